What follows belongs to an exercise in optimizing a design on an open flow for small area, a short achievable clock period and few clock cycles; a production flow would make more cautious choices. RTL that was checked went through simulation tests only; none was proved equivalent to the original. Runs are listed by start time; runs that overlapped did not see each other's results, and the first one shown may already differ from the original design. The series may have gaps, and a smaller design here may also do less where the tests do not look. For runs 2 to 7, 13 and 14, only the layout was checked, not whether the RTL still works.

==> design.v <==
module mux #(
    DATA_WIDTH = 32
) (
    input   logic [DATA_WIDTH-1:0]  in0,
    input   logic [DATA_WIDTH-1:0]  in1,
    input   logic                   sel,
    output  logic [DATA_WIDTH-1:0]  out
);
    assign out = sel ? in1 : in0;
endmodule
module  mux4 #(
    parameter   DATA_WIDTH = 32
) (
    input logic [DATA_WIDTH - 1: 0]     in0,
    input logic [DATA_WIDTH - 1: 0]     in1,
    input logic [DATA_WIDTH - 1: 0]     in2,
    input logic [DATA_WIDTH - 1: 0]     in3,
    input logic [1:0]                   sel,
    output logic [DATA_WIDTH - 1: 0]    out 
);
logic [DATA_WIDTH - 1: 0] mux0_out;
logic [DATA_WIDTH - 1: 0] mux1_out;
mux mux0(
    .in0    (in0),
    .in1    (in1),
    .sel    (sel[0]),
    .out    (mux0_out)
);
mux mux1(
    .in0    (in2),
    .in1    (in3),
    .sel    (sel[0]),
    .out    (mux1_out)
);
mux muxMSB(
    .in0    (mux0_out),
    .in1    (mux1_out),
    .sel    (sel[1]),
    .out    (out)
);
endmodule
module Adder(
    input logic [31:0]                in0,
    input logic [31:0]                in1,
    output logic[31:0]                out 
);
always_comb begin
    out = in0 + in1;
end
endmodule
module PCreg (
    input logic [31:0]          next_PC,         
    input logic                 rst,             
    input logic                 clk,             
    input logic                 stall_in,
    output logic [31:0]         PC               
);
logic [31:0] sreg;                               
logic hold;                                      
always_ff @(posedge clk or posedge rst)
    if (rst) begin
        sreg <= 32'b0;                         
        hold <= 1'b1;                          
    end
    else if (hold) begin
        sreg <= 32'b0;                           
        hold <= 1'b0;                      
    end
    else if (!stall_in)
        sreg <= next_PC;                       
assign PC = sreg;                                
endmodule
module ff1 (
    input logic             clk,
    input logic [31:0]      InstrF,
    input logic [31:0]      PCF,
    input logic [31:0]      inc_PCF,
    input logic             stall_in,
    output logic [31:0]     InstrD,
    output logic [31:0]     PCD,
    output logic [31:0]     inc_PCD
);
always_ff @ (posedge clk)
    begin
        if (!stall_in) begin
            InstrD <= InstrF; 
            PCD <= PCF;
            inc_PCD <= inc_PCF;
        end
    end
endmodule
module fetch (
    input logic             clk,
    input logic             rst,
    input logic             PCSrc,
    input logic [31:0]      PCTarget,
    input logic             stall_in,
    input logic             Flush,
    output logic [31:0]     imem_addr,
    input logic [31:0]      imem_rdata,
    output logic [31:0]     InstrD,
    output logic [31:0]     PCD,
    output logic [31:0]     inc_PCD
);
wire [31:0]         PCNext;
wire [31:0]         PC;
wire [31:0]         inc_PC;
wire [31:0]         InstrF;
wire [31:0]         Instr;
mux PC_mux(
    .in0        (inc_PC),
    .in1        (PCTarget),
    .sel        (PCSrc),
    .out        (PCNext)
);
PCreg PCreg(
    .next_PC    (PCNext),
    .rst        (rst),
    .clk        (clk),
    .stall_in   (stall_in),
    .PC         (PC)
);
Adder PC_inc_adder(
    .in0        (PC),
    .in1        (32'h0004),
    .out        (inc_PC)
);
assign imem_addr = PC;
assign InstrF = imem_rdata;
mux FLush_mux(
    .in0        (InstrF),
    .in1        (32'h0013),    
    .sel        (Flush),
    .out        (Instr)
);
ff1 FD_FF(
    .clk        (clk),
    .InstrF     (Instr),
    .PCF        (PC),
    .inc_PCF    (inc_PC),
    .stall_in   (stall_in),
    .InstrD     (InstrD),
    .PCD        (PCD),
    .inc_PCD    (inc_PCD)
);
endmodule
module CU (
    input logic [2:0]       funct3,
    input logic [6:0]       op,
    input logic             funct7_5,
    input logic             Flush,
    input logic             stall_in,
    output logic [2:0]      ImmSrc,
    output logic            MemWrite,
    output logic            RegWrite,
    output logic [3:0]      ALUctrl,
    output logic            ALUSrcA,
    output logic            ALUSrcB,
    output logic [1:0]      ResultSrc,
    output logic            Branch,
    output logic            Jump
);
always_comb begin
    ImmSrc = 3'b000;
    ResultSrc = 2'b00;
    ALUSrcA = 1'b0;
    ALUSrcB = 1'b0;
    ALUctrl = 4'b0000;
    RegWrite = 1'b0;
    MemWrite = 1'b0;
    Branch = 1'b0;
    Jump = 1'b0;
    if (!Flush) begin
        case(op)
            7'b0110011: begin
                if (!stall_in)
                    RegWrite = 1'b1;
                case(funct3)
                    3'b000: begin
                        ALUctrl = funct7_5 ? 4'b0001 : 4'b0000;
                    end
                    3'b100: begin
                        ALUctrl = 4'b0100;
                    end
                    3'b110: begin
                        ALUctrl = 4'b0011;
                    end
                    3'b111: begin
                        ALUctrl = 4'b0010;
                    end
                    3'b001: begin
                        ALUctrl = 4'b0101;
                    end
                    3'b101: begin
                        ALUctrl = funct7_5 ? 4'b0111 : 4'b0110;  
                    end
                    3'b010: begin
                        ALUctrl = 4'b1001;
                    end
                    3'b011: begin
                        ALUctrl = 4'b1010;
                        ImmSrc = 3'b001;
                    end
                endcase
            end
            7'b0010011: begin
                if (!stall_in)
                    RegWrite = 1'b1;
                ALUSrcB = 1'b1;
                case(funct3)
                    3'b000: begin
                        ALUctrl = 4'b0000;
                    end
                    3'b100: begin
                        ALUctrl = 4'b0100;
                    end
                    3'b110: begin
                        ALUctrl = 4'b0011;
                    end
                    3'b111: begin
                        ALUctrl = 4'b0010;
                    end
                    3'b001: begin
                        if (~funct7_5) begin
                            ALUctrl = 4'b0101;
                            ImmSrc = 3'b001;
                        end
                    end
                    3'b101: begin
                        ALUctrl = funct7_5 ? 4'b1000 : 4'b0110;
                        ImmSrc = 3'b001;
                    end
                    3'b010: begin
                        ALUctrl = 4'b1001;
                    end
                    3'b011: begin
                        ALUctrl = 4'b1010;
                    end
                endcase
            end
            7'b0000011: begin
                if (!stall_in)
                    RegWrite = 1'b1;
                ALUctrl = 4'b0000;
                ALUSrcB = 1'b1;
                if (!stall_in)
                    ResultSrc = 2'b01;   
            end
            7'b0100011: begin
                if (!stall_in)
                    MemWrite = 1'b1;
                ALUctrl = 4'b0000;
                ALUSrcB = 1'b1;
                ImmSrc = 3'b010;
            end
            7'b0110111: begin
                if (!stall_in)
                    RegWrite = 1'b1;
                ALUctrl = 4'b1011;
                ALUSrcB = 1'b1;
                ImmSrc = 3'b100;
            end
            7'b0010111: begin
                if (!stall_in)
                    RegWrite = 1'b1;
                ALUSrcA = 1'b1;
                ALUSrcB = 1'b1;
                ImmSrc = 3'b100;
                ALUctrl = 4'b0000;       
            end
            7'b1101111: begin
                if (!stall_in)
                    RegWrite = 1'b1;
                ALUSrcA = 1'b1;
                ALUSrcB = 1'b1;
                ImmSrc = 3'b101;
                ResultSrc = 2'b10;
                if (!stall_in)
                    Jump = 1'b1;
            end
            7'b1100111: begin
                if (!stall_in) begin
                    RegWrite = 1'b1;
                    Jump = 1'b1;
                end
                ALUSrcA = 1'b0;
                ALUSrcB = 1'b1;
                ResultSrc = 2'b10;
            end
            7'b1100011: begin
                if (!stall_in)
                    Branch = 1'b1;
                ALUSrcA = 1'b1;
                ALUSrcB = 1'b1;
                ImmSrc = 3'b011;
            end
        endcase
    end
end
endmodule
module regfile #(
    parameter ADDR_WIDTH = 5,           
    DATA_WIDTH = 32
)(
    input logic                     clk,
    input logic [ADDR_WIDTH-1:0]    A1,
    input logic [ADDR_WIDTH-1:0]    A2,
    input logic [ADDR_WIDTH-1:0]    A3,
    input logic                     WE3,  
    input logic [DATA_WIDTH-1:0]    WD3,
    output logic [DATA_WIDTH-1:0]   RD1,
    output logic [DATA_WIDTH-1:0]   RD2,
    output logic [DATA_WIDTH-1:0]   a0
);
logic [DATA_WIDTH-1:0] regfile_array [2**ADDR_WIDTH-1:1];
always_comb begin
        if (A1 == 5'b00000)
            RD1 = '0;
        else if (WE3 && A3 == A1)
            RD1 = WD3;
        else
            RD1 = regfile_array[A1];
        if (A2 == 5'b00000)
            RD2 = '0;
        else if (WE3 && A3 == A2)
            RD2 = WD3;
        else
            RD2 = regfile_array[A2];
        a0 = regfile_array[5'b01010];
    end
always_ff @(posedge clk)
    begin
        if(WE3 == 1'b1 && A3 != 5'b00000)
            regfile_array[A3] <= WD3;
    end
endmodule
module sign_ext (
    input   logic [31:7]      Instr,
    input   logic [2:0]       ImmSrc,
    output  logic [31:0]      ImmExt
);
always_comb begin
    case (ImmSrc)
        3'b000: ImmExt = {{20{Instr[31]}}, Instr[31:20]};
        3'b001: ImmExt = {{20{1'b0}}, Instr[31:20]};
        3'b010: ImmExt = {{20{Instr[31]}}, Instr[31:25], Instr[11:7]};
        3'b011: ImmExt = {{20{Instr[31]}}, Instr[7], Instr[30:25], Instr[11:8], 1'b0};
        3'b100: ImmExt = {Instr[31:12], {12{1'b0}}};
        3'b101: ImmExt = {{11{Instr[31]}}, Instr[31], Instr[19:12], Instr[20], Instr[30:21], 1'b0};
        default: begin
            ImmExt = 32'b0;
        end
    endcase
end
endmodule
module ff2 (
    input logic             clk,
    input logic             rst,
    input logic             JumpD,
    input logic             BranchD,
    input logic             RegWriteD,
    input logic [1:0]       ResultSrcD,
    input logic             MemWriteD,
    input logic [3:0]       ALUCtrlD,
    input logic             ALUSrcAD,
    input logic             ALUSrcBD,
    input logic [31:0]      RD1D,
    input logic [31:0]      RD2D,
    input logic [31:0]      ImmExtD,
    input logic [31:0]      PCD,
    input logic [2:0]       funct3D,
    input logic [4:0]       RdD,
    input logic [4:0]       Rs1D,
    input logic [4:0]       Rs2D,
    input logic [31:0]      inc_PCD,
    input logic             stall_cache,
    output logic             JumpE,
    output logic             BranchE,
    output logic             RegWriteE,
    output logic [1:0]       ResultSrcE,
    output logic             MemWriteE,
    output logic [3:0]       ALUCtrlE,
    output logic             ALUSrcAE,
    output logic             ALUSrcBE,
    output logic [31:0]      RD1E,
    output logic [31:0]      RD2E,
    output logic [31:0]      ImmExtE,
    output logic [31:0]      PCE,
    output logic [2:0]       funct3E,
    output logic [4:0]       RdE,
    output logic [4:0]       Rs1E,
    output logic [4:0]       Rs2E,
    output logic [31:0]      inc_PCE
);
always_ff @(posedge clk or posedge rst) begin
    if (rst) begin
        JumpE <= 1'b0;
        BranchE <= 1'b0;
        RegWriteE <= 1'b0;
        ResultSrcE <= 2'b00;
        MemWriteE <= 1'b0;
    end
    else if (!stall_cache) begin
        JumpE <= JumpD;
        BranchE <= BranchD;
        RegWriteE <= RegWriteD; 
        ResultSrcE <= ResultSrcD;
        MemWriteE <= MemWriteD;
    end
end
always_ff @(posedge clk) begin
    if (!stall_cache) begin
        ALUCtrlE <= ALUCtrlD;
        ALUSrcAE <= ALUSrcAD;
        ALUSrcBE <= ALUSrcBD;
        RD1E <= RD1D;
        RD2E <= RD2D;
        ImmExtE <= ImmExtD;
        PCE <= PCD;
        funct3E <= funct3D;
        RdE <= RdD;
        Rs1E <= Rs1D;
        Rs2E <= Rs2D;
        inc_PCE <= inc_PCD;
    end
end
endmodule
module decode (
    input logic                 clk,
    input logic                 rst,
    input logic [31:0]          InstrD,
    input logic [31:0]          PCD,
    input logic [31:0]          inc_PCD,
    input logic                 RegWriteW,
    input logic [4:0]           RdW,
    input logic [31:0]          ResultW,
    input logic                 Flush,
    input logic                 stall_in,
    input logic                 stall_cache,
    output logic                JumpE,
    output logic                BranchE,
    output logic                RegWriteE,
    output logic [1:0]          ResultSrcE,
    output logic                MemWriteE,
    output logic [3:0]          ALUCtrlE,
    output logic                ALUSrcAE,
    output logic                ALUSrcBE,
    output logic [31:0]         RD1E,
    output logic [31:0]         RD2E,
    output logic [31:0]         ImmExtE,
    output logic [31:0]         PCE,
    output logic [2:0]          funct3E,
    output logic [4:0]          RdE,
    output logic [4:0]          Rs1D,
    output logic [4:0]          Rs2D,
    output logic [4:0]          Rs1E,
    output logic [4:0]          Rs2E,
    output logic [31:0]         inc_PCE,
    output logic [31:0]         a0
);
wire                JumpD;
wire                BranchD;
wire                RegWriteD;
wire [1:0]          ResultSrcD;
wire                MemWriteD;
wire [3:0]          ALUCtrlD;
wire                ALUSrcAD;
wire                ALUSrcBD;
wire [31:0]         RD1D;
wire [31:0]         RD2D;
wire [31:0]         ImmExtD;
wire [2:0]          ImmSrc;
assign Rs1D = InstrD[19:15];
assign Rs2D = InstrD[24:20];
CU control_unit(
    .funct3         (InstrD[14:12]),
    .op             (InstrD[6:0]),
    .funct7_5       (InstrD[30]),
    .Flush          (Flush),
    .stall_in       (stall_in),
    .ImmSrc         (ImmSrc),
    .MemWrite       (MemWriteD),
    .RegWrite       (RegWriteD),
    .ALUctrl        (ALUCtrlD),
    .ALUSrcA        (ALUSrcAD),
    .ALUSrcB        (ALUSrcBD),
    .ResultSrc      (ResultSrcD),
    .Branch         (BranchD),
    .Jump           (JumpD)
);
regfile RegFile(
    .clk            (clk),
    .A1             (InstrD[19:15]),
    .A2             (InstrD[24:20]),
    .A3             (RdW),
    .WE3            (RegWriteW),
    .WD3            (ResultW),
    .RD1            (RD1D),
    .RD2            (RD2D),
    .a0             (a0)
);
sign_ext signext(
    .Instr          (InstrD[31:7]),
    .ImmSrc         (ImmSrc),
    .ImmExt         (ImmExtD)
);
ff2 DE_FF(
    .clk            (clk),
    .rst            (rst),
    .JumpD          (JumpD),
    .BranchD        (BranchD),
    .RegWriteD      (RegWriteD),
    .ResultSrcD     (ResultSrcD),
    .MemWriteD      (MemWriteD),
    .ALUCtrlD       (ALUCtrlD),
    .ALUSrcAD       (ALUSrcAD),
    .ALUSrcBD       (ALUSrcBD),
    .RD1D           (RD1D),
    .RD2D           (RD2D),
    .ImmExtD        (ImmExtD),
    .PCD            (PCD),
    .funct3D        (InstrD[14:12]),
    .RdD            (InstrD[11:7]),
    .Rs1D           (InstrD[19:15]),
    .Rs2D           (InstrD[24:20]),
    .inc_PCD        (inc_PCD),
    .stall_cache    (stall_cache),
    .JumpE          (JumpE),
    .BranchE        (BranchE),
    .RegWriteE      (RegWriteE),
    .ResultSrcE     (ResultSrcE),
    .MemWriteE      (MemWriteE),
    .ALUCtrlE       (ALUCtrlE),
    .ALUSrcAE       (ALUSrcAE),
    .ALUSrcBE       (ALUSrcBE),
    .RD1E           (RD1E),
    .RD2E           (RD2E),
    .ImmExtE        (ImmExtE),
    .PCE            (PCE),
    .funct3E        (funct3E),
    .RdE            (RdE),
    .Rs1E           (Rs1E),
    .Rs2E           (Rs2E),
    .inc_PCE        (inc_PCE)
);
endmodule
module ALU #(
    DATA_WIDTH = 32
) (
    input logic     [DATA_WIDTH-1:0]    ALUop1,
    input logic     [DATA_WIDTH-1:0]    ALUop2,
    input logic     [3:0]               ALUctrl,
    output logic    [DATA_WIDTH-1:0]    ALUout   
);
always_comb begin
    case(ALUctrl)
        4'b0000: ALUout = ALUop1 + ALUop2;           
        4'b0001: ALUout = ALUop1 - ALUop2;           
        4'b0010: ALUout = ALUop1 & ALUop2;           
        4'b0011: ALUout = ALUop1 | ALUop2;           
        4'b0100: ALUout = ALUop1 ^ ALUop2;           
        4'b0101: ALUout = ALUop1 << ALUop2[4:0];        
        4'b0110: ALUout = ALUop1 >> ALUop2[4:0];        
        4'b0111: ALUout = $signed(ALUop1) >>> ALUop2[4:0];       
        4'b1000: ALUout = $signed(ALUop1) >>> ALUop2[4:0];     
        4'b1001: ALUout = ($signed(ALUop1) < $signed(ALUop2)) ? 32'd1 : 32'd0;  
        4'b1010: ALUout = (ALUop1 < ALUop2) ? 32'd1 : 32'd0;  
        4'b1011: ALUout = ALUop2;
        default: begin
            ALUout = 32'b0;
        end
    endcase
end
endmodule
module Comparator(
    input logic [31:0]      rs1,
    input logic [31:0]      rs2,
    input logic [2:0]       funct3,
    output logic            Relation     
);
always_comb begin
    case (funct3)
        3'b000: Relation = (rs1 == rs2);
        3'b001: Relation = ~(rs1 == rs2);
        3'b100: Relation = ($signed(rs1) < $signed(rs2));
        3'b101: Relation = ~($signed(rs1) < $signed(rs2));
        3'b110: Relation = (rs1 < rs2);
        3'b111: Relation = ~(rs1 < rs2);
        default: Relation = 0;
    endcase
end
endmodule
module ff3 (
    input logic             clk,
    input logic             rst,
    input logic             RegWriteE,
    input logic [1:0]       ResultSrcE,
    input logic             MemWriteE,
    input logic [31:0]      ALUoutE,
    input logic [2:0]       funct3E,
    input logic [4:0]       RdE,
    input logic [31:0]      Rd2E,
    input logic [31:0]      inc_PCE,
    input logic             stall_cache,
    output logic            RegWriteM,
    output logic [1:0]      ResultSrcM,
    output logic            MemWriteM,
    output logic [31:0]     ALUoutM,
    output logic [2:0]      funct3M,
    output logic [31:0]     Rd2M,
    output logic [4:0]      RdM,
    output logic [31:0]     inc_PCM
);
always_ff @ (posedge clk or posedge rst) begin
    if (rst) begin
        RegWriteM <= 1'b0;
        ResultSrcM <= 2'b00;
        MemWriteM <= 1'b0;
    end
    else if (!stall_cache) begin
        RegWriteM <= RegWriteE;
        ResultSrcM <= ResultSrcE;
        MemWriteM <= MemWriteE;
    end
end
always_ff @ (posedge clk) begin
    if (!stall_cache) begin
        ALUoutM <= ALUoutE;
        funct3M <= funct3E;
        RdM <= RdE;
        Rd2M <= Rd2E;
        inc_PCM <= inc_PCE;
    end
end
endmodule
module execute (
    input logic             clk,
    input logic             rst,
    input logic             JumpE,
    input logic             BranchE,
    input logic             RegWriteE,
    input logic [1:0]       ResultSrcE,
    input logic             MemWriteE,
    input logic [3:0]       ALUCtrlE,
    input logic             ALUSrcAE,
    input logic             ALUSrcBE,
    input logic [31:0]      RD1E,
    input logic [31:0]      RD2E,
    input logic [31:0]      ImmExtE,
    input logic [31:0]      PCE,
    input logic [2:0]       funct3E,
    input logic [4:0]       RdE,
    input logic [31:0]      inc_PCE,
    input logic [1:0]       ForwardA,
    input logic [1:0]       ForwardB,
    input logic [31:0]      ResultW,
    input logic [31:0]      ALUoutM_i,
    input logic             stall_cache,
    output logic [31:0]     PCTarget,
    output logic            PCSrc,
    output logic            RegWriteM,
    output logic [1:0]      ResultSrcM,
    output logic            MemWriteM,
    output logic [31:0]     ALUoutM_o,
    output logic [2:0]      funct3M,
    output logic [4:0]      RdM,
    output logic [31:0]     Rd2M,
    output logic [31:0]     inc_PCM
);
logic                       Relation;
wire [31:0]                 SrcA;
wire [31:0]                 SrcB;
wire [31:0]                 ALUoutE;
logic [31:0]                Rd1;
logic [31:0]                Rd2;
mux4 ForwardA_mux(
    .in0                    (RD1E),
    .in1                    (ResultW),
    .in2                    (ALUoutM_i),
    .in3                    (32'd0000),
    .sel                    (ForwardA),
    .out                    (Rd1)
);
mux4 ForwardB_mux(
    .in0                    (RD2E),
    .in1                    (ResultW),
    .in2                    (ALUoutM_i),
    .in3                    (32'd0000),
    .sel                    (ForwardB),
    .out                    (Rd2)
);
mux SrcA_mux(
    .in0                    (Rd1),
    .in1                    (PCE),
    .sel                    (ALUSrcAE),
    .out                    (SrcA)
);
mux SrcB_mux(
    .in0                    (Rd2),
    .in1                    (ImmExtE),
    .sel                    (ALUSrcBE),
    .out                    (SrcB)
);
Comparator comparator_unit(
    .rs1                    (Rd1),
    .rs2                    (Rd2),
    .funct3                 (funct3E),
    .Relation               (Relation)
);
ALU ALU_unit(
    .ALUop1                 (SrcA),
    .ALUop2                 (SrcB),
    .ALUctrl                (ALUCtrlE),
    .ALUout                 (ALUoutE)
);
ff3 EM_FF(
    .clk                    (clk),
    .rst                    (rst),
    .RegWriteE              (RegWriteE),
    .ResultSrcE             (ResultSrcE),
    .MemWriteE              (MemWriteE),
    .ALUoutE                (ALUoutE),
    .funct3E                (funct3E),
    .RdE                    (RdE),
    .Rd2E                   (Rd2),
    .inc_PCE                (inc_PCE),
    .stall_cache            (stall_cache),
    .RegWriteM              (RegWriteM),
    .ResultSrcM             (ResultSrcM),
    .MemWriteM              (MemWriteM),
    .ALUoutM                (ALUoutM_o),
    .funct3M                (funct3M),
    .RdM                    (RdM),
    .Rd2M                   (Rd2M),
    .inc_PCM                (inc_PCM)
);
assign PCSrc = (BranchE & Relation) | JumpE;
assign PCTarget = ALUoutE;
endmodule
module setascache #(
    parameter DATA_WIDTH = 32
) (
    input logic clk,
    input logic rst,
    input logic WE,                   
    input logic [DATA_WIDTH-1:0] RD,   
    input logic ready,                
    input logic [DATA_WIDTH-1:0] WD,  
    input logic [DATA_WIDTH-1:0] A,   
    input logic Read,
    input logic [2:0] funct3,         
    output logic stall_cache,               
    output logic hit,                 
    output logic fetch,               
    output logic writeback,           
    output logic [DATA_WIDTH-1:0] WB_DATA,   
    output logic [DATA_WIDTH-1:0] WB_addr,
    output logic [DATA_WIDTH-1:0] DATA_OUT   
);
    logic [3:0] U;
    logic [3:0] ValidityBit0, ValidityBit1;
    logic [3:0] DB0, DB1;     
    logic [27:0] tag0 [4];
    logic [27:0] tag1 [4];
    logic [DATA_WIDTH-1:0] data0 [4];
    logic [DATA_WIDTH-1:0] data1 [4];
    logic [27:0] tag;
    logic [1:0] set;
    logic [DATA_WIDTH-1:0] Data;
    logic way_hit;
    logic fill;
    always_comb begin
        tag = A[31:4];   
        set = A[3:2];    
    end
    assign fetch = !hit && (Read || WE);
    assign fill = fetch && ready;
    always_comb begin
        hit = 0;
        way_hit = 0;
        stall_cache = 0;
        writeback = 0;
        WB_DATA = '0;
        WB_addr = '0;
        DATA_OUT = '0;
        Data = '0;
        if (ValidityBit0[set] && (tag0[set] == tag)) begin
            hit = 1;
            Data = data0[set];
            way_hit = 0;  
        end 
        else if (ValidityBit1[set] && (tag1[set] == tag)) begin
            hit = 1;
            Data = data1[set];
            way_hit = 1;  
        end 
        else if (Read || WE) begin
            hit = 0;
            stall_cache = 1;   
            if (U[set] == 0) begin
                if (DB0[set]) begin
                    writeback = 1;
                    WB_addr = {tag0[set], set, 2'b00};
                    WB_DATA = data0[set];
                end
            end else begin
                if (DB1[set]) begin
                    writeback = 1;
                    WB_addr = {tag1[set], set, 2'b00};
                    WB_DATA = data1[set];
                end
            end
        end
        if (Read && hit) begin
                case (funct3)
                    3'b000: begin                                            
                        case (A[1:0])
                            2'b00: DATA_OUT = {{24{Data[7]}}, Data[7:0]};
                            2'b01: DATA_OUT = {{24{Data[15]}}, Data[15:8]};
                            2'b10: DATA_OUT = {{24{Data[23]}}, Data[23:16]};
                            2'b11: DATA_OUT = {{24{Data[31]}}, Data[31:24]};      
                        endcase
                    end 
                    3'b001: begin                                            
                        if (A[1]) begin
                            DATA_OUT = {{16{Data[31]}}, Data[31:16]};
                        end 
                        else begin
                            DATA_OUT = {{16{Data[15]}}, Data[15:0]};
                        end
                    end          
                    3'b010: DATA_OUT = Data;                                 
                    3'b100: begin                                            
                        case (A[1:0])
                            2'b00: DATA_OUT = {{24{1'b0}}, Data[7:0]};
                            2'b01: DATA_OUT = {{24{1'b0}}, Data[15:8]};
                            2'b10: DATA_OUT = {{24{1'b0}}, Data[23:16]};
                            2'b11: DATA_OUT = {{24{1'b0}}, Data[31:24]};      
                        endcase
                    end
                    3'b101: begin                                            
                        if (A[1]) begin
                            DATA_OUT = {{16{1'b0}}, Data[31:16]};
                        end 
                        else begin
                            DATA_OUT = {{16{1'b0}}, Data[15:0]};
                        end
                    end           
                    default: DATA_OUT = 32'b0;                         
                endcase
            end
    end
    always_ff @(posedge clk or posedge rst) begin
        if (rst) begin
            U <= '0;
            ValidityBit0 <= '0;
            ValidityBit1 <= '0;
            DB0 <= '0;
            DB1 <= '0;
            for (int i = 0; i < 4; i++) begin
                tag0[i] <= '0;
                tag1[i] <= '0;
            end
        end 
        else begin
            if (hit) begin
                U[set] <= !(way_hit);
            end 
            if (hit && WE) begin
                if (way_hit == 0) begin 
                    DB0[set] <= 1;  
                    U[set] <= 1;
                end else begin
                    DB1[set] <= 1;  
                    U[set] <= 0;
                end
            end
            if (fill) begin  
                if (U[set] == 0) begin
                    DB0[set] <= 0;           
                    ValidityBit0[set] <= 1;
                    tag0[set] <= tag;
                    U[set] <= 1;             
                end 
                else begin
                    DB1[set] <= 0;           
                    ValidityBit1[set] <= 1;
                    tag1[set] <= tag;
                    U[set] <= 0;             
                end
            end
        end
    end
    always_ff @(posedge clk) begin
        if (hit && WE) begin  
            if (way_hit == 0) begin 
                case (funct3)
                    3'b000: begin  
                        case (A[1:0])
                            2'b00: data0[set][7:0] <= WD[7:0];
                            2'b01: data0[set][15:8] <= WD[7:0];
                            2'b10: data0[set][23:16] <= WD[7:0];
                            2'b11: data0[set][31:24] <= WD[7:0];       
                        endcase
                    end
                    3'b001: begin
                        if (A[1]) begin
                            data0[set][31:16] <= WD[15:0];     
                        end
                        else begin
                            data0[set][15:0] <= WD[15:0];
                        end
                    end
                    3'b010: data0[set] <= WD;                 
                    default: ;
                endcase
            end else begin
                case (funct3)
                    3'b000: begin  
                        case (A[1:0])
                            2'b00: data1[set][7:0] <= WD[7:0];
                            2'b01: data1[set][15:8] <= WD[7:0];
                            2'b10: data1[set][23:16] <= WD[7:0];
                            2'b11: data1[set][31:24] <= WD[7:0];       
                        endcase
                    end
                    3'b001: begin
                        if (A[1]) begin
                            data1[set][31:16] <= WD[15:0];     
                        end
                        else begin
                            data1[set][15:0] <= WD[15:0];
                        end
                    end
                    3'b010: data1[set] <= WD;                 
                    default: ;
                endcase
            end
        end
        if (fill) begin
            if (U[set] == 0)
                data0[set] <= RD;  
            else
                data1[set] <= RD;
        end
    end
endmodule
module ff4 (
    input logic                     clk,
    input logic                     rst,
    input logic                     RegWriteM,
    input logic [1:0]               ResultSrcM,
    input logic [31:0]              ALUoutM,
    input logic [31:0]              ReadDataM,  
    input logic [4:0]               RdM,
    input logic [31:0]              inc_PCM,
    input logic                     stall_cache,
    output logic                    RegWriteW,
    output logic [1:0]              ResultSrcW,
    output logic [31:0]             ALUoutW,
    output logic [31:0]             ReadDataW,
    output logic [4:0]              RdW,
    output logic [31:0]             inc_PCW
);
always_ff @ (posedge clk or posedge rst)
    begin
        if (rst) begin
            RegWriteW <= 1'b0;
        end
        else if (!stall_cache) begin
            RegWriteW <= RegWriteM;
        end
    end
always_ff @ (posedge clk)
    begin
        if (!stall_cache) begin
            ResultSrcW <= ResultSrcM;
            ALUoutW <= ALUoutM;
            ReadDataW <= ReadDataM;
            RdW <= RdM;
            inc_PCW <= inc_PCM;
        end
    end
endmodule
module memory(
    input logic                 clk, 
    input logic                 rst,
    input logic                 RegWriteM, 
    input logic [1:0]           ResultSrcM, 
    input logic                 MemWriteM, 
    input logic [31:0]          ALUoutM_i, 
    input logic [31:0]          Rd2M, 
    input logic [2:0]           funct3M, 
    input logic [4:0]           RdM, 
    input logic [31:0]          inc_PCM,  
    output logic                dmem_req,
    output logic [31:0]         dmem_addr,
    input logic [31:0]          dmem_rdata,
    input logic                 dmem_ready,
    output logic                dmem_we,
    output logic [31:0]         dmem_waddr,
    output logic [31:0]         dmem_wdata,
    output logic                RegWriteW, 
    output logic [1:0]          ResultSrcW, 
    output logic [31:0]         ALUoutW, 
    output logic [31:0]         ReadDataW,  
    output logic [4:0]          RdW, 
    output logic [31:0]         inc_PCW, 
    output logic                stall_cache
);
logic [31:0]            ReadDataM;
wire                    fetch;
wire                    writeback;
wire  [31:0]            WB_addr;
wire  [31:0]            WB_DATA;
assign dmem_req   = fetch;
assign dmem_addr  = {ALUoutM_i[31:2], 2'b00};
assign dmem_we    = writeback;
assign dmem_waddr = WB_addr;
assign dmem_wdata = WB_DATA;
ff4 MW_FF(
    .clk                        (clk),
    .rst                        (rst),
    .RegWriteM                  (RegWriteM),
    .ResultSrcM                 (ResultSrcM),
    .ALUoutM                    (ALUoutM_i),
    .ReadDataM                  (ReadDataM),
    .RdM                        (RdM),
    .inc_PCM                    (inc_PCM),
    .stall_cache                (stall_cache),
    .RegWriteW                  (RegWriteW),
    .ResultSrcW                 (ResultSrcW),
    .ALUoutW                    (ALUoutW),
    .ReadDataW                  (ReadDataW),
    .RdW                        (RdW),
    .inc_PCW                    (inc_PCW)
);
setascache two_way_cache (
    .clk                        (clk),
    .WE                         (MemWriteM),
    .RD                         (dmem_rdata),
    .ready                      (dmem_ready),
    .fetch                      (fetch),        
    .A                          (ALUoutM_i),
    .WD                         (Rd2M),
    .rst                        (rst),
    .funct3                     (funct3M),
    .Read                       (ResultSrcM[0]),
    .stall_cache                (stall_cache),
    .hit                        (),    
    .DATA_OUT                   (ReadDataM),
    .WB_DATA                    (WB_DATA),
    .WB_addr                    (WB_addr),
    .writeback                  (writeback)                    
);
endmodule
module writeback(
    input logic [1:0]               ResultSrcW,
    input logic [31:0]              ALUoutW,
    input logic [31:0]              ReadDataW,
    input logic [31:0]              inc_PCW,
    output logic [31:0]             ResultW
);
mux4 Result_mux(
    .in0                            (ALUoutW),
    .in1                            (ReadDataW),
    .in2                            (inc_PCW),
    .in3                            (32'h0000),
    .sel                            (ResultSrcW),
    .out                            (ResultW)
);
endmodule
module hazard_unit( 
    input logic             rst,
    input logic [4:0]       Rs1D,            
    input logic [4:0]       Rs2D,            
    input logic [4:0]       Rs1E,            
    input logic [4:0]       Rs2E,            
    input logic [4:0]       RdE,             
    input logic [4:0]       RdM,             
    input logic [4:0]       RdW,             
    input logic             RegWriteM,       
    input logic             RegWriteW,
    input logic             LoadE,           
    input logic             PCSrc,           
    output logic [1:0]      ForwardA,       
    output logic [1:0]      ForwardB,        
    output logic            Stall,           
    output logic            Flush            
);
always_comb begin
    Stall = 1'b0;
    Flush = (PCSrc || rst) ? 1'b1: 1'b0;  
    ForwardA = 2'b00;
    ForwardB = 2'b00;
    if (RegWriteM && (RdM == Rs1E) && (Rs1E != 5'b00000)) begin
        ForwardA = 2'b10;  
    end
    else if (RegWriteW && (RdW == Rs1E) && (Rs1E != 5'b00000)) begin
        ForwardA = 2'b01;  
    end
    if(RegWriteM && (RdM == Rs2E) && (Rs2E != 5'b00000)) begin
        ForwardB = 2'b10;  
    end
    else if (RegWriteW && (RdW == Rs2E) && (Rs2E != 5'b00000)) begin
        ForwardB = 2'b01;  
    end
    if(LoadE && ((RdE == Rs1D) || (RdE == Rs2D)))
        Stall = 1'b1;
end
endmodule
module top(
    input   logic           clk,
    input   logic           rst,
    output  logic [31:0]    imem_addr,
    input   logic [31:0]    imem_rdata,
    output  logic           dmem_req,
    output  logic [31:0]    dmem_addr,
    input   logic [31:0]    dmem_rdata,
    input   logic           dmem_ready,
    output  logic           dmem_we,
    output  logic [31:0]    dmem_waddr,
    output  logic [31:0]    dmem_wdata,
    output  logic [31:0]    a0
);
wire                        PCSrc;
wire [4:0]                  RdW;
wire                        RegWriteW;
wire [31:0]                 ResultW;
wire [31:0]                 PCTarget;
wire                        Stall;
wire                        Flush;
wire [1:0]                  ForwardA;
wire [1:0]                  ForwardB;
wire [4:0]                  Rs1D;
wire [4:0]                  Rs2D;
wire [4:0]                  Rs1E;
wire [4:0]                  Rs2E;
wire [31:0]                 InstrD;
wire [31:0]                 PCD;
wire [31:0]                 inc_PCD;
wire                        JumpE;
wire                        BranchE;
wire                        RegWriteE;
wire [1:0]                  ResultSrcE;
wire                        MemWriteE;
wire [3:0]                  ALUCtrlE;
wire                        ALUSrcAE;
wire                        ALUSrcBE;
wire [31:0]                 RD1E;
wire [31:0]                 RD2E;
wire [31:0]                 ImmExtE;
wire [31:0]                 PCE;
wire [2:0]                  funct3E;
wire [4:0]                  RdE;
wire [31:0]                 inc_PCE;
wire                        RegWriteM;
wire [1:0]                  ResultSrcM;
wire                        MemWriteM;
wire [31:0]                 ALUoutM;
wire [31:0]                 Rd2M;
wire [2:0]                  funct3M;
wire [4:0]                  RdM;
wire [31:0]                 inc_PCM;
wire [1:0]                  ResultSrcW;
wire [31:0]                 ALUoutW;
wire [31:0]                 ReadDataW;
wire [31:0]                 inc_PCW;
wire                        stall_in;
wire                        stall_cache;
assign stall_in = (stall_cache || Stall);
fetch fetch(
    .clk                    (clk),
    .rst                    (rst),
    .PCSrc                  (PCSrc),
    .PCTarget               (PCTarget),
    .stall_in               (stall_in),
    .Flush                  (Flush),
    .imem_addr              (imem_addr),
    .imem_rdata             (imem_rdata),
    .InstrD                 (InstrD),
    .PCD                    (PCD),
    .inc_PCD                (inc_PCD)
);
decode decode(
    .clk                    (clk),
    .rst                    (rst),
    .InstrD                 (InstrD),
    .PCD                    (PCD),
    .inc_PCD                (inc_PCD),
    .RegWriteW              (RegWriteW),
    .RdW                    (RdW),
    .ResultW                (ResultW),
    .stall_in               (stall_in),
    .stall_cache            (stall_cache),
    .Flush                  (Flush),
    .JumpE                  (JumpE),
    .BranchE                (BranchE),
    .RegWriteE              (RegWriteE),
    .ResultSrcE             (ResultSrcE),
    .MemWriteE              (MemWriteE),
    .ALUCtrlE               (ALUCtrlE),
    .ALUSrcAE               (ALUSrcAE),
    .ALUSrcBE               (ALUSrcBE),
    .RD1E                   (RD1E),
    .RD2E                   (RD2E),
    .ImmExtE                (ImmExtE),
    .PCE                    (PCE),
    .funct3E                (funct3E),
    .Rs1D                   (Rs1D),
    .Rs2D                   (Rs2D),
    .Rs1E                   (Rs1E),
    .Rs2E                   (Rs2E),
    .RdE                    (RdE),
    .inc_PCE                (inc_PCE),
    .a0                     (a0)
);
execute exectue(
    .clk                    (clk),
    .rst                    (rst),
    .JumpE                  (JumpE),
    .BranchE                (BranchE),
    .RegWriteE              (RegWriteE),
    .ResultSrcE             (ResultSrcE),
    .MemWriteE              (MemWriteE),
    .ALUCtrlE               (ALUCtrlE),
    .ALUSrcAE               (ALUSrcAE),
    .ALUSrcBE               (ALUSrcBE),
    .RD1E                   (RD1E),
    .RD2E                   (RD2E),
    .ImmExtE                (ImmExtE),
    .PCE                    (PCE),
    .funct3E                (funct3E),
    .RdE                    (RdE),
    .inc_PCE                (inc_PCE),
    .ForwardA               (ForwardA),
    .ForwardB               (ForwardB),
    .ResultW                (ResultW),
    .ALUoutM_i              (ALUoutM),
    .stall_cache            (stall_cache),
    .PCTarget               (PCTarget),
    .PCSrc                  (PCSrc),
    .RegWriteM              (RegWriteM),
    .ResultSrcM             (ResultSrcM),
    .MemWriteM              (MemWriteM),
    .ALUoutM_o              (ALUoutM),
    .funct3M                (funct3M),
    .Rd2M                   (Rd2M),
    .RdM                    (RdM),
    .inc_PCM                (inc_PCM)
);
memory memory(
    .clk                    (clk),
    .RegWriteM              (RegWriteM),
    .ResultSrcM             (ResultSrcM),
    .MemWriteM              (MemWriteM),
    .ALUoutM_i              (ALUoutM),
    .Rd2M                   (Rd2M),
    .funct3M                (funct3M),
    .RdM                    (RdM),
    .inc_PCM                (inc_PCM),
    .dmem_req               (dmem_req),
    .dmem_addr              (dmem_addr),
    .dmem_rdata             (dmem_rdata),
    .dmem_ready             (dmem_ready),
    .dmem_we                (dmem_we),
    .dmem_waddr             (dmem_waddr),
    .dmem_wdata             (dmem_wdata),
    .RegWriteW              (RegWriteW),
    .ResultSrcW             (ResultSrcW),
    .ALUoutW                (ALUoutW),
    .ReadDataW              (ReadDataW),
    .RdW                    (RdW),
    .inc_PCW                (inc_PCW),
    .stall_cache            (stall_cache),
    .rst                    (rst)
);
writeback writeback(
    .ResultSrcW             (ResultSrcW),
    .ALUoutW                (ALUoutW),
    .ReadDataW              (ReadDataW),
    .inc_PCW                (inc_PCW),
    .ResultW                (ResultW)
);
hazard_unit hazard_unit(
    .rst                    (rst),
    .Rs1D                   (Rs1D),
    .Rs2D                   (Rs2D),
    .Rs1E                   (Rs1E),
    .Rs2E                   (Rs2E),
    .RdE                    (RdE),
    .RdM                    (RdM),
    .RdW                    (RdW),
    .RegWriteM              (RegWriteM),
    .RegWriteW              (RegWriteW),
    .LoadE                  (ResultSrcE[0]),
    .PCSrc                  (PCSrc),
    .ForwardA               (ForwardA),
    .ForwardB               (ForwardB),
    .Stall                  (Stall),
    .Flush                  (Flush)
);
endmodule
==> run.sh <==
#!/bin/bash
# synth_recipe.tcl (not shown) runs the flow's synth.tcl, then flattens the netlist and writes it again
# the make line also repeats each setting of config.mk as NAME=value (left out here)
make -C /OpenROAD-flow-scripts/flow DESIGN_CONFIG=/design/flow/config.mk WORK_HOME=/design/flow/orfs CLKGATE_MAP_FILE= SYNTH_SCRIPT=/design/flow/synth_recipe.tcl finish
==> config.mk <==
export PLATFORM = sky130hd
export DESIGN_NAME = top
export DESIGN_NICKNAME = top
export VERILOG_FILES = /design/flow/design.v
export SDC_FILE = /design/flow/constraint.sdc
export NUM_CORES = 4
export LEC_CHECK = 0
export CAP_MARGIN = 20
export CORE_MARGIN = 2
export CORE_UTILIZATION = 40
export PLACE_DENSITY = 0.6
export SLEW_MARGIN = 20
==> constraint.sdc <==
create_clock -name core_clock -period 10.0 [get_ports {clk}]
set_input_delay 2.0000 -clock core_clock [delete_from_list [all_inputs] [get_ports {clk}]]
set_output_delay 2.0000 -clock core_clock [all_outputs]
set_load 0.01 [all_outputs]
==> out/qor.json, run 1 <==
{
  "clock_network": {
    "clockRootBuffer": "sky130_fd_sc_hd__clkbuf_16",
    "clk_path_buf_depth": 3,
    "tritoncts": "done",
    "ctsHtreeMaxLevel": 4,
    "worst_skew_late_latency_ps": 900,
    "cts.clk_slew.worst_paths_ps": 60,
    "postCtsResizedCells": 0,
    "numCtsBuffers": 214,
    "cts_hold_buffers": 0,
    "cts_setup_buffers": 0,
    "clock-sinks": 2021
  },
  "timing": {
    "worst_skew_ps": 61.3,
    "slew_headroom": 0.196,
    "report.final.hold_viol_count": 0,
    "final_period_minus_worst_setup_slack_ps": 8170,
    "totalNegativeSetupSlack_ps": 0,
    "timing.final.max_slew_violations": 0,
    "setup_viol": 0,
    "grt_setup_unrepaired": "no",
    "minimum_hold_slack_ps": 382,
    "worst_pin_slew_ps": 1170,
    "achievable-frequency_mhz": 122,
    "worst_slack_ps": 1830,
    "fin_crit_sh": 0.817
  },
  "worst_setup_path": {
    "worst_ep_arrival_time_ps": 6170,
    "critical_path.slowest_cell": "sky130_fd_sc_hd__ha_4",
    "crit_path_start_kind": "register",
    "critical_path_class": "reg2out",
    "crit_top_cell": "sky130_fd_sc_hd__buf_4",
    "cp.required_ps": 8000,
    "crit_chain": "inv_1, ha_4, buf_4, buf_4, mux2i_1, xnor2_1, nand4_1, nor4_1, nand2_1, nor3b_4, o21ai_4, o21bai_4, buf_12, nor2_1, clkdlybuf4s50_1",
    "worstSetupEndpointType": "primary output",
    "worst_path_largest_cell_delay_ps": 750,
    "worstPathMaxFanout": 51
  },
  "place": {
    "dp_hpwl_um": 256000,
    "post-place-ws_ps": 2640,
    "io_buffers": 224,
    "placer_congestion": 0.985
  },
  "routing": {
    "first_iter_violations": 10000,
    "detail_route.drc_violations": 0,
    "ant_nets": 0,
    "route.vias.total": 71700,
    "routed_wl_um": 385000,
    "drt_pass1_iterations": 7,
    "avgViaCountPerCell": 6.43,
    "routed_wire_length_per_instance_um": 34.5
  },
  "synth": {
    "synth_top_family_by_area": "multiplexers",
    "synth.area.top_cells": "sky130_fd_sc_hd__edfxtp_1, sky130_fd_sc_hd__mux4_2, sky130_fd_sc_hd__dfrtp_1, sky130_fd_sc_hd__mux2i_1, sky130_fd_sc_hd__nand2_1",
    "yosys_warnings": 15,
    "sequential_fraction_of_the_synthesis_area": 0.579,
    "postSynth.topFlopCell": "sky130_fd_sc_hd__edfxtp_1",
    "post_synth_mux_area_share": 0.188,
    "count_of_different_cell_masters_after_synthesis": 101,
    "synth_area_um2": 102000,
    "edff_count_synth": 1731,
    "yosys.area_share.simple": 0.0746,
    "yosys.area.top_type": "sky130_fd_sc_hd__edfxtp_1",
    "synth_compound_area_frac": 0.0974,
    "post_synth_xor_area_fraction": 0.0109,
    "avgSynthCellArea_um2": 13.6,
    "synth_async_sr_flop_share": 0.143,
    "yosys.area_share.adder": 0.0168,
    "yosys_register_bits": 2021,
    "syn_inst": 7523,
    "synth_largest_type_area_fraction": 0.509
  },
  "grt": {
    "grt_antenna_before_repair": 21,
    "overall_global_routing_resource_usage": 0.292,
    "grt_first_pass_wirelength_um": 539000,
    "grt_start_max_net_pins": 146,
    "global_route.overflow_total": 0,
    "grt_pass1_vias": 69100
  },
  "die": {
    "floorplan.initialDensity": 0.402,
    "die_width_um": 509,
    "row_count": 185,
    "floorplan.die.height_um": 509,
    "floorplan.io_pins": 229,
    "die_area_um2": 260000,
    "core_footprint_um2": 254000
  },
  "cells_and_area": {
    "ff_latch_area_um2": 59200,
    "syn_to_final_growth_pct": 13.7,
    "n_fill_cell": 22400,
    "nets": 7802,
    "final_layout_size_suffix_gt1_frac": 0.194,
    "postLayoutCoreUtil": 0.457,
    "multi_input_area_um2": 40300
  },
  "run": {
    "drv_cap": 0
  },
  "worst_hold_path": {
    "hold_class": "reg2reg"
  },
  "outcome": {
    "run_status": "complete, no violations"
  }
}
[final timing paths]
path,from,endpoint,slack [ps],cells past startpoint
max reg2reg,memory.MW_FF.ResultSrcW[1],fetch.PCreg.sreg[0],2480,21
min reg2reg,exectue.EM_FF.inc_PCM[20],memory.MW_FF.inc_PCW[20],380,0
max,exectue.EM_FF.ALUoutM[3],dmem_waddr[3],1830,15
min in group asynchronous,rst,decode.DE_FF.JumpE,2050,2
min,exectue.EM_FF.inc_PCM[20],memory.MW_FF.inc_PCW[20],380,0
max in group asynchronous,rst,memory.two_way_cache.tag1[1][9],5780,4
[layout make-up]
type / count / area share
diodes: 14 / 0.000301
clock buffers: 245 / 0.0472
clock inverters: 154 / 0.0169
inverters: 216 / 0.00711
multi-input cells: 4685 / 0.346
flip-flops and latches: 2021 / 0.510
well taps: 3366 / 0.0362
repair buffers: 461 / 0.0361
[flip-flops by register name (all words and copies together) (netlist names), 112 cells and up, named ones only]
| signal | count |
|---|---|
| memory.two_way_cache.tag1 | 112 |
| memory.two_way_cache.data0 | 128 |
| memory.two_way_cache.tag0 | 112 |
| decode.RegFile.regfile_array | 992 |
| memory.two_way_cache.data1 | 128 |
[cell usage after synthesis (18+ instances only)]
library cell	n
sky130_fd_sc_hd__nor3b_1	34
sky130_fd_sc_hd__o22ai_1	56
sky130_fd_sc_hd__and3_1	58
sky130_fd_sc_hd__and2_1	44
sky130_fd_sc_hd__a221oi_1	65
sky130_fd_sc_hd__ha_1	134
sky130_fd_sc_hd__o31ai_1	21
sky130_fd_sc_hd__mux2_2	227
sky130_fd_sc_hd__a222oi_1	65
sky130_fd_sc_hd__a22o_1	42
sky130_fd_sc_hd__a22oi_1	69
sky130_fd_sc_hd__mux2i_1	477
sky130_fd_sc_hd__nor2_1	440
sky130_fd_sc_hd__o221ai_1	68
sky130_fd_sc_hd__o21bai_1	18
sky130_fd_sc_hd__buf_4	41
sky130_fd_sc_hd__clkbuf_1	384
sky130_fd_sc_hd__a221o_1	23
sky130_fd_sc_hd__xor2_1	25
sky130_fd_sc_hd__a211oi_1	56
sky130_fd_sc_hd__o211ai_1	29
sky130_fd_sc_hd__nand2b_1	21
sky130_fd_sc_hd__nor3_1	106
sky130_fd_sc_hd__dfrtp_1	287
sky130_fd_sc_hd__a31oi_1	32
sky130_fd_sc_hd__nand3_1	78
sky130_fd_sc_hd__nor4_1	25
sky130_fd_sc_hd__buf_1	102
sky130_fd_sc_hd__or2_2	20
sky130_fd_sc_hd__a221oi_2	18
sky130_fd_sc_hd__a21oi_1	391
sky130_fd_sc_hd__mux4_2	520
sky130_fd_sc_hd__nand4_1	31
sky130_fd_sc_hd__edfxtp_1	1731
sky130_fd_sc_hd__o21ai_0	308
sky130_fd_sc_hd__a311oi_1	28
sky130_fd_sc_hd__nand2_1	756
sky130_fd_sc_hd__a21o_1	43
sky130_fd_sc_hd__xnor2_1	102
sky130_fd_sc_hd__nor2b_1	39
sky130_fd_sc_hd__buf_2	74
sky130_fd_sc_hd__inv_1	212
[cell families (layout without fill, tap and decap cells)]
| group | after synthesis | in the layout |
|---|---|---|
| AND/OR/NAND/NOR | 1711 | 1711 |
| buffers and inverters | 821 | 1076 |
| XOR/XNOR | 127 | 127 |
| flip-flops | 2021 | 2021 |
| other | 1 | 19 |
| multiplexers | 1236 | 1236 |
| AO/OA/AOI/OAI | 1470 | 1470 |
| adder cells (fa/ha/maj) | 136 | 136 |
[critical path, delay by kind of cell, from the launching register on]
family                   cells  cell delay, ps
adder cells (fa/ha/maj)      1             750
multiplexers                 1             290
AO/OA/AOI/OAI                2             380
buffers and inverters        5            1890
AND/OR/NAND/NOR              5            1070
XOR/XNOR                     1             130
flip-flops                   1             690
[metrics by stage]
step | area (µm²) | instances
finish | 116000 | 11200
floorplan | 102000 | 7527
CTS | 116000 | 11100
detailed placement | 109000 | 10700
global route | 116000 | 11200
global placement | 109000 | 10700
[layer usage]
metal	global-route usage	vias up	wire length (µm)
li1	-	29400	-
met1	0.394	37200	151000
met2	0.453	4356	177000
met3	0.0598	792	37600
met4	0.134	8	19900
met5	0	-	55
[cell usage in the layout, fill, tap and decap left out, types with 50 or more instances in the layout]
master / instances
sky130_fd_sc_hd__a211oi_1: 56
sky130_fd_sc_hd__a21oi_1: 391
sky130_fd_sc_hd__a221oi_1: 64
sky130_fd_sc_hd__a222oi_1: 65
sky130_fd_sc_hd__a22oi_1: 69
sky130_fd_sc_hd__and3_1: 50
sky130_fd_sc_hd__buf_4: 221
sky130_fd_sc_hd__clkbuf_16: 214
sky130_fd_sc_hd__clkdlybuf4s50_1: 224
sky130_fd_sc_hd__dfrtp_1: 287
sky130_fd_sc_hd__edfxtp_1: 1731
sky130_fd_sc_hd__ha_1: 130
sky130_fd_sc_hd__inv_1: 207
sky130_fd_sc_hd__mux2_2: 227
sky130_fd_sc_hd__mux2i_1: 477
sky130_fd_sc_hd__mux4_2: 520
sky130_fd_sc_hd__nand2_1: 756
sky130_fd_sc_hd__nand3_1: 76
sky130_fd_sc_hd__nor2_1: 400
sky130_fd_sc_hd__nor3_1: 98
sky130_fd_sc_hd__o21ai_0: 276
sky130_fd_sc_hd__o221ai_1: 68
sky130_fd_sc_hd__o22ai_1: 56
sky130_fd_sc_hd__xnor2_1: 102
Testbench counts, summed over its fixed seeds: cycles 94,057.
Power of run 1 is not shown: the default activity estimate is doubtful for this run.
==> run 2: changes to the inputs <==
==> design.v (replaced) <==
module regfile (
    input  logic        clk,
    input  logic [4:0]  ra1,
    input  logic [4:0]  ra2,
    input  logic        we,      
    input  logic [4:0]  wa,
    input  logic [31:0] wd,
    output logic [31:0] rd1,
    output logic [31:0] rd2,
    output logic [31:0] a0
);
logic [31:0] rf [1:31];
always_ff @(posedge clk)
    if (we) rf[wa] <= wd;
always_comb begin
    if (ra1 == 5'd0)           rd1 = '0;
    else if (we && wa == ra1)  rd1 = wd;
    else                       rd1 = rf[ra1];
    if (ra2 == 5'd0)           rd2 = '0;
    else if (we && wa == ra2)  rd2 = wd;
    else                       rd2 = rf[ra2];
end
assign a0 = rf[10];
endmodule
module top(
    input   logic           clk,
    input   logic           rst,
    output  logic [31:0]    imem_addr,
    input   logic [31:0]    imem_rdata,
    output  logic           dmem_req,
    output  logic [31:0]    dmem_addr,
    input   logic [31:0]    dmem_rdata,
    input   logic           dmem_ready,
    output  logic           dmem_we,
    output  logic [31:0]    dmem_waddr,
    output  logic [31:0]    dmem_wdata,
    output  logic [31:0]    a0
);
localparam logic [23:0] DREGION = 24'h000100;
logic        stallM;             
logic        stallD;             
logic        redirE;             
logic [31:0] tgtE;
logic        redirD;             
logic [31:0] tgtD;
logic [31:0] pcF;
always_ff @(posedge clk or posedge rst)
    if (rst)
        pcF <= '0;
    else if (!stallM) begin
        if (redirE)       pcF <= tgtE;
        else if (!stallD) pcF <= redirD ? tgtD : pcF + 32'd4;
    end
assign imem_addr = pcF;
logic        vD;
logic [31:0] instrD, pcD;
always_ff @(posedge clk or posedge rst)
    if (rst)
        vD <= 1'b0;
    else if (!stallM) begin
        if (redirE || redirD) vD <= 1'b0;
        else if (!stallD)     vD <= 1'b1;
    end
always_ff @(posedge clk)
    if (!stallM && !stallD) begin
        instrD <= imem_rdata;
        pcD    <= pcF;
    end
wire [4:0] opc = instrD[6:2];
wire [2:0] f3D = instrD[14:12];
wire [4:0] rs1 = instrD[19:15];
wire [4:0] rs2 = instrD[24:20];
wire [4:0] rdD = instrD[11:7];
wire isLoad   = opc == 5'b00000;
wire isStore  = opc == 5'b01000;
wire isOpImm  = opc == 5'b00100;
wire isOp     = opc == 5'b01100;
wire isLui    = opc == 5'b01101;
wire isAuipc  = opc == 5'b00101;
wire isJal    = opc == 5'b11011;
wire isJalr   = opc == 5'b11001;
wire isBranch = opc == 5'b11000;
wire usesRs1 = isLoad | isStore | isOpImm | isOp | isJalr | isBranch;
wire usesRs2 = isOp | isStore | isBranch;
wire wrD     = vD & (isLoad | isOpImm | isOp | isLui | isAuipc | isJal | isJalr) & (rdD != 5'd0);
wire [31:0] immI = {{20{instrD[31]}}, instrD[31:20]};
wire [31:0] immS = {{20{instrD[31]}}, instrD[31:25], instrD[11:7]};
wire [31:0] immB = {{20{instrD[31]}}, instrD[7], instrD[30:25], instrD[11:8], 1'b0};
wire [31:0] immU = {instrD[31:12], 12'b0};
wire [31:0] immJ = {{12{instrD[31]}}, instrD[19:12], instrD[20], instrD[30:21], 1'b0};
wire [31:0] tgtImm = isBranch ? immB : isJal ? immJ : immU;
assign tgtD = pcD + tgtImm;
wire [31:0] pcD4 = pcD + 32'd4;
wire predD = isJal | (isBranch & instrD[31]);
logic        wrE, ldE, stE, brE, jrE, predE;
logic [4:0]  rdE;
logic        wrM, ldM, stM;
logic [4:0]  rdM;
logic        wrW;
logic [4:0]  rdW;
logic [31:0] resM, resW;
assign stallD = vD & ldE & (((rdE == rs1) & usesRs1) | ((rdE == rs2) & usesRs2));
assign redirD = vD & predD & !stallD;
logic [31:0] rf1, rf2;
regfile rf (
    .clk (clk),
    .ra1 (rs1),
    .ra2 (rs2),
    .we  (wrW),
    .wa  (rdW),
    .wd  (resW),
    .rd1 (rf1),
    .rd2 (rf2),
    .a0  (a0)
);
wire [31:0] opBD  = usesRs2 ? rf2 : immI;
wire [31:0] auxD  = isStore ? immS :
                    isLui   ? immU :
                    (isJal | isJalr | (isBranch & predD)) ? pcD4 :
                    tgtD;                
wire aluOp  = isOp | isOpImm;
wire selAdd = (aluOp & f3D == 3'b000) | isLoad | isStore;
wire selSlt = aluOp & f3D == 3'b010;
wire selSltu= aluOp & f3D == 3'b011;
wire selXor = aluOp & f3D == 3'b100;
wire selOr  = aluOp & f3D == 3'b110;
wire selAnd = aluOp & f3D == 3'b111;
wire selSll = aluOp & f3D == 3'b001;
wire selSr  = aluOp & f3D == 3'b101;
wire selAux = isLui | isAuipc | isJal | isJalr;
wire subD   = (isOp & f3D == 3'b000 & instrD[30]) | selSlt | selSltu | isBranch;
wire sraD   = instrD[30];
wire fAM = wrE & (rdE == rs1);
wire fAW = !fAM & wrM & (rdM == rs1);
wire fBM = usesRs2 & wrE & (rdE == rs2);
wire fBW = usesRs2 & !fBM & wrM & (rdM == rs2);
logic [31:0] opA, opB, aux;
logic [2:0]  f3E;
logic        sAdd, sSlt, sSltu, sXor, sOr, sAnd, sSll, sSr, sAux, subE, sraE;
logic        eAM, eAW, eBM, eBW;
wire killE = !vD | stallD | redirE;
always_ff @(posedge clk or posedge rst)
    if (rst) begin
        wrE <= 1'b0; ldE <= 1'b0; stE <= 1'b0; brE <= 1'b0; jrE <= 1'b0;
    end else if (!stallM) begin
        wrE <= wrD & !killE;
        ldE <= isLoad & !killE;
        stE <= isStore & !killE;
        brE <= isBranch & !killE;
        jrE <= isJalr & !killE;
    end
always_ff @(posedge clk)
    if (!stallM) begin
        predE <= predD;
        rdE   <= rdD;
        f3E   <= f3D;
        opA   <= rf1;
        opB   <= opBD;
        aux   <= auxD;
        sAdd <= selAdd; sSlt <= selSlt; sSltu <= selSltu; sXor <= selXor;
        sOr  <= selOr;  sAnd <= selAnd; sSll  <= selSll;  sSr  <= selSr;
        sAux <= selAux; subE <= subD;   sraE  <= sraD;
        eAM <= fAM; eAW <= fAW; eBM <= fBM; eBW <= fBW;
    end
wire [31:0] A  = eAM ? resM : eAW ? resW : opA;
wire [31:0] Bf = eBM ? resM : eBW ? resW : opB;
wire [31:0] B  = stE ? aux : Bf;
wire [31:0] Bx = subE ? ~B : B;
wire [32:0] sum = {1'b0, A} + {1'b0, Bx} + {32'd0, subE};
wire ltu = !sum[32];
wire lt  = (A[31] ^ B[31]) ? A[31] : sum[31];
wire eq  = (A == B);
logic taken;
always_comb
    case (f3E)
        3'b000:  taken = eq;
        3'b001:  taken = !eq;
        3'b100:  taken = lt;
        3'b101:  taken = !lt;
        3'b110:  taken = ltu;
        3'b111:  taken = !ltu;
        default: taken = 1'b0;
    endcase
assign redirE = (brE & (taken ^ predE)) | jrE;
assign tgtE   = jrE ? {sum[31:1], 1'b0} : aux;
logic [31:0] shIn, shRev, shOut;
always_comb
    for (int i = 0; i < 32; i++) shRev[i] = A[31 - i];
assign shIn = sSll ? shRev : A;
wire         shFill = sraE & A[31] & !sSll;
wire [63:0]  shWide = {{32{shFill}}, shIn} >> B[4:0];
logic [31:0] shL;
always_comb
    for (int i = 0; i < 32; i++) shL[i] = shWide[31 - i];
assign shOut = sSll ? shL : shWide[31:0];
wire [31:0] resE = ({32{sAdd}}  & sum[31:0])
                 | ({32{sSlt}}  & {31'd0, lt})
                 | ({32{sSltu}} & {31'd0, ltu})
                 | ({32{sXor}}  & (A ^ B))
                 | ({32{sOr}}   & (A | B))
                 | ({32{sAnd}}  & (A & B))
                 | ({32{sSll | sSr}} & shOut)
                 | ({32{sAux}}  & aux);
logic [31:0] stdM;
logic [2:0]  f3M;
always_ff @(posedge clk or posedge rst)
    if (rst) begin
        wrM <= 1'b0; ldM <= 1'b0; stM <= 1'b0;
    end else if (!stallM) begin
        wrM <= wrE; ldM <= ldE; stM <= stE;
    end
always_ff @(posedge clk)
    if (!stallM) begin
        resM <= resE;
        stdM <= Bf;
        rdM  <= rdE;
        f3M  <= f3E;
    end
logic [31:0] cdata [8];
logic [2:0]  ctag  [8];
logic [7:0]  cvalid, cdirty;
wire [2:0] idx   = resM[4:2];
wire [2:0] tagA  = resM[7:5];
wire       inReg = resM[31:8] == DREGION;
wire [31:0] lineData = cdata[idx];
wire       hit   = inReg & cvalid[idx] & (ctag[idx] == tagA);
wire       memop = ldM | stM;
wire       vdirty = cvalid[idx] & cdirty[idx];
wire       isSW  = stM & (f3M[1:0] == 2'b10);
wire       noFetch = isSW & inReg & !vdirty;      
wire       needMem = memop & !hit & !noFetch;
assign stallM     = needMem & !dmem_ready;
assign dmem_req   = needMem;
assign dmem_addr  = {resM[31:2], 2'b00};
assign dmem_we    = needMem & inReg & vdirty;
assign dmem_waddr = {DREGION, ctag[idx], idx, 2'b00};
assign dmem_wdata = lineData;
wire [31:0] word = hit ? lineData : dmem_rdata;
wire [1:0] bo = resM[1:0];
logic [31:0] merged;
always_comb begin
    merged = word;
    if (stM) case (f3M[1:0])
        2'b00: merged[8*bo +: 8] = stdM[7:0];
        2'b01: merged[16*bo[1] +: 16] = stdM[15:0];
        default: merged = stdM;
    endcase
end
wire cwrite = memop & inReg & !stallM & (stM | !hit);
always_ff @(posedge clk or posedge rst)
    if (rst) begin
        cvalid <= '0;
        cdirty <= '0;
    end else if (cwrite) begin
        cvalid[idx] <= 1'b1;
        cdirty[idx] <= stM | (hit & cdirty[idx]);
    end
always_ff @(posedge clk)
    if (cwrite) begin
        cdata[idx] <= merged;
        ctag[idx]  <= tagA;
    end
logic [31:0] ldv;
always_comb begin
    logic [15:0] h;
    logic [7:0]  b;
    h = bo[1] ? word[31:16] : word[15:0];
    b = bo[0] ? h[15:8] : h[7:0];
    case (f3M)
        3'b000:  ldv = {{24{b[7]}}, b};
        3'b001:  ldv = {{16{h[15]}}, h};
        3'b100:  ldv = {24'd0, b};
        3'b101:  ldv = {16'd0, h};
        default: ldv = word;
    endcase
end
always_ff @(posedge clk or posedge rst)
    if (rst)
        wrW <= 1'b0;
    else if (!stallM)
        wrW <= wrM;
always_ff @(posedge clk)
    if (!stallM) begin
        resW <= ldM ? ldv : resM;
        rdW  <= rdM;
    end
endmodule
==> run 2 against run 1 <==
Final cell count fell by 20%. Global-route usage fell by 3.2 points. First-iteration DRC count fell by 25%. Clock skew fell by 6.4 ps. Register-to-register slack improved by 440 ps. Worst setup slack improved by 1100 ps. Synthesized cell count fell by 22%. Flip-flop and latch count fell by 392. Via count fell by 22%. Critical path type is now reg2reg.
==> out/qor.json, run 2 <==
{
  "place": {
    "io_buffers": {"value": 198, "change": "was 224"},
    "dp_hpwl": {"value": 184000, "unit": "µm", "change": "was 256000 µm"},
    "post-place-ws": {"value": 3150, "unit": "ps", "change": "was 2640 ps"},
    "placer_congestion": {"value": 0.946, "change": "was 0.985"}
  },
  "clock_network": {
    "numCtsBuffers": {"value": 175, "change": "was 214"},
    "ctsHtreeMaxLevel": {"value": 4, "change": "unchanged"},
    "worst_skew_late_latency": {"value": 860, "unit": "ps", "change": "was 900 ps"},
    "clock-sinks": {"value": 1629, "change": "was 2021"},
    "cts.clk_slew.worst_paths": {"value": 60, "unit": "ps", "change": "about the same"},
    "cts_setup_buffers": {"value": 0, "change": "unchanged"},
    "tritoncts": {"value": "done", "change": "unchanged"},
    "clockRootBuffer": {"value": "sky130_fd_sc_hd__clkbuf_16", "change": "unchanged"},
    "cts_hold_buffers": {"value": 0, "change": "unchanged"},
    "clk_path_buf_depth": {"value": 3, "change": "unchanged"},
    "postCtsResizedCells": {"value": 0, "change": "unchanged"}
  },
  "routing": {
    "detail_route.drc_violations": {"value": 0, "change": "unchanged"},
    "first_iter_violations": {"value": 7572, "change": "was 10000"},
    "routed_wl": {"value": 284000, "unit": "µm", "change": "was 385000 µm"},
    "avgViaCountPerCell": {"value": 6.25, "change": "was 6.43"},
    "routed_wire_length_per_instance": {"value": 31.7, "unit": "µm", "change": "was 34.5 µm"},
    "drt_pass1_iterations": {"value": 5, "change": "was 7"},
    "route.vias.total": {"value": 56100, "change": "was 71700"},
    "ant_nets": {"value": 0, "change": "unchanged"}
  },
  "timing": {
    "worst_skew": {"value": 54.9, "unit": "ps", "change": "was 61.3 ps"},
    "achievable-frequency": {"value": 141, "unit": "MHz", "change": "was 122 MHz"},
    "timing.final.max_slew_violations": {"value": 0, "change": "unchanged"},
    "totalNegativeSetupSlack": {"value": 0, "unit": "ps", "change": "unchanged"},
    "report.final.hold_viol_count": {"value": 0, "change": "unchanged"},
    "final_period_minus_worst_setup_slack": {"value": 7080, "unit": "ps", "change": "was 8170 ps"},
    "grt_setup_unrepaired": {"value": "no", "change": "unchanged"},
    "minimum_hold_slack": {"value": 464, "unit": "ps", "change": "was 382 ps"},
    "worst_pin_slew": {"value": 1270, "unit": "ps", "change": "was 1170 ps"},
    "slew_headroom": {"value": 0.131, "change": "was 0.196"},
    "fin_crit_sh": {"value": 0.708, "change": "was 0.817"},
    "setup_viol": {"value": 0, "change": "unchanged"},
    "worst_slack": {"value": 2920, "unit": "ps", "change": "was 1830 ps"}
  },
  "synth": {
    "synth_compound_area_frac": {"value": 0.0853, "change": "was 0.0974"},
    "syn_inst": {"value": 5868, "change": "was 7523"},
    "synth_async_sr_flop_share": {"value": 0.0356, "change": "was 0.143"},
    "yosys_register_bits": {"value": 1629, "change": "was 2021"},
    "synth_top_family_by_area": {"value": "multiplexers", "change": "unchanged"},
    "yosys.area.top_type": {"value": "sky130_fd_sc_hd__edfxtp_1", "change": "unchanged"},
    "most_numerous_cell_types_in_the_synthesized_netlist": {"value": "sky130_fd_sc_hd__edfxtp_1, sky130_fd_sc_hd__mux4_2, sky130_fd_sc_hd__a21oi_1", "change": "was sky130_fd_sc_hd__edfxtp_1, sky130_fd_sc_hd__nand2_1, sky130_fd_sc_hd__mux4_2"},
    "edff_count_synth": {"value": 1563, "change": "was 1731"},
    "yosys.area_share.adder": {"value": 0.0203, "change": "was 0.0168"},
    "yosys.area_share.simple": {"value": 0.0581, "change": "was 0.0746"},
    "post_synth_xor_area_fraction": {"value": 0.0182, "change": "was 0.0109"},
    "count_of_different_cell_masters_after_synthesis": {"value": 80, "change": "was 101"},
    "post_synth_mux_area_share": {"value": 0.215, "change": "was 0.188"},
    "synth.most_common_cell": {"value": "sky130_fd_sc_hd__edfxtp_1", "change": "unchanged"},
    "postSynth.topFlopCell": {"value": "sky130_fd_sc_hd__edfxtp_1", "change": "unchanged"},
    "sequential_fraction_of_the_synthesis_area": {"value": 0.574, "change": "was 0.579"},
    "synth_area": {"value": 84600, "unit": "µm²", "change": "was 102000 µm²"},
    "synth_largest_type_area_fraction": {"value": 0.555, "change": "was 0.509"},
    "synth.area.top_cells": {"value": "sky130_fd_sc_hd__edfxtp_1, sky130_fd_sc_hd__mux4_2, sky130_fd_sc_hd__mux2i_1, sky130_fd_sc_hd__a21oi_1, sky130_fd_sc_hd__ha_1", "change": "was sky130_fd_sc_hd__edfxtp_1, sky130_fd_sc_hd__mux4_2, sky130_fd_sc_hd__dfrtp_1, sky130_fd_sc_hd__mux2i_1, sky130_fd_sc_hd__nand2_1"},
    "avgSynthCellArea": {"value": 14.4, "unit": "µm²", "change": "was 13.6 µm²"},
    "yosys_warnings": {"value": 2, "change": "was 15"}
  },
  "worst_setup_path": {
    "critical_path.slowest_cell": {"value": "sky130_fd_sc_hd__edfxtp_1", "change": "was sky130_fd_sc_hd__ha_4"},
    "worstSetupEndpointType": {"value": "register", "change": "was primary output"},
    "setup.reg_to_reg.worst_slack": {"value": 2920, "unit": "ps", "change": "was 2480 ps"},
    "worstReg2RegStart": {"value": "eBW", "change": "was memory.MW_FF.ResultSrcW[1]"},
    "timing.critical_path.buf_inv": {"value": 6, "change": "was 5"},
    "worstPathMaxFanout": {"value": 32, "change": "was 51"},
    "crit_path_start_kind": {"value": "register", "change": "unchanged"},
    "critical_path_class": {"value": "reg2reg", "change": "was reg2out"},
    "worstSetupStartpoint": {"value": "eBW", "change": "was exectue.EM_FF.ALUoutM[3]"},
    "worst_ep_arrival_time": {"value": 7750, "unit": "ps", "change": "was 6170 ps"},
    "path_depth": {"value": 22, "change": "was 15"},
    "cp_top_family": {"value": "buffers and inverters", "change": "unchanged"},
    "ff2ff_path_depth": {"value": 22, "change": "was 21"},
    "cp.required": {"value": 10670, "unit": "ps", "change": "was 8000 ps"},
    "worstReg2RegEnd": {"value": "pcF[31]", "change": "was fetch.PCreg.sreg[0]"},
    "worst_path_largest_cell_delay": {"value": 720, "unit": "ps", "change": "was 750 ps"},
    "crit_chain": {"value": "buf_4, mux2_2, mux2i_1, o21a_1, buf_4, xnor2_1, inv_1, fa_1, nand2b_1, a21oi_1, o41ai_1, buf_4, o21ai_0, nand4b_1, a21oi_1, mux2i_1, a311oi_4, nor4_4, buf_4, or3_1, buf_4, o211ai_1", "change": "was inv_1, ha_4, buf_4, buf_4, mux2i_1, xnor2_1, nand4_1, nor4_1, nand2_1, nor3b_4, o21ai_4, o21bai_4, buf_12, nor2_1, clkdlybuf4s50_1"},
    "crit_top_cell": {"value": "sky130_fd_sc_hd__buf_4", "change": "unchanged"},
    "worstSetupEndpoint": {"value": "pcF[31]", "change": "was dmem_waddr[3]"}
  },
  "grt": {
    "overall_global_routing_resource_usage": {"value": 0.260, "change": "was 0.292"},
    "global_route.overflow_total": {"value": 0, "change": "unchanged"},
    "grt_first_pass_wirelength": {"value": 404000, "unit": "µm", "change": "was 539000 µm"},
    "grt_start_max_net_pins": {"value": 137, "change": "was 146"},
    "grt_pass1_vias": {"value": 55300, "change": "was 69100"},
    "grt_antenna_before_repair": {"value": 17, "change": "was 21"}
  },
  "cells_and_area": {
    "highest_count_cells_in_the_layout_ignoring_fill_and_taps": {"value": "sky130_fd_sc_hd__edfxtp_1, sky130_fd_sc_hd__mux4_2, sky130_fd_sc_hd__a21oi_1", "change": "was sky130_fd_sc_hd__edfxtp_1, sky130_fd_sc_hd__nand2_1, sky130_fd_sc_hd__mux4_2"},
    "final_layout_size_suffix_gt1_frac": {"value": 0.207, "change": "was 0.194"},
    "final_common_cell": {"value": "sky130_fd_sc_hd__edfxtp_1", "change": "unchanged"},
    "largest_register": {"value": "rf.rf", "change": "was decode.RegFile.regfile_array"},
    "n_fill_cell": {"value": 18200, "change": "was 22400"},
    "syn_to_final_growth": {"value": 13.7, "unit": "%", "change": "about the same"},
    "nets": {"value": 6223, "change": "was 7802"},
    "largest_reg_flops": {"value": 992, "change": "unchanged"},
    "postLayoutCoreUtil": {"value": 0.458, "change": "was 0.457"},
    "biggestRegsByFlops": {"value": "rf.rf: 992 flops, cdata: 256 flops", "change": "was decode.RegFile.regfile_array: 992 flops, memory.two_way_cache.data0: 128 flops, memory.two_way_cache.data1: 128 flops"}
  },
  "die": {
    "floorplan.io_pins": {"value": 229, "change": "unchanged"},
    "die_area": {"value": 215000, "unit": "µm²", "change": "was 260000 µm²"},
    "floorplan.initialDensity": {"value": 0.403, "change": "was 0.402"},
    "core_footprint": {"value": 210000, "unit": "µm²", "change": "was 254000 µm²"},
    "row_count": {"value": 168, "change": "was 185"},
    "floorplan.die.height": {"value": 464, "unit": "µm", "change": "was 509 µm"},
    "die_width": {"value": 464, "unit": "µm", "change": "was 509 µm"}
  },
  "worst_hold_path": {
    "hold_class": {"value": "reg2reg", "change": "unchanged"}
  },
  "run": {
    "drv_cap": {"value": 0, "change": "unchanged"}
  },
  "outcome": {
    "run_status": {"value": "complete, no violations", "change": "unchanged"}
  }
}
==> run 2: worst min-delay path by stage <==
stage,from,endpoint,slack [ps],cells past startpoint
floorplan,cvalid[4],cvalid[4],430,1
finish,cvalid[3],cvalid[3],460,1
global placement,cvalid[5],cvalid[5],450,1
detailed placement,cvalid[6],cvalid[6],450,1
CTS,cvalid[6],cvalid[6],470,1
global route,cvalid[4],cvalid[4],470,1
==> run 2: kinds of logic after synthesis <==
logic type | Yosys count
flops | 1629
compound gates | 1156
simple gates | 1099
mux | 1058
buf+inv | 612
xor+xnor | 176
fa+ha+maj | 136
other cells | 2
==> run 2: layout make-up <==
| class | count | area (µm²) | area share |
|---|---|---|---|
| tap | 2805 | 3510 | 0.0365 |
| timing repair buffer | 395 | 3660 | 0.0380 |
| sequential | 1629 | 48600 | 0.505 |
| antenna | 1 | 2.50 | 0.0000260 |
| clock inverter | 112 | 1280 | 0.0133 |
| multi-input combinational | 3653 | 34100 | 0.354 |
| clock buffer | 212 | 4530 | 0.0471 |
| inverter | 166 | 631 | 0.00655 |
==> run 2: stage by stage <==
stage / cell area, µm² / instances
after detailed placement: 90300 / 8637
final: 96200 / 8973
after global routing: 96200 / 8973
after global placement: 90300 / 8636
after CTS: 96100 / 8961
after floorplan: 84700 / 5894
==> run 2: metal layers <==
metal  routed length, µm  part of all wire  vias to the layer above  track usage
met2              128000              0.45                     3015        0.396
met5                 135           0.00048                        -      0.00111
met1              116000              0.41                    29000        0.366
met4               12900             0.045                       24        0.107
li1                    -                 -                    23500            -
met3               26400             0.093                      540       0.0492
Power of run 2 is not shown: the default activity estimate is doubtful for this run.
==> run 3: changes to the inputs <==
--- a/config.mk
+++ b/config.mk
@@ -6,7 +6,9 @@
 export NUM_CORES = 4
 export LEC_CHECK = 0
+export ABC_CLOCK_PERIOD_IN_PS = 3000
 export CAP_MARGIN = 20
 export CORE_MARGIN = 2
 export CORE_UTILIZATION = 40
 export PLACE_DENSITY = 0.6
+export SETUP_SLACK_MARGIN = 5
 export SLEW_MARGIN = 20
==> run 3 against run 2 <==
Largest cell class unchanged. Critical path depth is 14 lower. Worst setup slack better by 1900 ps. Flip-flop and latch count unchanged. First-iteration DRC count increased by 0.88%. Sequential share of layout area decreased by 1.5 points. Routed wire length increased by 3.3%. Still clean. Global-route usage rose by 0.76 points. Die area is the same. Final cell count grew 1.7%. Clock skew increased by 20 ps. Design area increased by 3.1%. Utilization grew 1.4 points.
==> out/qor.json, run 3 <==
{
  "routing": {
    "met3_wirelength": {"value": 28000, "unit": "µm", "change": "was 26400 µm"},
    "routed_wire_length_per_instance": {"value": 32.1, "unit": "µm", "change": "was 31.7 µm"},
    "dr_wl_met2": {"value": 135000, "unit": "µm", "change": "was 128000 µm"},
    "route.vias.total": {"value": 57200, "change": "was 56100"},
    "routed_wl": {"value": 293000, "unit": "µm", "change": "was 284000 µm"},
    "ant_nets": {"value": 0, "change": "unchanged"},
    "detail_route.drc_violations": {"value": 0, "change": "unchanged"},
    "drt_pass1_iterations": {"value": 9, "change": "was 5"},
    "first_iter_violations": {"value": 7639, "change": "was 7572"},
    "highest_signal_layer_in_the_routed_design": {"value": "met5", "change": "unchanged"},
    "avgViaCountPerCell": {"value": 6.26, "change": "was 6.25"},
    "wl_met1": {"value": 117000, "unit": "µm", "change": "was 116000 µm"}
  },
  "synth": {
    "avgSynthCellArea": {"value": 14.4, "unit": "µm²", "change": "unchanged"},
    "most_numerous_cell_types_in_the_synthesized_netlist": {"value": "sky130_fd_sc_hd__edfxtp_1, sky130_fd_sc_hd__mux4_2, sky130_fd_sc_hd__a21oi_1", "change": "unchanged"},
    "count_of_different_cell_masters_after_synthesis": {"value": 80, "change": "unchanged"},
    "post_synth_mux_area_share": {"value": 0.215, "change": "unchanged"},
    "synth.area.top_cells": {"value": "sky130_fd_sc_hd__edfxtp_1, sky130_fd_sc_hd__mux4_2, sky130_fd_sc_hd__mux2i_1, sky130_fd_sc_hd__a21oi_1, sky130_fd_sc_hd__ha_1", "change": "unchanged"},
    "yosys.area_share.simple": {"value": 0.0581, "change": "unchanged"},
    "synth_largest_type_area_fraction": {"value": 0.555, "change": "unchanged"},
    "yosys.area.top_type": {"value": "sky130_fd_sc_hd__edfxtp_1", "change": "unchanged"},
    "postSynth.topFlopCell": {"value": "sky130_fd_sc_hd__edfxtp_1", "change": "unchanged"},
    "syn_inst": {"value": 5868, "change": "unchanged"},
    "edff_count_synth": {"value": 1563, "change": "unchanged"},
    "post_synth_xor_area_fraction": {"value": 0.0182, "change": "unchanged"},
    "synth_async_sr_flop_share": {"value": 0.0356, "change": "unchanged"},
    "synth_top_family_by_area": {"value": "multiplexers", "change": "unchanged"},
    "synth_area": {"value": 84600, "unit": "µm²", "change": "unchanged"},
    "yosys_register_bits": {"value": 1629, "change": "unchanged"},
    "yosys_warnings": {"value": 2, "change": "unchanged"},
    "synth.most_common_cell": {"value": "sky130_fd_sc_hd__edfxtp_1", "change": "unchanged"},
    "synth_compound_area_frac": {"value": 0.0853, "change": "unchanged"},
    "yosys.area_share.adder": {"value": 0.0203, "change": "unchanged"},
    "sequential_fraction_of_the_synthesis_area": {"value": 0.574, "change": "unchanged"}
  },
  "timing": {
    "final_period_minus_worst_setup_slack": {"value": 5170, "unit": "ps", "change": "was 7080 ps"},
    "achievable-frequency": {"value": 194, "unit": "MHz", "change": "was 141 MHz"},
    "setup_viol": {"value": 0, "change": "unchanged"},
    "minimum_hold_slack": {"value": 465, "unit": "ps", "change": "was 464 ps"},
    "worst_pin_slew": {"value": 1120, "unit": "ps", "change": "was 1270 ps"},
    "timing.final.max_slew_violations": {"value": 0, "change": "unchanged"},
    "totalNegativeSetupSlack": {"value": 0, "unit": "ps", "change": "unchanged"},
    "report.final.hold_viol_count": {"value": 0, "change": "unchanged"},
    "fin_crit_sh": {"value": 0.517, "change": "was 0.708"},
    "slew_headroom": {"value": 0.252, "change": "was 0.131"},
    "worst_skew": {"value": 75.0, "unit": "ps", "change": "was 54.9 ps"},
    "grt_setup_unrepaired": {"value": "yes", "change": "was no"},
    "worst_slack": {"value": 4830, "unit": "ps", "change": "was 2920 ps"}
  },
  "grt": {
    "grt_pass1_vias": {"value": 56200, "change": "was 55300"},
    "global_route.overflow_total": {"value": 0, "change": "unchanged"},
    "grt_start_max_net_pins": {"value": 147, "change": "was 137"},
    "grt_antenna_before_repair": {"value": 18, "change": "was 17"},
    "grt_first_pass_wirelength": {"value": 415000, "unit": "µm", "change": "was 404000 µm"},
    "overall_global_routing_resource_usage": {"value": 0.267, "change": "was 0.260"}
  },
  "place": {
    "placer_congestion": {"value": 0.965, "change": "was 0.946"},
    "post-place-ws": {"value": 2730, "unit": "ps", "change": "was 3150 ps"},
    "dp_hpwl": {"value": 185000, "unit": "µm", "change": "was 184000 µm"},
    "numPlacedInstances": {"value": 8634, "change": "was 8637"},
    "io_buffers": {"value": 198, "change": "unchanged"}
  },
  "die": {
    "die_width": {"value": 464, "unit": "µm", "change": "unchanged"},
    "floorplan.initialDensity": {"value": 0.403, "change": "unchanged"},
    "row_count": {"value": 168, "change": "unchanged"},
    "floorplan.die.height": {"value": 464, "unit": "µm", "change": "unchanged"},
    "core_footprint": {"value": 210000, "unit": "µm²", "change": "unchanged"},
    "die_area": {"value": 215000, "unit": "µm²", "change": "unchanged"},
    "floorplan.io_pins": {"value": 229, "change": "unchanged"}
  },
  "outcome": {
    "run_status": {"value": "complete, no violations", "change": "unchanged"}
  },
  "cells_and_area": {
    "largest_register": {"value": "rf.rf", "change": "unchanged"},
    "nets": {"value": 6384, "change": "was 6223"},
    "syn_to_final_growth": {"value": 17.2, "unit": "%", "change": "was 13.7%"},
    "final_layout_size_suffix_gt1_frac": {"value": 0.253, "change": "was 0.207"},
    "n_fill_cell": {"value": 18000, "change": "was 18200"},
    "highest_count_cells_in_the_layout_ignoring_fill_and_taps": {"value": "sky130_fd_sc_hd__edfxtp_1, sky130_fd_sc_hd__mux4_2, sky130_fd_sc_hd__a21oi_1", "change": "unchanged"},
    "largest_reg_flops": {"value": 992, "change": "unchanged"},
    "final_common_cell": {"value": "sky130_fd_sc_hd__edfxtp_1", "change": "unchanged"},
    "ff_latch_area": {"value": 48600, "unit": "µm²", "change": "about the same"},
    "final_cell_count_no_fill": {"value": 9130, "change": "was 8973"},
    "biggestRegsByFlops": {"value": "rf.rf: 992 flops, cdata: 256 flops", "change": "unchanged"},
    "multi_input_area": {"value": 35000, "unit": "µm²", "change": "was 34100 µm²"}
  },
  "clock_network": {
    "clock-sinks": {"value": 1629, "change": "unchanged"},
    "clockRootBuffer": {"value": "sky130_fd_sc_hd__clkbuf_16", "change": "unchanged"},
    "cts.clk_slew.worst_paths": {"value": 60, "unit": "ps", "change": "about the same"},
    "worst_skew_late_latency": {"value": 850, "unit": "ps", "change": "was 860 ps"},
    "clk_path_buf_depth": {"value": 3, "change": "unchanged"},
    "cts_hold_buffers": {"value": 0, "change": "unchanged"},
    "tritoncts": {"value": "done", "change": "unchanged"},
    "ctsHtreeMaxLevel": {"value": 4, "change": "unchanged"},
    "numCtsBuffers": {"value": 172, "change": "was 175"}
  },
  "worst_setup_path": {
    "worstSetupEndpointType": {"value": "primary output", "change": "was register"},
    "cp.required": {"value": 8000, "unit": "ps", "change": "was 10670 ps"},
    "critical_path_class": {"value": "reg2out", "change": "was reg2reg"},
    "worstPathMaxFanout": {"value": 5, "change": "was 32"},
    "crit_path_start_kind": {"value": "register", "change": "unchanged"},
    "worst_ep_arrival_time": {"value": 3170, "unit": "ps", "change": "was 7750 ps"}
  },
  "worst_hold_path": {
    "hold_class": {"value": "reg2reg", "change": "unchanged"}
  },
  "run": {
    "drv_cap": {"value": 0, "change": "unchanged"}
  }
}
==> run 3: final timing paths <==
check / to / startpoint / slack (ps) / cells past startpoint
min in group asynchronous: cdirty[2] / rst / 1740 / 3
min: cvalid[2] / cvalid[2] / 460 / 1
max reg2reg: pcF[27] / eBW / 4840 / 23
max: dmem_we / register / 4830 / 8
max in group asynchronous: stE / rst / 7530 / 3
min reg2reg: cvalid[2] / cvalid[2] / 460 / 1
==> run 3: cell families after synthesis <==
family          count (synthesis)
compound gates               1156
simple gates                 1099
flops                        1629
buf+inv                       612
other cells                     2
xor+xnor                      176
fa+ha+maj                     136
mux                          1058
==> run 3: repair_timing <==
action,4_1_cts,5_1_grt
pin swaps,65,40
cloned,19,0
setup endpoints to repair,225,147
gates resized for setup,295,72
setup buffers,127,32
==> run 3: per-layer routing <==
layer  track usage  vias up
met2         0.415     3100
li1              -    23800
met5             0        -
met4         0.113       24
met1         0.360    29600
met3        0.0630      582
==> run 3: critical path, stage by stage, from the launching register on <==
cell,delay [ps]
sky130_fd_sc_hd__dfxtp_4,370
sky130_fd_sc_hd__buf_12,120
sky130_fd_sc_hd__mux4_2,490
sky130_fd_sc_hd__mux2_4,330
sky130_fd_sc_hd__xnor2_4,210
sky130_fd_sc_hd__nor4_4,80
sky130_fd_sc_hd__clkbuf_16,160
sky130_fd_sc_hd__nor4b_4,360
sky130_fd_sc_hd__buf_2,200
==> run 3: through the flow <==
step | area, µm² | util
2_1_floorplan | 84800 | -
3_3_place_gp | 90200 | 0.430
3_5_place_dp | 90200 | 0.430
4_1_cts | 98700 | 0.470
5_1_grt | 99200 | 0.472
6_report | 99200 | 0.473
==> run 3: layout make-up <==
type                    instances  share of cell area
well taps                    2805              0.0354
repair buffers                558              0.0565
clock buffers                 210              0.0455
inverters                     166             0.00660
diodes                          5            0.000126
flip-flops and latches       1629               0.490
clock inverters               103              0.0134
multi-input cells            3654               0.353
Power of run 3 is not shown: the default activity estimate is doubtful for this run.
==> run 4: changes to the inputs <==
--- a/design.v
+++ b/design.v
@@ -45,11 +45,10 @@
 logic [31:0] tgtD;
 logic [31:0] pcF;
+wire  [31:0] pcSeq = stallD ? pcF : redirD ? tgtD : pcF + 32'd4;
 always_ff @(posedge clk or posedge rst)
     if (rst)
         pcF <= '0;
-    else if (!stallM) begin
-        if (redirE)       pcF <= tgtE;
-        else if (!stallD) pcF <= redirD ? tgtD : pcF + 32'd4;
-    end
+    else if (!stallM)
+        pcF <= redirE ? tgtE : pcSeq;
 assign imem_addr = pcF;
 logic        vD;
@@ -129,5 +128,5 @@
 wire selSr  = aluOp & f3D == 3'b101;
 wire selAux = isLui | isAuipc | isJal | isJalr;
-wire subD   = (isOp & f3D == 3'b000 & instrD[30]) | selSlt | selSltu | isBranch;
+wire subD   = isOp & f3D == 3'b000 & instrD[30];
 wire sraD   = instrD[30];
 wire fAM = wrE & (rdE == rs1);
@@ -166,9 +165,8 @@
 wire [31:0] Bf = eBM ? resM : eBW ? resW : opB;
 wire [31:0] B  = stE ? aux : Bf;
-wire [31:0] Bx = subE ? ~B : B;
-wire [32:0] sum = {1'b0, A} + {1'b0, Bx} + {32'd0, subE};
-wire ltu = !sum[32];
-wire lt  = (A[31] ^ B[31]) ? A[31] : sum[31];
-wire eq  = (A == B);
+wire [31:0] sum = A + (subE ? ~B : B) + {31'd0, subE};
+wire eq  = (A == Bf);
+wire ltu = A < Bf;
+wire lt  = (A[31] ^ Bf[31]) ? A[31] : ltu;
 logic taken;
 always_comb
@@ -194,5 +192,5 @@
     for (int i = 0; i < 32; i++) shL[i] = shWide[31 - i];
 assign shOut = sSll ? shL : shWide[31:0];
-wire [31:0] resE = ({32{sAdd}}  & sum[31:0])
+wire [31:0] resE = ({32{sAdd}}  & sum)
                  | ({32{sSlt}}  & {31'd0, lt})
                  | ({32{sSltu}} & {31'd0, ltu})
@@ -202,6 +200,24 @@
                  | ({32{sSll | sSr}} & shOut)
                  | ({32{sAux}}  & aux);
+logic [31:0] cdata [8];
+logic [2:0]  ctag  [8];
+logic [7:0]  cvalid, cdirty;
+logic        cwrite;
+logic [31:0] merged;
+logic        wdirty;
+wire  [2:0]  idxM = resM[4:2];
+wire [2:0] idxE = sum[4:2];
+wire       byp  = cwrite & (idxM == idxE);
+wire [31:0] lnDataE  = byp ? merged    : cdata[idxE];
+wire [2:0]  lnTagE   = byp ? resM[7:5] : ctag[idxE];
+wire        lnValidE = byp | cvalid[idxE];
+wire        lnDirtyE = byp ? wdirty    : cdirty[idxE];
+wire        hitTagE  = lnValidE & (lnTagE == sum[7:5]);
+wire        inRegE   = sum[31:8] == DREGION;
 logic [31:0] stdM;
 logic [2:0]  f3M;
+logic [31:0] lnData;
+logic [2:0]  lnTag;
+logic        lnVD, hitTagM, inRegM;
 always_ff @(posedge clk or posedge rst)
     if (rst) begin
@@ -212,31 +228,35 @@
 always_ff @(posedge clk)
     if (!stallM) begin
-        resM <= resE;
-        stdM <= Bf;
-        rdM  <= rdE;
-        f3M  <= f3E;
+        resM    <= resE;
+        stdM    <= Bf;
+        rdM     <= rdE;
+        f3M     <= f3E;
+        lnData  <= lnDataE;
+        lnTag   <= lnTagE;
+        lnVD    <= lnValidE & lnDirtyE;
+        hitTagM <= hitTagE;
+        inRegM  <= inRegE;
     end
-logic [31:0] cdata [8];
-logic [2:0]  ctag  [8];
-logic [7:0]  cvalid, cdirty;
-wire [2:0] idx   = resM[4:2];
-wire [2:0] tagA  = resM[7:5];
-wire       inReg = resM[31:8] == DREGION;
-wire [31:0] lineData = cdata[idx];
-wire       hit   = inReg & cvalid[idx] & (ctag[idx] == tagA);
-wire       memop = ldM | stM;
-wire       vdirty = cvalid[idx] & cdirty[idx];
-wire       isSW  = stM & (f3M[1:0] == 2'b10);
-wire       noFetch = isSW & inReg & !vdirty;      
-wire       needMem = memop & !hit & !noFetch;
-assign stallM     = needMem & !dmem_ready;
-assign dmem_req   = needMem;
-assign dmem_addr  = {resM[31:2], 2'b00};
-assign dmem_we    = needMem & inReg & vdirty;
-assign dmem_waddr = {DREGION, ctag[idx], idx, 2'b00};
-assign dmem_wdata = lineData;
-wire [31:0] word = hit ? lineData : dmem_rdata;
+logic        pbValid, pfPend, pfBusy;
+logic [5:0]  pbAddr, pfAddr;
+logic [31:0] pbData;
+wire memop    = ldM | stM;
+wire cacheHit = hitTagM & inRegM;
+wire pbHit    = ldM & inRegM & pbValid & (pbAddr == resM[7:2]);
+wire isSW     = stM & (f3M[1:0] == 2'b10);
+wire noFetch  = isSW & inRegM & !cacheHit & !lnVD;    
+wire needMem  = memop & !cacheHit & !pbHit & !noFetch;
+wire pfOwn    = pfBusy | (pfPend & !memop);           
+wire pfJoin     = ldM & inRegM & pfBusy & (pfAddr == resM[7:2]);
+wire demGo    = needMem & !pfOwn;
+wire done     = !needMem | (demGo & dmem_ready) | (pfJoin & dmem_ready);
+assign stallM     = memop & !done;
+assign dmem_req   = pfOwn | needMem;
+assign dmem_addr  = pfOwn ? {DREGION, pfAddr, 2'b00} : {resM[31:2], 2'b00};
+assign dmem_we    = demGo & inRegM & lnVD;
+assign dmem_waddr = {DREGION, lnTag, idxM, 2'b00};
+assign dmem_wdata = lnData;
+wire [31:0] word = cacheHit ? lnData : pbHit ? pbData : dmem_rdata;
 wire [1:0] bo = resM[1:0];
-logic [31:0] merged;
 always_comb begin
     merged = word;
@@ -247,5 +267,6 @@
     endcase
 end
-wire cwrite = memop & inReg & !stallM & (stM | !hit);
+assign cwrite = memop & inRegM & !stallM & (stM | (!cacheHit & !pbHit & !pfJoin));
+assign wdirty = stM | (cacheHit & lnVD);
 always_ff @(posedge clk or posedge rst)
     if (rst) begin
@@ -253,12 +274,34 @@
         cdirty <= '0;
     end else if (cwrite) begin
-        cvalid[idx] <= 1'b1;
-        cdirty[idx] <= stM | (hit & cdirty[idx]);
+        cvalid[idxM] <= 1'b1;
+        cdirty[idxM] <= wdirty;
     end
 always_ff @(posedge clk)
     if (cwrite) begin
-        cdata[idx] <= merged;
-        ctag[idx]  <= tagA;
+        cdata[idxM] <= merged;
+        ctag[idxM]  <= resM[7:5];
     end
+wire pfDone  = pfOwn & dmem_ready;
+wire trigger = ldM & inRegM & !stallM & !cacheHit & !(pfOwn & !dmem_ready);
+wire wbPb    = demGo & dmem_ready & dmem_we & ({lnTag, idxM} == pbAddr);
+always_ff @(posedge clk or posedge rst)
+    if (rst) begin
+        pbValid <= 1'b0;
+        pfPend  <= 1'b0;
+        pfBusy  <= 1'b0;
+    end else begin
+        pfBusy <= pfOwn & !dmem_ready;
+        if (trigger)    pfPend <= 1'b1;
+        else if (pfOwn) pfPend <= 1'b0;
+        if (pfDone)     pbValid <= 1'b1;
+        else if (wbPb)  pbValid <= 1'b0;
+    end
+always_ff @(posedge clk) begin
+    if (trigger) pfAddr <= resM[7:2] + 6'd1;
+    if (pfDone) begin
+        pbData <= dmem_rdata;
+        pbAddr <= pfAddr;
+    end
+end
 logic [31:0] ldv;
 always_comb begin
==> run 4 against run 3 <==
Routed wire length up 2.3%. Worst setup slack better by 160 ps. Hold slack worse by 2.5 ps. Final cell count up 3.4%. Non-clock buffer count up 3. Clock skew down 21 ps. Critical path depth up 11. Register-to-register slack better by 150 ps. First-iteration DRC count down 6.6%.
==> out/qor.json, run 4 <==
{
  "cells_and_area": {
    "nets": {"value": 6556, "change": "was 6384"},
    "multi_input_area": {"value": 36600, "unit": "µm²", "change": "was 35000 µm²"},
    "syn_to_final_growth": {"value": 16.6, "unit": "%", "change": "was 17.2%"},
    "ff_latch_area": {"value": 51000, "unit": "µm²", "change": "was 48600 µm²"},
    "largest_reg_flops": {"value": 992, "change": "unchanged"},
    "final_layout_size_suffix_gt1_frac": {"value": 0.245, "change": "was 0.253"},
    "final_common_cell": {"value": "sky130_fd_sc_hd__edfxtp_1", "change": "unchanged"},
    "n_fill_cell": {"value": 18900, "change": "was 18000"},
    "biggestRegsByFlops": {"value": "rf.rf: 992 flops, cdata: 256 flops", "change": "unchanged"},
    "highest_count_cells_in_the_layout_ignoring_fill_and_taps": {"value": "sky130_fd_sc_hd__edfxtp_1, sky130_fd_sc_hd__mux4_2, sky130_fd_sc_hd__nand2_1", "change": "was sky130_fd_sc_hd__edfxtp_1, sky130_fd_sc_hd__mux4_2, sky130_fd_sc_hd__a21oi_1"},
    "largest_register": {"value": "rf.rf", "change": "unchanged"}
  },
  "clock_network": {
    "numCtsBuffers": {"value": 184, "change": "was 172"},
    "clockRootBuffer": {"value": "sky130_fd_sc_hd__clkbuf_16", "change": "unchanged"},
    "worst_skew_late_latency": {"value": 870, "unit": "ps", "change": "was 850 ps"},
    "cts.clk_slew.worst_paths": {"value": 60, "unit": "ps", "change": "about the same"},
    "tritoncts": {"value": "done", "change": "unchanged"},
    "clk_path_buf_depth": {"value": 3, "change": "unchanged"},
    "ctsHtreeMaxLevel": {"value": 4, "change": "unchanged"},
    "clock-sinks": {"value": 1711, "change": "was 1629"}
  },
  "worst_setup_path": {
    "worstPathMaxFanout": {"value": 20, "change": "was 5"},
    "critical_path.slowest_cell": {"value": "sky130_fd_sc_hd__a311oi_4", "change": "was sky130_fd_sc_hd__mux4_2"},
    "worstSetupEndpointType": {"value": "register", "change": "was primary output"},
    "cp.required": {"value": 10640, "unit": "ps", "change": "was 8000 ps"},
    "critical_path_class": {"value": "reg2reg", "change": "was reg2out"},
    "worst_path_largest_cell_delay": {"value": 480, "unit": "ps", "change": "was 490 ps"},
    "crit_path_start_kind": {"value": "register", "change": "unchanged"},
    "crit_chain": {"value": "buf_6, bufbuf_16, mux2i_1, o21a_1, o21a_2, buf_12, xnor2_1, ha_4, a21o_1, and4_4, o2111ai_4, a311oi_4, buf_4, nor3_4, o31ai_2, a21oi_2, xnor2_2, or4_4, nor4_4", "change": "was buf_12, mux4_2, mux2_4, xnor2_4, nor4_4, clkbuf_16, nor4b_4, buf_2"},
    "worst_ep_arrival_time": {"value": 5660, "unit": "ps", "change": "was 3170 ps"}
  },
  "timing": {
    "achievable-frequency": {"value": 200, "unit": "MHz", "change": "was 194 MHz"},
    "grt_setup_unrepaired": {"value": "yes", "change": "unchanged"},
    "slew_headroom": {"value": 0.227, "change": "was 0.252"},
    "final_period_minus_worst_setup_slack": {"value": 5010, "unit": "ps", "change": "was 5170 ps"},
    "worst_skew": {"value": 54.0, "unit": "ps", "change": "was 75.0 ps"},
    "fin_crit_sh": {"value": 0.501, "change": "was 0.517"},
    "totalNegativeSetupSlack": {"value": 0, "unit": "ps", "change": "unchanged"},
    "timing.final.max_slew_violations": {"value": 0, "change": "unchanged"},
    "report.final.hold_viol_count": {"value": 0, "change": "unchanged"},
    "setup_viol": {"value": 0, "change": "unchanged"},
    "worst_pin_slew": {"value": 1160, "unit": "ps", "change": "was 1120 ps"}
  },
  "place": {
    "io_buffers": {"value": 198, "change": "unchanged"},
    "placer_congestion": {"value": 0.988, "change": "was 0.965"},
    "dp_hpwl": {"value": 188000, "unit": "µm", "change": "was 185000 µm"}
  },
  "synth": {
    "avgSynthCellArea": {"value": 14.8, "unit": "µm²", "change": "was 14.4 µm²"},
    "edff_count_synth": {"value": 1645, "change": "was 1563"},
    "synth_area": {"value": 88700, "unit": "µm²", "change": "was 84600 µm²"},
    "synth_largest_type_area_fraction": {"value": 0.557, "change": "was 0.555"},
    "syn_inst": {"value": 5995, "change": "was 5868"},
    "synth_async_sr_flop_share": {"value": 0.0357, "change": "was 0.0356"},
    "postSynth.topFlopCell": {"value": "sky130_fd_sc_hd__edfxtp_1", "change": "unchanged"},
    "sequential_fraction_of_the_synthesis_area": {"value": 0.576, "change": "was 0.574"},
    "count_of_different_cell_masters_after_synthesis": {"value": 94, "change": "was 80"},
    "most_numerous_cell_types_in_the_synthesized_netlist": {"value": "sky130_fd_sc_hd__edfxtp_1, sky130_fd_sc_hd__mux4_2, sky130_fd_sc_hd__nor2_1", "change": "was sky130_fd_sc_hd__edfxtp_1, sky130_fd_sc_hd__mux4_2, sky130_fd_sc_hd__a21oi_1"},
    "yosys_warnings": {"value": 2, "change": "unchanged"},
    "synth.area.top_cells": {"value": "sky130_fd_sc_hd__edfxtp_1, sky130_fd_sc_hd__mux4_2, sky130_fd_sc_hd__mux2i_1, sky130_fd_sc_hd__ha_1, sky130_fd_sc_hd__a21oi_1", "change": "was sky130_fd_sc_hd__edfxtp_1, sky130_fd_sc_hd__mux4_2, sky130_fd_sc_hd__mux2i_1, sky130_fd_sc_hd__a21oi_1, sky130_fd_sc_hd__ha_1"},
    "yosys_register_bits": {"value": 1711, "change": "was 1629"},
    "yosys.area.top_type": {"value": "sky130_fd_sc_hd__edfxtp_1", "change": "unchanged"},
    "synth.most_common_cell": {"value": "sky130_fd_sc_hd__edfxtp_1", "change": "unchanged"}
  },
  "routing": {
    "ant_nets": {"value": 0, "change": "unchanged"},
    "detail_route.drc_violations": {"value": 0, "change": "unchanged"},
    "first_iter_violations": {"value": 7137, "change": "was 7639"},
    "avgViaCountPerCell": {"value": 6.15, "change": "was 6.26"},
    "routed_wire_length_per_instance": {"value": 31.8, "unit": "µm", "change": "was 32.1 µm"},
    "routed_wl": {"value": 300000, "unit": "µm", "change": "was 293000 µm"},
    "drt_pass1_iterations": {"value": 8, "change": "was 9"},
    "route.vias.total": {"value": 58100, "change": "was 57200"}
  },
  "grt": {
    "grt_first_pass_wirelength": {"value": 421000, "unit": "µm", "change": "was 415000 µm"},
    "overall_global_routing_resource_usage": {"value": 0.262, "change": "was 0.267"},
    "global_route.overflow_total": {"value": 0, "change": "unchanged"},
    "grt_antenna_before_repair": {"value": 17, "change": "was 18"},
    "grt_start_max_net_pins": {"value": 152, "change": "was 147"},
    "grt_pass1_vias": {"value": 56400, "change": "was 56200"}
  },
  "worst_hold_path": {
    "hold_class": {"value": "reg2reg", "change": "unchanged"}
  },
  "die": {
    "floorplan.io_pins": {"value": 229, "change": "unchanged"},
    "core_footprint": {"value": 220000, "unit": "µm²", "change": "was 210000 µm²"},
    "floorplan.die.height": {"value": 475, "unit": "µm", "change": "was 464 µm"},
    "die_area": {"value": 225000, "unit": "µm²", "change": "was 215000 µm²"},
    "floorplan.initialDensity": {"value": 0.403, "change": "about the same"},
    "die_width": {"value": 475, "unit": "µm", "change": "was 464 µm"},
    "row_count": {"value": 172, "change": "was 168"}
  },
  "outcome": {
    "run_status": {"value": "complete, no violations", "change": "unchanged"}
  },
  "run": {
    "drv_cap": {"value": 0, "change": "unchanged"}
  }
}
-- run 4: cell type report --
class | count | share of cell area
Tap cell | 2958 | 0.0358
Clock buffer | 230 | 0.0471
Clock inverter | 111 | 0.0109
Timing Repair Buffer | 561 | 0.0519
Inverter | 155 | 0.00591
Multi-Input combinational cell | 3707 | 0.354
Sequential cell | 1711 | 0.494
Antenna cell | 4 | 0.0000969
-- run 4: critical path, delay by kind of cell (launching register included) --
kind / cells / cell delay, ps
AOI/OAI and AO/OA: 7 / 1670
and+or+nand+nor: 4 / 1080
buffers and inverters: 4 / 820
DFF: 1 / 370
xor gates and xnor gates: 2 / 360
adders and majority gates: 1 / 340
muxes: 1 / 140
-- run 4: path summary, 6_finish.rpt --
kind | startpoint | end | slack, ps | cells past startpoint
worst max register to register | eBW | inRegM | 4990 | 19
worst min-delay path | cvalid[2] | cvalid[2] | 460 | 1
min in group asynchronous | rst | pcF[6] | 1800 | 3
worst max-delay path | eBW | inRegM | 4990 | 19
worst min register to register | cvalid[2] | cvalid[2] | 460 | 1
max in group asynchronous | rst | ldM | 7480 | 3
-- run 4: repair_timing --
item                       in CTS  in global routing
cloned                          7                  2
gates resized for setup       179                 75
pin swaps                      27                 47
hold buffers                    0                  0
setup endpoints to repair     144                 62
buffers inserted              104                 57
-- run 4: cell families after synthesis --
group,after synthesis,synth area share
fa+ha+maj,169,0.0240
flops,1711,0.576
compound gates,1154,0.0840
simple gates,1128,0.0567
mux,1026,0.212
other cells,2,0.0000847
buf+inv,604,0.0276
xor+xnor,201,0.0201
-- run 4: layer usage --
| layer | share of wire | up-vias | GRT usage |
|---|---|---|---|
| li1 | - | 24500 | - |
| met1 | 0.40 | 30000 | 0.363 |
| met2 | 0.46 | 3016 | 0.405 |
| met3 | 0.095 | 522 | 0.0515 |
| met4 | 0.045 | 6 | 0.104 |
| met5 | 0.00014 | - | 0 |
-- run 4: metrics by stage --
stage | worst slack, ps | instances | utilization | hold slack (ps) | area [µm²]
5_1_grt | 4860 | 9434 | 0.470 | 486 | 103000
6_report | 4990 | 9437 | 0.470 | 462 | 103000
4_1_cts | 5000 | 9374 | 0.466 | 465 | 102000
3_3_place_gp | 3460 | 8919 | 0.430 | 447 | 94500
2_1_floorplan | 4500 | 6021 | - | 429 | 88800
3_5_place_dp | 3390 | 8922 | 0.430 | 449 | 94500
Power of run 4 is not shown: the default activity estimate is doubtful for this run.
==> run 5: changes to the inputs <==
--- a/design.v
+++ b/design.v
@@ -38,4 +38,18 @@
 );
 localparam logic [23:0] DREGION = 24'h000100;
+function automatic logic [32:0] add32(input logic [31:0] a, input logic [31:0] b, input logic ci);
+    logic [31:0] g, p, gg, pp;
+    g = a & b;
+    p = a ^ b;
+    gg = g;
+    pp = p;
+    gg[0] = g[0] | (p[0] & ci);
+    for (int d = 1; d < 32; d = d * 2)
+        for (int i = 31; i >= d; i--) begin
+            gg[i] = gg[i] | (pp[i] & gg[i - d]);
+            pp[i] = pp[i] & pp[i - d];
+        end
+    add32 = {gg[31], p ^ {gg[30:0], ci}};
+endfunction
 logic        stallM;             
 logic        stallD;             
@@ -89,5 +103,6 @@
 wire [31:0] immJ = {{12{instrD[31]}}, instrD[19:12], instrD[20], instrD[30:21], 1'b0};
 wire [31:0] tgtImm = isBranch ? immB : isJal ? immJ : immU;
-assign tgtD = pcD + tgtImm;
+wire [32:0] tgtSum = add32(pcD, tgtImm, 1'b0);
+assign tgtD = tgtSum[31:0];
 wire [31:0] pcD4 = pcD + 32'd4;
 wire predD = isJal | (isBranch & instrD[31]);
@@ -113,6 +128,6 @@
     .a0  (a0)
 );
-wire [31:0] opBD  = usesRs2 ? rf2 : immI;
-wire [31:0] auxD  = isStore ? immS :
+wire [31:0] opBD  = (isOp | isBranch) ? rf2 : isStore ? immS : immI;
+wire [31:0] auxD  = isStore ? rf2 :
                     isLui   ? immU :
                     (isJal | isJalr | (isBranch & predD)) ? pcD4 :
@@ -128,14 +143,17 @@
 wire selSr  = aluOp & f3D == 3'b101;
 wire selAux = isLui | isAuipc | isJal | isJalr;
-wire subD   = isOp & f3D == 3'b000 & instrD[30];
+wire subD   = (isOp & f3D == 3'b000 & instrD[30]) | selSlt | selSltu | isBranch;
 wire sraD   = instrD[30];
 wire fAM = wrE & (rdE == rs1);
 wire fAW = !fAM & wrM & (rdM == rs1);
-wire fBM = usesRs2 & wrE & (rdE == rs2);
-wire fBW = usesRs2 & !fBM & wrM & (rdM == rs2);
+wire useB = isOp | isBranch;
+wire fBM = useB & wrE & (rdE == rs2);
+wire fBW = useB & !fBM & wrM & (rdM == rs2);
+wire fSM = isStore & wrE & (rdE == rs2);
+wire fSW = isStore & !fSM & wrM & (rdM == rs2);
 logic [31:0] opA, opB, aux;
 logic [2:0]  f3E;
 logic        sAdd, sSlt, sSltu, sXor, sOr, sAnd, sSll, sSr, sAux, subE, sraE;
-logic        eAM, eAW, eBM, eBW;
+logic        eAM, eAW, eBM, eBW, eSM, eSW;
 wire killE = !vD | stallD | redirE;
 always_ff @(posedge clk or posedge rst)
@@ -160,13 +178,15 @@
         sOr  <= selOr;  sAnd <= selAnd; sSll  <= selSll;  sSr  <= selSr;
         sAux <= selAux; subE <= subD;   sraE  <= sraD;
-        eAM <= fAM; eAW <= fAW; eBM <= fBM; eBW <= fBW;
+        eAM <= fAM; eAW <= fAW; eBM <= fBM; eBW <= fBW; eSM <= fSM; eSW <= fSW;
     end
 wire [31:0] A  = eAM ? resM : eAW ? resW : opA;
 wire [31:0] Bf = eBM ? resM : eBW ? resW : opB;
-wire [31:0] B  = stE ? aux : Bf;
-wire [31:0] sum = A + (subE ? ~B : B) + {31'd0, subE};
-wire eq  = (A == Bf);
-wire ltu = A < Bf;
-wire lt  = (A[31] ^ Bf[31]) ? A[31] : ltu;
+wire [31:0] B  = Bf;
+wire [31:0] stdE = eSM ? resM : eSW ? resW : aux;    
+wire [32:0] sumc = add32(A, subE ? ~B : B, subE);
+wire [31:0] sum  = sumc[31:0];
+wire eq  = (A == B);
+wire ltu = !sumc[32];
+wire lt  = (A[31] ^ B[31]) ? A[31] : sum[31];
 logic taken;
 always_comb
@@ -213,11 +233,11 @@
 wire        lnValidE = byp | cvalid[idxE];
 wire        lnDirtyE = byp ? wdirty    : cdirty[idxE];
-wire        hitTagE  = lnValidE & (lnTagE == sum[7:5]);
-wire        inRegE   = sum[31:8] == DREGION;
+wire        lnVDE    = lnValidE & lnDirtyE;
+wire        hitE     = lnValidE & (lnTagE == sum[7:5]);
 logic [31:0] stdM;
 logic [2:0]  f3M;
 logic [31:0] lnData;
 logic [2:0]  lnTag;
-logic        lnVD, hitTagM, inRegM;
+logic        lnVD, cacheHit;
 always_ff @(posedge clk or posedge rst)
     if (rst) begin
@@ -228,31 +248,30 @@
 always_ff @(posedge clk)
     if (!stallM) begin
-        resM    <= resE;
-        stdM    <= Bf;
-        rdM     <= rdE;
-        f3M     <= f3E;
-        lnData  <= lnDataE;
-        lnTag   <= lnTagE;
-        lnVD    <= lnValidE & lnDirtyE;
-        hitTagM <= hitTagE;
-        inRegM  <= inRegE;
+        resM     <= resE;
+        stdM     <= stdE;
+        rdM      <= rdE;
+        f3M      <= f3E;
+        lnData   <= lnDataE;
+        lnTag    <= lnTagE;
+        lnVD     <= lnVDE;
+        cacheHit <= hitE;
     end
-logic        pbValid, pfPend, pfBusy;
+logic        reqR, weR, ownPF;
+logic [29:0] addrR;
+logic        pbValid, pfPend;
 logic [5:0]  pbAddr, pfAddr;
 logic [31:0] pbData;
-wire memop    = ldM | stM;
-wire cacheHit = hitTagM & inRegM;
-wire pbHit    = ldM & inRegM & pbValid & (pbAddr == resM[7:2]);
-wire isSW     = stM & (f3M[1:0] == 2'b10);
-wire noFetch  = isSW & inRegM & !cacheHit & !lnVD;    
-wire needMem  = memop & !cacheHit & !pbHit & !noFetch;
-wire pfOwn    = pfBusy | (pfPend & !memop);           
-wire pfJoin     = ldM & inRegM & pfBusy & (pfAddr == resM[7:2]);
-wire demGo    = needMem & !pfOwn;
-wire done     = !needMem | (demGo & dmem_ready) | (pfJoin & dmem_ready);
+wire memop   = ldM | stM;
+wire inRegM  = resM[31:8] == DREGION;
+wire pbHit   = ldM & pbValid & (pbAddr == resM[7:2]);
+wire noFetch = stM & (f3M[1:0] == 2'b10) & !cacheHit & !lnVD;
+wire needMem = memop & !cacheHit & !pbHit & !noFetch;
+wire demGo   = reqR & !ownPF;                           
+wire pfJoin  = ldM & reqR & ownPF & (addrR[5:0] == resM[7:2]);
+wire done    = !needMem | ((demGo | pfJoin) & dmem_ready);
 assign stallM     = memop & !done;
-assign dmem_req   = pfOwn | needMem;
-assign dmem_addr  = pfOwn ? {DREGION, pfAddr, 2'b00} : {resM[31:2], 2'b00};
-assign dmem_we    = demGo & inRegM & lnVD;
+assign dmem_req   = reqR;
+assign dmem_addr  = {addrR, 2'b00};
+assign dmem_we    = weR;
 assign dmem_waddr = {DREGION, lnTag, idxM, 2'b00};
 assign dmem_wdata = lnData;
@@ -282,24 +301,42 @@
         ctag[idxM]  <= resM[7:5];
     end
-wire pfDone  = pfOwn & dmem_ready;
-wire trigger = ldM & inRegM & !stallM & !cacheHit & !(pfOwn & !dmem_ready);
-wire wbPb    = demGo & dmem_ready & dmem_we & ({lnTag, idxM} == pbAddr);
+wire       cont    = reqR & !dmem_ready;                
+wire       pfDone  = reqR & ownPF & dmem_ready;
+wire       wbPb    = demGo & dmem_ready & weR & ({lnTag, idxM} == pbAddr);
+wire       pbValidN = pfDone | (pbValid & !wbPb);
+wire [5:0] pbAddrN  = pfDone ? addrR[5:0] : pbAddr;
+wire       trigger = ldM & !stallM & !cacheHit;
+wire       pfPendN = trigger | pfPend;
+wire [5:0] pfAddrN = trigger ? resM[7:2] + 6'd1 : pfAddr;
+wire pbHitE   = ldE & pbValidN & (pbAddrN == sum[7:2]);
+wire noFetchE = stE & (f3E[1:0] == 2'b10) & !hitE & !lnVDE;
+wire needE    = (ldE | stE) & !hitE & !pbHitE & !noFetchE;
+wire nNeed    = stallM ? needMem : needE;
+wire [29:0] nAddr = stallM ? resM[31:2] : sum[31:2];
+wire nWe      = stallM ? lnVD : lnVDE;
+wire issuePF  = !cont & !nNeed & pfPendN;
 always_ff @(posedge clk or posedge rst)
     if (rst) begin
+        reqR    <= 1'b0;
+        weR     <= 1'b0;
+        ownPF   <= 1'b0;
         pbValid <= 1'b0;
         pfPend  <= 1'b0;
-        pfBusy  <= 1'b0;
     end else begin
-        pfBusy <= pfOwn & !dmem_ready;
-        if (trigger)    pfPend <= 1'b1;
-        else if (pfOwn) pfPend <= 1'b0;
-        if (pfDone)     pbValid <= 1'b1;
-        else if (wbPb)  pbValid <= 1'b0;
+        if (!cont) begin
+            reqR  <= nNeed | pfPendN;
+            weR   <= nNeed & nWe;
+            ownPF <= !nNeed;
+        end
+        pfPend  <= pfPendN & !issuePF;
+        pbValid <= pbValidN;
     end
 always_ff @(posedge clk) begin
-    if (trigger) pfAddr <= resM[7:2] + 6'd1;
+    if (!cont)
+        addrR <= nNeed ? nAddr : {DREGION, pfAddrN};
+    pfAddr <= pfAddrN;
     if (pfDone) begin
         pbData <= dmem_rdata;
-        pbAddr <= pfAddr;
+        pbAddr <= addrR[5:0];
     end
 end
--- a/config.mk
+++ b/config.mk
@@ -6,5 +6,4 @@
 export NUM_CORES = 4
 export LEC_CHECK = 0
-export ABC_CLOCK_PERIOD_IN_PS = 3000
 export CAP_MARGIN = 20
 export CORE_MARGIN = 2
==> run 5 against run 4 <==
Global-route usage increased by 0.88 points. Design area increased by 1.6%. Synthesized area increased by 1.6%. Non-clock buffer count decreased by 19. Final cell count increased by 2.7%. Flip-flop and latch count increased by 33.
==> out/qor.json, run 5 <==
{
  "die": {
    "floorplan.initialDensity": {"value": 0.401, "change": "was 0.403"},
    "row_count": {"value": 174, "change": "was 172"},
    "core_footprint": {"value": 224000, "unit": "µm²", "change": "was 220000 µm²"},
    "floorplan.io_pins": {"value": 229, "change": "unchanged"},
    "floorplan.die.height": {"value": 479, "unit": "µm", "change": "was 475 µm"},
    "die_width": {"value": 479, "unit": "µm", "change": "was 475 µm"},
    "die_area": {"value": 229000, "unit": "µm²", "change": "was 225000 µm²"}
  },
  "synth": {
    "synth_area": {"value": 90100, "unit": "µm²", "change": "was 88700 µm²"},
    "avgSynthCellArea": {"value": 14.4, "unit": "µm²", "change": "was 14.8 µm²"},
    "yosys_register_bits": {"value": 1744, "change": "was 1711"},
    "edff_count_synth": {"value": 1663, "change": "was 1645"},
    "yosys.area.top_type": {"value": "sky130_fd_sc_hd__edfxtp_1", "change": "unchanged"},
    "synth.most_common_cell": {"value": "sky130_fd_sc_hd__edfxtp_1", "change": "unchanged"},
    "count_of_different_cell_masters_after_synthesis": {"value": 92, "change": "was 94"},
    "synth_async_sr_flop_share": {"value": 0.0361, "change": "was 0.0357"},
    "syn_inst": {"value": 6261, "change": "was 5995"},
    "synth.area.top_cells": {"value": "sky130_fd_sc_hd__edfxtp_1, sky130_fd_sc_hd__mux4_2, sky130_fd_sc_hd__mux2i_1, sky130_fd_sc_hd__nand2_1, sky130_fd_sc_hd__ha_1", "change": "was sky130_fd_sc_hd__edfxtp_1, sky130_fd_sc_hd__mux4_2, sky130_fd_sc_hd__mux2i_1, sky130_fd_sc_hd__ha_1, sky130_fd_sc_hd__a21oi_1"},
    "sequential_fraction_of_the_synthesis_area": {"value": 0.576, "change": "about the same"},
    "most_numerous_cell_types_in_the_synthesized_netlist": {"value": "sky130_fd_sc_hd__edfxtp_1, sky130_fd_sc_hd__mux4_2, sky130_fd_sc_hd__nand2_1", "change": "was sky130_fd_sc_hd__edfxtp_1, sky130_fd_sc_hd__mux4_2, sky130_fd_sc_hd__nor2_1"},
    "yosys_warnings": {"value": 2, "change": "unchanged"},
    "postSynth.topFlopCell": {"value": "sky130_fd_sc_hd__edfxtp_1", "change": "unchanged"},
    "synth_largest_type_area_fraction": {"value": 0.554, "change": "was 0.557"}
  },
  "worst_setup_path": {
    "crit_path_start_kind": {"value": "register", "change": "unchanged"},
    "worstPathMaxFanout": {"value": 6, "change": "was 20"},
    "worstSetupEndpointType": {"value": "register", "change": "unchanged"},
    "worst_ep_arrival_time": {"value": 5930, "unit": "ps", "change": "was 5660 ps"},
    "cp.required": {"value": 10710, "unit": "ps", "change": "was 10640 ps"},
    "critical_path_class": {"value": "reg2reg", "change": "unchanged"}
  },
  "timing": {
    "fin_crit_sh": {"value": 0.522, "change": "was 0.501"},
    "totalNegativeSetupSlack": {"value": 0, "unit": "ps", "change": "unchanged"},
    "minimum_hold_slack": {"value": 469, "unit": "ps", "change": "was 462 ps"},
    "slew_headroom": {"value": 0.136, "change": "was 0.227"},
    "worst_pin_slew": {"value": 1290, "unit": "ps", "change": "was 1160 ps"},
    "grt_setup_unrepaired": {"value": "yes", "change": "unchanged"},
    "report.final.hold_viol_count": {"value": 0, "change": "unchanged"},
    "achievable-frequency": {"value": 192, "unit": "MHz", "change": "was 200 MHz"},
    "worst_skew": {"value": 80.3, "unit": "ps", "change": "was 54.0 ps"},
    "setup_viol": {"value": 0, "change": "unchanged"},
    "timing.final.max_slew_violations": {"value": 0, "change": "unchanged"},
    "final_period_minus_worst_setup_slack": {"value": 5220, "unit": "ps", "change": "was 5010 ps"}
  },
  "grt": {
    "grt_pass1_vias": {"value": 58900, "change": "was 56400"},
    "global_route.overflow_total": {"value": 0, "change": "unchanged"},
    "grt_first_pass_wirelength": {"value": 445000, "unit": "µm", "change": "was 421000 µm"},
    "overall_global_routing_resource_usage": {"value": 0.271, "change": "was 0.262"},
    "grt_antenna_before_repair": {"value": 6, "change": "was 17"},
    "grt_start_max_net_pins": {"value": 120, "change": "was 152"}
  },
  "cells_and_area": {
    "syn_to_final_growth": {"value": 16.5, "unit": "%", "change": "was 16.6%"},
    "final_common_cell": {"value": "sky130_fd_sc_hd__edfxtp_1", "change": "unchanged"},
    "nets": {"value": 6741, "change": "was 6556"},
    "largest_reg_flops": {"value": 992, "change": "unchanged"},
    "highest_count_cells_in_the_layout_ignoring_fill_and_taps": {"value": "sky130_fd_sc_hd__edfxtp_1, sky130_fd_sc_hd__mux4_2, sky130_fd_sc_hd__nand2_1", "change": "unchanged"},
    "largest_register": {"value": "rf.rf", "change": "unchanged"},
    "final_layout_size_suffix_gt1_frac": {"value": 0.228, "change": "was 0.245"},
    "biggestRegsByFlops": {"value": "rf.rf: 992 flops, cdata: 256 flops", "change": "unchanged"}
  },
  "routing": {
    "route.vias.total": {"value": 60600, "change": "was 58100"},
    "routed_wire_length_per_instance": {"value": 32.7, "unit": "µm", "change": "was 31.8 µm"},
    "ant_nets": {"value": 0, "change": "unchanged"},
    "detail_route.drc_violations": {"value": 0, "change": "unchanged"},
    "first_iter_violations": {"value": 7490, "change": "was 7137"},
    "avgViaCountPerCell": {"value": 6.26, "change": "was 6.15"},
    "drt_pass1_iterations": {"value": 6, "change": "was 8"},
    "routed_wl": {"value": 317000, "unit": "µm", "change": "was 300000 µm"}
  },
  "clock_network": {
    "clockRootBuffer": {"value": "sky130_fd_sc_hd__clkbuf_16", "change": "unchanged"},
    "cts.clk_slew.worst_paths": {"value": 70, "unit": "ps", "change": "was 60 ps"},
    "numCtsBuffers": {"value": 186, "change": "was 184"},
    "tritoncts": {"value": "done", "change": "unchanged"},
    "clock-sinks": {"value": 1744, "change": "was 1711"},
    "ctsHtreeMaxLevel": {"value": 4, "change": "unchanged"},
    "worst_skew_late_latency": {"value": 860, "unit": "ps", "change": "was 870 ps"},
    "clk_path_buf_depth": {"value": 3, "change": "unchanged"},
    "cts_hold_buffers": {"value": 0, "change": "unchanged"}
  },
  "run": {
    "drv_cap": {"value": 0, "change": "unchanged"}
  },
  "place": {
    "dp_hpwl": {"value": 209000, "unit": "µm", "change": "was 188000 µm"},
    "io_buffers": {"value": 198, "change": "unchanged"},
    "placer_congestion": {"value": 0.974, "change": "was 0.988"}
  },
  "worst_hold_path": {
    "hold_class": {"value": "reg2reg", "change": "unchanged"}
  },
  "outcome": {
    "run_status": {"value": "complete, no violations", "change": "unchanged"}
  }
}
run 5: cell types whose count changed after synthesis, sizes merged, moves of 22 or more:
| cell | before | now |
|---|---|---|
| a21o | 88 | 66 |
| a22oi | 31 | 53 |
| clkbuf | 293 | 333 |
| o211ai | 39 | 66 |
| mux4 | 673 | 631 |
| a21oi | 356 | 302 |
| o21ai | 255 | 293 |
| o21a | 32 | 54 |
| mux2i | 303 | 355 |
| ha | 167 | 136 |
| nand2 | 380 | 530 |
| a211oi | 107 | 207 |
| nor2 | 413 | 361 |
run 5: final timing paths:
check	startpoint	end	slack [ps]	cells past startpoint
min in group asynchronous	rst	pcF[20]	1820	3
max in group asynchronous	rst	cdirty[6]	7490	3
max	eBM	pcF[25]	4780	21
max reg2reg	eBM	pcF[25]	4780	21
min	pfPend	reqR	470	1
min reg2reg	pfPend	reqR	470	1
run 5: final cells by class:
cell class	instances	area, µm²
Timing Repair inverter	2	17.5
Sequential cell	1744	51900
Multi-Input combinational cell	3912	37200
Tap cell	2992	3740
Inverter	148	572
Clock buffer	230	4980
Clock inverter	118	1270
Antenna cell	4	10.0
Timing Repair Buffer	542	5290
Fill cell	19400	120000
run 5: timing repair:
action                     in CTS  in global routing
pin swaps                      34                 30
gates resized for setup       202                 52
hold endpoints to repair        0                  0
gates cloned                   14                  2
setup buffers                  95                 44
setup endpoints to repair     182                 84
run 5: per-layer routing:
metal  vias to the layer above  wire, µm  global-route usage  share of wire
met5                         -        34                   0        0.00011
met4                         6     14600               0.106          0.046
met3                       568     28200              0.0494          0.089
met2                      3212    146000               0.424           0.46
met1                     31500    128000               0.375           0.40
li1                      25400         -                   -              -
run 5: cells by family after synthesis:
group / synth area share
AO/OA/AOI/OAI: 0.0951
XOR/XNOR: 0.0199
adder cells (fa/ha/maj): 0.0193
buffers and inverters: 0.0282
flip-flops: 0.576
multiplexers: 0.203
other: 0.0000834
AND/OR/NAND/NOR: 0.0588
run 5: critical path, cell delays in order, from the launching register on:
cell and delay, ps:
sky130_fd_sc_hd__edfxtp_1 540, sky130_fd_sc_hd__buf_12 210, sky130_fd_sc_hd__nor2b_4 130, sky130_fd_sc_hd__a21o_4 220
sky130_fd_sc_hd__buf_12 120, sky130_fd_sc_hd__buf_4 120, sky130_fd_sc_hd__a21oi_2 160, sky130_fd_sc_hd__fa_2 250
sky130_fd_sc_hd__nor2b_2 50, sky130_fd_sc_hd__o31a_1 370, sky130_fd_sc_hd__o2111ai_4 360, sky130_fd_sc_hd__a2111oi_4 130
sky130_fd_sc_hd__o211ai_1 500, sky130_fd_sc_hd__and3_1 250, sky130_fd_sc_hd__a311o_1 230, sky130_fd_sc_hd__buf_4 160
sky130_fd_sc_hd__nor3_4 40, sky130_fd_sc_hd__buf_12 140, sky130_fd_sc_hd__buf_4 140, sky130_fd_sc_hd__nor2_4 260
sky130_fd_sc_hd__mux2_2 380, sky130_fd_sc_hd__a221o_1 300
run 5: stage by stage:
stage,area (µm²),setup slack [ps],utilization,instances
2_1_floorplan,90400,4220,-,6287
3_3_place_gp,95900,2740,0.427,9181
3_5_place_dp,95900,2690,0.427,9184
4_1_cts,104000,4950,0.465,9641
5_1_grt,105000,4700,0.468,9688
6_report,105000,4780,0.468,9692
Power of run 5 is not shown: default switching activity piles up to over one toggle a cycle in this logic, so the estimate is an artifact.
==> run 6: changes to the inputs <==
--- a/design.v
+++ b/design.v
@@ -4,4 +4,5 @@
     input  logic [4:0]  ra2,
     input  logic        we,      
+    input  logic        byp,     
     input  logic [4:0]  wa,
     input  logic [31:0] wd,
@@ -15,8 +16,8 @@
 always_comb begin
     if (ra1 == 5'd0)           rd1 = '0;
-    else if (we && wa == ra1)  rd1 = wd;
+    else if (byp && wa == ra1) rd1 = wd;
     else                       rd1 = rf[ra1];
     if (ra2 == 5'd0)           rd2 = '0;
-    else if (we && wa == ra2)  rd2 = wd;
+    else if (byp && wa == ra2) rd2 = wd;
     else                       rd2 = rf[ra2];
 end
@@ -67,5 +68,5 @@
 assign imem_addr = pcF;
 logic        vD;
-logic [31:0] instrD, pcD;
+logic [31:0] instrD;
 always_ff @(posedge clk or posedge rst)
     if (rst)
@@ -78,5 +79,4 @@
     if (!stallM && !stallD) begin
         instrD <= imem_rdata;
-        pcD    <= pcF;
     end
 wire [4:0] opc = instrD[6:2];
@@ -103,7 +103,9 @@
 wire [31:0] immJ = {{12{instrD[31]}}, instrD[19:12], instrD[20], instrD[30:21], 1'b0};
 wire [31:0] tgtImm = isBranch ? immB : isJal ? immJ : immU;
-wire [32:0] tgtSum = add32(pcD, tgtImm, 1'b0);
+wire [31:0] csaS = ~(pcF ^ tgtImm ^ 32'h3);
+wire [31:0] csaC = (pcF & tgtImm) | ((pcF | tgtImm) & 32'hFFFF_FFFC);
+wire [32:0] tgtSum = add32(csaS, {csaC[30:0], 1'b0}, 1'b0);
 assign tgtD = tgtSum[31:0];
-wire [31:0] pcD4 = pcD + 32'd4;
+wire [31:0] pcD4 = pcF;
 wire predD = isJal | (isBranch & instrD[31]);
 logic        wrE, ldE, stE, brE, jrE, predE;
@@ -111,7 +113,5 @@
 logic        wrM, ldM, stM;
 logic [4:0]  rdM;
-logic        wrW;
-logic [4:0]  rdW;
-logic [31:0] resM, resW;
+logic [31:0] resM, resultM;
 assign stallD = vD & ldE & (((rdE == rs1) & usesRs1) | ((rdE == rs2) & usesRs2));
 assign redirD = vD & predD & !stallD;
@@ -121,7 +121,8 @@
     .ra1 (rs1),
     .ra2 (rs2),
-    .we  (wrW),
-    .wa  (rdW),
-    .wd  (resW),
+    .we  (wrM & !stallM),
+    .byp (wrM),
+    .wa  (rdM),
+    .wd  (resultM),
     .rd1 (rf1),
     .rd2 (rf2),
@@ -146,14 +147,10 @@
 wire sraD   = instrD[30];
 wire fAM = wrE & (rdE == rs1);
-wire fAW = !fAM & wrM & (rdM == rs1);
-wire useB = isOp | isBranch;
-wire fBM = useB & wrE & (rdE == rs2);
-wire fBW = useB & !fBM & wrM & (rdM == rs2);
+wire fBM = (isOp | isBranch) & wrE & (rdE == rs2);
 wire fSM = isStore & wrE & (rdE == rs2);
-wire fSW = isStore & !fSM & wrM & (rdM == rs2);
 logic [31:0] opA, opB, aux;
 logic [2:0]  f3E;
 logic        sAdd, sSlt, sSltu, sXor, sOr, sAnd, sSll, sSr, sAux, subE, sraE;
-logic        eAM, eAW, eBM, eBW, eSM, eSW;
+logic        eAM, eBM, eSM;
 wire killE = !vD | stallD | redirE;
 always_ff @(posedge clk or posedge rst)
@@ -178,10 +175,10 @@
         sOr  <= selOr;  sAnd <= selAnd; sSll  <= selSll;  sSr  <= selSr;
         sAux <= selAux; subE <= subD;   sraE  <= sraD;
-        eAM <= fAM; eAW <= fAW; eBM <= fBM; eBW <= fBW; eSM <= fSM; eSW <= fSW;
+        eAM <= fAM; eBM <= fBM; eSM <= fSM;
     end
-wire [31:0] A  = eAM ? resM : eAW ? resW : opA;
-wire [31:0] Bf = eBM ? resM : eBW ? resW : opB;
+wire [31:0] A  = eAM ? resM : opA;
+wire [31:0] Bf = eBM ? resM : opB;
 wire [31:0] B  = Bf;
-wire [31:0] stdE = eSM ? resM : eSW ? resW : aux;    
+wire [31:0] stdE = eSM ? resM : aux;    
 wire [32:0] sumc = add32(A, subE ? ~B : B, subE);
 wire [31:0] sum  = sumc[31:0];
@@ -355,13 +352,4 @@
     endcase
 end
-always_ff @(posedge clk or posedge rst)
-    if (rst)
-        wrW <= 1'b0;
-    else if (!stallM)
-        wrW <= wrM;
-always_ff @(posedge clk)
-    if (!stallM) begin
-        resW <= ldM ? ldv : resM;
-        rdW  <= rdM;
-    end
+assign resultM = ldM ? ldv : resM;
 endmodule
==> run 6 against run 5 <==
Still clean on timing, DRC and antenna. Die area shrank 2.8%. Highest routed layer unchanged. Flip-flop and latch count is 73 lower. Non-clock buffer count is 76 lower. Largest cell class unchanged. Synthesized area shrank 2.8%. Clock skew rose by 11 ps. Final cell count fell by 5.0%.
==> out/qor.json, run 6 <==
{
  "outcome": {
    "run_status": {"value": "complete, no violations", "change": "unchanged"}
  },
  "timing": {
    "fin_crit_sh": {"value": 0.513, "change": "was 0.522"},
    "worst_slack": {"value": 4870, "unit": "ps", "change": "was 4780 ps"},
    "totalNegativeSetupSlack": {"value": 0, "unit": "ps", "change": "unchanged"},
    "worst_pin_slew": {"value": 1260, "unit": "ps", "change": "was 1290 ps"},
    "final_period_minus_worst_setup_slack": {"value": 5130, "unit": "ps", "change": "was 5220 ps"},
    "setup_viol": {"value": 0, "change": "unchanged"},
    "timing.final.max_slew_violations": {"value": 0, "change": "unchanged"},
    "report.final.hold_viol_count": {"value": 0, "change": "unchanged"},
    "grt_setup_unrepaired": {"value": "yes", "change": "unchanged"},
    "worst_skew": {"value": 91.1, "unit": "ps", "change": "was 80.3 ps"},
    "achievable-frequency": {"value": 195, "unit": "MHz", "change": "was 192 MHz"},
    "slew_headroom": {"value": 0.157, "change": "was 0.136"}
  },
  "cells_and_area": {
    "final_layout_size_suffix_gt1_frac": {"value": 0.233, "change": "was 0.228"},
    "highest_count_cells_in_the_layout_ignoring_fill_and_taps": {"value": "sky130_fd_sc_hd__edfxtp_1, sky130_fd_sc_hd__mux4_2, sky130_fd_sc_hd__nand2_1", "change": "unchanged"},
    "final_common_cell": {"value": "sky130_fd_sc_hd__edfxtp_1", "change": "unchanged"},
    "biggestRegsByFlops": {"value": "rf.rf: 992 flops, cdata: 256 flops", "change": "unchanged"},
    "largest_reg_flops": {"value": 992, "change": "unchanged"},
    "nets": {"value": 6428, "change": "was 6741"},
    "syn_to_final_growth": {"value": 15.2, "unit": "%", "change": "was 16.5%"},
    "largest_register": {"value": "rf.rf", "change": "unchanged"}
  },
  "worst_setup_path": {
    "critical_path_class": {"value": "reg2reg", "change": "unchanged"},
    "worst_ep_arrival_time": {"value": 5870, "unit": "ps", "change": "was 5930 ps"},
    "crit_top_cell": "sky130_fd_sc_hd__nor2_1",
    "crit_chain": {"value": "mux2i_1, ha_1, nor4_1, nand4_1, nor3_1, nor2_1, o31a_1, nor2_1, and3_4, nor3_2, buf_6, a211oi_2, o31ai_1", "change": "was buf_12, nor2b_4, a21o_4, buf_12, buf_4, a21oi_2, fa_2, nor2b_2, o31a_1, o2111ai_4, a2111oi_4, o211ai_1, and3_1, a311o_1, buf_4, nor3_4, buf_12, buf_4, nor2_4, mux2_2, a221o_1"},
    "crit_path_start_kind": {"value": "register", "change": "unchanged"},
    "critical_path.slowest_cell": {"value": "sky130_fd_sc_hd__edfxtp_1", "change": "unchanged"},
    "worstPathMaxFanout": {"value": 26, "change": "was 6"},
    "timing.critical_path.buf_inv": {"value": 1, "change": "was 6"},
    "worstSetupEndpointType": {"value": "register", "change": "unchanged"},
    "worst_path_largest_cell_delay": {"value": 790, "unit": "ps", "change": "was 540 ps"},
    "cp_top_family": {"value": "simple AND/OR/NAND/NOR gates", "change": "was compound AO/OA/AOI/OAI gates"},
    "cp.required": {"value": 10740, "unit": "ps", "change": "was 10710 ps"}
  },
  "routing": {
    "first_iter_violations": {"value": 8585, "change": "was 7490"},
    "routed_wire_length_per_instance": {"value": 34.0, "unit": "µm", "change": "was 32.7 µm"},
    "avgViaCountPerCell": {"value": 6.42, "change": "was 6.26"},
    "detail_route.drc_violations": {"value": 0, "change": "unchanged"},
    "ant_nets": {"value": 0, "change": "unchanged"},
    "routed_wl": {"value": 313000, "unit": "µm", "change": "was 317000 µm"},
    "route.vias.total": {"value": 59100, "change": "was 60600"},
    "drt_pass1_iterations": {"value": 7, "change": "was 6"}
  },
  "place": {
    "placer_congestion": {"value": 0.991, "change": "was 0.974"},
    "post-place-ws": {"value": 2770, "unit": "ps", "change": "was 2690 ps"},
    "dp_hpwl": {"value": 205000, "unit": "µm", "change": "was 209000 µm"},
    "io_buffers": {"value": 198, "change": "unchanged"}
  },
  "synth": {
    "sequential_fraction_of_the_synthesis_area": {"value": 0.567, "change": "was 0.576"},
    "most_numerous_cell_types_in_the_synthesized_netlist": {"value": "sky130_fd_sc_hd__edfxtp_1, sky130_fd_sc_hd__mux4_2, sky130_fd_sc_hd__nand2_1", "change": "unchanged"},
    "yosys_register_bits": {"value": 1671, "change": "was 1744"},
    "count_of_different_cell_masters_after_synthesis": {"value": 98, "change": "was 92"},
    "postSynth.topFlopCell": {"value": "sky130_fd_sc_hd__edfxtp_1", "change": "unchanged"},
    "syn_inst": {"value": 5965, "change": "was 6261"},
    "synth.most_common_cell": {"value": "sky130_fd_sc_hd__edfxtp_1", "change": "unchanged"},
    "yosys.area.top_type": {"value": "sky130_fd_sc_hd__edfxtp_1", "change": "unchanged"},
    "synth_async_sr_flop_share": {"value": 0.0371, "change": "was 0.0361"},
    "synth.area.top_cells": {"value": "sky130_fd_sc_hd__edfxtp_1, sky130_fd_sc_hd__mux4_2, sky130_fd_sc_hd__mux2i_1, sky130_fd_sc_hd__ha_1, sky130_fd_sc_hd__nand2_1", "change": "was sky130_fd_sc_hd__edfxtp_1, sky130_fd_sc_hd__mux4_2, sky130_fd_sc_hd__mux2i_1, sky130_fd_sc_hd__nand2_1, sky130_fd_sc_hd__ha_1"},
    "yosys_warnings": {"value": 2, "change": "unchanged"},
    "avgSynthCellArea": {"value": 14.7, "unit": "µm²", "change": "was 14.4 µm²"},
    "synth_area": {"value": 87600, "unit": "µm²", "change": "was 90100 µm²"},
    "synth_largest_type_area_fraction": {"value": 0.545, "change": "was 0.554"},
    "edff_count_synth": {"value": 1591, "change": "was 1663"}
  },
  "run": {
    "drv_cap": {"value": 0, "change": "unchanged"}
  },
  "die": {
    "floorplan.initialDensity": {"value": 0.403, "change": "was 0.401"},
    "core_footprint": {"value": 217000, "unit": "µm²", "change": "was 224000 µm²"},
    "die_area": {"value": 223000, "unit": "µm²", "change": "was 229000 µm²"},
    "die_width": {"value": 472, "unit": "µm", "change": "was 479 µm"},
    "floorplan.io_pins": {"value": 229, "change": "unchanged"},
    "floorplan.die.height": {"value": 472, "unit": "µm", "change": "was 479 µm"},
    "row_count": {"value": 171, "change": "was 174"}
  },
  "clock_network": {
    "worst_skew_late_latency": {"value": 870, "unit": "ps", "change": "was 860 ps"},
    "tritoncts": {"value": "done", "change": "unchanged"},
    "ctsHtreeMaxLevel": {"value": 4, "change": "unchanged"},
    "numCtsBuffers": {"value": 180, "change": "was 186"},
    "clk_path_buf_depth": {"value": 3, "change": "unchanged"},
    "cts_hold_buffers": {"value": 0, "change": "unchanged"},
    "clockRootBuffer": {"value": "sky130_fd_sc_hd__clkbuf_16", "change": "unchanged"},
    "cts.clk_slew.worst_paths": {"value": 60, "unit": "ps", "change": "was 70 ps"},
    "clock-sinks": {"value": 1671, "change": "was 1744"}
  },
  "grt": {
    "grt_first_pass_wirelength": {"value": 434000, "unit": "µm", "change": "was 445000 µm"},
    "grt_start_max_net_pins": {"value": 108, "change": "was 120"},
    "grt_pass1_vias": {"value": 56300, "change": "was 58900"},
    "grt_antenna_before_repair": {"value": 17, "change": "was 6"},
    "global_route.overflow_total": {"value": 0, "change": "unchanged"},
    "overall_global_routing_resource_usage": {"value": 0.274, "change": "was 0.271"}
  },
  "worst_hold_path": {
    "hold_class": {"value": "reg2reg", "change": "unchanged"}
  }
}
run 6: cell count changes after synthesis, moves of 35 or more:
| cell | change |
|---|---|
| sky130_fd_sc_hd__nand2_1 | -115 |
| sky130_fd_sc_hd__a211oi_1 | -111 |
| sky130_fd_sc_hd__edfxtp_1 | -72 |
| sky130_fd_sc_hd__o21ai_0 | -67 |
| sky130_fd_sc_hd__inv_1 | +61 |
| sky130_fd_sc_hd__a21oi_1 | -48 |
| sky130_fd_sc_hd__mux4_2 | +36 |
| sky130_fd_sc_hd__mux2i_1 | -35 |
run 6: cells by family after synthesis:
group,count (synthesis),synth area share
and+or+nand+nor,1078,0.0546
buffers and inverters,662,0.0301
xor gates and xnor gates,162,0.0164
AOI/OAI and AO/OA,1173,0.0910
other,2,0.0000857
adders and majority gates,166,0.0239
muxes,1051,0.216
DFF,1671,0.567
run 6: final cells by class:
| cell class | instances | area [µm²] |
|---|---|---|
| timing repair buffer | 466 | 4330 |
| antenna | 5 | 12.5 |
| tap | 2854 | 3570 |
| multi-input combinational | 3662 | 36500 |
| sequential | 1671 | 49700 |
| clock inverter | 107 | 1240 |
| inverter | 213 | 818 |
| clock buffer | 224 | 4740 |
| timing repair inverter | 1 | 7.51 |
| fill | 18800 | 117000 |
run 6: metrics by stage:
step | instances | area [µm²] | util | hold slack (ps)
finish | 9203 | 101000 | 0.464 | 476
global route | 9200 | 101000 | 0.464 | 486
CTS | 9168 | 100000 | 0.462 | 477
detailed placement | 8784 | 93400 | 0.430 | 462
global placement | 8784 | 93400 | 0.430 | 457
floorplan | 5991 | 87700 | - | 443
run 6: timing repair:
action                                  4_1_cts  5_1_grt
endpoints found under the setup margin     1035      369
pin swaps                                    28       16
gates resized for setup                     117       62
endpoints found under the hold margin         0        0
setup buffers                                49       25
gates cloned                                  4        5
run 6: worst register-to-register path, delay by kind of cell, from the launching register on:
kind / cells / cell delay (ps)
fa+ha+maj: 1 / 380
buf+inv: 1 / 200
simple gates: 7 / 1950
flops: 1 / 790
mux: 1 / 790
compound gates: 3 / 910
run 6: worst paths after layout:
kind / cells past startpoint / end / start / slack [ps]
worst max-delay path: 13 / pcF[28] / resM[9] / 4870
worst min-delay path: 1 / pfAddr[0] / pfAddr[0] / 480
worst max register to register: 13 / pcF[28] / resM[9] / 4870
worst min register to register: 1 / pfAddr[0] / pfAddr[0] / 480
max in group asynchronous: 3 / cdirty[6] / rst / 7590
min in group asynchronous: 3 / pcF[23] / rst / 1730
run 6: metal layers:
layer  wire length (µm)  GRT usage
met5                 65          0
met4              16500      0.126
met3              28900     0.0466
met2             144000      0.426
met1             123000      0.377
Power of run 6 is not shown: the default activity estimate is doubtful for this run.
==> run 7: changes to the inputs <==
==> flow/run.sh (new file) <==
#!/bin/bash
set -euo pipefail
bash standard.sh SETUP_SLACK_MARGIN=6 finish > standard.log 2>&1
==> standard.sh (new file) <==
#!/bin/bash
# synth_recipe.tcl (not shown) runs the flow's synth.tcl, then flattens the netlist and writes it again
# the make line also repeats each setting of config.mk as NAME=value (left out here)
make -C /OpenROAD-flow-scripts/flow DESIGN_CONFIG=/design/flow/config.mk WORK_HOME=/design/flow/orfs CLKGATE_MAP_FILE= SYNTH_SCRIPT=/design/flow/synth_recipe.tcl "${@:-finish}"
--- a/config.mk
+++ b/config.mk
@@ -10,4 +10,3 @@
 export CORE_UTILIZATION = 40
 export PLACE_DENSITY = 0.6
-export SETUP_SLACK_MARGIN = 5
 export SLEW_MARGIN = 20
removed: run.sh
==> run 7 against run 6 <==
Critical path depth grew 6. Still clean on timing, DRC and antenna. Hold slack lost 3.6 ps. Sequential share of layout area shrank 4.3 points. Global-route usage grew 1.9 points. Routed wire length grew 7.6%. Design area grew 9.6%. Largest cell class unchanged. Flip-flop and latch count is the same. Highest routed layer unchanged.
==> out/qor.json, run 7 <==
{
  "worst_setup_path": {
    "cp.required": {"value": 10740, "unit": "ps", "change": "about the same"},
    "ff2ff_path_depth": {"value": 19, "change": "was 13"},
    "crit_chain": {"value": "mux2i_4, buf_4, ha_1, nor4_2, nand4_1, buf_4, nor2_2, buf_4, o211a_1, o31a_1, nand3_2, nor3_4, buf_6, nor3_4, buf_6, buf_6, buf_16, a211oi_4, o31ai_4", "change": "was mux2i_1, ha_1, nor4_1, nand4_1, nor3_1, nor2_1, o31a_1, nor2_1, and3_4, nor3_2, buf_6, a211oi_2, o31ai_1"},
    "worstSetupEndpointType": {"value": "register", "change": "unchanged"},
    "timing.critical_path.buf_inv": {"value": 7, "change": "was 1"},
    "worstReg2RegStart": {"value": "resM[22]", "change": "was resM[9]"},
    "critical_path_class": {"value": "reg2reg", "change": "unchanged"},
    "worstPathMaxFanout": {"value": 8, "change": "was 26"},
    "crit_path_start_kind": {"value": "register", "change": "unchanged"},
    "setup.reg_to_reg.worst_slack": {"value": 5380, "unit": "ps", "change": "was 4870 ps"},
    "critical_path.slowest_cell": {"value": "sky130_fd_sc_hd__edfxtp_1", "change": "unchanged"},
    "worst_path_largest_cell_delay": {"value": 990, "unit": "ps", "change": "was 790 ps"},
    "cp_top_family": {"value": "buffers and inverters", "change": "was simple AND/OR/NAND/NOR gates"},
    "worstReg2RegEnd": {"value": "pcF[10]", "change": "was pcF[28]"},
    "worst_ep_arrival_time": {"value": 5360, "unit": "ps", "change": "was 5870 ps"}
  },
  "grt": {
    "global_route.overflow_total": {"value": 0, "change": "unchanged"},
    "grt_start_max_net_pins": {"value": 124, "change": "was 108"},
    "grt_first_pass_wirelength": {"value": 464000, "unit": "µm", "change": "was 434000 µm"},
    "grt_pass1_vias": {"value": 60100, "change": "was 56300"},
    "grt_antenna_before_repair": {"value": 19, "change": "was 17"},
    "overall_global_routing_resource_usage": {"value": 0.293, "change": "was 0.274"}
  },
  "timing": {
    "fin_crit_sh": {"value": 0.462, "change": "was 0.513"},
    "report.final.hold_viol_count": {"value": 0, "change": "unchanged"},
    "achievable-frequency": {"value": 217, "unit": "MHz", "change": "was 195 MHz"},
    "setup_viol": {"value": 0, "change": "unchanged"},
    "worst_pin_slew": {"value": 1090, "unit": "ps", "change": "was 1260 ps"},
    "totalNegativeSetupSlack": {"value": 0, "unit": "ps", "change": "unchanged"},
    "final_period_minus_worst_setup_slack": {"value": 4620, "unit": "ps", "change": "was 5130 ps"},
    "worst_skew": {"value": 81.2, "unit": "ps", "change": "was 91.1 ps"},
    "timing.final.max_slew_violations": {"value": 0, "change": "unchanged"},
    "grt_setup_unrepaired": {"value": "yes", "change": "unchanged"},
    "slew_headroom": {"value": 0.271, "change": "was 0.157"}
  },
  "routing": {
    "first_iter_violations": {"value": 8449, "change": "was 8585"},
    "routed_wire_length_per_instance": {"value": 34.7, "unit": "µm", "change": "was 34.0 µm"},
    "ant_nets": {"value": 0, "change": "unchanged"},
    "avgViaCountPerCell": {"value": 6.48, "change": "was 6.42"},
    "drt_pass1_iterations": {"value": 6, "change": "was 7"},
    "route.vias.total": {"value": 62900, "change": "was 59100"},
    "routed_wl": {"value": 336000, "unit": "µm", "change": "was 313000 µm"},
    "detail_route.drc_violations": {"value": 0, "change": "unchanged"}
  },
  "worst_hold_path": {
    "timing.hold.worst_path_depth": {"value": 1, "change": "unchanged"},
    "holdCritStartpoint": {"value": "pfAddr[1]", "change": "was pfAddr[0]"},
    "hold_class": {"value": "reg2reg", "change": "unchanged"},
    "hold_path_end": {"value": "pfAddr[1]", "change": "was pfAddr[0]"}
  },
  "die": {
    "floorplan.io_pins": {"value": 229, "change": "unchanged"},
    "row_count": {"value": 171, "change": "unchanged"},
    "die_area": {"value": 223000, "unit": "µm²", "change": "unchanged"},
    "floorplan.die.height": {"value": 472, "unit": "µm", "change": "unchanged"},
    "die_width": {"value": 472, "unit": "µm", "change": "unchanged"},
    "floorplan.initialDensity": {"value": 0.403, "change": "unchanged"},
    "core_footprint": {"value": 217000, "unit": "µm²", "change": "unchanged"}
  },
  "cells_and_area": {
    "largest_reg_flops": {"value": 992, "change": "unchanged"},
    "final_common_cell": {"value": "sky130_fd_sc_hd__edfxtp_1", "change": "unchanged"},
    "ff_latch_area": {"value": 49700, "unit": "µm²", "change": "about the same"},
    "multi_input_area": {"value": 40600, "unit": "µm²", "change": "was 36500 µm²"},
    "n_fill_cell": {"value": 17700, "change": "was 18800"},
    "syn_to_final_growth": {"value": 26.3, "unit": "%", "change": "was 15.2%"},
    "nets": {"value": 6927, "change": "was 6428"},
    "final_layout_size_suffix_gt1_frac": {"value": 0.355, "change": "was 0.233"},
    "highest_count_cells_in_the_layout_ignoring_fill_and_taps": {"value": "sky130_fd_sc_hd__edfxtp_1, sky130_fd_sc_hd__mux4_2, sky130_fd_sc_hd__buf_4", "change": "was sky130_fd_sc_hd__edfxtp_1, sky130_fd_sc_hd__mux4_2, sky130_fd_sc_hd__nand2_1"},
    "largest_register": {"value": "rf.rf", "change": "unchanged"},
    "biggestRegsByFlops": {"value": "rf.rf: 992 flops, cdata: 256 flops", "change": "unchanged"}
  },
  "clock_network": {
    "clockRootBuffer": {"value": "sky130_fd_sc_hd__clkbuf_16", "change": "unchanged"},
    "ctsHtreeMaxLevel": {"value": 4, "change": "unchanged"},
    "cts.clk_slew.worst_paths": {"value": 60, "unit": "ps", "change": "about the same"},
    "clock-sinks": {"value": 1671, "change": "unchanged"},
    "numCtsBuffers": {"value": 178, "change": "was 180"},
    "clk_path_buf_depth": {"value": 3, "change": "unchanged"},
    "worst_skew_late_latency": {"value": 870, "unit": "ps", "change": "about the same"},
    "tritoncts": {"value": "done", "change": "unchanged"},
    "cts_hold_buffers": {"value": 0, "change": "unchanged"}
  },
  "place": {
    "placer_congestion": {"value": 1.01, "change": "was 0.991"},
    "dp_hpwl": {"value": 202000, "unit": "µm", "change": "was 205000 µm"},
    "io_buffers": {"value": 198, "change": "unchanged"}
  },
  "synth": {
    "yosys.area.top_type": {"value": "sky130_fd_sc_hd__edfxtp_1", "change": "unchanged"},
    "synth.most_common_cell": {"value": "sky130_fd_sc_hd__edfxtp_1", "change": "unchanged"},
    "syn_inst": {"value": 5965, "change": "unchanged"},
    "postSynth.topFlopCell": {"value": "sky130_fd_sc_hd__edfxtp_1", "change": "unchanged"},
    "yosys_register_bits": {"value": 1671, "change": "unchanged"},
    "most_numerous_cell_types_in_the_synthesized_netlist": {"value": "sky130_fd_sc_hd__edfxtp_1, sky130_fd_sc_hd__mux4_2, sky130_fd_sc_hd__nand2_1", "change": "unchanged"},
    "synth_largest_type_area_fraction": {"value": 0.545, "change": "unchanged"},
    "yosys_warnings": {"value": 2, "change": "unchanged"},
    "synth_area": {"value": 87600, "unit": "µm²", "change": "unchanged"},
    "count_of_different_cell_masters_after_synthesis": {"value": 98, "change": "unchanged"},
    "synth_async_sr_flop_share": {"value": 0.0371, "change": "unchanged"},
    "avgSynthCellArea": {"value": 14.7, "unit": "µm²", "change": "unchanged"},
    "edff_count_synth": {"value": 1591, "change": "unchanged"},
    "synth.area.top_cells": {"value": "sky130_fd_sc_hd__edfxtp_1, sky130_fd_sc_hd__mux4_2, sky130_fd_sc_hd__mux2i_1, sky130_fd_sc_hd__ha_1, sky130_fd_sc_hd__nand2_1", "change": "unchanged"},
    "sequential_fraction_of_the_synthesis_area": {"value": 0.567, "change": "unchanged"}
  },
  "run": {
    "drv_cap": {"value": 0, "change": "unchanged"}
  },
  "outcome": {
    "run_status": {"value": "complete, no violations", "change": "unchanged"}
  }
}
run 7: cell counts after synthesis:
Identical to the previous run, type by type.
run 7: worst reg2reg max path: cells and delay by family, from the launching register on:
family          cells  cell delay [ps]
buf+inv             7             1090
flops               1              990
simple gates        6              950
compound gates      4              870
fa+ha+maj           1              320
mux                 1              280
run 7: worst max-delay path by stage:
stage / startpoint / endpoint / slack, ps / cells past startpoint
2_1_floorplan: dmem_ready / rf.rf[13][0] / 5470 / 8
5_1_grt: resM[22] / pcF[10] / 5470 / 19
4_1_cts: instrD[4] / aux[31] / 5730 / 18
3_3_place_gp: dmem_ready / rf.rf[1][26] / 3360 / 8
3_5_place_dp: dmem_ready / addrR[0] / 3350 / 11
6_report: resM[22] / pcF[10] / 5380 / 19
run 7: layout make-up:
class                           instances  share of cell area
Clock buffer                          224              0.0424
Antenna cell                           10            0.000226
Sequential cell                      1671               0.450
Inverter                              213             0.00760
Multi-Input combinational cell       3689               0.367
Tap cell                             2854              0.0323
Clock inverter                         98             0.00918
Timing Repair inverter                  6            0.000385
Timing Repair Buffer                  935              0.0911
run 7: metrics by stage:
| stage | area [µm²] | hold WS, ps | setup slack, ps | std cells | utilization |
|---|---|---|---|---|---|
| finish | 111000 | 472 | 5380 | 9700 | 0.509 |
| global route | 111000 | 508 | 5470 | 9693 | 0.509 |
| CTS | 108000 | 476 | 5730 | 9563 | 0.495 |
| detailed placement | 93800 | 458 | 3350 | 8803 | 0.431 |
| global placement | 93600 | 455 | 3360 | 8798 | 0.431 |
| floorplan | 88200 | 443 | 5470 | 5991 | - |
run 7: logic make-up (layout without fill, tap and decap cells):
| kind of cell | count (synthesis) | after routing | share of synthesized area |
|---|---|---|---|
| AOI/OAI and AO/OA | 1173 | 1192 | 0.0910 |
| buffers and inverters | 662 | 1476 | 0.0301 |
| other | 2 | 38 | 0.0000857 |
| DFF | 1671 | 1671 | 0.567 |
| muxes | 1051 | 1052 | 0.216 |
| adders and majority gates | 166 | 166 | 0.0239 |
| xor gates and xnor gates | 162 | 162 | 0.0164 |
| and+or+nand+nor | 1078 | 1089 | 0.0546 |
run 7: routing by layer:
metal  wire length [µm]  up-vias  global-route usage
met5                 99        -                   0
met4              20700       16               0.142
met3              37000      953              0.0763
met2             152000     3990               0.454
met1             126000    32500               0.384
li1                   -    25400                   -
run 7: what timing repair did:
| item | 4_1_cts | 5_1_grt |
|---|---|---|
| setup buffers | 374 | 116 |
| hold endpoints to repair | 0 | 0 |
| pin swaps | 234 | 201 |
| resized for setup | 829 | 369 |
| endpoints found under the setup margin | 2905 | 750 |
| cloned | 64 | 11 |
Power of run 7 is not shown: the default activity estimate is doubtful for this run.
==> run 8: changes to the inputs <==
--- a/design.v
+++ b/design.v
@@ -114,4 +114,5 @@
 logic [4:0]  rdM;
 logic [31:0] resM, resultM;
+logic [31:0] fwdM;           
 assign stallD = vD & ldE & (((rdE == rs1) & usesRs1) | ((rdE == rs2) & usesRs2));
 assign redirD = vD & predD & !stallD;
@@ -177,8 +178,8 @@
         eAM <= fAM; eBM <= fBM; eSM <= fSM;
     end
-wire [31:0] A  = eAM ? resM : opA;
-wire [31:0] Bf = eBM ? resM : opB;
+wire [31:0] A  = eAM ? fwdM : opA;
+wire [31:0] Bf = eBM ? fwdM : opB;
 wire [31:0] B  = Bf;
-wire [31:0] stdE = eSM ? resM : aux;    
+wire [31:0] stdE = eSM ? fwdM : aux;    
 wire [32:0] sumc = add32(A, subE ? ~B : B, subE);
 wire [31:0] sum  = sumc[31:0];
@@ -246,4 +247,5 @@
     if (!stallM) begin
         resM     <= resE;
+        if (wrE) fwdM <= resE;
         stdM     <= stdE;
         rdM      <= rdE;
@@ -309,8 +311,9 @@
 wire noFetchE = stE & (f3E[1:0] == 2'b10) & !hitE & !lnVDE;
 wire needE    = (ldE | stE) & !hitE & !pbHitE & !noFetchE;
+wire nMemop   = stallM | ldE | stE;
 wire nNeed    = stallM ? needMem : needE;
 wire [29:0] nAddr = stallM ? resM[31:2] : sum[31:2];
 wire nWe      = stallM ? lnVD : lnVDE;
-wire issuePF  = !cont & !nNeed & pfPendN;
+wire issuePF  = !cont & !nMemop & pfPendN;
 always_ff @(posedge clk or posedge rst)
     if (rst) begin
@@ -322,7 +325,7 @@
     end else begin
         if (!cont) begin
-            reqR  <= nNeed | pfPendN;
+            reqR  <= nNeed | issuePF;
             weR   <= nNeed & nWe;
-            ownPF <= !nNeed;
+            ownPF <= !nMemop;
         end
         pfPend  <= pfPendN & !issuePF;
@@ -331,5 +334,5 @@
 always_ff @(posedge clk) begin
     if (!cont)
-        addrR <= nNeed ? nAddr : {DREGION, pfAddrN};
+        addrR <= nMemop ? nAddr : {DREGION, pfAddrN};
     pfAddr <= pfAddrN;
     if (pfDone) begin
==> run 8 against run 7 <==
First-iteration DRC count rose by 0.80%. Register-to-register slack better by 70 ps. Critical path type unchanged. Final cell count is 0.62% lower. Synthesized area grew 0.88%. Clock skew shrank 19 ps. Highest routed layer unchanged. Die area increased by 0.87%. Non-clock buffer count down 209.
==> out/qor.json, run 8 <==
{
  "outcome": {
    "run_status": {"value": "complete, no violations", "change": "unchanged"}
  },
  "synth": {
    "avgSynthCellArea": {"value": 14.7, "unit": "µm²", "change": "about the same"},
    "yosys_warnings": {"value": 2, "change": "unchanged"},
    "sequential_fraction_of_the_synthesis_area": {"value": 0.573, "change": "was 0.567"},
    "edff_count_synth": {"value": 1623, "change": "was 1591"},
    "synth_area": {"value": 88400, "unit": "µm²", "change": "was 87600 µm²"},
    "syn_inst": {"value": 6026, "change": "was 5965"},
    "synth.most_common_cell": {"value": "sky130_fd_sc_hd__edfxtp_1", "change": "unchanged"},
    "yosys_register_bits": {"value": 1703, "change": "was 1671"},
    "synth.area.top_cells": {"value": "sky130_fd_sc_hd__edfxtp_1, sky130_fd_sc_hd__mux4_2, sky130_fd_sc_hd__mux2i_1, sky130_fd_sc_hd__ha_1, sky130_fd_sc_hd__dfrtp_1", "change": "was sky130_fd_sc_hd__edfxtp_1, sky130_fd_sc_hd__mux4_2, sky130_fd_sc_hd__mux2i_1, sky130_fd_sc_hd__ha_1, sky130_fd_sc_hd__nand2_1"},
    "yosys.area.top_type": {"value": "sky130_fd_sc_hd__edfxtp_1", "change": "unchanged"},
    "most_numerous_cell_types_in_the_synthesized_netlist": {"value": "sky130_fd_sc_hd__edfxtp_1, sky130_fd_sc_hd__mux4_2, sky130_fd_sc_hd__nand2_1", "change": "unchanged"},
    "postSynth.topFlopCell": {"value": "sky130_fd_sc_hd__edfxtp_1", "change": "unchanged"},
    "synth_largest_type_area_fraction": {"value": 0.552, "change": "was 0.545"},
    "count_of_different_cell_masters_after_synthesis": {"value": 92, "change": "was 98"},
    "synth_async_sr_flop_share": {"value": 0.0364, "change": "was 0.0371"}
  },
  "clock_network": {
    "cts_hold_buffers": {"value": 0, "change": "unchanged"},
    "ctsHtreeMaxLevel": {"value": 4, "change": "unchanged"},
    "clockRootBuffer": {"value": "sky130_fd_sc_hd__clkbuf_16", "change": "unchanged"},
    "cts.clk_slew.worst_paths": {"value": 60, "unit": "ps", "change": "about the same"},
    "worst_skew_late_latency": {"value": 860, "unit": "ps", "change": "was 870 ps"},
    "tritoncts": {"value": "done", "change": "unchanged"},
    "clock-sinks": {"value": 1703, "change": "was 1671"},
    "clk_path_buf_depth": {"value": 3, "change": "unchanged"},
    "numCtsBuffers": {"value": 185, "change": "was 178"}
  },
  "routing": {
    "route.vias.total": {"value": 61400, "change": "was 62900"},
    "avgViaCountPerCell": {"value": 6.37, "change": "was 6.48"},
    "ant_nets": {"value": 0, "change": "unchanged"},
    "detail_route.drc_violations": {"value": 0, "change": "unchanged"},
    "routed_wl": {"value": 332000, "unit": "µm", "change": "was 336000 µm"},
    "first_iter_violations": {"value": 8517, "change": "was 8449"},
    "routed_wire_length_per_instance": {"value": 34.4, "unit": "µm", "change": "was 34.7 µm"},
    "drt_pass1_iterations": {"value": 8, "change": "was 6"}
  },
  "timing": {
    "worst_skew": {"value": 62.2, "unit": "ps", "change": "was 81.2 ps"},
    "slew_headroom": {"value": 0.237, "change": "was 0.271"},
    "final_period_minus_worst_setup_slack": {"value": 4540, "unit": "ps", "change": "was 4620 ps"},
    "totalNegativeSetupSlack": {"value": 0, "unit": "ps", "change": "unchanged"},
    "worst_pin_slew": {"value": 1140, "unit": "ps", "change": "was 1090 ps"},
    "timing.final.max_slew_violations": {"value": 0, "change": "unchanged"},
    "achievable-frequency": {"value": 220, "unit": "MHz", "change": "was 217 MHz"},
    "report.final.hold_viol_count": {"value": 0, "change": "unchanged"},
    "setup_viol": {"value": 0, "change": "unchanged"},
    "fin_crit_sh": {"value": 0.454, "change": "was 0.462"},
    "grt_setup_unrepaired": {"value": "yes", "change": "unchanged"}
  },
  "worst_hold_path": {
    "hold_class": {"value": "reg2reg", "change": "unchanged"},
    "holdCritStartpoint": {"value": "cvalid[5]", "change": "was pfAddr[1]"}
  },
  "die": {
    "floorplan.io_pins": {"value": 229, "change": "unchanged"},
    "floorplan.initialDensity": {"value": 0.402, "change": "was 0.403"},
    "die_width": {"value": 474, "unit": "µm", "change": "was 472 µm"},
    "row_count": {"value": 172, "change": "was 171"},
    "core_footprint": {"value": 220000, "unit": "µm²", "change": "was 217000 µm²"},
    "die_area": {"value": 225000, "unit": "µm²", "change": "was 223000 µm²"},
    "floorplan.die.height": {"value": 474, "unit": "µm", "change": "was 472 µm"}
  },
  "cells_and_area": {
    "nets": {"value": 6750, "change": "was 6927"},
    "n_fill_cell": {"value": 18400, "change": "was 17700"},
    "biggestRegsByFlops": {"value": "rf.rf: 992 flops, cdata: 256 flops", "change": "unchanged"},
    "largest_reg_flops": {"value": 992, "change": "unchanged"},
    "largest_register": {"value": "rf.rf", "change": "unchanged"},
    "highest_count_cells_in_the_layout_ignoring_fill_and_taps": {"value": "sky130_fd_sc_hd__edfxtp_1, sky130_fd_sc_hd__mux4_2, sky130_fd_sc_hd__nand2_1", "change": "was sky130_fd_sc_hd__edfxtp_1, sky130_fd_sc_hd__mux4_2, sky130_fd_sc_hd__buf_4"},
    "final_common_cell": {"value": "sky130_fd_sc_hd__edfxtp_1", "change": "unchanged"},
    "syn_to_final_growth": {"value": 23.3, "unit": "%", "change": "was 26.3%"},
    "final_layout_size_suffix_gt1_frac": {"value": 0.322, "change": "was 0.355"}
  },
  "worst_setup_path": {
    "worstSetupStartpoint": {"value": "eBM", "change": "was resM[22]"},
    "worst_ep_arrival_time": {"value": 5280, "unit": "ps", "change": "was 5360 ps"},
    "worstReg2RegStart": {"value": "eBM", "change": "was resM[22]"},
    "worstSetupEndpointType": {"value": "register", "change": "unchanged"},
    "cp.required": {"value": 10730, "unit": "ps", "change": "was 10740 ps"},
    "crit_path_start_kind": {"value": "register", "change": "unchanged"},
    "critical_path_class": {"value": "reg2reg", "change": "unchanged"},
    "worstPathMaxFanout": {"value": 8, "change": "unchanged"}
  },
  "place": {
    "io_buffers": {"value": 198, "change": "unchanged"},
    "dp_hpwl": {"value": 203000, "unit": "µm", "change": "was 202000 µm"},
    "placer_congestion": {"value": 0.992, "change": "was 1.01"}
  },
  "grt": {
    "grt_start_max_net_pins": {"value": 127, "change": "was 124"},
    "global_route.overflow_total": {"value": 0, "change": "unchanged"},
    "grt_pass1_vias": {"value": 59300, "change": "was 60100"},
    "grt_antenna_before_repair": {"value": 19, "change": "unchanged"},
    "grt_first_pass_wirelength": {"value": 459000, "unit": "µm", "change": "was 464000 µm"},
    "overall_global_routing_resource_usage": {"value": 0.289, "change": "was 0.293"}
  },
  "run": {
    "drv_cap": {"value": 0, "change": "unchanged"}
  }
}
==> run 8: cell count changes in the layout (fill, tap and decap cells not counted), moves of 32 or more <==
cell	previous run	this run
sky130_fd_sc_hd__a211oi_1	57	124
sky130_fd_sc_hd__a21oi_1	190	229
sky130_fd_sc_hd__buf_4	472	324
sky130_fd_sc_hd__buf_6	115	74
sky130_fd_sc_hd__edfxtp_1	1591	1623
sky130_fd_sc_hd__o21a_1	64	26
==> run 8: repair_timing <==
| action | CTS | global route |
|---|---|---|
| resized for setup | 777 | 253 |
| gates cloned | 46 | 7 |
| pin swaps | 224 | 113 |
| buffers inserted | 224 | 67 |
| setup endpoints to repair | 2769 | 1348 |
==> run 8: path summary, 6_finish.rpt <==
kind / to / slack (ps) / cells after the start
hold / removal: cvalid[5] / 470 / 1
min in group asynchronous: pcF[1] / 1750 / 3
setup reg to reg: pcF[13] / 5460 / 20
hold reg to reg: cvalid[5] / 470 / 1
max in group asynchronous: ldM / 7400 / 3
setup / recovery: pcF[13] / 5460 / 20
==> run 8: layout make-up <==
cell class,instances,area [µm²],area share
multi-input cells,3684,39400,0.362
clock buffers,225,4880,0.0448
flip-flops and latches,1703,50700,0.466
diodes,9,22.5,0.000207
well taps,2958,3700,0.0340
repair buffers,726,8090,0.0742
inverters,212,850,0.00780
clock inverters,118,1210,0.0111
repair inverters,5,41.3,0.000379
==> run 8: through the flow <==
step / utilization / std cells / area, µm² / hold WS (ps) / setup slack (ps)
2_1_floorplan: - / 6052 / 88900 / 429 / 5560
3_3_place_gp: 0.430 / 8944 / 94500 / 447 / 3100
3_5_place_dp: 0.430 / 8944 / 94500 / 451 / 2940
4_1_cts: 0.487 / 9557 / 107000 / 469 / 5610
5_1_grt: 0.496 / 9633 / 109000 / 478 / 5320
6_report: 0.496 / 9640 / 109000 / 467 / 5460
==> run 8: cells by family after synthesis <==
family / synth area share
xor+xnor: 0.0172
fa+ha+maj: 0.0237
other cells: 0.0000850
flops: 0.573
mux: 0.211
buf+inv: 0.0309
compound gates: 0.0884
simple gates: 0.0551
==> run 8: worst max-delay path, stage by stage, from the launching register on <==
cell and delay [ps]:
sky130_fd_sc_hd__edfxtp_1 340, sky130_fd_sc_hd__buf_6 170, sky130_fd_sc_hd__buf_8 160, sky130_fd_sc_hd__buf_16 210, sky130_fd_sc_hd__buf_12 140, sky130_fd_sc_hd__mux2i_4 280
sky130_fd_sc_hd__xnor2_1 110, sky130_fd_sc_hd__ha_2 430, sky130_fd_sc_hd__nand2_1 70, sky130_fd_sc_hd__o21ai_1 230, sky130_fd_sc_hd__nand4_1 140, sky130_fd_sc_hd__nand4_1 110
sky130_fd_sc_hd__buf_6 180, sky130_fd_sc_hd__o2111ai_4 170, sky130_fd_sc_hd__mux2_4 330, sky130_fd_sc_hd__o2111a_2 300, sky130_fd_sc_hd__o41ai_4 310, sky130_fd_sc_hd__buf_4 180
sky130_fd_sc_hd__buf_12 120, sky130_fd_sc_hd__nand2b_4 270, sky130_fd_sc_hd__o221ai_2 140
==> run 8: layer usage <==
metal  global-route usage  vias up  part of all wire
met1                0.387    32000              0.38
met3               0.0662      733              0.10
met5                    0        -           0.00027
met2                0.442     3606              0.45
met4                0.150       14             0.061
li1                     -    25100                 -
Testbench counts for the RTL of run 8, summed over its fixed seeds: cycles 73,124.
Power of run 8 is not shown: the default activity estimate is doubtful for this run.
==> run 9: changes to the inputs <==
==> flow/run.sh (replaced) <==
#!/bin/bash
set -euo pipefail
bash standard.sh SETUP_SLACK_MARGIN=5.5 finish > standard.log 2>&1
==> run 9 against run 8 <==
Still clean. Design area fell by 4.2%. Die area did not move. Non-clock buffer count fell by 180. Via count fell by 1.9%. Utilization fell by 2.1 points. Synthesized area did not move. Hold slack got worse by 1.1 ps. Sequential share of layout area rose by 2.0 points. Clock skew fell by 22 ps. Largest cell class unchanged. Highest routed layer unchanged.
==> out/qor.json, run 9 <==
{
  "cells_and_area": {
    "largest_reg_flops": {"value": 992, "change": "unchanged"},
    "syn_to_final_growth": {"value": 18.1, "unit": "%", "change": "was 23.3%"},
    "highest_count_cells_in_the_layout_ignoring_fill_and_taps": {"value": "sky130_fd_sc_hd__edfxtp_1, sky130_fd_sc_hd__mux4_2, sky130_fd_sc_hd__nand2_1", "change": "unchanged"},
    "biggestRegsByFlops": {"value": "rf.rf: 992 flops, cdata: 256 flops", "change": "unchanged"},
    "nets": {"value": 6568, "change": "was 6750"},
    "final_common_cell": {"value": "sky130_fd_sc_hd__edfxtp_1", "change": "unchanged"},
    "final_layout_size_suffix_gt1_frac": {"value": 0.263, "change": "was 0.322"},
    "largest_register": {"value": "rf.rf", "change": "unchanged"}
  },
  "synth": {
    "post_synth_xor_area_fraction": {"value": 0.0172, "change": "unchanged"},
    "count_of_different_cell_masters_after_synthesis": {"value": 92, "change": "unchanged"},
    "synth.area.top_cells": {"value": "sky130_fd_sc_hd__edfxtp_1, sky130_fd_sc_hd__mux4_2, sky130_fd_sc_hd__mux2i_1, sky130_fd_sc_hd__ha_1, sky130_fd_sc_hd__dfrtp_1", "change": "unchanged"},
    "synth.most_common_cell": {"value": "sky130_fd_sc_hd__edfxtp_1", "change": "unchanged"},
    "post_synth_mux_area_share": {"value": 0.211, "change": "unchanged"},
    "yosys_warnings": {"value": 2, "change": "unchanged"},
    "synth_compound_area_frac": {"value": 0.0884, "change": "unchanged"},
    "syn_inst": {"value": 6026, "change": "unchanged"},
    "yosys.area_share.simple": {"value": 0.0551, "change": "unchanged"},
    "edff_count_synth": {"value": 1623, "change": "unchanged"},
    "synth_area": {"value": 88400, "unit": "µm²", "change": "unchanged"},
    "sequential_fraction_of_the_synthesis_area": {"value": 0.573, "change": "unchanged"},
    "synth_top_family_by_area": {"value": "multiplexers", "change": "unchanged"},
    "most_numerous_cell_types_in_the_synthesized_netlist": {"value": "sky130_fd_sc_hd__edfxtp_1, sky130_fd_sc_hd__mux4_2, sky130_fd_sc_hd__nand2_1", "change": "unchanged"},
    "yosys_register_bits": {"value": 1703, "change": "unchanged"},
    "yosys.area_share.adder": {"value": 0.0237, "change": "unchanged"},
    "avgSynthCellArea": {"value": 14.7, "unit": "µm²", "change": "unchanged"},
    "postSynth.topFlopCell": {"value": "sky130_fd_sc_hd__edfxtp_1", "change": "unchanged"},
    "yosys.area.top_type": {"value": "sky130_fd_sc_hd__edfxtp_1", "change": "unchanged"},
    "synth_async_sr_flop_share": {"value": 0.0364, "change": "unchanged"},
    "synth_largest_type_area_fraction": {"value": 0.552, "change": "unchanged"}
  },
  "routing": {
    "routed_wire_length_per_instance": {"value": 32.7, "unit": "µm", "change": "was 34.4 µm"},
    "drt_pass1_iterations": {"value": 8, "change": "unchanged"},
    "route.vias.total": {"value": 60200, "change": "was 61400"},
    "detail_route.drc_violations": {"value": 0, "change": "unchanged"},
    "ant_nets": {"value": 0, "change": "unchanged"},
    "avgViaCountPerCell": {"value": 6.37, "change": "about the same"},
    "first_iter_violations": {"value": 8616, "change": "was 8517"},
    "routed_wl": {"value": 309000, "unit": "µm", "change": "was 332000 µm"}
  },
  "worst_setup_path": {
    "worstSetupEndpointType": {"value": "register", "change": "unchanged"},
    "worst_ep_arrival_time": {"value": 5260, "unit": "ps", "change": "was 5280 ps"},
    "worst_path_largest_cell_delay": {"value": 810, "unit": "ps", "change": "was 430 ps"},
    "worstPathMaxFanout": {"value": 4, "change": "was 8"},
    "worstReg2RegStart": {"value": "eBM", "change": "unchanged"},
    "cp.required": {"value": 10690, "unit": "ps", "change": "was 10730 ps"},
    "critical_path.slowest_cell": {"value": "sky130_fd_sc_hd__xnor2_1", "change": "was sky130_fd_sc_hd__ha_2"},
    "crit_chain": {"value": "buf_6, mux2i_4, buf_12, inv_16, a2bb2oi_4, nand2_2, fa_2, nor2b_2, o31a_1, buf_12, o2111ai_4, a41oi_4, buf_4, a21oi_1, o21bai_1, a21oi_1, xnor2_1, a221o_1", "change": "was buf_6, buf_8, buf_16, buf_12, mux2i_4, xnor2_1, ha_2, nand2_1, o21ai_1, nand4_1, nand4_1, buf_6, o2111ai_4, mux2_4, o2111a_2, o41ai_4, buf_4, buf_12, nand2b_4, o221ai_2"},
    "crit_path_start_kind": {"value": "register", "change": "unchanged"},
    "setup.reg_to_reg.worst_slack": {"value": 5430, "unit": "ps", "change": "was 5460 ps"},
    "worstReg2RegEnd": {"value": "resM[30]", "change": "was pcF[13]"},
    "ff2ff_path_depth": {"value": 18, "change": "was 20"},
    "cp_top_family": {"value": "compound AO/OA/AOI/OAI gates", "change": "was buffers and inverters"},
    "timing.critical_path.buf_inv": {"value": 5, "change": "was 7"},
    "critical_path_class": {"value": "reg2reg", "change": "unchanged"}
  },
  "timing": {
    "final_period_minus_worst_setup_slack": {"value": 4570, "unit": "ps", "change": "was 4540 ps"},
    "worst_pin_slew": {"value": 1220, "unit": "ps", "change": "was 1140 ps"},
    "worst_slack": {"value": 5430, "unit": "ps", "change": "was 5460 ps"},
    "report.final.hold_viol_count": {"value": 0, "change": "unchanged"},
    "totalNegativeSetupSlack": {"value": 0, "unit": "ps", "change": "unchanged"},
    "worst_skew": {"value": 40.0, "unit": "ps", "change": "was 62.2 ps"},
    "minimum_hold_slack": {"value": 466, "unit": "ps", "change": "was 467 ps"},
    "slew_headroom": {"value": 0.190, "change": "was 0.237"},
    "setup_viol": {"value": 0, "change": "unchanged"},
    "timing.final.max_slew_violations": {"value": 0, "change": "unchanged"},
    "grt_setup_unrepaired": {"value": "yes", "change": "unchanged"},
    "fin_crit_sh": {"value": 0.457, "change": "was 0.454"},
    "achievable-frequency": {"value": 219, "unit": "MHz", "change": "was 220 MHz"}
  },
  "clock_network": {
    "tritoncts": {"value": "done", "change": "unchanged"},
    "clockRootBuffer": {"value": "sky130_fd_sc_hd__clkbuf_16", "change": "unchanged"},
    "clock-sinks": {"value": 1703, "change": "unchanged"},
    "worst_skew_late_latency": {"value": 850, "unit": "ps", "change": "was 860 ps"},
    "ctsHtreeMaxLevel": {"value": 4, "change": "unchanged"},
    "clk_path_buf_depth": {"value": 3, "change": "unchanged"},
    "cts.clk_slew.worst_paths": {"value": 70, "unit": "ps", "change": "was 60 ps"},
    "numCtsBuffers": {"value": 184, "change": "was 185"}
  },
  "grt": {
    "global_route.overflow_total": {"value": 0, "change": "unchanged"},
    "grt_start_max_net_pins": {"value": 115, "change": "was 127"},
    "grt_antenna_before_repair": {"value": 16, "change": "was 19"},
    "grt_pass1_vias": {"value": 57700, "change": "was 59300"},
    "grt_first_pass_wirelength": {"value": 429000, "unit": "µm", "change": "was 459000 µm"},
    "overall_global_routing_resource_usage": {"value": 0.266, "change": "was 0.289"}
  },
  "die": {
    "core_footprint": {"value": 220000, "unit": "µm²", "change": "unchanged"},
    "floorplan.die.height": {"value": 474, "unit": "µm", "change": "unchanged"},
    "floorplan.initialDensity": {"value": 0.402, "change": "unchanged"},
    "die_area": {"value": 225000, "unit": "µm²", "change": "unchanged"},
    "row_count": {"value": 172, "change": "unchanged"},
    "floorplan.io_pins": {"value": 229, "change": "unchanged"},
    "die_width": {"value": 474, "unit": "µm", "change": "unchanged"}
  },
  "place": {
    "io_buffers": {"value": 198, "change": "unchanged"},
    "dp_hpwl": {"value": 195000, "unit": "µm", "change": "was 203000 µm"},
    "placer_congestion": {"value": 1.05, "change": "was 0.992"},
    "post-place-ws": {"value": 3270, "unit": "ps", "change": "was 2940 ps"}
  },
  "worst_hold_path": {
    "hold_class": {"value": "reg2reg", "change": "unchanged"},
    "timing.hold.worst_path_depth": {"value": 1, "change": "unchanged"},
    "holdCritStartpoint": {"value": "cvalid[1]", "change": "was cvalid[5]"},
    "hold_path_end": {"value": "cvalid[1]", "change": "was cvalid[5]"}
  },
  "outcome": {
    "run_status": {"value": "complete, no violations", "change": "unchanged"}
  },
  "run": {
    "drv_cap": {"value": 0, "change": "unchanged"}
  }
}
-- run 9: cell counts after synthesis --
No cell type changed its count.
-- run 9: layout make-up --
| class | instances | area (µm²) |
|---|---|---|
| Fill cell | 18800 | 115000 |
| Sequential cell | 1703 | 50700 |
| Multi-Input combinational cell | 3686 | 37500 |
| Timing Repair Buffer | 546 | 5350 |
| Clock buffer | 218 | 4890 |
| Tap cell | 2958 | 3700 |
| Clock inverter | 118 | 1360 |
| Inverter | 212 | 827 |
| Antenna cell | 7 | 17.5 |
| Timing Repair inverter | 2 | 16.3 |
-- run 9: per-stage QoR --
step,instances,util,instance area [µm²]
3_3_place_gp,8934,0.429,94400
6_report,9450,0.475,104000
2_1_floorplan,6052,-,88600
4_1_cts,9358,0.467,103000
5_1_grt,9446,0.475,104000
3_5_place_dp,8935,0.430,94400
-- run 9: worst max path at each step --
stage	startpoint	end	slack, ps	cells after the start
finish	eBM	resM[30]	5430	18
global route	instrD[4]	aux[28]	5320	21
CTS	dmem_ready	lnData[14]	5450	9
detailed placement	eBM	pcF[15]	3270	17
global placement	eBM	pcF[19]	3370	17
floorplan	dmem_rdata[23]	rf.rf[10][13]	5320	5
-- run 9: repair_timing --
action	CTS	global route
gates resized for setup	218	206
buffers inserted	69	75
setup endpoints to repair	1928	1263
hold buffers	0	0
cloned	18	10
pin swaps	39	81
-- run 9: cells by family (layout without fill, tap and decap cells) --
family | after synthesis | count (layout)
AND/OR/NAND/NOR | 1082 | 1087
AO/OA/AOI/OAI | 1184 | 1191
buffers and inverters | 675 | 1096
XOR/XNOR | 171 | 171
other | 2 | 35
multiplexers | 1043 | 1043
adder cells (fa/ha/maj) | 166 | 166
flip-flops | 1703 | 1703
-- run 9: per-layer routing --
layer	wire length, µm	track usage
met4	18100	0.138
met3	33100	0.0658
met5	51	0
met1	118000	0.354
met2	140000	0.405
Power of run 9 is not shown: the default activity estimate is doubtful for this run.
==> run 10: changes to the inputs <==
==> flow/run.sh (replaced) <==
#!/bin/bash
set -euo pipefail
bash standard.sh SETUP_SLACK_MARGIN=6.2 TNS_END_PERCENT=5 finish > standard.log 2>&1
==> run 10 against run 9 <==
Still clean. Flip-flop and latch count is the same. Clock skew is 59 ps higher. Hold slack worse by 1.8 ps. Count of clock-buffer cells in the layout grew 4. Critical endpoint is now pcF[21].
==> out/qor.json, run 10 <==
{
  "grt": {
    "grt_antenna_before_repair": {"value": 17, "change": "was 16"},
    "grt_first_pass_wirelength": {"value": 445000, "unit": "µm", "change": "was 429000 µm"},
    "grt_pass1_vias": {"value": 58700, "change": "was 57700"},
    "global_route.overflow_total": {"value": 0, "change": "unchanged"},
    "grt_start_max_net_pins": {"value": 132, "change": "was 115"},
    "overall_global_routing_resource_usage": {"value": 0.279, "change": "was 0.266"}
  },
  "synth": {
    "postSynth.topFlopCell": {"value": "sky130_fd_sc_hd__edfxtp_1", "change": "unchanged"},
    "syn_inst": {"value": 6026, "change": "unchanged"},
    "most_numerous_cell_types_in_the_synthesized_netlist": {"value": "sky130_fd_sc_hd__edfxtp_1, sky130_fd_sc_hd__mux4_2, sky130_fd_sc_hd__nand2_1", "change": "unchanged"},
    "avgSynthCellArea": {"value": 14.7, "unit": "µm²", "change": "unchanged"},
    "yosys.area.top_type": {"value": "sky130_fd_sc_hd__edfxtp_1", "change": "unchanged"},
    "synth_async_sr_flop_share": {"value": 0.0364, "change": "unchanged"},
    "yosys_warnings": {"value": 2, "change": "unchanged"},
    "count_of_different_cell_masters_after_synthesis": {"value": 92, "change": "unchanged"},
    "sequential_fraction_of_the_synthesis_area": {"value": 0.573, "change": "unchanged"},
    "synth_area": {"value": 88400, "unit": "µm²", "change": "unchanged"},
    "synth.area.top_cells": {"value": "sky130_fd_sc_hd__edfxtp_1, sky130_fd_sc_hd__mux4_2, sky130_fd_sc_hd__mux2i_1, sky130_fd_sc_hd__ha_1, sky130_fd_sc_hd__dfrtp_1", "change": "unchanged"},
    "yosys_register_bits": {"value": 1703, "change": "unchanged"},
    "synth.most_common_cell": {"value": "sky130_fd_sc_hd__edfxtp_1", "change": "unchanged"},
    "synth_largest_type_area_fraction": {"value": 0.552, "change": "unchanged"},
    "edff_count_synth": {"value": 1623, "change": "unchanged"}
  },
  "routing": {
    "routed_wire_length_per_instance": {"value": 34.2, "unit": "µm", "change": "was 32.7 µm"},
    "detail_route.drc_violations": {"value": 0, "change": "unchanged"},
    "first_iter_violations": {"value": 8921, "change": "was 8616"},
    "avgViaCountPerCell": {"value": 6.42, "change": "was 6.37"},
    "drt_pass1_iterations": {"value": 7, "change": "was 8"},
    "route.vias.total": {"value": 62500, "change": "was 60200"},
    "ant_nets": {"value": 0, "change": "unchanged"},
    "routed_wl": {"value": 333000, "unit": "µm", "change": "was 309000 µm"}
  },
  "timing": {
    "achievable-frequency": {"value": 222, "unit": "MHz", "change": "was 219 MHz"},
    "grt_setup_unrepaired": {"value": "yes", "change": "unchanged"},
    "report.final.hold_viol_count": {"value": 0, "change": "unchanged"},
    "minimum_hold_slack": {"value": 464, "unit": "ps", "change": "was 466 ps"},
    "worst_pin_slew": {"value": 1320, "unit": "ps", "change": "was 1220 ps"},
    "timing.final.max_slew_violations": {"value": 0, "change": "unchanged"},
    "setup_viol": {"value": 0, "change": "unchanged"},
    "slew_headroom": {"value": 0.117, "change": "was 0.190"},
    "fin_crit_sh": {"value": 0.451, "change": "was 0.457"},
    "worst_skew": {"value": 99.1, "unit": "ps", "change": "was 40.0 ps"},
    "totalNegativeSetupSlack": {"value": 0, "unit": "ps", "change": "unchanged"},
    "final_period_minus_worst_setup_slack": {"value": 4510, "unit": "ps", "change": "was 4570 ps"}
  },
  "cells_and_area": {
    "nets": {"value": 6849, "change": "was 6568"},
    "largest_register": {"value": "rf.rf", "change": "unchanged"},
    "biggestRegsByFlops": {"value": "rf.rf: 992 flops, cdata: 256 flops", "change": "unchanged"},
    "multi_input_area": {"value": 39400, "unit": "µm²", "change": "was 37500 µm²"},
    "final_layout_size_suffix_gt1_frac": {"value": 0.326, "change": "was 0.263"},
    "largest_reg_flops": {"value": 992, "change": "unchanged"},
    "syn_to_final_growth": {"value": 24.9, "unit": "%", "change": "was 18.1%"},
    "ff_latch_area": {"value": 50700, "unit": "µm²", "change": "about the same"},
    "final_common_cell": {"value": "sky130_fd_sc_hd__edfxtp_1", "change": "unchanged"},
    "n_fill_cell": {"value": 18100, "change": "was 18800"},
    "highest_count_cells_in_the_layout_ignoring_fill_and_taps": {"value": "sky130_fd_sc_hd__edfxtp_1, sky130_fd_sc_hd__mux4_2, sky130_fd_sc_hd__nand2_1", "change": "unchanged"}
  },
  "worst_setup_path": {
    "critical_path_class": {"value": "reg2reg", "change": "unchanged"},
    "timing.critical_path.buf_inv": {"value": 9, "change": "was 5"},
    "crit_top_cell": "sky130_fd_sc_hd__buf_4",
    "critical_path.slowest_cell": {"value": "sky130_fd_sc_hd__edfxtp_1", "change": "was sky130_fd_sc_hd__xnor2_1"},
    "worstSetupEndpointType": {"value": "register", "change": "unchanged"},
    "cp_top_family": {"value": "buffers and inverters", "change": "was compound AO/OA/AOI/OAI gates"},
    "worstSetupEndpoint": {"value": "pcF[21]", "change": "was resM[30]"},
    "worst_path_largest_cell_delay": {"value": 480, "unit": "ps", "change": "was 810 ps"},
    "worst_ep_arrival_time": {"value": 5270, "unit": "ps", "change": "was 5260 ps"},
    "worstReg2RegStart": {"value": "eBM", "change": "unchanged"},
    "ff2ff_path_depth": {"value": 21, "change": "was 18"},
    "cp.required": {"value": 10760, "unit": "ps", "change": "was 10690 ps"},
    "setup.reg_to_reg.worst_slack": {"value": 5490, "unit": "ps", "change": "was 5430 ps"},
    "path_depth": {"value": 21, "change": "was 18"},
    "worstSetupStartpoint": {"value": "eBM", "change": "unchanged"},
    "crit_path_start_kind": {"value": "register", "change": "unchanged"},
    "crit_chain": {"value": "buf_6, buf_16, mux2i_4, buf_12, buf_4, buf_6, ha_1, nor4_2, nand4_1, buf_4, or3_4, a21oi_2, a41oi_2, o211a_1, a41oi_4, o41ai_4, buf_4, buf_12, buf_16, o21bai_4, o31ai_2", "change": "was buf_6, mux2i_4, buf_12, inv_16, a2bb2oi_4, nand2_2, fa_2, nor2b_2, o31a_1, buf_12, o2111ai_4, a41oi_4, buf_4, a21oi_1, o21bai_1, a21oi_1, xnor2_1, a221o_1"},
    "worstReg2RegEnd": {"value": "pcF[21]", "change": "was resM[30]"},
    "worstPathMaxFanout": {"value": 12, "change": "was 4"}
  },
  "place": {
    "dp_hpwl": {"value": 201000, "unit": "µm", "change": "was 195000 µm"},
    "io_buffers": {"value": 198, "change": "unchanged"},
    "placer_congestion": {"value": 1.01, "change": "was 1.05"}
  },
  "worst_hold_path": {
    "holdCritStartpoint": {"value": "cvalid[4]", "change": "was cvalid[1]"},
    "hold_class": {"value": "reg2reg", "change": "unchanged"}
  },
  "die": {
    "die_area": {"value": 225000, "unit": "µm²", "change": "unchanged"},
    "floorplan.die.height": {"value": 474, "unit": "µm", "change": "unchanged"},
    "floorplan.io_pins": {"value": 229, "change": "unchanged"},
    "floorplan.initialDensity": {"value": 0.402, "change": "unchanged"},
    "die_width": {"value": 474, "unit": "µm", "change": "unchanged"},
    "row_count": {"value": 172, "change": "unchanged"},
    "core_footprint": {"value": 220000, "unit": "µm²", "change": "unchanged"}
  },
  "clock_network": {
    "cts_hold_buffers": {"value": 0, "change": "unchanged"},
    "ctsHtreeMaxLevel": {"value": 4, "change": "unchanged"},
    "clockRootBuffer": {"value": "sky130_fd_sc_hd__clkbuf_16", "change": "unchanged"},
    "cts.clk_slew.worst_paths": {"value": 60, "unit": "ps", "change": "was 70 ps"},
    "clock-sinks": {"value": 1703, "change": "unchanged"},
    "numCtsBuffers": {"value": 183, "change": "was 184"},
    "tritoncts": {"value": "done", "change": "unchanged"},
    "worst_skew_late_latency": {"value": 900, "unit": "ps", "change": "was 850 ps"},
    "clk_path_buf_depth": {"value": 3, "change": "unchanged"}
  },
  "outcome": {
    "run_status": {"value": "complete, no violations", "change": "unchanged"}
  },
  "run": {
    "drv_cap": {"value": 0, "change": "unchanged"}
  }
}
==> run 10: cell count changes in the layout (fill, tap and decap cells not counted), moves of 22 or more <==
cell | previous run | this run
sky130_fd_sc_hd__buf_4 | 267 | 358
sky130_fd_sc_hd__o21ai_0 | 214 | 143
sky130_fd_sc_hd__buf_12 | 24 | 87
sky130_fd_sc_hd__a21oi_1 | 265 | 212
sky130_fd_sc_hd__buf_6 | 35 | 86
sky130_fd_sc_hd__o21ai_2 | 5 | 48
sky130_fd_sc_hd__buf_16 | 7 | 36
sky130_fd_sc_hd__a21oi_2 | 32 | 59
sky130_fd_sc_hd__a21oi_4 | 13 | 39
sky130_fd_sc_hd__o21ai_1 | 24 | 49
sky130_fd_sc_hd__ha_4 | 18 | 42
sky130_fd_sc_hd__ha_1 | 133 | 111
==> run 10: metal layers <==
| layer | GRT usage | wire length [µm] | vias to the layer above |
|---|---|---|---|
| met1 | 0.367 | 123000 | 32300 |
| met3 | 0.0581 | 37200 | 855 |
| met4 | 0.149 | 21600 | 12 |
| li1 | - | - | 25300 |
| met2 | 0.434 | 152000 | 4048 |
| met5 | 0 | 85 | - |
==> run 10: how the worst min path moves through the flow <==
stage	end	cells past startpoint	slack [ps]
floorplan	cvalid[6]	1	430
global placement	cvalid[1]	1	450
detailed placement	cvalid[4]	1	450
CTS	cvalid[4]	1	470
global route	cvalid[7]	1	480
finish	cvalid[4]	1	460
==> run 10: metrics by stage <==
step / instance area [µm²] / setup WS, ps / utilization / cells
floorplan: 88800 / 5560 / - / 6052
global placement: 94400 / 3090 / 0.429 / 8938
detailed placement: 94400 / 3060 / 0.430 / 8939
CTS: 106000 / 5640 / 0.481 / 9511
global route: 110000 / 5400 / 0.502 / 9732
finish: 110000 / 5490 / 0.502 / 9735
==> run 10: logic make-up after synthesis <==
logic type | synth area share
and+or+nand+nor | 0.0551
adders and majority gates | 0.0237
AOI/OAI and AO/OA | 0.0884
muxes | 0.211
xor gates and xnor gates | 0.0172
buffers and inverters | 0.0309
DFF | 0.573
other | 0.0000850
==> run 10: cell type report <==
type	instances	share of cell area
antenna	4	0.0000907
clock buffer	222	0.0438
clock inverter	120	0.0105
inverter	212	0.00769
multi-input combinational	3689	0.357
sequential	1703	0.459
tap	2958	0.0336
timing repair buffer	823	0.0876
timing repair inverter	4	0.000272
==> run 10: what timing repair did <==
item	CTS	global route
cloned	43	38
pin swaps	154	181
hold endpoints to repair	0	0
setup buffers	187	182
endpoints found under the setup margin	3113	2795
gates resized for setup	595	495
Power of run 10 is not shown: the default activity estimate is doubtful for this run.
==> run 11: changes to the inputs <==
==> flow/run.sh (replaced) <==
#!/bin/bash
set -euo pipefail
bash standard.sh SETUP_SLACK_MARGIN=5.5 "BUFFER_PORTS_ARGS=-buffer_cell sky130_fd_sc_hd__buf_4" finish > standard.log 2>&1
==> run 11 against run 10 <==
Count of clock-buffer cells in the layout shrank 9. Routed wire length fell by 7.0%. Non-clock buffer count is 252 lower. Clock skew shrank 36 ps. First-iteration DRC count up 1.4%. Critical path type unchanged. Highest routed layer unchanged.
==> out/qor.json, run 11 <==
{
  "outcome": {
    "run_status": {"value": "complete, no violations", "change": "unchanged"}
  },
  "die": {
    "row_count": {"value": 172, "change": "unchanged"},
    "die_area": {"value": 225000, "unit": "µm²", "change": "unchanged"},
    "floorplan.initialDensity": {"value": 0.402, "change": "unchanged"},
    "core_footprint": {"value": 220000, "unit": "µm²", "change": "unchanged"},
    "floorplan.io_pins": {"value": 229, "change": "unchanged"},
    "floorplan.die.height": {"value": 474, "unit": "µm", "change": "unchanged"},
    "die_width": {"value": 474, "unit": "µm", "change": "unchanged"}
  },
  "worst_setup_path": {
    "crit_path_start_kind": {"value": "register", "change": "unchanged"},
    "timing.critical_path.buf_inv": {"value": 8, "change": "was 9"},
    "cp_top_family": {"value": "compound AO/OA/AOI/OAI gates", "change": "was buffers and inverters"},
    "critical_path.slowest_cell": {"value": "sky130_fd_sc_hd__edfxtp_1", "change": "unchanged"},
    "critical_path_class": {"value": "reg2reg", "change": "unchanged"},
    "worst_path_largest_cell_delay": {"value": 440, "unit": "ps", "change": "was 480 ps"},
    "worst_ep_arrival_time": {"value": 5340, "unit": "ps", "change": "was 5270 ps"},
    "cp.required": {"value": 10730, "unit": "ps", "change": "was 10760 ps"},
    "crit_chain": {"value": "buf_12, buf_12, clkbuf_16, buf_6, mux2i_4, xnor2_1, ha_2, a21o_1, a2111oi_4, o31a_1, a41oi_2, buf_6, nand3_4, mux2i_4, buf_6, o2111a_2, o41ai_4, buf_4, buf_12, nand2b_4, o211ai_1", "change": "was buf_6, buf_16, mux2i_4, buf_12, buf_4, buf_6, ha_1, nor4_2, nand4_1, buf_4, or3_4, a21oi_2, a41oi_2, o211a_1, a41oi_4, o41ai_4, buf_4, buf_12, buf_16, o21bai_4, o31ai_2"},
    "worstReg2RegStart": {"value": "eBM", "change": "unchanged"},
    "worstPathMaxFanout": {"value": 7, "change": "was 12"},
    "worstSetupEndpointType": {"value": "register", "change": "unchanged"},
    "worstSetupStartpoint": {"value": "eBM", "change": "unchanged"}
  },
  "synth": {
    "yosys_register_bits": {"value": 1703, "change": "unchanged"},
    "synth_area": {"value": 88400, "unit": "µm²", "change": "unchanged"},
    "synth_async_sr_flop_share": {"value": 0.0364, "change": "unchanged"},
    "yosys.area.top_type": {"value": "sky130_fd_sc_hd__edfxtp_1", "change": "unchanged"},
    "count_of_different_cell_masters_after_synthesis": {"value": 92, "change": "unchanged"},
    "synth.area.top_cells": {"value": "sky130_fd_sc_hd__edfxtp_1, sky130_fd_sc_hd__mux4_2, sky130_fd_sc_hd__mux2i_1, sky130_fd_sc_hd__ha_1, sky130_fd_sc_hd__dfrtp_1", "change": "unchanged"},
    "most_numerous_cell_types_in_the_synthesized_netlist": {"value": "sky130_fd_sc_hd__edfxtp_1, sky130_fd_sc_hd__mux4_2, sky130_fd_sc_hd__nand2_1", "change": "unchanged"},
    "syn_inst": {"value": 6026, "change": "unchanged"},
    "synth.most_common_cell": {"value": "sky130_fd_sc_hd__edfxtp_1", "change": "unchanged"},
    "avgSynthCellArea": {"value": 14.7, "unit": "µm²", "change": "unchanged"},
    "synth_largest_type_area_fraction": {"value": 0.552, "change": "unchanged"},
    "edff_count_synth": {"value": 1623, "change": "unchanged"},
    "yosys_warnings": {"value": 2, "change": "unchanged"},
    "postSynth.topFlopCell": {"value": "sky130_fd_sc_hd__edfxtp_1", "change": "unchanged"},
    "sequential_fraction_of_the_synthesis_area": {"value": 0.573, "change": "unchanged"}
  },
  "cells_and_area": {
    "ff_latch_area": {"value": 50700, "unit": "µm²", "change": "about the same"},
    "largest_register": {"value": "rf.rf", "change": "unchanged"},
    "syn_to_final_growth": {"value": 17.9, "unit": "%", "change": "was 24.9%"},
    "final_layout_size_suffix_gt1_frac": {"value": 0.301, "change": "was 0.326"},
    "largest_reg_flops": {"value": 992, "change": "unchanged"},
    "final_cell_count_no_fill": {"value": 9466, "change": "was 9735"},
    "multi_input_area": {"value": 37800, "unit": "µm²", "change": "was 39400 µm²"},
    "biggestRegsByFlops": {"value": "rf.rf: 992 flops, cdata: 256 flops", "change": "unchanged"},
    "final_common_cell": {"value": "sky130_fd_sc_hd__edfxtp_1", "change": "unchanged"},
    "n_fill_cell": {"value": 18800, "change": "was 18100"},
    "highest_count_cells_in_the_layout_ignoring_fill_and_taps": {"value": "sky130_fd_sc_hd__edfxtp_1, sky130_fd_sc_hd__mux4_2, sky130_fd_sc_hd__buf_4", "change": "was sky130_fd_sc_hd__edfxtp_1, sky130_fd_sc_hd__mux4_2, sky130_fd_sc_hd__nand2_1"},
    "nets": {"value": 6587, "change": "was 6849"}
  },
  "routing": {
    "detail_route.drc_violations": {"value": 0, "change": "unchanged"},
    "routed_wl": {"value": 310000, "unit": "µm", "change": "was 333000 µm"},
    "dr_wl_met2": {"value": 139000, "unit": "µm", "change": "was 152000 µm"},
    "met3_wirelength": {"value": 34500, "unit": "µm", "change": "was 37200 µm"},
    "wl_met1": {"value": 118000, "unit": "µm", "change": "was 123000 µm"},
    "drt_pass1_iterations": {"value": 9, "change": "was 7"},
    "route.vias.total": {"value": 60300, "change": "was 62500"},
    "highest_signal_layer_in_the_routed_design": {"value": "met5", "change": "unchanged"},
    "avgViaCountPerCell": {"value": 6.37, "change": "was 6.42"},
    "ant_nets": {"value": 0, "change": "unchanged"},
    "routed_wire_length_per_instance": {"value": 32.7, "unit": "µm", "change": "was 34.2 µm"},
    "first_iter_violations": {"value": 9044, "change": "was 8921"}
  },
  "clock_network": {
    "clockRootBuffer": {"value": "sky130_fd_sc_hd__clkbuf_16", "change": "unchanged"},
    "numCtsBuffers": {"value": 182, "change": "was 183"},
    "ctsHtreeMaxLevel": {"value": 4, "change": "unchanged"},
    "worst_skew_late_latency": {"value": 860, "unit": "ps", "change": "was 900 ps"},
    "clock-sinks": {"value": 1703, "change": "unchanged"},
    "cts.clk_slew.worst_paths": {"value": 60, "unit": "ps", "change": "about the same"},
    "clk_path_buf_depth": {"value": 3, "change": "unchanged"},
    "tritoncts": {"value": "done", "change": "unchanged"},
    "cts_hold_buffers": {"value": 0, "change": "unchanged"}
  },
  "place": {
    "numPlacedInstances": {"value": 8938, "change": "was 8939"},
    "io_buffers": {"value": 198, "change": "unchanged"},
    "dp_hpwl": {"value": 195000, "unit": "µm", "change": "was 201000 µm"},
    "placer_congestion": {"value": 1.04, "change": "was 1.01"}
  },
  "grt": {
    "global_route.overflow_total": {"value": 0, "change": "unchanged"},
    "grt_first_pass_wirelength": {"value": 429000, "unit": "µm", "change": "was 445000 µm"},
    "grt_pass1_vias": {"value": 57800, "change": "was 58700"},
    "overall_global_routing_resource_usage": {"value": 0.266, "change": "was 0.279"},
    "grt_antenna_before_repair": {"value": 25, "change": "was 17"},
    "grt_start_max_net_pins": {"value": 107, "change": "was 132"}
  },
  "timing": {
    "timing.final.max_slew_violations": {"value": 0, "change": "unchanged"},
    "final_period_minus_worst_setup_slack": {"value": 4610, "unit": "ps", "change": "was 4510 ps"},
    "grt_setup_unrepaired": {"value": "yes", "change": "unchanged"},
    "worst_skew": {"value": 63.5, "unit": "ps", "change": "was 99.1 ps"},
    "totalNegativeSetupSlack": {"value": 0, "unit": "ps", "change": "unchanged"},
    "report.final.hold_viol_count": {"value": 0, "change": "unchanged"},
    "worst_pin_slew": {"value": 1390, "unit": "ps", "change": "was 1320 ps"},
    "achievable-frequency": {"value": 217, "unit": "MHz", "change": "was 222 MHz"},
    "fin_crit_sh": {"value": 0.461, "change": "was 0.451"},
    "setup_viol": {"value": 0, "change": "unchanged"},
    "slew_headroom": {"value": 0.0736, "change": "was 0.117"}
  },
  "worst_hold_path": {
    "hold_class": {"value": "reg2reg", "change": "unchanged"},
    "holdCritStartpoint": {"value": "cvalid[3]", "change": "was cvalid[4]"}
  },
  "run": {
    "drv_cap": {"value": 0, "change": "unchanged"}
  }
}
## run 11: final timing paths
| path | endpoint | slack (ps) | cells after the start |
|---|---|---|---|
| max reg2reg | pcF[14] | 5390 | 21 |
| min reg2reg | cvalid[3] | 460 | 1 |
| max | pcF[14] | 5390 | 21 |
| max in group asynchronous | ldM | 7800 | 3 |
| min in group asynchronous | jrE | 1480 | 3 |
| min | cvalid[3] | 460 | 1 |
## run 11: metal layers
metal / GRT usage / up-vias
met5: 0 / -
met4: 0.138 / 6
met3: 0.0587 / 808
met2: 0.403 / 3751
met1: 0.361 / 31100
li1: - / 24700
## run 11: kinds of logic after synthesis
group,Yosys count,share of synthesized area
adder cells (fa/ha/maj),166,0.0237
multiplexers,1043,0.211
flip-flops,1703,0.573
buffers and inverters,675,0.0309
other,2,0.0000850
AO/OA/AOI/OAI,1184,0.0884
AND/OR/NAND/NOR,1082,0.0551
XOR/XNOR,171,0.0172
## run 11: final cells by class
cell class,instances,area share
Antenna cell,6,0.000144
Clock buffer,213,0.0451
Clock inverter,119,0.0132
Inverter,212,0.00791
Multi-Input combinational cell,3683,0.363
Sequential cell,1703,0.487
Tap cell,2958,0.0355
Timing Repair Buffer,571,0.0490
Timing Repair inverter,1,0.0000841
## run 11: repair_timing
| action | CTS | global route |
|---|---|---|
| gates cloned | 11 | 15 |
| endpoints found under the setup margin | 2089 | 796 |
| pin swaps | 30 | 103 |
| gates resized for setup | 218 | 242 |
| buffers inserted | 59 | 105 |
## run 11: through the flow
step	setup WS [ps]	hold WS, ps	cell area [µm²]	utilization
global route	5350	486	104000	0.474
CTS	5500	463	102000	0.463
global placement	3090	448	93900	0.427
floorplan	5320	429	88600	-
finish	5390	463	104000	0.474
detailed placement	3020	450	93900	0.427
Power of run 11 is not shown: the default activity estimate is doubtful for this run.
==> run 12: changes to the inputs <==
==> flow/run.sh (replaced) <==
#!/bin/bash
set -euo pipefail
bash standard.sh SETUP_SLACK_MARGIN=6 "BUFFER_PORTS_ARGS=-buffer_cell sky130_fd_sc_hd__buf_4" finish > standard.log 2>&1
==> run 12 against run 11 <==
Routed wire length is 3.7% higher. Flip-flop and latch count stayed put. Non-clock buffer count is 138 higher. Highest routed layer unchanged.
==> out/qor.json, run 12 <==
{
  "cells_and_area": {
    "nets": {"value": 6734, "change": "was 6587"},
    "largest_reg_flops": {"value": 992, "change": "unchanged"},
    "ff_latch_area": {"value": 50700, "unit": "µm²", "change": "about the same"},
    "largest_register": {"value": "rf.rf", "change": "unchanged"},
    "syn_to_final_growth": {"value": 21.4, "unit": "%", "change": "was 17.9%"},
    "multi_input_area": {"value": 38800, "unit": "µm²", "change": "was 37800 µm²"},
    "biggestRegsByFlops": {"value": "rf.rf: 992 flops, cdata: 256 flops", "change": "unchanged"},
    "highest_count_cells_in_the_layout_ignoring_fill_and_taps": {"value": "sky130_fd_sc_hd__edfxtp_1, sky130_fd_sc_hd__mux4_2, sky130_fd_sc_hd__buf_4", "change": "unchanged"},
    "n_fill_cell": {"value": 18500, "change": "was 18800"},
    "final_cell_count_no_fill": {"value": 9623, "change": "was 9466"},
    "final_layout_size_suffix_gt1_frac": {"value": 0.337, "change": "was 0.301"},
    "final_common_cell": {"value": "sky130_fd_sc_hd__edfxtp_1", "change": "unchanged"}
  },
  "synth": {
    "synth.most_common_cell": {"value": "sky130_fd_sc_hd__edfxtp_1", "change": "unchanged"},
    "count_of_different_cell_masters_after_synthesis": {"value": 92, "change": "unchanged"},
    "most_numerous_cell_types_in_the_synthesized_netlist": {"value": "sky130_fd_sc_hd__edfxtp_1, sky130_fd_sc_hd__mux4_2, sky130_fd_sc_hd__nand2_1", "change": "unchanged"},
    "synth_compound_area_frac": {"value": 0.0884, "change": "unchanged"},
    "yosys.area.top_type": {"value": "sky130_fd_sc_hd__edfxtp_1", "change": "unchanged"},
    "yosys.area_share.simple": {"value": 0.0551, "change": "unchanged"},
    "yosys_warnings": {"value": 2, "change": "unchanged"},
    "avgSynthCellArea": {"value": 14.7, "unit": "µm²", "change": "unchanged"},
    "yosys.area_share.adder": {"value": 0.0237, "change": "unchanged"},
    "postSynth.topFlopCell": {"value": "sky130_fd_sc_hd__edfxtp_1", "change": "unchanged"},
    "synth.area.top_cells": {"value": "sky130_fd_sc_hd__edfxtp_1, sky130_fd_sc_hd__mux4_2, sky130_fd_sc_hd__mux2i_1, sky130_fd_sc_hd__ha_1, sky130_fd_sc_hd__dfrtp_1", "change": "unchanged"},
    "sequential_fraction_of_the_synthesis_area": {"value": 0.573, "change": "unchanged"},
    "synth_async_sr_flop_share": {"value": 0.0364, "change": "unchanged"},
    "yosys_register_bits": {"value": 1703, "change": "unchanged"},
    "syn_inst": {"value": 6026, "change": "unchanged"},
    "post_synth_mux_area_share": {"value": 0.211, "change": "unchanged"},
    "synth_largest_type_area_fraction": {"value": 0.552, "change": "unchanged"},
    "synth_top_family_by_area": {"value": "multiplexers", "change": "unchanged"},
    "synth_area": {"value": 88400, "unit": "µm²", "change": "unchanged"},
    "edff_count_synth": {"value": 1623, "change": "unchanged"},
    "post_synth_xor_area_fraction": {"value": 0.0172, "change": "unchanged"}
  },
  "worst_setup_path": {
    "cp.required": {"value": 10740, "unit": "ps", "change": "was 10730 ps"},
    "worst_ep_arrival_time": {"value": 5210, "unit": "ps", "change": "was 5340 ps"},
    "worstPathMaxFanout": {"value": 8, "change": "was 7"},
    "critical_path_class": {"value": "reg2reg", "change": "unchanged"},
    "crit_path_start_kind": {"value": "register", "change": "unchanged"},
    "worstSetupEndpointType": {"value": "register", "change": "unchanged"}
  },
  "die": {
    "floorplan.initialDensity": {"value": 0.402, "change": "unchanged"},
    "row_count": {"value": 172, "change": "unchanged"},
    "die_width": {"value": 474, "unit": "µm", "change": "unchanged"},
    "floorplan.io_pins": {"value": 229, "change": "unchanged"},
    "floorplan.die.height": {"value": 474, "unit": "µm", "change": "unchanged"},
    "die_area": {"value": 225000, "unit": "µm²", "change": "unchanged"},
    "core_footprint": {"value": 220000, "unit": "µm²", "change": "unchanged"}
  },
  "timing": {
    "final_period_minus_worst_setup_slack": {"value": 4460, "unit": "ps", "change": "was 4610 ps"},
    "worst_slack": {"value": 5540, "unit": "ps", "change": "was 5390 ps"},
    "timing.final.max_slew_violations": {"value": 0, "change": "unchanged"},
    "minimum_hold_slack": {"value": 470, "unit": "ps", "change": "was 463 ps"},
    "report.final.hold_viol_count": {"value": 0, "change": "unchanged"},
    "slew_headroom": {"value": 0.161, "change": "was 0.0736"},
    "worst_pin_slew": {"value": 1260, "unit": "ps", "change": "was 1390 ps"},
    "fin_crit_sh": {"value": 0.446, "change": "was 0.461"},
    "setup_viol": {"value": 0, "change": "unchanged"},
    "grt_setup_unrepaired": {"value": "yes", "change": "unchanged"},
    "totalNegativeSetupSlack": {"value": 0, "unit": "ps", "change": "unchanged"},
    "worst_skew": {"value": 72.7, "unit": "ps", "change": "was 63.5 ps"},
    "achievable-frequency": {"value": 224, "unit": "MHz", "change": "was 217 MHz"}
  },
  "run": {
    "drv_cap": {"value": 0, "change": "unchanged"}
  },
  "routing": {
    "first_iter_violations": {"value": 9039, "change": "was 9044"},
    "route.vias.total": {"value": 61700, "change": "was 60300"},
    "routed_wl": {"value": 321000, "unit": "µm", "change": "was 310000 µm"},
    "ant_nets": {"value": 0, "change": "unchanged"},
    "drt_pass1_iterations": {"value": 8, "change": "was 9"},
    "avgViaCountPerCell": {"value": 6.41, "change": "was 6.37"},
    "routed_wire_length_per_instance": {"value": 33.4, "unit": "µm", "change": "was 32.7 µm"},
    "detail_route.drc_violations": {"value": 0, "change": "unchanged"}
  },
  "clock_network": {
    "numCtsBuffers": {"value": 186, "change": "was 182"},
    "worst_skew_late_latency": {"value": 870, "unit": "ps", "change": "was 860 ps"},
    "clock-sinks": {"value": 1703, "change": "unchanged"},
    "ctsHtreeMaxLevel": {"value": 4, "change": "unchanged"},
    "tritoncts": {"value": "done", "change": "unchanged"},
    "cts_hold_buffers": {"value": 0, "change": "unchanged"},
    "clk_path_buf_depth": {"value": 3, "change": "unchanged"},
    "cts.clk_slew.worst_paths": {"value": 60, "unit": "ps", "change": "about the same"},
    "clockRootBuffer": {"value": "sky130_fd_sc_hd__clkbuf_16", "change": "unchanged"}
  },
  "grt": {
    "grt_antenna_before_repair": {"value": 13, "change": "was 25"},
    "global_route.overflow_total": {"value": 0, "change": "unchanged"},
    "grt_start_max_net_pins": {"value": 121, "change": "was 107"},
    "grt_pass1_vias": {"value": 58600, "change": "was 57800"},
    "overall_global_routing_resource_usage": {"value": 0.278, "change": "was 0.266"},
    "grt_first_pass_wirelength": {"value": 445000, "unit": "µm", "change": "was 429000 µm"}
  },
  "place": {
    "post-place-ws": {"value": 3400, "unit": "ps", "change": "was 3020 ps"},
    "dp_hpwl": {"value": 197000, "unit": "µm", "change": "was 195000 µm"},
    "io_buffers": {"value": 198, "change": "unchanged"},
    "placer_congestion": {"value": 1.03, "change": "was 1.04"},
    "numPlacedInstances": {"value": 8934, "change": "was 8938"}
  },
  "worst_hold_path": {
    "hold_class": {"value": "reg2reg", "change": "unchanged"}
  },
  "outcome": {
    "run_status": {"value": "complete, no violations", "change": "unchanged"}
  }
}
-- run 12: final timing paths --
| check | startpoint | to | slack, ps | cells after the start |
|---|---|---|---|---|
| max in group asynchronous | rst | stM | 7780 | 3 |
| hold / removal | cvalid[1] | cvalid[1] | 470 | 1 |
| setup reg to reg | eBM | pcF[3] | 5540 | 18 |
| hold reg to reg | cvalid[1] | cvalid[1] | 470 | 1 |
| setup / recovery | eBM | pcF[3] | 5540 | 18 |
| min in group asynchronous | rst | jrE | 1450 | 3 |
-- run 12: cell families after synthesis --
logic type,count (synthesis)
AOI/OAI and AO/OA,1184
DFF,1703
adders and majority gates,166
buffers and inverters,675
muxes,1043
other,2
xor gates and xnor gates,171
and+or+nand+nor,1082
-- run 12: area by class of cell --
class / count / share of cell area
Antenna cell: 13 / 0.000303
Multi-Input combinational cell: 3684 / 0.362
Inverter: 212 / 0.00796
Clock buffer: 237 / 0.0462
Sequential cell: 1703 / 0.473
Timing Repair inverter: 5 / 0.000315
Timing Repair Buffer: 709 / 0.0667
Tap cell: 2958 / 0.0345
Clock inverter: 102 / 0.00973
-- run 12: per-stage QoR --
step / cell area (µm²) / utilization
detailed placement: 93900 / 0.428
CTS: 105000 / 0.479
global route: 107000 / 0.488
floorplan: 88900 / -
global placement: 93900 / 0.427
finish: 107000 / 0.488
-- run 12: critical path, cell delays in order (launching register included) --
cell and delay, ps:
sky130_fd_sc_hd__edfxtp_1 430, sky130_fd_sc_hd__buf_12 200, sky130_fd_sc_hd__buf_16 160, sky130_fd_sc_hd__buf_12 150, sky130_fd_sc_hd__mux2i_4 300, sky130_fd_sc_hd__ha_4 250
sky130_fd_sc_hd__nor4_4 510, sky130_fd_sc_hd__nand4_1 230, sky130_fd_sc_hd__or3_1 350, sky130_fd_sc_hd__a21oi_1 140, sky130_fd_sc_hd__a41oi_1 70, sky130_fd_sc_hd__o211a_1 320
sky130_fd_sc_hd__o2111a_2 190, sky130_fd_sc_hd__buf_4 150, sky130_fd_sc_hd__nor2_4 290, sky130_fd_sc_hd__buf_12 200, sky130_fd_sc_hd__buf_4 140, sky130_fd_sc_hd__mux2i_1 180
sky130_fd_sc_hd__o21ai_1 80
-- run 12: repair_timing --
item,CTS,global route
resized for setup,574,252
setup buffers,204,85
endpoints found under the hold margin,0,0
cloned,38,8
endpoints found under the setup margin,2585,931
pin swaps,166,127
-- run 12: routing by layer --
metal	up-vias	wire (µm)	share of wire	global-route usage
met5	-	43	0.00013	0
met4	8	20100	0.062	0.144
met3	819	33400	0.10	0.0593
met2	3704	146000	0.46	0.428
met1	32100	122000	0.38	0.372
li1	25000	-	-	-
Power of run 12 is not shown: the default activity estimate is doubtful for this run.
==> run 13: changes to the inputs <==
--- a/design.v
+++ b/design.v
@@ -4,5 +4,4 @@
     input  logic [4:0]  ra2,
     input  logic        we,      
-    input  logic        byp,     
     input  logic [4:0]  wa,
     input  logic [31:0] wd,
@@ -11,14 +10,15 @@
     output logic [31:0] a0
 );
-logic [31:0] rf [1:31];
+logic [31:1][31:0] rf;
 always_ff @(posedge clk)
-    if (we) rf[wa] <= wd;
+    for (int i = 1; i < 32; i++)
+        if (we && wa == i) rf[i] <= wd;
 always_comb begin
-    if (ra1 == 5'd0)           rd1 = '0;
-    else if (byp && wa == ra1) rd1 = wd;
-    else                       rd1 = rf[ra1];
-    if (ra2 == 5'd0)           rd2 = '0;
-    else if (byp && wa == ra2) rd2 = wd;
-    else                       rd2 = rf[ra2];
+    rd1 = '0;
+    rd2 = '0;
+    for (int i = 1; i < 32; i++) begin
+        rd1 = rd1 | ({32{ra1 == i}} & rf[i]);
+        rd2 = rd2 | ({32{ra2 == i}} & rf[i]);
+    end
 end
 assign a0 = rf[10];
@@ -109,10 +109,10 @@
 wire [31:0] pcD4 = pcF;
 wire predD = isJal | (isBranch & instrD[31]);
-logic        wrE, ldE, stE, brE, jrE, predE;
+logic        wrE, ldE, stE, brE, jrE;
+logic        bEq, bLt, bLtu, bInv;    
 logic [4:0]  rdE;
 logic        wrM, ldM, stM;
 logic [4:0]  rdM;
-logic [31:0] resM, resultM;
-logic [31:0] fwdM;           
+logic [31:0] resE, resM, resultM;
 assign stallD = vD & ldE & (((rdE == rs1) & usesRs1) | ((rdE == rs2) & usesRs2));
 assign redirD = vD & predD & !stallD;
@@ -123,5 +123,4 @@
     .ra2 (rs2),
     .we  (wrM & !stallM),
-    .byp (wrM),
     .wa  (rdM),
     .wd  (resultM),
@@ -130,6 +129,20 @@
     .a0  (a0)
 );
-wire [31:0] opBD  = (isOp | isBranch) ? rf2 : isStore ? immS : immI;
-wire [31:0] auxD  = isStore ? rf2 :
+wire fA   = wrE & (rdE == rs1);
+wire fB   = wrE & (rdE == rs2);
+wire bypA = wrM & (rdM == rs1);
+wire bypB = wrM & (rdM == rs2);
+wire takeB = isOp | isBranch;               
+wire [31:0] opAD = ({32{fA}}               & resE)
+                 | ({32{!fA & bypA}}       & resultM)
+                 | ({32{!fA & !bypA}}      & rf1);
+wire [31:0] opBD = ({32{takeB & fB}}       & resE)
+                 | ({32{takeB & !fB & bypB}}  & resultM)
+                 | ({32{takeB & !fB & !bypB}} & rf2)
+                 | ({32{!takeB}}           & (isStore ? immS : immI));
+wire [31:0] valB = ({32{fB}}               & resE)
+                 | ({32{!fB & bypB}}       & resultM)
+                 | ({32{!fB & !bypB}}      & rf2);
+wire [31:0] auxD  = isStore ? valB :
                     isLui   ? immU :
                     (isJal | isJalr | (isBranch & predD)) ? pcD4 :
@@ -147,11 +160,7 @@
 wire subD   = (isOp & f3D == 3'b000 & instrD[30]) | selSlt | selSltu | isBranch;
 wire sraD   = instrD[30];
-wire fAM = wrE & (rdE == rs1);
-wire fBM = (isOp | isBranch) & wrE & (rdE == rs2);
-wire fSM = isStore & wrE & (rdE == rs2);
 logic [31:0] opA, opB, aux;
 logic [2:0]  f3E;
 logic        sAdd, sSlt, sSltu, sXor, sOr, sAnd, sSll, sSr, sAux, subE, sraE;
-logic        eAM, eBM, eSM;
 wire killE = !vD | stallD | redirE;
 always_ff @(posedge clk or posedge rst)
@@ -167,8 +176,11 @@
 always_ff @(posedge clk)
     if (!stallM) begin
-        predE <= predD;
+        bEq  <= f3D[2:1] == 2'b00;
+        bLt  <= f3D[2:1] == 2'b10;
+        bLtu <= f3D[2:1] == 2'b11;
+        bInv <= f3D[0] ^ predD;
         rdE   <= rdD;
         f3E   <= f3D;
-        opA   <= rf1;
+        opA   <= opAD;
         opB   <= opBD;
         aux   <= auxD;
@@ -176,10 +188,8 @@
         sOr  <= selOr;  sAnd <= selAnd; sSll  <= selSll;  sSr  <= selSr;
         sAux <= selAux; subE <= subD;   sraE  <= sraD;
-        eAM <= fAM; eBM <= fBM; eSM <= fSM;
     end
-wire [31:0] A  = eAM ? fwdM : opA;
-wire [31:0] Bf = eBM ? fwdM : opB;
-wire [31:0] B  = Bf;
-wire [31:0] stdE = eSM ? fwdM : aux;    
+wire [31:0] A  = opA;
+wire [31:0] B  = opB;
+wire [31:0] stdE = aux;                 
 wire [32:0] sumc = add32(A, subE ? ~B : B, subE);
 wire [31:0] sum  = sumc[31:0];
@@ -187,16 +197,6 @@
 wire ltu = !sumc[32];
 wire lt  = (A[31] ^ B[31]) ? A[31] : sum[31];
-logic taken;
-always_comb
-    case (f3E)
-        3'b000:  taken = eq;
-        3'b001:  taken = !eq;
-        3'b100:  taken = lt;
-        3'b101:  taken = !lt;
-        3'b110:  taken = ltu;
-        3'b111:  taken = !ltu;
-        default: taken = 1'b0;
-    endcase
-assign redirE = (brE & (taken ^ predE)) | jrE;
+wire cond = (bEq & eq) | (bLt & lt) | (bLtu & ltu);
+assign redirE = (brE & (cond ^ bInv)) | jrE;
 assign tgtE   = jrE ? {sum[31:1], 1'b0} : aux;
 logic [31:0] shIn, shRev, shOut;
@@ -210,5 +210,5 @@
     for (int i = 0; i < 32; i++) shL[i] = shWide[31 - i];
 assign shOut = sSll ? shL : shWide[31:0];
-wire [31:0] resE = ({32{sAdd}}  & sum)
+assign resE = ({32{sAdd}}  & sum)
                  | ({32{sSlt}}  & {31'd0, lt})
                  | ({32{sSltu}} & {31'd0, ltu})
@@ -237,5 +237,5 @@
 logic [31:0] lnData;
 logic [2:0]  lnTag;
-logic        lnVD, cacheHit;
+logic        lnVD, cacheHit, pbHit;
 always_ff @(posedge clk or posedge rst)
     if (rst) begin
@@ -247,5 +247,4 @@
     if (!stallM) begin
         resM     <= resE;
-        if (wrE) fwdM <= resE;
         stdM     <= stdE;
         rdM      <= rdE;
@@ -263,5 +262,4 @@
 wire memop   = ldM | stM;
 wire inRegM  = resM[31:8] == DREGION;
-wire pbHit   = ldM & pbValid & (pbAddr == resM[7:2]);
 wire noFetch = stM & (f3M[1:0] == 2'b10) & !cacheHit & !lnVD;
 wire needMem = memop & !cacheHit & !pbHit & !noFetch;
@@ -311,4 +309,6 @@
 wire noFetchE = stE & (f3E[1:0] == 2'b10) & !hitE & !lnVDE;
 wire needE    = (ldE | stE) & !hitE & !pbHitE & !noFetchE;
+always_ff @(posedge clk)
+    if (!stallM) pbHit <= pbHitE;
 wire nMemop   = stallM | ldE | stE;
 wire nNeed    = stallM ? needMem : needE;
==> flow/run.sh (replaced) <==
#!/bin/bash
set -euo pipefail
bash standard.sh SETUP_SLACK_MARGIN=5.5 "BUFFER_PORTS_ARGS=-buffer_cell sky130_fd_sc_hd__buf_4" finish > standard.log 2>&1
==> run 13 against run 12 <==
Still clean on timing, DRC and antenna. Final cell count shrank 2.0%. Non-clock buffer count shrank 146. Utilization shrank 1.8 points. Design area shrank 12%. Synthesized area shrank 8.3%. Via count grew 8.2%. Hold slack lost 39 ps. Register-to-register slack lost 220 ps. Flip-flop and latch count shrank 36. Routed wire length grew 16%. Global-route usage grew 6.9 points. Critical endpoint is now opA[7].
==> out/qor.json, run 13 <==
{
  "worst_setup_path": {
    "worst_ep_arrival_time": {"value": 5230, "unit": "ps", "change": "was 5210 ps"},
    "setup.reg_to_reg.worst_slack": {"value": 5320, "unit": "ps", "change": "was 5540 ps"},
    "worstReg2RegEnd": {"value": "opA[7]", "change": "was pcF[3]"},
    "worstSetupEndpointType": {"value": "register", "change": "unchanged"},
    "cp.required": {"value": 10540, "unit": "ps", "change": "was 10740 ps"},
    "worstPathMaxFanout": {"value": 24, "change": "was 8"},
    "crit_path_start_kind": {"value": "register", "change": "unchanged"},
    "worstSetupStartpoint": {"value": "instrD[17]", "change": "was eBM"},
    "ff2ff_path_depth": {"value": 10, "change": "was 18"},
    "worstReg2RegStart": {"value": "instrD[17]", "change": "was eBM"},
    "worstSetupEndpoint": {"value": "opA[7]", "change": "was pcF[3]"},
    "critical_path_class": {"value": "reg2reg", "change": "unchanged"}
  },
  "synth": {
    "yosys.area.top_type": {"value": "sky130_fd_sc_hd__edfxtp_1", "change": "unchanged"},
    "edff_count_synth": {"value": 1592, "change": "was 1623"},
    "post_synth_mux_area_share": {"value": 0.0580, "change": "was 0.211"},
    "synth_area": {"value": 81000, "unit": "µm²", "change": "was 88400 µm²"},
    "postSynth.topFlopCell": {"value": "sky130_fd_sc_hd__edfxtp_1", "change": "unchanged"},
    "synth.area.top_cells": {"value": "sky130_fd_sc_hd__edfxtp_1, sky130_fd_sc_hd__a22oi_1, sky130_fd_sc_hd__mux4_2, sky130_fd_sc_hd__ha_1, sky130_fd_sc_hd__nand2_1", "change": "was sky130_fd_sc_hd__edfxtp_1, sky130_fd_sc_hd__mux4_2, sky130_fd_sc_hd__mux2i_1, sky130_fd_sc_hd__ha_1, sky130_fd_sc_hd__dfrtp_1"},
    "synth_largest_type_area_fraction": {"value": 0.590, "change": "was 0.552"},
    "synth_top_family_by_area": {"value": "compound AO/OA/AOI/OAI gates", "change": "was multiplexers"},
    "yosys.area_share.simple": {"value": 0.0788, "change": "was 0.0551"},
    "count_of_different_cell_masters_after_synthesis": {"value": 87, "change": "was 92"},
    "post_synth_xor_area_fraction": {"value": 0.0176, "change": "was 0.0172"},
    "syn_inst": {"value": 6312, "change": "was 6026"},
    "yosys_warnings": {"value": 2, "change": "unchanged"},
    "synth_async_sr_flop_share": {"value": 0.0372, "change": "was 0.0364"},
    "yosys_register_bits": {"value": 1667, "change": "was 1703"},
    "synth_compound_area_frac": {"value": 0.171, "change": "was 0.0884"},
    "yosys.area_share.adder": {"value": 0.0258, "change": "was 0.0237"},
    "avgSynthCellArea": {"value": 12.8, "unit": "µm²", "change": "was 14.7 µm²"},
    "most_numerous_cell_types_in_the_synthesized_netlist": {"value": "sky130_fd_sc_hd__edfxtp_1, sky130_fd_sc_hd__a22oi_1, sky130_fd_sc_hd__nand2_1", "change": "was sky130_fd_sc_hd__edfxtp_1, sky130_fd_sc_hd__mux4_2, sky130_fd_sc_hd__nand2_1"},
    "sequential_fraction_of_the_synthesis_area": {"value": 0.613, "change": "was 0.573"},
    "synth.most_common_cell": {"value": "sky130_fd_sc_hd__edfxtp_1", "change": "unchanged"}
  },
  "grt": {
    "grt_first_pass_wirelength": {"value": 497000, "unit": "µm", "change": "was 445000 µm"},
    "global_route.overflow_total": {"value": 0, "change": "unchanged"},
    "overall_global_routing_resource_usage": {"value": 0.347, "change": "was 0.278"},
    "grt_antenna_before_repair": {"value": 24, "change": "was 13"},
    "grt_pass1_vias": {"value": 61200, "change": "was 58600"},
    "grt_start_max_net_pins": {"value": 163, "change": "was 121"}
  },
  "die": {
    "row_count": {"value": 165, "change": "was 172"},
    "floorplan.initialDensity": {"value": 0.402, "change": "about the same"},
    "floorplan.io_pins": {"value": 229, "change": "unchanged"},
    "die_width": {"value": 454, "unit": "µm", "change": "was 474 µm"},
    "die_area": {"value": 206000, "unit": "µm²", "change": "was 225000 µm²"},
    "core_footprint": {"value": 202000, "unit": "µm²", "change": "was 220000 µm²"},
    "floorplan.die.height": {"value": 454, "unit": "µm", "change": "was 474 µm"}
  },
  "timing": {
    "final_period_minus_worst_setup_slack": {"value": 4680, "unit": "ps", "change": "was 4460 ps"},
    "grt_setup_unrepaired": {"value": "yes", "change": "unchanged"},
    "totalNegativeSetupSlack": {"value": 0, "unit": "ps", "change": "unchanged"},
    "report.final.hold_viol_count": {"value": 0, "change": "unchanged"},
    "worst_skew": {"value": 61.6, "unit": "ps", "change": "was 72.7 ps"},
    "timing.final.max_slew_violations": {"value": 0, "change": "unchanged"},
    "achievable-frequency": {"value": 213, "unit": "MHz", "change": "was 224 MHz"},
    "fin_crit_sh": {"value": 0.468, "change": "was 0.446"},
    "minimum_hold_slack": {"value": 430, "unit": "ps", "change": "was 470 ps"},
    "slew_headroom": {"value": 0.0365, "change": "was 0.161"},
    "worst_pin_slew": {"value": 1430, "unit": "ps", "change": "was 1260 ps"},
    "setup_viol": {"value": 0, "change": "unchanged"}
  },
  "cells_and_area": {
    "biggestRegsByFlops": {"value": "rf.rf: 992 flops, cdata: 256 flops", "change": "unchanged"},
    "n_fill_cell": {"value": 17800, "change": "was 18500"},
    "final_layout_size_suffix_gt1_frac": {"value": 0.198, "change": "was 0.337"},
    "nets": {"value": 6835, "change": "was 6734"},
    "postLayoutCoreUtil": {"value": 0.470, "change": "was 0.488"},
    "final_common_cell": {"value": "sky130_fd_sc_hd__edfxtp_1", "change": "unchanged"},
    "largest_reg_flops": {"value": 992, "change": "unchanged"},
    "syn_to_final_growth": {"value": 17.1, "unit": "%", "change": "was 21.4%"},
    "largest_register": {"value": "rf.rf", "change": "unchanged"},
    "highest_count_cells_in_the_layout_ignoring_fill_and_taps": {"value": "sky130_fd_sc_hd__edfxtp_1, sky130_fd_sc_hd__a22oi_1, sky130_fd_sc_hd__buf_4", "change": "was sky130_fd_sc_hd__edfxtp_1, sky130_fd_sc_hd__mux4_2, sky130_fd_sc_hd__buf_4"},
    "final_cell_count_no_fill": {"value": 9430, "change": "was 9623"}
  },
  "clock_network": {
    "worst_skew_late_latency": {"value": 870, "unit": "ps", "change": "about the same"},
    "tritoncts": {"value": "done", "change": "unchanged"},
    "clockRootBuffer": {"value": "sky130_fd_sc_hd__clkbuf_16", "change": "unchanged"},
    "numCtsBuffers": {"value": 173, "change": "was 186"},
    "ctsHtreeMaxLevel": {"value": 4, "change": "unchanged"},
    "clock-sinks": {"value": 1667, "change": "was 1703"},
    "clk_path_buf_depth": {"value": 3, "change": "unchanged"},
    "cts.clk_slew.worst_paths": {"value": 70, "unit": "ps", "change": "was 60 ps"}
  },
  "outcome": {
    "run_status": {"value": "complete, no violations", "change": "unchanged"}
  },
  "routing": {
    "routed_wl": {"value": 373000, "unit": "µm", "change": "was 321000 µm"},
    "routed_wire_length_per_instance": {"value": 39.6, "unit": "µm", "change": "was 33.4 µm"},
    "avgViaCountPerCell": {"value": 7.07, "change": "was 6.41"},
    "ant_nets": {"value": 0, "change": "unchanged"},
    "detail_route.drc_violations": {"value": 0, "change": "unchanged"},
    "drt_pass1_iterations": {"value": 13, "change": "was 8"},
    "first_iter_violations": {"value": 13900, "change": "was 9039"},
    "route.vias.total": {"value": 66700, "change": "was 61700"}
  },
  "place": {
    "dp_hpwl": {"value": 224000, "unit": "µm", "change": "was 197000 µm"},
    "io_buffers": {"value": 198, "change": "unchanged"},
    "placer_congestion": {"value": 1.00, "change": "was 1.03"},
    "numPlacedInstances": {"value": 8973, "change": "was 8934"}
  },
  "worst_hold_path": {
    "hold_class": {"value": "reg2reg", "change": "unchanged"}
  },
  "run": {
    "drv_cap": {"value": 0, "change": "unchanged"}
  }
}
## run 13: metal layers
layer  track usage  vias to the layer above  part of all wire  routed length, µm
met1         0.436                    32700              0.35             130000
met5       0.00140                        -            0.0011                398
met2         0.500                     6500              0.41             154000
met3         0.139                     1825              0.16              58900
met4         0.215                       30             0.081              30300
li1              -                    25700                 -                  -
## run 13: logic make-up (layout without fill, tap and decap cells)
family,Yosys count,in the layout
flip-flops,1667,1667
XOR/XNOR,163,163
multiplexers,323,323
AND/OR/NAND/NOR,1371,1371
adder cells (fa/ha/maj),166,166
buffers and inverters,710,1119
other,2,38
AO/OA/AOI/OAI,1910,1911
## run 13: stage by stage
step | cell area (µm²) | setup WS, ps
final | 94900 | 5320
after global routing | 94800 | 5320
after CTS | 93600 | 5450
after detailed placement | 86700 | 3950
after global placement | 86700 | 4110
after floorplan | 81300 | 5070
## run 13: worst min-delay path by stage
stage / from / end / slack (ps) / cells past startpoint
6_report: f3E[2] / f3M[2] / 430 / 0
5_1_grt: f3E[2] / f3M[2] / 430 / 0
4_1_cts: f3E[2] / f3M[2] / 430 / 0
3_5_place_dp: f3E[2] / f3M[2] / 410 / 0
3_3_place_gp: f3E[2] / f3M[2] / 410 / 0
2_1_floorplan: f3E[2] / f3M[2] / 400 / 0
## run 13: timing repair
| action | in CTS | in global routing |
|---|---|---|
| resized for setup | 128 | 133 |
| setup buffers | 43 | 65 |
| hold endpoints to repair | 0 | 0 |
| pin swaps | 41 | 69 |
| setup endpoints to repair | 244 | 143 |
| cloned | 10 | 8 |
| hold buffers | 0 | 0 |
## run 13: cell type report
cell class,instances,area [µm²],area share
Sequential cell,1667,49600,0.523
Clock buffer,212,4540,0.0478
Antenna cell,10,25.0,0.000264
Inverter,228,903,0.00952
Multi-Input combinational cell,3962,30400,0.320
Tap cell,2672,3340,0.0352
Timing Repair inverter,7,35.0,0.000369
Clock inverter,109,1320,0.0139
Timing Repair Buffer,563,4690,0.0494
## run 13: worst max-delay path, cell delays in order (launching register included)
cell and delay [ps]:
sky130_fd_sc_hd__edfxtp_1 830, sky130_fd_sc_hd__nand3b_1 470, sky130_fd_sc_hd__nor2_4 230, sky130_fd_sc_hd__buf_4 430
sky130_fd_sc_hd__a22o_1 340, sky130_fd_sc_hd__a221oi_1 290, sky130_fd_sc_hd__nand4_1 150, sky130_fd_sc_hd__nor3_1 820
sky130_fd_sc_hd__nand2_1 120, sky130_fd_sc_hd__o211ai_1 380, sky130_fd_sc_hd__o21ai_0 260
Power of run 13 is not shown: the default activity estimate is doubtful for this run.
==> run 14: changes to the inputs <==
--- a/design.v
+++ b/design.v
@@ -10,17 +10,10 @@
     output logic [31:0] a0
 );
-logic [31:1][31:0] rf;
+logic [31:0] rf [1:31];
 always_ff @(posedge clk)
-    for (int i = 1; i < 32; i++)
-        if (we && wa == i) rf[i] <= wd;
-always_comb begin
-    rd1 = '0;
-    rd2 = '0;
-    for (int i = 1; i < 32; i++) begin
-        rd1 = rd1 | ({32{ra1 == i}} & rf[i]);
-        rd2 = rd2 | ({32{ra2 == i}} & rf[i]);
-    end
-end
-assign a0 = rf[10];
+    if (we) rf[wa] <= wd;
+assign rd1 = (ra1 == 5'd0) ? '0 : rf[ra1];
+assign rd2 = (ra2 == 5'd0) ? '0 : rf[ra2];
+assign a0  = rf[10];
 endmodule
 module top(
==> run 14 against run 13 <==
Critical path depth is 3 higher. Clock skew down 4.5 ps. Maximum frequency increased by 1.9%. Critical endpoint is now aux[29].
==> out/qor.json, run 14 <==
{
  "outcome": {
    "run_status": {"value": "complete, no violations", "change": "unchanged"}
  },
  "synth": {
    "postSynth.topFlopCell": {"value": "sky130_fd_sc_hd__edfxtp_1", "change": "unchanged"},
    "synth_largest_type_area_fraction": {"value": 0.556, "change": "was 0.590"},
    "yosys.area.top_type": {"value": "sky130_fd_sc_hd__edfxtp_1", "change": "unchanged"},
    "synth.area.top_cells": {"value": "sky130_fd_sc_hd__edfxtp_1, sky130_fd_sc_hd__mux4_2, sky130_fd_sc_hd__mux2i_1, sky130_fd_sc_hd__ha_1, sky130_fd_sc_hd__a21oi_1", "change": "was sky130_fd_sc_hd__edfxtp_1, sky130_fd_sc_hd__a22oi_1, sky130_fd_sc_hd__mux4_2, sky130_fd_sc_hd__ha_1, sky130_fd_sc_hd__nand2_1"},
    "synth_area": {"value": 86000, "unit": "µm²", "change": "was 81000 µm²"},
    "yosys_warnings": {"value": 2, "change": "unchanged"},
    "edff_count_synth": {"value": 1592, "change": "unchanged"},
    "synth_async_sr_flop_share": {"value": 0.0370, "change": "was 0.0372"},
    "syn_inst": {"value": 5753, "change": "was 6312"},
    "count_of_different_cell_masters_after_synthesis": {"value": 91, "change": "was 87"},
    "sequential_fraction_of_the_synthesis_area": {"value": 0.579, "change": "was 0.613"},
    "synth.most_common_cell": {"value": "sky130_fd_sc_hd__edfxtp_1", "change": "unchanged"},
    "yosys_register_bits": {"value": 1677, "change": "was 1667"},
    "avgSynthCellArea": {"value": 15.0, "unit": "µm²", "change": "was 12.8 µm²"},
    "most_numerous_cell_types_in_the_synthesized_netlist": {"value": "sky130_fd_sc_hd__edfxtp_1, sky130_fd_sc_hd__mux4_2, sky130_fd_sc_hd__nor2_1", "change": "was sky130_fd_sc_hd__edfxtp_1, sky130_fd_sc_hd__a22oi_1, sky130_fd_sc_hd__nand2_1"}
  },
  "grt": {
    "grt_start_max_net_pins": {"value": 143, "change": "was 163"},
    "global_route.overflow_total": {"value": 0, "change": "unchanged"},
    "grt_antenna_before_repair": {"value": 16, "change": "was 24"},
    "grt_first_pass_wirelength": {"value": 418000, "unit": "µm", "change": "was 497000 µm"},
    "overall_global_routing_resource_usage": {"value": 0.268, "change": "was 0.347"},
    "grt_pass1_vias": {"value": 55600, "change": "was 61200"}
  },
  "routing": {
    "detail_route.drc_violations": {"value": 0, "change": "unchanged"},
    "routed_wire_length_per_instance": {"value": 33.1, "unit": "µm", "change": "was 39.6 µm"},
    "drt_pass1_iterations": {"value": 6, "change": "was 13"},
    "routed_wl": {"value": 298000, "unit": "µm", "change": "was 373000 µm"},
    "route.vias.total": {"value": 57000, "change": "was 66700"},
    "avgViaCountPerCell": {"value": 6.33, "change": "was 7.07"},
    "ant_nets": {"value": 0, "change": "unchanged"},
    "first_iter_violations": {"value": 7967, "change": "was 13900"}
  },
  "worst_setup_path": {
    "worstPathMaxFanout": {"value": 32, "change": "was 24"},
    "crit_top_cell": "sky130_fd_sc_hd__o21ai_0",
    "timing.critical_path.buf_inv": {"value": 4, "change": "was 1"},
    "critical_path.slowest_cell": {"value": "sky130_fd_sc_hd__a221oi_1", "change": "was sky130_fd_sc_hd__edfxtp_1"},
    "worst_path_largest_cell_delay": {"value": 410, "unit": "ps", "change": "was 830 ps"},
    "cp_top_family": {"value": "compound AO/OA/AOI/OAI gates", "change": "was simple AND/OR/NAND/NOR gates"},
    "crit_path_start_kind": {"value": "primary input", "change": "was register"},
    "worstSetupEndpointType": {"value": "register", "change": "unchanged"},
    "critical_path_class": {"value": "in2reg", "change": "was reg2reg"},
    "cp.required": {"value": 10560, "unit": "ps", "change": "was 10540 ps"},
    "crit_chain": {"value": "buf_4, mux2_2, mux2i_2, mux4_2, o21ai_0, a21oi_1, buf_4, o21ai_0, o21ai_0, inv_4, a221oi_1, buf_4, o21ai_0", "change": "was nand3b_1, nor2_4, buf_4, a22o_1, a221oi_1, nand4_1, nor3_1, nand2_1, o211ai_1, o21ai_0"},
    "worst_ep_arrival_time": {"value": 5160, "unit": "ps", "change": "was 5230 ps"}
  },
  "timing": {
    "report.final.hold_viol_count": {"value": 0, "change": "unchanged"},
    "slew_headroom": {"value": 0.231, "change": "was 0.0365"},
    "achievable-frequency": {"value": 218, "unit": "MHz", "change": "was 213 MHz"},
    "worst_pin_slew": {"value": 1140, "unit": "ps", "change": "was 1430 ps"},
    "worst_skew": {"value": 57.1, "unit": "ps", "change": "was 61.6 ps"},
    "setup_viol": {"value": 0, "change": "unchanged"},
    "fin_crit_sh": {"value": 0.460, "change": "was 0.468"},
    "timing.final.max_slew_violations": {"value": 0, "change": "unchanged"},
    "final_period_minus_worst_setup_slack": {"value": 4600, "unit": "ps", "change": "was 4680 ps"},
    "grt_setup_unrepaired": {"value": "yes", "change": "unchanged"},
    "totalNegativeSetupSlack": {"value": 0, "unit": "ps", "change": "unchanged"}
  },
  "cells_and_area": {
    "final_common_cell": {"value": "sky130_fd_sc_hd__edfxtp_1", "change": "unchanged"},
    "syn_to_final_growth": {"value": 15.5, "unit": "%", "change": "was 17.1%"},
    "largest_reg_flops": {"value": 992, "change": "unchanged"},
    "nets": {"value": 6245, "change": "was 6835"},
    "largest_register": {"value": "rf.rf", "change": "unchanged"},
    "highest_count_cells_in_the_layout_ignoring_fill_and_taps": {"value": "sky130_fd_sc_hd__edfxtp_1, sky130_fd_sc_hd__mux4_2, sky130_fd_sc_hd__buf_4", "change": "was sky130_fd_sc_hd__edfxtp_1, sky130_fd_sc_hd__a22oi_1, sky130_fd_sc_hd__buf_4"},
    "final_layout_size_suffix_gt1_frac": {"value": 0.279, "change": "was 0.198"},
    "biggestRegsByFlops": {"value": "rf.rf: 992 flops, cdata: 256 flops", "change": "unchanged"}
  },
  "clock_network": {
    "clock-sinks": {"value": 1677, "change": "was 1667"},
    "ctsHtreeMaxLevel": {"value": 4, "change": "unchanged"},
    "tritoncts": {"value": "done", "change": "unchanged"},
    "clk_path_buf_depth": {"value": 3, "change": "unchanged"},
    "numCtsBuffers": {"value": 179, "change": "was 173"},
    "worst_skew_late_latency": {"value": 860, "unit": "ps", "change": "was 870 ps"},
    "cts.clk_slew.worst_paths": {"value": 70, "unit": "ps", "change": "about the same"},
    "clockRootBuffer": {"value": "sky130_fd_sc_hd__clkbuf_16", "change": "unchanged"}
  },
  "worst_hold_path": {
    "hold_class": {"value": "reg2reg", "change": "unchanged"}
  },
  "die": {
    "floorplan.die.height": {"value": 468, "unit": "µm", "change": "was 454 µm"},
    "die_width": {"value": 468, "unit": "µm", "change": "was 454 µm"},
    "floorplan.io_pins": {"value": 229, "change": "unchanged"},
    "die_area": {"value": 219000, "unit": "µm²", "change": "was 206000 µm²"},
    "row_count": {"value": 170, "change": "was 165"},
    "core_footprint": {"value": 214000, "unit": "µm²", "change": "was 202000 µm²"},
    "floorplan.initialDensity": {"value": 0.402, "change": "about the same"}
  },
  "place": {
    "placer_congestion": {"value": 0.991, "change": "was 1.00"},
    "dp_hpwl": {"value": 197000, "unit": "µm", "change": "was 224000 µm"},
    "io_buffers": {"value": 198, "change": "unchanged"}
  },
  "run": {
    "drv_cap": {"value": 0, "change": "unchanged"}
  }
}
-- run 14: worst paths after layout --
| path | start | endpoint | slack, ps | cells past startpoint |
|---|---|---|---|---|
| setup / recovery | dmem_rdata[7] | aux[29] | 5400 | 13 |
| hold reg to reg | f3E[2] | f3M[2] | 420 | 0 |
| hold / removal | f3E[2] | f3M[2] | 420 | 0 |
| setup reg to reg | instrD[5] | aux[30] | 5430 | 21 |
| min in group asynchronous | rst | pbValid | 1470 | 3 |
| max in group asynchronous | rst | ldM | 7850 | 3 |
-- run 14: area by class of cell --
cell class / instances / area (µm²)
fillers: 18600 / 115000
flip-flops and latches: 1677 / 49900
multi-input cells: 3445 / 34900
clock buffers: 212 / 4670
repair buffers: 479 / 3980
well taps: 2838 / 3550
clock inverters: 123 / 1510
inverters: 226 / 890
repair inverters: 3 / 22.5
diodes: 2 / 5.00
-- run 14: worst reg2reg max path, delay by kind of cell (launching register included) --
| kind | cells | cell delay (ps) |
|---|---|---|
| buf+inv | 4 | 390 |
| flops | 1 | 450 |
| mux | 1 | 240 |
| compound gates | 8 | 1780 |
| fa+ha+maj | 3 | 830 |
| simple gates | 5 | 610 |
-- run 14: kinds of logic after synthesis --
group / count (synthesis) / synth area share
flip-flops: 1677 / 0.579
AO/OA/AOI/OAI: 1070 / 0.0817
AND/OR/NAND/NOR: 1035 / 0.0534
multiplexers: 985 / 0.213
buffers and inverters: 657 / 0.0313
adder cells (fa/ha/maj): 167 / 0.0245
XOR/XNOR: 160 / 0.0166
other: 2 / 0.0000873
-- run 14: through the flow --
stage	cell area, µm²	hold WS [ps]	worst slack, ps	utilization	cells
after floorplan	86400	400	4560	-	5779
after global placement	91400	402	4060	0.427	8573
after detailed placement	91400	406	4090	0.427	8576
after CTS	98600	420	5200	0.460	8962
after global routing	99400	429	5300	0.464	9004
final	99400	419	5400	0.464	9005
-- run 14: metal layers --
layer | up-vias | part of all wire | GRT usage
met5 | - | 0.00012 | 0
met4 | 6 | 0.042 | 0.0991
met3 | 612 | 0.093 | 0.0508
met2 | 3160 | 0.47 | 0.421
met1 | 29700 | 0.40 | 0.370
li1 | 23500 | - | -
-- run 14: what timing repair did --
item,in CTS,in global routing
endpoints found under the hold margin,0,0
buffers inserted,47,36
resized for setup,144,94
pin swaps,39,45
cloned,4,1
setup endpoints to repair,1213,395
hold buffers,0,0
Power of run 14 is not shown: the default activity estimate is doubtful for this run.
==> run 15: changes to the inputs <==
--- a/design.v
+++ b/design.v
@@ -10,10 +10,17 @@
     output logic [31:0] a0
 );
-logic [31:0] rf [1:31];
+logic [31:1][31:0] rf;
 always_ff @(posedge clk)
-    if (we) rf[wa] <= wd;
-assign rd1 = (ra1 == 5'd0) ? '0 : rf[ra1];
-assign rd2 = (ra2 == 5'd0) ? '0 : rf[ra2];
-assign a0  = rf[10];
+    for (int i = 1; i < 32; i++)
+        if (we && wa == i) rf[i] <= wd;
+always_comb begin
+    rd1 = '0;
+    rd2 = '0;
+    for (int i = 1; i < 32; i++) begin
+        rd1 = rd1 | ({32{ra1 == i}} & rf[i]);
+        rd2 = rd2 | ({32{ra2 == i}} & rf[i]);
+    end
+end
+assign a0 = rf[10];
 endmodule
 module top(
@@ -126,15 +133,7 @@
 wire bypA = wrM & (rdM == rs1);
 wire bypB = wrM & (rdM == rs2);
-wire takeB = isOp | isBranch;               
-wire [31:0] opAD = ({32{fA}}               & resE)
-                 | ({32{!fA & bypA}}       & resultM)
-                 | ({32{!fA & !bypA}}      & rf1);
-wire [31:0] opBD = ({32{takeB & fB}}       & resE)
-                 | ({32{takeB & !fB & bypB}}  & resultM)
-                 | ({32{takeB & !fB & !bypB}} & rf2)
-                 | ({32{!takeB}}           & (isStore ? immS : immI));
-wire [31:0] valB = ({32{fB}}               & resE)
-                 | ({32{!fB & bypB}}       & resultM)
-                 | ({32{!fB & !bypB}}      & rf2);
+wire [31:0] valA = fA ? resE : bypA ? resultM : rf1;
+wire [31:0] valB = fB ? resE : bypB ? resultM : rf2;
+wire [31:0] opBD  = (isOp | isBranch) ? valB : isStore ? immS : immI;
 wire [31:0] auxD  = isStore ? valB :
                     isLui   ? immU :
@@ -175,5 +174,5 @@
         rdE   <= rdD;
         f3E   <= f3D;
-        opA   <= opAD;
+        opA   <= valA;
         opB   <= opBD;
         aux   <= auxD;
==> run 15 against run 14 <==
Count of clock-buffer cells in the layout up 12. Register-to-register slack worse by 80 ps. Flip-flop and latch count down 10. Maximum frequency down 1.1%. Non-clock buffer count up 68. Final cell count up 5.6%. Worst setup slack worse by 51 ps. Routed wire length up 28%. Synthesized cell count up 12%. Critical endpoint is now opB[9]. Design area down 4.0%. Via count up 18%. Still clean.
==> out/qor.json, run 15 <==
{
  "synth": {
    "synth_top_family_by_area": {"value": "compound AO/OA/AOI/OAI gates", "change": "was multiplexers"},
    "sequential_fraction_of_the_synthesis_area": {"value": 0.607, "change": "was 0.579"},
    "syn_inst": {"value": 6420, "change": "was 5753"},
    "yosys_register_bits": {"value": 1667, "change": "was 1677"},
    "synth.area.top_cells": {"value": "sky130_fd_sc_hd__edfxtp_1, sky130_fd_sc_hd__a22oi_1, sky130_fd_sc_hd__mux4_2, sky130_fd_sc_hd__ha_1, sky130_fd_sc_hd__nand2_1", "change": "was sky130_fd_sc_hd__edfxtp_1, sky130_fd_sc_hd__mux4_2, sky130_fd_sc_hd__mux2i_1, sky130_fd_sc_hd__ha_1, sky130_fd_sc_hd__a21oi_1"},
    "avgSynthCellArea": {"value": 12.7, "unit": "µm²", "change": "was 15.0 µm²"},
    "count_of_different_cell_masters_after_synthesis": {"value": 99, "change": "was 91"},
    "synth_compound_area_frac": {"value": 0.173, "change": "was 0.0817"},
    "most_numerous_cell_types_in_the_synthesized_netlist": {"value": "sky130_fd_sc_hd__edfxtp_1, sky130_fd_sc_hd__a22oi_1, sky130_fd_sc_hd__nand2_1", "change": "was sky130_fd_sc_hd__edfxtp_1, sky130_fd_sc_hd__mux4_2, sky130_fd_sc_hd__nor2_1"},
    "post_synth_mux_area_share": {"value": 0.0583, "change": "was 0.213"},
    "synth_largest_type_area_fraction": {"value": 0.585, "change": "was 0.556"},
    "post_synth_xor_area_fraction": {"value": 0.0172, "change": "was 0.0166"},
    "synth_area": {"value": 81800, "unit": "µm²", "change": "was 86000 µm²"},
    "yosys.area_share.simple": {"value": 0.0817, "change": "was 0.0534"},
    "postSynth.topFlopCell": {"value": "sky130_fd_sc_hd__edfxtp_1", "change": "unchanged"},
    "yosys.area.top_type": {"value": "sky130_fd_sc_hd__edfxtp_1", "change": "unchanged"},
    "edff_count_synth": {"value": 1592, "change": "unchanged"},
    "yosys.area_share.adder": {"value": 0.0256, "change": "was 0.0245"},
    "synth_async_sr_flop_share": {"value": 0.0372, "change": "was 0.0370"},
    "yosys_warnings": {"value": 2, "change": "unchanged"},
    "synth.most_common_cell": {"value": "sky130_fd_sc_hd__edfxtp_1", "change": "unchanged"}
  },
  "routing": {
    "routed_wire_length_per_instance": {"value": 40.2, "unit": "µm", "change": "was 33.1 µm"},
    "avgViaCountPerCell": {"value": 7.10, "change": "was 6.33"},
    "ant_nets": {"value": 0, "change": "unchanged"},
    "route.vias.total": {"value": 67500, "change": "was 57000"},
    "drt_pass1_iterations": {"value": 10, "change": "was 6"},
    "routed_wl": {"value": 382000, "unit": "µm", "change": "was 298000 µm"},
    "detail_route.drc_violations": {"value": 0, "change": "unchanged"},
    "first_iter_violations": {"value": 14700, "change": "was 7967"}
  },
  "timing": {
    "timing.final.max_slew_violations": {"value": 0, "change": "unchanged"},
    "report.final.hold_viol_count": {"value": 0, "change": "unchanged"},
    "totalNegativeSetupSlack": {"value": 0, "unit": "ps", "change": "unchanged"},
    "achievable-frequency": {"value": 215, "unit": "MHz", "change": "was 218 MHz"},
    "worst_skew": {"value": 71.8, "unit": "ps", "change": "was 57.1 ps"},
    "grt_setup_unrepaired": {"value": "yes", "change": "unchanged"},
    "setup_viol": {"value": 0, "change": "unchanged"},
    "fin_crit_sh": {"value": 0.465, "change": "was 0.460"},
    "final_period_minus_worst_setup_slack": {"value": 4650, "unit": "ps", "change": "was 4600 ps"},
    "slew_headroom": {"value": 0.201, "change": "was 0.231"},
    "worst_pin_slew": {"value": 1190, "unit": "ps", "change": "was 1140 ps"}
  },
  "clock_network": {
    "clockRootBuffer": {"value": "sky130_fd_sc_hd__clkbuf_16", "change": "unchanged"},
    "ctsHtreeMaxLevel": {"value": 4, "change": "unchanged"},
    "cts_hold_buffers": {"value": 0, "change": "unchanged"},
    "worst_skew_late_latency": {"value": 890, "unit": "ps", "change": "was 860 ps"},
    "clk_path_buf_depth": {"value": 3, "change": "unchanged"},
    "cts.clk_slew.worst_paths": {"value": 60, "unit": "ps", "change": "was 70 ps"},
    "numCtsBuffers": {"value": 178, "change": "was 179"},
    "tritoncts": {"value": "done", "change": "unchanged"},
    "clock-sinks": {"value": 1667, "change": "was 1677"}
  },
  "grt": {
    "grt_start_max_net_pins": {"value": 71, "change": "was 143"},
    "grt_first_pass_wirelength": {"value": 513000, "unit": "µm", "change": "was 418000 µm"},
    "global_route.overflow_total": {"value": 0, "change": "unchanged"},
    "grt_antenna_before_repair": {"value": 17, "change": "was 16"},
    "overall_global_routing_resource_usage": {"value": 0.353, "change": "was 0.268"},
    "grt_pass1_vias": {"value": 62300, "change": "was 55600"}
  },
  "worst_hold_path": {
    "hold_class": {"value": "reg2reg", "change": "unchanged"}
  },
  "cells_and_area": {
    "highest_count_cells_in_the_layout_ignoring_fill_and_taps": {"value": "sky130_fd_sc_hd__edfxtp_1, sky130_fd_sc_hd__a22oi_1, sky130_fd_sc_hd__buf_4", "change": "was sky130_fd_sc_hd__edfxtp_1, sky130_fd_sc_hd__mux4_2, sky130_fd_sc_hd__buf_4"},
    "final_common_cell": {"value": "sky130_fd_sc_hd__edfxtp_1", "change": "unchanged"},
    "biggestRegsByFlops": {"value": "rf.rf: 992 flops, cdata: 256 flops", "change": "unchanged"},
    "syn_to_final_growth": {"value": 16.6, "unit": "%", "change": "was 15.5%"},
    "final_layout_size_suffix_gt1_frac": {"value": 0.197, "change": "was 0.279"},
    "largest_reg_flops": {"value": 992, "change": "unchanged"},
    "n_fill_cell": {"value": 17900, "change": "was 18600"},
    "nets": {"value": 6909, "change": "was 6245"},
    "largest_register": {"value": "rf.rf", "change": "unchanged"}
  },
  "die": {
    "floorplan.die.height": {"value": 456, "unit": "µm", "change": "was 468 µm"},
    "core_footprint": {"value": 203000, "unit": "µm²", "change": "was 214000 µm²"},
    "floorplan.initialDensity": {"value": 0.403, "change": "was 0.402"},
    "floorplan.io_pins": {"value": 229, "change": "unchanged"},
    "die_width": {"value": 456, "unit": "µm", "change": "was 468 µm"},
    "die_area": {"value": 208000, "unit": "µm²", "change": "was 219000 µm²"},
    "row_count": {"value": 165, "change": "was 170"}
  },
  "worst_setup_path": {
    "critical_path.slowest_cell": {"value": "sky130_fd_sc_hd__edfxtp_1", "change": "was sky130_fd_sc_hd__a221oi_1"},
    "worst_path_largest_cell_delay": {"value": 670, "unit": "ps", "change": "was 410 ps"},
    "critical_path_class": {"value": "reg2reg", "change": "was in2reg"},
    "crit_chain": {"value": "nand3b_1, nor2_4, buf_4, buf_4, a222oi_1, nand3_1, nor2_1, nand3_1, o211ai_1, o21ai_0, mux2_2", "change": "was buf_4, mux2_2, mux2i_2, mux4_2, o21ai_0, a21oi_1, buf_4, o21ai_0, o21ai_0, inv_4, a221oi_1, buf_4, o21ai_0"},
    "worstPathMaxFanout": {"value": 21, "change": "was 32"},
    "worstSetupEndpointType": {"value": "register", "change": "unchanged"},
    "crit_path_start_kind": {"value": "register", "change": "was primary input"},
    "cp.required": {"value": 10580, "unit": "ps", "change": "was 10560 ps"},
    "setup.reg_to_reg.worst_slack": {"value": 5350, "unit": "ps", "change": "was 5430 ps"},
    "worst_ep_arrival_time": {"value": 5230, "unit": "ps", "change": "was 5160 ps"}
  },
  "place": {
    "placer_congestion": {"value": 1.03, "change": "was 0.991"},
    "dp_hpwl": {"value": 231000, "unit": "µm", "change": "was 197000 µm"},
    "io_buffers": {"value": 198, "change": "unchanged"}
  },
  "run": {
    "drv_cap": {"value": 0, "change": "unchanged"}
  },
  "outcome": {
    "run_status": {"value": "complete, no violations", "change": "unchanged"}
  }
}
## run 15: logic make-up after synthesis
kind of cell | Yosys count
simple gates | 1438
xor+xnor | 158
flops | 1667
fa+ha+maj | 166
mux | 309
buf+inv | 730
compound gates | 1950
other cells | 2
## run 15: stage by stage
| step | instance area, µm² | cells | util | setup WS [ps] | hold WS, ps |
|---|---|---|---|---|---|
| finish | 95400 | 9511 | 0.470 | 5350 | 447 |
| global route | 95300 | 9497 | 0.470 | 5320 | 468 |
| CTS | 94200 | 9439 | 0.465 | 5410 | 443 |
| detailed placement | 87400 | 9066 | 0.431 | 3570 | 413 |
| global placement | 87400 | 9064 | 0.431 | 3580 | 406 |
| floorplan | 82100 | 6446 | - | 5150 | 400 |
## run 15: final timing paths
path,startpoint,to,cells after the start
max in group asynchronous,rst,ldM,3
setup reg to reg,instrD[23],opB[9],11
min in group asynchronous,rst,pcF[6],3
setup / recovery,instrD[23],opB[9],11
hold reg to reg,f3E[2],f3M[2],0
hold / removal,f3E[2],f3M[2],0
## run 15: per-layer routing
layer  part of all wire  GRT usage  vias up  wire length (µm)
li1                   -          -    26000                 -
met1               0.35      0.442    33200            134000
met2               0.41      0.505     6513            157000
met3               0.15      0.143     1833             59100
met4              0.083      0.223       19             31700
met5            0.00063    0.00321        -               241
## run 15: cell type report
class | instances | area (µm²) | share of cell area
sequential | 1667 | 49600 | 0.520
multi-input combinational | 4050 | 31200 | 0.327
clock buffer | 224 | 4690 | 0.0491
timing repair buffer | 547 | 4400 | 0.0461
tap | 2672 | 3340 | 0.0351
clock inverter | 103 | 1190 | 0.0125
inverter | 230 | 900 | 0.00943
antenna | 16 | 40.0 | 0.000420
timing repair inverter | 2 | 13.8 | 0.000144
## run 15: repair_timing
action                                  CTS  global route
pin swaps                                27            44
buffers inserted                         42            53
gates resized for setup                 117           143
cloned                                    4             2
hold endpoints to repair                  0             0
endpoints found under the setup margin  226           169
## run 15: critical path: cells and delay by family (launching register included)
kind,cells,cell delay [ps]
AO/OA/AOI/OAI,3,1400
AND/OR/NAND/NOR,5,1120
buffers and inverters,2,700
flip-flops,1,670
multiplexers,1,420
Testbench counts for the RTL of run 15, summed over its fixed seeds: cycles 73,124.
Power of run 15 is not shown: the default activity estimate is doubtful for this run.
==> run 16: changes to the inputs <==
==> flow/run.sh (replaced) <==
#!/bin/bash
set -euo pipefail
bash standard.sh SETUP_SLACK_MARGIN=6 "BUFFER_PORTS_ARGS=-buffer_cell sky130_fd_sc_hd__buf_4" finish > standard.log 2>&1
--- a/config.mk
+++ b/config.mk
@@ -9,4 +9,5 @@
 export CORE_MARGIN = 2
 export CORE_UTILIZATION = 40
+export CTS_BUF_LIST = sky130_fd_sc_hd__clkbuf_8
 export PLACE_DENSITY = 0.6
 export SLEW_MARGIN = 20
==> run 16 against run 15 <==
Utilization is 1.8 points higher. Synthesized area stayed put. Clock skew is 31 ps higher. Routed wire length is 4.9% higher. Critical endpoint is now aux[30]. Flip-flop and latch count stayed put. Critical path type unchanged. Register-to-register slack better by 80 ps. Worst setup slack better by 83 ps.
==> out/qor.json, run 16 <==
{
  "outcome": {
    "run_status": {"value": "complete, no violations", "change": "unchanged"}
  },
  "die": {
    "floorplan.io_pins": {"value": 229, "change": "unchanged"},
    "die_width": {"value": 456, "unit": "µm", "change": "unchanged"},
    "floorplan.die.height": {"value": 456, "unit": "µm", "change": "unchanged"},
    "die_area": {"value": 208000, "unit": "µm²", "change": "unchanged"},
    "core_footprint": {"value": 203000, "unit": "µm²", "change": "unchanged"},
    "row_count": {"value": 165, "change": "unchanged"},
    "floorplan.initialDensity": {"value": 0.403, "change": "unchanged"}
  },
  "routing": {
    "route.vias.total": {"value": 70600, "change": "was 67500"},
    "drt_pass1_iterations": {"value": 17, "change": "was 10"},
    "ant_nets": {"value": 0, "change": "unchanged"},
    "first_iter_violations": {"value": 14900, "change": "was 14700"},
    "routed_wire_length_per_instance": {"value": 40.5, "unit": "µm", "change": "was 40.2 µm"},
    "detail_route.drc_violations": {"value": 0, "change": "unchanged"},
    "avgViaCountPerCell": {"value": 7.14, "change": "was 7.10"},
    "routed_wl": {"value": 401000, "unit": "µm", "change": "was 382000 µm"}
  },
  "synth": {
    "most_numerous_cell_types_in_the_synthesized_netlist": {"value": "sky130_fd_sc_hd__edfxtp_1, sky130_fd_sc_hd__a22oi_1, sky130_fd_sc_hd__nand2_1", "change": "unchanged"},
    "synth_area": {"value": 81800, "unit": "µm²", "change": "unchanged"},
    "synth_largest_type_area_fraction": {"value": 0.585, "change": "unchanged"},
    "sequential_fraction_of_the_synthesis_area": {"value": 0.607, "change": "unchanged"},
    "synth_async_sr_flop_share": {"value": 0.0372, "change": "unchanged"},
    "yosys.area.top_type": {"value": "sky130_fd_sc_hd__edfxtp_1", "change": "unchanged"},
    "yosys_register_bits": {"value": 1667, "change": "unchanged"},
    "syn_inst": {"value": 6420, "change": "unchanged"},
    "avgSynthCellArea": {"value": 12.7, "unit": "µm²", "change": "unchanged"},
    "synth.area.top_cells": {"value": "sky130_fd_sc_hd__edfxtp_1, sky130_fd_sc_hd__a22oi_1, sky130_fd_sc_hd__mux4_2, sky130_fd_sc_hd__ha_1, sky130_fd_sc_hd__nand2_1", "change": "unchanged"},
    "count_of_different_cell_masters_after_synthesis": {"value": 99, "change": "unchanged"},
    "synth.most_common_cell": {"value": "sky130_fd_sc_hd__edfxtp_1", "change": "unchanged"},
    "yosys_warnings": {"value": 2, "change": "unchanged"},
    "edff_count_synth": {"value": 1592, "change": "unchanged"},
    "postSynth.topFlopCell": {"value": "sky130_fd_sc_hd__edfxtp_1", "change": "unchanged"}
  },
  "worst_hold_path": {
    "holdCritStartpoint": {"value": "f3E[2]", "change": "unchanged"},
    "hold_path_end": {"value": "f3M[2]", "change": "unchanged"},
    "timing.hold.worst_path_depth": {"value": 0, "change": "unchanged"},
    "hold_class": {"value": "reg2reg", "change": "unchanged"}
  },
  "clock_network": {
    "clk_path_buf_depth": {"value": 4, "change": "was 3"},
    "worst_skew_late_latency": {"value": 1110, "unit": "ps", "change": "was 890 ps"},
    "cts.clk_slew.worst_paths": {"value": 60, "unit": "ps", "change": "about the same"},
    "tritoncts": {"value": "done", "change": "unchanged"},
    "clock-sinks": {"value": 1667, "change": "unchanged"},
    "clockRootBuffer": {"value": "sky130_fd_sc_hd__clkbuf_8", "change": "was sky130_fd_sc_hd__clkbuf_16"},
    "ctsHtreeMaxLevel": {"value": 5, "change": "was 4"},
    "numCtsBuffers": {"value": 302, "change": "was 178"}
  },
  "timing": {
    "slew_headroom": {"value": 0.132, "change": "was 0.201"},
    "setup_viol": {"value": 0, "change": "unchanged"},
    "fin_crit_sh": {"value": 0.456, "change": "was 0.465"},
    "worst_pin_slew": {"value": 1300, "unit": "ps", "change": "was 1190 ps"},
    "totalNegativeSetupSlack": {"value": 0, "unit": "ps", "change": "unchanged"},
    "worst_skew": {"value": 103, "unit": "ps", "change": "was 71.8 ps"},
    "achievable-frequency": {"value": 219, "unit": "MHz", "change": "was 215 MHz"},
    "grt_setup_unrepaired": {"value": "yes", "change": "unchanged"},
    "final_period_minus_worst_setup_slack": {"value": 4560, "unit": "ps", "change": "was 4650 ps"},
    "timing.final.max_slew_violations": {"value": 0, "change": "unchanged"},
    "report.final.hold_viol_count": {"value": 0, "change": "unchanged"}
  },
  "worst_setup_path": {
    "worstReg2RegStart": {"value": "instrD[5]", "change": "was instrD[23]"},
    "worst_ep_arrival_time": {"value": 5340, "unit": "ps", "change": "was 5230 ps"},
    "crit_path_start_kind": {"value": "register", "change": "unchanged"},
    "worstPathMaxFanout": {"value": 4, "change": "was 21"},
    "setup.reg_to_reg.worst_slack": {"value": 5440, "unit": "ps", "change": "was 5350 ps"},
    "worstReg2RegEnd": {"value": "aux[30]", "change": "was opB[9]"},
    "critical_path_class": {"value": "reg2reg", "change": "unchanged"},
    "timing.critical_path.buf_inv": {"value": 5, "change": "was 2"},
    "ff2ff_path_depth": {"value": 20, "change": "was 11"},
    "crit_chain": {"value": "buf_4, nand2b_4, nor4b_4, buf_4, buf_4, a22oi_2, ha_1, inv_2, ha_4, nor2b_4, o31a_1, o211a_1, a31o_4, a2111oi_4, o31ai_2, xnor2_2, buf_4, nand2_2, a21oi_2, mux2_4", "change": "was nand3b_1, nor2_4, buf_4, buf_4, a222oi_1, nand3_1, nor2_1, nand3_1, o211ai_1, o21ai_0, mux2_2"},
    "critical_path.slowest_cell": {"value": "sky130_fd_sc_hd__a2111oi_4", "change": "was sky130_fd_sc_hd__edfxtp_1"},
    "cp.required": {"value": 10770, "unit": "ps", "change": "was 10580 ps"},
    "worst_path_largest_cell_delay": {"value": 450, "unit": "ps", "change": "was 670 ps"},
    "cp_top_family": {"value": "compound AO/OA/AOI/OAI gates", "change": "unchanged"},
    "crit_top_cell": "sky130_fd_sc_hd__buf_4",
    "worstSetupEndpointType": {"value": "register", "change": "unchanged"}
  },
  "cells_and_area": {
    "largest_reg_flops": {"value": 992, "change": "unchanged"},
    "highest_count_cells_in_the_layout_ignoring_fill_and_taps": {"value": "sky130_fd_sc_hd__edfxtp_1, sky130_fd_sc_hd__a22oi_1, sky130_fd_sc_hd__buf_4", "change": "unchanged"},
    "syn_to_final_growth": {"value": 21.2, "unit": "%", "change": "was 16.6%"},
    "final_layout_size_suffix_gt1_frac": {"value": 0.261, "change": "was 0.197"},
    "nets": {"value": 7217, "change": "was 6909"},
    "biggestRegsByFlops": {"value": "rf.rf: 992 flops, cdata: 256 flops", "change": "unchanged"},
    "n_fill_cell": {"value": 17700, "change": "was 17900"},
    "final_common_cell": {"value": "sky130_fd_sc_hd__edfxtp_1", "change": "unchanged"},
    "largest_register": {"value": "rf.rf", "change": "unchanged"}
  },
  "place": {
    "io_buffers": {"value": 198, "change": "unchanged"},
    "placer_congestion": {"value": 1.02, "change": "was 1.03"},
    "dp_hpwl": {"value": 232000, "unit": "µm", "change": "was 231000 µm"}
  },
  "grt": {
    "overall_global_routing_resource_usage": {"value": 0.365, "change": "was 0.353"},
    "grt_antenna_before_repair": {"value": 16, "change": "was 17"},
    "grt_pass1_vias": {"value": 64800, "change": "was 62300"},
    "global_route.overflow_total": {"value": 0, "change": "unchanged"},
    "grt_start_max_net_pins": {"value": 66, "change": "was 71"},
    "grt_first_pass_wirelength": {"value": 532000, "unit": "µm", "change": "was 513000 µm"}
  },
  "run": {
    "drv_cap": {"value": 0, "change": "unchanged"}
  }
}
-- run 16: cell count changes in the layout (fill, tap and decap cells not counted), sizes merged --
cell | before | now
and2 | 11 | 10
bufbuf | 1 | 6
buf | 543 | 708
nand3 | 163 | 164
clkinv | 71 | 97
clkbuf | 227 | 316
a21oi | 246 | 259
bufinv | 18 | 13
inv | 235 | 310
clkinvlp | 11 | 15
diode | 16 | 19
-- run 16: how the worst max path moves through the flow --
| stage | from | to | slack [ps] | cells past startpoint |
|---|---|---|---|---|
| 2_1_floorplan | dmem_ready | cdirty[0] | 5590 | 9 |
| 3_3_place_gp | dmem_rdata[13] | opB[5] | 3640 | 11 |
| 3_5_place_dp | dmem_rdata[13] | opB[5] | 3630 | 11 |
| 4_1_cts | instrD[4] | pcF[30] | 5600 | 17 |
| 5_1_grt | instrD[4] | pcF[30] | 5340 | 20 |
| 6_report | instrD[5] | aux[30] | 5440 | 20 |
-- run 16: cells by family after synthesis --
group	count (synthesis)	synth area share
AOI/OAI and AO/OA	1950	0.173
DFF	1667	0.607
and+or+nand+nor	1438	0.0817
other	2	0.0000919
muxes	309	0.0583
adders and majority gates	166	0.0256
buffers and inverters	730	0.0373
xor gates and xnor gates	158	0.0172
-- run 16: final cells by class --
type | count | area, µm² | area share
Antenna cell | 19 | 47.5 | 0.000480
Clock buffer | 314 | 4320 | 0.0436
Clock inverter | 201 | 1190 | 0.0120
Inverter | 230 | 892 | 0.00900
Multi-Input combinational cell | 4063 | 33300 | 0.337
Sequential cell | 1667 | 49600 | 0.501
Tap cell | 2672 | 3340 | 0.0337
Timing Repair Buffer | 716 | 6290 | 0.0635
Timing Repair inverter | 4 | 25.0 | 0.000253
-- run 16: metal layers --
metal	GRT usage	part of all wire	vias up
met2	0.521	0.41	7291
met3	0.146	0.16	2097
met4	0.239	0.087	16
met5	0.00367	0.00050	-
li1	-	-	26700
met1	0.458	0.34	34500
-- run 16: stage by stage --
stage	setup slack (ps)	utilization	instance area (µm²)	cells	hold slack, ps
after detailed placement	3630	0.433	87800	9051	405
after global placement	3640	0.433	87800	9049	409
after global routing	5340	0.489	99000	9870	433
after floorplan	5590	-	82900	6446	400
final	5440	0.489	99100	9886	417
after CTS	5600	0.477	96800	9749	417
-- run 16: timing repair --
item	4_1_cts	5_1_grt
setup endpoints to repair	516	193
resized for setup	362	233
hold buffers	0	0
pin swaps	129	165
cloned	21	10
buffers inserted	162	105
Power of run 16 is not shown: the default activity estimate is doubtful for this run.
==> run 17: changes to the inputs <==
--- a/config.mk
+++ b/config.mk
@@ -8,6 +8,5 @@
 export CAP_MARGIN = 20
 export CORE_MARGIN = 2
-export CORE_UTILIZATION = 40
-export CTS_BUF_LIST = sky130_fd_sc_hd__clkbuf_8
-export PLACE_DENSITY = 0.6
+export CORE_UTILIZATION = 50
+export PLACE_DENSITY = 0.7
 export SLEW_MARGIN = 20
==> run 17 against run 16 <==
Flip-flop and latch count unchanged. Routed wire length decreased by 2.1%. Design area increased by 0.76%. Count of clock-buffer cells in the layout decreased by 113. Final cell count decreased by 6.3%. Critical endpoint is now pcF[30]. Global-route usage increased by 8.0 points. First-iteration DRC count increased by 7.5%. Highest routed layer unchanged. Critical path depth decreased by 2. Hold slack improved by 7.8 ps. Die area decreased by 20%. Utilization increased by 13 points. Synthesized area unchanged.
==> out/qor.json, run 17 <==
{
  "synth": {
    "syn_inst": {"value": 6420, "change": "unchanged"},
    "synth.most_common_cell": {"value": "sky130_fd_sc_hd__edfxtp_1", "change": "unchanged"},
    "sequential_fraction_of_the_synthesis_area": {"value": 0.607, "change": "unchanged"},
    "yosys.area.top_type": {"value": "sky130_fd_sc_hd__edfxtp_1", "change": "unchanged"},
    "synth_async_sr_flop_share": {"value": 0.0372, "change": "unchanged"},
    "count_of_different_cell_masters_after_synthesis": {"value": 99, "change": "unchanged"},
    "most_numerous_cell_types_in_the_synthesized_netlist": {"value": "sky130_fd_sc_hd__edfxtp_1, sky130_fd_sc_hd__a22oi_1, sky130_fd_sc_hd__nand2_1", "change": "unchanged"},
    "postSynth.topFlopCell": {"value": "sky130_fd_sc_hd__edfxtp_1", "change": "unchanged"},
    "synth_largest_type_area_fraction": {"value": 0.585, "change": "unchanged"},
    "synth_area": {"value": 81800, "unit": "µm²", "change": "unchanged"},
    "edff_count_synth": {"value": 1592, "change": "unchanged"},
    "yosys_warnings": {"value": 2, "change": "unchanged"},
    "yosys_register_bits": {"value": 1667, "change": "unchanged"},
    "synth.area.top_cells": {"value": "sky130_fd_sc_hd__edfxtp_1, sky130_fd_sc_hd__a22oi_1, sky130_fd_sc_hd__mux4_2, sky130_fd_sc_hd__ha_1, sky130_fd_sc_hd__nand2_1", "change": "unchanged"},
    "avgSynthCellArea": {"value": 12.7, "unit": "µm²", "change": "unchanged"}
  },
  "die": {
    "die_area": {"value": 167000, "unit": "µm²", "change": "was 208000 µm²"},
    "floorplan.io_pins": {"value": 229, "change": "unchanged"},
    "floorplan.initialDensity": {"value": 0.503, "change": "was 0.403"},
    "floorplan.die.height": {"value": 408, "unit": "µm", "change": "was 456 µm"},
    "row_count": {"value": 148, "change": "was 165"},
    "die_width": {"value": 408, "unit": "µm", "change": "was 456 µm"},
    "core_footprint": {"value": 163000, "unit": "µm²", "change": "was 203000 µm²"}
  },
  "place": {
    "io_buffers": {"value": 198, "change": "unchanged"},
    "dp_hpwl": {"value": 226000, "unit": "µm", "change": "was 232000 µm"},
    "placer_congestion": {"value": 1.07, "change": "was 1.02"},
    "numPlacedInstances": {"value": 8569, "change": "was 9051"}
  },
  "timing": {
    "timing.final.max_slew_violations": {"value": 0, "change": "unchanged"},
    "minimum_hold_slack": {"value": 424, "unit": "ps", "change": "was 417 ps"},
    "final_period_minus_worst_setup_slack": {"value": 4490, "unit": "ps", "change": "was 4560 ps"},
    "achievable-frequency": {"value": 223, "unit": "MHz", "change": "was 219 MHz"},
    "grt_setup_unrepaired": {"value": "yes", "change": "unchanged"},
    "worst_skew": {"value": 65.0, "unit": "ps", "change": "was 103 ps"},
    "totalNegativeSetupSlack": {"value": 0, "unit": "ps", "change": "unchanged"},
    "slew_headroom": {"value": 0.0451, "change": "was 0.132"},
    "worst_pin_slew": {"value": 1430, "unit": "ps", "change": "was 1300 ps"},
    "fin_crit_sh": {"value": 0.449, "change": "was 0.456"},
    "report.final.hold_viol_count": {"value": 0, "change": "unchanged"},
    "setup_viol": {"value": 0, "change": "unchanged"}
  },
  "routing": {
    "first_iter_violations": {"value": 16000, "change": "was 14900"},
    "drt_pass1_iterations": {"value": 14, "change": "was 17"},
    "avgViaCountPerCell": {"value": 7.71, "change": "was 7.14"},
    "detail_route.drc_violations": {"value": 0, "change": "unchanged"},
    "routed_wl": {"value": 392000, "unit": "µm", "change": "was 401000 µm"},
    "route.vias.total": {"value": 71500, "change": "was 70600"},
    "routed_wire_length_per_instance": {"value": 42.3, "unit": "µm", "change": "was 40.5 µm"},
    "ant_nets": {"value": 0, "change": "unchanged"}
  },
  "cells_and_area": {
    "n_fill_cell": {"value": 12400, "change": "was 17700"},
    "postLayoutCoreUtil": {"value": 0.614, "change": "was 0.489"},
    "highest_count_cells_in_the_layout_ignoring_fill_and_taps": {"value": "sky130_fd_sc_hd__edfxtp_1, sky130_fd_sc_hd__a22oi_1, sky130_fd_sc_hd__buf_4", "change": "unchanged"},
    "largest_reg_flops": {"value": 992, "change": "unchanged"},
    "nets": {"value": 7156, "change": "was 7217"},
    "final_common_cell": {"value": "sky130_fd_sc_hd__edfxtp_1", "change": "unchanged"},
    "biggestRegsByFlops": {"value": "rf.rf: 992 flops, cdata: 256 flops", "change": "unchanged"},
    "final_layout_size_suffix_gt1_frac": {"value": 0.262, "change": "was 0.261"},
    "largest_register": {"value": "rf.rf", "change": "unchanged"},
    "final_cell_count_no_fill": {"value": 9268, "change": "was 9886"},
    "syn_to_final_growth": {"value": 22.1, "unit": "%", "change": "was 21.2%"}
  },
  "clock_network": {
    "clockRootBuffer": {"value": "sky130_fd_sc_hd__clkbuf_16", "change": "was sky130_fd_sc_hd__clkbuf_8"},
    "worst_skew_late_latency": {"value": 880, "unit": "ps", "change": "was 1110 ps"},
    "ctsHtreeMaxLevel": {"value": 4, "change": "was 5"},
    "cts.clk_slew.worst_paths": {"value": 70, "unit": "ps", "change": "was 60 ps"},
    "numCtsBuffers": {"value": 170, "change": "was 302"},
    "clk_path_buf_depth": {"value": 3, "change": "was 4"},
    "tritoncts": {"value": "done", "change": "unchanged"},
    "clock-sinks": {"value": 1667, "change": "unchanged"},
    "cts_hold_buffers": {"value": 0, "change": "unchanged"}
  },
  "worst_setup_path": {
    "crit_path_start_kind": {"value": "register", "change": "unchanged"},
    "critical_path_class": {"value": "reg2reg", "change": "unchanged"},
    "cp.required": {"value": 10720, "unit": "ps", "change": "was 10770 ps"},
    "crit_top_cell": {"value": "sky130_fd_sc_hd__o211ai_1", "change": "was sky130_fd_sc_hd__buf_4"},
    "critical_path.slowest_cell": {"value": "sky130_fd_sc_hd__edfxtp_1", "change": "was sky130_fd_sc_hd__a2111oi_4"},
    "worstSetupStartpoint": {"value": "instrD[2]", "change": "was instrD[5]"},
    "worst_ep_arrival_time": {"value": 5210, "unit": "ps", "change": "was 5340 ps"},
    "worst_path_largest_cell_delay": {"value": 460, "unit": "ps", "change": "was 450 ps"},
    "worstReg2RegStart": {"value": "instrD[2]", "change": "was instrD[5]"},
    "crit_chain": {"value": "nand2b_4, nor4b_4, buf_6, buf_4, a22oi_2, ha_1, inv_1, ha_4, nor2b_2, o31a_1, o211a_4, a31o_4, a2111oi_4, o31ai_2, xnor2_2, o211ai_1, o211ai_1, mux2_4", "change": "was buf_4, nand2b_4, nor4b_4, buf_4, buf_4, a22oi_2, ha_1, inv_2, ha_4, nor2b_4, o31a_1, o211a_1, a31o_4, a2111oi_4, o31ai_2, xnor2_2, buf_4, nand2_2, a21oi_2, mux2_4"},
    "worstSetupEndpointType": {"value": "register", "change": "unchanged"},
    "worstPathMaxFanout": {"value": 8, "change": "was 4"}
  },
  "grt": {
    "globalRouteMet2Util": {"value": 0.616, "change": "was 0.521"},
    "grt_antenna_before_repair": {"value": 30, "change": "was 16"},
    "global_route.overflow_total": {"value": 0, "change": "unchanged"},
    "grt.met1_usage": {"value": 0.532, "change": "was 0.458"},
    "grt.busiest_layer": {"value": "met2", "change": "unchanged"},
    "grt_start_max_net_pins": {"value": 71, "change": "was 66"},
    "grt_pass1_vias": {"value": 64900, "change": "was 64800"},
    "global_routing_met3_resource_utilization": {"value": 0.219, "change": "was 0.146"},
    "grt_first_pass_wirelength": {"value": 516000, "unit": "µm", "change": "was 532000 µm"},
    "overall_global_routing_resource_usage": {"value": 0.445, "change": "was 0.365"}
  },
  "outcome": {
    "run_status": {"value": "complete, no violations", "change": "unchanged"}
  },
  "worst_hold_path": {
    "holdCritStartpoint": {"value": "f3E[2]", "change": "unchanged"},
    "hold_class": {"value": "reg2reg", "change": "unchanged"}
  },
  "run": {
    "drv_cap": {"value": 0, "change": "unchanged"}
  }
}
==> run 17: cell count changes in the layout (fill, tap and decap cells not counted), sizes merged <==
cell and change:
bufbuf -4, inv -76, nand3 -1, buf +66
clkbuf -106, bufinv +8, diode +9, a21oi +3
clkinvlp -1, clkinv -19
==> run 17: logic make-up (layout without fill, tap and decap cells) <==
group / after synthesis / count (layout) / share of synthesized area
AO/OA/AOI/OAI: 1950 / 1966 / 0.173
buffers and inverters: 730 / 1333 / 0.0373
flip-flops: 1667 / 1667 / 0.607
multiplexers: 309 / 309 / 0.0583
AND/OR/NAND/NOR: 1438 / 1438 / 0.0817
adder cells (fa/ha/maj): 166 / 166 / 0.0256
other: 2 / 56 / 0.0000919
XOR/XNOR: 158 / 158 / 0.0172
==> run 17: layout make-up <==
class                   count  area [µm²]  area share
diodes                     28        70.1    0.000702
clock buffers             201        4390      0.0440
clock inverters           113        1370      0.0137
inverters                 230         905     0.00906
multi-input cells        4065       33700       0.338
flip-flops and latches   1667       49600       0.497
well taps                2175        2720      0.0273
repair buffers            785        7000      0.0701
repair inverters            4        27.5    0.000276
==> run 17: final timing paths <==
| kind | end | cells past startpoint | slack [ps] |
|---|---|---|---|
| setup / recovery | pcF[30] | 18 | 5510 |
| hold / removal | f3M[2] | 0 | 420 |
| setup reg to reg | pcF[30] | 18 | 5510 |
| hold reg to reg | f3M[2] | 0 | 420 |
| max in group asynchronous | ldM | 3 | 7730 |
| min in group asynchronous | pcF[24] | 3 | 1490 |
==> run 17: through the flow <==
| step | instance area (µm²) | worst slack (ps) |
|---|---|---|
| final | 99800 | 5510 |
| after global routing | 99800 | 5440 |
| after CTS | 96500 | 5610 |
| after detailed placement | 87300 | 4060 |
| after global placement | 87300 | 4160 |
| after floorplan | 82900 | 5590 |
==> run 17: layer usage <==
layer,share of wire,up-vias,wire length (µm)
met3,0.18,2659,70500
met5,0.0029,-,1150
met2,0.40,7954,156000
li1,-,26500,-
met1,0.31,34300,123000
met4,0.10,38,40700
==> run 17: critical path, delay by kind of cell (launching register included) <==
kind | cells | cell delay (ps)
compound gates | 8 | 1840
simple gates | 3 | 630
fa+ha+maj | 2 | 560
xor+xnor | 1 | 180
flops | 1 | 460
buf+inv | 3 | 380
mux | 1 | 280
==> run 17: timing repair <==
item	4_1_cts	5_1_grt
resized for setup	359	326
pin swaps	130	177
setup buffers	171	147
gates cloned	21	17
setup endpoints to repair	485	255
Power of run 17 is not shown: the default activity estimate is doubtful for this run.
==> run 18: changes to the inputs <==
--- a/config.mk
+++ b/config.mk
@@ -8,5 +8,5 @@
 export CAP_MARGIN = 20
 export CORE_MARGIN = 2
-export CORE_UTILIZATION = 50
-export PLACE_DENSITY = 0.7
+export CORE_UTILIZATION = 40
+export PLACE_DENSITY = 0.6
 export SLEW_MARGIN = 20
==> run 18 against run 17 <==
Synthesized cell count stayed put. Critical path type unchanged. Critical path depth stayed put. Still clean. Utilization is 12 points lower. Sequential share of layout area hardly changed. Maximum frequency is 0.53% higher. Routed wire length is 2.5% higher.
==> out/qor.json, run 18 <==
{
  "grt": {
    "global_route.overflow_total": {"value": 0, "change": "unchanged"},
    "grt_pass1_vias": {"value": 64300, "change": "was 64900"},
    "grt_antenna_before_repair": {"value": 21, "change": "was 30"},
    "overall_global_routing_resource_usage": {"value": 0.368, "change": "was 0.445"},
    "grt_first_pass_wirelength": {"value": 534000, "unit": "µm", "change": "was 516000 µm"},
    "grt_start_max_net_pins": {"value": 66, "change": "was 71"}
  },
  "outcome": {
    "run_status": {"value": "complete, no violations", "change": "unchanged"}
  },
  "routing": {
    "ant_nets": {"value": 0, "change": "unchanged"},
    "first_iter_violations": {"value": 15000, "change": "was 16000"},
    "routed_wl": {"value": 402000, "unit": "µm", "change": "was 392000 µm"},
    "routed_wire_length_per_instance": {"value": 41.4, "unit": "µm", "change": "was 42.3 µm"},
    "drt_pass1_iterations": {"value": 13, "change": "was 14"},
    "avgViaCountPerCell": {"value": 7.21, "change": "was 7.71"},
    "route.vias.total": {"value": 70000, "change": "was 71500"},
    "detail_route.drc_violations": {"value": 0, "change": "unchanged"}
  },
  "cells_and_area": {
    "syn_to_final_growth": {"value": 22.2, "unit": "%", "change": "was 22.1%"},
    "n_fill_cell": {"value": 17500, "change": "was 12400"},
    "largest_reg_flops": {"value": 992, "change": "unchanged"},
    "largest_register": {"value": "rf.rf", "change": "unchanged"},
    "highest_count_cells_in_the_layout_ignoring_fill_and_taps": {"value": "sky130_fd_sc_hd__edfxtp_1, sky130_fd_sc_hd__a22oi_1, sky130_fd_sc_hd__buf_4", "change": "unchanged"},
    "biggestRegsByFlops": {"value": "rf.rf: 992 flops, cdata: 256 flops", "change": "unchanged"},
    "nets": {"value": 7124, "change": "was 7156"},
    "final_layout_size_suffix_gt1_frac": {"value": 0.256, "change": "was 0.262"},
    "final_common_cell": {"value": "sky130_fd_sc_hd__edfxtp_1", "change": "unchanged"}
  },
  "worst_setup_path": {
    "cp_top_family": {"value": "compound AO/OA/AOI/OAI gates", "change": "unchanged"},
    "timing.critical_path.buf_inv": {"value": 2, "change": "was 3"},
    "worst_path_largest_cell_delay": {"value": 460, "unit": "ps", "change": "about the same"},
    "worstSetupEndpointType": {"value": "register", "change": "unchanged"},
    "worstSetupEndpoint": {"value": "aux[14]", "change": "was pcF[30]"},
    "worstReg2RegStart": {"value": "instrD[5]", "change": "was instrD[2]"},
    "critical_path_class": {"value": "reg2reg", "change": "unchanged"},
    "ff2ff_path_depth": {"value": 18, "change": "unchanged"},
    "worstSetupStartpoint": {"value": "instrD[5]", "change": "was instrD[2]"},
    "crit_path_start_kind": {"value": "register", "change": "unchanged"},
    "critical_path.slowest_cell": {"value": "sky130_fd_sc_hd__a211oi_2", "change": "was sky130_fd_sc_hd__edfxtp_1"},
    "worst_ep_arrival_time": {"value": 5030, "unit": "ps", "change": "was 5210 ps"},
    "path_depth": {"value": 18, "change": "unchanged"},
    "worstPathMaxFanout": {"value": 8, "change": "unchanged"},
    "worstReg2RegEnd": {"value": "aux[14]", "change": "was pcF[30]"},
    "cp.required": {"value": 10560, "unit": "ps", "change": "was 10720 ps"},
    "crit_chain": {"value": "nor2b_4, and3_4, and2_4, buf_4, a22oi_2, ha_4, inv_1, ha_4, nor2b_4, o31a_1, o211a_1, a211oi_2, xor2_1, nor2_1, a21oi_2, nor2_1, a211oi_2, a31oi_1", "change": "was nand2b_4, nor4b_4, buf_6, buf_4, a22oi_2, ha_1, inv_1, ha_4, nor2b_2, o31a_1, o211a_4, a31o_4, a2111oi_4, o31ai_2, xnor2_2, o211ai_1, o211ai_1, mux2_4"},
    "setup.reg_to_reg.worst_slack": {"value": 5530, "unit": "ps", "change": "was 5510 ps"}
  },
  "synth": {
    "count_of_different_cell_masters_after_synthesis": {"value": 99, "change": "unchanged"},
    "synth_largest_type_area_fraction": {"value": 0.585, "change": "unchanged"},
    "synth_async_sr_flop_share": {"value": 0.0372, "change": "unchanged"},
    "sequential_fraction_of_the_synthesis_area": {"value": 0.607, "change": "unchanged"},
    "yosys_warnings": {"value": 2, "change": "unchanged"},
    "avgSynthCellArea": {"value": 12.7, "unit": "µm²", "change": "unchanged"},
    "synth.most_common_cell": {"value": "sky130_fd_sc_hd__edfxtp_1", "change": "unchanged"},
    "yosys_register_bits": {"value": 1667, "change": "unchanged"},
    "postSynth.topFlopCell": {"value": "sky130_fd_sc_hd__edfxtp_1", "change": "unchanged"},
    "edff_count_synth": {"value": 1592, "change": "unchanged"},
    "synth_area": {"value": 81800, "unit": "µm²", "change": "unchanged"},
    "syn_inst": {"value": 6420, "change": "unchanged"},
    "synth.area.top_cells": {"value": "sky130_fd_sc_hd__edfxtp_1, sky130_fd_sc_hd__a22oi_1, sky130_fd_sc_hd__mux4_2, sky130_fd_sc_hd__ha_1, sky130_fd_sc_hd__nand2_1", "change": "unchanged"},
    "most_numerous_cell_types_in_the_synthesized_netlist": {"value": "sky130_fd_sc_hd__edfxtp_1, sky130_fd_sc_hd__a22oi_1, sky130_fd_sc_hd__nand2_1", "change": "unchanged"},
    "yosys.area.top_type": {"value": "sky130_fd_sc_hd__edfxtp_1", "change": "unchanged"}
  },
  "die": {
    "row_count": {"value": 165, "change": "was 148"},
    "floorplan.io_pins": {"value": 229, "change": "unchanged"},
    "die_width": {"value": 456, "unit": "µm", "change": "was 408 µm"},
    "floorplan.die.height": {"value": 456, "unit": "µm", "change": "was 408 µm"},
    "core_footprint": {"value": 203000, "unit": "µm²", "change": "was 163000 µm²"},
    "floorplan.initialDensity": {"value": 0.403, "change": "was 0.503"},
    "die_area": {"value": 208000, "unit": "µm²", "change": "was 167000 µm²"}
  },
  "worst_hold_path": {
    "hold_class": {"value": "reg2reg", "change": "unchanged"}
  },
  "place": {
    "io_buffers": {"value": 198, "change": "unchanged"},
    "placer_congestion": {"value": 1.02, "change": "was 1.07"},
    "dp_hpwl": {"value": 232000, "unit": "µm", "change": "was 226000 µm"}
  },
  "clock_network": {
    "clk_path_buf_depth": {"value": 3, "change": "unchanged"},
    "clockRootBuffer": {"value": "sky130_fd_sc_hd__clkbuf_16", "change": "unchanged"},
    "tritoncts": {"value": "done", "change": "unchanged"},
    "numCtsBuffers": {"value": 179, "change": "was 170"},
    "ctsHtreeMaxLevel": {"value": 4, "change": "unchanged"},
    "cts.clk_slew.worst_paths": {"value": 60, "unit": "ps", "change": "was 70 ps"},
    "cts_hold_buffers": {"value": 0, "change": "unchanged"},
    "worst_skew_late_latency": {"value": 890, "unit": "ps", "change": "was 880 ps"},
    "clock-sinks": {"value": 1667, "change": "unchanged"}
  },
  "timing": {
    "worst_skew": {"value": 83.0, "unit": "ps", "change": "was 65.0 ps"},
    "fin_crit_sh": {"value": 0.447, "change": "was 0.449"},
    "slew_headroom": {"value": 0.193, "change": "was 0.0451"},
    "grt_setup_unrepaired": {"value": "yes", "change": "unchanged"},
    "worst_pin_slew": {"value": 1210, "unit": "ps", "change": "was 1430 ps"},
    "timing.final.max_slew_violations": {"value": 0, "change": "unchanged"},
    "report.final.hold_viol_count": {"value": 0, "change": "unchanged"},
    "achievable-frequency": {"value": 224, "unit": "MHz", "change": "was 223 MHz"},
    "final_period_minus_worst_setup_slack": {"value": 4470, "unit": "ps", "change": "was 4490 ps"},
    "setup_viol": {"value": 0, "change": "unchanged"},
    "totalNegativeSetupSlack": {"value": 0, "unit": "ps", "change": "unchanged"}
  },
  "run": {
    "drv_cap": {"value": 0, "change": "unchanged"}
  }
}
## run 18: cell counts after synthesis
No cell type changed its count.
## run 18: final cells by class
cell class              instances  area, µm²  area share
multi-input cells            4068      33600       0.336
flip-flops and latches       1667      49600       0.497
well taps                    2672       3340      0.0335
diodes                         14       35.0    0.000351
clock buffers                 216       4750      0.0476
inverters                     230        906     0.00907
repair buffers                739       6550      0.0655
clock inverters               102       1110      0.0111
repair inverters                6       37.5    0.000376
## run 18: worst min path at each step
stage | to | cells after the start | start | slack [ps]
6_report | f3M[2] | 0 | f3E[2] | 420
5_1_grt | f3M[2] | 0 | f3E[2] | 430
4_1_cts | f3M[2] | 0 | f3E[2] | 420
3_5_place_dp | f3M[2] | 0 | f3E[2] | 410
3_3_place_gp | f3M[2] | 0 | f3E[2] | 410
2_1_floorplan | f3M[2] | 0 | f3E[2] | 400
## run 18: metrics by stage
stage	cells	area [µm²]	util	setup WS (ps)	hold slack (ps)
2_1_floorplan	6446	82900	-	5590	400
3_3_place_gp	9049	87800	0.433	3640	409
3_5_place_dp	9051	87800	0.433	3630	405
4_1_cts	9574	97400	0.480	5640	419
5_1_grt	9702	99900	0.493	5490	435
6_report	9714	99900	0.493	5530	422
## run 18: logic make-up (layout without fill, tap and decap cells)
| family | after synthesis | after routing | synth area share |
|---|---|---|---|
| xor gates and xnor gates | 158 | 158 | 0.0172 |
| DFF | 1667 | 1667 | 0.607 |
| buffers and inverters | 730 | 1293 | 0.0373 |
| and+or+nand+nor | 1438 | 1439 | 0.0817 |
| muxes | 309 | 309 | 0.0583 |
| AOI/OAI and AO/OA | 1950 | 1968 | 0.173 |
| other | 2 | 42 | 0.0000919 |
| adders and majority gates | 166 | 166 | 0.0256 |
## run 18: layer usage
metal | routed length [µm] | part of all wire | global-route usage
met5 | 580 | 0.0014 | 0.00551
met4 | 34600 | 0.086 | 0.225
met3 | 66800 | 0.17 | 0.160
met2 | 164000 | 0.41 | 0.526
met1 | 136000 | 0.34 | 0.457
## run 18: repair_timing
item | CTS | global route
buffers inserted | 178 | 114
gates resized for setup | 367 | 264
cloned | 27 | 11
pin swaps | 111 | 159
setup endpoints to repair | 591 | 331
Power of run 18 is not shown: the default activity estimate is doubtful for this run.

-- re-timing with driven ports --
The results above use ideal ports. As a check the final layouts listed here were re-extracted and re-timed, cells and wires unchanged.
Step 1 assumes that a clkbuf_16 drives the clock port and a buf_2 every other input.
Step 2, shift: input delay + t, output delay - t, t = (earliest + latest rising clock arrival at the registers) / 2. This alone moves slack from input paths to output paths.
Three values: ideal ports, drivers, drivers and shift; two values: the first two.
run | shift t [ns] | slack for setup (ns) | hold WS [ns]
run 1 | 0.955 | 1.828 / 1.745 / 2.478 | 0.382 / 0.382 / 0.382
run 2 | 0.935 | 2.916 / 2.916 / 2.916 | 0.464 / 0.464 / 0.464
run 3 | 0.902 | 4.832 / 4.743 / 4.837 | 0.465 / 0.465 / 0.465
run 4 | 0.932 | 4.989 / 4.985 / 4.812 | 0.462 / 0.462 / 0.462
run 5 | 0.909 | 4.781 / 4.781 / 4.138 | 0.469 / 0.469 / 0.469
run 6 | 0.914 | 4.871 / 4.871 / 4.186 | 0.476 / 0.476 / 0.476
run 7 | 0.921 | 5.383 / 5.383 / 4.965 | 0.472 / 0.472 / 0.472
run 8 | 0.916 | 5.456 / 5.456 / 4.910 | 0.467 / 0.467 / 0.467
run 9 | 0.930 | 5.428 / 5.428 / 4.631 | 0.466 / 0.466 / 0.466
run 10 | 0.943 | 5.494 / 5.494 / 4.833 | 0.464 / 0.464 / 0.464
run 11 | 0.919 | 5.392 / 5.392 / 4.758 | 0.463 / 0.463 / 0.463
run 12 | 0.928 | 5.535 / 5.535 / 5.110 | 0.470 / 0.470 / 0.470
run 13 | 0.921 | 5.315 / 5.315 / 4.612 | 0.430 / 0.430 / 0.430
run 14 | 0.916 | 5.405 / 5.428 / 4.544 | 0.419 / 0.419 / 0.419
run 15 | 0.942 | 5.354 / 5.354 / 4.513 | 0.447 / 0.447 / 0.447
run 16 | 1.156 | 5.437 / 5.437 / 4.656 | 0.417 / 0.417 / 0.417
run 17 | 0.940 | 5.511 / 5.511 / 5.008 | 0.424 / 0.424 / 0.424
run 18 | 0.935 | 5.534 / 5.534 / 4.937 | 0.422 / 0.422 / 0.422
After both steps setup and hold are still met in every run listed. For run 14, which loses most, drivers alone change the setup slack by +0.023 ns; drivers and shift together by -0.861 ns.
